This is an optimization exercise on Yosys and OpenROAD, whose aim is small area and a short achievable clock period, not a production implementation.
RTL that was checked went through simulation tests only; none was proved equivalent to the original.
Order is by start time. A run may have started before the one above it ended, and the first run may already hold edits.
Not every run is shown, and edits may drop behaviour that the tests do not exercise.
Function not checked in runs 8, 9, 14, 16 to 20, 25, 26, 28, 33, 34, 42, 46, 49 and 55: the RTL went through the layout flow alone.
The clock input has no modelled driver; a real chip could not lean on it and would need a root buffer or a full tree.
Power and IR drop assume default switching activity.

===== flow/run.sh =====
#!/bin/bash
# synth_recipe.tcl (not shown) runs the flow's synth.tcl, then flattens the netlist and writes it again
# the make line also repeats each setting of config.mk as NAME=value (left out here)
make -C /OpenROAD-flow-scripts/flow DESIGN_CONFIG=/design/flow/config.mk WORK_HOME=/design/flow/orfs CLKGATE_MAP_FILE= SYNTH_SCRIPT=/design/flow/synth_recipe.tcl finish

===== flow/config.mk =====
export PLATFORM = sky130hd
export DESIGN_NAME = reservation_station
export DESIGN_NICKNAME = reservation_station
export VERILOG_FILES = /design/flow/design.v
export SDC_FILE = /design/flow/constraint.sdc
export NUM_CORES = 4
export LEC_CHECK = 0
export CAP_MARGIN = 20
export CORE_MARGIN = 2
export CORE_UTILIZATION = 40
export PLACE_DENSITY = 0.6
export SETUP_SLACK_MARGIN = 0.15
export SLEW_MARGIN = 20

===== flow/constraint.sdc =====
create_clock -name core_clock -period 4.5 [get_ports {clk}]
set_input_delay 0.9000 -clock core_clock [delete_from_list [all_inputs] [get_ports {clk}]]
set_output_delay 0.9000 -clock core_clock [all_outputs]
set_load 0.01 [all_outputs]

===== flow/design.v =====
module reservation_station #(
    parameter RS_SIZE = 8,
    parameter PR_BITS = 6,
    parameter ROB_SIZE = 16,
    parameter ROB_BITS = $clog2(ROB_SIZE)
)(
    input  logic clk,
    input  logic rst,
    input  logic                  dispatch_en,
    input  logic [PR_BITS-1:0]    src1,
    input  logic [PR_BITS-1:0]    src2,
    input  logic [PR_BITS-1:0]    dst,
    input  logic                  src1_ready,
    input  logic                  src2_ready,
    input  logic                  use_imm,
    input  logic [31:0]           imm,
    input  logic [ROB_BITS-1:0]   alloc_rob_idx,
    input  logic                  dispatch_is_branch,
    input  logic [31:0]           dispatch_pc,
    input logic [1:0] dispatch_br_type,
    input  logic                  wb_valid,
    input  logic [PR_BITS-1:0]    wb_phys,
    input  logic                  issue_grant,
    output logic [1:0] issue_br_type,
    output logic                  issue_valid,
    output logic [PR_BITS-1:0]    issue_src1,
    output logic [PR_BITS-1:0]    issue_src2,
    output logic [PR_BITS-1:0]    issue_dst,
    output logic                  issue_use_imm,
    output logic [31:0]           issue_imm,
    output logic                  issue_is_branch,
    output logic [31:0]           issue_pc,
    output logic [ROB_BITS-1:0]   issue_rob_idx,
    output logic [$clog2(RS_SIZE)-1:0] issue_idx,
    output logic                  rs_full
);
    logic [RS_SIZE-1:0]   rs_valid;
    logic [RS_SIZE-1:0]   rs_rdy1;
    logic [RS_SIZE-1:0]   rs_rdy2;
    logic [PR_BITS-1:0]   rs_s1      [RS_SIZE];
    logic [PR_BITS-1:0]   rs_s2      [RS_SIZE];
    logic [PR_BITS-1:0]   rs_d       [RS_SIZE];
    logic [RS_SIZE-1:0]   rs_use_imm;
    logic [31:0]          rs_imm     [RS_SIZE];
    logic [ROB_BITS-1:0]  rs_rob_idx [RS_SIZE];
    logic [RS_SIZE-1:0]   rs_is_branch;
    logic [31:0]          rs_pc      [RS_SIZE];
    logic [1:0]           rs_br_type [RS_SIZE];
    logic                       free_found;
    logic [$clog2(RS_SIZE)-1:0] free_idx;
    always_comb begin
        free_found = 1'b0;
        free_idx   = '0;
        for (int i = 0; i < RS_SIZE; i++) begin
            if (!free_found && !rs_valid[i]) begin
                free_found = 1'b1;
                free_idx   = i;
            end
        end
    end
always_ff @(posedge clk or posedge rst) begin
    if (rst) begin
        for (int i = 0; i < RS_SIZE; i++) begin
            rs_valid[i]     <= 1'b0;
            rs_rdy1[i]      <= 1'b0;
            rs_rdy2[i]      <= 1'b0;
            rs_s1[i]        <= '0;
            rs_s2[i]        <= '0;
            rs_d[i]         <= '0;
            rs_use_imm[i]   <= 1'b0;
            rs_imm[i]       <= '0;
            rs_rob_idx[i]   <= '0;
            rs_is_branch[i] <= 1'b0;
            rs_pc[i]        <= '0;
            rs_br_type[i]   <= '0;
        end
    end else begin
        if (wb_valid) begin
            for (int i = 0; i < RS_SIZE; i++) begin
                if (rs_valid[i]) begin
                    if (rs_s1[i] == wb_phys && rs_s1[i] != 0)
                        rs_rdy1[i] <= 1'b1;
                    if (rs_s2[i] == wb_phys && rs_s2[i] != 0)
                        rs_rdy2[i] <= 1'b1;
                end
            end
        end
        if (dispatch_en && dst != 0) begin
            for (int i = 0; i < RS_SIZE; i++) begin
                if (free_found && free_idx == i) begin
                    rs_valid[i]     <= 1'b1;
                    rs_rdy1[i]      <= src1_ready || (src1 == 0);
                    rs_rdy2[i]      <= src2_ready || (src2 == 0);
                    rs_s1[i]        <= src1;
                    rs_s2[i]        <= src2;
                    rs_d[i]         <= dst;
                    rs_use_imm[i]   <= use_imm;
                    rs_imm[i]       <= imm;
                    rs_rob_idx[i]   <= alloc_rob_idx;
                    rs_is_branch[i] <= dispatch_is_branch;
                    rs_pc[i]        <= dispatch_pc;
                    rs_br_type[i]   <= dispatch_br_type;
                end
            end
        end
        if (issue_valid && issue_grant) begin
            for (int i = 0; i < RS_SIZE; i++) begin
                if (issue_idx == i)
                    rs_valid[i] <= 1'b0;
            end
        end
    end
end
always_comb begin
    issue_valid      = 1'b0;
    issue_idx        = '0;
    issue_src1       = '0;
    issue_src2       = '0;
    issue_dst        = '0;
    issue_use_imm    = 1'b0;
    issue_imm        = '0;
    issue_pc         = '0;
    issue_rob_idx    = '0;
    issue_is_branch  = 1'b0;
    issue_br_type    = 2'b00;
    rs_full = 1'b1;
    for (int i = 0; i < RS_SIZE; i++) begin
        if (!rs_valid[i])
            rs_full = 1'b0;
        if (!issue_valid &&
            rs_valid[i] &&
            rs_rdy1[i] &&
            rs_rdy2[i]) begin
            issue_valid     = 1'b1;
            issue_idx       = i;
            issue_src1      = rs_s1[i];
            issue_src2      = rs_s2[i];
            issue_dst       = rs_d[i];
            issue_use_imm   = rs_use_imm[i];
            issue_imm       = rs_imm[i];
            issue_pc        = rs_pc[i];
            issue_rob_idx   = rs_rob_idx[i];
            issue_is_branch = rs_is_branch[i];
            issue_br_type   = rs_br_type[i];
        end
    end
end
endmodule

==> out/summary.txt, run 1 <==
status - no timing/DRC/antenna violations
Setup violations, final - 0
initial antenna violation count - 5
Synth async-reset ratio - 100%
top_reg_cell synth - dfrtp_1
worst-margin pin slew - 1.15 ns
DR pass1 iterations - 5
Layout Cell Area excl Fill - 42300 um^2
Clock Tree Root - clkbuf_16
Max Clock Freq - 231 MHz
share of the synthesized area in the top cell type - 52.9%
grt total ovfl - 0
core box area - 87000 um^2
synth unique cells - 58
Die Area - 90500 um^2
CP Capture Type - output port
Initial Utilization - 40.5%
synthesized flop and latch total - 744
cts bufs inserted - 82
Max Buffers Root-to-Sink - 3
pwr/cell area - 762 nW/um^2
FILL cells - 7986
total global-route track usage - 25.4%
Yosys top cell by area - dfrtp_1
Rows - 108
Area Overhead vs Synth - 20.1%
most common library cells after synthesis - dfrtp_1 (744), nand2_1 (684), mux2_2 (457)
Slew Viols, Final - 0
final WL - 116 mm
slowest stage delay, CP - 0.63 ns
Chip Width - 301 um
DRC - 0
Critical Path Fanout Max - 81
fin util - 48.6%
Net Count, Synth - 3464
largest net degree at the start of global routing - 106
CP cell instances - and3_4 > buf_12 > nand3_1 > a21oi_1 > a211oi_1 > o31ai_1 > clkdlybuf4s50_1
worst path required time - 3.60 ns
# H-tree levels - 3
I/O Buffers - 197
startpoint class of the critical path - flop
critical path arrival - 3.42 ns
min Tclk post-route - 4.32 ns
first-pass GRT wire length - 176 mm
Max VDD drop - 0.510 mV
Final Hold Viols - 0
vias in the first global route - 27.1k
IO Count - 198
Critical Path Slowest Stage Cell - clkdlybuf4s50_1
post-synthesis sequential area ratio - 52.9%
Final GP Congestion - 0.853
Iter 0 DRT Violations - 2484
cells after synthesis - 3361
CTS Sinks - 744
Vias - 27.4k
DP Wirelength - 68.3 mm
Wirelength per Cell - 24.5 um
Post-layout nets - 3633
Post-DRT Antenna Nets - 0
clk latency of the worst-skew pair - 0.65 ns
P_leak - 19.1 nW
worst min path class - reg2reg
Ys Warns - 8
Via density - 5.76
fraction of layout cells with a size suffix above 1 - 24.1%
most common cell in the netlist - dfrtp_1
Slew headroom - 23.4%
syn_area_per_cell - 10.5 um^2
DIE HEIGHT - 301 um
TritonCTS clock tree - done
WS Path Type - reg2out
hold buffers post-CTS - 0
clk slew on worst S/H paths - 0.06 ns
area of the mapped netlist - 35200 um^2
area post-placement - 39000 um^2
Clock Skew - 0.0274 ns
number of synthesized flops with an enable pin - 0
RSZ-0062 raised after global routing - true
ranking of synthesized cells by area - dfrtp_1 (53%), mux2_2 (15%), nand2_1 (7.3%)
max-cap viol count - 0
WHS - 0.465 ns
total power - 32.2 mW
Period Utilization, post-route - 96.0%
sequential cells by signal, summed over array words and instances, names as in the netlist, 16 cells and up:
signal      count
rs_rob_idx     32
rs_s1          48
rs_imm        256
rs_pc         256
rs_br_type     16
rs_d           48
rs_s2          48
final cells by class:
type | count | area [um^2] | share of cell area, %
tap | 1155 | 1450 | 3.42
clock inverter | 24 | 315 | 0.745
inverter | 7 | 30.0 | 0.0710
sequential | 744 | 18600 | 44.0
clock buffer | 123 | 2440 | 5.76
antenna | 2 | 5.00 | 0.0118
multi-input combinational | 2350 | 15800 | 37.2
timing repair buffer | 345 | 3700 | 8.74
per-stage QoR:
step,TNS (ns),cells,setup slack [ns]
after floorplan,-4908.49,3361,-6.60
after global placement,0,4573,0.465
after detailed placement,0,4573,0.491
after CTS,0,4730,0.0575
after global routing,0,4749,0.0431
final,0,4750,0.179
path summary, 6_finish.rpt:
path	start	end	slack, ns	cells past startpoint
setup reg to reg	rs_valid[5]	rs_pc[5][10]	1.26	5
hold reg to reg	rs_pc[7][11]	rs_pc[7][11]	0.46	2
hold / removal	rs_pc[7][11]	rs_pc[7][11]	0.46	2
setup / recovery	rs_valid[2]	issue_pc[21]	0.18	7
max in group asynchronous	rst	rs_pc[6][17]	2.74	3
min in group asynchronous	rst	rs_s2[7][5]	0.73	2
layout by cell type, fill, tap and decap left out, drive strengths merged, types with 11 or more instances in the layout:
cell           netlist  final
nand4               16     16
clkdlybuf4s50        0    189
o21ai              173    173
nand2              684    684
xor2                22     22
a22oi               18     18
o32a                11     11
or4                 16     16
clkbuf             170    126
mux2               540    540
dfrtp              744    744
nor3                12     12
nor2               161    161
nand3              133    133
o22ai               38     38
xnor2               58     58
a21oi              318    318
a2111oi             55     55
clkinv               0     15
buf                 90    144
repair_timing:
item                                   4_1_cts  5_1_grt
setup endpoints to repair                   89       90
endpoints found under the hold margin        0        0
pin swaps                                    1        2
cloned                                       2        3
buffers inserted                             8       14
resized for setup                           28       46
kinds of logic after synthesis:
family	synth area share [%]
XOR/XNOR	1.99
multiplexers	18.3
AND/OR/NAND/NOR	12.5
buffers and inverters	3.37
AO/OA/AOI/OAI	11.0
flip-flops	52.9
report_power, final:
group          internal [mW]  switching (mW)  leakage, nW
registers               9.17            1.63         9.40
logic                   6.89            7.67         8.31
clock network           4.09            2.81         1.36
per-layer routing:
layer / part of all wire [%] / GRT usage, % / vias up / wire [um]
li1: - / - / 12100 / -
met1: 44 / 35.9 / 14100 / 51100
met2: 47 / 40.4 / 999 / 54500
met3: 6.6 / 4.02 / 189 / 7630
met4: 2.6 / 7.50 / 6 / 2970
met5: 0.033 / 0 / - / 38
worst max-delay path: cells and delay by family, from the launching register on:
family	cells	cell delay, ns
AO/OA/AOI/OAI	3	0.73
buffers and inverters	2	1.07
flip-flops	1	0.49
AND/OR/NAND/NOR	2	0.42
==> run 2, diff against run 1 <==
==> flow/design.v (replaced) <==
module reservation_station #(
    parameter RS_SIZE = 8,
    parameter PR_BITS = 6,
    parameter ROB_SIZE = 16,
    parameter ROB_BITS = $clog2(ROB_SIZE)
)(
    input  logic clk,
    input  logic rst,
    input  logic                  dispatch_en,
    input  logic [PR_BITS-1:0]    src1,
    input  logic [PR_BITS-1:0]    src2,
    input  logic [PR_BITS-1:0]    dst,
    input  logic                  src1_ready,
    input  logic                  src2_ready,
    input  logic                  use_imm,
    input  logic [31:0]           imm,
    input  logic [ROB_BITS-1:0]   alloc_rob_idx,
    input  logic                  dispatch_is_branch,
    input  logic [31:0]           dispatch_pc,
    input logic [1:0] dispatch_br_type,
    input  logic                  wb_valid,
    input  logic [PR_BITS-1:0]    wb_phys,
    input  logic                  issue_grant,
    output logic [1:0] issue_br_type,
    output logic                  issue_valid,
    output logic [PR_BITS-1:0]    issue_src1,
    output logic [PR_BITS-1:0]    issue_src2,
    output logic [PR_BITS-1:0]    issue_dst,
    output logic                  issue_use_imm,
    output logic [31:0]           issue_imm,
    output logic                  issue_is_branch,
    output logic [31:0]           issue_pc,
    output logic [ROB_BITS-1:0]   issue_rob_idx,
    output logic [$clog2(RS_SIZE)-1:0] issue_idx,
    output logic                  rs_full
);
    localparam int W = 3*PR_BITS + 1 + 32 + ROB_BITS + 1 + 32 + 2;
    logic [W-1:0] din;
    assign din = {src1, src2, dst, use_imm, imm, alloc_rob_idx,
                  dispatch_is_branch, dispatch_pc, dispatch_br_type};
    logic [RS_SIZE-1:0] rs_valid;
    logic [RS_SIZE-1:0] rs_rdy1;
    logic [RS_SIZE-1:0] rs_rdy2;
    logic [RS_SIZE-1:0] sel;
    logic [W-1:0] rs_data [RS_SIZE];
    always_ff @(posedge clk) begin
        for (int i = 0; i < RS_SIZE; i++)
            if (!rs_valid[i])
                rs_data[i] <= din;
    end
    logic [RS_SIZE-1:0] free_oh;
    always_comb begin
        logic all_lower;
        all_lower = 1'b1;
        for (int i = 0; i < RS_SIZE; i++) begin
            free_oh[i] = !rs_valid[i] && all_lower;
            all_lower  = all_lower && rs_valid[i];
        end
    end
    logic disp_ok;
    assign disp_ok = dispatch_en && (dst != '0);
    logic rdy1_in, rdy2_in;
    assign rdy1_in = src1_ready || (src1 == '0);
    assign rdy2_in = src2_ready || (src2 == '0);
    logic [RS_SIZE-1:0] valid_n, rdy1_n, rdy2_n, ready_n, sel_n;
    always_comb begin
        logic [PR_BITS-1:0] s1, s2;
        logic hit1, hit2, disp_i, any_lower;
        for (int i = 0; i < RS_SIZE; i++) begin
            s1 = rs_data[i][W-1 -: PR_BITS];
            s2 = rs_data[i][W-1-PR_BITS -: PR_BITS];
            hit1 = wb_valid && (s1 == wb_phys);
            hit2 = wb_valid && (s2 == wb_phys);
            disp_i = disp_ok && free_oh[i];
            valid_n[i] = disp_i || (rs_valid[i] && !(issue_grant && sel[i]));
            rdy1_n[i]  = rs_valid[i] ? (rs_rdy1[i] || hit1) : rdy1_in;
            rdy2_n[i]  = rs_valid[i] ? (rs_rdy2[i] || hit2) : rdy2_in;
            ready_n[i] = valid_n[i] && rdy1_n[i] && rdy2_n[i];
        end
        any_lower = 1'b0;
        for (int i = 0; i < RS_SIZE; i++) begin
            sel_n[i]  = ready_n[i] && !any_lower;
            any_lower = any_lower || ready_n[i];
        end
    end
    always_ff @(posedge clk or posedge rst) begin
        if (rst) begin
            rs_valid <= '0;
            sel      <= '0;
        end else begin
            rs_valid <= valid_n;
            sel      <= sel_n;
        end
    end
    always_ff @(posedge clk) begin
        rs_rdy1 <= rdy1_n;
        rs_rdy2 <= rdy2_n;
    end
    logic [W-1:0] dout;
    always_comb begin
        dout = '0;
        for (int i = 0; i < RS_SIZE; i++)
            dout = dout | ({W{sel[i]}} & rs_data[i]);
    end
    assign {issue_src1, issue_src2, issue_dst, issue_use_imm, issue_imm, issue_rob_idx,
            issue_is_branch, issue_pc, issue_br_type} = dout;
    assign issue_valid = |sel;
    assign issue_idx   = {sel[4] | sel[5] | sel[6] | sel[7],
                          sel[2] | sel[3] | sel[6] | sel[7],
                          sel[1] | sel[3] | sel[5] | sel[7]};
    assign rs_full     = &rs_valid;
endmodule
==> run 2 against run 1 <==
  * Critical path depth is 3 lower
  * Worst hold slack better by 0.036 ns
  * Design area is 21% lower
  * Clock skew is 0.011 ns lower
  * Still clean on timing, DRC and antenna
  * Cell count is 42% lower
  * Maximum frequency is 7.3% higher
  * Combinational power is 48% lower
  * Total power is 21% lower
  * Sequential share of layout area is 23 points higher
  * Synthesized cell count is 54% lower
  * Clock power is 12% lower
==> out/summary.txt, run 2 <==
routed wl met3 - 5.28 mm (was 7.63 mm)
DR top layer - met5 (unchanged)
total power - 25.5 mW (was 32.2 mW)
first-pass GRT wire length - 108 mm (was 176 mm)
DP Wirelength - 39.9 mm (was 68.3 mm)
pwr/cell area - 767 nW/um^2 (was 762 nW/um^2)
M1 WL - 32.3 mm (was 51.1 mm)
area of the mapped netlist - 27700 um^2 (was 35200 um^2)
Yosys top cell by area - edfxtp_1 (was dfrtp_1)
Final GP Congestion - 0.884 (was 0.853)
Post CTS Setup Buffer Count - 0 (was 8)
synth unique cells - 43 (was 58)
worst min path class - reg2reg (unchanged)
register name with the most flops - rs_data
ranking of synthesized cells by area - edfxtp_1 (78%), a22oi_1 (9.7%), nand4_1 (2.4%) (was dfrtp_1 (53%), mux2_2 (15%), nand2_1 (7.3%))
cts bufs inserted - 76 (was 82)
RSZ-0062 raised after global routing - false (was true)
min Tclk post-route - 4.03 ns (was 4.32 ns)
CP Capture Type - output port (unchanged)
CTS Sinks - 752 (was 744)
clk slew on worst S/H paths - 0.06 ns (about the same)
Final Non-Filler Cells - 2742 (was 4750)
Initial Utilization - 40.4% (was 40.5%)
status - no timing/DRC/antenna violations (unchanged)
core box area - 68600 um^2 (was 87000 um^2)
Wirelength per Cell - 27.2 um (was 24.5 um)
post-synthesis sequential area ratio - 80.5% (was 52.9%)
post-cts resize count - 0 (was 28)
Max Clock Freq - 248 MHz (was 231 MHz)
Routed met2 length - 36.0 mm (was 54.5 mm)
Chip Width - 267 um (was 301 um)
top_reg_cell synth - edfxtp_1 (was dfrtp_1)
total global-route track usage - 20.7% (was 25.4%)
DIE HEIGHT - 267 um (was 301 um)
Via density - 5.76 (about the same)
hold buffers post-CTS - 0 (unchanged)
Setup violations, final - 0 (unchanged)
DP Cell Count - 2604 (was 4573)
Final Hold Viols - 0 (unchanged)
Slew headroom - 25.2% (was 23.4%)
FILL cells - 5683 (was 7986)
I/O Buffers - 197 (unchanged)
Layout Cell Area excl Fill - 33300 um^2 (was 42300 um^2)
TNS Setup - 0 ns (unchanged)
# H-tree levels - 3 (unchanged)
Net Count, Synth - 1638 (was 3464)
fraction of layout cells with a size suffix above 1 - 8.84% (was 24.1%)
worst path required time - 3.60 ns (about the same)
Area Overhead vs Synth - 20.1% (about the same)
worst slack, placed - 0.830 ns (was 0.491 ns)
P_leak - 10.7 nW (was 19.1 nW)
area post-placement - 30900 um^2 (was 39000 um^2)
synthesized flop and latch total - 752 (was 744)
most common cell after layout, fill and taps aside - edfxtp_1 (was dfrtp_1)
critical path arrival - 3.13 ns (was 3.42 ns)
clk latency of the worst-skew pair - 0.61 ns (was 0.65 ns)
share of the synthesized area in the top cell type - 78.0% (was 52.9%)
DR pass1 iterations - 5 (unchanged)
Synth async-reset ratio - 2.13% (was 100%)
most common library cells after synthesis - edfxtp_1 (720), a22oi_1 (360), nand4_1 (107) (was dfrtp_1 (744), nand2_1 (684), mux2_2 (457))
Ys Warns - 2 (was 8)
number of synthesized flops with an enable pin - 720 (was 0)
area of the multi-input gates - 4970 um^2 (was 15800 um^2)
Iter 0 DRT Violations - 1635 (was 2484)
Rows - 96 (was 108)
cells after synthesis - 1535 (was 3361)
Slew Viols, Final - 0 (unchanged)
most common cell in the netlist - edfxtp_1 (was dfrtp_1)
Clock Skew - 0.0167 ns (was 0.0274 ns)
WHS - 0.501 ns (was 0.465 ns)
WS Path Type - reg2out (unchanged)
-- run 2: cell types whose count changed after synthesis, moves of 130 or more --
cell      change
mux2_2      -457
edfxtp_1    +720
nor2_1      -144
a22oi_1     +342
dfrtp_1     -728
nand3_1     -130
o21ai_0     -159
nand2_1     -667
a21oi_1     -314
-- run 2: cell type report --
type                       count  share of cell area [%]
clock buffer                 104                    6.37
multi-input combinational    674                    14.9
clock inverter                32                   0.808
antenna                        2                  0.0150
tap                          931                    3.50
timing repair buffer         235                    7.00
sequential                   752                    67.2
inverter                      12                   0.195
-- run 2: worst paths after layout --
check | startpoint | endpoint | cells after the start
max | sel[4] | issue_br_type[1] | 4
min | rs_rdy1[5] | rs_rdy1[5] | 2
max reg2reg | rs_valid[7] | sel[7] | 6
min reg2reg | rs_rdy1[5] | rs_rdy1[5] | 2
max in group asynchronous | rst | sel[2] | 2
min in group asynchronous | rst | rs_valid[2] | 2
-- run 2: critical path: stages (launching register included) --
cell,delay [ns]
dfrtp_4,1.08
buf_4,0.40
a22oi_1,0.12
nand4_1,0.28
clkdlybuf4s50_1,0.60
-- run 2: logic make-up (layout without fill, tap and decap cells) --
kind of cell              count (synthesis)  count (layout)  synth area share [%]
and+or+nand+nor                         173             173                  3.73
DFF                                     752             752                  80.5
AOI/OAI and AO/OA                       405             405                  11.2
other                                     0               2                     0
buffers and inverters                   109             383                  1.53
xor gates and xnor gates                 96              96                  3.03
-- run 2: metal layers --
layer	vias up	global-route usage (%)
met4	12	5.01
li1	6828	-
met2	604	33.6
met3	87	4.09
met1	8267	28.9
met5	-	0
-- run 2: power by group --
group          total [mW]  leakage (nW)  internal [mW]  switching, mW
Combinational        7.61          2.28           2.99           4.62
Clock                6.10          1.17           3.53           2.57
Sequential           11.8          7.29           10.5           1.37
Total                25.5          10.7           17.0           8.56
==> run 3, diff against run 2 <==
--- a/flow/config.mk
+++ b/flow/config.mk
@@ -11,3 +11,3 @@
 export PLACE_DENSITY = 0.6
-export SETUP_SLACK_MARGIN = 0.15
+export SETUP_SLACK_MARGIN = 2.2
 export SLEW_MARGIN = 20
==> run 3 against run 2 <==
  * Critical path type unchanged
  * Still clean
  * Sequential power hardly changed
  * Non-clock buffer count is 145 higher
  * Largest cell class unchanged
  * Highest routed layer unchanged
  * Via count is 8.3% higher
  * Largest power group unchanged
==> out/summary.txt, run 3 <==
most common library cells after synthesis - edfxtp_1 (720), a22oi_1 (360), nand4_1 (107) (unchanged)
simple-gate portion of the synthesized area - 3.73% (unchanged)
IO Count - 198 (unchanged)
Register Area - 22400 um^2 (about the same)
FF-to-FF setup slack - 2.22 ns (was 1.48 ns)
top_reg_cell synth - edfxtp_1 (unchanged)
number of flip-flops in the largest register - 720 (unchanged)
total global-route track usage - 23.9% (was 20.7%)
Final Hold Viols - 0 (unchanged)
sw frac - 34.9% (was 33.5%)
worst min path class - reg2reg (unchanged)
ANT cells - 0 (was 2)
FILL cells - 5318 (was 5683)
Slew headroom - 28.3% (was 25.2%)
Final Non-Filler Cells - 2896 (was 2742)
# H-tree levels - 3 (unchanged)
CTS Sinks - 752 (unchanged)
pwr/cell area - 769 nW/um^2 (was 767 nW/um^2)
Critical Path Fanout Max - 8 (was 49)
clk slew on worst S/H paths - 0.06 ns (about the same)
synthesized flop and latch total - 752 (unchanged)
Ys Warns - 2 (unchanged)
DP Wirelength - 39.7 mm (was 39.9 mm)
Slew Viols, Final - 0 (unchanged)
area of the multi-input gates - 6130 um^2 (was 4970 um^2)
synth unique cells - 43 (unchanged)
Via density - 5.91 (was 5.76)
Clock power frac - 23.3% (was 23.9%)
NetSw - 9.86 mW (was 8.56 mW)
worst path required time - 3.60 ns (about the same)
status - no timing/DRC/antenna violations (unchanged)
Synth async-reset ratio - 2.13% (unchanged)
TNS Setup - 0 ns (unchanged)
Max power group - sequential cells (unchanged)
Wirelength per Cell - 30.2 um (was 27.2 um)
DIE HEIGHT - 267 um (unchanged)
Setup violations, final - 0 (unchanged)
vias in the first global route - 17.0k (was 16.0k)
fraction of layout cells with a size suffix above 1 - 32.7% (was 8.84%)
Max Clock Freq - 328 MHz (was 248 MHz)
worst-margin pin slew - 1.07 ns (was 1.12 ns)
min Tclk post-route - 3.05 ns (was 4.03 ns)
critical path arrival - 2.15 ns (was 3.13 ns)
P_clk - 6.56 mW (was 6.10 mW)
most common cell after layout, fill and taps aside - edfxtp_1 (unchanged)
Vias - 17.1k (was 15.8k)
most common cell in the netlist - edfxtp_1 (unchanged)
DP Cell Count - 2609 (was 2604)
WS Path Type - reg2out (unchanged)
combinational share of power - 36.1% (was 29.8%)
RSZ-0062 raised after global routing - true (was false)
P_leak - 12.2 nW (was 10.7 nW)
syn_area_per_cell - 18.1 um^2 (unchanged)
grt total ovfl - 0 (unchanged)
CP Capture Type - output port (unchanged)
Final GP Congestion - 0.886 (was 0.884)
TritonCTS clock tree - done (unchanged)
hold buffers post-CTS - 0 (unchanged)
sequential power share - 40.7% (was 46.3%)
Max Buffers Root-to-Sink - 3 (unchanged)
I/O Buffers - 197 (unchanged)
largest family of logic cells by synthesized area - compound AO/OA/AOI/OAI gates (unchanged)
core box area - 68600 um^2 (unchanged)
cts bufs inserted - 80 (was 76)
Die Area - 71500 um^2 (unchanged)
startpoint class of the critical path - flop (unchanged)
clk latency of the worst-skew pair - 0.64 ns (was 0.61 ns)
Clock Tree Root - clkbuf_16 (unchanged)
first-pass GRT wire length - 122 mm (was 108 mm)
Rows - 96 (unchanged)
Chip Width - 267 um (unchanged)
==> run 3: cell counts after synthesis <==
No cell type changed its count.
==> run 3: critical path: stages (launching register included) <==
cell	delay (ns)
dfrtp_4	0.53
buf_12	0.17
buf_12	0.13
buf_16	0.15
a22oi_2	0.16
nand4_1	0.17
buf_2	0.18
==> run 3: layout make-up <==
| cell class | count | share of cell area, % |
|---|---|---|
| repair buffers | 380 | 11.7 |
| clock inverters | 34 | 0.934 |
| flip-flops and latches | 752 | 61.0 |
| repair inverters | 2 | 0.0341 |
| inverters | 12 | 0.205 |
| multi-input cells | 674 | 16.7 |
| well taps | 931 | 3.17 |
| clock buffers | 111 | 6.21 |
==> run 3: per-stage QoR <==
stage	power (mW)	util (%)	worst slack, ns	cell area [um^2]	hold WS [ns]
after floorplan	15.0	-	1.52	27800	0.447
after global placement	19.7	45.2	0.898	31000	0.468
after detailed placement	19.8	45.2	0.828	31000	0.485
after CTS	27.5	52.2	1.46	35800	0.493
after global routing	29.3	53.5	1.41	36700	0.546
final	28.2	53.5	1.45	36700	0.519
==> run 3: worst paths after layout <==
| path | start | to | depth (start not counted) |
|---|---|---|---|
| worst max-delay path | sel[3] | issue_pc[11] | 6 |
| worst max register to register | sel[3] | sel[7] | 11 |
| min in group asynchronous | rst | sel[3] | 2 |
| worst min-delay path | rs_rdy1[7] | rs_rdy1[7] | 2 |
| worst min register to register | rs_rdy1[7] | rs_rdy1[7] | 2 |
| max in group asynchronous | rst | sel[2] | 2 |
==> run 3: logic make-up (layout without fill, tap and decap cells) <==
| family | after synthesis | in the layout |
|---|---|---|
| flip-flops | 752 | 752 |
| AND/OR/NAND/NOR | 173 | 173 |
| buffers and inverters | 109 | 539 |
| XOR/XNOR | 96 | 96 |
| AO/OA/AOI/OAI | 405 | 405 |
==> run 3: per-layer routing <==
layer | global-route usage [%] | vias to the layer above | part of all wire (%)
met5 | 0 | - | 0.11
met4 | 7.53 | 12 | 2.6
met3 | 5.54 | 170 | 9.1
met2 | 37.5 | 888 | 47
met1 | 33.1 | 8875 | 41
li1 | - | 7159 | -
==> run 3: repair_timing <==
action	CTS	global route
cloned	19	10
buffers inserted	98	15
setup endpoints to repair	382	153
pin swaps	68	98
gates resized for setup	669	155
==> run 4, diff against run 3 <==
--- a/flow/design.v
+++ b/flow/design.v
@@ -44,2 +44,5 @@
     logic [RS_SIZE-1:0] sel;
+    assign sel = sel_d[0];
+    localparam int NDUP = 3;
+    logic [RS_SIZE-1:0] sel_d [NDUP];
     logic [W-1:0] rs_data [RS_SIZE];
@@ -85,2 +88,20 @@
     end
+    logic [RS_SIZE-1:0] sel_nd [NDUP];
+    always_comb begin
+        logic [RS_SIZE-1:0] rk;
+        logic lower;
+        for (int k = 0; k < NDUP; k++) begin
+            for (int i = 0; i < RS_SIZE; i++)
+                case (k)
+                    0: rk[i] = (valid_n[i] && rdy1_n[i]) && rdy2_n[i];
+                    1: rk[i] = valid_n[i] && (rdy1_n[i] && rdy2_n[i]);
+                    default: rk[i] = (valid_n[i] && rdy2_n[i]) && rdy1_n[i];
+                endcase
+            lower = 1'b0;
+            for (int i = 0; i < RS_SIZE; i++) begin
+                sel_nd[k][i] = rk[i] && !lower;
+                lower = lower || rk[i];
+            end
+        end
+    end
     always_ff @(posedge clk or posedge rst) begin
@@ -88,6 +109,6 @@
             rs_valid <= '0;
-            sel      <= '0;
+            for (int k = 0; k < NDUP; k++) sel_d[k] <= '0;
         end else begin
             rs_valid <= valid_n;
-            sel      <= sel_n;
+            for (int k = 0; k < NDUP; k++) sel_d[k] <= sel_nd[k];
         end
@@ -102,3 +123,4 @@
         for (int i = 0; i < RS_SIZE; i++)
-            dout = dout | ({W{sel[i]}} & rs_data[i]);
+            for (int b = 0; b < W; b++)
+                dout[b] = dout[b] | (sel_d[b % NDUP][i] & rs_data[i][b]);
     end
==> run 4 against run 3 <==
  * Via count decreased by 0.90%
  * Setup slack improved by 0.020 ns
  * First-iteration DRC count decreased by 23%
  * Clock skew decreased by 0.0075 ns
  * Critical path type unchanged
==> out/summary.txt, run 4 <==
worst-margin pin slew - 0.729 ns (was 1.07 ns)
most common library cells after synthesis - edfxtp_1 (720), a22oi_1 (360), nand4_1 (106) (was edfxtp_1 (720), a22oi_1 (360), nand4_1 (107))
cell family with most CP delay - flip-flops (was buffers and inverters)
area of the multi-input gates - 6280 um^2 (was 6130 um^2)
P_leak - 12.4 nW (was 12.2 nW)
I/O Buffers - 197 (unchanged)
Signal inverters - 20 (was 14)
first-pass GRT wire length - 117 mm (was 122 mm)
reg2reg start - rs_data[4][88] (was sel[3])
NonClk Buf Share - 10.8% (was 11.7%)
Area Overhead vs Synth - 30.7% (was 32.3%)
RSZ-0062 raised after global routing - true (unchanged)
crit path from - sel_d[0][2] (was sel[3])
most common cell in the netlist - edfxtp_1 (unchanged)
share of the synthesized area in the top cell type - 76.5% (was 78.0%)
min Tclk post-route - 3.03 ns (was 3.05 ns)
NetSw - 9.57 mW (was 9.86 mW)
Internal - 17.9 mW (was 18.4 mW)
critical path arrival - 2.13 ns (was 2.15 ns)
top_reg_cell synth - edfxtp_1 (unchanged)
area of the mapped netlist - 28300 um^2 (was 27700 um^2)
Critical Path Slowest Stage Cell - dfrtp_4 (unchanged)
fraction of layout cells with a size suffix above 1 - 33.4% (was 32.7%)
pwr/cell area - 744 nW/um^2 (was 769 nW/um^2)
leading cell types in the layout, fill and taps excluded - edfxtp_1 (720), a22oi_1 (219), a22oi_2 (141), nand4_1 (106), buf_4 (102) (was edfxtp_1 (720), a22oi_1 (193), a22oi_2 (167), nand4_1 (107), clkbuf_16 (96))
most common cell after layout, fill and taps aside - edfxtp_1 (unchanged)
cells after synthesis - 1570 (was 1535)
TAP cells - 940 (was 931)
Yosys top cell by area - edfxtp_1 (unchanged)
Clock power frac - 23.4% (was 23.3%)
DRC - 0 (unchanged)
dominant kind of cell - flip-flops and latches (unchanged)
IO Count - 198 (unchanged)
sw frac - 34.8% (was 34.9%)
worst reg-to-reg path cell count - 7 (was 11)
Vias - 17.0k (was 17.1k)
Via density - 5.72 (was 5.91)
Max VDD drop - 0.536 mV (was 0.434 mV)
startpoint class of the critical path - flop (unchanged)
number of synthesized flops with an enable pin - 720 (unchanged)
clk latency of the worst-skew pair - 0.64 ns (about the same)
Iter 0 DRT Violations - 1648 (was 2138)
worst path required time - 3.60 ns (about the same)
Wirelength per Cell - 28.0 um (was 30.2 um)
CP cell instances - buf_12 > or4_1 > buf_2 (was buf_12 > buf_12 > buf_16 > a22oi_2 > nand4_1 > buf_2)
max-cap viol count - 0 (unchanged)
Post-layout nets - 2060 (was 2005)
Critical Path Fanout Max - 7 (was 8)
number of flip-flops in the largest register - 720 (unchanged)
synthesized flop and latch total - 768 (was 752)
status - no timing/DRC/antenna violations (unchanged)
P_clk - 6.44 mW (was 6.56 mW)
multi-input combinational area share - 17.0% (was 16.7%)
Synth async-reset ratio - 4.17% (was 2.13%)
CTS Sinks - 768 (was 752)
DR pass1 iterations - 5 (unchanged)
total global-route track usage - 21.8% (was 23.9%)
Final GP Congestion - 0.877 (was 0.886)
syn_area_per_cell - 18.0 um^2 (was 18.1 um^2)
biggest regs - rs_data x720, sel_d x24
vias in the first global route - 17.3k (was 17.0k)
Die Area - 72800 um^2 (was 71500 um^2)
Multi-In Gates - 691 (was 674)
clk slew on worst S/H paths - 0.06 ns (about the same)
sequential power share - 42.4% (was 40.7%)
WS Path Type - reg2out (unchanged)
ANT cells - 6 (was 0)
grt total ovfl - 0 (unchanged)
TNS Setup - 0 ns (unchanged)
FF-to-FF setup slack - 2.24 ns (was 2.22 ns)
non-clock buffer instance count of the final layout - 396 (was 380)
run 4: cell types whose count changed in the layout (fill, tap and decap cells not counted), moves of 7 or more:
cell | previous run | this run
buf_6 | 31 | 69
buf_12 | 41 | 24
buf_4 | 81 | 102
a22oi_1 | 193 | 219
a22oi_2 | 167 | 141
clkbuf_16 | 96 | 87
xnor2_1 | 40 | 48
buf_2 | 80 | 67
xor2_1 | 48 | 39
buf_16 | 24 | 7
nor2_1 | 17 | 29
clkbuf_1 | 23 | 16
run 4: cell families (layout without fill, tap and decap cells):
family                 Yosys count  count (layout)  synth area share [%]
other                            0               6                     0
AND/OR/NAND/NOR                186             187                  3.93
XOR/XNOR                        96              96                  2.98
buffers and inverters          112             558                  1.61
flip-flops                     768             768                  80.5
AO/OA/AOI/OAI                  408             408                  11.0
run 4: stage by stage:
stage / worst slack [ns] / hold WS (ns) / area [um^2] / std cells / util (%)
floorplan: 1.42 / 0.447 / 28300 / 1570 / -
global placement: 0.789 / 0.465 / 31500 / 2668 / 45.0
detailed placement: 0.698 / 0.467 / 31500 / 2668 / 45.0
CTS: 1.48 / 0.411 / 35700 / 2899 / 50.9
global route: 1.45 / 0.415 / 36900 / 2960 / 52.7
finish: 1.47 / 0.433 / 36900 / 2963 / 52.8
run 4: how the worst max path moves through the flow:
stage / to / slack, ns / depth (start not counted)
floorplan: rs_full / 1.42 / 3
global placement: sel_d[2][3] / 0.79 / 8
detailed placement: sel_d[1][5] / 0.70 / 8
CTS: issue_valid / 1.48 / 4
global route: issue_idx[1] / 1.45 / 3
finish: issue_idx[1] / 1.47 / 3
run 4: timing repair:
item	CTS	global route
setup buffers	78	50
pin swaps	80	88
hold buffers	0	0
resized for setup	635	256
endpoints found under the setup margin	353	173
gates cloned	11	8
run 4: routing by layer:
metal  global-route usage (%)  wire length [um]
met1                     28.5             34000
met4                     8.23              2930
met5                        0                57
met2                     35.3             39600
met3                     5.54              6190
run 4: worst reg2reg max path, cell delays in order, from the launching register on:
cell and delay [ns]:
edfxtp_1 0.41, xnor2_1 0.31, nand4_1 0.16, o41ai_2 0.44, o2111ai_1 0.25, o22ai_4 0.35, buf_6 0.17, nor3_4 0.03
==> run 5, diff against run 4 <==
--- a/flow/config.mk
+++ b/flow/config.mk
@@ -11,3 +11,3 @@
 export PLACE_DENSITY = 0.6
-export SETUP_SLACK_MARGIN = 2.2
+export SETUP_SLACK_MARGIN = 1.6
 export SLEW_MARGIN = 20
==> run 5 against run 4 <==
  * Still clean
  * Flip-flop and latch count did not move
  * Cell count fell by 2.5%
  * Setup slack improved by 0.0057 ns
  * Synthesized area did not move
  * First-iteration DRC count fell by 2.1%
  * Die area did not move
  * Routed wire length fell by 2.2%
  * Worst hold slack improved by 0.054 ns
  * Maximum frequency rose by 0.19%
  * Critical endpoint is now issue_valid
  * Clock power fell by 3%
  * Combinational power fell by 9.6%
==> out/summary.txt, run 5 <==
worst-margin pin slew - 1.10 ns (was 0.729 ns)
hold-critical path depth - 2
critical path arrival - 2.13 ns (about the same)
Post-DRT Antenna Nets - 0 (unchanged)
Net Count, Synth - 1673 (unchanged)
pwr/cell area - 740 nW/um^2 (was 744 nW/um^2)
DP Wirelength - 42.3 mm (was 43.9 mm)
register name with the most flops - rs_data (unchanged)
WS Path Type - reg2out (unchanged)
Max VDD drop - 0.522 mV (was 0.536 mV)
DR pass1 iterations - 5 (unchanged)
cell family with most CP delay - simple AND/OR/NAND/NOR gates (was flip-flops)
most common cell in the netlist - edfxtp_1 (unchanged)
status - no timing/DRC/antenna violations (unchanged)
first-pass GRT wire length - 117 mm (about the same)
Wirelength per Cell - 28.0 um (about the same)
largest net degree at the start of global routing - 61 (was 58)
Rows - 97 (unchanged)
IO Count - 198 (unchanged)
DP Cell Count - 2658 (was 2668)
number of flip-flops in the largest register - 720 (unchanged)
fraction of layout cells with a size suffix above 1 - 24.2% (was 33.4%)
cts bufs inserted - 80 (unchanged)
Routed met2 length - 39.0 mm (was 39.6 mm)
TritonCTS clock tree - done (unchanged)
Initial Utilization - 40.4% (unchanged)
FILL cells - 5695 (was 5585)
area of the mapped netlist - 28300 um^2 (unchanged)
Vias - 16.7k (was 17.0k)
Synth Area in Compound Gates - 11.0% (unchanged)
Final Non-Filler Cells - 2889 (was 2963)
# H-tree levels - 3 (unchanged)
min Tclk post-route - 3.03 ns (about the same)
share of the synthesized area in the top cell type - 76.5% (unchanged)
post-synthesis mux area share - 0% (unchanged)
Internal - 17.2 mW (was 17.9 mW)
worst path required time - 3.60 ns (about the same)
area share of fa/ha/maj cells after synthesis - 0% (unchanged)
startpoint class of the critical path - flop (unchanged)
reg2reg start - rs_valid[5] (was rs_data[4][88])
Clock power frac - 23.7% (was 23.4%)
Register Area - 22800 um^2 (about the same)
Final GP Congestion - 0.840 (was 0.877)
Max Clock Freq - 331 MHz (was 330 MHz)
NetSw - 9.08 mW (was 9.57 mW)
xor and xnor fraction of the mapped netlist area - 2.98% (unchanged)
Period Utilization, post-route - 67.2% (was 67.4%)
HP Start - rs_rdy2[7]
CP cell instances - buf_12 > or4_4 > nand2b_4 > buf_6 (was buf_12 > or4_1 > buf_2)
simple-gate portion of the synthesized area - 3.93% (unchanged)
Via density - 5.77 (was 5.72)
vias in the first global route - 16.8k (was 17.3k)
Setup violations, final - 0 (unchanged)
max-cap viol count - 0 (unchanged)
worst reg-to-reg path cell count - 5 (was 7)
Clock Tree Root - clkbuf_16 (unchanged)
worst min path class - reg2reg (was in2async)
DR top layer - met5 (unchanged)
Chip Width - 270 um (unchanged)
core box area - 70000 um^2 (unchanged)
sequential power share - 44.0% (was 42.4%)
initial antenna violation count - 10 (was 9)
CP Capture Type - output port (unchanged)
combinational share of power - 32.3% (was 34.2%)
Iter 0 DRT Violations - 1613 (was 1648)
DIE HEIGHT - 270 um (unchanged)
top_reg_cell synth - edfxtp_1 (unchanged)
area of the multi-input gates - 5540 um^2 (was 6280 um^2)
Final Hold Viols - 0 (unchanged)
most common library cells after synthesis - edfxtp_1 (720), a22oi_1 (360), nand4_1 (106) (unchanged)
most common cell after layout, fill and taps aside - edfxtp_1 (unchanged)
## run 5: cell counts after synthesis
No cell type changed its count.
## run 5: layer usage
layer	up-vias	global-route usage, %
li1	7155	-
met5	-	0
met3	144	5.72
met2	695	35.6
met4	16	5.66
met1	8661	29.4
## run 5: worst max path at each step
stage	end	startpoint	depth (start not counted)	slack, ns
after global placement	sel_d[1][5]	wb_phys[1]	6	0.78
final	issue_valid	sel_d[0][5]	4	1.47
after global routing	issue_valid	sel_d[0][5]	4	1.43
after detailed placement	sel_d[1][7]	wb_phys[1]	7	0.72
after floorplan	rs_full	rs_valid[3]	3	1.42
after CTS	issue_valid	sel_d[0][5]	4	1.42
## run 5: cell type report
cell class / instances / share of cell area (%)
multi-input cells: 690 / 15.6
flip-flops and latches: 768 / 64.2
repair buffers: 333 / 9.73
inverters: 17 / 0.264
clock buffers: 104 / 5.91
diodes: 1 / 0.00704
clock inverters: 36 / 1.02
well taps: 940 / 3.31
## run 5: timing repair
action,in CTS,in global routing
buffers inserted,72,10
cloned,6,2
resized for setup,435,135
pin swaps,32,29
setup endpoints to repair,113,90
## run 5: power by group through the flow
| stage | Clock, mW | Sequential (mW) | Combinational [mW] |
|---|---|---|---|
| after global routing | 6.63 | 11.7 | 9.05 |
| after floorplan | 0 | 11.3 | 3.78 |
| after CTS | 6.36 | 11.5 | 8.28 |
| after detailed placement | 0 | 12.0 | 7.44 |
| after global placement | 0 | 12.0 | 7.44 |
| final | 6.25 | 11.6 | 8.49 |
## run 5: metrics by stage
step	setup WS (ns)	total power, mW	instance area [um^2]	hold WS [ns]	util [%]
after global placement	0.779	19.4	31400	0.463	44.9
after floorplan	1.42	15.1	28300	0.447	-
final	1.47	26.3	35600	0.487	50.8
after global routing	1.43	27.4	35500	0.486	50.8
after CTS	1.42	26.1	35100	0.465	50.1
after detailed placement	0.719	19.5	31400	0.469	44.9
## run 5: tightest hold or removal path, cell delays in order, from the launching register on
cell	delay, ns
dfxtp_1	0.30
inv_1	0.05
a31oi_1	0.09
==> run 6, diff against run 5 <==
==> flow/flow/run.sh (new file) <==
#!/bin/bash
# Standard ORFS layout, with plain buffers on the ports instead of the
# delay-cell buffers that buffer_ports picks by default.
set -euo pipefail
EXTRA=()
[[ -f flow/extra.mk ]] && while IFS= read -r l; do [[ -n "$l" ]] && EXTRA+=("$l"); done < flow/extra.mk
bash standard.sh "BUFFER_PORTS_ARGS=-buffer_cell sky130_fd_sc_hd__buf_1" "${EXTRA[@]}" finish > flow_standard.log 2>&1
==> flow/flow/extra.mk (new file) <==
==> flow/standard.sh (new file) <==
#!/bin/bash
# synth_recipe.tcl (not shown) runs the flow's synth.tcl, then flattens the netlist and writes it again
# the make line also repeats each setting of config.mk as NAME=value (left out here)
make -C /OpenROAD-flow-scripts/flow DESIGN_CONFIG=/design/flow/config.mk WORK_HOME=/design/flow/orfs CLKGATE_MAP_FILE= SYNTH_SCRIPT=/design/flow/synth_recipe.tcl "${@:-finish}"
removed: flow/run.sh
==> run 6 against run 5 <==
  * Sequential power hardly changed
  * Synthesized cell count did not move
  * Synthesized area stayed put
  * Count of clock-buffer cells in the layout down 5
  * Global-route usage shrank 0.35 points
  * Clock power up 6.4%
  * Maximum frequency grew 2.9%
  * Critical path type unchanged
  * Largest cell class unchanged
  * Largest power group unchanged
  * Highest routed layer unchanged
==> out/summary.txt, run 6 <==
status - no timing/DRC/antenna violations (unchanged)
grt total ovfl - 0 (unchanged)
Slew Viols, Final - 0 (unchanged)
DP Cell Count - 2662 (was 2658)
TritonCTS clock tree - done (unchanged)
syn_area_per_cell - 18.0 um^2 (unchanged)
Clock Skew - 0.0307 ns (was 0.0237 ns)
first-pass GRT wire length - 115 mm (was 117 mm)
fraction of layout cells with a size suffix above 1 - 19.7% (was 24.2%)
FF-to-FF setup slack - 1.65 ns (was 1.83 ns)
sequential power share - 44.4% (was 44.0%)
clk slew on worst S/H paths - 0.07 ns (was 0.06 ns)
Via density - 5.76 (was 5.77)
top_reg_cell synth - edfxtp_1 (unchanged)
WS Path Type - reg2out (unchanged)
leading cell types in the layout, fill and taps excluded - edfxtp_1 (720), a22oi_1 (322), buf_1 (164), nand4_1 (106), clkbuf_16 (84) (was edfxtp_1 (720), a22oi_1 (293), nand4_1 (106), clkdlybuf4s50_1 (83), clkbuf_16 (82))
FILL cells - 5849 (was 5695)
Net Count, Synth - 1673 (unchanged)
register name with the most flops - rs_data (unchanged)
Max Buffers Root-to-Sink - 3 (unchanged)
Vias - 16.7k (about the same)
Clock power frac - 25.4% (was 23.7%)
clk latency of the worst-skew pair - 0.65 ns (was 0.64 ns)
IO Count - 198 (unchanged)
combinational share of power - 30.2% (was 32.3%)
min Tclk post-route - 2.94 ns (was 3.03 ns)
total power - 26.1 mW (was 26.3 mW)
Layout Cell Area excl Fill - 34600 um^2 (was 35600 um^2)
ANT cells - 0 (was 1)
cells after synthesis - 1570 (unchanged)
CP Capture Type - output port (unchanged)
Wirelength per Cell - 27.9 um (was 28.0 um)
initial antenna violation count - 6 (was 10)
TNS Setup - 0 ns (unchanged)
cts bufs inserted - 81 (was 80)
Area Overhead vs Synth - 22.4% (was 25.8%)
worst-margin pin slew - 1.01 ns (was 1.10 ns)
Final GP Congestion - 0.874 (was 0.840)
Chip Width - 270 um (unchanged)
worst reg-to-reg path cell count - 7 (was 5)
Setup violations, final - 0 (unchanged)
most common library cells after synthesis - edfxtp_1 (720), a22oi_1 (360), nand4_1 (106) (unchanged)
DRC - 0 (unchanged)
Rows - 97 (unchanged)
Post-DRT Antenna Nets - 0 (unchanged)
worst slack, placed - 0.937 ns (was 0.719 ns)
biggest regs - rs_data x720, sel_d x24 (unchanged)
pwr/cell area - 755 nW/um^2 (was 740 nW/um^2)
hold buffers post-CTS - 0 (unchanged)
Final Hold Viols - 0 (unchanged)
Internal - 17.1 mW (was 17.2 mW)
reg2reg start - rs_valid[2] (was rs_valid[5])
post-synthesis sequential area ratio - 80.5% (unchanged)
sw frac - 34.5% (about the same)
P_leak - 11.3 nW (was 11.9 nW)
Max Clock Freq - 340 MHz (was 331 MHz)
vias in the first global route - 16.5k (was 16.8k)
area of the mapped netlist - 28300 um^2 (unchanged)
number of synthesized flops with an enable pin - 720 (unchanged)
Slew headroom - 32.8% (was 26.5%)
Initial Utilization - 40.4% (unchanged)
most common cell in the netlist - edfxtp_1 (unchanged)
Register Area - 22800 um^2 (about the same)
# H-tree levels - 3 (unchanged)
share of the synthesized area in the top cell type - 76.5% (unchanged)
critical path arrival - 2.04 ns (was 2.13 ns)
number of flip-flops in the largest register - 720 (unchanged)
Post-layout nets - 1996 (was 1993)
startpoint class of the critical path - flop (unchanged)
Synth async-reset ratio - 4.17% (unchanged)
area post-placement - 30300 um^2 (was 31400 um^2)
==> run 6: kinds of logic after synthesis <==
logic type	after synthesis	synth area share (%)
AO/OA/AOI/OAI	408	11.0
buffers and inverters	112	1.61
AND/OR/NAND/NOR	186	3.93
XOR/XNOR	96	2.98
flip-flops	768	80.5
==> run 6: repair_timing <==
action | CTS | global route
gates cloned | 4 | 3
pin swaps | 11 | 22
resized for setup | 84 | 103
buffers inserted | 64 | 17
setup endpoints to repair | 110 | 69
==> run 6: final cells by class <==
type                    instances  share of cell area (%)
multi-input cells             690                    15.4
repair inverters                1                  0.0145
clock inverters                49                    1.61
flip-flops and latches        768                    65.9
repair buffers                334                    7.27
clock buffers                  99                    6.05
inverters                      17                   0.271
well taps                     940                    3.40
==> run 6: worst max path at each step <==
stage / start / to / slack (ns) / cells after the start
6_report: sel_d[0][3] / issue_idx[1] / 1.56 / 3
5_1_grt: sel_d[1][7] / issue_src2[1] / 1.52 / 5
4_1_cts: sel_d[0][1] / issue_idx[0] / 1.50 / 3
3_5_place_dp: wb_phys[2] / sel_d[1][5] / 0.94 / 7
3_3_place_gp: wb_phys[1] / sel_d[1][5] / 1.04 / 8
2_1_floorplan: rs_valid[3] / rs_full / 1.42 / 3
==> run 6: routing by layer <==
layer / part of all wire [%] / GRT usage (%)
met2: 48 / 34.2
met1: 42 / 29.5
met5: 0.094 / 0
met4: 2.3 / 6.23
met3: 7.9 / 5.49
==> run 6: power by group through the flow <==
stage               Clock (mW)  Sequential, mW  Combinational [mW]
global route              7.04            11.8                8.40
floorplan                    0            11.3                3.78
detailed placement           0            12.0                6.38
CTS                       6.73            11.6                7.56
finish                    6.65            11.6                7.88
global placement             0            12.0                6.29
==> run 6: critical path, stage by stage (launching register included) <==
cell	delay (ns)
dfrtp_4	0.56
buf_12	0.18
or4_4	0.52
buf_6	0.14
==> run 7, diff against run 6 <==
==> flow/flow/extra.mk (replaced) <==
CTS_ARGS=-sink_clustering_enable -repair_clock_nets -dont_use_dummy_load
--- a/flow/config.mk
+++ b/flow/config.mk
@@ -9,4 +9,4 @@
 export CORE_MARGIN = 2
-export CORE_UTILIZATION = 40
-export PLACE_DENSITY = 0.6
+export CORE_UTILIZATION = 65
+export PLACE_DENSITY = 0.75
 export SETUP_SLACK_MARGIN = 1.6
==> run 7 against run 6 <==
  * Combinational power decreased by 19%
  * Clock power decreased by 23%
  * Setup slack improved by 0.063 ns
  * Sequential power about the same
  * Critical path depth increased by 1
  * Global-route usage increased by 10 points
  * Sequential share of layout area increased by 5.4 points
  * Worst hold slack improved by 0.067 ns
  * Critical endpoint is now issue_pc[17]
==> out/summary.txt, run 7 <==
biggest regs - rs_data x720, sel_d x24 (unchanged)
initial antenna violation count - 1 (was 6)
TritonCTS clock tree - done (unchanged)
RSZ-0062 raised after global routing - true (unchanged)
Period Utilization, post-route - 63.9% (was 65.3%)
Via density - 6.82 (was 5.76)
Initial Utilization - 65.7% (was 40.4%)
fraction of layout cells with a size suffix above 1 - 10.6% (was 19.7%)
FILL cells - 2574 (was 5849)
Wirelength per Cell - 29.8 um (was 27.9 um)
ranking of synthesized cells by area - edfxtp_1 (77%), a22oi_1 (9.6%), dfrtp_1 (2.8%) (unchanged)
I/O Buffers - 197 (unchanged)
post-synthesis sequential area ratio - 80.5% (unchanged)
CP Capture Type - output port (unchanged)
final WL - 71.5 mm (was 80.9 mm)
first-pass GRT wire length - 102 mm (was 115 mm)
Max VDD drop - 0.608 mV (was 0.442 mV)
area post-placement - 29700 um^2 (was 30300 um^2)
max-cap viol count - 0 (unchanged)
Final Hold Viols - 0 (unchanged)
area of the multi-input gates - 5080 um^2 (was 5340 um^2)
number of flip-flops in the largest register - 720 (unchanged)
# H-tree levels - 3 (unchanged)
Post-layout nets - 1912 (was 1996)
worst path required time - 3.60 ns (about the same)
most common cell in the netlist - edfxtp_1 (unchanged)
Die Area - 45200 um^2 (was 72800 um^2)
pwr/cell area - 732 nW/um^2 (was 755 nW/um^2)
Critical Path Fanout Max - 16 (was 7)
Clock Tree Root - clkbuf_16 (unchanged)
Yosys top cell by area - edfxtp_1 (unchanged)
startpoint class of the critical path - flop (unchanged)
number of synthesized flops with an enable pin - 720 (unchanged)
Iter 0 DRT Violations - 2065 (was 1770)
Post-DRT Antenna Nets - 0 (unchanged)
Ys Warns - 4 (unchanged)
register name with the most flops - rs_data (unchanged)
synthesized flop and latch total - 768 (unchanged)
Slew Viols, Final - 0 (unchanged)
cts bufs inserted - 73 (was 81)
Rows - 76 (was 97)
DP Wirelength - 38.3 mm (was 43.9 mm)
Net Count, Synth - 1673 (unchanged)
leading cell types in the layout, fill and taps excluded - edfxtp_1 (720), a22oi_1 (360), buf_1 (193), nand4_1 (106), clkbuf_16 (73) (was edfxtp_1 (720), a22oi_1 (322), buf_1 (164), nand4_1 (106), clkbuf_16 (84))
critical path arrival - 1.98 ns (was 2.04 ns)
IO Count - 198 (unchanged)
Chip Width - 213 um (was 270 um)
Max Buffers Root-to-Sink - 3 (unchanged)
top_reg_cell synth - edfxtp_1 (unchanged)
hold buffers post-CTS - 0 (unchanged)
Slew headroom - 29.8% (was 32.8%)
Final GP Congestion - 0.967 (was 0.874)
syn_area_per_cell - 18.0 um^2 (unchanged)
total power - 23.4 mW (was 26.1 mW)
clk latency of the worst-skew pair - 0.59 ns (was 0.65 ns)
WS Path Type - reg2out (unchanged)
cells after synthesis - 1570 (unchanged)
clk slew on worst S/H paths - 0.06 ns (was 0.07 ns)
core box area - 43000 um^2 (was 70000 um^2)
min Tclk post-route - 2.88 ns (was 2.94 ns)
DIE HEIGHT - 213 um (was 270 um)
share of the synthesized area in the top cell type - 76.5% (unchanged)
Clock Skew - 0.0345 ns (was 0.0307 ns)
P_leak - 10.3 nW (was 11.3 nW)
DRC - 0 (unchanged)
largest net degree at the start of global routing - 59 (was 64)
Area Overhead vs Synth - 13.1% (was 22.4%)
status - no timing/DRC/antenna violations (unchanged)
most common library cells after synthesis - edfxtp_1 (720), a22oi_1 (360), nand4_1 (106) (unchanged)
TNS Setup - 0 ns (unchanged)
total global-route track usage - 31.7% (was 21.6%)
Vias - 16.3k (was 16.7k)
most common cell after layout, fill and taps aside - edfxtp_1 (unchanged)
Setup violations, final - 0 (unchanged)
vias in the first global route - 16.1k (was 16.5k)
worst-margin pin slew - 1.05 ns (was 1.01 ns)
CTS Sinks - 768 (unchanged)
Register Area - 22800 um^2 (about the same)
Synth async-reset ratio - 4.17% (unchanged)
Layout Cell Area excl Fill - 32000 um^2 (was 34600 um^2)
area of the mapped netlist - 28300 um^2 (unchanged)
Max Clock Freq - 348 MHz (was 340 MHz)
worst min path class - in2async (unchanged)
DR pass1 iterations - 5 (unchanged)
grt total ovfl - 0 (unchanged)
synth unique cells - 46 (unchanged)
==> run 7: logic make-up after synthesis <==
family | count (synthesis) | synth area share (%)
compound gates | 408 | 11.0
buf+inv | 112 | 1.61
simple gates | 186 | 3.93
flops | 768 | 80.5
xor+xnor | 96 | 2.98
==> run 7: through the flow <==
stage / util, % / setup WS, ns / hold WS, ns / cells
final: 74.4 / 1.62 / 0.411 / 2395
after global routing: 74.4 / 1.56 / 0.437 / 2393
after CTS: 73.8 / 1.60 / 0.409 / 2377
after detailed placement: 69.0 / 1.11 / 0.472 / 2292
after global placement: 69.0 / 1.11 / 0.463 / 2292
after floorplan: - / 1.42 / 0.447 / 1570
==> run 7: critical path, cell delays in order, from the launching register on <==
cell and delay [ns]:
dfrtp_4 0.63, buf_16 0.23, a22oi_1 0.20, nand4_1 0.14, buf_1 0.16
==> run 7: path summary, 6_finish.rpt <==
check | start | endpoint | slack [ns] | cells past startpoint
hold / removal | rst | rs_valid[7] | 0.41 | 3
max in group asynchronous | rst | rs_valid[0] | 3.76 | 3
setup reg to reg | rs_valid[5] | sel_d[2][7] | 1.73 | 6
hold reg to reg | rs_rdy2[7] | rs_rdy2[7] | 0.48 | 2
setup / recovery | sel_d[1][3] | issue_pc[17] | 1.62 | 4
min in group core_clock | rs_rdy2[7] | rs_rdy2[7] | 0.48 | 2
==> run 7: layer usage <==
metal | track usage, % | vias to the layer above | part of all wire, %
met2 | 49.5 | 1063 | 47
met5 | 0 | - | 0
met1 | 45.1 | 8204 | 38
met3 | 7.03 | 142 | 12
li1 | - | 6919 | -
met4 | 10.5 | 0 | 2.8
==> run 7: final cells by class <==
class	count	area share, %
Antenna cell	3	0.0235
Timing Repair inverter	1	0.0157
Sequential cell	768	71.4
Tap cell	585	2.29
Timing Repair Buffer	258	4.39
Multi-Input combinational cell	690	15.9
Clock buffer	73	5.71
Inverter	17	0.293
==> run 7: repair_timing <==
action | 4_1_cts | 5_1_grt
buffers inserted | 11 | 15
gates cloned | 1 | 0
resized for setup | 35 | 9
setup endpoints to repair | 95 | 40
==> run 7: power by group <==
group	internal, mW	leakage (nW)	switching, mW
Sequential	10.6	7.43	1.32
Clock	2.85	0.900	2.28
Combinational	1.89	1.92	4.46
Total	15.3	10.3	8.07
==> run 8, diff against run 7 <==
--- a/flow/design.v
+++ b/flow/design.v
@@ -37,2 +37,3 @@
     localparam int W = 3*PR_BITS + 1 + 32 + ROB_BITS + 1 + 32 + 2;
+    localparam int NSEL = 3;
     logic [W-1:0] din;
@@ -41,9 +42,8 @@
     logic [RS_SIZE-1:0] rs_valid;
-    logic [RS_SIZE-1:0] rs_rdy1;
+    logic [RS_SIZE-1:0] rs_rdy1;    
     logic [RS_SIZE-1:0] rs_rdy2;
+    logic [W-1:0]       rs_data [RS_SIZE];
+    logic [RS_SIZE-1:0] sel_q [NSEL];
     logic [RS_SIZE-1:0] sel;
-    assign sel = sel_d[0];
-    localparam int NDUP = 3;
-    logic [RS_SIZE-1:0] sel_d [NDUP];
-    logic [W-1:0] rs_data [RS_SIZE];
+    assign sel = sel_q[0];
     always_ff @(posedge clk) begin
@@ -53,3 +53,3 @@
     end
-    logic [RS_SIZE-1:0] free_oh;
+    logic [RS_SIZE-1:0] free_oh, free_below;
     always_comb begin
@@ -58,42 +58,33 @@
         for (int i = 0; i < RS_SIZE; i++) begin
-            free_oh[i] = !rs_valid[i] && all_lower;
-            all_lower  = all_lower && rs_valid[i];
+            free_oh[i]    = !rs_valid[i] && all_lower;
+            free_below[i] = !all_lower;
+            all_lower     = all_lower && rs_valid[i];
         end
     end
-    logic disp_ok;
-    assign disp_ok = dispatch_en && (dst != '0);
-    logic rdy1_in, rdy2_in;
-    assign rdy1_in = src1_ready || (src1 == '0);
-    assign rdy2_in = src2_ready || (src2 == '0);
-    logic [RS_SIZE-1:0] valid_n, rdy1_n, rdy2_n, ready_n, sel_n;
+    logic disp_ok, rdy1_in, rdy2_in, disp_rdy;
+    assign disp_ok  = dispatch_en && (dst != '0);
+    assign rdy1_in  = src1_ready || (src1 == '0);
+    assign rdy2_in  = src2_ready || (src2 == '0);
+    assign disp_rdy = disp_ok && rdy1_in && rdy2_in;
+    logic [RS_SIZE-1:0] keep, ok1, ok2, valid_n, rdy1_n, rdy2_n;
     always_comb begin
-        logic [PR_BITS-1:0] s1, s2;
-        logic hit1, hit2, disp_i, any_lower;
         for (int i = 0; i < RS_SIZE; i++) begin
-            s1 = rs_data[i][W-1 -: PR_BITS];
-            s2 = rs_data[i][W-1-PR_BITS -: PR_BITS];
-            hit1 = wb_valid && (s1 == wb_phys);
-            hit2 = wb_valid && (s2 == wb_phys);
-            disp_i = disp_ok && free_oh[i];
-            valid_n[i] = disp_i || (rs_valid[i] && !(issue_grant && sel[i]));
-            rdy1_n[i]  = rs_valid[i] ? (rs_rdy1[i] || hit1) : rdy1_in;
-            rdy2_n[i]  = rs_valid[i] ? (rs_rdy2[i] || hit2) : rdy2_in;
-            ready_n[i] = valid_n[i] && rdy1_n[i] && rdy2_n[i];
-        end
-        any_lower = 1'b0;
-        for (int i = 0; i < RS_SIZE; i++) begin
-            sel_n[i]  = ready_n[i] && !any_lower;
-            any_lower = any_lower || ready_n[i];
+            ok1[i]     = rs_rdy1[i] || (wb_valid && rs_data[i][W-1 -: PR_BITS] == wb_phys);
+            ok2[i]     = rs_rdy2[i] || (wb_valid && rs_data[i][W-1-PR_BITS -: PR_BITS] == wb_phys);
+            keep[i]    = rs_valid[i] && !(issue_grant && sel[i]);
+            valid_n[i] = keep[i] || (disp_ok && free_oh[i]);
+            rdy1_n[i]  = rs_valid[i] ? ok1[i] : rdy1_in;
+            rdy2_n[i]  = rs_valid[i] ? ok2[i] : rdy2_in;
         end
     end
-    logic [RS_SIZE-1:0] sel_nd [NDUP];
+    logic [RS_SIZE-1:0] sel_n [NSEL];
     always_comb begin
-        logic [RS_SIZE-1:0] rk;
+        logic [RS_SIZE-1:0] r;
         logic lower;
-        for (int k = 0; k < NDUP; k++) begin
+        for (int k = 0; k < NSEL; k++) begin
             for (int i = 0; i < RS_SIZE; i++)
                 case (k)
-                    0: rk[i] = (valid_n[i] && rdy1_n[i]) && rdy2_n[i];
-                    1: rk[i] = valid_n[i] && (rdy1_n[i] && rdy2_n[i]);
-                    default: rk[i] = (valid_n[i] && rdy2_n[i]) && rdy1_n[i];
+                    0:       r[i] = (keep[i] && ok1[i]) && ok2[i];
+                    1:       r[i] = keep[i] && (ok1[i] && ok2[i]);
+                    default: r[i] = (keep[i] && ok2[i]) && ok1[i];
                 endcase
@@ -101,4 +92,5 @@
             for (int i = 0; i < RS_SIZE; i++) begin
-                sel_nd[k][i] = rk[i] && !lower;
-                lower = lower || rk[i];
+                sel_n[k][i] = (r[i] && !lower && !(disp_rdy && free_below[i])) ||
+                              (disp_rdy && free_oh[i] && !lower);
+                lower = lower || r[i];
             end
@@ -109,6 +101,6 @@
             rs_valid <= '0;
-            for (int k = 0; k < NDUP; k++) sel_d[k] <= '0;
+            for (int k = 0; k < NSEL; k++) sel_q[k] <= '0;
         end else begin
             rs_valid <= valid_n;
-            for (int k = 0; k < NDUP; k++) sel_d[k] <= sel_nd[k];
+            for (int k = 0; k < NSEL; k++) sel_q[k] <= sel_n[k];
         end
@@ -124,3 +116,3 @@
             for (int b = 0; b < W; b++)
-                dout[b] = dout[b] | (sel_d[b % NDUP][i] & rs_data[i][b]);
+                dout[b] = dout[b] | (sel_q[b % NSEL][i] & rs_data[i][b]);
     end
==> flow/flow/extra.mk (replaced) <==
--- a/flow/config.mk
+++ b/flow/config.mk
@@ -9,4 +9,4 @@
 export CORE_MARGIN = 2
-export CORE_UTILIZATION = 65
-export PLACE_DENSITY = 0.75
+export CORE_UTILIZATION = 40
+export PLACE_DENSITY = 0.6
 export SETUP_SLACK_MARGIN = 1.6
==> run 8 against run 7 <==
  * Largest power group unchanged
  * Die area increased by 62%
  * Largest cell class unchanged
  * Total power up 14%
  * Flip-flop and latch count stayed put
  * Cell count up 21%
==> out/summary.txt, run 8 <==
register name with the most flops - rs_data (unchanged)
number of synthesized flops with an enable pin - 720 (unchanged)
Final GP Congestion - 0.910 (was 0.967)
Period Utilization, post-route - 65.5% (was 63.9%)
syn_area_per_cell - 18.0 um^2 (about the same)
worst-margin pin slew - 1.06 ns (was 1.05 ns)
first-pass GRT wire length - 116 mm (was 102 mm)
# H-tree levels - 3 (unchanged)
startpoint class of the critical path - flop (unchanged)
min Tclk post-route - 2.95 ns (was 2.88 ns)
Slew Viols, Final - 0 (unchanged)
DP Wirelength - 43.9 mm (was 38.3 mm)
Clock power frac - 23.7% (was 21.9%)
biggest regs - rs_data x720, sel_q x24 (was rs_data x720, sel_d x24)
pwr/cell area - 773 nW/um^2 (was 732 nW/um^2)
Rows - 97 (was 76)
area of the mapped netlist - 28400 um^2 (was 28300 um^2)
sequential power share - 44.7% (was 51.0%)
TritonCTS clock tree - done (unchanged)
FF-to-FF setup slack - 1.94 ns (was 1.73 ns)
combinational share of power - 31.6% (was 27.1%)
fraction of layout cells with a size suffix above 1 - 18.5% (was 10.6%)
Synth async-reset ratio - 4.17% (unchanged)
P_leak - 11.4 nW (was 10.3 nW)
initial antenna violation count - 14 (was 1)
Area Overhead vs Synth - 20.9% (was 13.1%)
Wirelength per Cell - 28.7 um (was 29.8 um)
worst min path class - in2async (unchanged)
IO Count - 198 (unchanged)
Max Buffers Root-to-Sink - 3 (unchanged)
Die Area - 73200 um^2 (was 45200 um^2)
status - no timing/DRC/antenna violations (unchanged)
most common library cells after synthesis - edfxtp_1 (720), a22oi_1 (361), nand4_1 (95) (was edfxtp_1 (720), a22oi_1 (360), nand4_1 (106))
RSZ-0062 raised after global routing - true (unchanged)
Initial Utilization - 40.5% (was 65.7%)
reg2reg start - sel_q[0][0] (was rs_valid[5])
synthesized flop and latch total - 768 (unchanged)
NetSw - 9.43 mW (was 8.07 mW)
max-cap viol count - 0 (unchanged)
cts bufs inserted - 78 (was 73)
TNS Setup - 0 ns (unchanged)
Internal - 17.1 mW (was 15.3 mW)
I/O Buffers - 197 (unchanged)
worst path required time - 3.60 ns (about the same)
most common cell after layout, fill and taps aside - edfxtp_1 (unchanged)
synth unique cells - 57 (was 46)
share of the synthesized area in the top cell type - 76.0% (was 76.5%)
ranking of synthesized cells by area - edfxtp_1 (76%), a22oi_1 (9.5%), dfrtp_1 (2.8%) (was edfxtp_1 (77%), a22oi_1 (9.6%), dfrtp_1 (2.8%))
Clock Tree Root - clkbuf_16 (unchanged)
grt total ovfl - 0 (unchanged)
Max Clock Freq - 339 MHz (was 348 MHz)
Post-DRT Antenna Nets - 0 (unchanged)
Setup violations, final - 0 (unchanged)
cells after synthesis - 1577 (was 1570)
Yosys top cell by area - edfxtp_1 (unchanged)
CTS Sinks - 768 (unchanged)
Net Count, Synth - 1680 (was 1673)
largest net degree at the start of global routing - 60 (was 59)
core box area - 70300 um^2 (was 43000 um^2)
DRC - 0 (unchanged)
Via density - 5.80 (was 6.82)
Critical Path Fanout Max - 6 (was 16)
Vias - 16.8k (was 16.3k)
Ys Warns - 4 (unchanged)
Iter 0 DRT Violations - 1705 (was 2065)
final WL - 83.0 mm (was 71.5 mm)
leading cell types in the layout, fill and taps excluded - edfxtp_1 (720), a22oi_1 (326), buf_1 (172), nand4_1 (95), clkbuf_16 (80) (was edfxtp_1 (720), a22oi_1 (360), buf_1 (193), nand4_1 (106), clkbuf_16 (73))
WS Path Type - reg2out (unchanged)
Max VDD drop - 0.503 mV (was 0.608 mV)
critical path arrival - 2.05 ns (was 1.98 ns)
most common cell in the netlist - edfxtp_1 (unchanged)
## run 8: worst paths after layout
kind	endpoint	cells past startpoint
min in group core_clock	rs_rdy1[2]	2
worst max register to register	sel_q[2][7]	7
worst min-delay path	sel_q[0][2]	2
worst min register to register	rs_rdy1[2]	2
max in group asynchronous	sel_q[2][0]	2
worst max-delay path	issue_valid	3
## run 8: worst max-delay path, stage by stage, from the launching register on
cell      delay [ns]
dfrtp_4         0.59
or4_4           0.56
nand2b_4        0.16
buf_6           0.12
## run 8: area by class of cell
class	count	area (um^2)
fillers	5789	35900
inverters	10	61.3
diodes	4	10.0
clock inverters	50	453
multi-input cells	704	5420
flip-flops and latches	768	22800
repair buffers	325	2400
clock buffers	94	2030
well taps	940	1180
## run 8: per-stage QoR
step           power [mW]  hold WS (ns)  util, %  cells  cell area (um^2)
3_3_place_gp         18.9         0.490     43.1   2659             30300
5_1_grt              27.7         0.488     48.9   2894             34400
2_1_floorplan        15.5         0.469        -   1577             28500
3_5_place_dp         19.0         0.498     43.1   2659             30300
6_report             26.6         0.459     48.9   2895             34400
4_1_cts              26.2         0.418     48.0   2870             33800
## run 8: power by group through the flow
stage | combinational (mW) | sequential (mW) | clock (mW)
after floorplan | 4.07 | 11.4 | 0
after global placement | 6.48 | 12.4 | 0
after detailed placement | 6.51 | 12.5 | 0
after CTS | 7.82 | 12.0 | 6.40
after global routing | 8.95 | 12.0 | 6.68
final | 8.40 | 11.9 | 6.31
## run 8: cells by family (layout without fill, tap and decap cells)
family / count (synthesis) / in the layout / share of synthesized area, %
muxes: 12 / 12 / 0.422
AOI/OAI and AO/OA: 410 / 410 / 11.1
xor gates and xnor gates: 96 / 96 / 2.96
DFF: 768 / 768 / 80.0
other: 0 / 4 / 0
buffers and inverters: 105 / 479 / 1.75
and+or+nand+nor: 186 / 186 / 3.84
## run 8: repair_timing
action / CTS / global route
gates cloned: 0 / 1
gates resized for setup: 70 / 94
hold buffers: 0 / 0
setup buffers: 67 / 20
setup endpoints to repair: 95 / 52
pin swaps: 6 / 18
## run 8: per-layer routing
layer | track usage, % | part of all wire, % | vias up
met1 | 29.0 | 41 | 8722
met5 | 0 | 0.15 | -
li1 | - | - | 7180
met3 | 5.38 | 7.9 | 158
met4 | 7.52 | 3.1 | 20
met2 | 34.8 | 47 | 703
==> run 9, diff against run 8 <==
==> flow/flow/extra.mk (replaced) <==
CTS_ARGS=-sink_clustering_enable -repair_clock_nets -dont_use_dummy_load -sink_clustering_size 30 -sink_clustering_max_diameter 80
--- a/flow/config.mk
+++ b/flow/config.mk
@@ -9,5 +9,5 @@
 export CORE_MARGIN = 2
-export CORE_UTILIZATION = 40
-export PLACE_DENSITY = 0.6
-export SETUP_SLACK_MARGIN = 1.6
+export CORE_UTILIZATION = 65
+export PLACE_DENSITY = 0.75
+export SETUP_SLACK_MARGIN = 2.0
 export SLEW_MARGIN = 20
==> run 9 against run 8 <==
  * Still clean
  * Non-clock buffer count increased by 16
  * Synthesized cell count unchanged
  * Utilization increased by 29 points
  * Flip-flop and latch count unchanged
  * Setup slack improved by 0.020 ns
  * Maximum frequency increased by 0.69%
  * Combinational power increased by 8.5%
  * Routed wire length decreased by 8.3%
  * Largest power group unchanged
==> out/summary.txt, run 9 <==
status - no timing/DRC/antenna violations (unchanged)
initial antenna violation count - 6 (was 14)
DP Wirelength - 38.9 mm (was 43.9 mm)
largest net degree at the start of global routing - 76 (was 60)
Max Buffers Root-to-Sink - 3 (unchanged)
max-cap viol count - 0 (unchanged)
Yosys top cell by area - edfxtp_1 (unchanged)
Critical Path Fanout Max - 3 (was 6)
DR pass1 iterations - 9 (was 5)
number of synthesized flops with an enable pin - 720 (unchanged)
cells after synthesis - 1577 (unchanged)
total power - 24.4 mW (was 26.6 mW)
worst reg-to-reg path cell count - 8 (was 7)
P_leak - 11.1 nW (was 11.4 nW)
Post-layout nets - 1962 (was 1990)
Chip Width - 213 um (was 271 um)
Via density - 6.87 (was 5.80)
number of flip-flops in the largest register - 720 (unchanged)
TNS Setup - 0 ns (unchanged)
CP Capture Type - output port (unchanged)
IO Count - 198 (unchanged)
synthesized flop and latch total - 768 (unchanged)
critical path arrival - 2.03 ns (was 2.05 ns)
Period Utilization, post-route - 65.1% (was 65.5%)
Max VDD drop - 0.523 mV (was 0.503 mV)
Iter 0 DRT Violations - 1915 (was 1705)
Initial Utilization - 65.9% (was 40.5%)
DRC - 0 (unchanged)
total global-route track usage - 33.2% (was 21.7%)
Post-DRT Antenna Nets - 0 (unchanged)
FILL cells - 2346 (was 5789)
most common library cells after synthesis - edfxtp_1 (720), a22oi_1 (361), nand4_1 (95) (unchanged)
first-pass GRT wire length - 107 mm (was 116 mm)
min Tclk post-route - 2.93 ns (was 2.95 ns)
Max Clock Freq - 342 MHz (was 339 MHz)
Net Count, Synth - 1680 (unchanged)
Die Area - 45400 um^2 (was 73200 um^2)
most common cell in the netlist - edfxtp_1 (unchanged)
DIE HEIGHT - 213 um (was 271 um)
# H-tree levels - 2 (was 3)
most common cell after layout, fill and taps aside - edfxtp_1 (unchanged)
Setup violations, final - 0 (unchanged)
RSZ-0062 raised after global routing - true (unchanged)
Slew Viols, Final - 0 (unchanged)
vias in the first global route - 16.5k (was 16.8k)
Clock Tree Root - clkbuf_16 (unchanged)
top_reg_cell synth - edfxtp_1 (unchanged)
core box area - 43200 um^2 (was 70300 um^2)
CTS Sinks - 768 (unchanged)
Synth async-reset ratio - 4.17% (unchanged)
Vias - 16.8k (about the same)
hold buffers post-CTS - 0 (unchanged)
Clock Skew - 0.0559 ns (was 0.0170 ns)
fraction of layout cells with a size suffix above 1 - 28.5% (was 18.5%)
cts bufs inserted - 34 (was 78)
worst min path class - in2async (unchanged)
final WL - 76.1 mm (was 83.0 mm)
synth unique cells - 57 (unchanged)
clk latency of the worst-skew pair - 0.58 ns (was 0.63 ns)
ranking of synthesized cells by area - edfxtp_1 (76%), a22oi_1 (9.5%), dfrtp_1 (2.8%) (unchanged)
register name with the most flops - rs_data (unchanged)
Wirelength per Cell - 31.1 um (was 28.7 um)
Final Hold Viols - 0 (unchanged)
I/O Buffers - 197 (unchanged)
leading cell types in the layout, fill and taps excluded - edfxtp_1 (720), a22oi_2 (187), a22oi_1 (174), nand4_1 (95), buf_1 (94) (was edfxtp_1 (720), a22oi_1 (326), buf_1 (172), nand4_1 (95), clkbuf_16 (80))
pwr/cell area - 726 nW/um^2 (was 773 nW/um^2)
Ys Warns - 4 (unchanged)
worst-margin pin slew - 1.06 ns (about the same)
grt total ovfl - 0 (unchanged)
worst path required time - 3.60 ns (about the same)
syn_area_per_cell - 18.0 um^2 (unchanged)
Final GP Congestion - 0.921 (was 0.910)
Slew headroom - 29.3% (was 29.1%)
biggest regs - rs_data x720, sel_q x24 (unchanged)
Area Overhead vs Synth - 18.3% (was 20.9%)
area of the mapped netlist - 28400 um^2 (unchanged)
post-synthesis sequential area ratio - 80.0% (unchanged)
WS Path Type - reg2out (unchanged)
startpoint class of the critical path - flop (unchanged)
TritonCTS clock tree - done (unchanged)
share of the synthesized area in the top cell type - 76.0% (unchanged)
clk slew on worst S/H paths - 0.11 ns (was 0.06 ns)
Rows - 76 (was 97)
[run 9: path summary, 6_finish.rpt]
kind                             start          end  slack [ns]
min reg2reg                 rs_rdy1[5]   rs_rdy1[5]        0.54
min in group core_clock     rs_rdy1[5]   rs_rdy1[5]        0.54
max reg2reg                sel_q[0][1]  sel_q[2][5]        2.10
max                        sel_q[0][7]  issue_valid        1.57
max in group asynchronous          rst  sel_q[1][0]        3.55
min                                rst  sel_q[0][5]        0.43
[run 9: area by class of cell]
class	instances	area [um^2]	share of cell area, %
multi-input combinational	704	6210	18.5
antenna	4	10.0	0.0298
inverter	10	66.3	0.197
sequential	768	22800	67.8
timing repair buffer	341	2950	8.76
clock buffer	34	851	2.53
tap	585	732	2.18
[run 9: logic make-up after synthesis]
kind of cell / share of synthesized area (%)
AND/OR/NAND/NOR: 3.84
XOR/XNOR: 2.96
AO/OA/AOI/OAI: 11.1
flip-flops: 80.0
buffers and inverters: 1.75
multiplexers: 0.422
[run 9: where the power goes]
part	switching, mW	total, mW	internal, mW
Combinational	5.64	9.11	3.48
Clock	2.00	3.37	1.37
Sequential	1.20	11.9	10.7
[run 9: repair_timing]
action,in CTS,in global routing
setup endpoints to repair,113,116
gates cloned,13,2
pin swaps,101,83
gates resized for setup,339,138
setup buffers,69,18
[run 9: per-layer routing]
metal | part of all wire [%] | wire length [um] | track usage (%) | up-vias
li1 | - | - | - | 7046
met1 | 38 | 28900 | 46.1 | 8689
met2 | 50 | 37700 | 53.3 | 921
met3 | 9.4 | 7120 | 7.37 | 155
met4 | 3.1 | 2360 | 11.1 | 4
met5 | 0.034 | 26 | 0 | -
[run 9: critical path, cell delays in order, from the launching register on]
cell and delay (ns):
dfrtp_4 0.53, buf_12 0.15, or4_4 0.50, nand2b_4 0.16
buf_6 0.12
[run 9: metrics by stage]
| stage | instances | hold WS, ns | util [%] | area, um^2 | setup slack (ns) |
|---|---|---|---|---|---|
| after global routing | 2443 | 0.479 | 77.9 | 33600 | 1.54 |
| final | 2446 | 0.435 | 77.9 | 33600 | 1.57 |
| after CTS | 2422 | 0.421 | 76.3 | 32900 | 1.54 |
| after global placement | 2306 | 0.496 | 69.2 | 29900 | 1.19 |
| after floorplan | 1577 | 0.469 | - | 28500 | 1.61 |
| after detailed placement | 2306 | 0.516 | 69.2 | 29900 | 1.15 |
==> run 10, diff against run 9 <==
--- a/flow/design.v
+++ b/flow/design.v
@@ -37,3 +37,3 @@
     localparam int W = 3*PR_BITS + 1 + 32 + ROB_BITS + 1 + 32 + 2;
-    localparam int NSEL = 3;
+    localparam int NSEL = 6;
     logic [W-1:0] din;
@@ -48,2 +48,4 @@
     assign sel = sel_q[0];
+    logic       valid_q, full_q;
+    logic [2:0] idx_q;
     always_ff @(posedge clk) begin
@@ -85,3 +87,3 @@
             for (int i = 0; i < RS_SIZE; i++)
-                case (k)
+                case (k % 3)
                     0:       r[i] = (keep[i] && ok1[i]) && ok2[i];
@@ -92,4 +94,8 @@
             for (int i = 0; i < RS_SIZE; i++) begin
-                sel_n[k][i] = (r[i] && !lower && !(disp_rdy && free_below[i])) ||
-                              (disp_rdy && free_oh[i] && !lower);
+                if (k < 3)
+                    sel_n[k][i] = (r[i] && !lower && !(disp_rdy && free_below[i])) ||
+                                  (disp_rdy && free_oh[i] && !lower);
+                else
+                    sel_n[k][i] = !lower && ((r[i] && !(disp_rdy && free_below[i])) ||
+                                             (disp_rdy && free_oh[i]));
                 lower = lower || r[i];
@@ -102,2 +108,5 @@
             for (int k = 0; k < NSEL; k++) sel_q[k] <= '0;
+            valid_q  <= 1'b0;
+            idx_q    <= '0;
+            full_q   <= 1'b0;
         end else begin
@@ -105,2 +114,7 @@
             for (int k = 0; k < NSEL; k++) sel_q[k] <= sel_n[k];
+            valid_q  <= |sel_n[0];
+            idx_q    <= {sel_n[0][4] | sel_n[0][5] | sel_n[0][6] | sel_n[0][7],
+                         sel_n[0][2] | sel_n[0][3] | sel_n[0][6] | sel_n[0][7],
+                         sel_n[0][1] | sel_n[0][3] | sel_n[0][5] | sel_n[0][7]};
+            full_q   <= &valid_n;
         end
@@ -120,7 +134,5 @@
             issue_is_branch, issue_pc, issue_br_type} = dout;
-    assign issue_valid = |sel;
-    assign issue_idx   = {sel[4] | sel[5] | sel[6] | sel[7],
-                          sel[2] | sel[3] | sel[6] | sel[7],
-                          sel[1] | sel[3] | sel[5] | sel[7]};
-    assign rs_full     = &rs_valid;
+    assign issue_valid = valid_q;
+    assign issue_idx   = idx_q;
+    assign rs_full     = full_q;
 endmodule
--- a/flow/config.mk
+++ b/flow/config.mk
@@ -11,3 +11,3 @@
 export PLACE_DENSITY = 0.75
-export SETUP_SLACK_MARGIN = 2.0
+export SETUP_SLACK_MARGIN = 1.9
 export SLEW_MARGIN = 20
==> run 10 against run 9 <==
  * Critical endpoint is now issue_dst[3]
  * Via count up 4.2%
  * Worst hold slack worse by 0.053 ns
  * Count of clock-buffer cells in the layout up 1
  * Critical path type unchanged
  * Design area up 1.1%
  * Still clean
  * Total power down 2.9%
  * Synthesized area up 1.9%
  * Combinational power down 12%
  * Die area up 1.9%
==> out/summary.txt, run 10 <==
status - no timing/DRC/antenna violations (unchanged)
Iter 0 DRT Violations - 2393 (was 1915)
startpoint class of the critical path - flop (unchanged)
cell family with most CP delay - flip-flops (was simple AND/OR/NAND/NOR gates)
FILL cells - 2367 (was 2346)
Clock power frac - 14.5% (was 13.8%)
max-cap viol count - 0 (unchanged)
leading cell types in the layout, fill and taps excluded - edfxtp_1 (720), a22oi_1 (245), a22oi_2 (115), buf_1 (104), nand4_1 (95) (was edfxtp_1 (720), a22oi_2 (187), a22oi_1 (174), nand4_1 (95), buf_1 (94))
vias in the first global route - 16.9k (was 16.5k)
worst min path class - in2async (unchanged)
min Tclk post-route - 2.80 ns (was 2.93 ns)
CP cell instances - buf_12 > a22oi_2 > nand4_1 > buf_2 (was buf_12 > or4_4 > nand2b_4 > buf_6)
clk slew on worst S/H paths - 0.10 ns (was 0.11 ns)
synth unique cells - 45 (was 57)
register name with the most flops - rs_data (unchanged)
share of the synthesized area in the top cell type - 74.6% (was 76.0%)
Max Clock Freq - 357 MHz (was 342 MHz)
final WL - 78.5 mm (was 76.1 mm)
pwr/cell area - 697 nW/um^2 (was 726 nW/um^2)
Synth async-reset ratio - 7.30% (was 4.17%)
CTS Sinks - 794 (was 768)
worst path required time - 3.60 ns (about the same)
Critical Path Fanout Max - 19 (was 3)
Ys Warns - 4 (unchanged)
post-synthesis sequential area ratio - 80.7% (was 80.0%)
sequential power - 12.2 mW (was 11.9 mW)
Via density - 6.98 (was 6.87)
Internal - 15.2 mW (was 15.6 mW)
TNS Setup - 0 ns (unchanged)
Rows - 77 (was 76)
Period Utilization, post-route - 62.2% (was 65.1%)
worst-margin pin slew - 1.09 ns (was 1.06 ns)
Wirelength per Cell - 31.3 um (was 31.1 um)
Final Non-Filler Cells - 2508 (was 2446)
slowest stage delay, CP - 0.54 ns (was 0.53 ns)
Post-layout nets - 2016 (was 1962)
Clock Skew - 0.0514 ns (was 0.0559 ns)
comb pwr - 8.02 mW (was 9.11 mW)
P_clk - 3.44 mW (was 3.37 mW)
Max power group - sequential cells (unchanged)
hold buffers post-CTS - 0 (unchanged)
Clock Tree Root - clkbuf_16 (unchanged)
Vias - 17.5k (was 16.8k)
Max Buffers Root-to-Sink - 3 (unchanged)
DR pass1 iterations - 5 (was 9)
top_reg_cell synth - edfxtp_1 (unchanged)
largest net degree at the start of global routing - 64 (was 76)
FF-to-FF setup slack - 1.92 ns (was 2.10 ns)
cts bufs inserted - 35 (was 34)
number of flip-flops in the largest register - 720 (unchanged)
combinational share of power - 33.8% (was 37.3%)
number of synthesized flops with an enable pin - 720 (unchanged)
first-pass GRT wire length - 111 mm (was 107 mm)
TritonCTS clock tree - done (unchanged)
Chip Width - 215 um (was 213 um)
# H-tree levels - 2 (unchanged)
Net Count, Synth - 1721 (was 1680)
sequential power share - 51.6% (was 48.8%)
worst slack, placed - 0.655 ns (was 1.15 ns)
IO Count - 198 (unchanged)
setup ws final - 1.70 ns (was 1.57 ns)
Area Overhead vs Synth - 17.3% (was 18.3%)
P_leak - 11.4 nW (was 11.1 nW)
Initial Utilization - 65.7% (was 65.9%)
Max VDD drop - 0.674 mV (was 0.523 mV)
grt total ovfl - 0 (unchanged)
DP Wirelength - 42.2 mm (was 38.9 mm)
Slew Viols, Final - 0 (unchanged)
total global-route track usage - 33.2% (about the same)
area of the mapped netlist - 29000 um^2 (was 28400 um^2)
Final Hold Viols - 0 (unchanged)
run 10: cell count changes in the layout (fill, tap and decap cells not counted), moves of 7 or more:
cell     before  now
a22oi_2     187  115
nor2_1       22   35
buf_1        94  104
buf_16       14    5
dfrtp_1       8   15
buf_2        73   62
buf_4        68   86
a22oi_1     174  245
nor2_4        1   13
dfrtp_4      17   30
buf_6        38   30
run 10: layer usage:
| metal | global-route usage [%] | share of wire, % |
|---|---|---|
| met5 | 0 | 0.017 |
| met4 | 11.0 | 4.0 |
| met3 | 7.97 | 11 |
| met2 | 51.7 | 48 |
| met1 | 47.0 | 37 |
run 10: area by class of cell:
cell class | count | area [um^2] | area share, %
flip-flops and latches | 794 | 23500 | 69.2
well taps | 592 | 741 | 2.18
repair inverters | 1 | 5.00 | 0.0147
diodes | 5 | 12.5 | 0.0368
repair buffers | 342 | 2720 | 8.00
inverters | 9 | 62.6 | 0.184
multi-input cells | 730 | 6070 | 17.8
clock buffers | 35 | 876 | 2.58
run 10: path summary, 6_finish.rpt:
kind	endpoint	from
min	sel_q[5][3]	rst
max reg2reg	valid_q	rs_data[0][84]
max	issue_dst[3]	sel_q[3][0]
max in group asynchronous	sel_q[4][0]	rst
min in group core_clock	rs_data[0][72]	dst[0]
min reg2reg	rs_rdy2[0]	rs_rdy2[0]
run 10: worst reg2reg max path, stage by stage, from the launching register on:
cell and delay (ns):
edfxtp_1 0.43, xor2_1 0.31, nor2_1 0.15, a41oi_1 0.35, or3_4 0.25, nand3_4 0.22
or3_4 0.50, or2_1 0.25
run 10: cells by family (layout without fill, tap and decap cells):
group / Yosys count / after routing / synth area share, %
AOI/OAI and AO/OA: 402 / 402 / 10.4
xor gates and xnor gates: 96 / 96 / 2.90
buffers and inverters: 94 / 387 / 1.36
DFF: 794 / 794 / 80.7
muxes: 12 / 12 / 0.414
other: 0 / 5 / 0
and+or+nand+nor: 220 / 220 / 4.20
run 10: through the flow:
stage                     cell area, um^2  power, mW
after floorplan                     29100       15.2
after global placement              30400       18.0
after detailed placement            30400       18.1
after CTS                           33200       22.9
after global routing                34000       24.5
final                               34000       23.7
run 10: what timing repair did:
action	in CTS	in global routing
cloned	5	0
pin swaps	55	42
gates resized for setup	293	147
endpoints found under the setup margin	127	124
setup buffers	77	32
==> run 11, diff against run 10 <==
==> flow/flow/extra.mk (replaced) <==
CTS_ARGS=-sink_clustering_enable -repair_clock_nets -dont_use_dummy_load -sink_clustering_size 24 -sink_clustering_max_diameter 80
--- a/flow/config.mk
+++ b/flow/config.mk
@@ -11,3 +11,3 @@
 export PLACE_DENSITY = 0.75
-export SETUP_SLACK_MARGIN = 1.9
+export SETUP_SLACK_MARGIN = 1.3
 export SLEW_MARGIN = 20
==> run 11 against run 10 <==
  * Still clean
  * Combinational power decreased by about 30%
  * Via count decreased by 6.7%
  * Flip-flop and latch count unchanged
  * Sequential share of layout area increased by 5.4 points
  * Synthesized area unchanged
  * Worst hold slack improved by 0.020 ns
  * Cell count decreased by 4.4%
  * Clock skew decreased by 0.0099 ns
  * Largest cell class unchanged
==> out/summary.txt, run 11 <==
Area Overhead vs Synth - 8.26% (was 17.3%)
grt total ovfl - 0 (unchanged)
Layout Cell Area excl Fill - 31400 um^2 (was 34000 um^2)
Internal - 13.9 mW (was 15.2 mW)
Rows - 77 (unchanged)
Ys Warns - 4 (unchanged)
number of synthesized flops with an enable pin - 720 (unchanged)
DP Cell Count - 2352 (was 2354)
WS Path Type - in2reg (was reg2out)
IO Count - 198 (unchanged)
total power - 21.6 mW (was 23.7 mW)
number of flip-flops in the largest register - 720 (unchanged)
Critical Path Fanout Max - 13 (was 19)
Chip Width - 215 um (unchanged)
total global-route track usage - 30.5% (was 33.2%)
startpoint class of the critical path - input port (was flop)
Net Count, Synth - 1721 (unchanged)
CP cell instances - clkbuf_2 > or4_4 > o31ai_4 > or3_4 > a21oi_1 > or3_4 > or3_4 > or2_1 (was buf_12 > a22oi_2 > nand4_1 > buf_2)
FF-to-FF setup slack - 1.76 ns (was 1.92 ns)
Slew headroom - 27.1% (was 27.5%)
met3 GRT Util - 5.49% (was 7.97%)
share of the synthesized area in the top cell type - 74.6% (unchanged)
Final Hold Viols - 0 (unchanged)
Post-layout nets - 1906 (was 2016)
Setup violations, final - 0 (unchanged)
CTS Sinks - 794 (unchanged)
core box area - 44100 um^2 (unchanged)
worst reg-to-reg path cell count - 7 (unchanged)
worst slack, placed - 0.650 ns (was 0.655 ns)
syn_area_per_cell - 17.9 um^2 (unchanged)
ranking of synthesized cells by area - edfxtp_1 (75%), a22oi_1 (9.3%), dfrtp_1 (5.0%) (unchanged)
I/O Buffers - 197 (unchanged)
Post-DRT Antenna Nets - 0 (unchanged)
TritonCTS clock tree - done (unchanged)
Wirelength per Cell - 29.6 um (was 31.3 um)
clk slew on worst S/H paths - 0.09 ns (was 0.10 ns)
grt met1 use - 43.7% (was 47.0%)
Vias - 16.3k (was 17.5k)
CP most frequent cell - or3_4
Die Area - 46300 um^2 (unchanged)
setup ws final - 1.45 ns (was 1.70 ns)
most common cell in the netlist - edfxtp_1 (unchanged)
busiest layer in global routing - met2 (unchanged)
DP Wirelength - 41.4 mm (was 42.2 mm)
clk latency of the worst-skew pair - 0.59 ns (about the same)
Clock Skew - 0.0415 ns (was 0.0514 ns)
largest net degree at the start of global routing - 61 (was 64)
Via density - 6.82 (was 6.98)
biggest regs - rs_data x720, sel_q x45 (unchanged)
DRC - 0 (unchanged)
TNS Setup - 0 ns (unchanged)
post-synthesis sequential area ratio - 80.7% (unchanged)
Max Clock Freq - 328 MHz (was 357 MHz)
top_reg_cell synth - edfxtp_1 (unchanged)
most common library cells after synthesis - edfxtp_1 (720), a22oi_1 (360), nand4_1 (95) (unchanged)
Max VDD drop - 0.733 mV (was 0.674 mV)
P_leak - 10.4 nW (was 11.4 nW)
Max Buffers Root-to-Sink - 3 (unchanged)
Period Utilization, post-route - 67.8% (was 62.2%)
final WL - 70.9 mm (was 78.5 mm)
sequential power share - 57.3% (was 51.6%)
FILL cells - 2855 (was 2367)
worst-margin pin slew - 1.09 ns (about the same)
CP Capture Type - flop (was output port)
Slew Viols, Final - 0 (unchanged)
Final Non-Filler Cells - 2397 (was 2508)
DIE HEIGHT - 215 um (unchanged)
status - no timing/DRC/antenna violations (unchanged)
DR pass1 iterations - 5 (unchanged)
NetSw - 7.65 mW (was 8.48 mW)
cells after synthesis - 1618 (unchanged)
-- run 11: cell counts after synthesis --
No cell type changed its count.
-- run 11: layout make-up --
class                      count  area, um^2  share of cell area, %
sequential                   794       23400                   74.5
clock buffer                  39         976                   3.11
antenna                        4        10.0                 0.0319
multi-input combinational    730        5220                   16.6
inverter                       9        56.3                  0.179
timing repair buffer         229         993                   3.17
tap                          592         741                   2.36
-- run 11: power by group through the flow --
stage,Combinational (mW),Clock (mW),Sequential (mW)
CTS,5.64,3.66,12.3
global placement,5.54,0,12.4
floorplan,3.67,0,11.6
finish,5.58,3.64,12.4
global route,6.02,3.90,12.5
detailed placement,5.60,0,12.5
-- run 11: metal layers --
| layer | routed length, um | up-vias |
|---|---|---|
| li1 | - | 6964 |
| met2 | 34100 | 934 |
| met3 | 7050 | 136 |
| met1 | 27700 | 8307 |
| met4 | 1950 | 6 |
| met5 | 45 | - |
-- run 11: worst max path at each step --
| stage | startpoint | endpoint | cells after the start | slack, ns |
|---|---|---|---|---|
| 2_1_floorplan | rs_valid[1] | idx_q[2] | 7 | 1.38 |
| 3_3_place_gp | dst[1] | valid_q | 8 | 0.75 |
| 3_5_place_dp | dst[1] | valid_q | 8 | 0.65 |
| 4_1_cts | dst[1] | valid_q | 8 | 1.32 |
| 5_1_grt | wb_valid | idx_q[2] | 7 | 1.36 |
| 6_report | dst[1] | valid_q | 8 | 1.45 |
-- run 11: cell families after synthesis --
kind of cell / count (synthesis) / share of synthesized area, %
AOI/OAI and AO/OA: 402 / 10.4
xor gates and xnor gates: 96 / 2.90
buffers and inverters: 94 / 1.36
DFF: 794 / 80.7
muxes: 12 / 0.414
and+or+nand+nor: 220 / 4.20
-- run 11: worst max-delay path: cells and delay by family --
kind	cells	cell delay, ns
AND/OR/NAND/NOR	5	1.97
AO/OA/AOI/OAI	2	0.44
buffers and inverters	1	0.21
-- run 11: repair_timing --
action	CTS	global route
pin swaps	0	1
endpoints found under the setup margin	15	8
setup buffers	0	2
gates resized for setup	2	2
hold buffers	0	0
==> run 12, diff against run 11 <==
--- a/flow/config.mk
+++ b/flow/config.mk
@@ -11,3 +11,4 @@
 export PLACE_DENSITY = 0.75
-export SETUP_SLACK_MARGIN = 1.3
+export SETUP_SLACK_MARGIN = 1.9
 export SLEW_MARGIN = 20
+export TNS_END_PERCENT = 5
==> run 12 against run 11 <==
  * Still clean on timing, DRC and antenna
  * Routed wire length is essentially flat
  * Via count increased by 0.15%
  * Design area up 2.3%
  * Sequential power about the same
  * Sequential share of layout area shrank 1.5 points
  * Critical path depth shrank 5
  * Maximum frequency up 11%
  * Die area stayed put
  * Register-to-register slack gained 0.33 ns
  * Critical path type is now reg2out
  * Largest cell class unchanged
  * Largest power group unchanged
==> out/summary.txt, run 12 <==
I/O Buffers - 197 (unchanged)
worst reg-to-reg path cell count - 7 (unchanged)
simple-gate portion of the synthesized area - 4.20% (unchanged)
FILL cells - 2764 (was 2855)
synthesized flop and latch total - 794 (unchanged)
number of synthesized flops with an enable pin - 720 (unchanged)
Internal - 14.3 mW (was 13.9 mW)
pwr/cell area - 687 nW/um^2 (was 688 nW/um^2)
Critical Path Fanout Max - 16 (was 13)
Period Utilization, post-route - 61.3% (was 67.8%)
worst-margin pin slew - 1.06 ns (was 1.09 ns)
core box area - 44100 um^2 (unchanged)
RSZ-0062 raised after global routing - true (was false)
Max VDD drop - 0.594 mV (was 0.733 mV)
startpoint class of the critical path - flop (was input port)
Wirelength per Cell - 29.1 um (was 29.6 um)
Final Non-Filler Cells - 2435 (was 2397)
post-synthesis mux area share - 0.414% (unchanged)
register name with the most flops - rs_data (unchanged)
CP Capture Type - output port (was flop)
sw frac - 35.2% (was 35.4%)
ranking of synthesized cells by area - edfxtp_1 (75%), a22oi_1 (9.3%), dfrtp_1 (5.0%) (unchanged)
reg2reg end - valid_q (was idx_q[2])
status - no timing/DRC/antenna violations (unchanged)
initial antenna violation count - 4 (was 7)
vias in the first global route - 15.8k (was 16.2k)
Synth Area in Compound Gates - 10.4% (unchanged)
share of the synthesized area in the top cell type - 74.6% (unchanged)
area share of fa/ha/maj cells after synthesis - 0% (unchanged)
Net Count, Synth - 1721 (unchanged)
grt total ovfl - 0 (unchanged)
Layout Cell Area excl Fill - 32100 um^2 (was 31400 um^2)
final WL - 70.9 mm (about the same)
worst slack, placed - 0.689 ns (was 0.650 ns)
crit path from - sel_q[0][5] (was dst[1])
total global-route track usage - 30.5% (about the same)
Post-DRT Antenna Nets - 0 (unchanged)
most common cell in the netlist - edfxtp_1 (unchanged)
Initial Utilization - 65.7% (unchanged)
area of the mapped netlist - 29000 um^2 (unchanged)
number of flip-flops in the largest register - 720 (unchanged)
DR pass1 iterations - 7 (was 5)
fraction of layout cells with a size suffix above 1 - 11.7% (was 5.00%)
Ys Warns - 4 (unchanged)
setup ws final - 1.74 ns (was 1.45 ns)
min Tclk post-route - 2.76 ns (was 3.05 ns)
Clock Tree Root - clkbuf_16 (unchanged)
area post-placement - 30400 um^2 (about the same)
Clock Skew - 0.0268 ns (was 0.0415 ns)
most common library cells after synthesis - edfxtp_1 (720), a22oi_1 (360), nand4_1 (95) (unchanged)
P_leak - 10.6 nW (was 10.4 nW)
area of the multi-input gates - 5370 um^2 (was 5220 um^2)
Post-layout nets - 1943 (was 1906)
leading cell types in the layout, fill and taps excluded - edfxtp_1 (720), a22oi_1 (356), buf_1 (173), nand4_1 (95), xor2_1 (67) (was edfxtp_1 (720), a22oi_1 (360), buf_1 (196), nand4_1 (95), xor2_1 (69))
Iter 0 DRT Violations - 2038 (was 1969)
Area Overhead vs Synth - 10.7% (was 8.26%)
post-synthesis sequential area ratio - 80.7% (unchanged)
DP Cell Count - 2350 (was 2352)
most common cell after layout, fill and taps aside - edfxtp_1 (unchanged)
Final Hold Viols - 0 (unchanged)
first-pass GRT wire length - 103 mm (about the same)
TNS Setup - 0 ns (unchanged)
sequential power share - 55.9% (was 57.3%)
Chip Width - 215 um (unchanged)
DP Wirelength - 41.2 mm (was 41.4 mm)
FF-to-FF setup slack - 2.09 ns (was 1.76 ns)
# H-tree levels - 2 (unchanged)
crit path capture - issue_src2[0] (was valid_q)
clk latency of the worst-skew pair - 0.58 ns (was 0.59 ns)
Yosys top cell by area - edfxtp_1 (unchanged)
cells after synthesis - 1618 (unchanged)
[run 12: cell count changes in the layout (fill, tap and decap cells not counted), moves of 3 or more]
| cell | previous run | this run |
|---|---|---|
| dfrtp_1 | 55 | 13 |
| dfrtp_2 | 3 | 41 |
| buf_1 | 196 | 173 |
| buf_4 | 31 | 49 |
| buf_2 | 0 | 11 |
| buf_6 | 0 | 11 |
| clkbuf_2 | 1 | 9 |
| buf_12 | 1 | 7 |
| a22oi_1 | 360 | 356 |
| a22oi_2 | 0 | 4 |
| dfrtp_4 | 0 | 4 |
| nor4_1 | 11 | 8 |
[run 12: routing by layer]
metal | wire length [um] | part of all wire [%] | vias to the layer above | track usage (%)
li1 | - | - | 7035 | -
met1 | 28100 | 40 | 8318 | 45.5
met2 | 33300 | 47 | 891 | 47.1
met3 | 7400 | 10 | 127 | 5.99
met4 | 2070 | 2.9 | 0 | 8.53
met5 | 0 | 0 | - | 0
[run 12: critical path, cell delays in order (launching register included)]
cell and delay (ns):
dfrtp_2 0.59, a22oi_1 0.24, nand4_1 0.22, buf_2 0.21
[run 12: layout make-up]
cell class              count  area share (%)
diodes                      5          0.0390
clock buffers              39            3.04
inverters                   9           0.175
multi-input cells         730            16.7
flip-flops and latches    794            73.1
well taps                 592            2.31
repair buffers            265            4.59
repair inverters            1          0.0156
[run 12: power by group through the flow]
stage               Combinational (mW)  Sequential, mW  Clock, mW
CTS                               6.03            12.3       3.65
floorplan                         3.70            11.6          0
finish                            6.11            12.3       3.61
detailed placement                5.51            12.5          0
global route                      6.56            12.5       3.89
global placement                  5.46            12.5          0
[run 12: kinds of logic (layout without fill, tap and decap cells)]
family          Yosys count  after routing
compound gates          402            402
xor+xnor                 96             96
buf+inv                  94            314
flops                   794            794
mux                      12             12
other cells               0              5
simple gates            220            220
[run 12: what timing repair did]
| item | in CTS | in global routing |
|---|---|---|
| gates cloned | 1 | 0 |
| pin swaps | 9 | 11 |
| buffers inserted | 27 | 13 |
| resized for setup | 81 | 50 |
| hold endpoints to repair | 0 | 0 |
| endpoints found under the setup margin | 136 | 110 |
==> run 13, diff against run 12 <==
--- a/flow/config.mk
+++ b/flow/config.mk
@@ -13,2 +13,2 @@
 export SLEW_MARGIN = 20
-export TNS_END_PERCENT = 5
+export TNS_END_PERCENT = 0
==> run 13 against run 12 <==
  * Still clean on timing, DRC and antenna
  * Synthesized area unchanged
  * First-iteration DRC count rose by 1.9%
  * Routed wire length grew 2.5%
  * Maximum frequency is 0.19% higher
  * Clock skew is 0.023 ns higher
  * Critical path type unchanged
==> out/summary.txt, run 13 <==
vias in the first global route - 16.4k (was 15.8k)
CP Capture Type - output port (unchanged)
reg2reg end - valid_q (unchanged)
Max Clock Freq - 363 MHz (about the same)
CTS Sinks - 794 (unchanged)
# H-tree levels - 2 (unchanged)
cts bufs inserted - 39 (unchanged)
Post-layout nets - 1964 (was 1943)
Max VDD drop - 0.521 mV (was 0.594 mV)
post-cts resize count - 69 (was 81)
Final Hold Viols - 0 (unchanged)
Post-DRT Antenna Nets - 0 (unchanged)
number of flip-flops in the largest register - 720 (unchanged)
area of the mapped netlist - 29000 um^2 (unchanged)
total global-route track usage - 30.7% (was 30.5%)
most common cell in the netlist - edfxtp_1 (unchanged)
max-cap viol count - 0 (unchanged)
cell family with most CP delay - flip-flops (unchanged)
Setup violations, final - 0 (unchanged)
Wirelength per Cell - 29.6 um (was 29.1 um)
CP Buf/Inv Count - 2 (was 1)
clk latency of the worst-skew pair - 0.60 ns (was 0.58 ns)
FF-to-FF setup slack - 1.83 ns (was 2.09 ns)
synthesized flop and latch total - 794 (unchanged)
status - no timing/DRC/antenna violations (unchanged)
Chip Width - 215 um (unchanged)
TNS Setup - 0 ns (unchanged)
post-synthesis sequential area ratio - 80.7% (unchanged)
Period Utilization, post-route - 61.2% (was 61.3%)
reg2reg start - rs_valid[1] (was rs_data[3][89])
RSZ-0062 raised after global routing - true (unchanged)
syn_area_per_cell - 17.9 um^2 (unchanged)
Critical Path Fanout Max - 8 (was 16)
clk slew on worst S/H paths - 0.09 ns (about the same)
CP Depth - 4 (was 3)
Rows - 77 (unchanged)
share of the synthesized area in the top cell type - 74.6% (unchanged)
DR pass1 iterations - 5 (was 7)
Clock Tree Root - clkbuf_16 (unchanged)
Ys Warns - 4 (unchanged)
first-pass GRT wire length - 104 mm (was 103 mm)
Die Area - 46300 um^2 (unchanged)
biggest regs - rs_data x720, sel_q x45 (unchanged)
DP Wirelength - 41.6 mm (was 41.2 mm)
Slew headroom - 28.9% (was 28.6%)
top_reg_cell synth - edfxtp_1 (unchanged)
TritonCTS clock tree - done (unchanged)
ranking of synthesized cells by area - edfxtp_1 (75%), a22oi_1 (9.3%), dfrtp_1 (5.0%) (unchanged)
register name with the most flops - rs_data (unchanged)
Via density - 6.78 (was 6.72)
slowest stage delay, CP - 0.55 ns (was 0.59 ns)
worst min path class - in2async (unchanged)
Yosys top cell by area - edfxtp_1 (unchanged)
Final Non-Filler Cells - 2456 (was 2435)
Post CTS Setup Buffer Count - 34 (was 27)
cells after synthesis - 1618 (unchanged)
DIE HEIGHT - 215 um (unchanged)
I/O Buffers - 197 (unchanged)
largest net degree at the start of global routing - 63 (was 65)
critical path arrival - 1.85 ns (was 1.86 ns)
WS Path Type - reg2out (unchanged)
Slew Viols, Final - 0 (unchanged)
Vias - 16.6k (was 16.4k)
synth unique cells - 45 (unchanged)
worst path required time - 3.60 ns (about the same)
DRC - 0 (unchanged)
hold buffers post-CTS - 0 (unchanged)
pwr/cell area - 691 nW/um^2 (was 687 nW/um^2)
leading cell types in the layout, fill and taps excluded - edfxtp_1 (720), a22oi_1 (332), buf_1 (171), nand4_1 (95), buf_4 (70) (was edfxtp_1 (720), a22oi_1 (356), buf_1 (173), nand4_1 (95), xor2_1 (67))
min Tclk post-route - 2.75 ns (was 2.76 ns)
Iter 0 DRT Violations - 2076 (was 2038)
-- run 13: cell type report --
| type | count | area (um^2) |
|---|---|---|
| Clock buffer | 39 | 976 |
| Antenna cell | 5 | 12.5 |
| Sequential cell | 794 | 23500 |
| Fill cell | 2694 | 11800 |
| Multi-Input combinational cell | 730 | 5410 |
| Inverter | 9 | 56.3 |
| Tap cell | 592 | 741 |
| Timing Repair Buffer | 287 | 1610 |
-- run 13: worst max path at each step --
stage	start	endpoint	slack, ns
2_1_floorplan	dst[1]	valid_q	1.38
3_3_place_gp	dst[1]	valid_q	0.75
3_5_place_dp	dst[1]	valid_q	0.66
4_1_cts	sel_q[5][0]	issue_pc[15]	1.75
5_1_grt	sel_q[5][6]	issue_dst[5]	1.69
6_report	sel_q[0][3]	issue_pc[10]	1.75
-- run 13: metrics by stage --
| stage | worst slack (ns) | instance area (um^2) | power [mW] | util (%) |
|---|---|---|---|---|
| after CTS | 1.75 | 31800 | 21.9 | 72.1 |
| after floorplan | 1.38 | 29000 | 15.2 | - |
| after global routing | 1.69 | 32300 | 23.1 | 73.1 |
| final | 1.75 | 32300 | 22.3 | 73.1 |
| after detailed placement | 0.662 | 30400 | 18.1 | 68.8 |
| after global placement | 0.748 | 30400 | 17.9 | 68.8 |
-- run 13: where the power goes --
| group | switching (mW) | leakage (nW) | internal [mW] | total (mW) |
|---|---|---|---|---|
| Sequential | 1.49 | 7.94 | 10.8 | 12.3 |
| Clock | 2.08 | 0.481 | 1.55 | 3.64 |
| Combinational | 4.31 | 2.33 | 2.09 | 6.40 |
| Total | 7.88 | 10.7 | 14.4 | 22.3 |
-- run 13: routing by layer --
| metal | vias up | share of wire, % | track usage, % |
|---|---|---|---|
| met2 | 966 | 47 | 46.3 |
| met3 | 155 | 10 | 6.78 |
| met4 | 0 | 3.8 | 12.1 |
| met1 | 8445 | 39 | 44.7 |
| met5 | - | 0 | 0 |
| li1 | 7077 | - | - |
-- run 13: logic make-up (layout without fill, tap and decap cells) --
group	after synthesis	count (layout)	synth area share, %
other cells	0	5	0
compound gates	402	402	10.4
mux	12	12	0.414
flops	794	794	80.7
buf+inv	94	335	1.36
simple gates	220	220	4.20
xor+xnor	96	96	2.90
==> run 14, diff against run 13 <==
--- a/flow/design.v
+++ b/flow/design.v
@@ -55,3 +55,3 @@
     end
-    logic [RS_SIZE-1:0] free_oh, free_below;
+    logic [RS_SIZE-1:0] free_oh;
     always_comb begin
@@ -60,5 +60,4 @@
         for (int i = 0; i < RS_SIZE; i++) begin
-            free_oh[i]    = !rs_valid[i] && all_lower;
-            free_below[i] = !all_lower;
-            all_lower     = all_lower && rs_valid[i];
+            free_oh[i] = !rs_valid[i] && all_lower;
+            all_lower  = all_lower && rs_valid[i];
         end
@@ -82,7 +81,8 @@
     logic [RS_SIZE-1:0] sel_n [NSEL];
+    logic [RS_SIZE-1:0] r0, prio_n, prio_d;
     always_comb begin
-        logic [RS_SIZE-1:0] r;
-        logic lower;
+        logic [RS_SIZE-1:0] r, rd, pn, pd;
+        logic lower_n, lower_d;
         for (int k = 0; k < NSEL; k++) begin
-            for (int i = 0; i < RS_SIZE; i++)
+            for (int i = 0; i < RS_SIZE; i++) begin
                 case (k % 3)
@@ -92,13 +92,37 @@
                 endcase
-            lower = 1'b0;
+                rd[i] = r[i] || free_oh[i];
+            end
+            lower_n = 1'b0;
+            lower_d = 1'b0;
             for (int i = 0; i < RS_SIZE; i++) begin
-                if (k < 3)
-                    sel_n[k][i] = (r[i] && !lower && !(disp_rdy && free_below[i])) ||
-                                  (disp_rdy && free_oh[i] && !lower);
-                else
-                    sel_n[k][i] = !lower && ((r[i] && !(disp_rdy && free_below[i])) ||
-                                             (disp_rdy && free_oh[i]));
-                lower = lower || r[i];
+                if (k < 3) begin
+                    pn[i] = r[i] && !lower_n;
+                    pd[i] = rd[i] && !lower_d;
+                end else begin
+                    pn[i] = !(!r[i] || lower_n);
+                    pd[i] = !(!rd[i] || lower_d);
+                end
+                lower_n = lower_n || r[i];
+                lower_d = lower_d || rd[i];
+            end
+            sel_n[k] = disp_rdy ? pd : pn;
+            if (k == 0) begin
+                r0     = r;
+                prio_n = pn;
+                prio_d = pd;
             end
         end
+    end
+    logic       valid_nq;
+    logic [2:0] idx_nq;
+    always_comb begin
+        logic [2:0] en, ed;
+        en = '0;
+        ed = '0;
+        for (int i = 0; i < RS_SIZE; i++) begin
+            en = en | ({3{prio_n[i]}} & 3'(i));
+            ed = ed | ({3{prio_d[i]}} & 3'(i));
+        end
+        valid_nq = disp_rdy ? ((|r0) || !(&rs_valid)) : (|r0);
+        idx_nq   = disp_rdy ? ed : en;
     end
@@ -114,6 +138,4 @@
             for (int k = 0; k < NSEL; k++) sel_q[k] <= sel_n[k];
-            valid_q  <= |sel_n[0];
-            idx_q    <= {sel_n[0][4] | sel_n[0][5] | sel_n[0][6] | sel_n[0][7],
-                         sel_n[0][2] | sel_n[0][3] | sel_n[0][6] | sel_n[0][7],
-                         sel_n[0][1] | sel_n[0][3] | sel_n[0][5] | sel_n[0][7]};
+            valid_q  <= valid_nq;
+            idx_q    <= idx_nq;
             full_q   <= &valid_n;
--- a/flow/config.mk
+++ b/flow/config.mk
@@ -13,2 +13,2 @@
 export SLEW_MARGIN = 20
-export TNS_END_PERCENT = 0
+export TNS_END_PERCENT = 5
==> run 14 against run 13 <==
  * Critical endpoint is now issue_imm[19]
  * Synthesized area shrank 0.41%
  * Die area shrank 0.40%
  * Flip-flop and latch count shrank 21
  * Highest routed layer is now met5
  * Critical path type unchanged
  * Routed wire length grew 6.8%
  * Clock skew shrank 0.0072 ns
  * Sequential power shrank 3%
  * Critical path depth is the same
  * Non-clock buffer count grew 44
  * Global-route usage grew 2.0 points
==> out/summary.txt, run 14 <==
Vias - 17.4k (was 16.6k)
max-cap viol count - 0 (unchanged)
share of the synthesized area in the top cell type - 74.9% (was 74.6%)
Yosys top cell by area - edfxtp_1 (unchanged)
Iter 0 DRT Violations - 2505 (was 2076)
worst min path class - in2async (unchanged)
reg2reg end - idx_q[1] (was valid_q)
IO Count - 198 (unchanged)
area share of fa/ha/maj cells after synthesis - 0% (unchanged)
simple-gate portion of the synthesized area - 3.89% (was 4.20%)
FF-to-FF setup slack - 1.96 ns (was 1.83 ns)
CTS Sinks - 773 (was 794)
most common cell after layout, fill and taps aside - edfxtp_1 (unchanged)
number of flip-flops in the largest register - 720 (unchanged)
leading cell types in the layout, fill and taps excluded - edfxtp_1 (720), a22oi_1 (305), buf_1 (162), nand4_1 (94), buf_4 (80) (was edfxtp_1 (720), a22oi_1 (332), buf_1 (171), nand4_1 (95), buf_4 (70))
FILL cells - 2556 (was 2694)
area post-placement - 30200 um^2 (was 30400 um^2)
Setup violations, final - 0 (unchanged)
reg2reg start - sel_q[3][3] (was rs_valid[1])
CP cell instances - buf_12 > a22oi_1 > nand4_1 > buf_2 (was buf_6 > a22oi_1 > nand4_1 > buf_1)
I/O Buffers - 197 (unchanged)
# H-tree levels - 2 (unchanged)
Post-layout nets - 1997 (was 1964)
DRC - 0 (unchanged)
cells after synthesis - 1615 (was 1618)
Max Clock Freq - 352 MHz (was 363 MHz)
cts bufs inserted - 38 (was 39)
Initial Utilization - 65.6% (was 65.7%)
initial antenna violation count - 2 (was 3)
syn_area_per_cell - 17.9 um^2 (about the same)
top_reg_cell synth - edfxtp_1 (unchanged)
TritonCTS clock tree - done (unchanged)
DIE HEIGHT - 215 um (about the same)
DR pass1 iterations - 6 (was 5)
cell family with most CP delay - flip-flops (unchanged)
synth unique cells - 62 (was 45)
CP Buf/Inv Count - 2 (unchanged)
Period Utilization, post-route - 63.1% (was 61.2%)
status - no timing/DRC/antenna violations (unchanged)
DP Wirelength - 39.8 mm (was 41.6 mm)
Net Count, Synth - 1718 (was 1721)
clk slew on worst S/H paths - 0.09 ns (about the same)
startpoint class of the critical path - flop (unchanged)
number of synthesized flops with an enable pin - 720 (unchanged)
TNS Setup - 0 ns (unchanged)
area of the mapped netlist - 28900 um^2 (was 29000 um^2)
Chip Width - 215 um (about the same)
P_leak - 10.9 nW (was 10.7 nW)
pwr/cell area - 722 nW/um^2 (was 691 nW/um^2)
Max Buffers Root-to-Sink - 3 (unchanged)
post-synthesis sequential area ratio - 79.2% (was 80.7%)
clk latency of the worst-skew pair - 0.61 ns (was 0.60 ns)
WS Path Type - reg2out (unchanged)
Area Overhead vs Synth - 14.6% (was 11.3%)
hold buffers post-CTS - 0 (unchanged)
grt total ovfl - 0 (unchanged)
Post-DRT Antenna Nets - 0 (unchanged)
Max VDD drop - 0.837 mV (was 0.521 mV)
Via density - 7.00 (was 6.78)
xor and xnor fraction of the mapped netlist area - 2.99% (was 2.90%)
Clock Skew - 0.0431 ns (was 0.0502 ns)
register name with the most flops - rs_data (unchanged)
worst-margin pin slew - 1.13 ns (was 1.07 ns)
CP Capture Type - output port (unchanged)
Ys Warns - 4 (unchanged)
RSZ-0062 raised after global routing - true (unchanged)
Final Hold Viols - 0 (unchanged)
most common cell in the netlist - edfxtp_1 (unchanged)
ranking of synthesized cells by area - edfxtp_1 (75%), a22oi_1 (9.4%), dfrtp_1 (3.2%) (was edfxtp_1 (75%), a22oi_1 (9.3%), dfrtp_1 (5.0%))
slowest stage delay, CP - 0.58 ns (was 0.55 ns)
Wirelength per Cell - 31.2 um (was 29.6 um)
-- run 14: changes by cell type after synthesis, moves of 8 or more --
cell      previous run  this run
nor2_1              50        29
buf_2               12         2
clkbuf_1            67        75
dfrtp_1             58        37
a221oi_1             0         9
nor4_1              11         2
-- run 14: layout make-up --
type                    count  area (um^2)  area share [%]
diodes                      2         5.00          0.0151
clock buffers              38          951            2.87
inverters                  12         66.3           0.200
multi-input cells         738         5860            17.7
flip-flops and latches    773        22900            69.3
well taps                 592          741            2.24
repair buffers            331         2520            7.62
-- run 14: worst min-delay path, delay by kind of cell --
kind / cells / cell delay (ns)
buf+inv: 3 / 0.53
-- run 14: power breakdown --
part	internal, mW	switching [mW]	total (mW)
clock network	1.52	2.04	3.56
registers	10.7	1.14	11.9
logic	2.85	5.58	8.43
-- run 14: through the flow --
step | hold WS (ns) | cells | utilization, % | worst slack [ns]
6_report | 0.383 | 2486 | 75.1 | 1.66
5_1_grt | 0.419 | 2484 | 75.1 | 1.64
4_1_cts | 0.373 | 2454 | 73.3 | 1.71
3_5_place_dp | 0.495 | 2345 | 68.5 | 0.922
3_3_place_gp | 0.498 | 2345 | 68.5 | 0.978
2_1_floorplan | 0.467 | 1615 | - | 1.60
-- run 14: timing repair --
action | in CTS | in global routing
buffers inserted | 71 | 25
gates resized for setup | 44 | 145
gates cloned | 0 | 5
endpoints found under the setup margin | 104 | 116
pin swaps | 4 | 29
-- run 14: worst max-delay path by stage --
stage	cells past startpoint	slack, ns	endpoint
floorplan	3	1.60	sel_q[2][3]
global placement	9	0.98	idx_q[1]
detailed placement	9	0.92	idx_q[1]
CTS	4	1.71	issue_pc[27]
global route	4	1.64	issue_imm[19]
finish	4	1.66	issue_imm[19]
-- run 14: logic make-up after synthesis --
kind of cell,Yosys count
AOI/OAI and AO/OA,433
xor gates and xnor gates,96
buffers and inverters,104
DFF,773
muxes,15
and+or+nand+nor,194
-- run 14: metal layers --
metal	vias up	wire length [um]	part of all wire [%]	track usage, %
met5	-	16	0.021	0
met4	2	2590	3.3	10.9
met3	165	8580	11	6.26
met2	1227	36900	48	51.8
met1	8831	29400	38	46.8
li1	7178	-	-	-
==> run 15, diff against run 14 <==
==> flow/design.v: back to that of run 10 <==
--- a/flow/config.mk
+++ b/flow/config.mk
@@ -11,3 +11,3 @@
 export PLACE_DENSITY = 0.75
-export SETUP_SLACK_MARGIN = 1.9
+export SETUP_SLACK_MARGIN = 2.3
 export SLEW_MARGIN = 20
==> run 15 against run 14 <==
  * Flip-flop and latch count grew 21
  * Cell count shrank 1.7%
  * Total power fell by 7.1%
  * Die area increased by 0.41%
  * Clock power is 1% higher
  * Setup slack better by 0.11 ns
  * Highest routed layer unchanged
  * Critical path depth did not move
  * Largest cell class unchanged
  * Synthesized cell count up 0.19%
  * Synthesized area grew 0.42%
  * Combinational power down 27%
  * Sequential power grew 4%
  * Sequential share of layout area increased by 3.5 points
==> out/summary.txt, run 15 <==
most common library cells after synthesis - edfxtp_1 (720), a22oi_1 (360), nand4_1 (95) (was edfxtp_1 (720), a22oi_1 (360), nand4_1 (94))
slowest stage delay, CP - 0.56 ns (was 0.58 ns)
DR pass1 iterations - 6 (unchanged)
core box area - 44100 um^2 (was 44000 um^2)
DP Cell Count - 2350 (was 2345)
clk slew on worst S/H paths - 0.10 ns (was 0.09 ns)
CP Buf/Inv Count - 2 (unchanged)
FILL cells - 2745 (was 2556)
# H-tree levels - 2 (unchanged)
Clock Tree Root - clkbuf_16 (unchanged)
startpoint class of the critical path - flop (unchanged)
Rows - 77 (unchanged)
Period Utilization, post-route - 60.7% (was 63.1%)
first-pass GRT wire length - 104 mm (was 110 mm)
FF-to-FF setup slack - 2.02 ns (was 1.96 ns)
max-cap viol count - 0 (unchanged)
initial antenna violation count - 6 (was 2)
DP Wirelength - 41.2 mm (was 39.8 mm)
area post-placement - 30400 um^2 (was 30200 um^2)
status - no timing/DRC/antenna violations (unchanged)
DRC - 0 (unchanged)
TNS Setup - 0 ns (unchanged)
Max Clock Freq - 366 MHz (was 352 MHz)
ranking of synthesized cells by area - edfxtp_1 (75%), a22oi_1 (9.3%), dfrtp_1 (5.0%) (was edfxtp_1 (75%), a22oi_1 (9.4%), dfrtp_1 (3.2%))
Initial Utilization - 65.7% (was 65.6%)
Slew Viols, Final - 0 (unchanged)
clk latency of the worst-skew pair - 0.59 ns (was 0.61 ns)
worst reg-to-reg path cell count - 8 (unchanged)
grt total ovfl - 0 (unchanged)
combinational share of power - 27.9% (was 35.3%)
Max VDD drop - 0.595 mV (was 0.837 mV)
Chip Width - 215 um (about the same)
vias in the first global route - 15.9k (was 16.9k)
Post-layout nets - 1951 (was 1997)
TritonCTS clock tree - done (unchanged)
CTS Sinks - 794 (was 773)
area of the mapped netlist - 29000 um^2 (was 28900 um^2)
sequential power share - 55.8% (was 49.7%)
I/O Buffers - 197 (unchanged)
synth unique cells - 45 (was 62)
reg2reg end - idx_q[1] (unchanged)
IO Count - 198 (unchanged)
largest net degree at the start of global routing - 65 (was 67)
CP cell instances - buf_12 > a22oi_1 > nand4_1 > buf_1 (was buf_12 > a22oi_1 > nand4_1 > buf_2)
Vias - 16.5k (was 17.4k)
setup ws final - 1.77 ns (was 1.66 ns)
NetSw - 7.81 mW (was 8.77 mW)
worst min path class - in2async (unchanged)
Clock Skew - 0.0325 ns (was 0.0431 ns)
synthesized flop and latch total - 794 (was 773)
Iter 0 DRT Violations - 2014 (was 2505)
CP Depth - 4 (unchanged)
top_reg_cell synth - edfxtp_1 (unchanged)
number of synthesized flops with an enable pin - 720 (unchanged)
register name with the most flops - rs_data (unchanged)
Layout Cell Area excl Fill - 32200 um^2 (was 33100 um^2)
syn_area_per_cell - 17.9 um^2 (about the same)
Critical Path Fanout Max - 5 (was 7)
post-synthesis sequential area ratio - 80.7% (was 79.2%)
share of the synthesized area in the top cell type - 74.6% (was 74.9%)
number of flip-flops in the largest register - 720 (unchanged)
cts bufs inserted - 39 (was 38)
reg2reg start - rs_data[4][87] (was sel_q[3][3])
Critical Path Slowest Stage Cell - dfrtp_4 (unchanged)
Yosys top cell by area - edfxtp_1 (unchanged)
cells after synthesis - 1618 (was 1615)
Ys Warns - 4 (unchanged)
Net Count, Synth - 1721 (was 1718)
Via density - 6.77 (was 7.00)
Post-DRT Antenna Nets - 0 (unchanged)
Die Area - 46300 um^2 (was 46100 um^2)
[run 15: changes by cell type after synthesis, moves of 6 or more]
cell / delta
a221oi_1: -9
and3b_1: +7
buf_2: +10
clkbuf_1: -8
dfrtp_1: +21
nor2_1: +21
nor3_1: -6
nor3b_1: +6
nor4_1: +9
xor2_1: +6
[run 15: kinds of logic after synthesis]
| group | synth area share (%) |
|---|---|
| multiplexers | 0.414 |
| XOR/XNOR | 2.90 |
| buffers and inverters | 1.36 |
| AO/OA/AOI/OAI | 10.4 |
| flip-flops | 80.7 |
| AND/OR/NAND/NOR | 4.20 |
[run 15: cell type report]
| class | instances | area [um^2] | share of cell area, % |
|---|---|---|---|
| flip-flops and latches | 794 | 23500 | 72.8 |
| repair buffers | 273 | 1560 | 4.82 |
| well taps | 592 | 741 | 2.30 |
| inverters | 9 | 56.3 | 0.175 |
| repair inverters | 1 | 5.00 | 0.0155 |
| diodes | 5 | 12.5 | 0.0388 |
| multi-input cells | 730 | 5430 | 16.8 |
| clock buffers | 39 | 976 | 3.03 |
[run 15: per-layer routing]
metal	track usage (%)	part of all wire, %	up-vias
met5	0	0.038	-
met4	10.3	3.2	4
met3	7.26	10	140
met2	46.8	47	880
met1	44.8	40	8464
li1	-	-	7054
[run 15: how the worst max path moves through the flow]
| stage | start | end | slack [ns] |
|---|---|---|---|
| global placement | dst[1] | valid_q | 0.78 |
| finish | sel_q[5][4] | issue_pc[27] | 1.77 |
| detailed placement | dst[1] | valid_q | 0.69 |
| global route | sel_q[5][0] | issue_dst[5] | 1.71 |
| CTS | sel_q[3][0] | issue_imm[24] | 1.74 |
| floorplan | dst[1] | valid_q | 1.38 |
[run 15: power by group through the flow]
| stage | clock [mW] | combinational [mW] | sequential (mW) |
|---|---|---|---|
| 3_3_place_gp | 0 | 5.46 | 12.5 |
| 2_1_floorplan | 0 | 3.70 | 11.6 |
| 3_5_place_dp | 0 | 5.51 | 12.5 |
| 5_1_grt | 3.89 | 6.63 | 12.5 |
| 6_report | 3.61 | 6.18 | 12.4 |
| 4_1_cts | 3.65 | 6.16 | 12.3 |
[run 15: repair_timing]
item	in CTS	in global routing
endpoints found under the setup margin	235	237
pin swaps	20	4
hold buffers	0	0
buffers inserted	48	0
resized for setup	125	26
cloned	1	0
==> run 16, diff against run 15 <==
--- a/flow/design.v
+++ b/flow/design.v
@@ -37,3 +37,3 @@
     localparam int W = 3*PR_BITS + 1 + 32 + ROB_BITS + 1 + 32 + 2;
-    localparam int NSEL = 6;
+    localparam int NSEL = 3;
     logic [W-1:0] din;
@@ -55,3 +55,3 @@
     end
-    logic [RS_SIZE-1:0] free_oh, free_below;
+    logic [RS_SIZE-1:0] free_oh;
     always_comb begin
@@ -60,5 +60,4 @@
         for (int i = 0; i < RS_SIZE; i++) begin
-            free_oh[i]    = !rs_valid[i] && all_lower;
-            free_below[i] = !all_lower;
-            all_lower     = all_lower && rs_valid[i];
+            free_oh[i] = !rs_valid[i] && all_lower;
+            all_lower  = all_lower && rs_valid[i];
         end
@@ -82,7 +81,8 @@
     logic [RS_SIZE-1:0] sel_n [NSEL];
+    logic [RS_SIZE-1:0] r0, prio_n, prio_d;
     always_comb begin
-        logic [RS_SIZE-1:0] r;
-        logic lower;
+        logic [RS_SIZE-1:0] r, rd, pn, pd;
+        logic lower_n, lower_d;
         for (int k = 0; k < NSEL; k++) begin
-            for (int i = 0; i < RS_SIZE; i++)
+            for (int i = 0; i < RS_SIZE; i++) begin
                 case (k % 3)
@@ -92,13 +92,32 @@
                 endcase
-            lower = 1'b0;
+                rd[i] = r[i] || free_oh[i];
+            end
+            lower_n = 1'b0;
+            lower_d = 1'b0;
             for (int i = 0; i < RS_SIZE; i++) begin
-                if (k < 3)
-                    sel_n[k][i] = (r[i] && !lower && !(disp_rdy && free_below[i])) ||
-                                  (disp_rdy && free_oh[i] && !lower);
-                else
-                    sel_n[k][i] = !lower && ((r[i] && !(disp_rdy && free_below[i])) ||
-                                             (disp_rdy && free_oh[i]));
-                lower = lower || r[i];
+                pn[i] = r[i] && !lower_n;
+                pd[i] = rd[i] && !lower_d;
+                lower_n = lower_n || r[i];
+                lower_d = lower_d || rd[i];
+            end
+            sel_n[k] = disp_rdy ? pd : pn;
+            if (k == 0) begin
+                r0     = r;
+                prio_n = pn;
+                prio_d = pd;
             end
         end
+    end
+    logic       valid_nq;
+    logic [2:0] idx_nq;
+    always_comb begin
+        logic [2:0] en, ed;
+        en = '0;
+        ed = '0;
+        for (int i = 0; i < RS_SIZE; i++) begin
+            en = en | ({3{prio_n[i]}} & 3'(i));
+            ed = ed | ({3{prio_d[i]}} & 3'(i));
+        end
+        valid_nq = disp_rdy ? ((|r0) || !(&rs_valid)) : (|r0);
+        idx_nq   = disp_rdy ? ed : en;
     end
@@ -114,6 +133,4 @@
             for (int k = 0; k < NSEL; k++) sel_q[k] <= sel_n[k];
-            valid_q  <= |sel_n[0];
-            idx_q    <= {sel_n[0][4] | sel_n[0][5] | sel_n[0][6] | sel_n[0][7],
-                         sel_n[0][2] | sel_n[0][3] | sel_n[0][6] | sel_n[0][7],
-                         sel_n[0][1] | sel_n[0][3] | sel_n[0][5] | sel_n[0][7]};
+            valid_q  <= valid_nq;
+            idx_q    <= idx_nq;
             full_q   <= &valid_n;
==> run 16 against run 15 <==
  * Sequential share of layout area is 3.6 points lower
  * Count of clock-buffer cells in the layout down 1
  * Clock power decreased by 2%
  * Global-route usage rose by 1.1 points
  * Still clean on timing, DRC and antenna
  * Setup slack worse by 0.066 ns
  * Synthesized cell count up 0.56%
  * Synthesized area decreased by 0.53%
  * First-iteration DRC count up 12%
  * Via count is 3.1% higher
  * Maximum frequency fell by 2.4%
  * Total power rose by 7.3%
==> out/summary.txt, run 16 <==
Period Utilization, post-route - 62.2% (was 60.7%)
Ys Warns - 4 (unchanged)
ranking of synthesized cells by area - edfxtp_1 (75%), a22oi_1 (9.4%), dfrtp_1 (3.2%) (was edfxtp_1 (75%), a22oi_1 (9.3%), dfrtp_1 (5.0%))
CTS Sinks - 773 (was 794)
DR pass1 iterations - 5 (was 6)
area of the mapped netlist - 28800 um^2 (was 29000 um^2)
Setup violations, final - 0 (unchanged)
vias in the first global route - 16.5k (was 15.9k)
share of the synthesized area in the top cell type - 75.0% (was 74.6%)
max-cap viol count - 0 (unchanged)
first-pass GRT wire length - 107 mm (was 104 mm)
Slew headroom - 15.8% (was 29.2%)
most common cell in the netlist - edfxtp_1 (unchanged)
Net Count, Synth - 1730 (was 1721)
Final GP Congestion - 0.944 (was 0.961)
initial antenna violation count - 6 (unchanged)
I/O Buffers - 197 (unchanged)
Rows - 77 (unchanged)
Vias - 17.0k (was 16.5k)
fraction of layout cells with a size suffix above 1 - 19.8% (was 12.8%)
startpoint class of the critical path - flop (unchanged)
status - no timing/DRC/antenna violations (unchanged)
hold buffers post-CTS - 0 (unchanged)
Via density - 6.85 (was 6.77)
DP Wirelength - 40.5 mm (was 41.2 mm)
Max VDD drop - 0.595 mV (about the same)
leading cell types in the layout, fill and taps excluded - edfxtp_1 (720), a22oi_1 (292), buf_1 (140), nand4_1 (96), buf_4 (84) (was edfxtp_1 (720), a22oi_1 (351), buf_1 (167), nand4_1 (95), xor2_1 (68))
Iter 0 DRT Violations - 2250 (was 2014)
Slew Viols, Final - 0 (unchanged)
crit path from - sel_q[0][7] (was sel_q[5][4])
Clock Tree Root - clkbuf_16 (unchanged)
slowest stage delay, CP - 0.55 ns (was 0.56 ns)
worst min path class - in2async (unchanged)
IO Count - 198 (unchanged)
Post-layout nets - 1998 (was 1951)
CP cell instances - buf_12 > a22oi_2 > nand4_1 > buf_2 (was buf_12 > a22oi_1 > nand4_1 > buf_1)
Max Buffers Root-to-Sink - 3 (unchanged)
clk latency of the worst-skew pair - 0.59 ns (about the same)
Wirelength per Cell - 30.3 um (was 29.3 um)
WHS - 0.419 ns (was 0.446 ns)
synthesized flop and latch total - 773 (was 794)
Area Overhead vs Synth - 14.8% (was 11.2%)
RSZ-0062 raised after global routing - true (unchanged)
largest net degree at the start of global routing - 58 (was 65)
cell family with most CP delay - flip-flops (unchanged)
TNS Setup - 0 ns (unchanged)
Chip Width - 215 um (about the same)
grt total ovfl - 0 (unchanged)
number of synthesized flops with an enable pin - 720 (unchanged)
WS Path Type - reg2out (unchanged)
P_leak - 11.0 nW (was 10.7 nW)
worst-margin pin slew - 1.26 ns (was 1.06 ns)
most common library cells after synthesis - edfxtp_1 (720), a22oi_1 (361), nand4_1 (96) (was edfxtp_1 (720), a22oi_1 (360), nand4_1 (95))
Post-DRT Antenna Nets - 0 (unchanged)
number of flip-flops in the largest register - 720 (unchanged)
Synth async-reset ratio - 4.79% (was 7.30%)
# H-tree levels - 2 (unchanged)
FILL cells - 2643 (was 2745)
cells after synthesis - 1627 (was 1618)
Die Area - 46100 um^2 (was 46300 um^2)
DRC - 0 (unchanged)
register name with the most flops - rs_data (unchanged)
CP Buf/Inv Count - 2 (unchanged)
Initial Utilization - 65.5% (was 65.7%)
cts bufs inserted - 38 (was 39)
most common cell after layout, fill and taps aside - edfxtp_1 (unchanged)
worst path required time - 3.60 ns (about the same)
Final Hold Viols - 0 (unchanged)
DIE HEIGHT - 215 um (about the same)
Yosys top cell by area - edfxtp_1 (unchanged)
biggest regs - rs_data x720, sel_q x24 (was rs_data x720, sel_q x45)
run 16: kinds of logic after synthesis:
| kind of cell | share of synthesized area [%] |
|---|---|
| flops | 79.3 |
| compound gates | 11.6 |
| simple gates | 3.91 |
| buf+inv | 1.78 |
| xor+xnor | 2.92 |
| mux | 0.521 |
run 16: area by class of cell:
| cell class | count | area [um^2] | share of cell area, % |
|---|---|---|---|
| timing repair buffer | 322 | 2290 | 6.91 |
| timing repair inverter | 1 | 5.00 | 0.0151 |
| tap | 592 | 741 | 2.24 |
| sequential | 773 | 22900 | 69.2 |
| inverter | 10 | 65.1 | 0.197 |
| clock buffer | 38 | 951 | 2.87 |
| multi-input combinational | 749 | 6130 | 18.5 |
| antenna | 3 | 7.51 | 0.0227 |
run 16: tightest hold or removal path: cells and delay by family:
family	cells	cell delay, ns
buf+inv	3	0.56
run 16: per-layer routing:
| metal | wire (um) | global-route usage [%] | part of all wire (%) |
|---|---|---|---|
| met1 | 29000 | 44.0 | 38 |
| met2 | 37100 | 51.7 | 49 |
| met3 | 7280 | 7.05 | 9.6 |
| met4 | 2080 | 9.88 | 2.8 |
| met5 | 43 | 0 | 0.057 |
run 16: path summary, 6_finish.rpt:
check	cells after the start	slack (ns)	endpoint
min in group core_clock	2	0.52	rs_rdy2[0]
worst min register to register	2	0.52	rs_rdy2[0]
worst min-delay path	3	0.42	sel_q[1][5]
max in group asynchronous	3	3.70	sel_q[2][3]
worst max register to register	3	1.90	rs_data[3][27]
worst max-delay path	4	1.70	issue_dst[0]
run 16: where the power goes:
| group | switching (mW) | internal, mW | leakage [nW] |
|---|---|---|---|
| logic | 5.66 | 2.91 | 2.80 |
| clock network | 2.01 | 1.52 | 0.468 |
| registers | 1.04 | 10.6 | 7.69 |
run 16: timing repair:
item                                    CTS  global route
endpoints found under the setup margin  325           402
resized for setup                       133           149
cloned                                    1             7
buffers inserted                         44            28
pin swaps                                23            42
run 16: metrics by stage:
step                util, %  cell area (um^2)  std cells  worst slack [ns]  power, mW
finish                 75.2             33100       2488              1.70       23.8
global route           75.2             33100       2487              1.63       24.7
CTS                    73.1             32200       2450              1.70       23.1
detailed placement     68.9             30300       2367             0.974       18.8
global placement       68.9             30300       2367              1.03       18.7
floorplan                 -             29000       1627              1.57       15.6
==> run 17, diff against run 16 <==
--- a/flow/config.mk
+++ b/flow/config.mk
@@ -9,4 +9,4 @@
 export CORE_MARGIN = 2
-export CORE_UTILIZATION = 65
-export PLACE_DENSITY = 0.75
+export CORE_UTILIZATION = 75
+export PLACE_DENSITY = 0.85
 export SETUP_SLACK_MARGIN = 2.3
==> run 17 against run 16 <==
  * Count of clock-buffer cells in the layout unchanged
  * Maximum frequency decreased by 0.42%
  * Critical path depth stayed put
  * Die area fell by 13%
  * Via count rose by 2.3%
  * Setup slack got worse by 0.012 ns
  * Routed wire length is 1.8% lower
==> out/summary.txt, run 17 <==
WS Path Type - reg2out (unchanged)
post-synthesis sequential area ratio - 79.3% (unchanged)
Post-DRT Antenna Nets - 0 (unchanged)
DR pass1 iterations - 6 (was 5)
Yosys top cell by area - edfxtp_1 (unchanged)
top_reg_cell synth - edfxtp_1 (unchanged)
synth unique cells - 61 (unchanged)
grt total ovfl - 0 (unchanged)
Slew headroom - 26.3% (was 15.8%)
DP Wirelength - 39.8 mm (was 40.5 mm)
Max VDD drop - 0.605 mV (was 0.595 mV)
Ys Warns - 4 (unchanged)
clk latency of the worst-skew pair - 0.61 ns (was 0.59 ns)
final WL - 74.1 mm (was 75.5 mm)
Initial Utilization - 76.4% (was 65.5%)
hold buffers post-CTS - 0 (unchanged)
worst path required time - 3.60 ns (about the same)
Synth Area in Compound Gates - 11.6% (unchanged)
DIE HEIGHT - 200 um (was 215 um)
Via density - 7.36 (was 6.85)
Setup violations, final - 0 (unchanged)
total power - 23.3 mW (was 23.8 mW)
Chip Width - 200 um (was 215 um)
area of the mapped netlist - 28800 um^2 (unchanged)
Synth async-reset ratio - 4.79% (unchanged)
IO Count - 198 (unchanged)
Critical Path Fanout Max - 15 (was 6)
FILL cells - 1631 (was 2643)
Final GP Congestion - 0.970 (was 0.944)
Clock Skew - 0.0671 ns (was 0.0406 ns)
Period Utilization, post-route - 62.5% (was 62.2%)
Critical Path Slowest Stage Cell - dfrtp_4 (was dfrtp_2)
largest net degree at the start of global routing - 94 (was 58)
xor and xnor fraction of the mapped netlist area - 2.92% (unchanged)
status - no timing/DRC/antenna violations (unchanged)
pwr/cell area - 722 nW/um^2 (was 719 nW/um^2)
Iter 0 DRT Violations - 2398 (was 2250)
initial antenna violation count - 7 (was 6)
most common cell after layout, fill and taps aside - edfxtp_1 (unchanged)
worst min path class - in2async (unchanged)
Final Hold Viols - 0 (unchanged)
synthesized flop and latch total - 773 (unchanged)
RSZ-0062 raised after global routing - true (unchanged)
fraction of layout cells with a size suffix above 1 - 13.4% (was 19.8%)
area share of fa/ha/maj cells after synthesis - 0% (unchanged)
total global-route track usage - 37.2% (was 31.9%)
share of the synthesized area in the top cell type - 75.0% (unchanged)
Post-layout nets - 1957 (was 1998)
vias in the first global route - 17.3k (was 16.5k)
min Tclk post-route - 2.81 ns (was 2.80 ns)
ranking of synthesized cells by area - edfxtp_1 (75%), a22oi_1 (9.4%), dfrtp_1 (3.2%) (unchanged)
post-synthesis mux area share - 0.521% (unchanged)
setup ws final - 1.69 ns (was 1.70 ns)
Net Count, Synth - 1730 (unchanged)
most common library cells after synthesis - edfxtp_1 (720), a22oi_1 (361), nand4_1 (96) (unchanged)
number of flip-flops in the largest register - 720 (unchanged)
cts bufs inserted - 38 (unchanged)
TritonCTS clock tree - done (unchanged)
I/O Buffers - 197 (unchanged)
Max Clock Freq - 356 MHz (was 357 MHz)
FF-to-FF setup slack - 1.83 ns (was 1.90 ns)
CTS Sinks - 773 (unchanged)
DRC - 0 (unchanged)
Area Overhead vs Synth - 12.0% (was 14.8%)
fin util - 85.6% (was 75.2%)
startpoint class of the critical path - flop (unchanged)
largest family of logic cells by synthesized area - compound AO/OA/AOI/OAI gates (unchanged)
syn_area_per_cell - 17.7 um^2 (unchanged)
slowest stage delay, CP - 0.58 ns (was 0.55 ns)
register name with the most flops - rs_data (unchanged)
CP cell instances - buf_16 > a22oi_1 > nand4_1 > buf_1 (was buf_12 > a22oi_2 > nand4_1 > buf_2)
run 17: cell count changes in the layout (fill, tap and decap cells not counted), sizes merged:
cell and change:
clkbuf -5, or3 -2, diode +3, buf -33, clkinvlp -1
run 17: worst paths after layout:
| check | start | endpoint | cells after the start |
|---|---|---|---|
| max in group asynchronous | rst | sel_q[2][4] | 3 |
| hold reg to reg | rs_rdy2[0] | rs_rdy2[0] | 2 |
| hold / removal | rst | sel_q[0][2] | 3 |
| setup / recovery | sel_q[0][3] | issue_pc[19] | 4 |
| min in group core_clock | rs_rdy2[0] | rs_rdy2[0] | 2 |
| setup reg to reg | rs_valid[4] | rs_data[4][4] | 3 |
run 17: repair_timing:
action                                  in CTS  in global routing
pin swaps                                    8                 13
gates resized for setup                     75                101
endpoints found under the setup margin     245                288
setup buffers                               34                  7
cloned                                       0                  1
run 17: layer usage:
metal / up-vias / global-route usage [%] / wire length, um
met1: 8683 / 49.2 / 25500
met3: 237 / 8.52 / 8910
met2: 1371 / 59.9 / 36400
met4: 4 / 18.1 / 3300
met5: - / 0 / 20
li1: 7145 / - / -
run 17: report_power, final:
part	internal, mW	switching (mW)
logic	2.57	5.46
clock network	1.52	2.02
registers	10.7	1.08
run 17: logic make-up (layout without fill, tap and decap cells):
family,after synthesis,in the layout
muxes,15,15
xor gates and xnor gates,96,96
DFF,773,773
and+or+nand+nor,196,196
other,0,6
buffers and inverters,107,332
AOI/OAI and AO/OA,440,440
run 17: area by class of cell:
cell class	instances	area [um^2]	share of cell area, %
repair buffers	284	1900	5.88
inverters	10	65.1	0.201
multi-input cells	747	5820	18.0
flip-flops and latches	773	22900	70.9
well taps	511	639	1.98
clock buffers	38	951	2.94
diodes	6	15.0	0.0465
run 17: critical path, delay by kind of cell, from the launching register on:
family,cells,cell delay [ns]
flops,1,0.58
buf+inv,2,0.35
compound gates,1,0.18
simple gates,1,0.15
run 17: through the flow:
step                hold WS, ns  cells  instance area, um^2
finish                    0.395   2369                32300
global route              0.451   2367                32300
CTS                       0.407   2355                31900
detailed placement        0.496   2283                30200
global placement          0.489   2283                30200
floorplan                 0.463   1627                29000
==> run 18, diff against run 17 <==
--- a/flow/design.v
+++ b/flow/design.v
@@ -37,3 +37,3 @@
     localparam int W = 3*PR_BITS + 1 + 32 + ROB_BITS + 1 + 32 + 2;
-    localparam int NSEL = 3;
+    localparam int NSEL = 6;
     logic [W-1:0] din;
@@ -55,3 +55,3 @@
     end
-    logic [RS_SIZE-1:0] free_oh;
+    logic [RS_SIZE-1:0] free_oh, free_below;
     always_comb begin
@@ -60,4 +60,5 @@
         for (int i = 0; i < RS_SIZE; i++) begin
-            free_oh[i] = !rs_valid[i] && all_lower;
-            all_lower  = all_lower && rs_valid[i];
+            free_oh[i]    = !rs_valid[i] && all_lower;
+            free_below[i] = !all_lower;
+            all_lower     = all_lower && rs_valid[i];
         end
@@ -80,2 +81,7 @@
     end
+    function automatic logic lower_below(input logic [RS_SIZE-1:0] v, input int n);
+        lower_below = 1'b0;
+        for (int j = 0; j < RS_SIZE; j++)
+            if (j < n) lower_below = lower_below || v[j];
+    endfunction
     logic [RS_SIZE-1:0] sel_n [NSEL];
@@ -102,3 +108,8 @@
             end
-            sel_n[k] = disp_rdy ? pd : pn;
+            if (k < 3)
+                sel_n[k] = disp_rdy ? pd : pn;
+            else
+                for (int i = 0; i < RS_SIZE; i++)
+                    sel_n[k][i] = (pn[i] && !(disp_rdy && free_below[i])) ||
+                                  (disp_rdy && free_oh[i] && (pn[i] || !lower_below(r, i)));
             if (k == 0) begin
--- a/flow/config.mk
+++ b/flow/config.mk
@@ -9,4 +9,4 @@
 export CORE_MARGIN = 2
-export CORE_UTILIZATION = 75
-export PLACE_DENSITY = 0.85
+export CORE_UTILIZATION = 65
+export PLACE_DENSITY = 0.75
 export SETUP_SLACK_MARGIN = 2.3
==> run 18 against run 17 <==
  * Still clean on timing, DRC and antenna
  * Maximum frequency grew 2.1%
  * Utilization shrank 10 points
  * Worst hold slack better by 0.13 ns
  * Flip-flop and latch count grew 24
  * Die area grew 17%
  * Synthesized cell count up 1.2%
  * Sequential power rose by 8%
  * Count of clock-buffer cells in the layout is 2 higher
  * Critical path depth shrank 1
  * Via count fell by 0.20%
  * Setup slack improved by 0.058 ns
  * Non-clock buffer count is 26 higher
  * Highest routed layer unchanged
==> out/summary.txt, run 18 <==
status - no timing/DRC/antenna violations (unchanged)
CTS Sinks - 797 (was 773)
DRC - 0 (unchanged)
Initial Utilization - 66.1% (was 76.4%)
Clock Skew - 0.0312 ns (was 0.0671 ns)
WHS - 0.522 ns (was 0.395 ns)
CP Capture Type - output port (unchanged)
share of the synthesized area in the top cell type - 73.4% (was 75.0%)
crit path from - sel_q[0][4] (was sel_q[0][3])
max-cap viol count - 0 (unchanged)
Final GP Congestion - 0.931 (was 0.970)
Final Hold Viols - 0 (unchanged)
simple-gate portion of the synthesized area - 4.17% (was 3.91%)
min Tclk post-route - 2.75 ns (was 2.81 ns)
number of flip-flops in the largest register - 720 (unchanged)
largest net degree at the start of global routing - 71 (was 94)
area post-placement - 30900 um^2 (was 30200 um^2)
FILL cells - 2661 (was 1631)
clk latency of the worst-skew pair - 0.59 ns (was 0.61 ns)
worst reg-to-reg path cell count - 7 (was 3)
area of the multi-input gates - 6110 um^2 (was 5820 um^2)
Chip Width - 217 um (was 200 um)
I/O Buffers - 197 (unchanged)
pwr/cell area - 696 nW/um^2 (was 722 nW/um^2)
post-synthesis mux area share - 0.408% (was 0.521%)
TritonCTS clock tree - done (unchanged)
worst min path class - reg2reg (was in2async)
worst slack, placed - 0.717 ns (was 0.993 ns)
most common cell in the netlist - edfxtp_1 (unchanged)
Slew Viols, Final - 0 (unchanged)
WS Path Type - reg2out (unchanged)
Max Buffers Root-to-Sink - 3 (unchanged)
leading cell types in the layout, fill and taps excluded - edfxtp_1 (720), a22oi_1 (338), buf_1 (167), nand4_1 (95), buf_4 (87) (was edfxtp_1 (720), a22oi_1 (323), buf_1 (171), nand4_1 (96), xor2_1 (55))
Area Overhead vs Synth - 13.5% (was 12.0%)
Ys Warns - 4 (unchanged)
worst path required time - 3.60 ns (about the same)
register name with the most flops - rs_data (unchanged)
grt total ovfl - 0 (unchanged)
critical path arrival - 1.85 ns (was 1.91 ns)
setup ws final - 1.75 ns (was 1.69 ns)
Final Non-Filler Cells - 2516 (was 2369)
DR pass1 iterations - 6 (unchanged)
number of synthesized flops with an enable pin - 720 (unchanged)
Synth Area in Compound Gates - 11.5% (was 11.6%)
syn_area_per_cell - 17.9 um^2 (was 17.7 um^2)
area share of fa/ha/maj cells after synthesis - 0% (unchanged)
CP cell instances - a22oi_2 > nand4_1 > buf_2 (was buf_16 > a22oi_1 > nand4_1 > buf_1)
Register Area - 23500 um^2 (was 22900 um^2)
cts bufs inserted - 40 (was 38)
Period Utilization, post-route - 61.2% (was 62.5%)
Setup violations, final - 0 (unchanged)
DP Wirelength - 43.4 mm (was 39.8 mm)
Critical Path Fanout Max - 16 (was 15)
total power - 23.3 mW (about the same)
vias in the first global route - 17.0k (was 17.3k)
final WL - 76.4 mm (was 74.1 mm)
Layout Cell Area excl Fill - 33400 um^2 (was 32300 um^2)
Rows - 77 (was 71)
Post-DRT Antenna Nets - 0 (unchanged)
TNS Setup - 0 ns (unchanged)
Synth async-reset ratio - 7.65% (was 4.79%)
most common cell after layout, fill and taps aside - edfxtp_1 (unchanged)
cells after synthesis - 1646 (was 1627)
initial antenna violation count - 5 (was 7)
Yosys top cell by area - edfxtp_1 (unchanged)
largest family of logic cells by synthesized area - compound AO/OA/AOI/OAI gates (unchanged)
reg2reg end - sel_q[0][3] (was rs_data[4][4])
Max Clock Freq - 363 MHz (was 356 MHz)
synth unique cells - 58 (was 61)
DIE HEIGHT - 217 um (was 200 um)
slowest stage delay, CP - 0.62 ns (was 0.58 ns)
## run 18: cell types whose count changed in the layout (fill, tap and decap cells not counted), moves of 6 or more
cell	previous run	this run
o21ai_0	10	3
nor2_2	1	9
xor2_1	55	67
buf_4	39	87
nor3_4	2	8
a21oi_1	3	10
a22oi_2	38	23
o2111a_1	0	7
dfrtp_1	23	14
xnor2_1	39	19
dfrtp_2	2	39
buf_8	12	2
a22oi_1	323	338
buf_2	11	19
## run 18: how the worst min path moves through the flow
stage,startpoint,to,cells past startpoint
floorplan,rs_rdy1[4],rs_rdy1[4],2
global placement,rs_rdy2[4],rs_rdy2[4],2
detailed placement,rs_rdy2[4],rs_rdy2[4],2
CTS,rs_rdy2[4],rs_rdy2[4],2
global route,rs_rdy2[4],rs_rdy2[4],2
finish,rs_rdy2[4],rs_rdy2[4],2
## run 18: cells by family after synthesis
group	count (synthesis)
flip-flops	797
buffers and inverters	85
AO/OA/AOI/OAI	441
AND/OR/NAND/NOR	215
multiplexers	12
XOR/XNOR	96
## run 18: layout make-up
class / count / share of cell area, %
Clock buffer: 40 / 2.99
Antenna cell: 4 / 0.0299
Inverter: 9 / 0.247
Tap cell: 592 / 2.22
Sequential cell: 797 / 70.4
Multi-Input combinational cell: 764 / 18.3
Timing Repair Buffer: 310 / 5.80
## run 18: repair_timing
item | in CTS | in global routing
gates cloned | 2 | 0
pin swaps | 22 | 22
buffers inserted | 61 | 23
resized for setup | 157 | 61
setup endpoints to repair | 237 | 320
## run 18: report_power, final
group | switching [mW] | leakage, nW | internal (mW)
clock network | 2.08 | 0.493 | 1.59
logic | 4.64 | 2.70 | 2.36
registers | 1.65 | 7.91 | 11.0
total | 8.37 | 11.1 | 14.9
## run 18: metal layers
metal  vias to the layer above  track usage [%]  share of wire [%]  wire length (um)
met5                         -                0              0.051                39
met4                         6             12.0                3.9              3020
met3                       152             5.63                9.7              7400
met2                      1011             50.7                 48             36600
met1                      8907             46.8                 38             29300
li1                       7329                -                  -                 -
## run 18: worst register-to-register path: stages, from the launching register on
cell and delay, ns:
dfrtp_4 0.51, buf_6 0.18, a21boi_2 0.31, nor4bb_1 0.36, a22oi_2 0.15, buf_4 0.17, nor3_1 0.66, o2111a_1 0.27
==> run 19, diff against run 18 <==
--- a/flow/config.mk
+++ b/flow/config.mk
@@ -9,4 +9,4 @@
 export CORE_MARGIN = 2
-export CORE_UTILIZATION = 65
-export PLACE_DENSITY = 0.75
+export CORE_UTILIZATION = 75
+export PLACE_DENSITY = 0.85
 export SETUP_SLACK_MARGIN = 2.3
==> run 19 against run 18 <==
  * Still clean
  * Flip-flop and latch count is the same
  * Worst hold slack lost 0.10 ns
  * Sequential share of layout area shrank 0.32 points
  * Die area shrank 13%
  * Routed wire length grew 2.5%
  * Total power grew 0.90%
  * Utilization grew 12 points
  * Design area grew 0.58%
  * Maximum frequency shrank 1.6%
  * Synthesized area is the same
  * Sequential power is essentially flat
  * First-iteration DRC count shrank 5.7%
  * Critical path type unchanged
  * Highest routed layer unchanged
==> out/summary.txt, run 19 <==
RSZ-0062 raised after global routing - true (unchanged)
Post-DRT Antenna Nets - 0 (unchanged)
number of synthesized flops with an enable pin - 720 (unchanged)
Ys Warns - 4 (unchanged)
leading cell types in the layout, fill and taps excluded - edfxtp_1 (720), a22oi_1 (301), buf_1 (149), nand4_1 (95), buf_4 (74) (was edfxtp_1 (720), a22oi_1 (338), buf_1 (167), nand4_1 (95), buf_4 (87))
DIE HEIGHT - 202 um (was 217 um)
WHS - 0.422 ns (was 0.522 ns)
Max Clock Freq - 357 MHz (was 363 MHz)
Slew Viols, Final - 0 (unchanged)
Final Hold Viols - 0 (unchanged)
CTS Sinks - 797 (unchanged)
cell family with most CP delay - flip-flops (unchanged)
Rows - 72 (was 77)
worst min path class - in2async (was reg2reg)
Vias - 17.9k (was 17.4k)
grt total ovfl - 0 (unchanged)
total global-route track usage - 37.9% (was 32.4%)
reg2reg end - idx_q[0] (was sel_q[0][3])
Critical Path Slowest Stage Cell - dfrtp_4 (was dfrtp_2)
# H-tree levels - 2 (unchanged)
TNS Setup - 0 ns (unchanged)
most common cell after layout, fill and taps aside - edfxtp_1 (unchanged)
I/O Buffers - 197 (unchanged)
first-pass GRT wire length - 112 mm (was 111 mm)
Die Area - 40900 um^2 (was 47000 um^2)
fraction of layout cells with a size suffix above 1 - 20.3% (was 17.3%)
Iter 0 DRT Violations - 2103 (was 2230)
number of flip-flops in the largest register - 720 (unchanged)
share of the synthesized area in the top cell type - 73.4% (unchanged)
IO Count - 198 (unchanged)
TritonCTS clock tree - done (unchanged)
biggest regs - rs_data x720, sel_q x48 (unchanged)
most common library cells after synthesis - edfxtp_1 (720), a22oi_1 (361), nand4_1 (95) (unchanged)
fin util - 86.8% (was 75.1%)
Via density - 7.34 (was 6.92)
ranking of synthesized cells by area - edfxtp_1 (73%), a22oi_1 (9.2%), dfrtp_1 (5.2%) (unchanged)
Net Count, Synth - 1749 (unchanged)
area of the mapped netlist - 29400 um^2 (unchanged)
Max Buffers Root-to-Sink - 3 (unchanged)
status - no timing/DRC/antenna violations (unchanged)
FILL cells - 1578 (was 2661)
DP Wirelength - 43.1 mm (was 43.4 mm)
Area Overhead vs Synth - 14.2% (was 13.5%)
Setup violations, final - 0 (unchanged)
core box area - 38700 um^2 (was 44500 um^2)
clk latency of the worst-skew pair - 0.58 ns (was 0.59 ns)
clk slew on worst S/H paths - 0.09 ns (was 0.07 ns)
worst path required time - 3.60 ns (about the same)
Yosys top cell by area - edfxtp_1 (unchanged)
register name with the most flops - rs_data (unchanged)
min Tclk post-route - 2.80 ns (was 2.75 ns)
CP Capture Type - output port (unchanged)
Synth async-reset ratio - 7.65% (unchanged)
worst reg-to-reg path cell count - 8 (was 7)
P_leak - 11.2 nW (was 11.1 nW)
area post-placement - 30800 um^2 (was 30900 um^2)
cts bufs inserted - 39 (was 40)
most common cell in the netlist - edfxtp_1 (unchanged)
Critical Path Fanout Max - 7 (was 16)
WS Path Type - reg2out (unchanged)
Clock Tree Root - clkbuf_16 (unchanged)
syn_area_per_cell - 17.9 um^2 (unchanged)
Wirelength per Cell - 32.0 um (was 30.4 um)
post-synthesis sequential area ratio - 79.7% (unchanged)
synth unique cells - 58 (unchanged)
Slew headroom - 25.0% (was 27.2%)
hold buffers post-CTS - 0 (unchanged)
Layout Cell Area excl Fill - 33600 um^2 (was 33400 um^2)
total power - 23.5 mW (was 23.3 mW)
Clock Skew - 0.0266 ns (was 0.0312 ns)
Post-layout nets - 2027 (was 2025)
## run 19: cells by family (layout without fill, tap and decap cells)
family | Yosys count | count (layout) | share of synthesized area [%]
AOI/OAI and AO/OA | 441 | 441 | 11.5
other | 0 | 3 | 0
buffers and inverters | 85 | 361 | 1.41
and+or+nand+nor | 215 | 215 | 4.17
muxes | 12 | 12 | 0.408
DFF | 797 | 797 | 79.7
xor gates and xnor gates | 96 | 96 | 2.86
## run 19: final cells by class
type | instances | area, um^2 | area share, %
Sequential cell | 797 | 23600 | 70.1
Multi-Input combinational cell | 764 | 6270 | 18.7
Timing Repair Buffer | 313 | 2070 | 6.16
Tap cell | 518 | 648 | 1.93
Inverter | 9 | 68.8 | 0.205
Antenna cell | 3 | 7.51 | 0.0223
Clock buffer | 39 | 976 | 2.90
## run 19: worst register-to-register path, stage by stage (launching register included)
cell      delay (ns)
edfxtp_1        0.42
xor2_1          0.21
nor3_1          0.37
a41oi_2         0.22
nor3_4          0.35
buf_4           0.22
a21o_2          0.23
a31oi_1         0.07
or4_1           0.40
## run 19: report_power, final
group | internal, mW | switching (mW)
clock network | 1.56 | 2.05
logic | 2.43 | 4.81
registers | 11.0 | 1.65
## run 19: per-stage QoR
| stage | setup slack (ns) | std cells |
|---|---|---|
| 4_1_cts | 1.82 | 2430 |
| 6_report | 1.70 | 2443 |
| 2_1_floorplan | 1.56 | 1646 |
| 3_5_place_dp | 0.726 | 2313 |
| 5_1_grt | 1.70 | 2441 |
| 3_3_place_gp | 0.704 | 2313 |
## run 19: worst max path at each step
stage	from	end	slack (ns)	cells past startpoint
floorplan	dst[1]	idx_q[0]	1.56	7
global placement	wb_phys[3]	idx_q[0]	0.70	9
detailed placement	wb_phys[3]	idx_q[0]	0.73	9
CTS	sel_q[1][2]	issue_pc[11]	1.82	4
global route	sel_q[1][2]	issue_imm[10]	1.70	4
finish	sel_q[1][4]	issue_imm[10]	1.70	4
## run 19: per-layer routing
metal / vias up / share of wire, % / track usage (%)
met2: 1463 / 48 / 59.3
met4: 6 / 5.0 / 16.4
met5: - / 0.052 / 0
met1: 8908 / 34 / 53.1
met3: 255 / 13 / 8.27
li1: 7311 / - / -
==> run 20, diff against run 19 <==
--- a/flow/design.v
+++ b/flow/design.v
@@ -158,3 +158,3 @@
             for (int b = 0; b < W; b++)
-                dout[b] = dout[b] | (sel_q[b % NSEL][i] & rs_data[i][b]);
+                dout[b] = dout[b] | (sel_q[b * NSEL / W][i] & rs_data[i][b]);
     end
==> run 20 against run 19 <==
  * Non-clock buffer count shrank 34
  * Clock skew is 0.064 ns higher
  * Largest cell class unchanged
  * Synthesized cell count unchanged
  * Sequential power is essentially flat
  * Via count is 0.30% higher
  * Combinational power down 5.3%
  * Routed wire length down 1.1%
  * Highest routed layer unchanged
  * Flip-flop and latch count unchanged
==> out/summary.txt, run 20 <==
status - no timing/DRC/antenna violations (unchanged)
Register Area - 23600 um^2 (about the same)
vias in the first global route - 17.7k (was 17.4k)
Slew Viols, Final - 0 (unchanged)
worst-margin pin slew - 1.09 ns (was 1.12 ns)
fraction of layout cells with a size suffix above 1 - 15.8% (was 20.3%)
clk latency of the worst-skew pair - 0.60 ns (was 0.58 ns)
most common cell after layout, fill and taps aside - edfxtp_1 (unchanged)
initial antenna violation count - 6 (was 4)
final WL - 77.4 mm (was 78.2 mm)
DP Wirelength - 40.3 mm (was 43.1 mm)
ranking of synthesized cells by area - edfxtp_1 (73%), a22oi_1 (9.2%), dfrtp_1 (5.2%) (unchanged)
reg2reg end - sel_q[1][7] (was idx_q[0])
register name with the most flops - rs_data (unchanged)
CTS Sinks - 797 (unchanged)
post-synthesis sequential area ratio - 79.7% (unchanged)
cell family with most CP delay - flip-flops (unchanged)
top_reg_cell synth - edfxtp_1 (unchanged)
area post-placement - 30800 um^2 (about the same)
Setup violations, final - 0 (unchanged)
worst min path class - in2async (unchanged)
FF-to-FF setup slack - 1.75 ns (was 1.90 ns)
number of flip-flops in the largest register - 720 (unchanged)
leading cell types in the layout, fill and taps excluded - edfxtp_1 (720), a22oi_1 (315), buf_1 (170), nand4_1 (95), xor2_1 (74) (was edfxtp_1 (720), a22oi_1 (301), buf_1 (149), nand4_1 (95), buf_4 (74))
synthesized flop and latch total - 797 (unchanged)
pwr/cell area - 704 nW/um^2 (was 699 nW/um^2)
share of the synthesized area in the top cell type - 73.4% (unchanged)
DIE HEIGHT - 202 um (unchanged)
cells after synthesis - 1646 (unchanged)
CP Buf/Inv Count - 1 (was 2)
Period Utilization, post-route - 62.8% (was 62.2%)
Via density - 7.46 (was 7.34)
area of the mapped netlist - 29400 um^2 (unchanged)
IO Count - 198 (unchanged)
TritonCTS clock tree - done (unchanged)
first-pass GRT wire length - 109 mm (was 112 mm)
Ys Warns - 4 (unchanged)
reg2reg start - sel_q[0][3] (was rs_data[0][80])
core box area - 38700 um^2 (unchanged)
Max Clock Freq - 354 MHz (was 357 MHz)
Max VDD drop - 0.593 mV (was 0.730 mV)
Layout Cell Area excl Fill - 32900 um^2 (was 33600 um^2)
syn_area_per_cell - 17.9 um^2 (unchanged)
Post-DRT Antenna Nets - 0 (unchanged)
Final GP Congestion - 0.954 (was 0.986)
Synth async-reset ratio - 7.65% (unchanged)
worst path required time - 3.60 ns (about the same)
Initial Utilization - 76.0% (unchanged)
CP Depth - 3 (was 4)
crit path capture - issue_pc[27] (was issue_imm[10])
Wirelength per Cell - 32.1 um (was 32.0 um)
I/O Buffers - 197 (unchanged)
worst reg-to-reg path cell count - 7 (was 8)
CP Capture Type - output port (unchanged)
slowest stage delay, CP - 0.58 ns (about the same)
Max Buffers Root-to-Sink - 3 (unchanged)
hold buffers post-CTS - 0 (unchanged)
Post-layout nets - 1994 (was 2027)
biggest regs - rs_data x720, sel_q x48 (unchanged)
Vias - 18.0k (was 17.9k)
# H-tree levels - 2 (unchanged)
cts bufs inserted - 39 (unchanged)
area of the multi-input gates - 5980 um^2 (was 6270 um^2)
Final Hold Viols - 0 (unchanged)
TNS Setup - 0 ns (unchanged)
Clock Skew - 0.0906 ns (was 0.0266 ns)
DR pass1 iterations - 6 (unchanged)
critical path arrival - 1.93 ns (was 1.90 ns)
total global-route track usage - 36.7% (was 37.9%)
Slew headroom - 27.4% (was 25.0%)
synth unique cells - 58 (unchanged)
-- run 20: cell count changes in the layout (fill, tap and decap cells not counted), moves of 6 or more --
cell     change
a22oi_1     +14
a22oi_2     -14
buf_1       +21
buf_2       -20
buf_4       -22
buf_6        -9
xor2_1       +6
-- run 20: worst reg2reg max path: stages, from the launching register on --
cell,delay (ns)
dfrtp_2,0.66
a21boi_1,0.23
nor4bb_1,0.18
a22oi_2,0.29
o2bb2ai_4,0.14
or3_4,0.49
buf_4,0.20
a2111oi_0,0.42
-- run 20: cells by family (layout without fill, tap and decap cells) --
group,Yosys count,after routing,share of synthesized area [%]
simple gates,215,216,4.17
compound gates,441,441,11.5
mux,12,12,0.408
xor+xnor,96,96,2.86
flops,797,797,79.7
other cells,0,5,0
buf+inv,85,327,1.41
-- run 20: area by class of cell --
class | count | share of cell area, %
Inverter | 9 | 0.186
Multi-Input combinational cell | 765 | 18.2
Timing Repair Buffer | 279 | 5.10
Clock buffer | 39 | 2.96
Antenna cell | 5 | 0.0380
Tap cell | 518 | 1.97
Sequential cell | 797 | 71.6
-- run 20: routing by layer --
layer	vias up	routed length, um	track usage [%]
met5	-	25	0
met4	4	3510	16.4
met3	251	9480	8.30
met2	1489	38000	59.0
met1	8990	26400	49.3
li1	7262	-	-
-- run 20: per-stage QoR --
| step | hold slack [ns] | util, % | power, mW | instances |
|---|---|---|---|---|
| after detailed placement | 0.524 | 79.5 | 18.5 | 2309 |
| after CTS | 0.316 | 83.9 | 22.6 | 2389 |
| final | 0.311 | 85.1 | 23.2 | 2412 |
| after global placement | 0.523 | 79.5 | 18.3 | 2309 |
| after floorplan | 0.467 | - | 15.7 | 1646 |
| after global routing | 0.358 | 85.0 | 23.9 | 2411 |
-- run 20: where the power goes --
group	leakage, nW	total [mW]	switching (mW)	internal, mW
clock network	0.481	3.68	2.12	1.56
registers	7.90	12.7	1.66	11.0
logic	2.48	6.85	4.69	2.16
-- run 20: what timing repair did --
item / in CTS / in global routing
gates cloned: 1 / 0
resized for setup: 128 / 66
setup buffers: 40 / 18
endpoints found under the setup margin: 292 / 375
pin swaps: 21 / 18
==> run 21, diff against run 20 <==
==> flow/design.v: back to that of run 10 <==
--- a/flow/config.mk
+++ b/flow/config.mk
@@ -9,5 +9,5 @@
 export CORE_MARGIN = 2
-export CORE_UTILIZATION = 75
-export PLACE_DENSITY = 0.85
-export SETUP_SLACK_MARGIN = 2.3
+export CORE_UTILIZATION = 65
+export PLACE_DENSITY = 0.75
+export SETUP_SLACK_MARGIN = 2.6
 export SLEW_MARGIN = 20
==> run 21 against run 20 <==
  * Critical path type unchanged
  * Critical endpoint is now issue_src1[2]
  * Via count down 7.4%
  * First-iteration DRC count down 26%
  * Combinational power down 6.1%
  * Flip-flop and latch count down 3
  * Still clean
  * Highest routed layer unchanged
==> out/summary.txt, run 21 <==
status - no timing/DRC/antenna violations (unchanged)
initial antenna violation count - 6 (unchanged)
top_reg_cell synth - edfxtp_1 (unchanged)
most common library cells after synthesis - edfxtp_1 (720), a22oi_1 (360), nand4_1 (95) (was edfxtp_1 (720), a22oi_1 (361), nand4_1 (95))
sequential power share - 55.1% (was 54.6%)
Final GP Congestion - 0.961 (was 0.954)
ranking of synthesized cells by area - edfxtp_1 (75%), a22oi_1 (9.3%), dfrtp_1 (5.0%) (was edfxtp_1 (73%), a22oi_1 (9.2%), dfrtp_1 (5.2%))
TritonCTS clock tree - done (unchanged)
combinational share of power - 28.7% (was 29.5%)
Vias - 16.7k (was 18.0k)
Chip Width - 215 um (was 202 um)
Max VDD drop - 0.599 mV (was 0.593 mV)
worst path required time - 3.60 ns (about the same)
Final Non-Filler Cells - 2447 (was 2412)
worst-margin pin slew - 1.08 ns (was 1.09 ns)
DP Cell Count - 2350 (was 2309)
FILL cells - 2717 (was 1691)
startpoint class of the critical path - flop (unchanged)
sw frac - 35.3% (was 36.5%)
NetSw - 7.92 mW (was 8.47 mW)
setup ws final - 1.72 ns (was 1.67 ns)
Setup violations, final - 0 (unchanged)
I/O Buffers - 197 (unchanged)
Ys Warns - 4 (unchanged)
synth unique cells - 45 (was 58)
Max Clock Freq - 360 MHz (was 354 MHz)
Via density - 6.81 (was 7.46)
IO Count - 198 (unchanged)
DIE HEIGHT - 215 um (was 202 um)
Max Buffers Root-to-Sink - 3 (unchanged)
total power - 22.4 mW (was 23.2 mW)
fin util - 73.6% (was 85.1%)
WS Path Type - reg2out (unchanged)
Area Overhead vs Synth - 12.0% (was 11.9%)
min Tclk post-route - 2.78 ns (was 2.83 ns)
number of synthesized flops with an enable pin - 720 (unchanged)
Layout Cell Area excl Fill - 32500 um^2 (was 32900 um^2)
post-synthesis sequential area ratio - 80.7% (was 79.7%)
P_leak - 10.8 nW (was 10.9 nW)
reg2reg start - rs_data[4][87] (was sel_q[0][3])
number of flip-flops in the largest register - 720 (unchanged)
grt total ovfl - 0 (unchanged)
Slew headroom - 28.0% (was 27.4%)
syn_area_per_cell - 17.9 um^2 (about the same)
Synth async-reset ratio - 7.30% (was 7.65%)
worst slack, placed - 0.689 ns (was 0.530 ns)
area post-placement - 30400 um^2 (was 30800 um^2)
Critical Path Fanout Max - 9 (was 15)
core box area - 44100 um^2 (was 38700 um^2)
clk latency of the worst-skew pair - 0.59 ns (was 0.60 ns)
Clock Tree Root - clkbuf_16 (unchanged)
DRC - 0 (unchanged)
Final Hold Viols - 0 (unchanged)
synthesized flop and latch total - 794 (was 797)
WHS - 0.457 ns (was 0.311 ns)
DP Wirelength - 41.2 mm (was 40.3 mm)
Post-layout nets - 1957 (was 1994)
hold buffers post-CTS - 0 (unchanged)
Initial Utilization - 65.7% (was 76.0%)
DR pass1 iterations - 5 (was 6)
fraction of layout cells with a size suffix above 1 - 14.4% (was 15.8%)
final WL - 72.4 mm (was 77.4 mm)
Internal - 14.5 mW (was 14.7 mW)
RSZ-0062 raised after global routing - true (unchanged)
Iter 0 DRT Violations - 2017 (was 2715)
register name with the most flops - rs_data (unchanged)
cells after synthesis - 1618 (was 1646)
most common cell in the netlist - edfxtp_1 (unchanged)
first-pass GRT wire length - 104 mm (was 109 mm)
worst reg-to-reg path cell count - 7 (unchanged)
CTS Sinks - 794 (was 797)
## run 21: per-layer routing
metal | GRT usage (%) | up-vias | share of wire, %
li1 | - | 7070 | -
met1 | 45.0 | 8447 | 38
met2 | 46.9 | 986 | 47
met3 | 7.08 | 147 | 11
met4 | 10.6 | 6 | 3.3
met5 | 0 | - | 0.059
## run 21: layout make-up
type	instances	area, um^2	share of cell area, %
Antenna cell	3	7.51	0.0231
Timing Repair Buffer	279	1700	5.22
Multi-Input combinational cell	730	5500	16.9
Sequential cell	794	23500	72.3
Timing Repair inverter	1	5.00	0.0154
Clock buffer	39	976	3.01
Inverter	9	56.3	0.173
Tap cell	592	741	2.28
## run 21: worst max path at each step
| stage | start | end | slack [ns] | cells past startpoint |
|---|---|---|---|---|
| after floorplan | dst[1] | valid_q | 1.38 | 8 |
| after global placement | dst[1] | valid_q | 0.78 | 8 |
| after detailed placement | dst[1] | valid_q | 0.69 | 8 |
| after CTS | sel_q[3][0] | issue_imm[24] | 1.74 | 4 |
| after global routing | sel_q[5][0] | issue_src1[2] | 1.67 | 4 |
| final | sel_q[5][0] | issue_src1[2] | 1.72 | 4 |
## run 21: timing repair
action | in CTS | in global routing
endpoints found under the setup margin | 482 | 544
setup buffers | 49 | 5
pin swaps | 23 | 10
gates resized for setup | 142 | 62
gates cloned | 1 | 0
## run 21: critical path: stages, from the launching register on
cell and delay (ns):
dfrtp_4 0.55, buf_12 0.17, a22oi_1 0.22, nand4_1 0.16, clkbuf_2 0.18
## run 21: logic make-up (layout without fill, tap and decap cells)
logic type / after synthesis / after routing / synth area share [%]
other cells: 0 / 3 / 0
simple gates: 220 / 220 / 4.20
flops: 794 / 794 / 80.7
xor+xnor: 96 / 96 / 2.90
buf+inv: 94 / 328 / 1.36
compound gates: 402 / 402 / 10.4
mux: 12 / 12 / 0.414
## run 21: power by group through the flow
stage	sequential [mW]	combinational, mW	clock [mW]
finish	12.4	6.43	3.63
global route	12.5	6.86	3.90
CTS	12.3	6.19	3.65
detailed placement	12.5	5.51	0
global placement	12.5	5.46	0
floorplan	11.6	3.70	0
==> run 22, diff against run 21 <==
--- a/flow/config.mk
+++ b/flow/config.mk
@@ -11,4 +11,4 @@
 export PLACE_DENSITY = 0.75
-export SETUP_SLACK_MARGIN = 2.6
+export SETUP_SLACK_MARGIN = 2.3
 export SLEW_MARGIN = 20
-export TNS_END_PERCENT = 5
+export TNS_END_PERCENT = 15
==> run 22 against run 21 <==
  * Via count increased by 2.6%
  * Design area rose by 2.8%
  * Flip-flop and latch count stayed put
  * Critical endpoint is now idx_q[2]
  * Setup slack better by 0.014 ns
  * Utilization up 2.1 points
  * Non-clock buffer count grew 29
  * Die area is the same
==> out/summary.txt, run 22 <==
worst-margin pin slew - 1.18 ns (was 1.08 ns)
Net Count, Synth - 1721 (unchanged)
clk latency of the worst-skew pair - 0.60 ns (was 0.59 ns)
CTS Sinks - 794 (unchanged)
Die Area - 46300 um^2 (unchanged)
synth unique cells - 45 (unchanged)
Yosys top cell by area - edfxtp_1 (unchanged)
Ys Warns - 4 (unchanged)
critical path arrival - 3.24 ns (was 1.88 ns)
startpoint class of the critical path - input port (was flop)
DIE HEIGHT - 215 um (unchanged)
worst slack, placed - 0.631 ns (was 0.689 ns)
Critical Path Slowest Stage Cell - or4_4 (was dfrtp_4)
Slew headroom - 21.6% (was 28.0%)
number of synthesized flops with an enable pin - 720 (unchanged)
grt total ovfl - 0 (unchanged)
Post-DRT Antenna Nets - 0 (unchanged)
Final Hold Viols - 0 (unchanged)
initial antenna violation count - 7 (was 6)
most common cell after layout, fill and taps aside - edfxtp_1 (unchanged)
Post-layout nets - 1985 (was 1957)
Max Clock Freq - 362 MHz (was 360 MHz)
share of the synthesized area in the top cell type - 74.6% (unchanged)
Area Overhead vs Synth - 15.1% (was 12.0%)
top_reg_cell synth - edfxtp_1 (unchanged)
Max Buffers Root-to-Sink - 3 (unchanged)
vias in the first global route - 16.7k (was 16.0k)
RSZ-0062 raised after global routing - true (unchanged)
total global-route track usage - 32.2% (was 30.9%)
Clock Skew - 0.0491 ns (was 0.0333 ns)
most common cell in the netlist - edfxtp_1 (unchanged)
synthesized flop and latch total - 794 (unchanged)
Vias - 17.1k (was 16.7k)
Initial Utilization - 65.7% (unchanged)
leading cell types in the layout, fill and taps excluded - edfxtp_1 (720), a22oi_1 (303), buf_1 (135), nand4_1 (95), buf_4 (70) (was edfxtp_1 (720), a22oi_1 (341), buf_1 (156), nand4_1 (95), xor2_1 (68))
DP Wirelength - 42.4 mm (was 41.2 mm)
syn_area_per_cell - 17.9 um^2 (unchanged)
Period Utilization, post-route - 61.4% (was 61.7%)
ranking of synthesized cells by area - edfxtp_1 (75%), a22oi_1 (9.3%), dfrtp_1 (5.0%) (unchanged)
min Tclk post-route - 2.76 ns (was 2.78 ns)
worst path required time - 4.98 ns (was 3.60 ns)
post-synthesis sequential area ratio - 80.7% (unchanged)
setup ws final - 1.74 ns (was 1.72 ns)
worst min path class - in2async (unchanged)
WS Path Type - in2reg (was reg2out)
CP cell instances - buf_12 > or4_4 > o31ai_4 > or3_4 > buf_4 > nor2_1 > nor2_2 > nor4_1 > or3_1 (was buf_12 > a22oi_1 > nand4_1 > clkbuf_2)
Clock Tree Root - clkbuf_16 (unchanged)
Synth async-reset ratio - 7.30% (unchanged)
CP Capture Type - flop (was output port)
largest net degree at the start of global routing - 62 (was 65)
I/O Buffers - 197 (unchanged)
biggest regs - rs_data x720, sel_q x45 (unchanged)
IO Count - 198 (unchanged)
TritonCTS clock tree - done (unchanged)
area of the mapped netlist - 29000 um^2 (unchanged)
most common library cells after synthesis - edfxtp_1 (720), a22oi_1 (360), nand4_1 (95) (unchanged)
Max VDD drop - 0.687 mV (was 0.599 mV)
CP Buf/Inv Count - 2 (unchanged)
max-cap viol count - 0 (unchanged)
register name with the most flops - rs_data (unchanged)
Setup violations, final - 0 (unchanged)
DR pass1 iterations - 5 (unchanged)
Wirelength per Cell - 30.9 um (was 29.6 um)
status - no timing/DRC/antenna violations (unchanged)
cell family with most CP delay - simple AND/OR/NAND/NOR gates (was flip-flops)
cells after synthesis - 1618 (unchanged)
Slew Viols, Final - 0 (unchanged)
Rows - 77 (unchanged)
number of flip-flops in the largest register - 720 (unchanged)
DRC - 0 (unchanged)
Chip Width - 215 um (unchanged)
# H-tree levels - 2 (unchanged)
fraction of layout cells with a size suffix above 1 - 20.7% (was 14.4%)
pwr/cell area - 696 nW/um^2 (was 690 nW/um^2)
P_leak - 11.1 nW (was 10.8 nW)
Iter 0 DRT Violations - 2302 (was 2017)
final WL - 76.6 mm (was 72.4 mm)
Via density - 6.90 (was 6.81)
cts bufs inserted - 39 (unchanged)
fin util - 75.6% (was 73.6%)
Critical Path Fanout Max - 6 (was 9)
clk slew on worst S/H paths - 0.10 ns (about the same)
first-pass GRT wire length - 108 mm (was 104 mm)
Final GP Congestion - 0.948 (was 0.961)
slowest stage delay, CP - 0.52 ns (was 0.55 ns)
core box area - 44100 um^2 (unchanged)
TNS Setup - 0 ns (unchanged)
## run 22: cells by family after synthesis
| group | share of synthesized area, % |
|---|---|
| and+or+nand+nor | 4.20 |
| buffers and inverters | 1.36 |
| DFF | 80.7 |
| muxes | 0.414 |
| AOI/OAI and AO/OA | 10.4 |
| xor gates and xnor gates | 2.90 |
## run 22: power by group
part	total, mW	switching, mW	internal (mW)
clock	3.64	2.08	1.56
sequential	12.4	1.62	10.8
combinational	7.20	4.61	2.59
total	23.2	8.32	14.9
## run 22: area by class of cell
class / instances / area, um^2
Sequential cell: 794 / 23500
Clock buffer: 39 / 976
Tap cell: 592 / 741
Multi-Input combinational cell: 730 / 5990
Inverter: 9 / 58.8
Fill cell: 2544 / 10700
Antenna cell: 4 / 10.0
Timing Repair Buffer: 308 / 2100
## run 22: path summary, 6_finish.rpt
kind	startpoint	cells after the start	end	slack, ns
worst max-delay path	dst[1]	9	idx_q[2]	1.74
worst min-delay path	rst	2	sel_q[3][5]	0.38
worst max register to register	rs_valid[1]	3	rs_data[1][7]	1.98
worst min register to register	rs_rdy2[0]	2	rs_rdy2[0]	0.54
max in group asynchronous	rst	3	sel_q[0][4]	3.25
min in group core_clock	dst[0]	1	rs_data[6][72]	0.48
## run 22: per-stage QoR
stage / instance area (um^2) / hold slack, ns / total power, mW / instances
5_1_grt: 33400 / 0.428 / 24.1 / 2473
3_5_place_dp: 30400 / 0.505 / 18.1 / 2353
2_1_floorplan: 29000 / 0.467 / 15.3 / 1618
3_3_place_gp: 30400 / 0.491 / 17.9 / 2353
6_report: 33400 / 0.385 / 23.2 / 2476
4_1_cts: 32500 / 0.376 / 22.4 / 2440
## run 22: metal layers
layer / track usage, % / wire (um) / vias up
met5: 0 / 63 / -
met4: 10.3 / 2270 / 10
met3: 7.53 / 8150 / 177
met2: 50.2 / 37100 / 1089
met1: 45.8 / 29000 / 8711
li1: - / - / 7107
## run 22: repair_timing
action / in CTS / in global routing
pin swaps: 27 / 37
setup buffers: 47 / 31
setup endpoints to repair: 251 / 341
cloned: 1 / 1
hold buffers: 0 / 0
resized for setup: 189 / 170
## run 22: worst register-to-register path: stages, from the launching register on
cell and delay [ns]:
dfrtp_1 0.50, clkinvlp_4 0.12, buf_4 0.55, buf_4 0.83
==> run 23, diff against run 22 <==
==> flow/flow/extra.mk (replaced) <==
CTS_ARGS=-sink_clustering_enable -repair_clock_nets -dont_use_dummy_load -sink_clustering_size 24 -sink_clustering_max_diameter 80
RECOVER_POWER=100
--- a/flow/config.mk
+++ b/flow/config.mk
@@ -13,2 +13,2 @@
 export SLEW_MARGIN = 20
-export TNS_END_PERCENT = 15
+export TNS_END_PERCENT = 5
==> run 23 against run 22 <==
  * The layout now fails its checks (capacitance limit, slew limit)
  * Critical path type is now reg2out
  * Non-clock buffer count decreased by 35
  * Critical path depth decreased by 5
  * Maximum frequency decreased by 20%
  * Worst hold slack improved by 0.14 ns
==> out/summary.txt, run 23 <==
status - finished with violations (was no timing/DRC/antenna violations)
Failing Checks - capacitance limit, slew limit
Iter 0 DRT Violations - 1915 (was 2302)
critical path arrival - 2.55 ns (was 3.24 ns)
Rows - 77 (unchanged)
synthesized flop and latch total - 794 (unchanged)
Final GP Congestion - 0.961 (was 0.948)
worst-margin pin slew - 2.32 ns (was 1.18 ns)
most common library cells after synthesis - edfxtp_1 (720), a22oi_1 (360), nand4_1 (95) (unchanged)
DP Wirelength - 41.2 mm (was 42.4 mm)
Net Count, Synth - 1721 (unchanged)
# H-tree levels - 2 (unchanged)
Ys Warns - 4 (unchanged)
Chip Width - 215 um (unchanged)
syn_area_per_cell - 17.9 um^2 (unchanged)
Post-DRT Antenna Nets - 0 (unchanged)
Setup violations, final - 0 (unchanged)
top_reg_cell synth - edfxtp_1 (unchanged)
ranking of synthesized cells by area - edfxtp_1 (75%), a22oi_1 (9.3%), dfrtp_1 (5.0%) (unchanged)
share of the synthesized area in the top cell type - 74.6% (unchanged)
Initial Utilization - 65.7% (unchanged)
Slew headroom - -54.8% (was 21.6%)
Period Utilization, post-route - 76.6% (was 61.4%)
register name with the most flops - rs_data (unchanged)
biggest regs - rs_data x720, sel_q x45 (unchanged)
Max Clock Freq - 290 MHz (was 362 MHz)
Via density - 6.75 (was 6.90)
Slew Viols, Final - 318 (was 0)
M1 WL - 27.9 mm (was 29.0 mm)
DR pass1 iterations - 5 (unchanged)
DP Cell Count - 2350 (was 2353)
Critical Path Slowest Stage Cell - clkbuf_1 (was or4_4)
CTS Sinks - 794 (unchanged)
grt total ovfl - 0 (unchanged)
final WL - 71.4 mm (was 76.6 mm)
Max Buffers Root-to-Sink - 3 (unchanged)
Final Non-Filler Cells - 2442 (was 2476)
Critical Path Fanout Max - 15 (was 6)
worst min path class - reg2reg (was in2async)
pwr/cell area - 689 nW/um^2 (was 696 nW/um^2)
DRC - 0 (unchanged)
Area Overhead vs Synth - 9.82% (was 15.1%)
Post-layout nets - 1951 (was 1985)
max-cap viol count - 11 (was 0)
Routed met2 length - 33.6 mm (was 37.1 mm)
slowest stage delay, CP - 0.95 ns (was 0.52 ns)
CP Buf/Inv Count - 2 (unchanged)
TritonCTS clock tree - done (unchanged)
Die Area - 46300 um^2 (unchanged)
cts bufs inserted - 39 (unchanged)
CP cell instances - clkbuf_1 > a22oi_1 > nand4_1 > buf_1 (was buf_12 > or4_4 > o31ai_4 > or3_4 > buf_4 > nor2_1 > nor2_2 > nor4_1 > or3_1)
Synth async-reset ratio - 7.30% (unchanged)
DR top layer - met5 (unchanged)
Clock Skew - 0.0354 ns (was 0.0491 ns)
WHS - 0.522 ns (was 0.385 ns)
area post-placement - 30400 um^2 (about the same)
post-synthesis sequential area ratio - 80.7% (unchanged)
worst path required time - 3.60 ns (was 4.98 ns)
Max VDD drop - 0.597 mV (was 0.687 mV)
Final Hold Viols - 0 (unchanged)
I/O Buffers - 197 (unchanged)
area of the mapped netlist - 29000 um^2 (unchanged)
initial antenna violation count - 5 (was 7)
clk latency of the worst-skew pair - 0.59 ns (was 0.60 ns)
cell family with most CP delay - buffers and inverters (was simple AND/OR/NAND/NOR gates)
Yosys top cell by area - edfxtp_1 (unchanged)
IO Count - 198 (unchanged)
largest net degree at the start of global routing - 65 (was 62)
vias in the first global route - 15.9k (was 16.7k)
first-pass GRT wire length - 104 mm (was 108 mm)
most common cell after layout, fill and taps aside - edfxtp_1 (unchanged)
run 23: cell types whose count changed in the layout (fill, tap and decap cells not counted), sizes merged:
cell and delta:
clkinvlp -1, buf -167, clkbuf +132, inv +2
run 23: power breakdown:
group	total (mW)	leakage [nW]	switching (mW)	internal, mW
clock network	3.62	0.481	2.06	1.55
logic	5.92	2.02	4.12	1.81
registers	12.4	7.95	1.59	10.8
run 23: layout make-up:
type                    instances  area (um^2)
multi-input cells             730         5330
diodes                          4         10.0
flip-flops and latches        794        23500
clock buffers                  39          976
inverters                       9         51.3
repair buffers                273         1270
fillers                      2844        12300
repair inverters                1         5.00
well taps                     592          741
run 23: per-stage QoR:
step | worst slack, ns | total power, mW | util, %
floorplan | 1.38 | 15.3 | -
global placement | 0.782 | 17.9 | 68.8
detailed placement | 0.689 | 18.1 | 68.8
CTS | 1.74 | 22.1 | 72.9
global route | 0.917 | 22.8 | 72.1
finish | 1.05 | 21.9 | 72.2
run 23: worst paths after layout:
kind | start | endpoint | slack, ns | depth (start not counted)
max | sel_q[4][0] | issue_pc[17] | 1.05 | 4
min | rs_rdy2[2] | rs_rdy2[2] | 0.52 | 2
max reg2reg | rs_valid[4] | rs_data[4][13] | 1.28 | 2
min reg2reg | rs_rdy2[2] | rs_rdy2[2] | 0.52 | 2
max in group asynchronous | rst | sel_q[4][0] | 1.86 | 3
min in group asynchronous | rst | sel_q[1][2] | 0.73 | 2
run 23: cell families after synthesis:
logic type / count (synthesis) / share of synthesized area [%]
compound gates: 402 / 10.4
xor+xnor: 96 / 2.90
buf+inv: 94 / 1.36
flops: 794 / 80.7
mux: 12 / 0.414
simple gates: 220 / 4.20
run 23: metal layers:
metal / vias up / track usage (%)
li1: 7050 / -
met1: 8355 / 44.8
met2: 943 / 46.8
met3: 127 / 7.26
met4: 2 / 10.3
met5: - / 0
run 23: repair_timing:
| action | CTS | global route |
|---|---|---|
| endpoints found under the setup margin | 235 | 237 |
| hold buffers | 0 | 0 |
| gates resized for setup | 125 | 26 |
| buffers inserted | 48 | 0 |
| cloned | 1 | 0 |
| pin swaps | 20 | 4 |
run 23: worst register-to-register path, stage by stage, from the launching register on:
cell and delay [ns]:
dfrtp_1 0.55, inv_4 0.52, clkbuf_1 1.71
==> run 24, diff against run 23 <==
==> flow/flow/run.sh (replaced) <==
#!/bin/bash
# Standard ORFS layout, with plain buffers on the ports instead of the
# delay-cell buffers that buffer_ports picks by default, extra settings from
# flow/extra.mk, and flow/post_cts.tcl run at the end of CTS.
set -euo pipefail
EXTRA=()
[[ -f flow/extra.mk ]] && while IFS= read -r l; do [[ -n "$l" ]] && EXTRA+=("$l"); done < flow/extra.mk
bash standard.sh "BUFFER_PORTS_ARGS=-buffer_cell sky130_fd_sc_hd__buf_1" "POST_CTS_TCL=$PWD/flow/post_cts.tcl" "${EXTRA[@]}" finish > flow_standard.log 2>&1
==> flow/flow/extra.mk (replaced) <==
CTS_ARGS=-sink_clustering_enable -repair_clock_nets -dont_use_dummy_load -sink_clustering_size 24 -sink_clustering_max_diameter 80
==> flow/flow/post_cts.tcl (new file) <==
set block [ord::get_db_block]
set root [$block findInst clkbuf_0_clk]
if {$root != "NULL"} {
  set in_net [[$root findITerm A] getNet]
  set out_net [[$root findITerm X] getNet]
  set loads {}
  foreach it [$out_net getITerms] {
    if {[$it getInst] != $root} { lappend loads $it }
  }
  if {[llength $loads] <= 4 && [llength [$out_net getBTerms]] == 0} {
    puts "post_cts: removing [$root getName], clock port now feeds [llength $loads] buffers"
    foreach it $loads {
      $it disconnect
      $it connect $in_net
    }
    odb::dbInst_destroy $root
    odb::dbNet_destroy $out_net
    estimate_parasitics -placement
    repair_timing_helper
    detailed_placement
    check_placement -verbose
  } else {
    puts "post_cts: root buffer kept ([llength $loads] loads)"
  }
}
==> run 24 against run 23 <==
  * Now clean on timing, DRC and antenna
  * Sequential share of layout area is 1.6 points lower
  * Register-to-register slack improved by 0.82 ns
  * Via count up 1.2%
  * Highest routed layer unchanged
  * Die area stayed put
  * Critical path type is now in2reg
  * Synthesized cell count did not move
  * Critical path depth increased by 5
  * Total power rose by 1.6%
  * Routed wire length is 0.57% higher
==> out/summary.txt, run 24 <==
status - no timing/DRC/antenna violations (was finished with violations)
TNS Setup - 0 ns (unchanged)
Chip Width - 215 um (unchanged)
DP Cell Count - 2350 (unchanged)
most common cell after layout, fill and taps aside - edfxtp_1 (unchanged)
WHS - 0.524 ns (was 0.522 ns)
CP Buf/Inv Count - 2 (unchanged)
Critical Path Fanout Max - 9 (was 15)
Post-DRT Antenna Nets - 0 (unchanged)
Max Clock Freq - 358 MHz (was 290 MHz)
total global-route track usage - 30.7% (was 30.8%)
Wirelength per Cell - 29.1 um (was 29.2 um)
register name with the most flops - rs_data (unchanged)
WS Path Type - in2reg (was reg2out)
Synth async-reset ratio - 7.30% (unchanged)
vias in the first global route - 16.0k (was 15.9k)
pwr/cell area - 685 nW/um^2 (was 689 nW/um^2)
P_leak - 10.8 nW (was 10.4 nW)
syn_area_per_cell - 17.9 um^2 (unchanged)
clk latency of the worst-skew pair - 0.40 ns (was 0.59 ns)
leading cell types in the layout, fill and taps excluded - edfxtp_1 (720), a22oi_1 (359), buf_1 (174), nand4_1 (95), buf_4 (79) (was edfxtp_1 (720), a22oi_1 (353), clkbuf_1 (140), nand4_1 (95), buf_1 (88))
DP Wirelength - 41.2 mm (unchanged)
Yosys top cell by area - edfxtp_1 (unchanged)
Period Utilization, post-route - 62.1% (was 76.6%)
CP cell instances - buf_1 > nor4_2 > a21oi_1 > or3_4 > buf_6 > a21oi_2 > or3_4 > or3_4 > or2_1 (was clkbuf_1 > a22oi_1 > nand4_1 > buf_1)
reg2reg start - rs_valid[1] (was rs_valid[4])
Final Hold Viols - 0 (unchanged)
number of flip-flops in the largest register - 720 (unchanged)
largest net degree at the start of global routing - 65 (unchanged)
Critical Path Slowest Stage Cell - a21oi_1 (was clkbuf_1)
synth unique cells - 45 (unchanged)
max-cap viol count - 0 (was 11)
Clock Skew - 0.0274 ns (was 0.0354 ns)
Area Overhead vs Synth - 12.3% (was 9.82%)
CTS Sinks - 794 (unchanged)
Via density - 6.76 (was 6.75)
CP Capture Type - flop (was output port)
grt total ovfl - 0 (unchanged)
clk slew on worst S/H paths - 0.09 ns (was 0.08 ns)
Layout Cell Area excl Fill - 32600 um^2 (was 31800 um^2)
most common cell in the netlist - edfxtp_1 (unchanged)
worst-margin pin slew - 1.08 ns (was 2.32 ns)
core box area - 44100 um^2 (unchanged)
final WL - 71.8 mm (was 71.4 mm)
worst path required time - 4.76 ns (was 3.60 ns)
Max VDD drop - 0.599 mV (was 0.597 mV)
top_reg_cell synth - edfxtp_1 (unchanged)
CP most frequent cell - or3_4
setup ws final - 1.70 ns (was 1.05 ns)
ranking of synthesized cells by area - edfxtp_1 (75%), a22oi_1 (9.3%), dfrtp_1 (5.0%) (unchanged)
area post-placement - 30400 um^2 (unchanged)
Initial Utilization - 65.7% (unchanged)
first-pass GRT wire length - 104 mm (about the same)
Slew Viols, Final - 0 (was 318)
Net Count, Synth - 1721 (unchanged)
Slew headroom - 28.3% (was -54.8%)
worst reg-to-reg path cell count - 7 (was 2)
Ys Warns - 4 (unchanged)
Final Non-Filler Cells - 2467 (was 2442)
slowest stage delay, CP - 0.42 ns (was 0.95 ns)
min Tclk post-route - 2.80 ns (was 3.45 ns)
Post-layout nets - 1976 (was 1951)
reg2reg end - idx_q[1] (was rs_data[4][13])
cells after synthesis - 1618 (unchanged)
DIE HEIGHT - 215 um (unchanged)
initial antenna violation count - 6 (was 5)
area of the mapped netlist - 29000 um^2 (unchanged)
DR pass1 iterations - 7 (was 5)
hold-critical path depth - 2 (unchanged)
biggest regs - rs_data x720, sel_q x45 (unchanged)
RSZ-0062 raised after global routing - true (unchanged)
run 24: cell counts after synthesis:
No cell type changed its count.
run 24: kinds of logic after synthesis:
kind of cell	after synthesis	synth area share, %
buffers and inverters	94	1.36
DFF	794	80.7
xor gates and xnor gates	96	2.90
and+or+nand+nor	220	4.20
muxes	12	0.414
AOI/OAI and AO/OA	402	10.4
run 24: where the power goes:
part	internal, mW	switching [mW]	leakage (nW)	total [mW]
clock	1.52	2.00	0.468	3.52
combinational	2.18	4.24	2.43	6.42
sequential	10.8	1.60	7.94	12.4
total	14.4	7.84	10.8	22.3
run 24: how the worst max path moves through the flow:
stage	slack, ns	to	from	cells past startpoint
final	1.70	valid_q	src1[2]	9
after detailed placement	0.69	valid_q	dst[1]	8
after global routing	1.68	valid_q	dst[0]	10
after floorplan	1.38	valid_q	dst[1]	8
after global placement	0.78	valid_q	dst[1]	8
run 24: area by class of cell:
class / instances / area (um^2)
Antenna cell: 4 / 10.0
Clock buffer: 38 / 951
Fill cell: 2689 / 11600
Inverter: 9 / 56.3
Multi-Input combinational cell: 730 / 5530
Sequential cell: 794 / 23500
Tap cell: 592 / 741
Timing Repair Buffer: 299 / 1800
Timing Repair inverter: 1 / 5.00
run 24: metal layers:
layer / vias to the layer above / wire length, um / global-route usage [%]
met4: 4 / 2630 / 10.5
met5: - / 25 / 0
li1: 7102 / - / -
met2: 949 / 33700 / 47.2
met3: 156 / 7650 / 6.71
met1: 8468 / 27700 / 44.6
run 24: worst reg2reg max path, cell delays in order (launching register included):
cell and delay (ns):
dfrtp_1 0.60, clkinvlp_4 0.21, a21oi_1 0.34, o211ai_1 0.31, nand3_4 0.20, buf_4 0.17
nor2_1 0.08, or3_1 0.36
run 24: through the flow:
step	utilization (%)	total power [mW]
after floorplan	-	15.3
after global placement	68.8	17.9
after detailed placement	68.8	18.1
after global routing	73.8	23.2
final	73.8	22.3
==> run 25, diff against run 24 <==
==> flow/design.v: back to that of run 18 <==
==> run 25 against run 24 <==
  * Synthesized area up 1.6%
  * Register-to-register slack got worse by 0.14 ns
  * Count of clock-buffer cells in the layout is 1 higher
  * Largest power group unchanged
  * First-iteration DRC count up 15%
  * Utilization grew 1.7 points
  * Critical path type unchanged
  * Critical path depth rose by 1
  * Setup slack lost 0.043 ns
  * Non-clock buffer count up 15
  * Routed wire length is 6.2% higher
  * Critical endpoint is now idx_q[0]
==> out/summary.txt, run 25 <==
Max Clock Freq - 352 MHz (was 358 MHz)
final WL - 76.3 mm (was 71.8 mm)
biggest regs - rs_data x720, sel_q x48 (was rs_data x720, sel_q x45)
worst hold path endpoint - rs_rdy2[4] (unchanged)
FF-to-FF setup slack - 1.96 ns (was 2.10 ns)
Critical Path Fanout Max - 6 (was 9)
combinational share of power - 30.7% (was 28.8%)
Ys Warns - 4 (unchanged)
DP Wirelength - 43.4 mm (was 41.2 mm)
number of synthesized flops with an enable pin - 720 (unchanged)
reg2reg start - rs_data[2][82] (was rs_valid[1])
core box area - 44500 um^2 (was 44100 um^2)
clk latency of the worst-skew pair - 0.39 ns (was 0.40 ns)
cell family with most CP delay - simple AND/OR/NAND/NOR gates (unchanged)
Clock Skew - 0.0301 ns (was 0.0274 ns)
most common cell in the netlist - edfxtp_1 (unchanged)
slowest stage delay, CP - 0.49 ns (was 0.42 ns)
critical path arrival - 3.11 ns (was 3.06 ns)
Area Overhead vs Synth - 14.1% (was 12.3%)
sw frac - 36.1% (was 35.2%)
synthesized flop and latch total - 797 (was 794)
HP Start - rs_rdy2[4] (unchanged)
Post-layout nets - 2028 (was 1976)
area of the mapped netlist - 29400 um^2 (was 29000 um^2)
Net Count, Synth - 1749 (was 1721)
Final Hold Viols - 0 (unchanged)
worst path required time - 4.77 ns (was 4.76 ns)
post-synthesis sequential area ratio - 79.7% (was 80.7%)
Rows - 77 (unchanged)
grt total ovfl - 0 (unchanged)
P_leak - 11.1 nW (was 10.8 nW)
largest net degree at the start of global routing - 71 (was 65)
initial antenna violation count - 6 (unchanged)
NetSw - 8.44 mW (was 7.84 mW)
Initial Utilization - 66.1% (was 65.7%)
Max VDD drop - 0.610 mV (was 0.599 mV)
crit path from - wb_phys[2] (was src1[2])
Layout Cell Area excl Fill - 33600 um^2 (was 32600 um^2)
sequential power share - 54.0% (was 55.4%)
most common cell after layout, fill and taps aside - edfxtp_1 (unchanged)
status - no timing/DRC/antenna violations (unchanged)
WS Path Type - in2reg (unchanged)
CP Capture Type - flop (unchanged)
total global-route track usage - 32.3% (was 30.7%)
Final GP Congestion - 0.931 (was 0.961)
Iter 0 DRT Violations - 2286 (was 1983)
worst-margin pin slew - 1.08 ns (about the same)
ranking of synthesized cells by area - edfxtp_1 (73%), a22oi_1 (9.2%), dfrtp_1 (5.2%) (was edfxtp_1 (75%), a22oi_1 (9.3%), dfrtp_1 (5.0%))
IO Count - 198 (unchanged)
min Tclk post-route - 2.84 ns (was 2.80 ns)
DIE HEIGHT - 217 um (was 215 um)
Setup violations, final - 0 (unchanged)
top_reg_cell synth - edfxtp_1 (unchanged)
number of flip-flops in the largest register - 720 (unchanged)
startpoint class of the critical path - input port (unchanged)
worst min path class - reg2reg (unchanged)
DR pass1 iterations - 5 (was 7)
area post-placement - 30900 um^2 (was 30400 um^2)
Via density - 6.89 (was 6.76)
RSZ-0062 raised after global routing - true (unchanged)
Yosys top cell by area - edfxtp_1 (unchanged)
setup ws final - 1.66 ns (was 1.70 ns)
leading cell types in the layout, fill and taps excluded - edfxtp_1 (720), a22oi_1 (358), buf_1 (175), nand4_1 (95), buf_4 (81) (was edfxtp_1 (720), a22oi_1 (359), buf_1 (174), nand4_1 (95), buf_4 (79))
vias in the first global route - 17.1k (was 16.0k)
cells after synthesis - 1646 (was 1618)
Die Area - 47000 um^2 (was 46300 um^2)
Chip Width - 217 um (was 215 um)
Period Utilization, post-route - 63.1% (was 62.1%)
clk slew on worst S/H paths - 0.09 ns (about the same)
first-pass GRT wire length - 111 mm (was 104 mm)
most common library cells after synthesis - edfxtp_1 (720), a22oi_1 (361), nand4_1 (95) (was edfxtp_1 (720), a22oi_1 (360), nand4_1 (95))
run 25: area by class of cell:
cell class                 instances  area (um^2)
tap                              592          741
clock buffer                      39          976
inverter                           9         82.6
antenna                            3         7.51
sequential                       797        23500
fill                            2619        10900
multi-input combinational        764         6240
timing repair buffer             314         2020
run 25: power by group through the flow:
stage	registers, mW	logic [mW]	clock network [mW]
6_report	12.6	7.16	3.59
5_1_grt	12.8	7.60	3.84
3_5_place_dp	12.7	6.00	0
3_3_place_gp	12.6	5.92	0
2_1_floorplan	11.8	3.87	0
run 25: cell families after synthesis:
| family | after synthesis | synth area share (%) |
|---|---|---|
| xor+xnor | 96 | 2.86 |
| compound gates | 441 | 11.5 |
| mux | 12 | 0.408 |
| simple gates | 215 | 4.17 |
| buf+inv | 85 | 1.41 |
| flops | 797 | 79.7 |
run 25: layer usage:
layer	up-vias	track usage, %	wire [um]
met5	-	0	55
met4	8	12.9	3130
met3	178	4.85	7310
met2	1018	50.8	36200
met1	8810	46.4	29500
li1	7333	-	-
run 25: worst register-to-register path: cells and delay by family (launching register included):
| kind | cells | cell delay (ns) |
|---|---|---|
| compound gates | 3 | 0.70 |
| simple gates | 2 | 0.62 |
| flops | 1 | 0.52 |
| buf+inv | 3 | 0.40 |
| xor+xnor | 1 | 0.19 |
run 25: how the worst max path moves through the flow:
stage / slack [ns] / end / cells past startpoint
floorplan: 1.56 / idx_q[0] / 7
global placement: 0.74 / idx_q[0] / 9
detailed placement: 0.72 / idx_q[0] / 9
global route: 1.64 / valid_q / 12
finish: 1.66 / idx_q[0] / 10
run 25: stage by stage:
stage | power [mW] | util, % | instances
after floorplan | 15.7 | - | 1646
after global placement | 18.5 | 69.5 | 2386
after detailed placement | 18.7 | 69.5 | 2386
after global routing | 24.2 | 75.5 | 2517
final | 23.3 | 75.5 | 2518
==> run 26, diff against run 25 <==
--- a/flow/design.v
+++ b/flow/design.v
@@ -37,3 +37,3 @@
     localparam int W = 3*PR_BITS + 1 + 32 + ROB_BITS + 1 + 32 + 2;
-    localparam int NSEL = 6;
+    localparam int NSEL = 3;
     logic [W-1:0] din;
@@ -55,3 +55,3 @@
     end
-    logic [RS_SIZE-1:0] free_oh, free_below;
+    logic [RS_SIZE-1:0] free_oh;
     always_comb begin
@@ -60,5 +60,4 @@
         for (int i = 0; i < RS_SIZE; i++) begin
-            free_oh[i]    = !rs_valid[i] && all_lower;
-            free_below[i] = !all_lower;
-            all_lower     = all_lower && rs_valid[i];
+            free_oh[i] = !rs_valid[i] && all_lower;
+            all_lower  = all_lower && rs_valid[i];
         end
@@ -81,7 +80,2 @@
     end
-    function automatic logic lower_below(input logic [RS_SIZE-1:0] v, input int n);
-        lower_below = 1'b0;
-        for (int j = 0; j < RS_SIZE; j++)
-            if (j < n) lower_below = lower_below || v[j];
-    endfunction
     logic [RS_SIZE-1:0] sel_n [NSEL];
@@ -108,8 +102,3 @@
             end
-            if (k < 3)
-                sel_n[k] = disp_rdy ? pd : pn;
-            else
-                for (int i = 0; i < RS_SIZE; i++)
-                    sel_n[k][i] = (pn[i] && !(disp_rdy && free_below[i])) ||
-                                  (disp_rdy && free_oh[i] && (pn[i] || !lower_below(r, i)));
+            sel_n[k] = disp_rdy ? pd : pn;
             if (k == 0) begin
==> run 26 against run 25 <==
  * Total power rose by 1.9%
  * Register-to-register slack worse by 0.03 ns
  * Via count fell by 1.5%
  * Maximum frequency grew 7.2%
  * Die area decreased by 2.0%
  * First-iteration DRC count down 4.0%
==> out/summary.txt, run 26 <==
Clock Skew - 0.0421 ns (was 0.0301 ns)
Vias - 17.1k (was 17.3k)
vias in the first global route - 16.9k (was 17.1k)
setup ws final - 1.85 ns (was 1.66 ns)
top_reg_cell synth - edfxtp_1 (unchanged)
Ys Warns - 4 (unchanged)
biggest regs - rs_data x720, sel_q x24 (was rs_data x720, sel_q x48)
Final Hold Viols - 0 (unchanged)
Iter 0 DRT Violations - 2195 (was 2286)
TNS Setup - 0 ns (unchanged)
most common library cells after synthesis - edfxtp_1 (720), a22oi_1 (361), nand4_1 (96) (was edfxtp_1 (720), a22oi_1 (361), nand4_1 (95))
IO Count - 198 (unchanged)
DP Wirelength - 40.5 mm (was 43.4 mm)
worst min path class - reg2reg (unchanged)
Net Count, Synth - 1730 (was 1749)
cell family with most CP delay - flip-flops (was simple AND/OR/NAND/NOR gates)
Initial Utilization - 65.5% (was 66.1%)
Post-layout nets - 2001 (was 2028)
Period Utilization, post-route - 58.8% (was 63.1%)
largest net degree at the start of global routing - 58 (was 71)
busiest layer in global routing - met2 (unchanged)
Via density - 6.86 (was 6.89)
RSZ-0062 raised after global routing - true (unchanged)
Critical Path Slowest Stage Cell - dfrtp_4 (was or4_1)
Final GP Congestion - 0.944 (was 0.931)
register name with the most flops - rs_data (unchanged)
CP cell instances - buf_12 > a22oi_2 > nand4_1 > buf_2 (was clkbuf_2 > clkbuf_16 > buf_4 > xor2_1 > nor2_1 > a41oi_2 > nor3_4 > or3_4 > a2111oi_4 > or4_1)
final WL - 75.6 mm (was 76.3 mm)
fin util - 75.7% (was 75.5%)
Post-DRT Antenna Nets - 0 (unchanged)
initial antenna violation count - 7 (was 6)
most common cell in the netlist - edfxtp_1 (unchanged)
DP Cell Count - 2367 (was 2386)
Max VDD drop - 0.589 mV (was 0.610 mV)
clk slew on worst S/H paths - 0.09 ns (about the same)
post-synthesis sequential area ratio - 79.3% (was 79.7%)
Critical Path Fanout Max - 6 (unchanged)
Rows - 77 (unchanged)
ranking of synthesized cells by area - edfxtp_1 (75%), a22oi_1 (9.4%), dfrtp_1 (3.2%) (was edfxtp_1 (73%), a22oi_1 (9.2%), dfrtp_1 (5.2%))
DRC - 0 (unchanged)
slowest stage delay, CP - 0.60 ns (was 0.49 ns)
number of flip-flops in the largest register - 720 (unchanged)
clk latency of the worst-skew pair - 0.39 ns (about the same)
Wirelength per Cell - 30.3 um (about the same)
grt met1 use - 44.4% (was 46.4%)
worst slack, placed - 0.974 ns (was 0.717 ns)
WHS - 0.522 ns (was 0.530 ns)
CP Capture Type - output port (was flop)
Die Area - 46100 um^2 (was 47000 um^2)
Chip Width - 215 um (was 217 um)
core box area - 44000 um^2 (was 44500 um^2)
I/O Buffers - 197 (unchanged)
number of synthesized flops with an enable pin - 720 (unchanged)
synthesized flop and latch total - 773 (was 797)
total global-route track usage - 32.4% (was 32.3%)
max-cap viol count - 0 (unchanged)
Slew headroom - 24.9% (was 27.7%)
CP Buf/Inv Count - 2 (was 3)
Synth async-reset ratio - 4.79% (was 7.65%)
critical path arrival - 1.75 ns (was 3.11 ns)
synth unique cells - 61 (was 58)
Max Clock Freq - 378 MHz (was 352 MHz)
met3 GRT Util - 7.46% (was 4.85%)
Slew Viols, Final - 0 (unchanged)
Yosys top cell by area - edfxtp_1 (unchanged)
leading cell types in the layout, fill and taps excluded - edfxtp_1 (720), a22oi_1 (295), buf_1 (139), nand4_1 (96), buf_4 (81) (was edfxtp_1 (720), a22oi_1 (358), buf_1 (175), nand4_1 (95), buf_4 (81))
first-pass GRT wire length - 109 mm (was 111 mm)
WS Path Type - reg2out (was in2reg)
grt total ovfl - 0 (unchanged)
M2 GR Usage - 52.5% (was 50.8%)
Setup violations, final - 0 (unchanged)
area of the mapped netlist - 28800 um^2 (was 29400 um^2)
worst-margin pin slew - 1.12 ns (was 1.08 ns)
cells after synthesis - 1627 (was 1646)
pwr/cell area - 714 nW/um^2 (was 695 nW/um^2)
fraction of layout cells with a size suffix above 1 - 20.8% (was 17.3%)
DR pass1 iterations - 5 (unchanged)
Final Non-Filler Cells - 2492 (was 2518)
startpoint class of the critical path - flop (was input port)
worst path required time - 3.60 ns (was 4.77 ns)
CTS Sinks - 773 (was 797)
status - no timing/DRC/antenna violations (unchanged)
syn_area_per_cell - 17.7 um^2 (was 17.9 um^2)
share of the synthesized area in the top cell type - 75.0% (was 73.4%)
DIE HEIGHT - 215 um (was 217 um)
min Tclk post-route - 2.65 ns (was 2.84 ns)
most common cell after layout, fill and taps aside - edfxtp_1 (unchanged)
Area Overhead vs Synth - 15.5% (was 14.1%)
P_leak - 11.0 nW (was 11.1 nW)
[run 26: cell type report]
cell class / instances / area, um^2
Clock buffer: 37 / 926
Fill cell: 2595 / 10700
Tap cell: 592 / 741
Antenna cell: 4 / 10.0
Sequential cell: 773 / 22900
Timing Repair Buffer: 327 / 2370
Multi-Input combinational cell: 749 / 6290
Inverter: 10 / 65.1
[run 26: worst paths after layout]
kind	startpoint	slack [ns]	depth (start not counted)	endpoint
max	sel_q[0][7]	1.85	4	issue_dst[0]
min	rs_rdy2[0]	0.52	2	rs_rdy2[0]
max reg2reg	rs_valid[3]	1.93	3	rs_data[3][27]
min reg2reg	rs_rdy2[0]	0.52	2	rs_rdy2[0]
max in group asynchronous	rst	3.51	3	sel_q[2][3]
min in group asynchronous	rst	0.61	3	sel_q[2][5]
[run 26: stage by stage]
step	cell area [um^2]	power, mW
floorplan	29000	15.6
global placement	30300	18.7
detailed placement	30300	18.8
global route	33300	24.7
finish	33300	23.8
[run 26: worst reg2reg max path, cell delays in order (launching register included)]
cell and delay, ns:
dfrtp_1 0.52, clkinvlp_4 0.16, buf_4 0.55, buf_4 0.83
[run 26: per-layer routing]
metal | part of all wire [%] | vias up
met5 | 0.049 | -
met4 | 3.5 | 6
met3 | 9.7 | 161
met2 | 48 | 949
met1 | 39 | 8752
li1 | - | 7218
[run 26: cells by family (layout without fill, tap and decap cells)]
logic type             count (synthesis)  count (layout)  synth area share [%]
other                                  0               4                     0
multiplexers                          15              15                 0.521
flip-flops                           773             773                  79.3
buffers and inverters                107             374                  1.78
XOR/XNOR                              96              96                  2.92
AO/OA/AOI/OAI                        440             440                  11.6
AND/OR/NAND/NOR                      196             198                  3.91
[run 26: power breakdown]
group | total (mW) | internal, mW | switching (mW)
Clock | 3.43 | 1.48 | 1.96
Sequential | 11.7 | 10.6 | 1.04
Combinational | 8.67 | 2.97 | 5.69
Total | 23.8 | 15.1 | 8.69
==> run 27, diff against run 26 <==
--- a/flow/design.v
+++ b/flow/design.v
@@ -37,3 +37,3 @@
     localparam int W = 3*PR_BITS + 1 + 32 + ROB_BITS + 1 + 32 + 2;
-    localparam int NSEL = 3;
+    localparam int NSEL = 4;
     logic [W-1:0] din;
@@ -55,3 +55,3 @@
     end
-    logic [RS_SIZE-1:0] free_oh;
+    logic [RS_SIZE-1:0] free_oh, free_below;
     always_comb begin
@@ -60,4 +60,5 @@
         for (int i = 0; i < RS_SIZE; i++) begin
-            free_oh[i] = !rs_valid[i] && all_lower;
-            all_lower  = all_lower && rs_valid[i];
+            free_oh[i]    = !rs_valid[i] && all_lower;
+            free_below[i] = !all_lower;
+            all_lower     = all_lower && rs_valid[i];
         end
@@ -80,2 +81,7 @@
     end
+    function automatic logic lower_below(input logic [RS_SIZE-1:0] v, input int n);
+        lower_below = 1'b0;
+        for (int j = 0; j < RS_SIZE; j++)
+            if (j < n) lower_below = lower_below || v[j];
+    endfunction
     logic [RS_SIZE-1:0] sel_n [NSEL];
@@ -102,3 +108,8 @@
             end
-            sel_n[k] = disp_rdy ? pd : pn;
+            if (k < 3)
+                sel_n[k] = disp_rdy ? pd : pn;
+            else
+                for (int i = 0; i < RS_SIZE; i++)
+                    sel_n[k][i] = (pn[i] && !(disp_rdy && free_below[i])) ||
+                                  (disp_rdy && free_oh[i] && (pn[i] || !lower_below(r, i)));
             if (k == 0) begin
==> run 27 against run 26 <==
  * Still clean
  * First-iteration DRC count grew 25%
  * Register-to-register slack gained 0.20 ns
  * Critical path depth grew 5
  * Sequential share of layout area grew 0.61 points
  * Count of clock-buffer cells in the layout is the same
  * Design area grew 0.18%
  * Setup slack gained 0.039 ns
  * Synthesized cell count shrank 1.0%
  * Routed wire length grew 0.74%
  * Critical endpoint is now idx_q[1]
  * Largest cell class unchanged
  * Largest power group unchanged
==> out/summary.txt, run 27 <==
grt total ovfl - 0 (unchanged)
startpoint class of the critical path - input port (was flop)
Wirelength per Cell - 30.7 um (was 30.3 um)
CP cell instances - buf_8 > buf_12 > xor2_2 > nor3_2 > a41oi_2 > or3_4 > nand4_4 > and4b_4 > or3_1 (was buf_12 > a22oi_2 > nand4_1 > buf_2)
number of synthesized flops with an enable pin - 720 (unchanged)
total power - 23.4 mW (was 23.8 mW)
Period Utilization, post-route - 58.0% (was 58.8%)
largest net degree at the start of global routing - 58 (unchanged)
DIE HEIGHT - 215 um (unchanged)
most common cell in the netlist - edfxtp_1 (unchanged)
synth unique cells - 52 (was 61)
ranking of synthesized cells by area - edfxtp_1 (75%), a22oi_1 (9.4%), dfrtp_1 (3.9%) (was edfxtp_1 (75%), a22oi_1 (9.4%), dfrtp_1 (3.2%))
status - no timing/DRC/antenna violations (unchanged)
Max VDD drop - 0.495 mV (was 0.589 mV)
Critical Path Fanout Max - 8 (was 6)
core box area - 44000 um^2 (unchanged)
Post-DRT Antenna Nets - 0 (unchanged)
critical path arrival - 2.87 ns (was 1.75 ns)
WS Path Type - in2reg (was reg2out)
fraction of layout cells with a size suffix above 1 - 19.0% (was 20.8%)
Final GP Congestion - 0.958 (was 0.944)
DP Wirelength - 41.2 mm (was 40.5 mm)
P_leak - 11.0 nW (about the same)
worst-margin pin slew - 1.03 ns (was 1.12 ns)
Final Hold Viols - 0 (unchanged)
cells after synthesis - 1610 (was 1627)
total global-route track usage - 31.8% (was 32.4%)
Max Clock Freq - 383 MHz (was 378 MHz)
Clock Skew - 0.0261 ns (was 0.0421 ns)
Yosys top cell by area - edfxtp_1 (unchanged)
Slew headroom - 31.6% (was 24.9%)
most common cell after layout, fill and taps aside - edfxtp_1 (unchanged)
CTS Sinks - 781 (was 773)
min Tclk post-route - 2.61 ns (was 2.65 ns)
max-cap viol count - 0 (unchanged)
Setup violations, final - 0 (unchanged)
RSZ-0062 raised after global routing - true (unchanged)
Die Area - 46100 um^2 (unchanged)
Synth async-reset ratio - 5.76% (was 4.79%)
Ys Warns - 4 (unchanged)
pwr/cell area - 700 nW/um^2 (was 714 nW/um^2)
vias in the first global route - 16.3k (was 16.9k)
Initial Utilization - 65.5% (unchanged)
TNS Setup - 0 ns (unchanged)
synthesized flop and latch total - 781 (was 773)
register name with the most flops - rs_data (unchanged)
Rows - 77 (unchanged)
I/O Buffers - 197 (unchanged)
Iter 0 DRT Violations - 2736 (was 2195)
final WL - 76.2 mm (was 75.6 mm)
top_reg_cell synth - edfxtp_1 (unchanged)
slowest stage delay, CP - 0.46 ns (was 0.60 ns)
Slew Viols, Final - 0 (unchanged)
number of flip-flops in the largest register - 720 (unchanged)
Post-layout nets - 1994 (was 2001)
DRC - 0 (unchanged)
Chip Width - 215 um (unchanged)
CP Capture Type - flop (was output port)
worst min path class - reg2reg (unchanged)
Net Count, Synth - 1713 (was 1730)
leading cell types in the layout, fill and taps excluded - edfxtp_1 (720), a22oi_1 (342), buf_1 (159), nand4_1 (93), buf_4 (75) (was edfxtp_1 (720), a22oi_1 (295), buf_1 (139), nand4_1 (96), buf_4 (81))
first-pass GRT wire length - 107 mm (was 109 mm)
clk latency of the worst-skew pair - 0.39 ns (about the same)
WHS - 0.532 ns (was 0.522 ns)
post-synthesis sequential area ratio - 80.0% (was 79.3%)
worst path required time - 4.76 ns (was 3.60 ns)
FF-to-FF setup slack - 2.13 ns (was 1.93 ns)
DR pass1 iterations - 6 (was 5)
area of the mapped netlist - 28800 um^2 (unchanged)
most common library cells after synthesis - edfxtp_1 (720), a22oi_1 (360), nand4_1 (93) (was edfxtp_1 (720), a22oi_1 (361), nand4_1 (96))
share of the synthesized area in the top cell type - 75.0% (unchanged)
Via density - 6.94 (was 6.86)
Critical Path Slowest Stage Cell - or3_4 (was dfrtp_4)
clk slew on worst S/H paths - 0.09 ns (about the same)
initial antenna violation count - 6 (was 7)
biggest regs - rs_data x720, sel_q x32 (was rs_data x720, sel_q x24)
Vias - 17.2k (was 17.1k)
IO Count - 198 (unchanged)
syn_area_per_cell - 17.9 um^2 (was 17.7 um^2)
Area Overhead vs Synth - 15.7% (was 15.5%)
[run 27: cell types whose count changed in the layout (fill, tap and decap cells not counted), sizes merged, moves of 6 or more]
cell / change
dfrtp: +8
xnor2: -19
xor2: +19
nor3: +6
and4: -6
a21boi: -6
a21oi: +8
[run 27: per-stage QoR]
step                instance area [um^2]  setup slack [ns]  cells  utilization [%]
floorplan                          29000              1.73   1610                -
global placement                   30300             0.941   2356             68.8
detailed placement                 30300             0.938   2356             68.8
global route                       33400              1.85   2481             75.8
finish                             33400              1.89   2483             75.8
[run 27: logic make-up after synthesis]
| logic type | synth area share [%] |
|---|---|
| multiplexers | 0.486 |
| flip-flops | 80.0 |
| AND/OR/NAND/NOR | 3.90 |
| AO/OA/AOI/OAI | 11.2 |
| XOR/XNOR | 2.92 |
| buffers and inverters | 1.53 |
[run 27: report_power, final]
part,total (mW),switching (mW),internal [mW]
Clock,3.46,1.98,1.48
Combinational,7.81,5.28,2.53
Sequential,12.1,1.24,10.8
[run 27: worst max-delay path, delay by kind of cell]
| kind | cells | cell delay, ns |
|---|---|---|
| xor+xnor | 1 | 0.16 |
| simple gates | 5 | 1.36 |
| compound gates | 1 | 0.16 |
| buf+inv | 2 | 0.27 |
[run 27: worst paths after layout]
| check | startpoint | endpoint | depth (start not counted) |
|---|---|---|---|
| worst max-delay path | wb_phys[5] | idx_q[1] | 9 |
| worst min-delay path | rs_rdy1[4] | rs_rdy1[4] | 2 |
| worst max register to register | rs_data[2][87] | idx_q[1] | 7 |
| worst min register to register | rs_rdy1[4] | rs_rdy1[4] | 2 |
| max in group asynchronous | rst | sel_q[3][0] | 2 |
| min in group asynchronous | rst | sel_q[1][7] | 2 |
[run 27: layer usage]
| metal | wire, um | global-route usage [%] | vias to the layer above |
|---|---|---|---|
| li1 | - | - | 7151 |
| met2 | 37300 | 50.7 | 1136 |
| met1 | 29000 | 45.9 | 8827 |
| met4 | 1800 | 8.19 | 2 |
| met3 | 8090 | 6.38 | 126 |
| met5 | 7 | 0 | - |
[run 27: cell type report]
class,instances,area (um^2)
sequential,781,23200
fill,2519,10700
multi-input combinational,735,6220
timing repair buffer,326,2240
clock buffer,37,926
tap,592,741
inverter,10,77.6
antenna,2,5.00
==> run 28, diff against run 27 <==
--- a/flow/design.v
+++ b/flow/design.v
@@ -37,3 +37,3 @@
     localparam int W = 3*PR_BITS + 1 + 32 + ROB_BITS + 1 + 32 + 2;
-    localparam int NSEL = 4;
+    localparam int NSEL = 3;
     logic [W-1:0] din;
@@ -55,3 +55,3 @@
     end
-    logic [RS_SIZE-1:0] free_oh, free_below;
+    logic [RS_SIZE-1:0] free_oh;
     always_comb begin
@@ -60,5 +60,4 @@
         for (int i = 0; i < RS_SIZE; i++) begin
-            free_oh[i]    = !rs_valid[i] && all_lower;
-            free_below[i] = !all_lower;
-            all_lower     = all_lower && rs_valid[i];
+            free_oh[i] = !rs_valid[i] && all_lower;
+            all_lower  = all_lower && rs_valid[i];
         end
@@ -81,7 +80,2 @@
     end
-    function automatic logic lower_below(input logic [RS_SIZE-1:0] v, input int n);
-        lower_below = 1'b0;
-        for (int j = 0; j < RS_SIZE; j++)
-            if (j < n) lower_below = lower_below || v[j];
-    endfunction
     logic [RS_SIZE-1:0] sel_n [NSEL];
@@ -108,8 +102,3 @@
             end
-            if (k < 3)
-                sel_n[k] = disp_rdy ? pd : pn;
-            else
-                for (int i = 0; i < RS_SIZE; i++)
-                    sel_n[k][i] = (pn[i] && !(disp_rdy && free_below[i])) ||
-                                  (disp_rdy && free_oh[i] && (pn[i] || !lower_below(r, i)));
+            sel_n[k] = disp_rdy ? pd : pn;
             if (k == 0) begin
--- a/flow/config.mk
+++ b/flow/config.mk
@@ -11,3 +11,3 @@
 export PLACE_DENSITY = 0.75
-export SETUP_SLACK_MARGIN = 2.3
+export SETUP_SLACK_MARGIN = 2.6
 export SLEW_MARGIN = 20
==> run 28 against run 27 <==
  * Clock power down 1%
  * Flip-flop and latch count is 8 lower
  * Design area up 0.74%
  * Critical path depth down 5
  * Die area stayed put
  * Clock skew grew 0.018 ns
  * Global-route usage grew 0.79 points
  * Critical endpoint is now issue_src1[0]
==> out/summary.txt, run 28 <==
Register Area - 22900 um^2 (was 23200 um^2)
Slew headroom - 24.6% (was 31.6%)
M2 GR Usage - 53.4% (was 50.7%)
syn_area_per_cell - 17.7 um^2 (was 17.9 um^2)
Period Utilization, post-route - 59.6% (was 58.0%)
first-pass GRT wire length - 110 mm (was 107 mm)
Clock Skew - 0.0441 ns (was 0.0261 ns)
Max VDD drop - 0.549 mV (was 0.495 mV)
min Tclk post-route - 2.68 ns (was 2.61 ns)
clk latency of the worst-skew pair - 0.39 ns (about the same)
leading cell types in the layout, fill and taps excluded - edfxtp_1 (720), a22oi_1 (283), buf_1 (124), nand4_1 (96), a22oi_2 (78) (was edfxtp_1 (720), a22oi_1 (342), buf_1 (159), nand4_1 (93), buf_4 (75))
Post-DRT Antenna Nets - 0 (unchanged)
share of the synthesized area in the top cell type - 75.0% (unchanged)
most common library cells after synthesis - edfxtp_1 (720), a22oi_1 (361), nand4_1 (96) (was edfxtp_1 (720), a22oi_1 (360), nand4_1 (93))
Final Non-Filler Cells - 2498 (was 2483)
final WL - 76.1 mm (was 76.2 mm)
DR pass1 iterations - 8 (was 6)
initial antenna violation count - 6 (unchanged)
Iter 0 DRT Violations - 2246 (was 2736)
crit path from - sel_q[0][3] (was wb_phys[5])
Via density - 6.92 (was 6.94)
HP Start - rs_rdy2[0] (was rs_rdy1[4])
Net Count, Synth - 1730 (was 1713)
busiest layer in global routing - met2 (unchanged)
Max Clock Freq - 373 MHz (was 383 MHz)
CTS Sinks - 773 (was 781)
Die Area - 46100 um^2 (unchanged)
grt met1 use - 44.3% (was 45.9%)
area of the mapped netlist - 28800 um^2 (unchanged)
worst min path class - reg2reg (unchanged)
NetSw - 8.78 mW (was 8.50 mW)
core box area - 44000 um^2 (unchanged)
DP Cell Count - 2367 (was 2356)
cells after synthesis - 1627 (was 1610)
area share of fa/ha/maj cells after synthesis - 0% (unchanged)
Post-layout nets - 2009 (was 1994)
post-synthesis mux area share - 0.521% (was 0.486%)
synth unique cells - 61 (was 52)
fraction of layout cells with a size suffix above 1 - 23.2% (was 19.0%)
Clock power frac - 14.3% (was 14.8%)
largest net degree at the start of global routing - 58 (unchanged)
startpoint class of the critical path - flop (was input port)
vias in the first global route - 17.0k (was 16.3k)
DP Wirelength - 40.5 mm (was 41.2 mm)
area post-placement - 30300 um^2 (about the same)
P_leak - 11.2 nW (was 11.0 nW)
combinational share of power - 36.9% (was 33.4%)
status - no timing/DRC/antenna violations (unchanged)
TNS Setup - 0 ns (unchanged)
FILL cells - 2549 (was 2519)
Final GP Congestion - 0.944 (was 0.958)
Synth async-reset ratio - 4.79% (was 5.76%)
setup ws final - 1.82 ns (was 1.89 ns)
ranking of synthesized cells by area - edfxtp_1 (75%), a22oi_1 (9.4%), dfrtp_1 (3.2%) (was edfxtp_1 (75%), a22oi_1 (9.4%), dfrtp_1 (3.9%))
WS Path Type - reg2out (was in2reg)
total global-route track usage - 32.5% (was 31.8%)
Initial Utilization - 65.5% (unchanged)
most common cell after layout, fill and taps aside - edfxtp_1 (unchanged)
area of the multi-input gates - 6430 um^2 (was 6220 um^2)
sequential power share - 48.8% (was 51.8%)
Final Hold Viols - 0 (unchanged)
sw frac - 36.6% (was 36.4%)
total power - 24.0 mW (was 23.4 mW)
worst slack, placed - 0.974 ns (was 0.938 ns)
max-cap viol count - 0 (unchanged)
Critical Path Fanout Max - 8 (unchanged)
Chip Width - 215 um (unchanged)
CP Capture Type - output port (was flop)
top_reg_cell synth - edfxtp_1 (unchanged)
pwr/cell area - 714 nW/um^2 (was 700 nW/um^2)
Yosys top cell by area - edfxtp_1 (unchanged)
[run 28: changes by cell type after synthesis, sizes merged, moves of 5 or more]
cell     delta
or3         -5
a2111oi     -5
xor2       -19
clkbuf     +15
dfrtp       -8
and2        +5
nand2       -5
xnor2      +19
and4        +6
a21oi       -8
nor3        -5
a21boi      +6
[run 28: path summary, 6_finish.rpt]
check                                      end  slack [ns]  cells past startpoint
worst max register to register  rs_data[3][27]        1.94                      3
min in group asynchronous             idx_q[1]        0.61                      3
worst min register to register      rs_rdy2[0]        0.52                      2
worst min-delay path                rs_rdy2[0]        0.52                      2
max in group asynchronous          sel_q[2][3]        3.52                      3
worst max-delay path             issue_src1[0]        1.82                      4
[run 28: final cells by class]
| class | count | area share, % |
|---|---|---|
| inverter | 10 | 0.194 |
| timing repair inverter | 1 | 0.0149 |
| tap | 592 | 2.20 |
| sequential | 773 | 68.2 |
| timing repair buffer | 334 | 7.54 |
| clock buffer | 37 | 2.75 |
| antenna | 2 | 0.0149 |
| multi-input combinational | 749 | 19.1 |
[run 28: power groups by stage]
stage / sequential, mW / combinational, mW / clock [mW]
3_3_place_gp: 11.9 / 6.76 / 0
6_report: 11.7 / 8.85 / 3.42
2_1_floorplan: 11.4 / 4.24 / 0
5_1_grt: 11.9 / 9.31 / 3.68
3_5_place_dp: 12.0 / 6.83 / 0
[run 28: critical path: stages (launching register included)]
cell	delay, ns
dfrtp_4	0.61
buf_12	0.20
a22oi_2	0.21
nand4_1	0.17
buf_4	0.20
[run 28: cells by family (layout without fill, tap and decap cells)]
kind of cell / count (synthesis) / after routing
compound gates: 440 / 440
flops: 773 / 773
buf+inv: 107 / 382
xor+xnor: 96 / 96
other cells: 0 / 2
mux: 15 / 15
simple gates: 196 / 198
[run 28: layer usage]
layer | vias up | wire (um)
met5 | - | 56
met3 | 170 | 7860
met4 | 8 | 2430
li1 | 7227 | -
met1 | 8867 | 28400
met2 | 1019 | 37400
==> run 29, diff against run 28 <==
--- a/flow/design.v
+++ b/flow/design.v
@@ -37,3 +37,3 @@
     localparam int W = 3*PR_BITS + 1 + 32 + ROB_BITS + 1 + 32 + 2;
-    localparam int NSEL = 3;
+    localparam int NSEL = 4;
     logic [W-1:0] din;
@@ -55,3 +55,3 @@
     end
-    logic [RS_SIZE-1:0] free_oh;
+    logic [RS_SIZE-1:0] free_oh, free_below;
     always_comb begin
@@ -60,4 +60,5 @@
         for (int i = 0; i < RS_SIZE; i++) begin
-            free_oh[i] = !rs_valid[i] && all_lower;
-            all_lower  = all_lower && rs_valid[i];
+            free_oh[i]    = !rs_valid[i] && all_lower;
+            free_below[i] = !all_lower;
+            all_lower     = all_lower && rs_valid[i];
         end
@@ -80,2 +81,7 @@
     end
+    function automatic logic lower_below(input logic [RS_SIZE-1:0] v, input int n);
+        lower_below = 1'b0;
+        for (int j = 0; j < RS_SIZE; j++)
+            if (j < n) lower_below = lower_below || v[j];
+    endfunction
     logic [RS_SIZE-1:0] sel_n [NSEL];
@@ -102,3 +108,8 @@
             end
-            sel_n[k] = disp_rdy ? pd : pn;
+            if (k < 3)
+                sel_n[k] = disp_rdy ? pd : pn;
+            else
+                for (int i = 0; i < RS_SIZE; i++)
+                    sel_n[k][i] = (pn[i] && !(disp_rdy && free_below[i])) ||
+                                  (disp_rdy && free_oh[i] && (pn[i] || !lower_below(r, i)));
             if (k == 0) begin
==> flow/flow/extra.mk (replaced) <==
CTS_ARGS=-sink_clustering_enable -repair_clock_nets -dont_use_dummy_load -sink_clustering_size 28 -sink_clustering_max_diameter 70
--- a/flow/config.mk
+++ b/flow/config.mk
@@ -9,5 +9,5 @@
 export CORE_MARGIN = 2
-export CORE_UTILIZATION = 65
-export PLACE_DENSITY = 0.75
-export SETUP_SLACK_MARGIN = 2.6
+export CORE_UTILIZATION = 72
+export PLACE_DENSITY = 0.82
+export SETUP_SLACK_MARGIN = 2.3
 export SLEW_MARGIN = 20
==> run 29 against run 28 <==
  * Still clean
  * Die area is 9.5% lower
  * Cell count decreased by 3.3%
  * Global-route usage up 3.9 points
  * Sequential power grew 6%
  * Clock skew decreased by 0.015 ns
  * Utilization rose by 6.9 points
  * Setup slack lost 0.073 ns
  * Via count up 3.3%
  * Clock power rose by 1%
  * Non-clock buffer count shrank 10
  * Synthesized cell count down 1.0%
  * Register-to-register slack lost 0.09 ns
  * Largest cell class unchanged
  * Highest routed layer unchanged
==> out/summary.txt, run 29 <==
worst hold path endpoint - rs_rdy2[6] (was rs_rdy2[0])
grt total ovfl - 0 (unchanged)
Setup violations, final - 0 (unchanged)
Layout Cell Area excl Fill - 33000 um^2 (was 33600 um^2)
FILL cells - 1817 (was 2549)
Yosys top cell by area - edfxtp_1 (unchanged)
CP Capture Type - flop (was output port)
Clock Skew - 0.0295 ns (was 0.0441 ns)
Iter 0 DRT Violations - 2704 (was 2246)
synthesized flop and latch total - 781 (was 773)
cells after synthesis - 1610 (was 1627)
fraction of layout cells with a size suffix above 1 - 17.9% (was 23.2%)
most common cell in the netlist - edfxtp_1 (unchanged)
Synth async-reset ratio - 5.76% (was 4.79%)
final WL - 78.1 mm (was 76.1 mm)
total global-route track usage - 36.4% (was 32.5%)
ranking of synthesized cells by area - edfxtp_1 (75%), a22oi_1 (9.4%), dfrtp_1 (3.9%) (was edfxtp_1 (75%), a22oi_1 (9.4%), dfrtp_1 (3.2%))
reg2reg start - rs_valid[0] (was rs_valid[3])
leading cell types in the layout, fill and taps excluded - edfxtp_1 (720), a22oi_1 (347), buf_1 (165), nand4_1 (93), buf_4 (76) (was edfxtp_1 (720), a22oi_1 (283), buf_1 (124), nand4_1 (96), a22oi_2 (78))
sw frac - 36.8% (was 36.6%)
pwr/cell area - 707 nW/um^2 (was 714 nW/um^2)
clk slew on worst S/H paths - 0.10 ns (about the same)
register name with the most flops - rs_data (unchanged)
fin util - 83.3% (was 76.4%)
Post-DRT Antenna Nets - 0 (unchanged)
WS Path Type - in2reg (was reg2out)
Slew Viols, Final - 0 (unchanged)
P_leak - 10.9 nW (was 11.2 nW)
I/O Buffers - 197 (unchanged)
startpoint class of the critical path - input port (was flop)
share of the synthesized area in the top cell type - 75.0% (unchanged)
core box area - 39600 um^2 (was 44000 um^2)
most common cell after layout, fill and taps aside - edfxtp_1 (unchanged)
critical path arrival - 3.02 ns (was 1.78 ns)
number of flip-flops in the largest register - 720 (unchanged)
area of the mapped netlist - 28800 um^2 (unchanged)
Chip Width - 204 um (was 215 um)
max-cap viol count - 0 (unchanged)
vias in the first global route - 17.4k (was 17.0k)
Wirelength per Cell - 32.4 um (was 30.5 um)
DP Wirelength - 40.9 mm (was 40.5 mm)
WHS - 0.536 ns (was 0.523 ns)
status - no timing/DRC/antenna violations (unchanged)
RSZ-0062 raised after global routing - true (unchanged)
Register Area - 23200 um^2 (was 22900 um^2)
Via density - 7.40 (was 6.92)
Critical Path Fanout Max - 11 (was 8)
syn_area_per_cell - 17.9 um^2 (was 17.7 um^2)
Post-layout nets - 1990 (was 2009)
top_reg_cell synth - edfxtp_1 (unchanged)
synth unique cells - 52 (was 61)
Net Count, Synth - 1713 (was 1730)
DR pass1 iterations - 6 (was 8)
largest net degree at the start of global routing - 64 (was 58)
HP Start - rs_rdy2[6] (was rs_rdy2[0])
worst min path class - reg2reg (unchanged)
post-synthesis sequential area ratio - 80.0% (was 79.3%)
CTS Sinks - 781 (was 773)
Final Hold Viols - 0 (unchanged)
Die Area - 41700 um^2 (was 46100 um^2)
clk latency of the worst-skew pair - 0.39 ns (about the same)
Clock power frac - 14.8% (was 14.3%)
worst reg-to-reg path cell count - 7 (was 3)
initial antenna violation count - 3 (was 6)
number of synthesized flops with an enable pin - 720 (unchanged)
TNS Setup - 0 ns (unchanged)
Slew headroom - 26.1% (was 24.6%)
reg2reg end - valid_q (was rs_data[3][27])
Rows - 73 (was 77)
area of the multi-input gates - 5960 um^2 (was 6430 um^2)
Ys Warns - 4 (unchanged)
[run 29: changes by cell type after synthesis, sizes merged, moves of 5 or more]
cell | previous run | this run
xnor2 | 40 | 21
xor2 | 56 | 75
clkbuf | 77 | 62
a21oi | 4 | 12
dfrtp | 37 | 45
a21boi | 7 | 1
and4 | 6 | 0
a2111oi | 0 | 5
and2 | 5 | 0
nand2 | 20 | 25
nor3 | 17 | 22
or3 | 4 | 9
[run 29: worst max-delay path: stages]
cell     delay (ns)
buf_8          0.14
buf_6          0.15
xor2_1         0.17
nor2_1         0.26
a41oi_2        0.21
or3_4          0.41
nand4_4        0.16
buf_4          0.14
buf_6          0.14
a21o_1         0.20
o22ai_2        0.11
[run 29: routing by layer]
metal | global-route usage, % | wire (um)
met1 | 49.6 | 26900
met2 | 58.2 | 37900
met3 | 8.04 | 9780
met4 | 15.5 | 3590
met5 | 0 | 11
[run 29: cell type report]
class                   instances  share of cell area [%]
flip-flops and latches        781                    70.2
multi-input cells             733                    18.1
repair buffers                324                    6.66
clock buffers                  37                    2.80
well taps                     525                    1.99
inverters                      10                   0.235
diodes                          5                  0.0379
[run 29: worst max path at each step]
stage                     from  cells past startpoint  endpoint  slack, ns
finish              wb_phys[5]                     11  idx_q[2]       1.74
global route        wb_phys[5]                     11  idx_q[2]       1.71
detailed placement  wb_phys[5]                      8  idx_q[1]       0.88
global placement    wb_phys[5]                      9   valid_q       0.91
floorplan           wb_phys[5]                      9  idx_q[1]       1.73
[run 29: power groups by stage]
stage / Clock [mW] / Combinational (mW) / Sequential (mW)
final: 3.46 / 7.45 / 12.4
after global routing: 3.68 / 7.84 / 12.5
after detailed placement: 0 / 5.93 / 12.6
after global placement: 0 / 5.83 / 12.5
after floorplan: 0 / 3.89 / 11.6
[run 29: kinds of logic after synthesis]
logic type	count (synthesis)	synth area share [%]
multiplexers	14	0.486
flip-flops	781	80.0
AND/OR/NAND/NOR	194	3.90
buffers and inverters	96	1.53
AO/OA/AOI/OAI	429	11.2
XOR/XNOR	96	2.92
[run 29: through the flow]
stage               total power, mW  std cells  worst slack (ns)
floorplan                      15.5       1610              1.73
global placement               18.3       2280             0.905
detailed placement             18.5       2281             0.878
global route                   24.1       2410              1.71
finish                         23.3       2415              1.74
==> run 30, diff against run 29 <==
--- a/flow/design.v
+++ b/flow/design.v
@@ -48,4 +48,2 @@
     assign sel = sel_q[0];
-    logic       valid_q, full_q;
-    logic [2:0] idx_q;
     always_ff @(posedge clk) begin
@@ -87,3 +85,2 @@
     logic [RS_SIZE-1:0] sel_n [NSEL];
-    logic [RS_SIZE-1:0] r0, prio_n, prio_d;
     always_comb begin
@@ -114,21 +111,3 @@
                                   (disp_rdy && free_oh[i] && (pn[i] || !lower_below(r, i)));
-            if (k == 0) begin
-                r0     = r;
-                prio_n = pn;
-                prio_d = pd;
-            end
         end
-    end
-    logic       valid_nq;
-    logic [2:0] idx_nq;
-    always_comb begin
-        logic [2:0] en, ed;
-        en = '0;
-        ed = '0;
-        for (int i = 0; i < RS_SIZE; i++) begin
-            en = en | ({3{prio_n[i]}} & 3'(i));
-            ed = ed | ({3{prio_d[i]}} & 3'(i));
-        end
-        valid_nq = disp_rdy ? ((|r0) || !(&rs_valid)) : (|r0);
-        idx_nq   = disp_rdy ? ed : en;
     end
@@ -138,5 +117,2 @@
             for (int k = 0; k < NSEL; k++) sel_q[k] <= '0;
-            valid_q  <= 1'b0;
-            idx_q    <= '0;
-            full_q   <= 1'b0;
         end else begin
@@ -144,5 +120,2 @@
             for (int k = 0; k < NSEL; k++) sel_q[k] <= sel_n[k];
-            valid_q  <= valid_nq;
-            idx_q    <= idx_nq;
-            full_q   <= &valid_n;
         end
@@ -162,5 +135,7 @@
             issue_is_branch, issue_pc, issue_br_type} = dout;
-    assign issue_valid = valid_q;
-    assign issue_idx   = idx_q;
-    assign rs_full     = full_q;
+    assign issue_valid = |sel_q[3];
+    assign issue_idx   = {sel_q[2][4] | sel_q[2][5] | sel_q[2][6] | sel_q[2][7],
+                          sel_q[1][2] | sel_q[1][3] | sel_q[1][6] | sel_q[1][7],
+                          sel_q[0][1] | sel_q[0][3] | sel_q[0][5] | sel_q[0][7]};
+    assign rs_full     = &rs_valid;
 endmodule
==> flow/flow/extra.mk (replaced) <==
CTS_ARGS=-sink_clustering_enable -repair_clock_nets -dont_use_dummy_load -sink_clustering_size 24 -sink_clustering_max_diameter 80
--- a/flow/config.mk
+++ b/flow/config.mk
@@ -9,4 +9,4 @@
 export CORE_MARGIN = 2
-export CORE_UTILIZATION = 72
-export PLACE_DENSITY = 0.82
+export CORE_UTILIZATION = 65
+export PLACE_DENSITY = 0.75
 export SETUP_SLACK_MARGIN = 2.3
==> run 30 against run 29 <==
  * Still clean on timing, DRC and antenna
  * Setup slack better by 0.11 ns
  * Global-route usage is 3.3 points lower
  * Total power hardly changed
  * First-iteration DRC count is 7.6% lower
  * Sequential share of layout area is 0.79 points lower
  * Largest cell class unchanged
  * Largest power group unchanged
==> out/summary.txt, run 30 <==
status - no timing/DRC/antenna violations (unchanged)
Slew headroom - 23.2% (was 26.1%)
Final GP Congestion - 0.923 (was 0.948)
DP Cell Count - 2345 (was 2281)
FILL cells - 2491 (was 1817)
FF-to-FF setup slack - 2.06 ns (was 1.85 ns)
clk slew on worst S/H paths - 0.10 ns (about the same)
Period Utilization, post-route - 58.9% (was 61.2%)
P_leak - 11.0 nW (was 10.9 nW)
Critical Path Fanout Max - 5 (was 11)
busiest layer in global routing - met2 (unchanged)
ranking of synthesized cells by area - edfxtp_1 (75%), a22oi_1 (9.4%), dfrtp_1 (3.5%) (was edfxtp_1 (75%), a22oi_1 (9.4%), dfrtp_1 (3.9%))
number of synthesized flops with an enable pin - 720 (unchanged)
worst path required time - 3.60 ns (was 4.77 ns)
core box area - 43900 um^2 (was 39600 um^2)
cells after synthesis - 1598 (was 1610)
Net Count, Synth - 1701 (was 1713)
Max Clock Freq - 377 MHz (was 363 MHz)
final WL - 77.4 mm (was 78.1 mm)
Initial Utilization - 65.5% (was 72.8%)
first-pass GRT wire length - 111 mm (was 109 mm)
Setup violations, final - 0 (unchanged)
reg2reg start - rs_valid[3] (was rs_valid[0])
grt met1 use - 46.2% (was 49.6%)
clk latency of the worst-skew pair - 0.40 ns (was 0.39 ns)
Register Area - 23000 um^2 (was 23200 um^2)
share of the synthesized area in the top cell type - 75.1% (was 75.0%)
total global-route track usage - 33.1% (was 36.4%)
reg2reg end - rs_data[3][87] (was valid_q)
worst reg-to-reg path cell count - 3 (was 7)
Critical Path Slowest Stage Cell - dfrtp_4 (was or3_4)
post-synthesis sequential area ratio - 79.7% (was 80.0%)
largest net degree at the start of global routing - 64 (unchanged)
vias in the first global route - 17.1k (was 17.4k)
Final Non-Filler Cells - 2487 (was 2415)
critical path arrival - 1.75 ns (was 3.02 ns)
IO Count - 198 (unchanged)
fraction of layout cells with a size suffix above 1 - 18.4% (was 17.9%)
biggest regs - rs_data x720, sel_q x32 (unchanged)
worst-margin pin slew - 1.15 ns (was 1.11 ns)
RSZ-0062 raised after global routing - true (unchanged)
grt total ovfl - 0 (unchanged)
CP Buf/Inv Count - 2 (was 4)
pwr/cell area - 705 nW/um^2 (was 707 nW/um^2)
DP Wirelength - 39.1 mm (was 40.9 mm)
Final Hold Viols - 0 (unchanged)
TNS Setup - 0 ns (unchanged)
Die Area - 46000 um^2 (was 41700 um^2)
Yosys top cell by area - edfxtp_1 (unchanged)
synthesized flop and latch total - 776 (was 781)
area of the multi-input gates - 5890 um^2 (was 5960 um^2)
Synth async-reset ratio - 5.15% (was 5.76%)
Ys Warns - 4 (unchanged)
worst min path class - reg2reg (unchanged)
CTS Sinks - 776 (was 781)
Rows - 77 (was 73)
Post-layout nets - 1995 (was 1990)
top_reg_cell synth - edfxtp_1 (unchanged)
DR pass1 iterations - 5 (was 6)
cell family with most CP delay - flip-flops (was simple AND/OR/NAND/NOR gates)
WS Path Type - reg2out (was in2reg)
number of flip-flops in the largest register - 720 (unchanged)
area of the mapped netlist - 28800 um^2 (about the same)
CP Depth - 4 (was 11)
register name with the most flops - rs_data (unchanged)
syn_area_per_cell - 18.0 um^2 (was 17.9 um^2)
Area Overhead vs Synth - 15.2% (was 14.5%)
DIE HEIGHT - 214 um (was 204 um)
met3 GRT Util - 6.20% (was 8.04%)
CP Capture Type - output port (was flop)
Post-DRT Antenna Nets - 0 (unchanged)
most common cell after layout, fill and taps aside - edfxtp_1 (unchanged)
Iter 0 DRT Violations - 2499 (was 2704)
Clock Skew - 0.0326 ns (was 0.0295 ns)
DRC - 0 (unchanged)
crit path capture - issue_src2[3] (was idx_q[2])
Chip Width - 214 um (was 204 um)
Vias - 17.5k (was 17.9k)
I/O Buffers - 197 (unchanged)
M2 GR Usage - 52.3% (was 58.2%)
synth unique cells - 58 (was 52)
Via density - 7.05 (was 7.40)
startpoint class of the critical path - flop (was input port)
leading cell types in the layout, fill and taps excluded - edfxtp_1 (720), a22oi_1 (327), buf_1 (148), nand4_1 (96), buf_4 (81) (was edfxtp_1 (720), a22oi_1 (347), buf_1 (165), nand4_1 (93), buf_4 (76))
min Tclk post-route - 2.65 ns (was 2.76 ns)
most common cell in the netlist - edfxtp_1 (unchanged)
CP cell instances - buf_8 > a22oi_2 > nand4_1 > buf_2 (was buf_8 > buf_6 > xor2_1 > nor2_1 > a41oi_2 > or3_4 > nand4_4 > buf_4 > buf_6 > a21o_1 > o22ai_2)
fin util - 75.4% (was 83.3%)
max-cap viol count - 0 (unchanged)
HP Start - rs_rdy1[7] (was rs_rdy2[6])
Wirelength per Cell - 31.1 um (was 32.4 um)
Slew Viols, Final - 0 (unchanged)
crit path from - sel_q[1][5] (was wb_phys[5])
Max VDD drop - 0.523 mV (was 0.512 mV)
most common library cells after synthesis - edfxtp_1 (720), a22oi_1 (361), nand4_1 (96) (was edfxtp_1 (720), a22oi_1 (360), nand4_1 (93))
slowest stage delay, CP - 0.52 ns (was 0.41 ns)
initial antenna violation count - 5 (was 3)
==> run 30: layout make-up <==
class,count,share of cell area (%)
antenna,5,0.0378
clock buffer,37,2.79
inverter,9,0.196
multi-input combinational,729,17.8
sequential,776,69.4
tap,592,2.23
timing repair buffer,339,7.55
==> run 30: worst min-delay path by stage <==
stage / endpoint / slack [ns] / cells past startpoint
floorplan: rs_rdy1[2] / 0.46 / 2
global placement: rs_rdy1[3] / 0.48 / 2
detailed placement: rs_rdy1[2] / 0.50 / 2
global route: rs_rdy1[3] / 0.53 / 2
finish: rs_rdy1[7] / 0.52 / 2
==> run 30: cells by family after synthesis <==
group                     share of synthesized area (%)
and+or+nand+nor                                    3.70
AOI/OAI and AO/OA                                  11.5
buffers and inverters                              1.67
muxes                                             0.522
xor gates and xnor gates                           2.92
DFF                                                79.7
==> run 30: power breakdown <==
group	internal [mW]	switching (mW)
clock network	1.48	1.98
registers	10.6	1.06
logic	2.76	5.49
total	14.8	8.53
==> run 30: metrics by stage <==
step,setup slack (ns),hold slack [ns],area (um^2),power [mW]
after floorplan,1.02,0.463,28900,15.3
after global placement,1.13,0.483,30300,18.2
after detailed placement,1.07,0.499,30300,18.4
after global routing,1.79,0.535,33100,24.1
final,1.85,0.524,33100,23.4
==> run 30: routing by layer <==
metal / up-vias / wire, um
met5: - / 27
met4: 4 / 3210
met3: 222 / 8970
met2: 1320 / 37300
met1: 8813 / 27900
li1: 7185 / -
==> run 30: worst register-to-register path, stage by stage (launching register included) <==
cell	delay, ns
dfrtp_1	0.41
clkinvlp_4	0.10
buf_4	0.52
buf_4	0.95
==> run 31, diff against run 30 <==
--- a/flow/design.v
+++ b/flow/design.v
@@ -48,2 +48,4 @@
     assign sel = sel_q[0];
+    logic       valid_q, full_q;
+    logic [2:0] idx_q;
     always_ff @(posedge clk) begin
@@ -85,2 +87,3 @@
     logic [RS_SIZE-1:0] sel_n [NSEL];
+    logic [RS_SIZE-1:0] r0, prio_n, prio_d;
     always_comb begin
@@ -111,3 +114,21 @@
                                   (disp_rdy && free_oh[i] && (pn[i] || !lower_below(r, i)));
+            if (k == 0) begin
+                r0     = r;
+                prio_n = pn;
+                prio_d = pd;
+            end
         end
+    end
+    logic       valid_nq;
+    logic [2:0] idx_nq;
+    always_comb begin
+        logic [2:0] en, ed;
+        en = '0;
+        ed = '0;
+        for (int i = 0; i < RS_SIZE; i++) begin
+            en = en | ({3{prio_n[i]}} & 3'(i));
+            ed = ed | ({3{prio_d[i]}} & 3'(i));
+        end
+        valid_nq = disp_rdy ? ((|r0) || !(&rs_valid)) : (|r0);
+        idx_nq   = disp_rdy ? ed : en;
     end
@@ -117,2 +138,5 @@
             for (int k = 0; k < NSEL; k++) sel_q[k] <= '0;
+            valid_q  <= 1'b0;
+            idx_q    <= '0;
+            full_q   <= 1'b0;
         end else begin
@@ -120,2 +144,5 @@
             for (int k = 0; k < NSEL; k++) sel_q[k] <= sel_n[k];
+            valid_q  <= valid_nq;
+            idx_q    <= idx_nq;
+            full_q   <= &valid_n;
         end
@@ -135,7 +162,5 @@
             issue_is_branch, issue_pc, issue_br_type} = dout;
-    assign issue_valid = |sel_q[3];
-    assign issue_idx   = {sel_q[2][4] | sel_q[2][5] | sel_q[2][6] | sel_q[2][7],
-                          sel_q[1][2] | sel_q[1][3] | sel_q[1][6] | sel_q[1][7],
-                          sel_q[0][1] | sel_q[0][3] | sel_q[0][5] | sel_q[0][7]};
-    assign rs_full     = &rs_valid;
+    assign issue_valid = valid_q;
+    assign issue_idx   = idx_q;
+    assign rs_full     = full_q;
 endmodule
--- a/flow/config.mk
+++ b/flow/config.mk
@@ -13,2 +13,2 @@
 export SLEW_MARGIN = 20
-export TNS_END_PERCENT = 5
+export TNS_END_PERCENT = 2
==> run 31 against run 30 <==
  * Routed wire length rose by 0.13%
  * Total power rose by 0.76%
  * Non-clock buffer count did not move
  * Worst hold slack improved by 0.0055 ns
  * Sequential power rose by 4%
  * Synthesized cell count rose by 0.75%
  * Sequential share of layout area rose by 0.28 points
  * Synthesized area rose by 0.21%
  * Still clean
  * Clock power barely moved
==> out/summary.txt, run 31 <==
worst path required time - 4.80 ns (was 3.60 ns)
reg2reg end - idx_q[1] (was rs_data[3][87])
pwr/cell area - 708 nW/um^2 (was 705 nW/um^2)
first-pass GRT wire length - 108 mm (was 111 mm)
vias in the first global route - 17.0k (was 17.1k)
Via density - 6.99 (was 7.05)
fin util - 75.5% (was 75.4%)
Wirelength per Cell - 31.0 um (was 31.1 um)
register name with the most flops - rs_data (unchanged)
clk slew on worst S/H paths - 0.11 ns (was 0.10 ns)
Chip Width - 215 um (was 214 um)
crit path capture - valid_q (was issue_src2[3])
Setup violations, final - 0 (unchanged)
P_leak - 11.1 nW (was 11.0 nW)
total power - 23.5 mW (was 23.4 mW)
ranking of synthesized cells by area - edfxtp_1 (75%), a22oi_1 (9.4%), dfrtp_1 (3.9%) (was edfxtp_1 (75%), a22oi_1 (9.4%), dfrtp_1 (3.5%))
CP Capture Type - flop (was output port)
Critical Path Slowest Stage Cell - or3_1 (was dfrtp_4)
number of flip-flops in the largest register - 720 (unchanged)
status - no timing/DRC/antenna violations (unchanged)
Die Area - 46100 um^2 (was 46000 um^2)
Area Overhead vs Synth - 15.2% (about the same)
worst-margin pin slew - 1.04 ns (was 1.15 ns)
I/O Buffers - 197 (unchanged)
top_reg_cell synth - edfxtp_1 (unchanged)
leading cell types in the layout, fill and taps excluded - edfxtp_1 (720), a22oi_1 (326), buf_1 (146), nand4_1 (93), buf_4 (91) (was edfxtp_1 (720), a22oi_1 (327), buf_1 (148), nand4_1 (96), buf_4 (81))
fraction of layout cells with a size suffix above 1 - 19.7% (was 18.4%)
Net Count, Synth - 1713 (was 1701)
synth unique cells - 52 (was 58)
startpoint class of the critical path - input port (was flop)
Critical Path Fanout Max - 8 (was 5)
Iter 0 DRT Violations - 2375 (was 2499)
Slew headroom - 30.6% (was 23.2%)
Ys Warns - 4 (unchanged)
Post-layout nets - 2008 (was 1995)
max-cap viol count - 0 (unchanged)
Synth async-reset ratio - 5.76% (was 5.15%)
Slew Viols, Final - 0 (unchanged)
CTS Sinks - 781 (was 776)
Initial Utilization - 65.5% (about the same)
worst min path class - reg2reg (unchanged)
DIE HEIGHT - 215 um (was 214 um)
biggest regs - rs_data x720, sel_q x32 (unchanged)
crit path from - wb_phys[4] (was sel_q[1][5])
critical path arrival - 2.95 ns (was 1.75 ns)
min Tclk post-route - 2.65 ns (about the same)
most common cell after layout, fill and taps aside - edfxtp_1 (unchanged)
number of synthesized flops with an enable pin - 720 (unchanged)
RSZ-0062 raised after global routing - true (unchanged)
synthesized flop and latch total - 781 (was 776)
grt total ovfl - 0 (unchanged)
share of the synthesized area in the top cell type - 75.0% (was 75.1%)
DP Wirelength - 40.7 mm (was 39.1 mm)
TNS Setup - 0 ns (unchanged)
Post-DRT Antenna Nets - 0 (unchanged)
Final Non-Filler Cells - 2496 (was 2487)
initial antenna violation count - 3 (was 5)
most common cell in the netlist - edfxtp_1 (unchanged)
syn_area_per_cell - 17.9 um^2 (was 18.0 um^2)
total global-route track usage - 31.8% (was 33.1%)
CP cell instances - buf_6 > buf_12 > xor2_1 > nor3_2 > a41oi_2 > or3_4 > nand4_4 > buf_4 > or2_1 > or3_1 (was buf_8 > a22oi_2 > nand4_1 > buf_2)
Yosys top cell by area - edfxtp_1 (unchanged)
worst reg-to-reg path cell count - 7 (was 3)
slowest stage delay, CP - 0.39 ns (was 0.52 ns)
DR pass1 iterations - 5 (unchanged)
clk latency of the worst-skew pair - 0.42 ns (was 0.40 ns)
Max VDD drop - 0.594 mV (was 0.523 mV)
cells after synthesis - 1610 (was 1598)
FF-to-FF setup slack - 2.11 ns (was 2.06 ns)
largest net degree at the start of global routing - 62 (was 64)
Final Hold Viols - 0 (unchanged)
reg2reg start - rs_data[2][82] (was rs_valid[3])
Final GP Congestion - 0.931 (was 0.923)
IO Count - 198 (unchanged)
DRC - 0 (unchanged)
area of the mapped netlist - 28800 um^2 (about the same)
Max Clock Freq - 377 MHz (about the same)
post-synthesis sequential area ratio - 80.0% (was 79.7%)
Period Utilization, post-route - 58.9% (about the same)
WS Path Type - in2reg (was reg2out)
Clock Skew - 0.0694 ns (was 0.0326 ns)
core box area - 44000 um^2 (was 43900 um^2)
Rows - 77 (unchanged)
Vias - 17.5k (about the same)
most common library cells after synthesis - edfxtp_1 (720), a22oi_1 (360), nand4_1 (93) (was edfxtp_1 (720), a22oi_1 (361), nand4_1 (96))
DP Cell Count - 2352 (was 2345)
final WL - 77.5 mm (was 77.4 mm)
==> run 31: kinds of logic after synthesis <==
logic type             share of synthesized area (%)
buffers and inverters                           1.53
AO/OA/AOI/OAI                                   11.2
AND/OR/NAND/NOR                                 3.90
flip-flops                                      80.0
XOR/XNOR                                        2.92
multiplexers                                   0.486
==> run 31: through the flow <==
step	hold WS, ns	worst slack, ns	area, um^2
after detailed placement	0.499	0.883	30300
after floorplan	0.463	1.73	28900
final	0.530	1.85	33200
after global routing	0.548	1.81	33200
after global placement	0.491	0.933	30300
==> run 31: cell type report <==
type	count	area, um^2
sequential	781	23200
fill	2513	10800
multi-input combinational	734	5990
timing repair buffer	339	2330
clock buffer	37	926
tap	592	741
inverter	10	73.8
timing repair inverter	2	10.0
antenna	1	2.50
==> run 31: layer usage <==
layer	GRT usage (%)	up-vias	share of wire [%]
li1	-	7187	-
met1	44.9	8860	38
met2	50.8	1192	47
met3	7.09	212	11
met4	9.10	6	3.7
met5	0	-	0.052
==> run 31: how the worst min path moves through the flow <==
stage	start	to	slack (ns)	cells past startpoint
2_1_floorplan	rs_rdy2[0]	rs_rdy2[0]	0.46	2
3_3_place_gp	rs_rdy2[5]	rs_rdy2[5]	0.49	2
3_5_place_dp	rs_rdy2[4]	rs_rdy2[4]	0.50	2
5_1_grt	rs_rdy1[0]	rs_rdy1[0]	0.55	2
6_report	rs_rdy1[1]	rs_rdy1[1]	0.53	2
==> run 31: where the power goes <==
group          leakage (nW)  internal (mW)  switching [mW]
Combinational          2.86           2.61            5.35
Clock                 0.456           1.48            2.00
Sequential             7.73           10.8            1.24
==> run 31: critical path: cells and delay by family <==
family / cells / cell delay [ns]
xor gates and xnor gates: 1 / 0.31
buffers and inverters: 3 / 0.45
and+or+nand+nor: 5 / 1.09
AOI/OAI and AO/OA: 1 / 0.20
==> run 32, diff against run 31 <==
--- a/flow/config.mk
+++ b/flow/config.mk
@@ -13,2 +13,2 @@
 export SLEW_MARGIN = 20
-export TNS_END_PERCENT = 2
+export TNS_END_PERCENT = 10
==> run 32 against run 31 <==
  * Sequential power is essentially flat
  * Die area is the same
  * Register-to-register slack gained 0.05 ns
  * Via count shrank 1.7%
  * Worst hold slack gained 0.0044 ns
  * Flip-flop and latch count is the same
  * First-iteration DRC count shrank 2.8%
  * Largest power group unchanged
==> out/summary.txt, run 32 <==
number of synthesized flops with an enable pin - 720 (unchanged)
critical path arrival - 2.89 ns (was 2.95 ns)
Chip Width - 215 um (unchanged)
P_leak - 10.9 nW (was 11.1 nW)
status - no timing/DRC/antenna violations (unchanged)
CP cell instances - buf_4 > buf_12 > xor2_4 > nor2_2 > a41oi_2 > or3_4 > nand4_4 > buf_4 > or2_1 > or3_1 (was buf_6 > buf_12 > xor2_1 > nor3_2 > a41oi_2 > or3_4 > nand4_4 > buf_4 > or2_1 > or3_1)
Net Count, Synth - 1713 (unchanged)
Post-DRT Antenna Nets - 0 (unchanged)
most common library cells after synthesis - edfxtp_1 (720), a22oi_1 (360), nand4_1 (93) (unchanged)
Final Hold Viols - 0 (unchanged)
pwr/cell area - 698 nW/um^2 (was 708 nW/um^2)
share of the synthesized area in the top cell type - 75.0% (unchanged)
Yosys top cell by area - edfxtp_1 (unchanged)
crit path from - wb_phys[3] (was wb_phys[4])
RSZ-0062 raised after global routing - true (unchanged)
first-pass GRT wire length - 108 mm (about the same)
Vias - 17.2k (was 17.5k)
largest net degree at the start of global routing - 58 (was 62)
Die Area - 46100 um^2 (unchanged)
Period Utilization, post-route - 58.7% (was 58.9%)
Area Overhead vs Synth - 15.3% (was 15.2%)
worst min path class - reg2reg (unchanged)
Iter 0 DRT Violations - 2309 (was 2375)
CP most frequent cell - buf_4
min Tclk post-route - 2.64 ns (was 2.65 ns)
worst path required time - 4.75 ns (was 4.80 ns)
worst-margin pin slew - 1.03 ns (was 1.04 ns)
startpoint class of the critical path - input port (unchanged)
CP Buf/Inv Count - 3 (unchanged)
synth unique cells - 52 (unchanged)
post-synthesis sequential area ratio - 80.0% (unchanged)
Post-layout nets - 1990 (was 2008)
worst reg-to-reg path cell count - 7 (unchanged)
CP Capture Type - flop (unchanged)
I/O Buffers - 197 (unchanged)
Synth async-reset ratio - 5.76% (unchanged)
leading cell types in the layout, fill and taps excluded - edfxtp_1 (720), a22oi_1 (349), buf_1 (162), nand4_1 (93), buf_4 (81) (was edfxtp_1 (720), a22oi_1 (326), buf_1 (146), nand4_1 (93), buf_4 (91))
Final GP Congestion - 0.958 (was 0.931)
Setup violations, final - 0 (unchanged)
Max VDD drop - 0.531 mV (was 0.594 mV)
DRC - 0 (unchanged)
Max Clock Freq - 379 MHz (was 377 MHz)
Initial Utilization - 65.5% (unchanged)
max-cap viol count - 0 (unchanged)
Wirelength per Cell - 30.4 um (was 31.0 um)
CP Depth - 10 (unchanged)
WHS - 0.534 ns (was 0.530 ns)
CTS Sinks - 781 (unchanged)
Ys Warns - 4 (unchanged)
syn_area_per_cell - 17.9 um^2 (unchanged)
vias in the first global route - 16.4k (was 17.0k)
Critical Path Fanout Max - 8 (unchanged)
Rows - 77 (unchanged)
area of the mapped netlist - 28800 um^2 (unchanged)
Clock Skew - 0.0234 ns (was 0.0694 ns)
Critical Path Slowest Stage Cell - or3_1 (unchanged)
top_reg_cell synth - edfxtp_1 (unchanged)
IO Count - 198 (unchanged)
initial antenna violation count - 3 (unchanged)
synthesized flop and latch total - 781 (unchanged)
number of flip-flops in the largest register - 720 (unchanged)
reg2reg end - idx_q[1] (unchanged)
cells after synthesis - 1610 (unchanged)
most common cell in the netlist - edfxtp_1 (unchanged)
fraction of layout cells with a size suffix above 1 - 18.2% (was 19.7%)
Slew headroom - 31.5% (was 30.6%)
Slew Viols, Final - 0 (unchanged)
grt total ovfl - 0 (unchanged)
Via density - 6.93 (was 6.99)
clk slew on worst S/H paths - 0.09 ns (was 0.11 ns)
crit path capture - valid_q (unchanged)
run 32: cell counts after synthesis:
No cell type changed its count.
run 32: final cells by class:
cell class	count	area [um^2]
Antenna cell	1	2.50
Clock buffer	37	926
Fill cell	2527	10800
Inverter	10	86.3
Multi-Input combinational cell	735	6190
Sequential cell	781	23200
Tap cell	592	741
Timing Repair Buffer	322	2150
run 32: cells by family (layout without fill, tap and decap cells):
group	Yosys count	after routing	share of synthesized area [%]
other	0	1	0
and+or+nand+nor	194	196	3.90
muxes	14	14	0.486
buffers and inverters	96	369	1.53
xor gates and xnor gates	96	96	2.92
AOI/OAI and AO/OA	429	429	11.2
DFF	781	781	80.0
run 32: worst min path at each step:
stage | start | endpoint | cells past startpoint
after detailed placement | rs_rdy2[0] | rs_rdy2[0] | 2
after floorplan | rs_rdy2[0] | rs_rdy2[0] | 2
after global routing | rs_rdy1[4] | rs_rdy1[4] | 2
after global placement | rs_rdy2[1] | rs_rdy2[1] | 2
final | rs_rdy1[4] | rs_rdy1[4] | 2
run 32: worst reg2reg max path, stage by stage, from the launching register on:
cell and delay, ns:
edfxtp_1 0.47, xor2_2 0.22, nor3_1 0.18, a41oi_2 0.18, or3_4 0.46, nand4_4 0.15, and4b_4 0.23, or3_1 0.32
run 32: where the power goes:
group	leakage [nW]	internal (mW)	switching [mW]
combinational	2.75	2.47	5.10
clock	0.456	1.48	1.98
sequential	7.74	10.8	1.35
run 32: metal layers:
| layer | track usage (%) | share of wire [%] | up-vias |
|---|---|---|---|
| met5 | 0 | 0.049 | - |
| met4 | 8.75 | 2.6 | 6 |
| met3 | 6.43 | 11 | 137 |
| met2 | 50.7 | 49 | 1116 |
| met1 | 46.0 | 38 | 8760 |
| li1 | - | - | 7144 |
run 32: through the flow:
| step | area (um^2) | total power [mW] | setup WS, ns | util, % | std cells |
|---|---|---|---|---|---|
| finish | 33300 | 23.2 | 1.86 | 75.5 | 2478 |
| global route | 33200 | 24.0 | 1.84 | 75.5 | 2477 |
| detailed placement | 30300 | 18.6 | 0.938 | 68.8 | 2356 |
| global placement | 30300 | 18.4 | 0.941 | 68.8 | 2356 |
| floorplan | 29000 | 15.5 | 1.73 | - | 1610 |
==> run 33, diff against run 32 <==
--- a/flow/design.v
+++ b/flow/design.v
@@ -37,3 +37,3 @@
     localparam int W = 3*PR_BITS + 1 + 32 + ROB_BITS + 1 + 32 + 2;
-    localparam int NSEL = 4;
+    localparam int NSEL = 6;
     logic [W-1:0] din;
@@ -48,4 +48,2 @@
     assign sel = sel_q[0];
-    logic       valid_q, full_q;
-    logic [2:0] idx_q;
     always_ff @(posedge clk) begin
@@ -55,3 +53,3 @@
     end
-    logic [RS_SIZE-1:0] free_oh, free_below;
+    logic [RS_SIZE-1:0] free_oh;
     always_comb begin
@@ -60,8 +58,7 @@
         for (int i = 0; i < RS_SIZE; i++) begin
-            free_oh[i]    = !rs_valid[i] && all_lower;
-            free_below[i] = !all_lower;
-            all_lower     = all_lower && rs_valid[i];
+            free_oh[i] = !rs_valid[i] && all_lower;
+            all_lower  = all_lower && rs_valid[i];
         end
     end
-    logic disp_ok, rdy1_in, rdy2_in, disp_rdy;
+    logic disp_ok, rdy1_in, rdy2_in;
     assign disp_ok  = dispatch_en && (dst != '0);
@@ -69,3 +66,5 @@
     assign rdy2_in  = src2_ready || (src2 == '0);
-    assign disp_rdy = disp_ok && rdy1_in && rdy2_in;
+    logic [1:0] disp_rdy;
+    assign disp_rdy[0] = (disp_ok && rdy1_in) && rdy2_in;
+    assign disp_rdy[1] = disp_ok && (rdy1_in && rdy2_in);
     logic [RS_SIZE-1:0] keep, ok1, ok2, valid_n, rdy1_n, rdy2_n;
@@ -81,9 +80,3 @@
     end
-    function automatic logic lower_below(input logic [RS_SIZE-1:0] v, input int n);
-        lower_below = 1'b0;
-        for (int j = 0; j < RS_SIZE; j++)
-            if (j < n) lower_below = lower_below || v[j];
-    endfunction
     logic [RS_SIZE-1:0] sel_n [NSEL];
-    logic [RS_SIZE-1:0] r0, prio_n, prio_d;
     always_comb begin
@@ -108,27 +101,4 @@
             end
-            if (k < 3)
-                sel_n[k] = disp_rdy ? pd : pn;
-            else
-                for (int i = 0; i < RS_SIZE; i++)
-                    sel_n[k][i] = (pn[i] && !(disp_rdy && free_below[i])) ||
-                                  (disp_rdy && free_oh[i] && (pn[i] || !lower_below(r, i)));
-            if (k == 0) begin
-                r0     = r;
-                prio_n = pn;
-                prio_d = pd;
-            end
+            sel_n[k] = disp_rdy[k / 3] ? pd : pn;
         end
-    end
-    logic       valid_nq;
-    logic [2:0] idx_nq;
-    always_comb begin
-        logic [2:0] en, ed;
-        en = '0;
-        ed = '0;
-        for (int i = 0; i < RS_SIZE; i++) begin
-            en = en | ({3{prio_n[i]}} & 3'(i));
-            ed = ed | ({3{prio_d[i]}} & 3'(i));
-        end
-        valid_nq = disp_rdy ? ((|r0) || !(&rs_valid)) : (|r0);
-        idx_nq   = disp_rdy ? ed : en;
     end
@@ -138,5 +108,2 @@
             for (int k = 0; k < NSEL; k++) sel_q[k] <= '0;
-            valid_q  <= 1'b0;
-            idx_q    <= '0;
-            full_q   <= 1'b0;
         end else begin
@@ -144,5 +111,2 @@
             for (int k = 0; k < NSEL; k++) sel_q[k] <= sel_n[k];
-            valid_q  <= valid_nq;
-            idx_q    <= idx_nq;
-            full_q   <= &valid_n;
         end
@@ -162,5 +126,7 @@
             issue_is_branch, issue_pc, issue_br_type} = dout;
-    assign issue_valid = valid_q;
-    assign issue_idx   = idx_q;
-    assign rs_full     = full_q;
+    assign issue_valid = |sel_q[5];
+    assign issue_idx   = {sel_q[4][4] | sel_q[4][5] | sel_q[4][6] | sel_q[4][7],
+                          sel_q[3][2] | sel_q[3][3] | sel_q[3][6] | sel_q[3][7],
+                          sel_q[2][1] | sel_q[2][3] | sel_q[2][5] | sel_q[2][7]};
+    assign rs_full     = &rs_valid;
 endmodule
--- a/flow/config.mk
+++ b/flow/config.mk
@@ -13,2 +13,2 @@
 export SLEW_MARGIN = 20
-export TNS_END_PERCENT = 10
+export TNS_END_PERCENT = 5
==> run 33 against run 32 <==
  * Routed wire length up 2.7%
  * Utilization up 0.99 points
  * Non-clock buffer count up 20
  * Total power up 3.9%
  * Cell count up 1.4%
  * Synthesized cell count up 0.62%
  * Register-to-register slack worse by 0.18 ns
==> out/summary.txt, run 33 <==
Chip Width - 216 um (was 215 um)
cells after synthesis - 1620 (was 1610)
Period Utilization, post-route - 58.5% (was 58.7%)
Via density - 7.00 (was 6.93)
Setup violations, final - 0 (unchanged)
CP most frequent cell - buf_6 (was buf_4)
first-pass GRT wire length - 109 mm (was 108 mm)
number of synthesized flops with an enable pin - 720 (unchanged)
Final Non-Filler Cells - 2513 (was 2478)
Layout Cell Area excl Fill - 33800 um^2 (was 33300 um^2)
area of the multi-input gates - 6130 um^2 (was 6190 um^2)
total global-route track usage - 31.9% (about the same)
pwr/cell area - 713 nW/um^2 (was 698 nW/um^2)
initial antenna violation count - 4 (was 3)
CP cell instances - buf_1 > buf_6 > buf_6 > xor2_2 > nor2_1 > a41o_2 > a22oi_4 > buf_6 > nand4_4 > nor4_1 (was buf_4 > buf_12 > xor2_4 > nor2_2 > a41oi_2 > or3_4 > nand4_4 > buf_4 > or2_1 > or3_1)
slowest stage delay, CP - 0.40 ns (was 0.38 ns)
worst reg-to-reg path cell count - 9 (was 7)
CTS Sinks - 792 (was 781)
CP Capture Type - flop (unchanged)
reg2reg start - sel_q[0][1] (was rs_data[2][89])
Die Area - 46400 um^2 (was 46100 um^2)
RSZ-0062 raised after global routing - true (unchanged)
grt total ovfl - 0 (unchanged)
register name with the most flops - rs_data (unchanged)
biggest regs - rs_data x720, sel_q x48 (was rs_data x720, sel_q x32)
final WL - 77.4 mm (was 75.4 mm)
Wirelength per Cell - 30.8 um (was 30.4 um)
post-synthesis sequential area ratio - 80.3% (was 80.0%)
Slew headroom - 31.2% (was 31.5%)
syn_area_per_cell - 18.0 um^2 (was 17.9 um^2)
number of flip-flops in the largest register - 720 (unchanged)
leading cell types in the layout, fill and taps excluded - edfxtp_1 (720), a22oi_1 (342), buf_1 (155), buf_4 (98), nand4_1 (93) (was edfxtp_1 (720), a22oi_1 (349), buf_1 (162), nand4_1 (93), buf_4 (81))
core box area - 44200 um^2 (was 44000 um^2)
Synth async-reset ratio - 7.07% (was 5.76%)
Vias - 17.6k (was 17.2k)
Register Area - 23500 um^2 (was 23200 um^2)
Area Overhead vs Synth - 16.4% (was 15.3%)
fraction of layout cells with a size suffix above 1 - 20.7% (was 18.2%)
most common cell in the netlist - edfxtp_1 (unchanged)
I/O Buffers - 197 (unchanged)
reg2reg end - sel_q[5][6] (was idx_q[1])
P_leak - 11.2 nW (was 10.9 nW)
most common library cells after synthesis - edfxtp_1 (720), a22oi_1 (360), nand4_1 (93) (unchanged)
vias in the first global route - 16.9k (was 16.4k)
Yosys top cell by area - edfxtp_1 (unchanged)
DP Cell Count - 2353 (was 2356)
Final Hold Viols - 0 (unchanged)
share of the synthesized area in the top cell type - 74.4% (was 75.0%)
clk slew on worst S/H paths - 0.09 ns (about the same)
FF-to-FF setup slack - 1.98 ns (was 2.16 ns)
Iter 0 DRT Violations - 2293 (was 2309)
Net Count, Synth - 1723 (was 1713)
worst min path class - reg2reg (unchanged)
WS Path Type - in2reg (unchanged)
clk latency of the worst-skew pair - 0.40 ns (was 0.39 ns)
ranking of synthesized cells by area - edfxtp_1 (74%), a22oi_1 (9.3%), dfrtp_1 (4.8%) (was edfxtp_1 (75%), a22oi_1 (9.4%), dfrtp_1 (3.9%))
Final GP Congestion - 0.985 (was 0.958)
worst-margin pin slew - 1.03 ns (about the same)
top_reg_cell synth - edfxtp_1 (unchanged)
area of the mapped netlist - 29100 um^2 (was 28800 um^2)
min Tclk post-route - 2.63 ns (was 2.64 ns)
most common cell after layout, fill and taps aside - edfxtp_1 (unchanged)
startpoint class of the critical path - input port (unchanged)
max-cap viol count - 0 (unchanged)
synthesized flop and latch total - 792 (was 781)
Critical Path Fanout Max - 7 (was 8)
status - no timing/DRC/antenna violations (unchanged)
area post-placement - 30500 um^2 (was 30300 um^2)
synth unique cells - 48 (was 52)
IO Count - 198 (unchanged)
largest net degree at the start of global routing - 58 (unchanged)
==> run 33: critical path, delay by kind of cell <==
family | cells | cell delay [ns]
buffers and inverters | 4 | 0.59
AO/OA/AOI/OAI | 2 | 0.48
XOR/XNOR | 1 | 0.24
AND/OR/NAND/NOR | 3 | 0.64
==> run 33: final cells by class <==
class                      instances  area share (%)
clock buffer                      38            2.81
inverter                           9           0.189
antenna                            2          0.0148
multi-input combinational        737            18.1
timing repair buffer             342            7.33
timing repair inverter             1          0.0148
sequential                       792            69.3
tap                              592            2.19
==> run 33: report_power, final <==
group	switching [mW]	internal, mW	total, mW	leakage, nW
Combinational	5.09	2.77	7.86	2.89
Clock	2.01	1.52	3.53	0.468
Sequential	1.77	11.0	12.7	7.85
Total	8.87	15.3	24.1	11.2
==> run 33: logic make-up (layout without fill, tap and decap cells) <==
logic type | Yosys count | count (layout) | share of synthesized area [%]
xor gates and xnor gates | 96 | 96 | 2.89
DFF | 792 | 792 | 80.3
other | 0 | 2 | 0
buffers and inverters | 92 | 390 | 1.39
and+or+nand+nor | 212 | 213 | 4.13
muxes | 11 | 11 | 0.379
AOI/OAI and AO/OA | 417 | 417 | 10.9
==> run 33: worst min path at each step <==
stage | startpoint | to | slack [ns] | cells after the start
2_1_floorplan | rs_rdy1[2] | rs_rdy1[2] | 0.46 | 2
3_3_place_gp | rs_rdy2[4] | rs_rdy2[4] | 0.49 | 2
3_5_place_dp | rs_rdy1[2] | rs_rdy1[2] | 0.50 | 2
5_1_grt | rs_rdy2[2] | rs_rdy2[2] | 0.56 | 2
6_report | rs_rdy1[2] | rs_rdy1[2] | 0.53 | 2
==> run 33: stage by stage <==
stage               power [mW]  hold WS (ns)  setup WS, ns  utilization, %
floorplan                 15.9         0.463          1.65               -
global placement          18.8         0.494         0.919            69.1
detailed placement        19.0         0.496         0.764            69.1
global route              24.9         0.560          1.83            76.5
finish                    24.1         0.528          1.87            76.5
==> run 33: layer usage <==
layer	track usage [%]	up-vias	routed length, um
li1	-	7234	-
met1	45.3	8912	29000
met2	50.1	1220	36200
met3	7.09	212	9050
met4	10.6	4	3090
met5	0	-	28
==> run 34, diff against run 33 <==
--- a/flow/config.mk
+++ b/flow/config.mk
@@ -11,3 +11,3 @@
 export PLACE_DENSITY = 0.75
-export SETUP_SLACK_MARGIN = 2.3
+export SETUP_SLACK_MARGIN = 2.5
 export SLEW_MARGIN = 20
==> run 34 against run 33 <==
  * Still clean
  * Worst hold slack got worse by 0.0042 ns
  * Synthesized cell count unchanged
  * Count of clock-buffer cells in the layout unchanged
  * Critical path type unchanged
==> out/summary.txt, run 34 <==
Critical Path Slowest Stage Cell - or4_4 (was nor4_1)
Rows - 77 (unchanged)
DRC - 0 (unchanged)
worst path required time - 4.75 ns (was 4.74 ns)
leading cell types in the layout, fill and taps excluded - edfxtp_1 (720), a22oi_1 (336), buf_1 (152), buf_4 (99), nand4_1 (93) (was edfxtp_1 (720), a22oi_1 (342), buf_1 (155), buf_4 (98), nand4_1 (93))
min Tclk post-route - 2.59 ns (was 2.63 ns)
Ys Warns - 4 (unchanged)
Via density - 6.94 (was 7.00)
clk latency of the worst-skew pair - 0.40 ns (about the same)
Final GP Congestion - 0.985 (unchanged)
Critical Path Fanout Max - 9 (was 7)
CTS Sinks - 792 (unchanged)
RSZ-0062 raised after global routing - true (unchanged)
startpoint class of the critical path - input port (unchanged)
cell family with most CP delay - simple AND/OR/NAND/NOR gates (unchanged)
post-synthesis sequential area ratio - 80.3% (unchanged)
Final Hold Viols - 0 (unchanged)
core box area - 44200 um^2 (unchanged)
share of the synthesized area in the top cell type - 74.4% (unchanged)
IO Count - 198 (unchanged)
reg2reg end - rs_data[3][81] (was sel_q[5][6])
total global-route track usage - 32.3% (was 31.9%)
DR pass1 iterations - 8 (was 6)
most common cell in the netlist - edfxtp_1 (unchanged)
worst-margin pin slew - 1.05 ns (was 1.03 ns)
CP most frequent cell - buf_12 (was buf_6)
Synth async-reset ratio - 7.07% (unchanged)
most common library cells after synthesis - edfxtp_1 (720), a22oi_1 (360), nand4_1 (93) (unchanged)
most common cell after layout, fill and taps aside - edfxtp_1 (unchanged)
max-cap viol count - 0 (unchanged)
vias in the first global route - 17.0k (was 16.9k)
Max VDD drop - 0.518 mV (was 0.515 mV)
Slew headroom - 29.7% (was 31.2%)
synth unique cells - 48 (unchanged)
final WL - 76.8 mm (was 77.4 mm)
pwr/cell area - 712 nW/um^2 (was 713 nW/um^2)
status - no timing/DRC/antenna violations (unchanged)
WS Path Type - in2reg (unchanged)
worst slack, placed - 0.764 ns (unchanged)
crit path from - dst[1] (was wb_phys[2])
CP Buf/Inv Count - 4 (unchanged)
number of flip-flops in the largest register - 720 (unchanged)
reg2reg start - rs_valid[3] (was sel_q[0][1])
synthesized flop and latch total - 792 (unchanged)
Area Overhead vs Synth - 16.8% (was 16.4%)
Yosys top cell by area - edfxtp_1 (unchanged)
Iter 0 DRT Violations - 2582 (was 2293)
Net Count, Synth - 1723 (unchanged)
worst min path class - reg2reg (unchanged)
Slew Viols, Final - 0 (unchanged)
cells after synthesis - 1620 (unchanged)
fraction of layout cells with a size suffix above 1 - 21.7% (was 20.7%)
number of synthesized flops with an enable pin - 720 (unchanged)
critical path arrival - 2.84 ns (was 2.88 ns)
Period Utilization, post-route - 57.5% (was 58.5%)
CP Capture Type - flop (unchanged)
I/O Buffers - 197 (unchanged)
crit path capture - sel_q[2][4] (was sel_q[5][6])
CP cell instances - buf_8 > or4_4 > o31ai_4 > or3_4 > buf_6 > o21ai_4 > buf_12 > buf_12 > a2111oi_4 (was buf_1 > buf_6 > buf_6 > xor2_2 > nor2_1 > a41o_2 > a22oi_4 > buf_6 > nand4_4 > nor4_1)
top_reg_cell synth - edfxtp_1 (unchanged)
DIE HEIGHT - 216 um (unchanged)
slowest stage delay, CP - 0.57 ns (was 0.40 ns)
DP Wirelength - 40.9 mm (unchanged)
Max Clock Freq - 387 MHz (was 380 MHz)
P_leak - 11.2 nW (about the same)
FILL cells - 2387 (was 2415)
setup ws final - 1.91 ns (was 1.87 ns)
first-pass GRT wire length - 110 mm (was 109 mm)
Vias - 17.4k (was 17.6k)
CP Depth - 9 (was 10)
Chip Width - 216 um (unchanged)
run 34: metal layers:
| layer | vias to the layer above | global-route usage (%) | share of wire, % |
|---|---|---|---|
| met5 | - | 0 | 0.070 |
| met2 | 1161 | 49.8 | 48 |
| met1 | 8818 | 46.2 | 37 |
| li1 | 7242 | - | - |
| met4 | 8 | 11.7 | 3.6 |
| met3 | 192 | 7.36 | 11 |
run 34: where the power goes:
| part | internal [mW] | switching (mW) | total (mW) | leakage, nW |
|---|---|---|---|---|
| Sequential | 11.0 | 1.82 | 12.8 | 7.84 |
| Combinational | 2.85 | 5.01 | 7.86 | 2.92 |
| Clock | 1.52 | 2.02 | 3.53 | 0.468 |
| Total | 15.3 | 8.84 | 24.2 | 11.2 |
run 34: worst min-delay path by stage:
stage                          start  slack (ns)          to  cells after the start
final                     rs_rdy1[2]        0.52  rs_rdy1[2]                      2
after global routing      rs_rdy1[0]        0.54  rs_rdy1[0]                      2
after detailed placement  rs_rdy1[2]        0.50  rs_rdy1[2]                      2
after global placement    rs_rdy2[4]        0.49  rs_rdy2[4]                      2
after floorplan           rs_rdy1[2]        0.46  rs_rdy1[2]                      2
run 34: stage by stage:
step / cell area (um^2) / std cells / utilization [%]
6_report: 34000 / 2512 / 76.8
2_1_floorplan: 29300 / 1620 / -
3_5_place_dp: 30500 / 2353 / 69.1
3_3_place_gp: 30500 / 2353 / 69.1
5_1_grt: 34000 / 2511 / 76.8
run 34: worst register-to-register path, stage by stage, from the launching register on:
cell,delay [ns]
dfrtp_2,0.47
clkinvlp_4,0.10
buf_4,0.60
buf_4,0.82
run 34: layout make-up:
cell class                 count  area [um^2]  share of cell area, %
timing repair inverter         1         5.00                 0.0147
inverter                       9         63.8                  0.188
sequential                   792        23500                   69.1
multi-input combinational    737         6280                   18.5
tap                          592          741                   2.18
antenna                        2         5.00                 0.0147
clock buffer                  38          951                   2.80
timing repair buffer         341         2460                   7.23
run 34: cells by family after synthesis:
group                  synth area share, %
AND/OR/NAND/NOR                       4.13
flip-flops                            80.3
XOR/XNOR                              2.89
multiplexers                         0.379
AO/OA/AOI/OAI                         10.9
buffers and inverters                 1.39
==> run 35, diff against run 34 <==
==> flow/design.v: back to that of run 27 <==
--- a/flow/config.mk
+++ b/flow/config.mk
@@ -11,4 +11,4 @@
 export PLACE_DENSITY = 0.75
-export SETUP_SLACK_MARGIN = 2.5
+export SETUP_SLACK_MARGIN = 2.3
 export SLEW_MARGIN = 20
-export TNS_END_PERCENT = 5
+export TNS_END_PERCENT = 100
==> run 35 against run 34 <==
  * Flip-flop and latch count down 11
  * Setup slack worse by 0.14 ns
  * First-iteration DRC count up 5.7%
  * Synthesized area down 0.82%
  * Sequential share of layout area down 5.6 points
  * Count of clock-buffer cells in the layout unchanged
  * Die area down 0.81%
  * Combinational power up 34%
  * Via count up 8.3%
  * Utilization up 6.1 points
  * Critical path depth up 5
  * Largest power group unchanged
  * Worst hold slack better by 0.0017 ns
==> out/summary.txt, run 35 <==
Wirelength per Cell - 34.5 um (was 30.6 um)
vias in the first global route - 17.8k (was 17.0k)
Vias - 18.9k (was 17.4k)
worst-margin pin slew - 1.05 ns (about the same)
largest net degree at the start of global routing - 58 (unchanged)
Yosys top cell by area - edfxtp_1 (unchanged)
pwr/cell area - 725 nW/um^2 (was 712 nW/um^2)
I/O Buffers - 197 (unchanged)
Via density - 7.24 (was 6.94)
Die Area - 46100 um^2 (was 46400 um^2)
clk latency of the worst-skew pair - 0.42 ns (was 0.40 ns)
Iter 0 DRT Violations - 2728 (was 2582)
area of the mapped netlist - 28800 um^2 (was 29100 um^2)
Post-layout nets - 2116 (was 2023)
critical path arrival - 2.98 ns (was 2.84 ns)
cells after synthesis - 1610 (was 1620)
Max Clock Freq - 366 MHz (was 387 MHz)
share of the synthesized area in the top cell type - 75.0% (was 74.4%)
leading cell types in the layout, fill and taps excluded - edfxtp_1 (720), a22oi_2 (231), a22oi_1 (129), buf_4 (111), nand4_1 (93) (was edfxtp_1 (720), a22oi_1 (336), buf_1 (152), buf_4 (99), nand4_1 (93))
top_reg_cell synth - edfxtp_1 (unchanged)
Max VDD drop - 0.518 mV (about the same)
combinational share of power - 39.7% (was 32.5%)
Critical Path Fanout Max - 7 (was 9)
Period Utilization, post-route - 60.6% (was 57.5%)
final WL - 90.0 mm (was 76.8 mm)
Synth async-reset ratio - 5.76% (was 7.07%)
sw frac - 37.4% (was 36.5%)
first-pass GRT wire length - 120 mm (was 110 mm)
Final GP Congestion - 0.925 (was 0.985)
Initial Utilization - 65.5% (was 65.8%)
Slew Viols, Final - 0 (unchanged)
IO Count - 198 (unchanged)
total global-route track usage - 36.0% (was 32.3%)
register name with the most flops - rs_data (unchanged)
number of synthesized flops with an enable pin - 720 (unchanged)
Clock Skew - 0.0575 ns (was 0.0372 ns)
post-synthesis sequential area ratio - 80.0% (was 80.3%)
DIE HEIGHT - 215 um (was 216 um)
RSZ-0062 raised after global routing - true (unchanged)
HP Start - rs_rdy1[5] (was rs_rdy1[2])
startpoint class of the critical path - input port (unchanged)
worst min path class - reg2reg (unchanged)
number of flip-flops in the largest register - 720 (unchanged)
CTS Sinks - 781 (was 792)
reg2reg end - idx_q[0] (was rs_data[3][81])
Clock power frac - 13.6% (was 14.6%)
NetSw - 9.91 mW (was 8.84 mW)
reg2reg start - rs_data[2][89] (was rs_valid[3])
core box area - 44000 um^2 (was 44200 um^2)
Chip Width - 215 um (was 216 um)
ranking of synthesized cells by area - edfxtp_1 (75%), a22oi_1 (9.4%), dfrtp_1 (3.9%) (was edfxtp_1 (74%), a22oi_1 (9.3%), dfrtp_1 (4.8%))
crit path from - wb_phys[2] (was dst[1])
Setup violations, final - 0 (unchanged)
syn_area_per_cell - 17.9 um^2 (was 18.0 um^2)
DRC - 0 (unchanged)
Final Hold Viols - 0 (unchanged)
min Tclk post-route - 2.73 ns (was 2.59 ns)
sequential power share - 46.7% (was 52.9%)
fraction of layout cells with a size suffix above 1 - 38.5% (was 21.7%)
biggest regs - rs_data x720, sel_q x32 (was rs_data x720, sel_q x48)
CP Capture Type - flop (unchanged)
DP Wirelength - 40.7 mm (was 40.9 mm)
grt total ovfl - 0 (unchanged)
clk slew on worst S/H paths - 0.10 ns (was 0.09 ns)
synth unique cells - 52 (was 48)
synthesized flop and latch total - 781 (was 792)
P_leak - 12.2 nW (was 11.2 nW)
status - no timing/DRC/antenna violations (unchanged)
WHS - 0.525 ns (was 0.524 ns)
Ys Warns - 4 (unchanged)
most common library cells after synthesis - edfxtp_1 (720), a22oi_1 (360), nand4_1 (93) (unchanged)
[run 35: cell types whose count changed in the layout (fill, tap and decap cells not counted), moves of 15 or more]
cell	change
a22oi_1	-207
a22oi_2	+207
buf_1	-65
buf_2	+61
buf_6	+43
buf_12	+31
dfrtp_2	-23
xor2_1	+15
[run 35: logic make-up after synthesis]
logic type	count (synthesis)	synth area share [%]
simple gates	194	3.90
buf+inv	96	1.53
compound gates	429	11.2
mux	14	0.486
xor+xnor	96	2.92
flops	781	80.0
[run 35: through the flow]
stage	area (um^2)	utilization [%]	cells	total power [mW]	worst slack, ns
6_report	36500	82.9	2606	26.5	1.77
5_1_grt	36500	82.9	2604	27.1	1.76
3_5_place_dp	30300	68.8	2352	18.5	0.835
3_3_place_gp	30300	68.8	2351	18.4	0.860
2_1_floorplan	29000	-	1610	15.5	1.73
[run 35: routing by layer]
metal,up-vias,share of wire (%),GRT usage (%)
met2,1639,47,56.6
li1,7412,-,-
met4,6,5.9,14.8
met3,380,13,8.06
met1,9429,34,49.7
met5,-,0.041,0
[run 35: area by class of cell]
cell class / instances / area, um^2
antenna: 3 / 7.51
clock buffer: 38 / 951
fill: 1975 / 7520
inverter: 10 / 80.1
multi-input combinational: 733 / 7220
sequential: 781 / 23200
tap: 592 / 741
timing repair buffer: 446 / 4310
timing repair inverter: 3 / 17.5
[run 35: worst max-delay path, cell delays in order]
cell	delay, ns
buf_1	0.08
buf_6	0.14
buf_12	0.13
buf_8	0.11
xor2_4	0.18
nor2_2	0.13
a41oi_2	0.14
or3_4	0.45
nand4_4	0.13
buf_6	0.15
buf_6	0.09
buf_6	0.09
a21o_4	0.14
o22ai_1	0.11
[run 35: power groups by stage]
stage,registers (mW),logic (mW),clock network [mW]
6_report,12.4,10.5,3.60
2_1_floorplan,11.6,3.90,0
3_5_place_dp,12.5,6.05,0
5_1_grt,12.5,10.8,3.81
3_3_place_gp,12.4,5.99,0
[run 35: worst min path at each step]
stage | endpoint | slack [ns] | depth (start not counted)
after floorplan | rs_rdy2[0] | 0.46 | 2
after global placement | rs_rdy2[1] | 0.48 | 2
after detailed placement | rs_rdy2[0] | 0.49 | 2
after global routing | rs_rdy1[5] | 0.57 | 2
final | rs_rdy1[5] | 0.53 | 2
==> run 36, diff against run 35 <==
--- a/flow/config.mk
+++ b/flow/config.mk
@@ -13,2 +13,2 @@
 export SLEW_MARGIN = 20
-export TNS_END_PERCENT = 100
+export TNS_END_PERCENT = 30
==> run 36 against run 35 <==
  * Cell count decreased by 1.8%
  * Design area decreased by 1.3%
  * Maximum frequency decreased by 8.6%
  * Flip-flop and latch count unchanged
  * Via count decreased by 1.5%
  * Critical path depth decreased by 5
  * Highest routed layer unchanged
  * Still clean
  * Register-to-register slack got worse by 0.13 ns
  * Setup slack got worse by 0.26 ns
  * Routed wire length decreased by 2.1%
  * Sequential share of layout area increased by 0.78 points
  * Sequential power about the same
==> out/summary.txt, run 36 <==
Critical Path Fanout Max - 9 (was 7)
top_reg_cell synth - edfxtp_1 (unchanged)
Die Area - 46100 um^2 (unchanged)
initial antenna violation count - 3 (was 5)
Vias - 18.6k (was 18.9k)
clk latency of the worst-skew pair - 0.40 ns (was 0.42 ns)
Area Overhead vs Synth - 25.0% (was 26.6%)
Internal - 16.2 mW (was 16.6 mW)
P_clk - 3.51 mW (was 3.60 mW)
clk slew on worst S/H paths - 0.10 ns (about the same)
WS Path Type - in2reg (unchanged)
RSZ-0062 raised after global routing - true (unchanged)
Slew headroom - 33.1% (was 30.2%)
combinational share of power - 38.4% (was 39.7%)
worst-margin pin slew - 1.00 ns (was 1.05 ns)
leading cell types in the layout, fill and taps excluded - edfxtp_1 (720), a22oi_2 (236), a22oi_1 (124), buf_1 (98), nand4_1 (93) (was edfxtp_1 (720), a22oi_2 (231), a22oi_1 (129), buf_4 (111), nand4_1 (93))
CTS Sinks - 781 (unchanged)
total global-route track usage - 36.0% (about the same)
Net Count, Synth - 1713 (unchanged)
synthesized flop and latch total - 781 (unchanged)
most common cell after layout, fill and taps aside - edfxtp_1 (unchanged)
Setup violations, final - 0 (unchanged)
DIE HEIGHT - 215 um (unchanged)
Ys Warns - 4 (unchanged)
Clock power frac - 13.6% (about the same)
startpoint class of the critical path - input port (unchanged)
Initial Utilization - 65.5% (unchanged)
P_leak - 12.0 nW (was 12.2 nW)
pwr/cell area - 715 nW/um^2 (was 725 nW/um^2)
most common library cells after synthesis - edfxtp_1 (720), a22oi_1 (360), nand4_1 (93) (unchanged)
vias in the first global route - 17.8k (about the same)
Period Utilization, post-route - 66.3% (was 60.6%)
Iter 0 DRT Violations - 2960 (was 2728)
DP Wirelength - 39.5 mm (was 40.7 mm)
FF-to-FF setup slack - 1.87 ns (was 2.00 ns)
Rows - 77 (unchanged)
reg2reg start - rs_valid[1] (was rs_data[2][89])
I/O Buffers - 197 (unchanged)
worst path required time - 4.81 ns (was 4.75 ns)
Slew Viols, Final - 0 (unchanged)
FILL cells - 2049 (was 1975)
Final GP Congestion - 0.976 (was 0.925)
most common cell in the netlist - edfxtp_1 (unchanged)
syn_area_per_cell - 17.9 um^2 (unchanged)
worst reg-to-reg path cell count - 6 (was 8)
CP Capture Type - flop (unchanged)
Post-DRT Antenna Nets - 0 (unchanged)
TNS Setup - 0 ns (unchanged)
NetSw - 9.61 mW (was 9.91 mW)
share of the synthesized area in the top cell type - 75.0% (unchanged)
worst hold path endpoint - rs_rdy1[6] (was rs_rdy1[5])
biggest regs - rs_data x720, sel_q x32 (unchanged)
min Tclk post-route - 2.98 ns (was 2.73 ns)
comb pwr - 9.89 mW (was 10.5 mW)
number of synthesized flops with an enable pin - 720 (unchanged)
Via density - 7.26 (was 7.24)
Layout Cell Area excl Fill - 36100 um^2 (was 36500 um^2)
cells after synthesis - 1610 (unchanged)
status - no timing/DRC/antenna violations (unchanged)
sw frac - 37.3% (was 37.4%)
Max Clock Freq - 335 MHz (was 366 MHz)
post-synthesis sequential area ratio - 80.0% (unchanged)
final WL - 88.1 mm (was 90.0 mm)
Max VDD drop - 0.583 mV (was 0.518 mV)
Max power group - sequential cells (unchanged)
core box area - 44000 um^2 (unchanged)
Post-layout nets - 2070 (was 2116)
IO Count - 198 (unchanged)
first-pass GRT wire length - 120 mm (about the same)
Final Hold Viols - 0 (unchanged)
area of the mapped netlist - 28800 um^2 (unchanged)
==> run 36: cell counts after synthesis <==
No cell type changed its count.
==> run 36: worst max path at each step <==
stage	start	end	slack, ns	cells after the start
after floorplan	wb_phys[5]	idx_q[1]	1.73	9
after global placement	wb_phys[0]	idx_q[1]	0.98	8
after detailed placement	wb_phys[0]	valid_q	0.96	8
after global routing	src2[1]	idx_q[0]	1.39	9
final	src2[1]	idx_q[0]	1.52	9
==> run 36: metrics by stage <==
step | power [mW] | hold slack, ns | utilization (%) | setup WS [ns]
after floorplan | 15.5 | 0.463 | - | 1.73
after global placement | 18.4 | 0.482 | 68.8 | 0.982
after detailed placement | 18.6 | 0.495 | 68.9 | 0.962
after global routing | 26.4 | 0.562 | 81.9 | 1.39
final | 25.8 | 0.543 | 81.9 | 1.52
==> run 36: cell families (layout without fill, tap and decap cells) <==
| family | Yosys count | in the layout | share of synthesized area (%) |
|---|---|---|---|
| AO/OA/AOI/OAI | 429 | 429 | 11.2 |
| XOR/XNOR | 96 | 96 | 2.92 |
| buffers and inverters | 96 | 450 | 1.53 |
| flip-flops | 781 | 781 | 80.0 |
| multiplexers | 14 | 14 | 0.486 |
| other | 0 | 3 | 0 |
| AND/OR/NAND/NOR | 194 | 195 | 3.90 |
==> run 36: worst max-delay path: stages <==
cell       delay (ns)
buf_4            0.16
nor4_4           0.44
a21oi_2          0.13
buf_6            0.16
nor3_4           0.41
buf_4            0.21
nand2_1          0.06
a2111oi_0        0.56
nand4bb_1        0.26
==> run 36: cell type report <==
class	count	area (um^2)	area share [%]
Multi-Input combinational cell	734	7240	20.1
Sequential cell	781	23200	64.3
Timing Repair Buffer	402	3900	10.8
Tap cell	592	741	2.05
Timing Repair inverter	1	7.51	0.0208
Inverter	10	72.6	0.201
Antenna cell	3	7.51	0.0208
Clock buffer	37	926	2.57
==> run 36: layer usage <==
layer  routed length [um]  global-route usage (%)  up-vias
li1                     -                       -     7326
met1                30600                    49.7     9368
met2                41700                    57.1     1557
met3                10800                    7.39      329
met4                 4960                    15.0        2
met5                   12                       0        -
==> run 37, diff against run 36 <==
--- a/flow/config.mk
+++ b/flow/config.mk
@@ -11,4 +11,4 @@
 export PLACE_DENSITY = 0.75
-export SETUP_SLACK_MARGIN = 2.3
+export SETUP_SLACK_MARGIN = 2.45
 export SLEW_MARGIN = 20
-export TNS_END_PERCENT = 30
+export TNS_END_PERCENT = 5
==> run 37 against run 36 <==
  * Worst hold slack lost 0.028 ns
  * Sequential power is essentially flat
  * Cell count shrank 2.1%
  * Sequential share of layout area increased by 4.3 points
  * First-iteration DRC count decreased by 17%
  * Clock power barely moved
  * Via count shrank 5.7%
  * Critical path depth unchanged
  * Largest cell class unchanged
==> out/summary.txt, run 37 <==
status - no timing/DRC/antenna violations (unchanged)
DRC - 0 (unchanged)
Setup violations, final - 0 (unchanged)
DP Cell Count - 2345 (was 2351)
worst min path class - reg2reg (unchanged)
synthesized flop and latch total - 781 (unchanged)
vias in the first global route - 16.9k (was 17.8k)
startpoint class of the critical path - input port (unchanged)
Area Overhead vs Synth - 17.3% (was 25.0%)
RSZ-0062 raised after global routing - true (unchanged)
critical path arrival - 2.93 ns (was 3.29 ns)
Final Hold Viols - 0 (unchanged)
fraction of layout cells with a size suffix above 1 - 21.0% (was 36.8%)
area of the mapped netlist - 28800 um^2 (unchanged)
HP Start - rs_rdy2[5] (was rs_rdy1[6])
Wirelength per Cell - 31.4 um (was 34.4 um)
most common cell after layout, fill and taps aside - edfxtp_1 (unchanged)
number of flip-flops in the largest register - 720 (unchanged)
worst hold path endpoint - rs_rdy2[5] (was rs_rdy1[6])
CP Capture Type - flop (unchanged)
Period Utilization, post-route - 59.4% (was 66.3%)
simple-gate portion of the synthesized area - 3.90% (unchanged)
clk latency of the worst-skew pair - 0.41 ns (was 0.40 ns)
Slew Viols, Final - 0 (unchanged)
Final GP Congestion - 0.924 (was 0.976)
slowest stage delay, CP - 0.48 ns (was 0.56 ns)
hold-critical path depth - 2 (unchanged)
xor and xnor fraction of the mapped netlist area - 2.92% (unchanged)
leading cell types in the layout, fill and taps excluded - edfxtp_1 (720), a22oi_1 (330), buf_1 (154), nand4_1 (93), buf_4 (75) (was edfxtp_1 (720), a22oi_2 (236), a22oi_1 (124), buf_1 (98), nand4_1 (93))
DIE HEIGHT - 215 um (unchanged)
most common cell in the netlist - edfxtp_1 (unchanged)
WS Path Type - in2reg (unchanged)
P_leak - 11.2 nW (was 12.0 nW)
initial antenna violation count - 6 (was 3)
Chip Width - 215 um (unchanged)
Post-layout nets - 2018 (was 2070)
ranking of synthesized cells by area - edfxtp_1 (75%), a22oi_1 (9.4%), dfrtp_1 (3.9%) (unchanged)
clk slew on worst S/H paths - 0.09 ns (was 0.10 ns)
first-pass GRT wire length - 114 mm (was 120 mm)
IO Count - 198 (unchanged)
I/O Buffers - 197 (unchanged)
CTS Sinks - 781 (unchanged)
post-synthesis mux area share - 0.486% (unchanged)
worst reg-to-reg path cell count - 7 (was 6)
Clock Skew - 0.0381 ns (was 0.0250 ns)
CP most frequent cell - buf_12 (was buf_4)
Slew headroom - 31.0% (was 33.1%)
Via density - 6.99 (was 7.26)
top_reg_cell synth - edfxtp_1 (unchanged)
reg2reg end - full_q (was idx_q[0])
largest family of logic cells by synthesized area - compound AO/OA/AOI/OAI gates (unchanged)
Critical Path Fanout Max - 8 (was 9)
Initial Utilization - 65.5% (unchanged)
pwr/cell area - 705 nW/um^2 (was 715 nW/um^2)
core box area - 44000 um^2 (unchanged)
most common library cells after synthesis - edfxtp_1 (720), a22oi_1 (360), nand4_1 (93) (unchanged)
total power - 23.8 mW (was 25.8 mW)
synth unique cells - 52 (unchanged)
Yosys top cell by area - edfxtp_1 (unchanged)
grt total ovfl - 0 (unchanged)
Synth Area in Compound Gates - 11.2% (unchanged)
register name with the most flops - rs_data (unchanged)
Final Non-Filler Cells - 2506 (was 2560)
TNS Setup - 0 ns (unchanged)
reg2reg start - rs_valid[1] (unchanged)
FF-to-FF setup slack - 1.94 ns (was 1.87 ns)
Ys Warns - 4 (unchanged)
largest net degree at the start of global routing - 62 (was 96)
Iter 0 DRT Violations - 2466 (was 2960)
Synth async-reset ratio - 5.76% (unchanged)
area share of fa/ha/maj cells after synthesis - 0% (unchanged)
## run 37: cell counts after synthesis
Identical to the previous run, type by type.
## run 37: worst max-delay path by stage
| stage | start | to | slack (ns) |
|---|---|---|---|
| final | wb_phys[5] | idx_q[1] | 1.83 |
| after global routing | wb_phys[5] | idx_q[1] | 1.80 |
| after detailed placement | wb_phys[1] | idx_q[1] | 0.88 |
| after global placement | wb_phys[1] | idx_q[1] | 0.88 |
| after floorplan | wb_phys[5] | idx_q[1] | 1.73 |
## run 37: power by group
| part | total (mW) | internal [mW] | switching, mW |
|---|---|---|---|
| Combinational | 8.19 | 2.78 | 5.41 |
| Clock | 3.53 | 1.52 | 2.01 |
| Sequential | 12.1 | 10.9 | 1.26 |
| Total | 23.8 | 15.2 | 8.67 |
## run 37: kinds of logic after synthesis
| logic type | Yosys count |
|---|---|
| XOR/XNOR | 96 |
| AO/OA/AOI/OAI | 429 |
| AND/OR/NAND/NOR | 194 |
| buffers and inverters | 96 |
| flip-flops | 781 |
| multiplexers | 14 |
## run 37: final cells by class
cell class | count | area (um^2)
Sequential cell | 781 | 23200
Fill cell | 2396 | 10200
Multi-Input combinational cell | 735 | 6200
Timing Repair Buffer | 349 | 2680
Clock buffer | 38 | 951
Tap cell | 592 | 741
Inverter | 10 | 67.6
Antenna cell | 1 | 2.50
## run 37: critical path: cells and delay by family
family / cells / cell delay [ns]
AO/OA/AOI/OAI: 1 / 0.17
buffers and inverters: 2 / 0.25
XOR/XNOR: 1 / 0.18
AND/OR/NAND/NOR: 5 / 1.41
## run 37: metal layers
layer	GRT usage, %	wire length, um	vias up
li1	-	-	7218
met1	48.6	29200	8803
met4	12.9	3690	10
met2	52.1	36600	1251
met5	0	64	-
met3	7.35	9000	236
## run 37: per-stage QoR
step                cell area [um^2]  worst slack, ns  hold slack [ns]  util, %
floorplan                      29000             1.73            0.463        -
global placement               30200            0.876            0.481     68.7
detailed placement             30300            0.877            0.490     68.7
global route                   33800             1.80            0.534     76.8
finish                         33800             1.83            0.515     76.8
==> run 38, diff against run 37 <==
--- a/flow/config.mk
+++ b/flow/config.mk
@@ -11,3 +11,3 @@
 export PLACE_DENSITY = 0.75
-export SETUP_SLACK_MARGIN = 2.45
+export SETUP_SLACK_MARGIN = 1.9
 export SLEW_MARGIN = 20
==> run 38 against run 37 <==
  * Design area shrank 3.9%
  * Clock power shrank 1%
  * Die area is the same
  * Critical path type unchanged
  * Critical endpoint is now valid_q
==> out/summary.txt, run 38 <==
biggest regs - rs_data x720, sel_q x32 (unchanged)
DP Wirelength - 39.8 mm (was 39.5 mm)
FILL cells - 2715 (was 2396)
startpoint class of the critical path - input port (unchanged)
Max Clock Freq - 376 MHz (was 374 MHz)
area of the mapped netlist - 28800 um^2 (unchanged)
ranking of synthesized cells by area - edfxtp_1 (75%), a22oi_1 (9.4%), dfrtp_1 (3.9%) (unchanged)
clk latency of the worst-skew pair - 0.38 ns (was 0.41 ns)
Net Count, Synth - 1713 (unchanged)
worst reg-to-reg path cell count - 5 (was 7)
fin util - 73.8% (was 76.8%)
fraction of layout cells with a size suffix above 1 - 13.9% (was 21.0%)
Ys Warns - 4 (unchanged)
Max VDD drop - 0.602 mV (was 0.451 mV)
setup ws final - 1.84 ns (was 1.83 ns)
initial antenna violation count - 3 (was 6)
most common cell in the netlist - edfxtp_1 (unchanged)
pwr/cell area - 702 nW/um^2 (was 705 nW/um^2)
I/O Buffers - 197 (unchanged)
Area Overhead vs Synth - 12.7% (was 17.3%)
DR pass1 iterations - 7 (was 5)
crit path from - wb_phys[1] (was wb_phys[5])
Slew Viols, Final - 0 (unchanged)
Via density - 6.84 (was 6.99)
Post-DRT Antenna Nets - 0 (unchanged)
final WL - 74.2 mm (was 78.6 mm)
grt total ovfl - 0 (unchanged)
worst slack, placed - 0.842 ns (was 0.877 ns)
Synth async-reset ratio - 5.76% (unchanged)
slowest stage delay, CP - 0.38 ns (was 0.48 ns)
Final Hold Viols - 0 (unchanged)
Final GP Congestion - 0.903 (was 0.924)
top_reg_cell synth - edfxtp_1 (unchanged)
first-pass GRT wire length - 108 mm (was 114 mm)
RSZ-0062 raised after global routing - true (unchanged)
worst path required time - 4.76 ns (was 4.75 ns)
min Tclk post-route - 2.66 ns (was 2.67 ns)
P_leak - 10.7 nW (was 11.2 nW)
post-synthesis sequential area ratio - 80.0% (unchanged)
CP most frequent cell - buf_4 (was buf_12)
max-cap viol count - 0 (unchanged)
status - no timing/DRC/antenna violations (unchanged)
core box area - 44000 um^2 (unchanged)
leading cell types in the layout, fill and taps excluded - edfxtp_1 (720), a22oi_1 (355), buf_1 (177), nand4_1 (93), buf_4 (82) (was edfxtp_1 (720), a22oi_1 (330), buf_1 (154), nand4_1 (93), buf_4 (75))
WS Path Type - in2reg (unchanged)
CP Capture Type - flop (unchanged)
Setup violations, final - 0 (unchanged)
Vias - 16.9k (was 17.5k)
most common cell after layout, fill and taps aside - edfxtp_1 (unchanged)
Clock Skew - 0.0326 ns (was 0.0381 ns)
vias in the first global route - 16.5k (was 16.9k)
Post-layout nets - 1983 (was 2018)
synth unique cells - 52 (unchanged)
total global-route track usage - 32.2% (was 33.9%)
Wirelength per Cell - 30.0 um (was 31.4 um)
reg2reg end - full_q (unchanged)
syn_area_per_cell - 17.9 um^2 (unchanged)
share of the synthesized area in the top cell type - 75.0% (unchanged)
area of the multi-input gates - 5570 um^2 (was 6200 um^2)
Chip Width - 215 um (unchanged)
clk slew on worst S/H paths - 0.09 ns (about the same)
CP cell instances - buf_4 > buf_4 > xor2_1 > nor3_1 > a41oi_1 > or3_4 > nand3_2 > or2_1 > or3_1 (was buf_12 > buf_12 > xor2_1 > nor3_2 > a41oi_2 > or3_4 > nand4_4 > and4b_4 > or3_1)
Die Area - 46100 um^2 (unchanged)
IO Count - 198 (unchanged)
reg2reg start - rs_valid[0] (was rs_valid[1])
cells after synthesis - 1610 (unchanged)
number of synthesized flops with an enable pin - 720 (unchanged)
largest net degree at the start of global routing - 61 (was 62)
crit path capture - valid_q (was idx_q[1])
critical path arrival - 2.91 ns (was 2.93 ns)
Initial Utilization - 65.5% (unchanged)
CTS Sinks - 781 (unchanged)
TNS Setup - 0 ns (unchanged)
Period Utilization, post-route - 59.0% (was 59.4%)
number of flip-flops in the largest register - 720 (unchanged)
worst-margin pin slew - 1.01 ns (was 1.04 ns)
Rows - 77 (unchanged)
DRC - 0 (unchanged)
Critical Path Slowest Stage Cell - or3_1 (was or3_4)
Iter 0 DRT Violations - 2101 (was 2466)
most common library cells after synthesis - edfxtp_1 (720), a22oi_1 (360), nand4_1 (93) (unchanged)
Slew headroom - 32.6% (was 31.0%)
register name with the most flops - rs_data (unchanged)
FF-to-FF setup slack - 2.04 ns (was 1.94 ns)
DIE HEIGHT - 215 um (unchanged)
Critical Path Fanout Max - 8 (unchanged)
Register Area - 23200 um^2 (unchanged)
synthesized flop and latch total - 781 (unchanged)
Yosys top cell by area - edfxtp_1 (unchanged)
worst min path class - reg2reg (unchanged)
[run 38: cell counts after synthesis]
No cell type changed its count.
[run 38: layout make-up]
class                   count  share of cell area (%)
repair buffers            315                    6.12
inverters                  10                   0.192
well taps                 592                    2.28
clock buffers              38                    2.93
flip-flops and latches    781                    71.3
diodes                      6                  0.0462
multi-input cells         734                    17.1
[run 38: per-layer routing]
layer | wire length, um | global-route usage, % | vias to the layer above
met5 | 0 | 0 | -
met4 | 2570 | 11.3 | 0
met3 | 8010 | 6.70 | 157
met2 | 35000 | 50.4 | 1128
met1 | 28600 | 45.9 | 8492
li1 | - | - | 7160
[run 38: cells by family after synthesis]
logic type / after synthesis / synth area share [%]
AND/OR/NAND/NOR: 194 / 3.90
XOR/XNOR: 96 / 2.92
flip-flops: 781 / 80.0
AO/OA/AOI/OAI: 429 / 11.2
multiplexers: 14 / 0.486
buffers and inverters: 96 / 1.53
[run 38: per-stage QoR]
stage	hold WS (ns)	cell area, um^2	cells	power [mW]
6_report	0.527	32500	2476	22.8
5_1_grt	0.550	32500	2472	23.7
3_5_place_dp	0.496	30300	2351	18.6
3_3_place_gp	0.480	30300	2350	18.4
2_1_floorplan	0.463	28900	1610	15.5
[run 38: worst min-delay path by stage]
stage                       endpoint  depth (start not counted)  slack (ns)        from
after floorplan           rs_rdy2[0]                          2        0.46  rs_rdy2[0]
after global placement    rs_rdy2[6]                          2        0.48  rs_rdy2[6]
after detailed placement  rs_rdy2[6]                          2        0.50  rs_rdy2[6]
after global routing      rs_rdy2[1]                          2        0.55  rs_rdy2[1]
final                     rs_rdy2[6]                          2        0.53  rs_rdy2[6]
[run 38: power by group]
part	internal [mW]	total, mW	switching [mW]
logic	2.25	7.19	4.94
clock network	1.52	3.49	1.97
registers	10.9	12.1	1.27
total	14.6	22.8	8.18
[run 38: worst max-delay path: cells and delay by family]
family / cells / cell delay, ns
and+or+nand+nor: 5 / 1.14
buffers and inverters: 2 / 0.34
AOI/OAI and AO/OA: 1 / 0.28
xor gates and xnor gates: 1 / 0.23
==> run 39, diff against run 38 <==
--- a/flow/config.mk
+++ b/flow/config.mk
@@ -11,3 +11,3 @@
 export PLACE_DENSITY = 0.75
-export SETUP_SLACK_MARGIN = 1.9
+export SETUP_SLACK_MARGIN = 2.0
 export SLEW_MARGIN = 20
==> run 39 against run 38 <==
  * Flip-flop and latch count unchanged
  * Via count about the same
  * Critical path depth fell by 5
  * Sequential share of layout area rose by 0.18 points
  * Design area is 0.31% lower
  * Routed wire length increased by 0.11%
  * Total power decreased by 0.54%
  * Global-route usage down 0.71 points
  * Clock power barely moved
  * Maximum frequency grew 1.1%
  * Count of clock-buffer cells in the layout unchanged
  * Critical path type is now reg2out
  * Critical endpoint is now issue_pc[13]
==> out/summary.txt, run 39 <==
comb pwr - 7.00 mW (was 7.19 mW)
P_leak - 10.6 nW (was 10.7 nW)
CP Capture Type - output port (was flop)
total global-route track usage - 31.5% (was 32.2%)
TNS Setup - 0 ns (unchanged)
fraction of layout cells with a size suffix above 1 - 13.4% (was 13.9%)
startpoint class of the critical path - flop (was input port)
Die Area - 46100 um^2 (unchanged)
most common cell after layout, fill and taps aside - edfxtp_1 (unchanged)
Critical Path Fanout Max - 11 (was 8)
Internal - 14.5 mW (was 14.6 mW)
Final GP Congestion - 0.952 (was 0.903)
core box area - 44000 um^2 (unchanged)
max-cap viol count - 0 (unchanged)
number of flip-flops in the largest register - 720 (unchanged)
Final Non-Filler Cells - 2449 (was 2476)
Net Count, Synth - 1713 (unchanged)
synthesized flop and latch total - 781 (unchanged)
syn_area_per_cell - 17.9 um^2 (unchanged)
worst min path class - reg2reg (unchanged)
Clock Skew - 0.0603 ns (was 0.0326 ns)
Ys Warns - 4 (unchanged)
biggest regs - rs_data x720, sel_q x32 (unchanged)
most common library cells after synthesis - edfxtp_1 (720), a22oi_1 (360), nand4_1 (93) (unchanged)
CP cell instances - buf_8 > a22oi_1 > nand4_1 > buf_1 (was buf_4 > buf_4 > xor2_1 > nor3_1 > a41oi_1 > or3_4 > nand3_2 > or2_1 > or3_1)
Rows - 77 (unchanged)
grt total ovfl - 0 (unchanged)
Period Utilization, post-route - 58.4% (was 59.0%)
clk latency of the worst-skew pair - 0.40 ns (was 0.38 ns)
post-synthesis sequential area ratio - 80.0% (unchanged)
CP Buf/Inv Count - 2 (unchanged)
WS Path Type - reg2out (was in2reg)
worst-margin pin slew - 1.05 ns (was 1.01 ns)
Slew headroom - 30.0% (was 32.6%)
final WL - 74.3 mm (was 74.2 mm)
DP Wirelength - 40.1 mm (was 39.8 mm)
Vias - 16.9k (about the same)
Final Hold Viols - 0 (unchanged)
sequential power share - 53.6% (was 53.2%)
Max VDD drop - 0.485 mV (was 0.602 mV)
largest net degree at the start of global routing - 57 (was 61)
critical path arrival - 1.73 ns (was 2.91 ns)
Synth async-reset ratio - 5.76% (unchanged)
ranking of synthesized cells by area - edfxtp_1 (75%), a22oi_1 (9.4%), dfrtp_1 (3.9%) (unchanged)
pwr/cell area - 700 nW/um^2 (was 702 nW/um^2)
Post-layout nets - 1959 (was 1983)
worst path required time - 3.60 ns (was 4.76 ns)
top_reg_cell synth - edfxtp_1 (unchanged)
P_clk - 3.51 mW (was 3.49 mW)
Max Clock Freq - 380 MHz (was 376 MHz)
DR pass1 iterations - 5 (was 7)
Critical Path Slowest Stage Cell - dfrtp_4 (was or3_1)
I/O Buffers - 197 (unchanged)
Area Overhead vs Synth - 12.4% (was 12.7%)
sw frac - 35.9% (about the same)
sequential power - 12.2 mW (was 12.1 mW)
Wirelength per Cell - 30.3 um (was 30.0 um)
synth unique cells - 52 (unchanged)
Clock power frac - 15.5% (was 15.3%)
DIE HEIGHT - 215 um (unchanged)
status - no timing/DRC/antenna violations (unchanged)
Chip Width - 215 um (unchanged)
most common cell in the netlist - edfxtp_1 (unchanged)
cell family with most CP delay - flip-flops (was simple AND/OR/NAND/NOR gates)
NetSw - 8.15 mW (was 8.18 mW)
CTS Sinks - 781 (unchanged)
RSZ-0062 raised after global routing - true (unchanged)
Setup violations, final - 0 (unchanged)
Initial Utilization - 65.5% (unchanged)
Iter 0 DRT Violations - 2098 (was 2101)
Post-DRT Antenna Nets - 0 (unchanged)
## run 39: cell types whose count changed in the layout (fill, tap and decap cells not counted), moves of 4 or more
cell / before / now
xnor2_2: 0 / 4
xnor2_1: 21 / 17
buf_6: 18 / 13
buf_4: 82 / 62
dfrtp_4: 28 / 24
xor2_2: 1 / 10
xor2_1: 74 / 65
nor3_2: 5 / 9
buf_1: 177 / 181
## run 39: layout make-up
type                            count  area [um^2]
Sequential cell                   781        23200
Fill cell                        2637        11600
Multi-Input combinational cell    733         5670
Timing Repair Buffer              292         1810
Clock buffer                       38          951
Tap cell                          592          741
Inverter                           10         62.6
Antenna cell                        3         7.51
## run 39: worst paths after layout
kind	startpoint	to	slack (ns)	depth (start not counted)
min reg2reg	rs_rdy2[1]	rs_rdy2[1]	0.51	2
min	rs_rdy2[1]	rs_rdy2[1]	0.51	2
max in group asynchronous	rst	sel_q[0][3]	3.05	2
max	sel_q[3][5]	issue_pc[13]	1.87	4
min in group asynchronous	rst	sel_q[1][5]	0.72	2
max reg2reg	rs_valid[0]	full_q	2.06	7
## run 39: layer usage
layer  share of wire [%]  up-vias  GRT usage [%]
li1                    -     7083              -
met1                  38     8649           45.2
met2                  48     1051           50.0
met3                  11      146           6.28
met4                 2.8       10           9.10
met5                0.10        -              0
## run 39: cells by family after synthesis
kind of cell | count (synthesis) | share of synthesized area, %
flops | 781 | 80.0
compound gates | 429 | 11.2
simple gates | 194 | 3.90
xor+xnor | 96 | 2.92
buf+inv | 96 | 1.53
mux | 14 | 0.486
## run 39: worst reg2reg max path, cell delays in order (launching register included)
cell,delay (ns)
dfrtp_1,0.64
and3_1,0.29
nand2_1,0.15
nor2_1,0.28
nand3_1,0.35
o31ai_1,0.42
nand4_1,0.13
nor2_1,0.13
## run 39: per-stage QoR
stage	power [mW]	util, %	hold slack, ns	area, um^2	setup WS (ns)
2_1_floorplan	15.5	-	0.463	29000	1.73
3_3_place_gp	18.4	68.7	0.483	30300	0.881
3_5_place_dp	18.5	68.7	0.492	30300	0.899
5_1_grt	23.5	73.6	0.542	32400	1.86
6_report	22.7	73.6	0.513	32400	1.87
==> run 40, diff against run 39 <==
--- a/flow/config.mk
+++ b/flow/config.mk
@@ -11,3 +11,3 @@
 export PLACE_DENSITY = 0.75
-export SETUP_SLACK_MARGIN = 2.0
+export SETUP_SLACK_MARGIN = 2.1
 export SLEW_MARGIN = 20
==> run 40 against run 39 <==
  * Sequential share of layout area shrank 1.3 points
  * Critical endpoint is now idx_q[1]
  * Critical path depth increased by 4
  * Via count up 0.53%
  * Clock power is 1% lower
  * Register-to-register slack better by 0.14 ns
  * Still clean on timing, DRC and antenna
  * Highest routed layer unchanged
  * Largest cell class unchanged
==> out/summary.txt, run 40 <==
DP Wirelength - 41.2 mm (was 40.1 mm)
max-cap viol count - 0 (unchanged)
post-synthesis mux area share - 0.486% (unchanged)
Chip Width - 215 um (unchanged)
clk latency of the worst-skew pair - 0.39 ns (was 0.40 ns)
P_leak - 10.9 nW (was 10.6 nW)
Initial Utilization - 65.5% (unchanged)
area of the mapped netlist - 28800 um^2 (unchanged)
Final Non-Filler Cells - 2479 (was 2449)
Post-DRT Antenna Nets - 0 (unchanged)
Layout Cell Area excl Fill - 33000 um^2 (was 32400 um^2)
register name with the most flops - rs_data (unchanged)
status - no timing/DRC/antenna violations (unchanged)
Max Clock Freq - 384 MHz (was 380 MHz)
most common cell in the netlist - edfxtp_1 (unchanged)
WS Path Type - in2reg (was reg2out)
DP Cell Count - 2356 (was 2348)
worst min path class - reg2reg (unchanged)
core box area - 44000 um^2 (unchanged)
post-synthesis sequential area ratio - 80.0% (unchanged)
top_reg_cell synth - edfxtp_1 (unchanged)
Wirelength per Cell - 30.4 um (was 30.3 um)
biggest regs - rs_data x720, sel_q x32 (unchanged)
Area Overhead vs Synth - 14.4% (was 12.4%)
Critical Path Fanout Max - 8 (was 11)
synthesized flop and latch total - 781 (unchanged)
CP Capture Type - flop (was output port)
synth unique cells - 52 (unchanged)
first-pass GRT wire length - 107 mm (about the same)
Vias - 17.0k (was 16.9k)
xor and xnor fraction of the mapped netlist area - 2.92% (unchanged)
simple-gate portion of the synthesized area - 3.90% (unchanged)
Iter 0 DRT Violations - 2336 (was 2098)
Synth async-reset ratio - 5.76% (unchanged)
Die Area - 46100 um^2 (unchanged)
Via density - 6.87 (was 6.92)
Ys Warns - 4 (unchanged)
syn_area_per_cell - 17.9 um^2 (unchanged)
Setup violations, final - 0 (unchanged)
vias in the first global route - 16.4k (about the same)
FILL cells - 2569 (was 2637)
cells after synthesis - 1610 (unchanged)
DR pass1 iterations - 6 (was 5)
Slew headroom - 29.8% (was 30.0%)
critical path arrival - 2.87 ns (was 1.73 ns)
area post-placement - 30300 um^2 (about the same)
Max VDD drop - 0.569 mV (was 0.485 mV)
cell family with most CP delay - simple AND/OR/NAND/NOR gates (was flip-flops)
Period Utilization, post-route - 57.8% (was 58.4%)
number of flip-flops in the largest register - 720 (unchanged)
Slew Viols, Final - 0 (unchanged)
min Tclk post-route - 2.60 ns (was 2.63 ns)
DRC - 0 (unchanged)
CP cell instances - buf_2 > clkbuf_16 > xnor2_1 > a41oi_2 > or3_4 > a21boi_4 > and4b_4 > or3_1 (was buf_8 > a22oi_1 > nand4_1 > buf_1)
Final Hold Viols - 0 (unchanged)
ranking of synthesized cells by area - edfxtp_1 (75%), a22oi_1 (9.4%), dfrtp_1 (3.9%) (unchanged)
area of the multi-input gates - 5940 um^2 (was 5670 um^2)
worst slack, placed - 0.938 ns (was 0.899 ns)
Critical Path Slowest Stage Cell - or3_4 (was dfrtp_4)
TNS Setup - 0 ns (unchanged)
startpoint class of the critical path - input port (was flop)
largest net degree at the start of global routing - 58 (was 57)
total power - 23.1 mW (was 22.7 mW)
Register Area - 23200 um^2 (about the same)
Clock Skew - 0.0262 ns (was 0.0603 ns)
worst-margin pin slew - 1.05 ns (about the same)
Net Count, Synth - 1713 (unchanged)
total global-route track usage - 31.7% (was 31.5%)
share of the synthesized area in the top cell type - 75.0% (unchanged)
pwr/cell area - 701 nW/um^2 (was 700 nW/um^2)
Post-layout nets - 1988 (was 1959)
==> run 40: cell counts after synthesis <==
Identical to the previous run, type by type.
==> run 40: worst register-to-register path, stage by stage, from the launching register on <==
cell	delay (ns)
edfxtp_1	0.45
xor2_1	0.20
nor3_2	0.20
a41oi_2	0.19
or3_4	0.45
nand4_4	0.17
and4b_4	0.23
or3_1	0.30
==> run 40: path summary, 6_finish.rpt <==
| kind | from | to | slack [ns] | depth (start not counted) |
|---|---|---|---|---|
| setup / recovery | wb_phys[3] | idx_q[1] | 1.90 | 8 |
| hold / removal | rs_rdy2[6] | rs_rdy2[6] | 0.52 | 2 |
| setup reg to reg | rs_data[2][85] | idx_q[1] | 2.20 | 7 |
| hold reg to reg | rs_rdy2[6] | rs_rdy2[6] | 0.52 | 2 |
| max in group asynchronous | rst | sel_q[1][4] | 3.13 | 2 |
| min in group asynchronous | rst | sel_q[1][7] | 0.71 | 2 |
==> run 40: report_power, final <==
group          internal (mW)  switching [mW]  leakage [nW]
clock                   1.48            1.98         0.456
combinational           2.44            5.18          2.69
sequential              10.8            1.21          7.74
total                   14.8            8.38          10.9
==> run 40: per-layer routing <==
layer	wire (um)	vias to the layer above	global-route usage [%]	part of all wire, %
li1	-	7147	-	-
met1	28700	8683	45.9	38
met2	36800	1061	50.6	49
met3	7970	133	6.38	11
met4	1770	4	8.33	2.3
met5	14	-	0	0.019
==> run 40: kinds of logic after synthesis <==
| group | Yosys count |
|---|---|
| buf+inv | 96 |
| flops | 781 |
| compound gates | 429 |
| simple gates | 194 |
| mux | 14 |
| xor+xnor | 96 |
==> run 40: layout make-up <==
class,instances,share of cell area (%)
flip-flops and latches,781,70.2
multi-input cells,735,18.0
repair buffers,320,6.50
clock buffers,37,2.81
well taps,592,2.24
inverters,10,0.235
diodes,4,0.0303
==> run 41, diff against run 40 <==
==> flow/flow/run.sh (replaced) <==
#!/bin/bash
# Standard ORFS layout, with plain buffers on the ports instead of the
# delay-cell buffers that buffer_ports picks by default, extra settings from
# flow/extra.mk, flow/post_gpl.tcl run after global placement and flow/post_cts.tcl run at
# the end of CTS.
set -euo pipefail
EXTRA=()
[[ -f flow/extra.mk ]] && while IFS= read -r l; do [[ -n "$l" ]] && EXTRA+=("$l"); done < flow/extra.mk
bash standard.sh "BUFFER_PORTS_ARGS=-buffer_cell sky130_fd_sc_hd__buf_1" "POST_CTS_TCL=$PWD/flow/post_cts.tcl" "POST_GLOBAL_PLACE_TCL=$PWD/flow/post_gpl.tcl" "${EXTRA[@]}" finish > flow_standard.log 2>&1
==> flow/flow/post_gpl.tcl (new file) <==
# Output port buffers: start them at buf_2 rather than buf_1, since every
# output path is near the critical one.
set block [ord::get_db_block]
set m [[ord::get_db] findMaster sky130_fd_sc_hd__buf_2]
set n 0
foreach inst [$block getInsts] {
  if {[string match "output*" [$inst getName]] && [[$inst getMaster] getName] == "sky130_fd_sc_hd__buf_1"} {
    $inst swapMaster $m
    incr n
  }
}
puts "post_gpl: $n output buffers set to buf_2"
--- a/flow/config.mk
+++ b/flow/config.mk
@@ -11,3 +11,3 @@
 export PLACE_DENSITY = 0.75
-export SETUP_SLACK_MARGIN = 2.1
+export SETUP_SLACK_MARGIN = 2.0
 export SLEW_MARGIN = 20
==> run 41 against run 40 <==
  * Cell count is 0.44% higher
  * Worst hold slack worse by 0.0043 ns
  * Setup slack worse by 0.0069 ns
  * Synthesized cell count stayed put
  * Count of clock-buffer cells in the layout is 1 higher
  * Clock skew is 0.0096 ns higher
  * Sequential share of layout area is 0.61 points lower
  * Die area stayed put
  * Critical endpoint unchanged
  * Largest cell class unchanged
  * Largest power group unchanged
==> out/summary.txt, run 41 <==
status - no timing/DRC/antenna violations (unchanged)
critical path arrival - 2.89 ns (was 2.87 ns)
FF-to-FF setup slack - 2.06 ns (was 2.20 ns)
Yosys top cell by area - edfxtp_1 (unchanged)
worst slack, placed - 0.898 ns (was 0.938 ns)
FILL cells - 2526 (was 2569)
worst hold path endpoint - rs_rdy2[1] (was rs_rdy2[6])
Slew Viols, Final - 0 (unchanged)
grt total ovfl - 0 (unchanged)
RSZ-0062 raised after global routing - true (unchanged)
area post-placement - 30400 um^2 (was 30300 um^2)
CTS Sinks - 781 (unchanged)
min Tclk post-route - 2.61 ns (was 2.60 ns)
largest net degree at the start of global routing - 57 (was 58)
clk slew on worst S/H paths - 0.10 ns (was 0.09 ns)
P_leak - 11.3 nW (was 10.9 nW)
CP Capture Type - flop (unchanged)
IO Count - 198 (unchanged)
Post-layout nets - 2001 (was 1988)
Chip Width - 215 um (unchanged)
pwr/cell area - 704 nW/um^2 (was 701 nW/um^2)
cells after synthesis - 1610 (unchanged)
Die Area - 46100 um^2 (unchanged)
reg2reg start - rs_valid[1] (was rs_data[2][85])
Setup violations, final - 0 (unchanged)
DRC - 0 (unchanged)
Initial Utilization - 65.5% (unchanged)
Max Clock Freq - 383 MHz (was 384 MHz)
TNS Setup - 0 ns (unchanged)
share of the synthesized area in the top cell type - 75.0% (unchanged)
DR pass1 iterations - 6 (unchanged)
Area Overhead vs Synth - 15.4% (was 14.4%)
Critical Path Fanout Max - 9 (was 8)
DIE HEIGHT - 215 um (unchanged)
area of the mapped netlist - 28800 um^2 (unchanged)
initial antenna violation count - 6 (unchanged)
setup ws final - 1.89 ns (was 1.90 ns)
DP Wirelength - 40.2 mm (was 41.2 mm)
worst path required time - 4.79 ns (was 4.77 ns)
startpoint class of the critical path - input port (unchanged)
Synth async-reset ratio - 5.76% (unchanged)
syn_area_per_cell - 17.9 um^2 (unchanged)
first-pass GRT wire length - 111 mm (was 107 mm)
total global-route track usage - 32.9% (was 31.7%)
Clock Skew - 0.0359 ns (was 0.0262 ns)
Iter 0 DRT Violations - 2258 (was 2336)
final WL - 76.7 mm (was 75.3 mm)
Net Count, Synth - 1713 (unchanged)
worst reg-to-reg path cell count - 7 (unchanged)
reg2reg end - full_q (was idx_q[1])
register name with the most flops - rs_data (unchanged)
worst min path class - reg2reg (unchanged)
Layout Cell Area excl Fill - 33300 um^2 (was 33000 um^2)
total power - 23.4 mW (was 23.1 mW)
Via density - 6.99 (was 6.87)
Vias - 17.4k (was 17.0k)
HP Start - rs_rdy2[1] (was rs_rdy2[6])
Post-DRT Antenna Nets - 0 (unchanged)
number of synthesized flops with an enable pin - 720 (unchanged)
leading cell types in the layout, fill and taps excluded - edfxtp_1 (720), a22oi_1 (332), buf_2 (99), nand4_1 (93), buf_1 (86) (was edfxtp_1 (720), a22oi_1 (342), buf_1 (162), nand4_1 (93), buf_4 (74))
number of flip-flops in the largest register - 720 (unchanged)
worst-margin pin slew - 1.04 ns (was 1.05 ns)
biggest regs - rs_data x720, sel_q x32 (unchanged)
post-synthesis sequential area ratio - 80.0% (unchanged)
most common cell after layout, fill and taps aside - edfxtp_1 (unchanged)
synthesized flop and latch total - 781 (unchanged)
Ys Warns - 4 (unchanged)
fraction of layout cells with a size suffix above 1 - 21.6% (was 17.6%)
top_reg_cell synth - edfxtp_1 (unchanged)
vias in the first global route - 16.9k (was 16.4k)
Rows - 77 (unchanged)
most common library cells after synthesis - edfxtp_1 (720), a22oi_1 (360), nand4_1 (93) (unchanged)
ranking of synthesized cells by area - edfxtp_1 (75%), a22oi_1 (9.4%), dfrtp_1 (3.9%) (unchanged)
WS Path Type - in2reg (unchanged)
clk latency of the worst-skew pair - 0.40 ns (was 0.39 ns)
most common cell in the netlist - edfxtp_1 (unchanged)
max-cap viol count - 0 (unchanged)
core box area - 44000 um^2 (unchanged)
Slew headroom - 30.5% (was 29.8%)
synth unique cells - 52 (unchanged)
Final Hold Viols - 0 (unchanged)
Period Utilization, post-route - 58.0% (was 57.8%)
Wirelength per Cell - 30.8 um (was 30.4 um)
Max VDD drop - 0.538 mV (was 0.569 mV)
I/O Buffers - 197 (unchanged)
hold-critical path depth - 2 (unchanged)
## run 41: cells by family after synthesis
group           after synthesis  synth area share [%]
flops                       781                  80.0
compound gates              429                  11.2
simple gates                194                  3.90
xor+xnor                     96                  2.92
buf+inv                      96                  1.53
mux                          14                 0.486
## run 41: report_power, final
| group | leakage (nW) | switching (mW) | total, mW | internal [mW] |
|---|---|---|---|---|
| Clock | 0.468 | 2.00 | 3.52 | 1.52 |
| Sequential | 7.73 | 1.15 | 12.0 | 10.9 |
| Combinational | 3.06 | 5.20 | 7.91 | 2.71 |
## run 41: worst max-delay path, cell delays in order
cell     delay (ns)
buf_4          0.15
or4_4          0.55
o31ai_4        0.36
or3_4          0.24
o21ai_2        0.08
and4b_4        0.23
or3_4          0.38
## run 41: how the worst max path moves through the flow
stage	startpoint	to	slack [ns]	depth (start not counted)
floorplan	wb_phys[5]	idx_q[1]	1.73	9
global placement	wb_phys[5]	idx_q[1]	0.88	8
finish	dst[5]	idx_q[1]	1.89	7
global route	wb_phys[1]	idx_q[1]	1.87	9
detailed placement	wb_phys[5]	idx_q[1]	0.90	8
## run 41: metal layers
| metal | track usage [%] | share of wire [%] | up-vias |
|---|---|---|---|
| li1 | - | - | 7181 |
| met1 | 46.3 | 37 | 8851 |
| met2 | 51.4 | 47 | 1143 |
| met3 | 7.99 | 11 | 209 |
| met4 | 11.8 | 3.9 | 10 |
| met5 | 0 | 0.094 | - |
## run 41: cell type report
| type | count | area (um^2) | share of cell area, % |
|---|---|---|---|
| clock buffer | 38 | 951 | 2.86 |
| tap | 592 | 741 | 2.22 |
| antenna | 2 | 5.00 | 0.0150 |
| multi-input combinational | 733 | 5800 | 17.4 |
| timing repair buffer | 334 | 2570 | 7.71 |
| inverter | 10 | 62.6 | 0.188 |
| sequential | 781 | 23200 | 69.6 |
## run 41: per-stage QoR
step           instances  hold WS [ns]  util (%)
5_1_grt             2489         0.551      75.6
6_report            2490         0.513      75.6
2_1_floorplan       1610         0.463         -
3_5_place_dp        2348         0.484      69.0
3_3_place_gp        2348         0.483      68.7
==> run 42, diff against run 41 <==
--- a/flow/design.v
+++ b/flow/design.v
@@ -37,3 +37,3 @@
     localparam int W = 3*PR_BITS + 1 + 32 + ROB_BITS + 1 + 32 + 2;
-    localparam int NSEL = 4;
+    localparam int NSEL = 5;
     logic [W-1:0] din;
==> flow/flow/run.sh (replaced) <==
#!/bin/bash
# Standard ORFS layout, with plain buffers on the ports instead of the
# delay-cell buffers that buffer_ports picks by default, extra settings from
# flow/extra.mk, and flow/post_cts.tcl run at the end of CTS.
set -euo pipefail
EXTRA=()
[[ -f flow/extra.mk ]] && while IFS= read -r l; do [[ -n "$l" ]] && EXTRA+=("$l"); done < flow/extra.mk
bash standard.sh "BUFFER_PORTS_ARGS=-buffer_cell sky130_fd_sc_hd__buf_1" "POST_CTS_TCL=$PWD/flow/post_cts.tcl" "${EXTRA[@]}" finish > flow_standard.log 2>&1
removed: flow/flow/post_gpl.tcl
==> run 42 against run 41 <==
  * Cell count increased by 1.0%
  * Design area is essentially flat
  * Global-route usage shrank 0.34 points
  * Worst hold slack gained 0.034 ns
  * Routed wire length down 0.33%
  * Die area increased by 1.5%
  * Sequential power up 6%
  * Flip-flop and latch count increased by 8
  * Clock skew shrank 0.0045 ns
  * Non-clock buffer count down 9
==> out/summary.txt, run 42 <==
FILL cells - 2593 (was 2526)
worst-margin pin slew - 1.10 ns (was 1.04 ns)
fraction of layout cells with a size suffix above 1 - 18.0% (was 21.6%)
worst reg-to-reg path cell count - 8 (was 7)
clk latency of the worst-skew pair - 0.39 ns (was 0.40 ns)
startpoint class of the critical path - input port (unchanged)
P_leak - 11.1 nW (was 11.3 nW)
clk slew on worst S/H paths - 0.09 ns (was 0.10 ns)
Die Area - 46800 um^2 (was 46100 um^2)
total global-route track usage - 32.6% (was 32.9%)
reg2reg end - full_q (unchanged)
Via density - 6.90 (was 6.99)
Final Non-Filler Cells - 2516 (was 2490)
area of the multi-input gates - 5920 um^2 (was 5800 um^2)
Final GP Congestion - 0.935
crit path capture - idx_q[2] (was idx_q[1])
Post-layout nets - 2027 (was 2001)
I/O Buffers - 197 (unchanged)
largest net degree at the start of global routing - 92 (was 57)
DIE HEIGHT - 216 um (was 215 um)
Chip Width - 216 um (was 215 um)
number of synthesized flops with an enable pin - 720 (unchanged)
Clock Skew - 0.0314 ns (was 0.0359 ns)
grt total ovfl - 0 (unchanged)
Vias - 17.4k (about the same)
syn_area_per_cell - 17.6 um^2 (was 17.9 um^2)
hold-critical path depth - 2 (unchanged)
Setup violations, final - 0 (unchanged)
TNS Setup - 0 ns (unchanged)
synthesized flop and latch total - 789 (was 781)
CP Capture Type - flop (unchanged)
register name with the most flops - rs_data (unchanged)
vias in the first global route - 17.0k (was 16.9k)
Slew headroom - 26.9% (was 30.5%)
max-cap viol count - 0 (unchanged)
top_reg_cell synth - edfxtp_1 (unchanged)
most common cell after layout, fill and taps aside - edfxtp_1 (unchanged)
leading cell types in the layout, fill and taps excluded - edfxtp_1 (720), a22oi_1 (325), buf_1 (160), nand4_1 (96), buf_4 (83) (was edfxtp_1 (720), a22oi_1 (332), buf_2 (99), nand4_1 (93), buf_1 (86))
share of the synthesized area in the top cell type - 73.8% (was 75.0%)
Iter 0 DRT Violations - 2243 (was 2258)
Register Area - 23400 um^2 (was 23200 um^2)
CTS Sinks - 789 (was 781)
DP Wirelength - 41.1 mm (was 40.2 mm)
Max Clock Freq - 381 MHz (was 383 MHz)
Post-DRT Antenna Nets - 0 (unchanged)
status - no timing/DRC/antenna violations (unchanged)
number of flip-flops in the largest register - 720 (unchanged)
core box area - 44300 um^2 (was 44000 um^2)
critical path arrival - 2.91 ns (was 2.89 ns)
DP Cell Count - 2373 (was 2348)
Final Hold Viols - 0 (unchanged)
Ys Warns - 4 (unchanged)
Critical Path Fanout Max - 11 (was 9)
RSZ-0062 raised after global routing - true (unchanged)
FF-to-FF setup slack - 1.89 ns (was 2.06 ns)
reg2reg start - rs_valid[1] (unchanged)
Synth async-reset ratio - 6.72% (was 5.76%)
WS Path Type - in2reg (unchanged)
cells after synthesis - 1665 (was 1610)
worst path required time - 4.78 ns (was 4.79 ns)
Net Count, Synth - 1768 (was 1713)
Initial Utilization - 66.1% (was 65.5%)
initial antenna violation count - 1 (was 6)
min Tclk post-route - 2.63 ns (was 2.61 ns)
synth unique cells - 53 (was 52)
worst min path class - reg2reg (unchanged)
Period Utilization, post-route - 58.4% (was 58.0%)
first-pass GRT wire length - 111 mm (about the same)
Wirelength per Cell - 30.4 um (was 30.8 um)
final WL - 76.4 mm (was 76.7 mm)
pwr/cell area - 723 nW/um^2 (was 704 nW/um^2)
-- run 42: layer usage --
layer | up-vias | GRT usage, % | share of wire (%)
met5 | - | 0 | 0.016
met2 | 1166 | 51.6 | 47
li1 | 7301 | - | -
met3 | 207 | 6.93 | 11
met1 | 8692 | 45.8 | 37
met4 | 2 | 11.6 | 3.9
-- run 42: kinds of logic (layout without fill, tap and decap cells) --
family / Yosys count / count (layout) / synth area share (%)
AO/OA/AOI/OAI: 440 / 440 / 11.3
XOR/XNOR: 96 / 96 / 2.87
buffers and inverters: 118 / 373 / 1.87
flip-flops: 789 / 789 / 79.5
multiplexers: 14 / 14 / 0.479
other: 0 / 2 / 0
AND/OR/NAND/NOR: 208 / 210 / 3.99
-- run 42: layout make-up --
type	instances	share of cell area, %
antenna	2	0.0150
clock buffer	38	2.86
inverter	10	0.188
multi-input combinational	760	17.8
sequential	789	70.3
tap	592	2.22
timing repair buffer	325	6.65
-- run 42: worst min-delay path by stage --
stage	start	endpoint	slack, ns
3_5_place_dp	rs_rdy2[0]	rs_rdy2[0]	0.51
3_3_place_gp	rs_rdy1[4]	rs_rdy1[4]	0.49
5_1_grt	rs_rdy2[7]	rs_rdy2[7]	0.57
6_report	rs_rdy2[3]	rs_rdy2[3]	0.55
2_1_floorplan	rs_rdy2[4]	rs_rdy2[4]	0.47
-- run 42: where the power goes --
group | leakage, nW | total (mW) | internal [mW] | switching [mW]
combinational | 2.82 | 7.85 | 2.73 | 5.11
sequential | 7.84 | 12.7 | 11.0 | 1.74
clock | 0.468 | 3.51 | 1.52 | 1.99
total | 11.1 | 24.1 | 15.2 | 8.84
-- run 42: critical path, stage by stage --
cell and delay (ns):
buf_6 0.14, buf_4 0.16, xor2_1 0.16, nor2_1 0.21
a41oi_2 0.18, or3_4 0.46, and3_4 0.22, and2_4 0.17
a211oi_2 0.24, nor2_1 0.07
-- run 42: per-stage QoR --
step | power [mW] | setup WS, ns | hold WS [ns] | cell area (um^2)
6_report | 24.1 | 1.87 | 0.547 | 33300
5_1_grt | 24.9 | 1.80 | 0.571 | 33300
3_5_place_dp | 19.3 | 0.923 | 0.509 | 30600
3_3_place_gp | 19.1 | 0.976 | 0.490 | 30600
2_1_floorplan | 16.1 | 1.75 | 0.470 | 29400
==> run 43, diff against run 42 <==
--- a/flow/design.v
+++ b/flow/design.v
@@ -37,3 +37,3 @@
     localparam int W = 3*PR_BITS + 1 + 32 + ROB_BITS + 1 + 32 + 2;
-    localparam int NSEL = 5;
+    localparam int NSEL = 4;
     logic [W-1:0] din;
--- a/flow/config.mk
+++ b/flow/config.mk
@@ -10,3 +10,3 @@
 export CORE_UTILIZATION = 65
-export PLACE_DENSITY = 0.75
+export PLACE_DENSITY = 0.85
 export SETUP_SLACK_MARGIN = 2.0
==> run 43 against run 42 <==
  * First-iteration DRC count increased by 5.3%
  * Combinational power is 5.2% lower
  * Critical path type unchanged
  * Flip-flop and latch count decreased by 8
  * Worst hold slack about the same
  * Critical path depth is 3 lower
  * Cell count shrank 1.8%
  * Utilization shrank 0.52 points
  * Design area shrank 1.3%
  * Die area fell by 1.5%
  * Sequential power down 4%
  * Clock power is 2% lower
==> out/summary.txt, run 43 <==
CP cell instances - buf_4 > xnor2_1 > a41oi_2 > or3_4 > a21boi_4 > and4b_4 > or3_1 (was buf_6 > buf_4 > xor2_1 > nor2_1 > a41oi_2 > or3_4 > and3_4 > and2_4 > a211oi_2 > nor2_1)
max-cap viol count - 0 (unchanged)
Slew headroom - 23.1% (was 26.9%)
area of the mapped netlist - 28800 um^2 (was 29300 um^2)
Via density - 7.11 (was 6.90)
Critical Path Slowest Stage Cell - xnor2_1 (was or3_4)
DIE HEIGHT - 215 um (was 216 um)
fraction of layout cells with a size suffix above 1 - 16.1% (was 18.0%)
Final GP Congestion - 0.932 (was 0.935)
crit path from - wb_phys[3] (unchanged)
DP Wirelength - 40.4 mm (was 41.1 mm)
DRC - 0 (unchanged)
Layout Cell Area excl Fill - 32900 um^2 (was 33300 um^2)
Synth async-reset ratio - 5.76% (was 6.72%)
CP Capture Type - flop (unchanged)
Area Overhead vs Synth - 13.9% (was 13.7%)
top_reg_cell synth - edfxtp_1 (unchanged)
DR pass1 iterations - 6 (unchanged)
TNS Setup - 0 ns (unchanged)
reg2reg start - rs_valid[1] (unchanged)
Yosys top cell by area - edfxtp_1 (unchanged)
most common library cells after synthesis - edfxtp_1 (720), a22oi_1 (360), nand4_1 (93) (was edfxtp_1 (720), a22oi_1 (360), nand4_1 (96))
I/O Buffers - 197 (unchanged)
status - no timing/DRC/antenna violations (unchanged)
most common cell after layout, fill and taps aside - edfxtp_1 (unchanged)
min Tclk post-route - 2.82 ns (was 2.63 ns)
worst path required time - 4.79 ns (was 4.78 ns)
WHS - 0.547 ns (about the same)
register name with the most flops - rs_data (unchanged)
Post-DRT Antenna Nets - 0 (unchanged)
initial antenna violation count - 10 (was 1)
Iter 0 DRT Violations - 2362 (was 2243)
Ys Warns - 4 (unchanged)
Slew Viols, Final - 0 (unchanged)
cells after synthesis - 1610 (was 1665)
total global-route track usage - 32.2% (was 32.6%)
pwr/cell area - 704 nW/um^2 (was 723 nW/um^2)
synth unique cells - 52 (was 53)
Period Utilization, post-route - 62.6% (was 58.4%)
first-pass GRT wire length - 109 mm (was 111 mm)
largest net degree at the start of global routing - 57 (was 92)
clk slew on worst S/H paths - 0.10 ns (was 0.09 ns)
cell family with most CP delay - simple AND/OR/NAND/NOR gates (unchanged)
synthesized flop and latch total - 781 (was 789)
M2 GR Usage - 52.0% (was 51.6%)
worst min path class - reg2reg (unchanged)
P_leak - 10.8 nW (was 11.1 nW)
worst reg-to-reg path cell count - 2 (was 8)
total power - 23.1 mW (was 24.1 mW)
most common cell in the netlist - edfxtp_1 (unchanged)
startpoint class of the critical path - input port (unchanged)
Die Area - 46100 um^2 (was 46800 um^2)
FILL cells - 2402 (was 2593)
worst-margin pin slew - 1.15 ns (was 1.10 ns)
met3 GRT Util - 7.40% (was 6.93%)
share of the synthesized area in the top cell type - 75.0% (was 73.8%)
Post-layout nets - 1978 (was 2027)
Net Count, Synth - 1713 (was 1768)
RSZ-0062 raised after global routing - true (unchanged)
FF-to-FF setup slack - 1.86 ns (was 1.89 ns)
ranking of synthesized cells by area - edfxtp_1 (75%), a22oi_1 (9.4%), dfrtp_1 (3.9%) (was edfxtp_1 (74%), a22oi_1 (9.2%), dfrtp_1 (4.5%))
Wirelength per Cell - 31.5 um (was 30.4 um)
critical path arrival - 3.11 ns (was 2.91 ns)
vias in the first global route - 17.1k (was 17.0k)
Initial Utilization - 65.5% (was 66.1%)
final WL - 77.8 mm (was 76.4 mm)
hold-critical path depth - 2 (unchanged)
post-synthesis sequential area ratio - 80.0% (was 79.5%)
number of flip-flops in the largest register - 720 (unchanged)
Vias - 17.6k (was 17.4k)
CP Depth - 7 (was 10)
## run 43: cell types whose count changed after synthesis, moves of 4 or more
cell	previous run	this run
a2111oi_0	0	4
a21boi_0	4	0
a21oi_1	16	11
and4_2	4	0
buf_1	15	7
clkbuf_1	73	62
dfrtp_1	53	45
nand2_1	30	25
nor2_1	33	27
o2111a_1	4	0
or3_1	3	8
xnor2_1	26	21
xor2_1	70	75
## run 43: kinds of logic (layout without fill, tap and decap cells)
logic type | Yosys count | count (layout) | share of synthesized area (%)
DFF | 781 | 781 | 80.0
AOI/OAI and AO/OA | 429 | 429 | 11.2
and+or+nand+nor | 194 | 194 | 3.90
xor gates and xnor gates | 96 | 96 | 2.92
buffers and inverters | 96 | 359 | 1.53
muxes | 14 | 14 | 0.486
other | 0 | 5 | 0
## run 43: area by class of cell
type,instances,area (um^2),share of cell area [%]
well taps,592,741,2.25
diodes,5,12.5,0.0381
flip-flops and latches,781,23200,70.6
clock buffers,37,926,2.82
repair buffers,312,2110,6.44
inverters,10,62.6,0.190
multi-input cells,733,5820,17.7
## run 43: tightest hold or removal path, stage by stage (launching register included)
cell	delay, ns
dfxtp_1	0.34
a41oi_2	0.05
mux2i_1	0.11
## run 43: power breakdown
group / internal (mW) / switching [mW] / leakage [nW]
clock: 1.48 / 1.97 / 0.456
combinational: 2.34 / 5.11 / 2.61
sequential: 10.9 / 1.37 / 7.73
## run 43: per-stage QoR
step | cells | util, %
final | 2470 | 74.6
after detailed placement | 2344 | 68.6
after global placement | 2344 | 68.6
after global routing | 2469 | 74.6
after floorplan | 1610 | -
## run 43: final timing paths
| path | endpoint |
|---|---|
| hold reg to reg | rs_rdy1[6] |
| min in group asynchronous | sel_q[1][5] |
| max in group asynchronous | sel_q[0][7] |
| setup / recovery | idx_q[1] |
| hold / removal | rs_rdy1[6] |
| setup reg to reg | rs_data[1][46] |
## run 43: routing by layer
layer | up-vias | part of all wire, %
met5 | - | 0.069
met4 | 10 | 4.7
met3 | 266 | 12
met2 | 1374 | 48
met1 | 8788 | 35
li1 | 7130 | -
==> run 44, diff against run 43 <==
==> flow/flow/extra.mk (replaced) <==
CTS_ARGS=-sink_clustering_enable -repair_clock_nets -dont_use_dummy_load -sink_clustering_size 24 -sink_clustering_max_diameter 80
DONT_USE_CELLS=sky130_fd_sc_hd__probe_p_8 sky130_fd_sc_hd__probec_p_8 sky130_fd_sc_hd__lpflow_bleeder_1 sky130_fd_sc_hd__lpflow_clkbufkapwr_1 sky130_fd_sc_hd__lpflow_clkbufkapwr_16 sky130_fd_sc_hd__lpflow_clkbufkapwr_2 sky130_fd_sc_hd__lpflow_clkbufkapwr_4 sky130_fd_sc_hd__lpflow_clkbufkapwr_8 sky130_fd_sc_hd__lpflow_clkinvkapwr_1 sky130_fd_sc_hd__lpflow_clkinvkapwr_16 sky130_fd_sc_hd__lpflow_clkinvkapwr_2 sky130_fd_sc_hd__lpflow_clkinvkapwr_4 sky130_fd_sc_hd__lpflow_clkinvkapwr_8 sky130_fd_sc_hd__lpflow_decapkapwr_12 sky130_fd_sc_hd__lpflow_decapkapwr_3 sky130_fd_sc_hd__lpflow_decapkapwr_4 sky130_fd_sc_hd__lpflow_decapkapwr_6 sky130_fd_sc_hd__lpflow_decapkapwr_8 sky130_fd_sc_hd__lpflow_inputiso0n_1 sky130_fd_sc_hd__lpflow_inputiso0p_1 sky130_fd_sc_hd__lpflow_inputiso1n_1 sky130_fd_sc_hd__lpflow_inputiso1p_1 sky130_fd_sc_hd__lpflow_inputisolatch_1 sky130_fd_sc_hd__lpflow_isobufsrc_1 sky130_fd_sc_hd__lpflow_isobufsrc_16 sky130_fd_sc_hd__lpflow_isobufsrc_2 sky130_fd_sc_hd__lpflow_isobufsrc_4 sky130_fd_sc_hd__lpflow_isobufsrc_8 sky130_fd_sc_hd__lpflow_isobufsrckapwr_16 sky130_fd_sc_hd__lpflow_lsbuf_lh_hl_isowell_tap_1 sky130_fd_sc_hd__lpflow_lsbuf_lh_hl_isowell_tap_2 sky130_fd_sc_hd__lpflow_lsbuf_lh_hl_isowell_tap_4 sky130_fd_sc_hd__lpflow_lsbuf_lh_isowell_4 sky130_fd_sc_hd__lpflow_lsbuf_lh_isowell_tap_1 sky130_fd_sc_hd__lpflow_lsbuf_lh_isowell_tap_2 sky130_fd_sc_hd__lpflow_lsbuf_lh_isowell_tap_4 sky130_fd_sc_hd__or3_1 sky130_fd_sc_hd__or3_2 sky130_fd_sc_hd__or3_4 sky130_fd_sc_hd__or4_1 sky130_fd_sc_hd__or4_2 sky130_fd_sc_hd__or4_4 sky130_fd_sc_hd__or3b_1 sky130_fd_sc_hd__or3b_2 sky130_fd_sc_hd__or3b_4 sky130_fd_sc_hd__or4b_1 sky130_fd_sc_hd__or4b_2 sky130_fd_sc_hd__or4b_4 sky130_fd_sc_hd__or4bb_1 sky130_fd_sc_hd__or4bb_2 sky130_fd_sc_hd__or4bb_4
--- a/flow/config.mk
+++ b/flow/config.mk
@@ -10,3 +10,3 @@
 export CORE_UTILIZATION = 65
-export PLACE_DENSITY = 0.85
+export PLACE_DENSITY = 0.75
 export SETUP_SLACK_MARGIN = 2.0
==> run 44 against run 43 <==
  * Maximum frequency up 7.8%
  * Utilization down 0.42 points
  * Worst hold slack worse by 0.010 ns
  * Via count down 3.3%
  * Flip-flop and latch count unchanged
  * Clock skew down 0.033 ns
  * Setup slack better by 0.20 ns
  * Critical path depth up 3
==> out/summary.txt, run 44 <==
synthesized flop and latch total - 781 (unchanged)
comb pwr - 7.71 mW (was 7.44 mW)
Critical Path Slowest Stage Cell - a311o_1 (was xnor2_1)
P_clk - 3.44 mW (was 3.45 mW)
worst path required time - 4.78 ns (was 4.79 ns)
total global-route track usage - 31.0% (was 32.2%)
ranking of synthesized cells by area - edfxtp_1 (75%), a22oi_1 (9.3%), dfrtp_1 (3.9%) (was edfxtp_1 (75%), a22oi_1 (9.4%), dfrtp_1 (3.9%))
Slew headroom - 31.5% (was 23.1%)
cells after synthesis - 1619 (was 1610)
Synth async-reset ratio - 5.76% (unchanged)
P_leak - 10.8 nW (about the same)
startpoint class of the critical path - input port (unchanged)
leading cell types in the layout, fill and taps excluded - edfxtp_1 (720), a22oi_1 (335), buf_1 (166), nand4_1 (96), buf_4 (65) (was edfxtp_1 (720), a22oi_1 (347), buf_1 (170), nand4_1 (93), buf_4 (72))
most common cell in the netlist - edfxtp_1 (unchanged)
most common library cells after synthesis - edfxtp_1 (720), a22oi_1 (360), nand4_1 (96) (was edfxtp_1 (720), a22oi_1 (360), nand4_1 (93))
worst-margin pin slew - 1.03 ns (was 1.15 ns)
Max power group - sequential cells (unchanged)
register name with the most flops - rs_data (unchanged)
critical path arrival - 2.90 ns (was 3.11 ns)
Wirelength per Cell - 29.6 um (was 31.5 um)
Post-DRT Antenna Nets - 0 (unchanged)
Internal - 14.9 mW (was 14.7 mW)
TNS Setup - 0 ns (unchanged)
WS Path Type - in2reg (unchanged)
number of synthesized flops with an enable pin - 720 (unchanged)
Max Clock Freq - 383 MHz (was 355 MHz)
vias in the first global route - 16.8k (was 17.1k)
CTS Sinks - 781 (unchanged)
Clock Skew - 0.0212 ns (was 0.0547 ns)
area post-placement - 30400 um^2 (was 30200 um^2)
initial antenna violation count - 3 (was 10)
sequential power - 12.3 mW (was 12.2 mW)
largest net degree at the start of global routing - 60 (was 57)
clk latency of the worst-skew pair - 0.39 ns (was 0.41 ns)
DIE HEIGHT - 215 um (about the same)
area of the mapped netlist - 29000 um^2 (was 28800 um^2)
grt total ovfl - 0 (unchanged)
Rows - 77 (unchanged)
Initial Utilization - 65.7% (was 65.5%)
IO Count - 198 (unchanged)
status - no timing/DRC/antenna violations (unchanged)
Critical Path Fanout Max - 8 (was 13)
Clock power frac - 14.6% (was 14.9%)
most common cell after layout, fill and taps aside - edfxtp_1 (unchanged)
WHS - 0.537 ns (was 0.547 ns)
Setup violations, final - 0 (unchanged)
Chip Width - 215 um (about the same)
top_reg_cell synth - edfxtp_1 (unchanged)
ANT cells - 0 (was 5)
core box area - 44100 um^2 (was 44000 um^2)
DRC - 0 (unchanged)
Post-layout nets - 1983 (was 1978)
max-cap viol count - 0 (unchanged)
slowest stage delay, CP - 0.31 ns (was 0.62 ns)
CP cell instances - clkbuf_4 > buf_12 > xor2_1 > nor3_2 > a41oi_2 > nor3_4 > nor4b_4 > buf_6 > and4bb_1 > a311o_1 (was buf_4 > xnor2_1 > a41oi_2 > or3_4 > a21boi_4 > and4b_4 > or3_1)
Iter 0 DRT Violations - 2309 (was 2362)
first-pass GRT wire length - 106 mm (was 109 mm)
Via density - 6.88 (was 7.11)
NetSw - 8.57 mW (was 8.45 mW)
I/O Buffers - 197 (unchanged)
Slew Viols, Final - 0 (unchanged)
RSZ-0062 raised after global routing - true (unchanged)
Final GP Congestion - 0.949 (was 0.932)
Final Hold Viols - 0 (unchanged)
Yosys top cell by area - edfxtp_1 (unchanged)
Area Overhead vs Synth - 13.0% (was 13.9%)
Max VDD drop - 0.440 mV (was 0.453 mV)
Vias - 17.0k (was 17.6k)
Layout Cell Area excl Fill - 32700 um^2 (was 32900 um^2)
worst min path class - reg2reg (unchanged)
sw frac - 36.5% (about the same)
[run 44: cell count changes after synthesis, sizes merged, moves of 6 or more]
| cell | previous run | this run |
|---|---|---|
| xnor2 | 21 | 28 |
| or3 | 9 | 0 |
| o2111a | 0 | 9 |
| nand3 | 4 | 10 |
| nor2 | 27 | 39 |
| xor2 | 75 | 68 |
| a211oi | 9 | 2 |
[run 44: area by class of cell]
cell class | count | area (um^2)
inverters | 10 | 62.6
repair buffers | 305 | 2040
flip-flops and latches | 781 | 23200
fillers | 2689 | 11400
repair inverters | 1 | 5.00
clock buffers | 37 | 926
multi-input cells | 744 | 5800
well taps | 592 | 741
[run 44: worst max-delay path, delay by kind of cell]
family / cells / cell delay, ns
simple gates: 4 / 0.85
compound gates: 2 / 0.51
buf+inv: 3 / 0.45
xor+xnor: 1 / 0.17
[run 44: cells by family after synthesis]
group | Yosys count | share of synthesized area, %
AO/OA/AOI/OAI | 425 | 11.1
AND/OR/NAND/NOR | 211 | 4.26
flip-flops | 781 | 79.6
XOR/XNOR | 96 | 2.95
multiplexers | 12 | 0.423
buffers and inverters | 94 | 1.63
[run 44: path summary, 6_finish.rpt]
check / start / endpoint / slack, ns / depth (start not counted)
hold / removal: rs_rdy1[2] / rs_rdy1[2] / 0.54 / 2
min in group asynchronous: rst / valid_q / 0.73 / 2
setup reg to reg: rs_valid[6] / idx_q[1] / 2.12 / 4
setup / recovery: wb_phys[4] / idx_q[1] / 1.89 / 10
hold reg to reg: rs_rdy1[2] / rs_rdy1[2] / 0.54 / 2
max in group asynchronous: rst / sel_q[3][0] / 3.06 / 2
[run 44: layer usage]
layer | up-vias | global-route usage (%) | wire, um
met4 | 4 | 9.56 | 2130
met1 | 8680 | 43.6 | 28000
met5 | - | 0 | 17
met3 | 151 | 6.20 | 7110
li1 | 7160 | - | -
met2 | 998 | 50.0 | 35900
[run 44: per-stage QoR]
step | setup slack (ns) | util, % | cells | power, mW
2_1_floorplan | 1.60 | - | 1619 | 15.9
3_3_place_gp | 0.910 | 68.7 | 2359 | 18.9
3_5_place_dp | 0.794 | 68.8 | 2361 | 19.1
5_1_grt | 1.84 | 74.2 | 2470 | 24.4
6_report | 1.89 | 74.2 | 2470 | 23.5
==> run 45, diff against run 44 <==
==> flow/flow/extra.mk (replaced) <==
CTS_ARGS=-sink_clustering_enable -repair_clock_nets -dont_use_dummy_load -sink_clustering_size 24 -sink_clustering_max_diameter 80
--- a/flow/config.mk
+++ b/flow/config.mk
@@ -9,4 +9,4 @@
 export CORE_MARGIN = 2
-export CORE_UTILIZATION = 65
-export PLACE_DENSITY = 0.75
+export CORE_UTILIZATION = 60
+export PLACE_DENSITY = 0.7
 export SETUP_SLACK_MARGIN = 2.0
==> run 45 against run 44 <==
  * Still clean on timing, DRC and antenna
  * Design area is 1.1% higher
  * Via count is 0.51% lower
  * Synthesized cell count is 0.56% lower
  * Flip-flop and latch count stayed put
  * Cell count is 1.8% higher
  * First-iteration DRC count is 15% lower
  * Synthesized area is 0.49% lower
  * Combinational power is 2% lower
  * Critical path type unchanged
  * Largest cell class unchanged
==> out/summary.txt, run 45 <==
Ys Warns - 4 (unchanged)
final WL - 76.0 mm (was 73.1 mm)
leading cell types in the layout, fill and taps excluded - edfxtp_1 (720), a22oi_1 (343), buf_1 (163), nand4_1 (93), buf_4 (86) (was edfxtp_1 (720), a22oi_1 (335), buf_1 (166), nand4_1 (96), buf_4 (65))
Vias - 16.9k (was 17.0k)
Setup violations, final - 0 (unchanged)
largest net degree at the start of global routing - 94 (was 60)
CTS Sinks - 781 (unchanged)
Routed met2 length - 36.6 mm (was 35.9 mm)
startpoint class of the critical path - input port (unchanged)
top_reg_cell synth - edfxtp_1 (unchanged)
most common cell in the netlist - edfxtp_1 (unchanged)
routed wl met3 - 7.06 mm (was 7.11 mm)
CP Buf/Inv Count - 2 (was 3)
Final Hold Viols - 0 (unchanged)
worst min path class - reg2reg (unchanged)
Die Area - 49800 um^2 (was 46300 um^2)
Slew headroom - 33.1% (was 31.5%)
TNS Setup - 0 ns (unchanged)
post-synthesis sequential area ratio - 80.0% (was 79.6%)
register name with the most flops - rs_data (unchanged)
Critical Path Fanout Max - 8 (unchanged)
fraction of layout cells with a size suffix above 1 - 17.2% (was 15.9%)
Final GP Congestion - 0.929 (was 0.949)
DP Wirelength - 41.4 mm (was 40.0 mm)
Post-layout nets - 2002 (was 1983)
Area Overhead vs Synth - 14.7% (was 13.0%)
Clock Skew - 0.0458 ns (was 0.0212 ns)
share of the synthesized area in the top cell type - 75.0% (was 74.6%)
area of the multi-input gates - 5810 um^2 (was 5800 um^2)
Wirelength per Cell - 30.2 um (was 29.6 um)
min Tclk post-route - 2.64 ns (was 2.61 ns)
most common library cells after synthesis - edfxtp_1 (720), a22oi_1 (360), nand4_1 (93) (was edfxtp_1 (720), a22oi_1 (360), nand4_1 (96))
max-cap viol count - 0 (unchanged)
grt total ovfl - 0 (unchanged)
Rows - 80 (was 77)
grt met1 use - 43.1% (was 43.6%)
Slew Viols, Final - 0 (unchanged)
DIE HEIGHT - 223 um (was 215 um)
Max VDD drop - 0.432 mV (was 0.440 mV)
ranking of synthesized cells by area - edfxtp_1 (75%), a22oi_1 (9.4%), dfrtp_1 (3.9%) (was edfxtp_1 (75%), a22oi_1 (9.3%), dfrtp_1 (3.9%))
first-pass GRT wire length - 110 mm (was 106 mm)
core box area - 47500 um^2 (was 44100 um^2)
Yosys top cell by area - edfxtp_1 (unchanged)
vias in the first global route - 16.8k (about the same)
I/O Buffers - 197 (unchanged)
Synth async-reset ratio - 5.76% (unchanged)
Iter 0 DRT Violations - 1966 (was 2309)
DR pass1 iterations - 5 (unchanged)
biggest regs - rs_data x720, sel_q x32 (unchanged)
total global-route track usage - 30.3% (was 31.0%)
IO Count - 198 (unchanged)
Post-DRT Antenna Nets - 0 (unchanged)
critical path arrival - 2.91 ns (was 2.90 ns)
status - no timing/DRC/antenna violations (unchanged)
total power - 23.1 mW (was 23.5 mW)
Initial Utilization - 60.7% (was 65.7%)
number of synthesized flops with an enable pin - 720 (unchanged)
Period Utilization, post-route - 58.7% (was 58.0%)
Net Count, Synth - 1713 (was 1722)
Via density - 6.73 (was 6.88)
Chip Width - 223 um (was 215 um)
clk latency of the worst-skew pair - 0.39 ns (about the same)
clk slew on worst S/H paths - 0.10 ns (was 0.09 ns)
Max Clock Freq - 379 MHz (was 383 MHz)
area of the mapped netlist - 28800 um^2 (was 29000 um^2)
worst-margin pin slew - 1.00 ns (was 1.03 ns)
Register Area - 23200 um^2 (about the same)
M1 WL - 30.1 mm (was 28.0 mm)
CP Capture Type - flop (unchanged)
pwr/cell area - 699 nW/um^2 (was 718 nW/um^2)
DRC - 0 (unchanged)
==> run 45: changes by cell type in the layout (fill, tap and decap cells not counted), moves of 7 or more <==
cell / before / now
a211oi_1: 2 / 9
buf_6: 19 / 28
o2111a_1: 7 / 0
or3_4: 0 / 7
a22oi_2: 25 / 17
a22oi_1: 335 / 343
buf_4: 65 / 86
nor2_1: 34 / 26
==> run 45: where the power goes <==
part	switching (mW)	internal [mW]
combinational	5.06	2.47
clock	2.01	1.52
sequential	1.23	10.9
total	8.29	14.8
==> run 45: per-stage QoR <==
stage	setup WS (ns)	cell area [um^2]	hold WS, ns	std cells	util (%)
2_1_floorplan	1.73	29000	0.463	1610	-
3_3_place_gp	0.857	30400	0.480	2380	63.9
3_5_place_dp	0.811	30400	0.492	2380	63.9
5_1_grt	1.85	33100	0.544	2513	69.6
6_report	1.86	33100	0.517	2514	69.6
==> run 45: worst min-delay path, cell delays in order (launching register included) <==
cell and delay [ns]:
dfxtp_1 0.33, a41oi_2 0.04, mux2i_1 0.10
==> run 45: final cells by class <==
cell class                 count  share of cell area (%)
multi-input combinational    734                    17.6
tap                          615                    2.33
timing repair buffer         334                    6.96
clock buffer                  38                    2.87
antenna                        2                  0.0151
sequential                   781                    70.1
inverter                      10                   0.197
==> run 45: cells by family (layout without fill, tap and decap cells) <==
group | after synthesis | in the layout | share of synthesized area, %
AOI/OAI and AO/OA | 429 | 429 | 11.2
xor gates and xnor gates | 96 | 96 | 2.92
buffers and inverters | 96 | 382 | 1.53
DFF | 781 | 781 | 80.0
muxes | 14 | 14 | 0.486
other | 0 | 2 | 0
and+or+nand+nor | 194 | 195 | 3.90
==> run 45: worst paths after layout <==
kind                       depth (start not counted)             end        start  slack, ns
setup / recovery                                   9        idx_q[1]   wb_phys[2]       1.86
hold / removal                                     2      rs_rdy2[4]   rs_rdy2[4]       0.52
setup reg to reg                                   2  rs_data[1][86]  rs_valid[1]       2.07
hold reg to reg                                    2      rs_rdy2[4]   rs_rdy2[4]       0.52
max in group asynchronous                          3     sel_q[0][4]          rst       3.41
min in group asynchronous                          2     sel_q[3][4]          rst       0.56
==> run 46, diff against run 45 <==
==> flow/design.v: back to that of run 33 <==
--- a/flow/config.mk
+++ b/flow/config.mk
@@ -9,4 +9,4 @@
 export CORE_MARGIN = 2
-export CORE_UTILIZATION = 60
-export PLACE_DENSITY = 0.7
+export CORE_UTILIZATION = 65
+export PLACE_DENSITY = 0.75
 export SETUP_SLACK_MARGIN = 2.0
==> run 46 against run 45 <==
  * Via count increased by 0.52%
  * Maximum frequency increased by 1.1%
  * Global-route usage rose by 1.0 points
  * Flip-flop and latch count up 11
  * Routed wire length shrank 1.9%
  * First-iteration DRC count rose by 8.3%
  * Still clean
  * Cell count is 1.7% lower
==> out/summary.txt, run 46 <==
status - no timing/DRC/antenna violations (unchanged)
I/O Buffers - 197 (unchanged)
hold-critical path depth - 2 (unchanged)
DIE HEIGHT - 216 um (was 223 um)
Wirelength per Cell - 30.1 um (was 30.2 um)
share of the synthesized area in the top cell type - 74.4% (was 75.0%)
area of the mapped netlist - 29100 um^2 (was 28800 um^2)
DR pass1 iterations - 5 (unchanged)
most common cell after layout, fill and taps aside - edfxtp_1 (unchanged)
core box area - 44200 um^2 (was 47500 um^2)
synth unique cells - 48 (was 52)
setup ws final - 1.89 ns (was 1.86 ns)
critical path arrival - 2.87 ns (was 2.91 ns)
ranking of synthesized cells by area - edfxtp_1 (74%), a22oi_1 (9.3%), dfrtp_1 (4.8%) (was edfxtp_1 (75%), a22oi_1 (9.4%), dfrtp_1 (3.9%))
FF-to-FF setup slack - 2.12 ns (was 2.07 ns)
RSZ-0062 raised after global routing - true (unchanged)
Rows - 77 (was 80)
area post-placement - 30500 um^2 (was 30400 um^2)
final WL - 74.5 mm (was 76.0 mm)
Iter 0 DRT Violations - 2129 (was 1966)
CP cell instances - buf_6 > or4_4 > o31ai_4 > or3_4 > nor2_1 > buf_4 > a2111oi_2 (was buf_6 > buf_12 > xor2_2 > nor3_2 > a41oi_2 > or3_4 > a21boi_4 > and4b_4 > or3_1)
Chip Width - 216 um (was 223 um)
Yosys top cell by area - edfxtp_1 (unchanged)
worst path required time - 4.76 ns (was 4.77 ns)
most common library cells after synthesis - edfxtp_1 (720), a22oi_1 (360), nand4_1 (93) (unchanged)
reg2reg end - sel_q[0][7] (was rs_data[1][86])
worst reg-to-reg path cell count - 8 (was 2)
largest family of logic cells by synthesized area - compound AO/OA/AOI/OAI gates (unchanged)
initial antenna violation count - 7 (was 3)
DP Cell Count - 2354 (was 2380)
Ys Warns - 4 (unchanged)
xor and xnor fraction of the mapped netlist area - 2.89% (was 2.92%)
clk latency of the worst-skew pair - 0.40 ns (was 0.39 ns)
DP Wirelength - 41.9 mm (was 41.4 mm)
Post-layout nets - 1983 (was 2002)
Vias - 17.0k (was 16.9k)
Area Overhead vs Synth - 12.6% (was 14.7%)
total power - 23.5 mW (was 23.1 mW)
DRC - 0 (unchanged)
Layout Cell Area excl Fill - 32700 um^2 (was 33100 um^2)
FILL cells - 2542 (was 3075)
pwr/cell area - 717 nW/um^2 (was 699 nW/um^2)
Period Utilization, post-route - 58.0% (was 58.7%)
TNS Setup - 0 ns (unchanged)
Critical Path Slowest Stage Cell - or4_4 (was or3_4)
slowest stage delay, CP - 0.58 ns (was 0.48 ns)
clk slew on worst S/H paths - 0.09 ns (was 0.10 ns)
Slew headroom - 30.1% (was 33.1%)
number of flip-flops in the largest register - 720 (unchanged)
max-cap viol count - 0 (unchanged)
reg2reg start - sel_q[0][1] (was rs_valid[1])
leading cell types in the layout, fill and taps excluded - edfxtp_1 (720), a22oi_1 (345), buf_1 (169), nand4_1 (93), buf_4 (83) (was edfxtp_1 (720), a22oi_1 (343), buf_1 (163), nand4_1 (93), buf_4 (86))
area share of fa/ha/maj cells after synthesis - 0% (unchanged)
post-synthesis sequential area ratio - 80.3% (was 80.0%)
startpoint class of the critical path - input port (unchanged)
Net Count, Synth - 1723 (was 1713)
register name with the most flops - rs_data (unchanged)
Final Non-Filler Cells - 2471 (was 2514)
fraction of layout cells with a size suffix above 1 - 16.0% (was 17.2%)
Clock Skew - 0.0243 ns (was 0.0458 ns)
vias in the first global route - 16.4k (was 16.8k)
first-pass GRT wire length - 106 mm (was 110 mm)
syn_area_per_cell - 18.0 um^2 (was 17.9 um^2)
Final Hold Viols - 0 (unchanged)
Slew Viols, Final - 0 (unchanged)
IO Count - 198 (unchanged)
biggest regs - rs_data x720, sel_q x48 (was rs_data x720, sel_q x32)
WHS - 0.525 ns (was 0.517 ns)
cells after synthesis - 1620 (was 1610)
worst-margin pin slew - 1.05 ns (was 1.00 ns)
WS Path Type - in2reg (unchanged)
-- run 46: report_power, final --
| group | switching [mW] | internal (mW) | total [mW] | leakage (nW) |
|---|---|---|---|---|
| clock network | 2.02 | 1.52 | 3.54 | 0.468 |
| logic | 4.77 | 2.46 | 7.23 | 2.46 |
| registers | 1.75 | 11.0 | 12.7 | 7.85 |
-- run 46: kinds of logic after synthesis --
group           Yosys count
compound gates          417
xor+xnor                 96
buf+inv                  92
flops                   792
mux                      11
simple gates            212
-- run 46: worst max-delay path by stage --
| stage | from | to | slack [ns] |
|---|---|---|---|
| floorplan | rs_valid[7] | rs_full | 1.65 |
| global placement | wb_phys[0] | sel_q[5][3] | 0.96 |
| detailed placement | wb_phys[5] | sel_q[0][4] | 0.85 |
| global route | dst[0] | sel_q[2][4] | 1.83 |
| finish | dst[0] | sel_q[2][4] | 1.89 |
-- run 46: cell type report --
| cell class | instances | area [um^2] | share of cell area, % |
|---|---|---|---|
| sequential | 792 | 23500 | 71.6 |
| multi-input combinational | 738 | 5730 | 17.5 |
| timing repair buffer | 301 | 1790 | 5.48 |
| clock buffer | 38 | 951 | 2.90 |
| tap | 592 | 741 | 2.26 |
| inverter | 9 | 62.6 | 0.191 |
| antenna | 1 | 2.50 | 0.00764 |
-- run 46: worst min-delay path: stages, from the launching register on --
cell and delay (ns):
dfxtp_1 0.33, a31oi_1 0.05, mux2i_1 0.11
-- run 46: per-layer routing --
layer | part of all wire [%] | track usage [%] | vias to the layer above
met3 | 9.7 | 6.19 | 170
met4 | 3.5 | 9.68 | 10
met2 | 48 | 49.5 | 951
li1 | - | - | 7172
met1 | 39 | 45.1 | 8692
met5 | 0.089 | 0 | -
==> run 47, diff against run 46 <==
==> flow/design.v: back to that of run 30 <==
==> run 47 against run 46 <==
  * Still clean
  * Design area is 1.5% lower
  * Cell count is 1.1% lower
  * Utilization is 0.63 points lower
  * Critical path depth stayed put
  * Sequential share of layout area is 0.27 points lower
  * Die area is 1.0% lower
  * Count of clock-buffer cells in the layout is 1 lower
  * Critical path type unchanged
  * Largest power group unchanged
  * Highest routed layer unchanged
==> out/summary.txt, run 47 <==
status - no timing/DRC/antenna violations (unchanged)
Net Count, Synth - 1701 (was 1723)
Via density - 6.93 (was 6.88)
synthesized flop and latch total - 776 (was 792)
DP Wirelength - 40.0 mm (was 41.9 mm)
worst-margin pin slew - 1.10 ns (was 1.05 ns)
Iter 0 DRT Violations - 2077 (was 2129)
FILL cells - 2678 (was 2542)
number of flip-flops in the largest register - 720 (unchanged)
post-synthesis sequential area ratio - 79.7% (was 80.3%)
clk_buf instances - 37 (was 38)
Clock power frac - 15.3% (was 15.1%)
register name with the most flops - rs_data (unchanged)
worst path required time - 4.76 ns (about the same)
Max VDD drop - 0.575 mV (was 0.515 mV)
Ys Warns - 4 (unchanged)
share of the synthesized area in the top cell type - 75.1% (was 74.4%)
Final Non-Filler Cells - 2443 (was 2471)
Final GP Congestion - 0.954 (was 0.988)
TNS Setup - 0 ns (unchanged)
CTS Sinks - 776 (was 792)
Slew headroom - 27.0% (was 30.1%)
Critical Path Fanout Max - 10 (was 12)
WHS - 0.523 ns (was 0.525 ns)
dominant kind of cell - flip-flops and latches (unchanged)
leading cell types in the layout, fill and taps excluded - edfxtp_1 (720), a22oi_1 (349), buf_1 (177), nand4_1 (96), buf_4 (71) (was edfxtp_1 (720), a22oi_1 (345), buf_1 (169), nand4_1 (93), buf_4 (83))
area of the mapped netlist - 28800 um^2 (was 29100 um^2)
IO Count - 198 (unchanged)
TAP cells - 592 (unchanged)
Yosys top cell by area - edfxtp_1 (unchanged)
Seq cells - 776 (was 792)
startpoint class of the critical path - input port (unchanged)
Initial Utilization - 65.5% (was 65.8%)
I/O Buffers - 197 (unchanged)
NonClk Buf Share - 5.77% (was 5.48%)
Register Area - 23000 um^2 (was 23500 um^2)
Area Overhead vs Synth - 12.0% (was 12.6%)
clk latency of the worst-skew pair - 0.40 ns (about the same)
ANT cells - 2 (was 1)
final WL - 73.4 mm (was 74.5 mm)
number of synthesized flops with an enable pin - 720 (unchanged)
RSZ-0062 raised after global routing - true (unchanged)
initial antenna violation count - 7 (unchanged)
Clock Skew - 0.0431 ns (was 0.0243 ns)
CP Capture Type - flop (unchanged)
Post-layout nets - 1954 (was 1983)
clk slew on worst S/H paths - 0.10 ns (was 0.09 ns)
total global-route track usage - 31.5% (was 31.3%)
Synth async-reset ratio - 5.15% (was 7.07%)
Chip Width - 214 um (was 216 um)
Rows - 77 (unchanged)
combinational share of power - 33.3% (was 30.8%)
Period Utilization, post-route - 57.6% (was 58.0%)
pwr/cell area - 699 nW/um^2 (was 717 nW/um^2)
worst min path class - reg2reg (unchanged)
Slew Viols, Final - 0 (unchanged)
Vias - 16.9k (was 17.0k)
Setup violations, final - 0 (unchanged)
DIE HEIGHT - 214 um (was 216 um)
Internal - 14.4 mW (was 14.9 mW)
DR pass1 iterations - 6 (was 5)
NetSw - 8.13 mW (was 8.54 mW)
most common cell after layout, fill and taps aside - edfxtp_1 (unchanged)
WS Path Type - in2reg (unchanged)
fraction of layout cells with a size suffix above 1 - 13.2% (was 16.0%)
vias in the first global route - 16.7k (was 16.4k)
area of the multi-input gates - 5630 um^2 (was 5730 um^2)
grt total ovfl - 0 (unchanged)
Multi-In Gates - 726 (was 738)
ClkCell Share - 2.87% (was 2.90%)
DRC - 0 (unchanged)
run 47: cell count changes after synthesis, sizes merged, moves of 4 or more:
cell | before | now
and3 | 6 | 0
a211oi | 0 | 8
xnor2 | 26 | 35
a22o | 0 | 4
dfrtp | 56 | 40
xor2 | 70 | 61
nor3b | 6 | 0
mux2i | 11 | 15
nor4 | 12 | 7
nor3 | 29 | 15
a221oi | 0 | 8
a21oi | 10 | 5
o21ai | 9 | 2
run 47: worst paths after layout:
check / from / to / slack (ns) / cells after the start
max: src2[0] / sel_q[3][2] / 1.91 / 7
min: rs_rdy2[2] / rs_rdy2[2] / 0.52 / 2
max reg2reg: rs_valid[3] / sel_q[2][3] / 1.97 / 5
min reg2reg: rs_rdy2[2] / rs_rdy2[2] / 0.52 / 2
max in group asynchronous: rst / sel_q[1][0] / 3.50 / 3
min in group asynchronous: rst / sel_q[0][7] / 0.59 / 3
run 47: per-stage QoR:
stage | util [%] | area, um^2 | worst slack, ns | power, mW
3_3_place_gp | 68.8 | 30200 | 1.24 | 18.2
2_1_floorplan | - | 28800 | 1.02 | 15.3
3_5_place_dp | 68.9 | 30300 | 1.11 | 18.4
6_report | 73.4 | 32200 | 1.91 | 22.5
5_1_grt | 73.4 | 32200 | 1.85 | 23.4
run 47: layer usage:
layer	GRT usage [%]	share of wire (%)	wire length, um	up-vias
met5	0	0.072	53	-
met4	10.0	3.5	2560	8
met3	5.82	9.9	7260	167
met2	51.6	49	35700	1017
met1	43.7	38	27800	8632
li1	-	-	-	7101
run 47: critical path, cell delays in order:
cell and delay, ns:
buf_1 0.25, nor4_4 0.38, a21oi_4 0.16, nor3_4 0.37
buf_4 0.20, nand2_1 0.14, a221oi_1 0.44
run 47: logic make-up after synthesis:
family	count (synthesis)	synth area share, %
XOR/XNOR	96	2.92
multiplexers	15	0.522
AND/OR/NAND/NOR	187	3.70
flip-flops	776	79.7
buffers and inverters	97	1.67
AO/OA/AOI/OAI	427	11.5
run 47: power by group through the flow:
stage / Combinational (mW) / Clock (mW) / Sequential, mW
2_1_floorplan: 3.96 / 0 / 11.3
3_3_place_gp: 6.36 / 0 / 11.8
3_5_place_dp: 6.46 / 0 / 11.9
5_1_grt: 7.95 / 3.69 / 11.8
6_report: 7.50 / 3.44 / 11.6
==> run 48, diff against run 47 <==
--- a/flow/config.mk
+++ b/flow/config.mk
@@ -11,3 +11,3 @@
 export PLACE_DENSITY = 0.75
-export SETUP_SLACK_MARGIN = 2.0
+export SETUP_SLACK_MARGIN = 2.1
 export SLEW_MARGIN = 20
==> run 48 against run 47 <==
  * Utilization increased by 0.91 points
  * Still clean on timing, DRC and antenna
  * Critical endpoint is now issue_imm[17]
  * Via count increased by 1.5%
  * Highest routed layer unchanged
  * Die area unchanged
  * Non-clock buffer count increased by 15
  * Largest power group unchanged
  * Design area increased by 1.2%
  * Largest cell class unchanged
  * Setup slack got worse by 0.039 ns
  * Global-route usage increased by 0.48 points
==> out/summary.txt, run 48 <==
CTS Sinks - 776 (unchanged)
DRC - 0 (unchanged)
worst-margin pin slew - 1.11 ns (was 1.10 ns)
sw frac - 36.2% (was 36.1%)
DR pass1 iterations - 6 (unchanged)
worst min path class - reg2reg (unchanged)
Via density - 6.98 (was 6.93)
grt total ovfl - 0 (unchanged)
Final GP Congestion - 0.923 (was 0.954)
Vias - 17.2k (was 16.9k)
startpoint class of the critical path - flop (was input port)
Ys Warns - 4 (unchanged)
synth unique cells - 58 (unchanged)
combinational share of power - 34.4% (was 33.3%)
worst slack, placed - 1.07 ns (was 1.11 ns)
area share of fa/ha/maj cells after synthesis - 0% (unchanged)
Iter 0 DRT Violations - 2485 (was 2077)
Slew Viols, Final - 0 (unchanged)
largest net degree at the start of global routing - 64 (was 67)
pwr/cell area - 705 nW/um^2 (was 699 nW/um^2)
Synth Area in Compound Gates - 11.5% (unchanged)
Initial Utilization - 65.5% (unchanged)
Final Non-Filler Cells - 2460 (was 2443)
vias in the first global route - 16.8k (was 16.7k)
number of flip-flops in the largest register - 720 (unchanged)
final WL - 74.9 mm (was 73.4 mm)
post-synthesis sequential area ratio - 79.7% (unchanged)
top_reg_cell synth - edfxtp_1 (unchanged)
Chip Width - 214 um (unchanged)
max-cap viol count - 0 (unchanged)
Max VDD drop - 0.539 mV (was 0.575 mV)
Setup violations, final - 0 (unchanged)
RSZ-0062 raised after global routing - true (unchanged)
most common library cells after synthesis - edfxtp_1 (720), a22oi_1 (361), nand4_1 (96) (unchanged)
number of synthesized flops with an enable pin - 720 (unchanged)
status - no timing/DRC/antenna violations (unchanged)
worst path required time - 3.60 ns (was 4.76 ns)
Final Hold Viols - 0 (unchanged)
NetSw - 8.35 mW (was 8.13 mW)
Period Utilization, post-route - 58.4% (was 57.6%)
Internal - 14.7 mW (was 14.4 mW)
critical path arrival - 1.73 ns (was 2.86 ns)
first-pass GRT wire length - 108 mm (was 107 mm)
post-synthesis mux area share - 0.522% (unchanged)
Wirelength per Cell - 30.4 um (was 30.0 um)
Clock Skew - 0.0262 ns (was 0.0431 ns)
Post-DRT Antenna Nets - 0 (unchanged)
register name with the most flops - rs_data (unchanged)
Post-layout nets - 1970 (was 1954)
IO Count - 198 (unchanged)
biggest regs - rs_data x720, sel_q x32 (unchanged)
TNS Setup - 0 ns (unchanged)
min Tclk post-route - 2.63 ns (was 2.59 ns)
I/O Buffers - 197 (unchanged)
DP Cell Count - 2345 (was 2348)
DP Wirelength - 39.1 mm (was 40.0 mm)
fraction of layout cells with a size suffix above 1 - 15.5% (was 13.2%)
Critical Path Fanout Max - 7 (was 10)
Max Clock Freq - 380 MHz (was 386 MHz)
ranking of synthesized cells by area - edfxtp_1 (75%), a22oi_1 (9.4%), dfrtp_1 (3.5%) (unchanged)
leading cell types in the layout, fill and taps excluded - edfxtp_1 (720), a22oi_1 (331), buf_1 (161), nand4_1 (96), buf_4 (67) (was edfxtp_1 (720), a22oi_1 (349), buf_1 (177), nand4_1 (96), buf_4 (71))
sequential power share - 50.5% (was 51.5%)
Synth async-reset ratio - 5.15% (unchanged)
share of the synthesized area in the top cell type - 75.1% (unchanged)
total global-route track usage - 32.0% (was 31.5%)
clk latency of the worst-skew pair - 0.39 ns (was 0.40 ns)
area of the mapped netlist - 28800 um^2 (unchanged)
P_leak - 10.8 nW (was 10.6 nW)
simple-gate portion of the synthesized area - 3.70% (unchanged)
reg2reg start - sel_q[0][3] (was rs_valid[3])
cells after synthesis - 1598 (unchanged)
Clock power frac - 15.0% (was 15.3%)
Yosys top cell by area - edfxtp_1 (unchanged)
WS Path Type - reg2out (was in2reg)
largest family of logic cells by synthesized area - compound AO/OA/AOI/OAI gates (unchanged)
synthesized flop and latch total - 776 (unchanged)
CP Capture Type - output port (was flop)
Area Overhead vs Synth - 13.4% (was 12.0%)
Die Area - 46000 um^2 (unchanged)
most common cell after layout, fill and taps aside - edfxtp_1 (unchanged)
Rows - 77 (unchanged)
crit path from - sel_q[0][3] (was src2[0])
Net Count, Synth - 1701 (unchanged)
Slew headroom - 25.7% (was 27.0%)
syn_area_per_cell - 18.0 um^2 (unchanged)
most common cell in the netlist - edfxtp_1 (unchanged)
setup ws final - 1.87 ns (was 1.91 ns)
core box area - 43900 um^2 (unchanged)
clk slew on worst S/H paths - 0.10 ns (about the same)
DIE HEIGHT - 214 um (unchanged)
xor and xnor fraction of the mapped netlist area - 2.92% (unchanged)
initial antenna violation count - 7 (unchanged)
HP Start - rs_rdy1[3] (was rs_rdy2[2])
## run 48: cell counts after synthesis
Identical to the previous run, type by type.
## run 48: per-layer routing
layer	vias up	track usage, %	part of all wire, %
met4	8	12.7	3.7
met1	8700	44.5	37
met5	-	0	0.069
met3	200	6.16	10
met2	1144	51.0	48
li1	7130	-	-
## run 48: cell type report
| cell class | instances | area [um^2] |
|---|---|---|
| fill | 2586 | 11300 |
| inverter | 9 | 65.1 |
| tap | 592 | 741 |
| antenna | 3 | 7.51 |
| sequential | 776 | 23000 |
| timing repair buffer | 316 | 2160 |
| multi-input combinational | 727 | 5740 |
| clock buffer | 37 | 926 |
## run 48: final timing paths
kind	to	slack [ns]	cells after the start
worst max register to register	sel_q[1][5]	2.02	8
min in group asynchronous	sel_q[0][1]	0.61	3
worst min-delay path	rs_rdy1[3]	0.53	2
max in group asynchronous	sel_q[1][4]	3.46	3
worst max-delay path	issue_imm[17]	1.87	5
worst min register to register	rs_rdy1[3]	0.53	2
## run 48: critical path, stage by stage (launching register included)
cell and delay, ns:
dfrtp_2 0.48, buf_12 0.18, buf_8 0.15, a22oi_2 0.14, nand4_1 0.18, buf_2 0.19
## run 48: per-stage QoR
step / utilization [%] / power (mW) / hold WS, ns / instance area, um^2
global placement: 68.9 / 18.2 / 0.483 / 30300
detailed placement: 68.9 / 18.4 / 0.499 / 30300
finish: 74.3 / 23.0 / 0.526 / 32600
floorplan: - / 15.3 / 0.463 / 28900
global route: 74.3 / 23.8 / 0.535 / 32600
## run 48: power groups by stage
stage	combinational (mW)	sequential (mW)	clock, mW
6_report	7.93	11.6	3.46
5_1_grt	8.37	11.8	3.67
2_1_floorplan	4.03	11.3	0
3_5_place_dp	6.44	12.0	0
3_3_place_gp	6.37	11.9	0
## run 48: cell families after synthesis
kind of cell | Yosys count
xor+xnor | 96
mux | 15
flops | 776
buf+inv | 97
compound gates | 427
simple gates | 187
==> run 49, diff against run 48 <==
--- a/flow/design.v
+++ b/flow/design.v
@@ -37,3 +37,3 @@
     localparam int W = 3*PR_BITS + 1 + 32 + ROB_BITS + 1 + 32 + 2;
-    localparam int NSEL = 4;
+    localparam int NSEL = 3;
     logic [W-1:0] din;
@@ -135,3 +135,3 @@
             issue_is_branch, issue_pc, issue_br_type} = dout;
-    assign issue_valid = |sel_q[3];
+    assign issue_valid = |sel_q[2];
     assign issue_idx   = {sel_q[2][4] | sel_q[2][5] | sel_q[2][6] | sel_q[2][7],
--- a/flow/config.mk
+++ b/flow/config.mk
@@ -11,3 +11,3 @@
 export PLACE_DENSITY = 0.75
-export SETUP_SLACK_MARGIN = 2.1
+export SETUP_SLACK_MARGIN = 2.0
 export SLEW_MARGIN = 20
==> run 49 against run 48 <==
  * Critical path type unchanged
  * Global-route usage down 0.54 points
  * Highest routed layer unchanged
  * Worst hold slack better by 0.0027 ns
  * First-iteration DRC count down 19%
==> out/summary.txt, run 49 <==
Area Overhead vs Synth - 12.4% (was 13.4%)
ranking of synthesized cells by area - edfxtp_1 (76%), a22oi_1 (9.5%), dfrtp_1 (2.8%) (was edfxtp_1 (75%), a22oi_1 (9.4%), dfrtp_1 (3.5%))
Via density - 6.89 (was 6.98)
vias in the first global route - 16.1k (was 16.8k)
CTS Sinks - 768 (was 776)
first-pass GRT wire length - 102 mm (was 108 mm)
post-synthesis sequential area ratio - 80.3% (was 79.7%)
cells after synthesis - 1571 (was 1598)
largest net degree at the start of global routing - 64 (unchanged)
min Tclk post-route - 2.66 ns (was 2.63 ns)
core box area - 43100 um^2 (was 43900 um^2)
DRC - 0 (unchanged)
TAP cells - 585 (was 592)
hold-critical path depth - 2 (unchanged)
biggest regs - rs_data x720, sel_q x24 (was rs_data x720, sel_q x32)
I/O Buffers - 197 (unchanged)
critical path arrival - 1.76 ns (was 1.73 ns)
Critical Path Fanout Max - 3 (was 7)
Final Non-Filler Cells - 2411 (was 2460)
NetSw - 8.35 mW (about the same)
CP Depth - 3 (was 5)
IO Count - 198 (unchanged)
Post-layout nets - 1927 (was 1970)
CP Capture Type - output port (unchanged)
slowest stage delay, CP - 0.55 ns (was 0.48 ns)
top_reg_cell synth - edfxtp_1 (unchanged)
Period Utilization, post-route - 59.2% (was 58.4%)
total global-route track usage - 31.4% (was 32.0%)
register name with the most flops - rs_data (unchanged)
synth unique cells - 49 (was 58)
Chip Width - 213 um (was 214 um)
ANT cells - 4 (was 3)
Clock Skew - 0.0831 ns (was 0.0262 ns)
DP Cell Count - 2298 (was 2345)
Vias - 16.6k (was 17.2k)
Multi-In Gates - 704 (was 727)
status - no timing/DRC/antenna violations (unchanged)
worst min path class - reg2reg (unchanged)
NonClk Buf Share - 6.19% (was 6.62%)
Critical Path Slowest Stage Cell - or4_4 (was dfrtp_2)
syn_area_per_cell - 18.0 um^2 (about the same)
Final Hold Viols - 0 (unchanged)
non-clock buffer instance count of the final layout - 301 (was 316)
Slew Viols, Final - 0 (unchanged)
DP Wirelength - 37.9 mm (was 39.1 mm)
ClkCell Share - 2.91% (was 2.84%)
P_leak - 10.4 nW (was 10.8 nW)
CP cell instances - or4_4 > nand2b_4 > buf_2 (was buf_12 > buf_8 > a22oi_2 > nand4_1 > buf_2)
Max Clock Freq - 376 MHz (was 380 MHz)
Final GP Congestion - 0.911 (was 0.923)
Yosys top cell by area - edfxtp_1 (unchanged)
Register Area - 22800 um^2 (was 23000 um^2)
Synth async-reset ratio - 4.17% (was 5.15%)
pwr/cell area - 722 nW/um^2 (was 705 nW/um^2)
cell family with most CP delay - simple AND/OR/NAND/NOR gates (was buffers and inverters)
max-cap viol count - 0 (unchanged)
startpoint class of the critical path - flop (unchanged)
number of synthesized flops with an enable pin - 720 (unchanged)
dominant kind of cell - flip-flops and latches (unchanged)
Rows - 76 (was 77)
final WL - 71.8 mm (was 74.9 mm)
synthesized flop and latch total - 768 (was 776)
number of flip-flops in the largest register - 720 (unchanged)
Layout Cell Area excl Fill - 31800 um^2 (was 32600 um^2)
Internal - 14.7 mW (about the same)
Ys Warns - 4 (unchanged)
area post-placement - 29700 um^2 (was 30300 um^2)
grt total ovfl - 0 (unchanged)
DIE HEIGHT - 213 um (was 214 um)
CP Buf/Inv Count - 1 (was 3)
DR pass1 iterations - 5 (was 6)
[run 49: cell count changes in the layout (fill, tap and decap cells not counted), moves of 8 or more]
cell and delta:
xnor2_1 -11, a221oi_1 -8, buf_6 -21, xor2_1 +12
a22oi_2 -18, buf_1 +15, dfrtp_1 -9, buf_2 -15
nand2_1 -8, a21oi_1 +10, a22oi_1 +17
[run 49: cells by family after synthesis]
logic type / count (synthesis) / share of synthesized area [%]
AO/OA/AOI/OAI: 407 / 10.8
XOR/XNOR: 96 / 2.97
buffers and inverters: 99 / 1.56
flip-flops: 768 / 80.3
multiplexers: 10 / 0.353
AND/OR/NAND/NOR: 191 / 3.98
[run 49: worst register-to-register path, delay by kind of cell (launching register included)]
kind                   cells  cell delay [ns]
buffers and inverters      3             1.50
flip-flops                 1             0.46
[run 49: power by group through the flow]
stage / Sequential, mW / Combinational, mW / Clock (mW)
2_1_floorplan: 11.4 / 4.06 / 0
3_3_place_gp: 12.2 / 6.21 / 0
3_5_place_dp: 12.3 / 6.27 / 0
5_1_grt: 11.8 / 8.44 / 3.65
6_report: 11.7 / 7.92 / 3.42
[run 49: metal layers]
layer | up-vias | wire length (um) | global-route usage (%)
met5 | - | 16 | 0
met4 | 2 | 2270 | 10.8
met3 | 150 | 8250 | 6.05
met2 | 1078 | 33600 | 49.0
met1 | 8401 | 27700 | 45.5
li1 | 6978 | - | -
[run 49: path summary, 6_finish.rpt]
kind                        startpoint        endpoint  slack, ns
max in group asynchronous          rst     sel_q[2][2]       3.54
setup reg to reg           rs_valid[4]  rs_data[4][18]       2.05
min in group asynchronous          rst     sel_q[0][0]       0.60
hold reg to reg             rs_rdy1[5]      rs_rdy1[5]       0.53
setup / recovery           sel_q[2][4]     issue_valid       1.84
hold / removal              rs_rdy1[5]      rs_rdy1[5]       0.53
[run 49: per-stage QoR]
stage / setup WS (ns) / hold slack [ns] / total power [mW]
global route: 1.81 / 0.567 / 23.9
global placement: 1.32 / 0.482 / 18.4
detailed placement: 1.22 / 0.510 / 18.6
floorplan: 1.60 / 0.463 / 15.5
finish: 1.84 / 0.528 / 23.0
==> run 50, diff against run 49 <==
--- a/flow/design.v
+++ b/flow/design.v
@@ -37,3 +37,3 @@
     localparam int W = 3*PR_BITS + 1 + 32 + ROB_BITS + 1 + 32 + 2;
-    localparam int NSEL = 3;
+    localparam int NSEL = 4;
     logic [W-1:0] din;
@@ -135,3 +135,3 @@
             issue_is_branch, issue_pc, issue_br_type} = dout;
-    assign issue_valid = |sel_q[2];
+    assign issue_valid = |sel_q[3];
     assign issue_idx   = {sel_q[2][4] | sel_q[2][5] | sel_q[2][6] | sel_q[2][7],
==> flow/flow/extra.mk (replaced) <==
CTS_ARGS=-sink_clustering_enable -repair_clock_nets -dont_use_dummy_load -sink_clustering_size 24 -sink_clustering_max_diameter 80
DONT_USE_CELLS=sky130_fd_sc_hd__probe_p_8 sky130_fd_sc_hd__probec_p_8 sky130_fd_sc_hd__lpflow_bleeder_1 sky130_fd_sc_hd__lpflow_clkbufkapwr_1 sky130_fd_sc_hd__lpflow_clkbufkapwr_16 sky130_fd_sc_hd__lpflow_clkbufkapwr_2 sky130_fd_sc_hd__lpflow_clkbufkapwr_4 sky130_fd_sc_hd__lpflow_clkbufkapwr_8 sky130_fd_sc_hd__lpflow_clkinvkapwr_1 sky130_fd_sc_hd__lpflow_clkinvkapwr_16 sky130_fd_sc_hd__lpflow_clkinvkapwr_2 sky130_fd_sc_hd__lpflow_clkinvkapwr_4 sky130_fd_sc_hd__lpflow_clkinvkapwr_8 sky130_fd_sc_hd__lpflow_decapkapwr_12 sky130_fd_sc_hd__lpflow_decapkapwr_3 sky130_fd_sc_hd__lpflow_decapkapwr_4 sky130_fd_sc_hd__lpflow_decapkapwr_6 sky130_fd_sc_hd__lpflow_decapkapwr_8 sky130_fd_sc_hd__lpflow_inputiso0n_1 sky130_fd_sc_hd__lpflow_inputiso0p_1 sky130_fd_sc_hd__lpflow_inputiso1n_1 sky130_fd_sc_hd__lpflow_inputiso1p_1 sky130_fd_sc_hd__lpflow_inputisolatch_1 sky130_fd_sc_hd__lpflow_isobufsrc_1 sky130_fd_sc_hd__lpflow_isobufsrc_16 sky130_fd_sc_hd__lpflow_isobufsrc_2 sky130_fd_sc_hd__lpflow_isobufsrc_4 sky130_fd_sc_hd__lpflow_isobufsrc_8 sky130_fd_sc_hd__lpflow_isobufsrckapwr_16 sky130_fd_sc_hd__lpflow_lsbuf_lh_hl_isowell_tap_1 sky130_fd_sc_hd__lpflow_lsbuf_lh_hl_isowell_tap_2 sky130_fd_sc_hd__lpflow_lsbuf_lh_hl_isowell_tap_4 sky130_fd_sc_hd__lpflow_lsbuf_lh_isowell_4 sky130_fd_sc_hd__lpflow_lsbuf_lh_isowell_tap_1 sky130_fd_sc_hd__lpflow_lsbuf_lh_isowell_tap_2 sky130_fd_sc_hd__lpflow_lsbuf_lh_isowell_tap_4 sky130_fd_sc_hd__or3_1 sky130_fd_sc_hd__or3_2 sky130_fd_sc_hd__or3_4 sky130_fd_sc_hd__or4_1 sky130_fd_sc_hd__or4_2 sky130_fd_sc_hd__or4_4 sky130_fd_sc_hd__or3b_1 sky130_fd_sc_hd__or3b_2 sky130_fd_sc_hd__or3b_4 sky130_fd_sc_hd__or4b_1 sky130_fd_sc_hd__or4b_2 sky130_fd_sc_hd__or4b_4 sky130_fd_sc_hd__or4bb_1 sky130_fd_sc_hd__or4bb_2 sky130_fd_sc_hd__or4bb_4
==> run 50 against run 49 <==
  * Synthesized cell count up 2.4%
  * Routed wire length up 0.78%
  * Total power up 1.4%
  * Via count up 0.79%
  * Clock skew down 0.030 ns
  * First-iteration DRC count down 3.2%
  * Largest power group unchanged
==> out/summary.txt, run 50 <==
status - no timing/DRC/antenna violations (unchanged)
slowest stage delay, CP - 0.44 ns (was 0.55 ns)
fin util - 72.6% (was 73.9%)
area of the mapped netlist - 28800 um^2 (was 28300 um^2)
worst slack, placed - 1.02 ns (was 1.22 ns)
Die Area - 46000 um^2 (was 45300 um^2)
FILL cells - 2702 (was 2540)
Ys Warns - 4 (unchanged)
FF-to-FF setup slack - 2.00 ns (was 2.05 ns)
number of flip-flops in the largest register - 720 (unchanged)
largest net degree at the start of global routing - 64 (unchanged)
critical path arrival - 2.85 ns (was 1.76 ns)
Final GP Congestion - 0.949 (was 0.911)
worst path required time - 4.73 ns (was 3.60 ns)
sw frac - 37.2% (was 36.3%)
fraction of layout cells with a size suffix above 1 - 11.9% (was 13.2%)
most common cell after layout, fill and taps aside - edfxtp_1 (unchanged)
worst hold path endpoint - rs_rdy2[2] (was rs_rdy1[5])
DP Wirelength - 39.7 mm (was 37.9 mm)
share of the synthesized area in the top cell type - 75.1% (was 76.3%)
DIE HEIGHT - 214 um (was 213 um)
CP Buf/Inv Count - 2 (was 1)
DRC - 0 (unchanged)
Post-DRT Antenna Nets - 0 (unchanged)
WS Path Type - in2reg (was reg2out)
total global-route track usage - 31.1% (was 31.4%)
Slew Viols, Final - 0 (unchanged)
post-synthesis sequential area ratio - 79.7% (was 80.3%)
Rows - 77 (was 76)
area of the multi-input gates - 5510 um^2 (was 5300 um^2)
CP Capture Type - flop (was output port)
biggest regs - rs_data x720, sel_q x32 (was rs_data x720, sel_q x24)
IO Count - 198 (unchanged)
Max VDD drop - 0.580 mV (was 0.492 mV)
worst-margin pin slew - 1.07 ns (about the same)
cells after synthesis - 1609 (was 1571)
Register Area - 23000 um^2 (was 22800 um^2)
synth unique cells - 55 (was 49)
Max Clock Freq - 383 MHz (was 376 MHz)
Layout Cell Area excl Fill - 31900 um^2 (was 31800 um^2)
reg2reg start - rs_valid[3] (was rs_valid[4])
first-pass GRT wire length - 105 mm (was 102 mm)
most common library cells after synthesis - edfxtp_1 (720), a22oi_1 (362), nand4_1 (96) (was edfxtp_1 (720), a22oi_1 (360), nand4_1 (94))
most common cell in the netlist - edfxtp_1 (unchanged)
Area Overhead vs Synth - 10.7% (was 12.4%)
register name with the most flops - rs_data (unchanged)
P_leak - 10.5 nW (was 10.4 nW)
combinational share of power - 33.5% (was 34.4%)
Slew headroom - 28.9% (was 28.7%)
Critical Path Fanout Max - 9 (was 3)
Synth async-reset ratio - 5.15% (was 4.17%)
Vias - 16.7k (was 16.6k)
Clock power frac - 14.8% (was 14.9%)
number of synthesized flops with an enable pin - 720 (unchanged)
min Tclk post-route - 2.61 ns (was 2.66 ns)
reg2reg end - sel_q[0][3] (was rs_data[4][18])
worst reg-to-reg path cell count - 5 (was 3)
clk slew on worst S/H paths - 0.09 ns (about the same)
I/O Buffers - 197 (unchanged)
Net Count, Synth - 1712 (was 1674)
CP cell instances - buf_2 > buf_6 > xnor2_1 > and4_1 > a32o_1 > a2bb2oi_4 > o2111ai_4 > a2111oi_2 (was or4_4 > nand2b_4 > buf_2)
Final Hold Viols - 0 (unchanged)
startpoint class of the critical path - input port (was flop)
Setup violations, final - 0 (unchanged)
Via density - 6.89 (about the same)
TNS Setup - 0 ns (unchanged)
Period Utilization, post-route - 58.0% (was 59.2%)
Yosys top cell by area - edfxtp_1 (unchanged)
Iter 0 DRT Violations - 1952 (was 2017)
pwr/cell area - 732 nW/um^2 (was 722 nW/um^2)
setup ws final - 1.89 ns (was 1.84 ns)
## run 50: how the worst max path moves through the flow
| stage | startpoint | end | slack, ns | cells past startpoint |
|---|---|---|---|---|
| after global placement | src2[0] | sel_q[0][4] | 1.14 | 6 |
| after detailed placement | src2[0] | sel_q[0][4] | 1.02 | 6 |
| after global routing | rs_valid[3] | rs_full | 1.82 | 5 |
| final | wb_phys[4] | sel_q[2][7] | 1.89 | 8 |
| after floorplan | rs_valid[3] | rs_full | 1.02 | 4 |
## run 50: logic make-up after synthesis
kind of cell / synth area share, %
compound gates: 11.5
xor+xnor: 2.92
buf+inv: 1.72
flops: 79.7
mux: 0.491
simple gates: 3.70
## run 50: power by group through the flow
stage	Sequential, mW	Clock [mW]	Combinational [mW]
6_report	12.0	3.46	7.82
5_1_grt	12.2	3.72	8.31
3_3_place_gp	12.2	0	6.80
2_1_floorplan	11.5	0	4.42
3_5_place_dp	12.3	0	6.95
## run 50: layout make-up
cell class                      instances  area share [%]
Sequential cell                       776            72.2
Multi-Input combinational cell        730            17.3
Inverter                               14           0.275
Clock buffer                           37            2.90
Tap cell                              592            2.32
Timing Repair Buffer                  279            5.04
## run 50: stage by stage
stage / total power, mW / cells
after floorplan: 15.9 / 1609
after global placement: 19.0 / 2350
after detailed placement: 19.3 / 2351
after global routing: 24.2 / 2428
final: 23.3 / 2428
## run 50: metal layers
metal / vias up / GRT usage, % / part of all wire (%)
li1: 7065 / - / -
met3: 141 / 5.36 / 8.7
met4: 4 / 9.68 / 3.2
met5: - / 0 / 0.030
met1: 8640 / 44.4 / 39
met2: 890 / 50.0 / 49
## run 50: worst register-to-register path: cells and delay by family, from the launching register on
| family | cells | cell delay [ns] |
|---|---|---|
| buffers and inverters | 3 | 1.36 |
| AO/OA/AOI/OAI | 2 | 0.58 |
| flip-flops | 1 | 0.46 |
==> run 51, diff against run 50 <==
--- a/flow/design.v
+++ b/flow/design.v
@@ -37,3 +37,3 @@
     localparam int W = 3*PR_BITS + 1 + 32 + ROB_BITS + 1 + 32 + 2;
-    localparam int NSEL = 4;
+    localparam int NSEL = 3;
     logic [W-1:0] din;
@@ -53,3 +53,3 @@
     end
-    logic [RS_SIZE-1:0] free_oh, free_below;
+    logic [RS_SIZE-1:0] free_oh;
     always_comb begin
@@ -58,5 +58,4 @@
         for (int i = 0; i < RS_SIZE; i++) begin
-            free_oh[i]    = !rs_valid[i] && all_lower;
-            free_below[i] = !all_lower;
-            all_lower     = all_lower && rs_valid[i];
+            free_oh[i] = !rs_valid[i] && all_lower;
+            all_lower  = all_lower && rs_valid[i];
         end
@@ -79,7 +78,2 @@
     end
-    function automatic logic lower_below(input logic [RS_SIZE-1:0] v, input int n);
-        lower_below = 1'b0;
-        for (int j = 0; j < RS_SIZE; j++)
-            if (j < n) lower_below = lower_below || v[j];
-    endfunction
     logic [RS_SIZE-1:0] sel_n [NSEL];
@@ -105,8 +99,3 @@
             end
-            if (k < 3)
-                sel_n[k] = disp_rdy ? pd : pn;
-            else
-                for (int i = 0; i < RS_SIZE; i++)
-                    sel_n[k][i] = (pn[i] && !(disp_rdy && free_below[i])) ||
-                                  (disp_rdy && free_oh[i] && (pn[i] || !lower_below(r, i)));
+            sel_n[k] = disp_rdy ? pd : pn;
         end
@@ -135,3 +124,3 @@
             issue_is_branch, issue_pc, issue_br_type} = dout;
-    assign issue_valid = |sel_q[3];
+    assign issue_valid = |sel_q[2];
     assign issue_idx   = {sel_q[2][4] | sel_q[2][5] | sel_q[2][6] | sel_q[2][7],
==> flow/flow/extra.mk (replaced) <==
CTS_ARGS=-sink_clustering_enable -repair_clock_nets -dont_use_dummy_load -sink_clustering_size 24 -sink_clustering_max_diameter 80
==> run 51 against run 50 <==
  * Setup slack got worse by 0.050 ns
  * Synthesized cell count fell by 2.4%
  * Synthesized area fell by 1.6%
  * Largest power group unchanged
==> out/summary.txt, run 51 <==
largest net degree at the start of global routing - 64 (unchanged)
vias in the first global route - 16.1k (was 16.4k)
DP Cell Count - 2298 (was 2351)
grt total ovfl - 0 (unchanged)
DIE HEIGHT - 213 um (was 214 um)
DR pass1 iterations - 5 (was 6)
number of synthesized flops with an enable pin - 720 (unchanged)
Post-DRT Antenna Nets - 0 (unchanged)
fin util - 73.9% (was 72.6%)
share of the synthesized area in the top cell type - 76.3% (was 75.1%)
reg2reg start - rs_valid[4] (was rs_valid[3])
Final Hold Viols - 0 (unchanged)
number of flip-flops in the largest register - 720 (unchanged)
Final Non-Filler Cells - 2411 (was 2428)
Register Area - 22800 um^2 (was 23000 um^2)
status - no timing/DRC/antenna violations (unchanged)
fraction of layout cells with a size suffix above 1 - 13.2% (was 11.9%)
core box area - 43100 um^2 (was 43900 um^2)
startpoint class of the critical path - flop (was input port)
FF-to-FF setup slack - 2.05 ns (was 2.00 ns)
DRC - 0 (unchanged)
DP Wirelength - 37.9 mm (was 39.7 mm)
Final GP Congestion - 0.911 (was 0.949)
CP cell instances - or4_4 > nand2b_4 > buf_2 (was buf_2 > buf_6 > xnor2_1 > and4_1 > a32o_1 > a2bb2oi_4 > o2111ai_4 > a2111oi_2)
worst min path class - reg2reg (unchanged)
initial antenna violation count - 3 (unchanged)
Vias - 16.6k (was 16.7k)
Slew headroom - 28.7% (was 28.9%)
most common library cells after synthesis - edfxtp_1 (720), a22oi_1 (360), nand4_1 (94) (was edfxtp_1 (720), a22oi_1 (362), nand4_1 (96))
setup ws final - 1.84 ns (was 1.89 ns)
area of the mapped netlist - 28300 um^2 (was 28800 um^2)
Post-layout nets - 1927 (was 1941)
WHS - 0.528 ns (was 0.525 ns)
TNS Setup - 0 ns (unchanged)
cells after synthesis - 1571 (was 1609)
RSZ-0062 raised after global routing - true (unchanged)
top_reg_cell synth - edfxtp_1 (unchanged)
biggest regs - rs_data x720, sel_q x24 (was rs_data x720, sel_q x32)
pwr/cell area - 722 nW/um^2 (was 732 nW/um^2)
Iter 0 DRT Violations - 2017 (was 1952)
Setup violations, final - 0 (unchanged)
P_leak - 10.4 nW (was 10.5 nW)
Yosys top cell by area - edfxtp_1 (unchanged)
Max Clock Freq - 376 MHz (was 383 MHz)
Critical Path Fanout Max - 3 (was 9)
max-cap viol count - 0 (unchanged)
Area Overhead vs Synth - 12.4% (was 10.7%)
final WL - 71.8 mm (was 72.4 mm)
CTS Sinks - 768 (was 776)
area of the multi-input gates - 5300 um^2 (was 5510 um^2)
HP Start - rs_rdy1[5] (was rs_rdy2[2])
register name with the most flops - rs_data (unchanged)
total global-route track usage - 31.4% (was 31.1%)
Period Utilization, post-route - 59.2% (was 58.0%)
Critical Path Slowest Stage Cell - or4_4 (was a2111oi_2)
Clock Skew - 0.0831 ns (was 0.0531 ns)
Synth async-reset ratio - 4.17% (was 5.15%)
worst path required time - 3.60 ns (was 4.73 ns)
crit path from - sel_q[2][4] (was wb_phys[4])
min Tclk post-route - 2.66 ns (was 2.61 ns)
I/O Buffers - 197 (unchanged)
post-synthesis sequential area ratio - 80.3% (was 79.7%)
Chip Width - 213 um (was 214 um)
synth unique cells - 49 (was 55)
synthesized flop and latch total - 768 (was 776)
FILL cells - 2540 (was 2702)
first-pass GRT wire length - 102 mm (was 105 mm)
clk latency of the worst-skew pair - 0.40 ns (about the same)
clk slew on worst S/H paths - 0.09 ns (about the same)
worst slack, placed - 1.22 ns (was 1.02 ns)
Net Count, Synth - 1674 (was 1712)
Max VDD drop - 0.492 mV (was 0.580 mV)
CP Capture Type - output port (was flop)
leading cell types in the layout, fill and taps excluded - edfxtp_1 (720), a22oi_1 (348), buf_1 (176), nand4_1 (94) (was edfxtp_1 (720), a22oi_1 (351), buf_1 (177), nand4_1 (96), xor2_1 (58))
Wirelength per Cell - 29.8 um (about the same)
ranking of synthesized cells by area - edfxtp_1 (76%), a22oi_1 (9.5%), dfrtp_1 (2.8%) (was edfxtp_1 (75%), a22oi_1 (9.4%), dfrtp_1 (3.5%))
IO Count - 198 (unchanged)
slowest stage delay, CP - 0.55 ns (was 0.44 ns)
Rows - 76 (was 77)
Die Area - 45300 um^2 (was 46000 um^2)
Slew Viols, Final - 0 (unchanged)
WS Path Type - reg2out (was in2reg)
most common cell after layout, fill and taps aside - edfxtp_1 (unchanged)
most common cell in the netlist - edfxtp_1 (unchanged)
Initial Utilization - 65.8% (was 65.6%)
Ys Warns - 4 (unchanged)
worst-margin pin slew - 1.07 ns (about the same)
critical path arrival - 1.76 ns (was 2.85 ns)
syn_area_per_cell - 18.0 um^2 (was 17.9 um^2)
Via density - 6.89 (about the same)
## run 51: per-stage QoR
step	power, mW	area, um^2
after global routing	23.9	31800
after detailed placement	18.6	29700
after global placement	18.4	29700
final	23.0	31800
after floorplan	15.5	28300
## run 51: layout make-up
| cell class | instances | area share, % |
|---|---|---|
| Sequential cell | 768 | 71.7 |
| Clock buffer | 37 | 2.91 |
| Timing Repair Buffer | 301 | 6.19 |
| Multi-Input combinational cell | 704 | 16.7 |
| Tap cell | 585 | 2.30 |
| Antenna cell | 4 | 0.0314 |
| Inverter | 10 | 0.196 |
| Timing Repair inverter | 2 | 0.0314 |
## run 51: report_power, final
group / internal, mW / leakage (nW) / total (mW) / switching, mW
sequential: 10.7 / 7.53 / 11.7 / 0.994
combinational: 2.50 / 2.40 / 7.92 / 5.42
clock: 1.48 / 0.456 / 3.42 / 1.94
total: 14.7 / 10.4 / 23.0 / 8.35
## run 51: worst max-delay path: cells and delay by family (launching register included)
family	cells	cell delay, ns
buf+inv	1	0.14
simple gates	2	0.70
flops	1	0.54
## run 51: cell families (layout without fill, tap and decap cells)
| group | after synthesis | in the layout | synth area share [%] |
|---|---|---|---|
| AOI/OAI and AO/OA | 407 | 407 | 10.8 |
| xor gates and xnor gates | 96 | 96 | 2.97 |
| buffers and inverters | 99 | 350 | 1.56 |
| DFF | 768 | 768 | 80.3 |
| muxes | 10 | 10 | 0.353 |
| other | 0 | 4 | 0 |
| and+or+nand+nor | 191 | 191 | 3.98 |
## run 51: per-layer routing
layer | global-route usage [%] | routed length [um] | up-vias
li1 | - | - | 6978
met1 | 45.5 | 27700 | 8401
met2 | 49.0 | 33600 | 1078
met3 | 6.05 | 8250 | 150
met4 | 10.8 | 2270 | 2
met5 | 0 | 16 | -
## run 51: path summary, 6_finish.rpt
kind | endpoint | cells past startpoint
worst max register to register | rs_data[4][18] | 3
worst min register to register | rs_rdy1[5] | 2
max in group asynchronous | sel_q[2][2] | 3
min in group asynchronous | sel_q[0][0] | 3
worst max-delay path | issue_valid | 3
worst min-delay path | rs_rdy1[5] | 2
==> run 52, diff against run 51 <==
==> flow/flow/extra.mk (replaced) <==
CTS_ARGS=-sink_clustering_enable -repair_clock_nets -dont_use_dummy_load -sink_clustering_size 24 -sink_clustering_max_diameter 80
DONT_USE_CELLS=sky130_fd_sc_hd__probe_p_8 sky130_fd_sc_hd__probec_p_8 sky130_fd_sc_hd__lpflow_bleeder_1 sky130_fd_sc_hd__lpflow_clkbufkapwr_1 sky130_fd_sc_hd__lpflow_clkbufkapwr_16 sky130_fd_sc_hd__lpflow_clkbufkapwr_2 sky130_fd_sc_hd__lpflow_clkbufkapwr_4 sky130_fd_sc_hd__lpflow_clkbufkapwr_8 sky130_fd_sc_hd__lpflow_clkinvkapwr_1 sky130_fd_sc_hd__lpflow_clkinvkapwr_16 sky130_fd_sc_hd__lpflow_clkinvkapwr_2 sky130_fd_sc_hd__lpflow_clkinvkapwr_4 sky130_fd_sc_hd__lpflow_clkinvkapwr_8 sky130_fd_sc_hd__lpflow_decapkapwr_12 sky130_fd_sc_hd__lpflow_decapkapwr_3 sky130_fd_sc_hd__lpflow_decapkapwr_4 sky130_fd_sc_hd__lpflow_decapkapwr_6 sky130_fd_sc_hd__lpflow_decapkapwr_8 sky130_fd_sc_hd__lpflow_inputiso0n_1 sky130_fd_sc_hd__lpflow_inputiso0p_1 sky130_fd_sc_hd__lpflow_inputiso1n_1 sky130_fd_sc_hd__lpflow_inputiso1p_1 sky130_fd_sc_hd__lpflow_inputisolatch_1 sky130_fd_sc_hd__lpflow_isobufsrc_1 sky130_fd_sc_hd__lpflow_isobufsrc_16 sky130_fd_sc_hd__lpflow_isobufsrc_2 sky130_fd_sc_hd__lpflow_isobufsrc_4 sky130_fd_sc_hd__lpflow_isobufsrc_8 sky130_fd_sc_hd__lpflow_isobufsrckapwr_16 sky130_fd_sc_hd__lpflow_lsbuf_lh_hl_isowell_tap_1 sky130_fd_sc_hd__lpflow_lsbuf_lh_hl_isowell_tap_2 sky130_fd_sc_hd__lpflow_lsbuf_lh_hl_isowell_tap_4 sky130_fd_sc_hd__lpflow_lsbuf_lh_isowell_4 sky130_fd_sc_hd__lpflow_lsbuf_lh_isowell_tap_1 sky130_fd_sc_hd__lpflow_lsbuf_lh_isowell_tap_2 sky130_fd_sc_hd__lpflow_lsbuf_lh_isowell_tap_4 sky130_fd_sc_hd__or3_1 sky130_fd_sc_hd__or3_2 sky130_fd_sc_hd__or3_4 sky130_fd_sc_hd__or4_1 sky130_fd_sc_hd__or4_2 sky130_fd_sc_hd__or4_4 sky130_fd_sc_hd__or3b_1 sky130_fd_sc_hd__or3b_2 sky130_fd_sc_hd__or3b_4 sky130_fd_sc_hd__or4b_1 sky130_fd_sc_hd__or4b_2 sky130_fd_sc_hd__or4b_4 sky130_fd_sc_hd__or4bb_1 sky130_fd_sc_hd__or4bb_2 sky130_fd_sc_hd__or4bb_4
==> run 52 against run 51 <==
  * Still clean on timing, DRC and antenna
  * Sequential power hardly changed
  * Clock power hardly changed
  * Cell count is 1.7% higher
  * Critical path depth is 2 higher
  * Register-to-register slack worse by 0.04 ns
  * Clock skew is 0.031 ns lower
  * Count of clock-buffer cells in the layout is 1 lower
  * Non-clock buffer count is 22 higher
  * Critical path type unchanged
  * Critical endpoint is now issue_imm[29]
  * Largest cell class unchanged
  * Highest routed layer is now met4
==> out/summary.txt, run 52 <==
IO Count - 198 (unchanged)
pwr/cell area - 726 nW/um^2 (was 722 nW/um^2)
Max VDD drop - 0.686 mV (was 0.492 mV)
Net Count, Synth - 1694 (was 1674)
synth unique cells - 47 (was 49)
critical path arrival - 1.72 ns (was 1.76 ns)
total global-route track usage - 33.5% (was 31.4%)
leading cell types in the layout, fill and taps excluded - edfxtp_1 (720), a22oi_1 (330), buf_1 (159), nand4_1 (94), xor2_1 (65) (was edfxtp_1 (720), a22oi_1 (348), buf_1 (176), nand4_1 (94))
Ys Warns - 4 (unchanged)
vias in the first global route - 16.4k (was 16.1k)
Via density - 6.94 (was 6.89)
Max Clock Freq - 381 MHz (was 376 MHz)
TNS Setup - 0 ns (unchanged)
final WL - 76.2 mm (was 71.8 mm)
share of the synthesized area in the top cell type - 76.1% (was 76.3%)
worst path required time - 3.60 ns (about the same)
Post-DRT Antenna Nets - 0 (unchanged)
most common library cells after synthesis - edfxtp_1 (720), a22oi_1 (360), nand4_1 (94) (unchanged)
Rows - 76 (unchanged)
WS Path Type - reg2out (unchanged)
Clock Skew - 0.0522 ns (was 0.0831 ns)
area of the mapped netlist - 28400 um^2 (was 28300 um^2)
synthesized flop and latch total - 768 (unchanged)
biggest regs - rs_data x720, sel_q x24 (unchanged)
DP Wirelength - 38.3 mm (was 37.9 mm)
Die Area - 45400 um^2 (was 45300 um^2)
Final Hold Viols - 0 (unchanged)
P_leak - 10.8 nW (was 10.4 nW)
first-pass GRT wire length - 108 mm (was 102 mm)
Yosys top cell by area - edfxtp_1 (unchanged)
initial antenna violation count - 5 (was 3)
I/O Buffers - 197 (unchanged)
min Tclk post-route - 2.62 ns (was 2.66 ns)
Vias - 17.0k (was 16.6k)
DIE HEIGHT - 213 um (about the same)
DR pass1 iterations - 7 (was 5)
WHS - 0.535 ns (was 0.528 ns)
CP cell instances - buf_4 > clkbuf_16 > a22oi_1 > nand4_1 > buf_2 (was or4_4 > nand2b_4 > buf_2)
setup ws final - 1.88 ns (was 1.84 ns)
startpoint class of the critical path - flop (unchanged)
Final GP Congestion - 0.921 (was 0.911)
Critical Path Slowest Stage Cell - dfrtp_4 (was or4_4)
Chip Width - 213 um (about the same)
max-cap viol count - 0 (unchanged)
Setup violations, final - 0 (unchanged)
register name with the most flops - rs_data (unchanged)
Initial Utilization - 65.9% (was 65.8%)
worst-margin pin slew - 0.986 ns (was 1.07 ns)
CP Capture Type - output port (unchanged)
fraction of layout cells with a size suffix above 1 - 16.4% (was 13.2%)
most common cell in the netlist - edfxtp_1 (unchanged)
Slew Viols, Final - 0 (unchanged)
number of synthesized flops with an enable pin - 720 (unchanged)
Area Overhead vs Synth - 14.8% (was 12.4%)
CTS Sinks - 768 (unchanged)
DRC - 0 (unchanged)
Critical Path Fanout Max - 7 (was 3)
cells after synthesis - 1591 (was 1571)
most common cell after layout, fill and taps aside - edfxtp_1 (unchanged)
CP Buf/Inv Count - 3 (was 1)
ranking of synthesized cells by area - edfxtp_1 (76%), a22oi_1 (9.5%), dfrtp_1 (2.8%) (unchanged)
largest net degree at the start of global routing - 57 (was 64)
Iter 0 DRT Violations - 2727 (was 2017)
Wirelength per Cell - 31.1 um (was 29.8 um)
slowest stage delay, CP - 0.50 ns (was 0.55 ns)
status - no timing/DRC/antenna violations (unchanged)
syn_area_per_cell - 17.8 um^2 (was 18.0 um^2)
grt total ovfl - 0 (unchanged)
post-synthesis sequential area ratio - 80.1% (was 80.3%)
worst min path class - reg2reg (unchanged)
Post-layout nets - 1965 (was 1927)
clk latency of the worst-skew pair - 0.41 ns (was 0.40 ns)
clk slew on worst S/H paths - 0.10 ns (was 0.09 ns)
worst slack, placed - 1.30 ns (was 1.22 ns)
RSZ-0062 raised after global routing - true (unchanged)
Synth async-reset ratio - 4.17% (unchanged)
core box area - 43100 um^2 (unchanged)
top_reg_cell synth - edfxtp_1 (unchanged)
FILL cells - 2438 (was 2540)
Slew headroom - 34.3% (was 28.7%)
Period Utilization, post-route - 58.3% (was 59.2%)
number of flip-flops in the largest register - 720 (unchanged)
cell family with most CP delay - buffers and inverters (was simple AND/OR/NAND/NOR gates)
## run 52: cells by family after synthesis
group,Yosys count,share of synthesized area (%)
AND/OR/NAND/NOR,197,3.95
XOR/XNOR,96,2.96
flip-flops,768,80.1
multiplexers,3,0.119
buffers and inverters,103,1.64
AO/OA/AOI/OAI,424,11.2
## run 52: power by group
group	internal [mW]	total (mW)	switching, mW
Clock	1.44	3.41	1.96
Sequential	10.8	11.8	1.03
Combinational	2.86	8.48	5.62
Total	15.1	23.7	8.62
## run 52: path summary, 6_finish.rpt
kind / end / cells after the start / start / slack, ns
worst max-delay path: issue_imm[29] / 5 / sel_q[2][4] / 1.88
worst min-delay path: rs_rdy1[7] / 2 / rs_rdy1[7] / 0.54
worst max register to register: rs_data[7][71] / 3 / rs_valid[7] / 2.01
worst min register to register: rs_rdy1[7] / 2 / rs_rdy1[7] / 0.54
max in group asynchronous: sel_q[1][2] / 3 / rst / 3.55
min in group asynchronous: sel_q[0][3] / 3 / rst / 0.59
## run 52: cell type report
class,count,area (um^2),area share [%]
multi-input combinational,720,5510,16.9
clock buffer,36,901,2.76
timing repair buffer,323,2550,7.81
inverter,13,71.3,0.219
sequential,768,22800,70.0
tap,585,732,2.25
antenna,6,15.0,0.0461
## run 52: stage by stage
step	util, %	area (um^2)	std cells	power [mW]
after floorplan	-	28400	1591	15.6
after global placement	69.1	29800	2311	18.5
after detailed placement	69.1	29800	2311	18.6
after global routing	75.6	32600	2445	24.5
final	75.7	32600	2451	23.7
## run 52: per-layer routing
layer / track usage (%) / part of all wire (%) / vias up
met1: 48.5 / 37 / 8564
met3: 6.57 / 12 / 149
li1: - / - / 7073
met5: 0 / 0 / -
met2: 52.2 / 47 / 1229
met4: 11.0 / 3.4 / 0
## run 52: worst register-to-register path, stage by stage, from the launching register on
cell        delay [ns]
dfrtp_2           0.48
clkinvlp_4        0.13
buf_4             0.64
buf_4             0.77
==> run 53, diff against run 52 <==
==> flow/flow/extra.mk (replaced) <==
CTS_ARGS=-sink_clustering_enable -repair_clock_nets -dont_use_dummy_load -sink_clustering_size 24 -sink_clustering_max_diameter 80
--- a/flow/config.mk
+++ b/flow/config.mk
@@ -11,3 +11,3 @@
 export PLACE_DENSITY = 0.75
-export SETUP_SLACK_MARGIN = 2.0
+export SETUP_SLACK_MARGIN = 1.9
 export SLEW_MARGIN = 20
==> run 53 against run 52 <==
  * Synthesized cell count shrank 1.3%
  * Count of clock-buffer cells in the layout grew 1
  * Non-clock buffer count shrank 32
  * Register-to-register slack gained 0.04 ns
  * Largest cell class unchanged
  * Largest power group unchanged
==> out/summary.txt, run 53 <==
Critical Path Fanout Max - 15 (was 7)
Max Clock Freq - 373 MHz (was 381 MHz)
Yosys top cell by area - edfxtp_1 (unchanged)
hold-critical path depth - 2 (unchanged)
Die Area - 45300 um^2 (was 45400 um^2)
core box area - 43100 um^2 (unchanged)
reg2reg start - rs_valid[4] (was rs_valid[7])
HP Start - rs_rdy2[5] (was rs_rdy1[7])
Period Utilization, post-route - 59.6% (was 58.3%)
Area Overhead vs Synth - 11.9% (was 14.8%)
largest net degree at the start of global routing - 64 (was 57)
number of synthesized flops with an enable pin - 720 (unchanged)
Initial Utilization - 65.8% (was 65.9%)
top_reg_cell synth - edfxtp_1 (unchanged)
Setup violations, final - 0 (unchanged)
Vias - 16.6k (was 17.0k)
most common library cells after synthesis - edfxtp_1 (720), a22oi_1 (360), nand4_1 (94) (unchanged)
clk latency of the worst-skew pair - 0.41 ns (about the same)
area post-placement - 29700 um^2 (was 29800 um^2)
Via density - 6.90 (was 6.94)
Chip Width - 213 um (about the same)
CP Capture Type - flop (was output port)
Synth async-reset ratio - 4.17% (unchanged)
Max VDD drop - 0.493 mV (was 0.686 mV)
fin util - 73.6% (was 75.7%)
Clock Skew - 0.0885 ns (was 0.0522 ns)
status - no timing/DRC/antenna violations (unchanged)
Wirelength per Cell - 29.9 um (was 31.1 um)
synthesized flop and latch total - 768 (unchanged)
DIE HEIGHT - 213 um (about the same)
reg2reg end - rs_data[4][18] (was rs_data[7][71])
synth unique cells - 49 (was 47)
register name with the most flops - rs_data (unchanged)
total global-route track usage - 31.4% (was 33.5%)
final WL - 71.8 mm (was 76.2 mm)
total power - 22.9 mW (was 23.7 mW)
TNS Setup - 0 ns (unchanged)
DR pass1 iterations - 6 (was 7)
Ys Warns - 4 (unchanged)
number of flip-flops in the largest register - 720 (unchanged)
first-pass GRT wire length - 103 mm (was 108 mm)
initial antenna violation count - 4 (was 5)
worst hold path endpoint - rs_rdy2[5] (was rs_rdy1[7])
worst path required time - 4.74 ns (was 3.60 ns)
biggest regs - rs_data x720, sel_q x24 (unchanged)
Post-layout nets - 1917 (was 1965)
leading cell types in the layout, fill and taps excluded - edfxtp_1 (720), a22oi_1 (353), buf_1 (180), nand4_1 (94), xor2_1 (72) (was edfxtp_1 (720), a22oi_1 (330), buf_1 (159), nand4_1 (94), xor2_1 (65))
CTS Sinks - 768 (unchanged)
grt total ovfl - 0 (unchanged)
post-synthesis sequential area ratio - 80.3% (was 80.1%)
Slew Viols, Final - 0 (unchanged)
IO Count - 198 (unchanged)
DP Wirelength - 37.9 mm (was 38.3 mm)
WS Path Type - in2reg (was reg2out)
Net Count, Synth - 1674 (was 1694)
syn_area_per_cell - 18.0 um^2 (was 17.8 um^2)
max-cap viol count - 0 (unchanged)
Layout Cell Area excl Fill - 31700 um^2 (was 32600 um^2)
ranking of synthesized cells by area - edfxtp_1 (76%), a22oi_1 (9.5%), dfrtp_1 (2.8%) (unchanged)
worst reg-to-reg path cell count - 3 (unchanged)
pwr/cell area - 723 nW/um^2 (was 726 nW/um^2)
clk slew on worst S/H paths - 0.10 ns (about the same)
Final GP Congestion - 0.911 (was 0.921)
vias in the first global route - 16.2k (was 16.4k)
fraction of layout cells with a size suffix above 1 - 12.2% (was 16.4%)
Rows - 76 (unchanged)
P_leak - 10.3 nW (was 10.8 nW)
Final Hold Viols - 0 (unchanged)
cells after synthesis - 1571 (was 1591)
Iter 0 DRT Violations - 2294 (was 2727)
Post-DRT Antenna Nets - 0 (unchanged)
Slew headroom - 26.7% (was 34.3%)
startpoint class of the critical path - input port (was flop)
share of the synthesized area in the top cell type - 76.3% (was 76.1%)
critical path arrival - 2.93 ns (was 1.72 ns)
worst-margin pin slew - 1.10 ns (was 0.986 ns)
WHS - 0.541 ns (was 0.535 ns)
DRC - 0 (unchanged)
area of the mapped netlist - 28300 um^2 (was 28400 um^2)
min Tclk post-route - 2.68 ns (was 2.62 ns)
FF-to-FF setup slack - 2.05 ns (was 2.01 ns)
most common cell after layout, fill and taps aside - edfxtp_1 (unchanged)
I/O Buffers - 197 (unchanged)
RSZ-0062 raised after global routing - true (unchanged)
most common cell in the netlist - edfxtp_1 (unchanged)
worst min path class - reg2reg (unchanged)
-- run 53: stage by stage --
step / instances / setup WS, ns
5_1_grt: 2398 / 1.73
3_5_place_dp: 2298 / 1.22
6_report: 2403 / 1.82
3_3_place_gp: 2298 / 1.32
2_1_floorplan: 1571 / 1.60
-- run 53: per-layer routing --
layer / vias to the layer above / part of all wire [%] / global-route usage (%)
met5: - / 0.042 / 0
met4: 4 / 2.8 / 9.60
met3: 134 / 10 / 5.52
met2: 1013 / 47 / 49.6
met1: 8475 / 39 / 45.6
li1: 6951 / - / -
-- run 53: area by class of cell --
type | count | area (um^2)
Multi-Input combinational cell | 704 | 5280
Timing Repair Buffer | 291 | 1850
Fill cell | 2560 | 11400
Tap cell | 585 | 732
Clock buffer | 37 | 926
Timing Repair inverter | 2 | 10.0
Inverter | 10 | 62.6
Antenna cell | 6 | 15.0
Sequential cell | 768 | 22800
-- run 53: worst max-delay path by stage --
stage	depth (start not counted)	slack (ns)	end	startpoint
6_report	8	1.82	sel_q[0][7]	wb_phys[5]
5_1_grt	8	1.73	sel_q[0][7]	wb_phys[5]
3_5_place_dp	7	1.22	sel_q[0][5]	wb_phys[1]
3_3_place_gp	7	1.32	sel_q[1][5]	wb_phys[1]
2_1_floorplan	2	1.60	rs_full	rs_valid[7]
-- run 53: cells by family after synthesis --
kind of cell | Yosys count | synth area share (%)
DFF | 768 | 80.3
muxes | 10 | 0.353
and+or+nand+nor | 191 | 3.98
AOI/OAI and AO/OA | 407 | 10.8
xor gates and xnor gates | 96 | 2.97
buffers and inverters | 99 | 1.56
-- run 53: critical path, cell delays in order --
cell	delay (ns)
buf_2	0.20
buf_4	0.24
xor2_1	0.19
nor3_1	0.09
a41oi_1	0.36
or3_1	0.24
nand3_4	0.20
nor4_1	0.49
-- run 53: power by group --
part / internal, mW / switching (mW) / leakage, nW
Combinational: 2.42 / 5.36 / 2.33
Sequential: 10.7 / 1.04 / 7.53
Clock: 1.48 / 1.95 / 0.456
Total: 14.6 / 8.35 / 10.3
==> run 54, diff against run 53 <==
--- a/flow/config.mk
+++ b/flow/config.mk
@@ -11,3 +11,3 @@
 export PLACE_DENSITY = 0.75
-export SETUP_SLACK_MARGIN = 1.9
+export SETUP_SLACK_MARGIN = 2.2
 export SLEW_MARGIN = 20
==> run 54 against run 53 <==
  * Still clean on timing, DRC and antenna
  * Cell count grew 0.83%
  * Via count grew 0.87%
  * Design area grew 1.3%
  * Total power grew 1.8%
  * Sequential power is essentially flat
  * Global-route usage grew 0.56 points
  * Count of clock-buffer cells in the layout is the same
  * Synthesized cell count is the same
  * First-iteration DRC count grew 4.1%
  * Sequential share of layout area shrank 0.93 points
  * Maximum frequency shrank 2.1%
  * Die area is the same
  * Largest cell class unchanged
==> out/summary.txt, run 54 <==
Net Count, Synth - 1674 (unchanged)
leading cell types in the layout, fill and taps excluded - edfxtp_1 (720), a22oi_1 (352), buf_1 (173), nand4_1 (94), buf_4 (74) (was edfxtp_1 (720), a22oi_1 (353), buf_1 (180), nand4_1 (94), xor2_1 (72))
largest net degree at the start of global routing - 66 (was 64)
final WL - 73.0 mm (was 71.8 mm)
Post-layout nets - 1935 (was 1917)
P_leak - 10.5 nW (was 10.3 nW)
total global-route track usage - 31.9% (was 31.4%)
Slew Viols, Final - 0 (unchanged)
most common cell in the netlist - edfxtp_1 (unchanged)
synthesized flop and latch total - 768 (unchanged)
CTS Sinks - 768 (unchanged)
Area Overhead vs Synth - 13.4% (was 11.9%)
most common cell after layout, fill and taps aside - edfxtp_1 (unchanged)
Setup violations, final - 0 (unchanged)
min Tclk post-route - 2.74 ns (was 2.68 ns)
syn_area_per_cell - 18.0 um^2 (unchanged)
Final GP Congestion - 0.921 (was 0.911)
Iter 0 DRT Violations - 2389 (was 2294)
worst path required time - 3.60 ns (was 4.74 ns)
fin util - 74.6% (was 73.6%)
CP Capture Type - output port (was flop)
worst-margin pin slew - 0.994 ns (was 1.10 ns)
DP Wirelength - 37.5 mm (was 37.9 mm)
area of the mapped netlist - 28300 um^2 (unchanged)
Die Area - 45300 um^2 (unchanged)
first-pass GRT wire length - 104 mm (was 103 mm)
most common library cells after synthesis - edfxtp_1 (720), a22oi_1 (360), nand4_1 (94) (unchanged)
clk slew on worst S/H paths - 0.10 ns (about the same)
worst min path class - reg2reg (unchanged)
FILL cells - 2467 (was 2560)
grt total ovfl - 0 (unchanged)
Max VDD drop - 0.653 mV (was 0.493 mV)
Max Clock Freq - 365 MHz (was 373 MHz)
RSZ-0062 raised after global routing - true (unchanged)
Period Utilization, post-route - 60.8% (was 59.6%)
DIE HEIGHT - 213 um (unchanged)
WS Path Type - reg2out (was in2reg)
synth unique cells - 49 (unchanged)
max-cap viol count - 0 (unchanged)
Ys Warns - 4 (unchanged)
Register Area - 22800 um^2 (about the same)
clk latency of the worst-skew pair - 0.40 ns (was 0.41 ns)
Chip Width - 213 um (unchanged)
cells after synthesis - 1571 (unchanged)
Post-DRT Antenna Nets - 0 (unchanged)
Wirelength per Cell - 30.1 um (was 29.9 um)
Clock Skew - 0.0529 ns (was 0.0885 ns)
top_reg_cell synth - edfxtp_1 (unchanged)
DRC - 0 (unchanged)
area of the multi-input gates - 5340 um^2 (was 5280 um^2)
biggest regs - rs_data x720, sel_q x24 (unchanged)
Initial Utilization - 65.8% (unchanged)
core box area - 43100 um^2 (unchanged)
Vias - 16.7k (was 16.6k)
critical path arrival - 1.84 ns (was 2.93 ns)
startpoint class of the critical path - flop (was input port)
initial antenna violation count - 8 (was 4)
Slew headroom - 33.7% (was 26.7%)
ranking of synthesized cells by area - edfxtp_1 (76%), a22oi_1 (9.5%), dfrtp_1 (2.8%) (unchanged)
register name with the most flops - rs_data (unchanged)
pwr/cell area - 727 nW/um^2 (was 723 nW/um^2)
Yosys top cell by area - edfxtp_1 (unchanged)
Final Hold Viols - 0 (unchanged)
status - no timing/DRC/antenna violations (unchanged)
TNS Setup - 0 ns (unchanged)
IO Count - 198 (unchanged)
post-synthesis sequential area ratio - 80.3% (unchanged)
I/O Buffers - 197 (unchanged)
Synth async-reset ratio - 4.17% (unchanged)
share of the synthesized area in the top cell type - 76.3% (unchanged)
number of flip-flops in the largest register - 720 (unchanged)
fraction of layout cells with a size suffix above 1 - 13.7% (was 12.2%)
Critical Path Fanout Max - 5 (was 15)
DR pass1 iterations - 6 (unchanged)
vias in the first global route - 16.3k (was 16.2k)
Rows - 76 (unchanged)
number of synthesized flops with an enable pin - 720 (unchanged)
Via density - 6.90 (about the same)
[run 54: metal layers]
layer	track usage (%)	wire length [um]
met1	45.0	27600
met2	49.2	34500
met3	6.56	7980
met4	14.1	2890
met5	0	23
[run 54: worst max-delay path, stage by stage (launching register included)]
cell     delay [ns]
dfrtp_4        0.51
buf_12         0.16
buf_4          0.14
a22oi_1        0.20
nand4_1        0.21
buf_1          0.20
[run 54: cell type report]
class	count	share of cell area, %
multi-input cells	705	16.6
well taps	585	2.28
diodes	8	0.0623
repair buffers	310	6.86
flip-flops and latches	768	71.1
inverters	10	0.195
clock buffers	37	2.88
[run 54: path summary, 6_finish.rpt]
check	start	endpoint	slack, ns	cells after the start
max	sel_q[0][7]	issue_imm[6]	1.76	5
min	rs_rdy1[2]	rs_rdy1[2]	0.52	2
max reg2reg	rs_valid[7]	rs_data[7][20]	1.98	3
min reg2reg	rs_rdy1[2]	rs_rdy1[2]	0.52	2
max in group asynchronous	rst	sel_q[0][0]	3.56	3
min in group asynchronous	rst	sel_q[1][4]	0.58	3
[run 54: kinds of logic (layout without fill, tap and decap cells)]
kind of cell / after synthesis / after routing / synth area share, %
buf+inv: 99 / 357 / 1.56
mux: 10 / 10 / 0.353
xor+xnor: 96 / 96 / 2.97
other cells: 0 / 8 / 0
compound gates: 407 / 407 / 10.8
simple gates: 191 / 192 / 3.98
flops: 768 / 768 / 80.3
[run 54: power by group]
group	internal, mW	switching, mW	leakage, nW
clock	1.48	1.97	0.456
combinational	2.67	5.38	2.53
sequential	10.7	1.18	7.53
[run 54: stage by stage]
| stage | power [mW] | cell area, um^2 | hold WS, ns | cells | setup slack, ns |
|---|---|---|---|---|---|
| finish | 23.3 | 32100 | 0.520 | 2423 | 1.76 |
| detailed placement | 18.6 | 29700 | 0.495 | 2294 | 1.21 |
| global route | 24.2 | 32100 | 0.544 | 2418 | 1.74 |
| global placement | 18.4 | 29700 | 0.482 | 2294 | 1.30 |
| floorplan | 15.5 | 28400 | 0.463 | 1571 | 1.60 |
==> run 55, diff against run 54 <==
--- a/flow/design.v
+++ b/flow/design.v
@@ -37,3 +37,3 @@
     localparam int W = 3*PR_BITS + 1 + 32 + ROB_BITS + 1 + 32 + 2;
-    localparam int NSEL = 3;
+    localparam int NSEL = 2;
     logic [W-1:0] din;
@@ -124,4 +124,4 @@
             issue_is_branch, issue_pc, issue_br_type} = dout;
-    assign issue_valid = |sel_q[2];
-    assign issue_idx   = {sel_q[2][4] | sel_q[2][5] | sel_q[2][6] | sel_q[2][7],
+    assign issue_valid = |sel_q[1];
+    assign issue_idx   = {sel_q[0][4] | sel_q[0][5] | sel_q[0][6] | sel_q[0][7],
                           sel_q[1][2] | sel_q[1][3] | sel_q[1][6] | sel_q[1][7],
--- a/flow/config.mk
+++ b/flow/config.mk
@@ -11,3 +11,3 @@
 export PLACE_DENSITY = 0.75
-export SETUP_SLACK_MARGIN = 2.2
+export SETUP_SLACK_MARGIN = 2.0
 export SLEW_MARGIN = 20
==> run 55 against run 54 <==
  * Synthesized area decreased by 0.53%
  * Total power down 2.8%
  * Global-route usage up 0.43 points
  * Critical endpoint is now issue_valid
==> out/summary.txt, run 55 <==
most common cell in the netlist - edfxtp_1 (unchanged)
share of the synthesized area in the top cell type - 76.7% (was 76.3%)
core box area - 42900 um^2 (was 43100 um^2)
Chip Width - 212 um (was 213 um)
Clock power frac - 14.8% (about the same)
clk latency of the worst-skew pair - 0.40 ns (about the same)
most common library cells after synthesis - edfxtp_1 (720), a22oi_1 (360), nand4_1 (95) (was edfxtp_1 (720), a22oi_1 (360), nand4_1 (94))
worst path required time - 3.60 ns (about the same)
combinational share of power - 34.3% (was 34.5%)
top_reg_cell synth - edfxtp_1 (unchanged)
reg2reg end - rs_data[7][3] (was rs_data[7][20])
initial antenna violation count - 8 (unchanged)
Wirelength per Cell - 30.3 um (was 30.1 um)
NetSw - 8.18 mW (was 8.53 mW)
P_leak - 10.3 nW (was 10.5 nW)
post-synthesis mux area share - 0.426% (was 0.353%)
biggest regs - rs_data x720, sel_q x16 (was rs_data x720, sel_q x24)
synth unique cells - 55 (was 49)
xor and xnor fraction of the mapped netlist area - 2.98% (was 2.97%)
Synth Area in Compound Gates - 10.9% (was 10.8%)
register name with the most flops - rs_data (unchanged)
I/O Buffers - 197 (unchanged)
number of flip-flops in the largest register - 720 (unchanged)
DR pass1 iterations - 6 (unchanged)
first-pass GRT wire length - 105 mm (was 104 mm)
Internal - 14.5 mW (was 14.8 mW)
Slew Viols, Final - 0 (unchanged)
Initial Utilization - 65.7% (was 65.8%)
Rows - 76 (unchanged)
Clock Skew - 0.0337 ns (was 0.0529 ns)
Ys Warns - 4 (unchanged)
cells after synthesis - 1565 (was 1571)
worst slack, placed - 1.25 ns (was 1.21 ns)
Max Clock Freq - 366 MHz (was 365 MHz)
Post-DRT Antenna Nets - 0 (unchanged)
WS Path Type - reg2out (unchanged)
largest net degree at the start of global routing - 69 (was 66)
leading cell types in the layout, fill and taps excluded - edfxtp_1 (720), a22oi_1 (341), buf_1 (179), nand4_1 (95), xor2_1 (68) (was edfxtp_1 (720), a22oi_1 (352), buf_1 (173), nand4_1 (94), buf_4 (74))
area share of fa/ha/maj cells after synthesis - 0% (unchanged)
FF-to-FF setup slack - 1.95 ns (was 1.98 ns)
Synth async-reset ratio - 3.16% (was 4.17%)
Slew headroom - 27.2% (was 33.7%)
area of the mapped netlist - 28200 um^2 (was 28300 um^2)
post-synthesis sequential area ratio - 80.0% (was 80.3%)
fraction of layout cells with a size suffix above 1 - 12.0% (was 13.7%)
Net Count, Synth - 1668 (was 1674)
vias in the first global route - 16.2k (was 16.3k)
Setup violations, final - 0 (unchanged)
simple-gate portion of the synthesized area - 3.84% (was 3.98%)
Vias - 16.6k (was 16.7k)
sequential power share - 50.9% (was 50.8%)
largest family of logic cells by synthesized area - compound AO/OA/AOI/OAI gates (unchanged)
CTS Sinks - 760 (was 768)
worst hold path endpoint - rs_rdy1[0] (was rs_rdy1[2])
grt total ovfl - 0 (unchanged)
status - no timing/DRC/antenna violations (unchanged)
min Tclk post-route - 2.73 ns (was 2.74 ns)
clk slew on worst S/H paths - 0.09 ns (was 0.10 ns)
Max VDD drop - 0.735 mV (was 0.653 mV)
Final GP Congestion - 0.872 (was 0.921)
HP Start - rs_rdy1[0] (was rs_rdy1[2])
sw frac - 36.1% (was 36.5%)
worst reg-to-reg path cell count - 3 (unchanged)
ranking of synthesized cells by area - edfxtp_1 (77%), a22oi_1 (9.6%), dfrtp_1 (2.1%) (was edfxtp_1 (76%), a22oi_1 (9.5%), dfrtp_1 (2.8%))
Iter 0 DRT Violations - 2394 (was 2389)
Final Hold Viols - 0 (unchanged)
most common cell after layout, fill and taps aside - edfxtp_1 (unchanged)
Yosys top cell by area - edfxtp_1 (unchanged)
Post-layout nets - 1909 (was 1935)
worst min path class - reg2reg (unchanged)
worst-margin pin slew - 1.09 ns (was 0.994 ns)
-- run 55: power by group through the flow --
| stage | logic, mW | clock network, mW | registers [mW] |
|---|---|---|---|
| 2_1_floorplan | 3.96 | 0 | 11.3 |
| 3_3_place_gp | 6.14 | 0 | 12.0 |
| 3_5_place_dp | 6.20 | 0 | 12.1 |
| 5_1_grt | 8.27 | 3.60 | 11.7 |
| 6_report | 7.78 | 3.36 | 11.5 |
-- run 55: worst max-delay path, cell delays in order (launching register included) --
cell	delay, ns
dfrtp_4	0.54
buf_12	0.19
or4_4	0.43
nand2b_4	0.15
buf_6	0.12
-- run 55: through the flow --
stage          cell area [um^2]  hold WS, ns  cells  utilization (%)
2_1_floorplan             28200        0.463   1565                -
3_3_place_gp              29500        0.492   2291             68.8
3_5_place_dp              29500        0.504   2291             68.8
5_1_grt                   31600        0.549   2391             73.7
6_report                  31600        0.533   2394             73.8
-- run 55: how the worst max path moves through the flow --
stage,endpoint,cells after the start,from
global route,issue_valid,4,sel_q[1][3]
detailed placement,sel_q[1][6],8,wb_phys[1]
floorplan,rs_full,3,rs_valid[7]
global placement,sel_q[1][4],7,wb_phys[1]
finish,issue_valid,4,sel_q[1][7]
-- run 55: area by class of cell --
class                   count  area [um^2]
flip-flops and latches    760        22600
fillers                  2583        11300
multi-input cells         702         5250
repair buffers            297         2080
clock buffers              36          901
well taps                 585          732
inverters                   9         56.3
diodes                      5         12.5
-- run 55: logic make-up after synthesis --
kind of cell	count (synthesis)
DFF	760
buffers and inverters	103
muxes	12
xor gates and xnor gates	96
and+or+nand+nor	188
AOI/OAI and AO/OA	406
-- run 55: routing by layer --
metal | vias to the layer above | track usage (%) | part of all wire (%) | routed length, um
li1 | 6930 | - | - | -
met1 | 8430 | 45.1 | 38 | 27900
met2 | 1055 | 50.5 | 47 | 34300
met3 | 184 | 8.35 | 11 | 7910
met4 | 10 | 11.0 | 3.3 | 2400
met5 | - | 0 | 0.10 | 73
==> run 56, diff against run 55 <==
--- a/flow/design.v
+++ b/flow/design.v
@@ -37,3 +37,3 @@
     localparam int W = 3*PR_BITS + 1 + 32 + ROB_BITS + 1 + 32 + 2;
-    localparam int NSEL = 2;
+    localparam int NSEL = 3;
     logic [W-1:0] din;
@@ -124,4 +124,4 @@
             issue_is_branch, issue_pc, issue_br_type} = dout;
-    assign issue_valid = |sel_q[1];
-    assign issue_idx   = {sel_q[0][4] | sel_q[0][5] | sel_q[0][6] | sel_q[0][7],
+    assign issue_valid = |sel_q[2];
+    assign issue_idx   = {sel_q[2][4] | sel_q[2][5] | sel_q[2][6] | sel_q[2][7],
                           sel_q[1][2] | sel_q[1][3] | sel_q[1][6] | sel_q[1][7],
--- a/flow/config.mk
+++ b/flow/config.mk
@@ -9,4 +9,4 @@
 export CORE_MARGIN = 2
-export CORE_UTILIZATION = 65
-export PLACE_DENSITY = 0.75
+export CORE_UTILIZATION = 70
+export PLACE_DENSITY = 0.8
 export SETUP_SLACK_MARGIN = 2.0
==> run 56 against run 55 <==
  * Still clean on timing, DRC and antenna
  * Flip-flop and latch count increased by 8
  * Synthesized cell count increased by 0.38%
  * Design area increased by 0.73%
  * Setup slack improved by 0.043 ns
  * Critical endpoint unchanged
  * Largest cell class unchanged
  * Largest power group unchanged
==> out/summary.txt, run 56 <==
status - no timing/DRC/antenna violations (unchanged)
area post-placement - 29600 um^2 (was 29500 um^2)
Net Count, Synth - 1674 (was 1668)
biggest regs - rs_data x720, sel_q x24 (was rs_data x720, sel_q x16)
clk latency of the worst-skew pair - 0.40 ns (about the same)
FILL cells - 2037 (was 2583)
Yosys top cell by area - edfxtp_1 (unchanged)
P_leak - 10.4 nW (was 10.3 nW)
most common cell in the netlist - edfxtp_1 (unchanged)
Slew Viols, Final - 0 (unchanged)
max-cap viol count - 0 (unchanged)
fraction of layout cells with a size suffix above 1 - 13.0% (was 12.0%)
FF-to-FF setup slack - 1.98 ns (was 1.95 ns)
CTS Sinks - 768 (was 760)
Slew headroom - 35.2% (was 27.2%)
register name with the most flops - rs_data (unchanged)
core box area - 39800 um^2 (was 42900 um^2)
syn_area_per_cell - 18.0 um^2 (about the same)
combinational share of power - 34.0% (was 34.3%)
setup ws final - 1.81 ns (was 1.77 ns)
WS Path Type - reg2out (unchanged)
Final GP Congestion - 0.907 (was 0.872)
sw frac - 36.6% (was 36.1%)
Post-layout nets - 1934 (was 1909)
Die Area - 42100 um^2 (was 45000 um^2)
Final Hold Viols - 0 (unchanged)
Vias - 17.1k (was 16.6k)
total global-route track usage - 34.5% (was 32.3%)
Critical Path Fanout Max - 5 (was 24)
min Tclk post-route - 2.69 ns (was 2.73 ns)
vias in the first global route - 16.6k (was 16.2k)
critical path arrival - 1.79 ns (was 1.83 ns)
Synth async-reset ratio - 4.17% (was 3.16%)
largest net degree at the start of global routing - 58 (was 69)
total power - 23.3 mW (was 22.7 mW)
Wirelength per Cell - 31.5 um (was 30.3 um)
final WL - 74.2 mm (was 72.6 mm)
DIE HEIGHT - 205 um (was 212 um)
ranking of synthesized cells by area - edfxtp_1 (76%), a22oi_1 (9.5%), dfrtp_1 (2.8%) (was edfxtp_1 (77%), a22oi_1 (9.6%), dfrtp_1 (2.1%))
most common cell after layout, fill and taps aside - edfxtp_1 (unchanged)
share of the synthesized area in the top cell type - 76.3% (was 76.7%)
Period Utilization, post-route - 59.7% (was 60.7%)
Clock power frac - 14.8% (about the same)
cells after synthesis - 1571 (was 1565)
worst path required time - 3.60 ns (about the same)
DP Wirelength - 37.6 mm (was 37.3 mm)
Layout Cell Area excl Fill - 31900 um^2 (was 31600 um^2)
worst slack, placed - 1.23 ns (was 1.25 ns)
Final Non-Filler Cells - 2358 (was 2394)
RSZ-0062 raised after global routing - true (unchanged)
Initial Utilization - 71.1% (was 65.7%)
synthesized flop and latch total - 768 (was 760)
clk slew on worst S/H paths - 0.09 ns (about the same)
fin util - 80.0% (was 73.8%)
post-synthesis sequential area ratio - 80.3% (was 80.0%)
DR pass1 iterations - 7 (was 6)
top_reg_cell synth - edfxtp_1 (unchanged)
leading cell types in the layout, fill and taps excluded - edfxtp_1 (720), a22oi_1 (351), buf_1 (184), nand4_1 (94), buf_4 (76) (was edfxtp_1 (720), a22oi_1 (341), buf_1 (179), nand4_1 (95), xor2_1 (68))
IO Count - 198 (unchanged)
CP Capture Type - output port (unchanged)
Via density - 7.24 (was 6.94)
WHS - 0.532 ns (was 0.533 ns)
first-pass GRT wire length - 105 mm (unchanged)
Area Overhead vs Synth - 12.5% (was 12.3%)
Rows - 73 (was 76)
area of the mapped netlist - 28300 um^2 (was 28200 um^2)
most common library cells after synthesis - edfxtp_1 (720), a22oi_1 (360), nand4_1 (94) (was edfxtp_1 (720), a22oi_1 (360), nand4_1 (95))
startpoint class of the critical path - flop (unchanged)
DRC - 0 (unchanged)
grt total ovfl - 0 (unchanged)
Iter 0 DRT Violations - 2342 (was 2394)
Clock Skew - 0.0442 ns (was 0.0337 ns)
synth unique cells - 49 (was 55)
Post-DRT Antenna Nets - 0 (unchanged)
worst-margin pin slew - 0.971 ns (was 1.09 ns)
Max VDD drop - 0.737 mV (was 0.735 mV)
pwr/cell area - 730 nW/um^2 (was 717 nW/um^2)
I/O Buffers - 197 (unchanged)
sequential power share - 51.2% (was 50.9%)
worst min path class - reg2reg (unchanged)
Internal - 14.7 mW (was 14.5 mW)
TNS Setup - 0 ns (unchanged)
NetSw - 8.52 mW (was 8.18 mW)
DP Cell Count - 2236 (was 2291)
Chip Width - 205 um (was 212 um)
initial antenna violation count - 4 (was 8)
number of flip-flops in the largest register - 720 (unchanged)
number of synthesized flops with an enable pin - 720 (unchanged)
Ys Warns - 4 (unchanged)
Max Clock Freq - 372 MHz (was 366 MHz)
Setup violations, final - 0 (unchanged)
==> run 56: changes by cell type in the layout (fill, tap and decap cells not counted), sizes merged, moves of 4 or more <==
cell	before	now
buf	296	305
xnor2	28	24
xor2	68	72
a21oi	8	15
dfrtp	24	32
nand2	17	12
nand3	3	7
nor4	7	14
==> run 56: layout make-up <==
| type | instances | area [um^2] | area share (%) |
|---|---|---|---|
| antenna | 4 | 10.0 | 0.0314 |
| clock buffer | 37 | 926 | 2.91 |
| inverter | 10 | 62.6 | 0.196 |
| multi-input combinational | 704 | 5280 | 16.6 |
| sequential | 768 | 22800 | 71.6 |
| tap | 525 | 657 | 2.06 |
| timing repair buffer | 310 | 2100 | 6.60 |
==> run 56: power groups by stage <==
stage                     Sequential [mW]  Clock (mW)  Combinational (mW)
after global routing                 12.0        3.67                8.38
after floorplan                      11.4           0                4.06
after detailed placement             12.4           0                6.11
final                                11.9        3.44                7.92
after global placement               12.3           0                6.02
==> run 56: kinds of logic after synthesis <==
logic type	count (synthesis)	share of synthesized area (%)
mux	10	0.353
compound gates	407	10.8
flops	768	80.3
xor+xnor	96	2.97
simple gates	191	3.98
buf+inv	99	1.56
==> run 56: final timing paths <==
path,startpoint,cells past startpoint,end
setup / recovery,sel_q[2][5],3,issue_valid
min in group asynchronous,rst,2,sel_q[1][0]
max in group asynchronous,rst,2,sel_q[1][4]
hold reg to reg,rs_rdy2[6],2,rs_rdy2[6]
setup reg to reg,rs_valid[1],4,rs_data[1][20]
hold / removal,rs_rdy2[6],2,rs_rdy2[6]
==> run 56: metal layers <==
metal  GRT usage [%]  vias up  share of wire (%)
met1            49.8     8502                 36
met5               0        -              0.018
met4            13.1        2                3.9
li1                -     6985                  -
met3            7.02      204                 13
met2            53.3     1369                 47
==> run 56: worst max-delay path, cell delays in order, from the launching register on <==
cell      delay [ns]
dfrtp_4         0.55
or4_4           0.57
nand2b_4        0.16
buf_6           0.13

-- what the ideal ports hide --
Ports are ideal in the flow. The routed layouts listed here were re-timed in OpenROAD.
Step 1 assumes that a clkbuf_16 drives the clock port and a buf_2 every other input.
Step 2 adds t to the input delays and takes it off the output delays; t is the mean of the earliest and latest rising clock arrival at the registers after step 1. Input paths then give back, and output paths get back, about the clock's delay inside the block.
Three values: no drivers, after step 1, after step 2; two values: the first two.
run | shift t [ns] | slack for setup (ns) | hold WS [ns] | worst register clock-pin slew, ns | pins driven straight from the clock port
run 1 | 0.701 | 0.179 / 0.115 / 0.614 | 0.465 / 0.465 / 0.465 | 0.06 / 0.06 | 1
run 2 | 0.667 | 0.474 / 0.414 / 0.764 | 0.501 / 0.501 / 0.501 | 0.07 / 0.07 | 1
run 3 | 0.686 | 1.449 / 1.385 / 1.552 | 0.519 / 0.512 / 0.519 | 0.06 / 0.06 | 1
run 4 | 0.688 | 1.469 / 1.410 / 1.378 | 0.433 / 0.455 / 0.507 | 0.06 / 0.06 | 1
run 5 | 0.689 | 1.475 / 1.417 / 1.006 | 0.487 / 0.485 / 0.487 | 0.06 / 0.06 | 1
run 6 | 0.688 | 1.561 / 1.503 / 0.977 | 0.343 / 0.351 / 0.477 | 0.07 / 0.07 | 1
run 7 | 0.636 | 1.624 / 1.566 / 1.103 | 0.411 / 0.373 / 0.484 | 0.06 / 0.06 | 1
run 8 | 0.675 | 1.552 / 1.494 / 0.897 | 0.459 / 0.427 / 0.517 | 0.06 / 0.06 | 1
run 9 | 0.612 | 1.572 / 1.517 / 1.454 | 0.435 / 0.406 / 0.537 | 0.11 / 0.11 | 1
run 10 | 0.621 | 1.701 / 1.642 / 1.100 | 0.382 / 0.373 / 0.543 | 0.11 / 0.11 | 1
run 11 | 0.633 | 1.447 / 1.396 / 0.833 | 0.402 / 0.369 / 0.512 | 0.10 / 0.10 | 1
run 12 | 0.632 | 1.742 / 1.682 / 1.186 | 0.455 / 0.417 / 0.522 | 0.09 / 0.09 | 1
run 13 | 0.631 | 1.748 / 1.691 / 1.125 | 0.303 / 0.269 / 0.522 | 0.10 / 0.10 | 1
run 14 | 0.645 | 1.659 / 1.599 / 1.253 | 0.383 / 0.360 / 0.518 | 0.10 / 0.10 | 1
run 15 | 0.634 | 1.767 / 1.707 / 1.244 | 0.446 / 0.408 / 0.517 | 0.10 / 0.10 | 1
run 16 | 0.627 | 1.701 / 1.642 / 1.422 | 0.419 / 0.381 / 0.520 | 0.10 / 0.10 | 1
run 17 | 0.633 | 1.689 / 1.632 / 1.374 | 0.395 / 0.359 / 0.529 | 0.10 / 0.10 | 1
run 18 | 0.637 | 1.747 / 1.686 / 1.153 | 0.522 / 0.490 / 0.522 | 0.09 / 0.09 | 1
run 19 | 0.625 | 1.701 / 1.643 / 1.166 | 0.422 / 0.419 / 0.516 | 0.09 / 0.09 | 1
run 20 | 0.611 | 1.674 / 1.618 / 1.101 | 0.311 / 0.323 / 0.562 | 0.10 / 0.10 | 1
run 21 | 0.634 | 1.722 / 1.662 / 1.211 | 0.457 / 0.418 / 0.529 | 0.10 / 0.10 | 1
run 22 | 0.633 | 1.736 / 1.686 / 1.100 | 0.385 / 0.367 / 0.536 | 0.10 / 0.10 | 1
run 23 | 0.631 | 1.051 / 0.994 / 0.483 | 0.522 / 0.522 / 0.522 | 0.10 / 0.10 | 1
run 24 | 0.502 | 1.704 / 1.769 / 1.266 | 0.524 / 0.524 / 0.524 | 0.09 / 0.09 | 4
run 25 | 0.497 | 1.661 / 1.722 / 1.225 | 0.530 / 0.530 / 0.530 | 0.10 / 0.10 | 4
run 26 | 0.495 | 1.852 / 1.732 / 1.555 | 0.522 / 0.509 / 0.522 | 0.10 / 0.10 | 4
run 27 | 0.500 | 1.892 / 1.812 / 1.452 | 0.532 / 0.532 / 0.532 | 0.10 / 0.10 | 4
run 28 | 0.492 | 1.817 / 1.696 / 1.533 | 0.523 / 0.513 / 0.523 | 0.10 / 0.10 | 4
run 29 | 0.493 | 1.744 / 1.773 / 1.312 | 0.536 / 0.536 / 0.536 | 0.11 / 0.11 | 4
run 30 | 0.498 | 1.851 / 1.733 / 1.499 | 0.524 / 0.524 / 0.524 | 0.10 / 0.10 | 4
run 31 | 0.502 | 1.848 / 1.778 / 1.408 | 0.530 / 0.530 / 0.530 | 0.11 / 0.11 | 4
run 32 | 0.496 | 1.858 / 1.795 / 1.408 | 0.534 / 0.534 / 0.534 | 0.10 / 0.10 | 4
run 33 | 0.508 | 1.869 / 1.797 / 1.435 | 0.528 / 0.528 / 0.528 | 0.10 / 0.10 | 4
run 34 | 0.505 | 1.913 / 1.803 / 1.476 | 0.524 / 0.524 / 0.524 | 0.10 / 0.10 | 4
run 35 | 0.517 | 1.771 / 1.664 / 1.289 | 0.525 / 0.525 / 0.525 | 0.11 / 0.11 | 4
run 36 | 0.507 | 1.515 / 1.570 / 1.063 | 0.543 / 0.543 / 0.543 | 0.10 / 0.10 | 4
run 37 | 0.504 | 1.826 / 1.769 / 1.379 | 0.515 / 0.515 / 0.515 | 0.10 / 0.10 | 4
run 38 | 0.495 | 1.844 / 1.781 / 1.407 | 0.527 / 0.527 / 0.527 | 0.10 / 0.10 | 4
run 39 | 0.495 | 1.871 / 1.748 / 1.475 | 0.513 / 0.513 / 0.513 | 0.10 / 0.10 | 4
run 40 | 0.499 | 1.898 / 1.811 / 1.462 | 0.517 / 0.517 / 0.517 | 0.10 / 0.10 | 4
run 41 | 0.502 | 1.892 / 1.792 / 1.440 | 0.513 / 0.513 / 0.513 | 0.10 / 0.10 | 4
run 42 | 0.492 | 1.873 / 1.822 / 1.429 | 0.547 / 0.547 / 0.547 | 0.09 / 0.09 | 4
run 43 | 0.504 | 1.685 / 1.745 / 1.246 | 0.547 / 0.547 / 0.547 | 0.11 / 0.11 | 4
run 44 | 0.500 | 1.888 / 1.780 / 1.461 | 0.537 / 0.537 / 0.537 | 0.09 / 0.09 | 4
run 45 | 0.492 | 1.861 / 1.804 / 1.441 | 0.517 / 0.462 / 0.517 | 0.10 / 0.10 | 4
run 46 | 0.509 | 1.889 / 1.809 / 1.448 | 0.525 / 0.525 / 0.525 | 0.09 / 0.09 | 4
run 47 | 0.499 | 1.909 / 1.790 / 1.484 | 0.523 / 0.519 / 0.523 | 0.10 / 0.10 | 4
run 48 | 0.496 | 1.870 / 1.752 / 1.529 | 0.526 / 0.526 / 0.526 | 0.10 / 0.10 | 4
run 49 | 0.480 | 1.838 / 1.719 / 1.461 | 0.528 / 0.498 / 0.528 | 0.10 / 0.10 | 4
run 50 | 0.504 | 1.888 / 1.774 / 1.451 | 0.525 / 0.523 / 0.525 | 0.10 / 0.10 | 4
run 51 | 0.480 | 1.838 / 1.719 / 1.461 | 0.528 / 0.498 / 0.528 | 0.10 / 0.10 | 4
run 52 | 0.503 | 1.875 / 1.755 / 1.437 | 0.535 / 0.494 / 0.535 | 0.10 / 0.10 | 4
run 53 | 0.488 | 1.820 / 1.702 / 1.387 | 0.541 / 0.495 / 0.541 | 0.10 / 0.10 | 4
run 54 | 0.501 | 1.763 / 1.640 / 1.425 | 0.520 / 0.479 / 0.520 | 0.10 / 0.10 | 4
run 55 | 0.495 | 1.771 / 1.649 / 1.450 | 0.533 / 0.523 / 0.533 | 0.09 / 0.09 | 4
run 56 | 0.495 | 1.814 / 1.692 / 1.410 | 0.532 / 0.532 / 0.532 | 0.10 / 0.10 | 4
The setup slack of run 8, which loses most, moves by -0.058 ns with the drivers and by -0.655 ns with both steps.
